Background: an optimization exercise with open tools, aiming at small area, a short achievable clock period and few clock cycles per item. Do not read the settings as production practice.
At most, simulation tests tie the RTL to the original design; equivalence was not proved.
Runs are listed by start time; runs that overlapped did not see each other's results, and the first one shown may already differ from the original design.
Some runs may be left out. An edit can pass the tests and still lose a function that they never use.
For runs 10 to 13 and 16 to 18, only the layout was checked, not whether the RTL still works.

==> flow/design.v <==
module rom #( parameter  DATA_WIDTH = 16, ADDR_WIDTH = 4)
(
	input [(ADDR_WIDTH-1):0] addr,
	output[(DATA_WIDTH-1):0] q
);
	parameter INITIAL_VALUE ={
  	  16'h3244,
	  16'h1dac,
	  16'h0fae,
	  16'h07f5,
	  16'h03ff,
	  16'h0200,
	  16'h0100,
	  16'h0080,
	  16'h0040,
	  16'h0020,
	  16'h0010,
	  16'h0008,
	  16'h0004,
	  16'h0002,
	  16'h0001,
	  16'h0001
	  };
	assign q = INITIAL_VALUE[((2**ADDR_WIDTH-1)-addr)*DATA_WIDTH +: DATA_WIDTH];
endmodule
module cordic_core #(parameter DATA_WIDTH = 16, ADDR_WIDTH = 4)
(
	input	clk, rst, en,
	input signed [DATA_WIDTH-1:0] z,q,
	output [ADDR_WIDTH-1:0] addr,
	output done,
	output signed [DATA_WIDTH-1:0] x,y
);
	reg [4:0] n,n_next;
	reg done_int, done_dly;
	wire done_redge;
	reg signed [19:0]x_reg,y_reg,x_next,y_next,z_reg,z_next;
	reg [1:0] state,state_next; 
	parameter idle = 1'b0, iteration = 1'b1;
	always @ (posedge clk, posedge rst) 
	begin
		if (rst)
		begin
			state <= idle;
			n 	  <= 0;
			x_reg <= 0;
			y_reg <= 0;
			z_reg <= 0;
			done_dly <=1;
		end
		else
		begin
			state <= state_next;
			n 	  <= n_next;
			x_reg <= x_next;
			y_reg <= y_next;
			z_reg <= z_next;
			done_dly <= done_int;
		end	
	end
	always @ (*)
	begin
		n_next = n;
		done_int = 1'b0;
		state_next = idle;
		case (state)
			idle:
			begin
				if (en)
				begin
					state_next = iteration;
				end
				else
				begin
					state_next = idle;
				end
				n_next = 0;
				done_int = 1'b1;
			end
			iteration:
			begin
				if (n == (DATA_WIDTH-2))
				begin
					state_next = idle;
				end
				else
				begin
					n_next = n + 1'b1;
					state_next = iteration;
				end
			end
		endcase
	end
	always @ (*)
	begin
		x_next = x_reg;
		y_next = y_reg;
		z_next = z_reg;
		case (state)
			idle:
			begin
				x_next = 16'h26dd;
				y_next = 0;
				z_next = z;
			end
			iteration:
			begin
				if (z_reg[DATA_WIDTH-1]==1'b0) 
				begin
					x_next = x_reg - (y_reg >>> n);
					y_next = y_reg + (x_reg >>> n);
					z_next = z_reg - q;
				end
				else
				begin
					x_next = x_reg + (y_reg >>> n);
					y_next = y_reg - (x_reg >>> n);
					z_next = z_reg + q;
				end
			end
		endcase
	end
	assign addr = n;
	assign done = done_redge;
	assign done_redge = done_int & (~done_dly);   
	assign x = done_redge? x_reg: 0;
	assign y = done_redge? y_reg: 0;
endmodule
`timescale 1ns/100ps
module cordic #(parameter DATA_WIDTH = 16 , ADDR_WIDTH = 4)
(
	input  clk,rst,en,
	output done,
	input  signed [DATA_WIDTH-1:0] z,
	output signed [DATA_WIDTH-1:0] x,y
);
	wire [ADDR_WIDTH-1:0] rom_addr;
	wire [DATA_WIDTH-1:0] rom_data;
	cordic_core #(.DATA_WIDTH(DATA_WIDTH),.ADDR_WIDTH(ADDR_WIDTH)) u_cordic_core
	(
		.clk(clk),
		.rst(rst),
		.en(en),
		.done(done), 
		.z(z),
		.addr(rom_addr),
		.q(rom_data),
		.x(x),
		.y(y)
	);
	rom #(.DATA_WIDTH(DATA_WIDTH),.ADDR_WIDTH(ADDR_WIDTH)) u_rom
	(
		.addr(rom_addr),
		.q(rom_data)
	);
endmodule
==> flow/run.sh <==
#!/bin/bash
# synth_recipe.tcl (not shown) runs the flow's synth.tcl, then flattens the netlist and writes it again
# the make line also repeats each setting of config.mk as NAME=value (left out here)
make -C /OpenROAD-flow-scripts/flow DESIGN_CONFIG=/design/flow/config.mk WORK_HOME=/design/flow/orfs CLKGATE_MAP_FILE= SYNTH_SCRIPT=/design/flow/synth_recipe.tcl finish
==> flow/config.mk <==
export PLATFORM = sky130hd
export DESIGN_NAME = cordic
export DESIGN_NICKNAME = cordic
export VERILOG_FILES = /design/flow/design.v
export SDC_FILE = /design/flow/constraint.sdc
export NUM_CORES = 4
export LEC_CHECK = 0
export CAP_MARGIN = 20
export CORE_MARGIN = 2
export CORE_UTILIZATION = 40
export SLEW_MARGIN = 20
==> flow/constraint.sdc <==
create_clock -name core_clock -period 6.0 [get_ports {clk}]
set_input_delay 1.2000 -clock core_clock [delete_from_list [all_inputs] [get_ports {clk}]]
set_output_delay 1.2000 -clock core_clock [all_outputs]
set_load 0.01 [all_outputs]
==> results of run 1 <==
area by class of cell:
cell class,instances,area (sq um),area share (%)
Clock buffer,12,236,2.44
Clock inverter,4,22.5,0.233
Sequential cell,63,1580,16.4
Multi-Input combinational cell,862,6560,67.7
Tap cell,275,344,3.56
Inverter,35,131,1.36
Timing Repair Buffer,87,806,8.33
per-layer routing:
metal  vias to the layer above  part of all wire (%)  global-route usage, %
li1                       3823                     -                      -
met1                      3898                    46                   34.8
met2                       320                    44                   36.9
met3                        56                   6.3                   3.60
met4                         0                   3.6                   10.5
met5                         -                     0                      0
cell usage in the layout, fill, tap and decap left out, types with 32 or more instances in the layout:
| cell type | n |
|---|---|
| a21oi_1 | 87 |
| and2_1 | 36 |
| buf_4 | 34 |
| clkdlybuf4s50_1 | 51 |
| dfrtp_1 | 60 |
| ha_1 | 69 |
| inv_1 | 32 |
| mux2_2 | 35 |
| mux4_2 | 34 |
| nand2_1 | 81 |
| nor2_1 | 101 |
| o21ai_0 | 45 |
| xnor2_1 | 55 |
cells by family (layout without fill, tap and decap cells):
family	after synthesis	in the layout	synth area share, %
and+or+nand+nor	334	334	19.2
buffers and inverters	96	138	4.72
xor gates and xnor gates	82	82	8.42
muxes	97	97	17.0
adders and majority gates	72	72	10.8
DFF	63	63	18.5
AOI/OAI and AO/OA	277	277	21.3
tightest hold or removal path, cell delays in order (launching register included):
cell	delay (ps)
dfrtp_1	330
ha_1	120
mux2_2	140
stage by stage:
| stage | cell area [sq um] | setup WS [ps] | instances | utilization, % |
|---|---|---|---|---|
| floorplan | 8530 | 733 | 1021 | - |
| global placement | 9390 | 485 | 1321 | 44.8 |
| detailed placement | 9390 | 368 | 1321 | 44.8 |
| CTS | 9650 | 345 | 1337 | 46.1 |
| global route | 9680 | 234 | 1338 | 46.2 |
| finish | 9680 | 492 | 1338 | 46.2 |
worst max path at each step:
stage / depth (start not counted) / end / slack [ps]
global route: 19 / u_cordic_core.x_reg[19]$_DFF_PP0_ / 230
detailed placement: 19 / u_cordic_core.x_reg[19]$_DFF_PP0_ / 370
finish: 16 / u_cordic_core.y_reg[19]$_DFF_PP0_ / 490
CTS: 19 / u_cordic_core.x_reg[19]$_DFF_PP0_ / 350
floorplan: 21 / u_cordic_core.x_reg[19]$_DFF_PP0_ / 730
global placement: 19 / u_cordic_core.x_reg[19]$_DFF_PP0_ / 490
repair_timing:
action                     4_1_cts  5_1_grt
buffers inserted                 0        1
hold endpoints to repair         0        0
setup endpoints to repair        0        1
hold buffers                     0        0
==> Flow_metrics.wiki, run 1 <==
{| class="wikitable"
! Metric !! Value
|-
| WHS || 617 ps
|-
| Worst stage delay on the critical path || 670 ps
|-
| Number of global-route vias before repair || 7643
|-
| First-pass detailed-route iteration total || 5
|-
| Result of the run || complete, no violations
|-
| Floorplan row count || 53
|-
| Mapped Cells || 1021
|-
| Cell area after technology mapping || 8530 sq um
|-
| Area overhead of the layout relative to synthesis || 13.5%
|-
| EDFF count, synth || 0
|-
| Setup repair after global routing missed its margin || false
|-
| Final TNS setup || 0 ps
|-
| Number of violations of the max-capacitance limit || 0
|-
| Detailed-route DRC error count || 0
|-
| Setup crit start || u_cordic_core.n[0]$_DFFE_PP0P_
|-
| Top_reg_cell synth || dfrtp_1
|-
| Depth of the worst hold-timing path || 2
|-
| Worst hold path type || reg -> reg
|-
| Share of the synthesized area in the top cell type || 18.2%
|-
| Endpoints failing hold || 0
|-
| Register-to-register setup slack || 490 ps
|-
| Leading cell type by number of instances after synthesis || nor2_1
|-
| Number of buffer and inverter instances along the worst setup path || 1
|-
| Share of synthesized flip-flops with an asynchronous set or reset || 100%
|-
| CP delay by family, top || simple AND/OR/NAND/NOR gates
|-
| Synth top cells by count || nor2_1, a21oi_1, nand2_1, ha_1, dfrtp_1
|-
| Cell Chain, Critical Path || buf_12, mux4_2, a221o_1, or2_2, or4_4, or2_4, or4_1, and2_0, o32a_1, ha_1, or3_1, a211o_1, a41oi_1, o21ai_0, xnor2_1, and2_1
|-
| Total Wirelength || 26900 microns
|-
| Number of resized instances in the post-cts repair step || 0
|-
| Type of element launching the critical path || flip-flop
|-
| Max frequency || 182 MHz
|-
| Worst Setup Path Type || reg -> reg
|-
| Final Wtd Congestion || 0.974
|-
| Area of the die || 22500 sq um
|-
| Layout filler cell count || 2113
|-
| Core area || 21000 sq um
|-
| Reg-to-reg critical path endpoint || u_cordic_core.y_reg[19]$_DFF_PP0_
|-
| Max-slew violation count || 0
|-
| Antenna violations before repair || 0
|-
| Crit path capture type || flip-flop
|-
| Number of warnings issued by yosys || 1
|-
| Slowest-stage cell, CP || dfrtp_4
|-
| Overflow left after global routing || 0
|-
| Final-report setup violation count || 0
|-
| Total number of H-tree levels || 3
|-
| Number of nets with antenna violations after routing || 0
|-
| IO Port Bufs || 51
|-
| Diode insertion count for antenna repair || 0
|-
| Worst min-delay path startpoint || u_cordic_core.z_reg[0]$_DFF_PP0_
|-
| Total number of vias || 8097
|-
| Die height || 150 microns
|-
| Count of nets after finishing || 1149
|-
| Max_slew headroom || 35.3%
|-
| Final HPWL from detailed placement || 20100 microns
|-
| Fraction of final layout cells with drive strength greater than 1 || 13.0%
|-
| Total Routing Usage GR || 24.5%
|-
| Max clock buf depth || 2
|-
| Horiz. Die Dim || 150 microns
|-
| Least-Margin Pin Slew || 960 ps
|-
| Post-synthesis cell type count || 84
|-
| Cell accounting for the most synthesized area || dfrtp_1
|-
| Initial Utilization || 40.7%
|-
| Count of boundary I/O pins || 52
|-
| Post-synth net total || 1112
|-
| Clock-pin slew of the registers on the worst-case setup and hold paths || 60 ps
|-
| Number of flip-flops and latches in the synthesized netlist || 63
|-
| Final period utilization || 91.8%
|-
| Peak fanout along the critical path || 25
|-
| Sink Count || 63
|-
| DRT iter0 DRCs || 716
|-
| Worst hold endpoint || u_cordic_core.z_reg[0]$_DFF_PP0_
|-
| Top cells by area, synth || dfrtp_1, ha_1, mux4_2
|-
| Sequential share of the synthesized area || 18.5%
|-
| CTS root buf || clkbuf_16
|-
| Maximum number of pins on one net before global-route repair || 48
|-
| Worst Clk Skew || 7.66 ps
|-
| CP Data Arrival Time || 5750 ps
|-
| First-pass GRT wire length || 42500 microns
|-
| Period minus WS final || 5510 ps
|-
| Post-DR vias/cell || 6.05
|-
| Worst r2r src || u_cordic_core.n[0]$_DFFE_PP0P_
|-
| Avg Synthesized Cell Area || 8.35 sq um
|-
| Register-to-Register Path Depth || 16
|-
| CTS tree || done
|-
| Clock latency on the worst-skew pair || 350 ps
|-
| Avg WL per Cell || 20.1 microns
|-
| Number of buffers created by CTS || 9
|-
| Worst Path Required || 6250 ps
|}
Testbench counts, summed over its fixed seeds: cycles 38,400, items 2,400.
Power of run 1 is left out: the tool's default activity adds up to more than one toggle a clock period on the data nets, which glitch-free logic cannot reach.
==> inputs of run 2 (changes only) <==
==> flow/design.v (replaced) <==
module rom (
	input  [3:0]  addr,
	output [15:0] q
);
	assign q = (addr == 4'd0) ? 16'h3244 :
	           (addr == 4'd1) ? 16'h1dac :
	           (addr == 4'd2) ? 16'h0fae :
	           (addr == 4'd3) ? 16'h07f5 :
	           (addr == 4'd4) ? 16'h03ff :
	           (addr == 4'd15) ? 16'h0001 :
	           (16'h4000 >> addr);
endmodule
module cordic_core (
	input             clk, rst, en,
	input      [15:0] z,
	input      [15:0] q,
	output     [3:0]  addr,
	output reg        done,
	output     [15:0] x, y
);
	localparam [15:0] A0 = 16'h3244, X0 = 16'h26dd;
	reg               busy;
	reg        [3:0]  n;
	reg signed [15:0] xr, yr, zr;
	wire accept = en & ~busy;
	wire               dn = zr[15];
	wire signed [15:0] ysh = yr >>> n;
	wire signed [15:0] xsh = xr >>> n;
	wire        [15:0] oy = ysh ^ {16{~dn}};
	wire        [15:0] ox = xsh ^ {16{dn}};
	wire        [15:0] oz = q ^ {16{~dn}};
	wire        [16:0] sx = {xr, 1'b1} + {oy, ~dn};
	wire        [16:0] sy = {yr, 1'b1} + {ox, dn};
	wire        [16:0] sz = {zr, 1'b1} + {oz, ~dn};
	always @(posedge clk) begin
		if (accept) begin
			xr <= X0;
			yr <= z[15] ? -X0 : X0;
			zr <= z[15] ? z + A0 : z - A0;
			n  <= 4'd1;
		end else begin
			xr <= sx[16:1];
			yr <= sy[16:1];
			zr <= sz[16:1];
			n  <= n + 4'd1;
		end
	end
	always @(posedge clk, posedge rst) begin
		if (rst) begin
			busy <= 1'b0;
			done <= 1'b0;
		end else begin
			busy <= accept | (busy & (n != 4'd14));
			done <= busy & (n == 4'd14);
		end
	end
	assign addr = n;
	assign x = xr;
	assign y = yr;
endmodule
module cordic (
	input                clk, rst, en,
	output               done,
	input  signed [15:0] z,
	output signed [15:0] x, y
);
	wire [3:0]  rom_addr;
	wire [15:0] rom_data;
	cordic_core u_cordic_core (
		.clk(clk), .rst(rst), .en(en), .z(z),
		.addr(rom_addr), .q(rom_data),
		.done(done), .x(x), .y(y)
	);
	rom u_rom (.addr(rom_addr), .q(rom_data));
endmodule
--- a/flow/config.mk
+++ b/flow/config.mk
@@ -5,6 +5,7 @@
 export SDC_FILE = /design/flow/constraint.sdc
 export NUM_CORES = 4
 export LEC_CHECK = 0
+export ABC_AREA = 1
 export CAP_MARGIN = 20
 export CORE_MARGIN = 2
 export CORE_UTILIZATION = 40
==> run 2 against run 1 <==
Effect of this change: still clean on timing, DRC and antenna; global-route usage decreased by 2.9 points; synthesized cell count decreased by 4.8%; flip-flop and latch count decreased by 9; first-iteration DRC count decreased by 34%; cell count decreased by 11%; setup slack improved by 1500 ps; critical path type unchanged.
==> Flow_metrics.wiki, run 2 <==
{| class="wikitable"
! Metric !! Value
|-
| DRT iter0 DRCs || 476 (was 716)
|-
| First-pass detailed-route iteration total || 5 (unchanged)
|-
| Most frequent cells in the layout || nand2_1, nand3_1, o21ai_0, inv_1, a21oi_1 (was nor2_1, a21oi_1, nand2_1, ha_1, dfrtp_1)
|-
| Final HPWL from detailed placement || 13400 microns (was 20100 microns)
|-
| Avg WL per Cell || 14.4 microns (was 20.1 microns)
|-
| Simple-Gate Fraction of Synth Area || 30.5% (was 19.2%)
|-
| Critical path endpoint || u_cordic_core.zr[12]$_DFF_P_ (was u_cordic_core.y_reg[19]$_DFF_PP0_)
|-
| Worst Path Required || 6210 ps (was 6250 ps)
|-
| Cell Chain, Critical Path || inv_1, ha_1, nand2_1, inv_1, nand2_2, nand2_2, nor2_2, nor2_1, nand2_1, nand2_1, inv_1, ha_1, nand2_1, a21oi_1, a21oi_1, o21ai_1, nand2_1, a31oi_1, nand2_1, nand2_1, nand2_1, nand3_1, nand2_1 (was buf_12, mux4_2, a221o_1, or2_2, or4_4, or2_4, or4_1, and2_0, o32a_1, ha_1, or3_1, a211o_1, a41oi_1, o21ai_0, xnor2_1, and2_1)
|-
| Detailed-route DRC error count || 0 (unchanged)
|-
| Number of flip-flops and latches in the synthesized netlist || 54 (was 63)
|-
| Count of nets after finishing || 1089 (was 1149)
|-
| Overflow left after global routing || 0 (unchanged)
|-
| Sequential share of the synthesized area || 17.7% (was 18.5%)
|-
| Least-Margin Pin Slew || 976 ps (was 960 ps)
|-
| EDFF count, synth || 0 (unchanged)
|-
| Total setup buffers inserted after CTS || 0 (unchanged)
|-
| Leading cell type by number of instances after synthesis || nand2_1 (was nor2_1)
|-
| Final Wtd Congestion || 0.890 (was 0.974)
|-
| Post-synth net total || 1056 (was 1112)
|-
| Post-DR vias/cell || 5.30 (was 6.05)
|-
| Max_slew headroom || 34.8% (was 35.3%)
|-
| Core area || 15100 sq um (was 21000 sq um)
|-
| Worst Setup Path Type || reg -> reg (unchanged)
|-
| Total number of H-tree levels || 2 (was 3)
|-
| Result of the run || complete, no violations (unchanged)
|-
| Worst r2r src || u_cordic_core.n[1]$_SDFF_PP0_ (was u_cordic_core.n[0]$_DFFE_PP0P_)
|-
| Sink Count || 54 (was 63)
|-
| Dominant combinational cell family by area after synthesis || simple AND/OR/NAND/NOR gates (was compound AO/OA/AOI/OAI gates)
|-
| Compound-gate portion of the synthesized area || 21.1% (was 21.3%)
|-
| Floorplan row count || 45 (was 53)
|-
| Final period utilization || 66.7% (was 91.8%)
|-
| First-pass GRT wire length || 28700 microns (was 42500 microns)
|-
| XOR/XNOR Fraction of Synth Area || 8.67% (was 8.42%)
|-
| Horiz. Die Dim || 128 microns (was 150 microns)
|-
| Final-report setup violation count || 0 (unchanged)
|-
| Worst stage delay on the critical path || 630 ps (was 670 ps)
|-
| CP Data Arrival Time || 4210 ps (was 5750 ps)
|-
| Sequential cell area || 1090 sq um (was 1580 sq um)
|-
| Register-to-register setup slack || 2000 ps (was 490 ps)
|-
| Number of violations of the max-capacitance limit || 0 (unchanged)
|-
| Area overhead of the layout relative to synthesis || 13.0% (was 13.5%)
|-
| Clock latency on the worst-skew pair || 310 ps (was 350 ps)
|-
| Number of nets with antenna violations after routing || 0 (unchanged)
|-
| Initial Utilization || 40.7% (about the same)
|-
| Cell area after technology mapping || 6160 sq um (was 8530 sq um)
|-
| Avg Synthesized Cell Area || 6.34 sq um (was 8.35 sq um)
|-
| Type of element launching the critical path || flip-flop (unchanged)
|-
| Total number of vias || 6333 (was 8097)
|-
| Number of resized instances in the post-cts repair step || 0 (unchanged)
|-
| Total Wirelength || 17200 microns (was 26900 microns)
|-
| Synth top cells by count || nand2_1, nand3_1, inv_1, o21ai_0, a21oi_1 (was nor2_1, a21oi_1, nand2_1, ha_1, dfrtp_1)
|-
| Top cells by area, synth || dfxtp_1, nand2_1, ha_1 (was dfrtp_1, ha_1, mux4_2)
|-
| Max clock buf depth || 2 (unchanged)
|-
| Worst hold path type || reg -> reg (unchanged)
|-
| Fraction of final layout cells with drive strength greater than 1 || 4.17% (was 13.0%)
|-
| Maximum number of pins on one net before global-route repair || 37 (was 48)
|-
| Share of synthesized area spent on multiplexers || 0.812% (was 17.0%)
|-
| Most used cell along the critical path || nand2_1
|-
| Register-to-Register Path Depth || 23 (was 16)
|-
| Number of global-route vias before repair || 5928 (was 7643)
|-
| Number of buffers created by CTS || 5 (was 9)
|-
| Layout filler cell count || 1570 (was 2113)
|-
| Peak fanout along the critical path || 31 (was 25)
|-
| Depth of the worst hold-timing path || 2 (unchanged)
|-
| Period minus WS final || 4000 ps (was 5510 ps)
|-
| Area of combinational cells with multiple inputs || 4590 sq um (was 6560 sq um)
|-
| IO Port Bufs || 51 (unchanged)
|-
| Top_reg_cell synth || dfxtp_1 (was dfrtp_1)
|-
| Area share of fa/ha/maj cells after synthesis || 13.3% (was 10.8%)
|-
| Setup crit start || u_cordic_core.n[1]$_SDFF_PP0_ (was u_cordic_core.n[0]$_DFFE_PP0P_)
|-
| Crit path capture type || flip-flop (unchanged)
|-
| Antenna violations before repair || 0 (unchanged)
|-
| Mapped Cells || 972 (was 1021)
|-
| Reg-to-reg critical path endpoint || u_cordic_core.zr[12]$_DFF_P_ (was u_cordic_core.y_reg[19]$_DFF_PP0_)
|-
| CTS hold repair buffers || 0 (unchanged)
|-
| Final TNS setup || 0 ps (unchanged)
|-
| Max-slew violation count || 0 (unchanged)
|-
| Slowest-stage cell, CP || inv_1 (was dfrtp_4)
|-
| Clock-pin slew of the registers on the worst-case setup and hold paths || 70 ps (was 60 ps)
|-
| Commonest non-fill, non-tap cell in the layout || nand2_1 (was nor2_1)
|-
| Area of the die || 16400 sq um (was 22500 sq um)
|-
| Endpoints failing hold || 0 (unchanged)
|-
| CTS root buf || clkbuf_16 (unchanged)
|-
| Diode insertion count for antenna repair || 0 (unchanged)
|-
| Die height || 128 microns (was 150 microns)
|-
| Setup repair after global routing missed its margin || false (unchanged)
|-
| Total Routing Usage GR || 21.5% (was 24.5%)
|-
| Post-synthesis cell type count || 53 (was 84)
|-
| Number of warnings issued by yosys || 1 (unchanged)
|-
| Share of synthesized flip-flops with an asynchronous set or reset || 3.70% (was 100%)
|-
| Worst Clk Skew || 10.4 ps (was 7.66 ps)
|-
| Share of the synthesized area in the top cell type || 16.9% (was 18.2%)
|-
| Count of boundary I/O pins || 52 (unchanged)
|-
| Max frequency || 250 MHz (was 182 MHz)
|-
| CTS tree || done (unchanged)
|-
| Cell accounting for the most synthesized area || dfxtp_1 (was dfrtp_1)
|}
==> run 2: cells by family (layout without fill, tap and decap cells) <==
kind of cell / after synthesis / after routing
mux: 5 / 5
simple gates: 444 / 444
flops: 54 / 54
fa+ha+maj: 65 / 65
compound gates: 225 / 225
buf+inv: 118 / 152
xor+xnor: 61 / 61
==> run 2: critical path: cells and delay by family (launching register included) <==
kind,cells,cell delay (ps)
and+or+nand+nor,14,1160
AOI/OAI and AO/OA,4,960
buffers and inverters,3,800
adders and majority gates,2,650
DFF,1,310
==> run 2: per-stage QoR <==
step | cell area (sq um) | util [%] | cells | setup WS (ps) | hold WS (ps)
after detailed placement | 6800 | 44.9 | 1186 | 1990 | 496
after floorplan | 6160 | - | 972 | 2720 | 468
after global routing | 6960 | 46.0 | 1194 | 1430 | 584
after global placement | 6800 | 44.9 | 1186 | 2010 | 495
final | 6960 | 46.0 | 1194 | 2000 | 503
after CTS | 6960 | 46.0 | 1194 | 1960 | 514
==> run 2: area by class of cell <==
cell class                      count  share of cell area [%]
Clock buffer                        5                    1.80
Sequential cell                    54                    15.7
Inverter                           87                    4.76
Multi-Input combinational cell    800                    65.8
Tap cell                          188                    3.38
Clock inverter                      3                   0.575
Timing Repair Buffer               57                    7.98
==> run 2: how the worst min path moves through the flow <==
stage                                       startpoint  slack (ps)                            to
after floorplan           u_cordic_core.busy$_DFF_PP0_         470  u_cordic_core.done$_DFF_PP0_
after global placement    u_cordic_core.busy$_DFF_PP0_         500  u_cordic_core.done$_DFF_PP0_
after detailed placement  u_cordic_core.busy$_DFF_PP0_         500  u_cordic_core.done$_DFF_PP0_
after CTS                 u_cordic_core.busy$_DFF_PP0_         510  u_cordic_core.done$_DFF_PP0_
after global routing      u_cordic_core.busy$_DFF_PP0_         580  u_cordic_core.done$_DFF_PP0_
final                     u_cordic_core.busy$_DFF_PP0_         500  u_cordic_core.done$_DFF_PP0_
==> run 2: layer usage <==
metal / GRT usage (%) / vias up / wire length (microns)
met5: 0 / - / 0
met2: 38.4 / 161 / 8330
met1: 27.1 / 2793 / 7860
met4: 6.40 / 0 / 330
met3: 2.67 / 19 / 695
li1: - / 3360 / -
Testbench counts for the RTL of run 2, summed over its fixed seeds: cycles 36,000, items 2,400.
Power of run 2 is left out for the same reason.
==> inputs of run 3 (changes only) <==
--- a/flow/config.mk
+++ b/flow/config.mk
@@ -8,5 +8,6 @@
 export ABC_AREA = 1
 export CAP_MARGIN = 20
 export CORE_MARGIN = 2
-export CORE_UTILIZATION = 40
+export CORE_UTILIZATION = 60
+export SETUP_SLACK_MARGIN = 2.0
 export SLEW_MARGIN = 20
==> run 3 against run 2 <==
Effect of this change: die area is 32% lower; critical path depth is the same; clock-buffer cell count grew 1; critical endpoint unchanged; via count increased by 7.2%; register-to-register slack improved by 180 ps; setup slack better by 180 ps; first-iteration DRC count grew 5.5%; sequential share of layout area rose by 0.34 points; routed wire length increased by 6.1%.
==> Flow_metrics.wiki, run 3 <==
{| class="wikitable"
! Metric !! Value
|-
| Sequential share of the synthesized area || 17.7% (unchanged)
|-
| Slowest-stage cell, CP || dfxtp_1 (was inv_1)
|-
| Top_reg_cell synth || dfxtp_1 (unchanged)
|-
| Area of the die || 11100 sq um (was 16400 sq um)
|-
| Clock latency on the worst-skew pair || 330 ps (was 310 ps)
|-
| Area overhead of the layout relative to synthesis || 10.8% (was 13.0%)
|-
| Final Wtd Congestion || 0.987 (was 0.890)
|-
| Clock-pin slew of the registers on the worst-case setup and hold paths || 110 ps (was 70 ps)
|-
| Total number of vias || 6787 (was 6333)
|-
| First-pass detailed-route iteration total || 7 (was 5)
|-
| Peak fanout along the critical path || 32 (was 31)
|-
| Number of buffers created by CTS || 5 (unchanged)
|-
| Share of the synthesized area in the top cell type || 16.9% (unchanged)
|-
| Overflow left after global routing || 0 (unchanged)
|-
| Total Wirelength || 18300 microns (was 17200 microns)
|-
| CP Data Arrival Time || 4050 ps (was 4210 ps)
|-
| Number of global-route vias before repair || 6425 (was 5928)
|-
| Worst Clk Skew || 12.3 ps (was 10.4 ps)
|-
| Diode insertion count for antenna repair || 0 (unchanged)
|-
| Top cells by area, synth || dfxtp_1, nand2_1, ha_1 (unchanged)
|-
| Max clock buf depth || 2 (unchanged)
|-
| Die height || 105 microns (was 128 microns)
|-
| Period minus WS final || 3820 ps (was 4000 ps)
|-
| Max-slew violation count || 0 (unchanged)
|-
| Floorplan row count || 37 (was 45)
|-
| Final HPWL from detailed placement || 14200 microns (was 13400 microns)
|-
| Worst Path Required || 6220 ps (was 6210 ps)
|-
| Total Routing Usage GR || 32.8% (was 21.5%)
|-
| Avg Synthesized Cell Area || 6.34 sq um (unchanged)
|-
| Result of the run || complete, no violations (unchanged)
|-
| Antenna violations before repair || 0 (unchanged)
|-
| Detailed-route DRC error count || 0 (unchanged)
|-
| First-pass GRT wire length || 29800 microns (was 28700 microns)
|-
| Post-DR vias/cell || 5.95 (was 5.30)
|-
| Number of violations of the max-capacitance limit || 0 (unchanged)
|-
| Post-synth net total || 1056 (unchanged)
|-
| Worst stage delay on the critical path || 450 ps (was 630 ps)
|-
| Commonest non-fill, non-tap cell in the layout || nand2_1 (unchanged)
|-
| Least-Margin Pin Slew || 695 ps (was 976 ps)
|-
| Type of element launching the critical path || flip-flop (unchanged)
|-
| Worst Setup Path Type || reg -> reg (unchanged)
|-
| CTS root buf || clkbuf_8 (was clkbuf_16)
|-
| Leading cell type by number of instances after synthesis || nand2_1 (unchanged)
|-
| Number of flip-flops and latches in the synthesized netlist || 54 (unchanged)
|-
| Cell accounting for the most synthesized area || dfxtp_1 (unchanged)
|-
| Core area || 10100 sq um (was 15100 sq um)
|-
| Share of synthesized flip-flops with an asynchronous set or reset || 3.70% (unchanged)
|-
| Fraction of final layout cells with drive strength greater than 1 || 4.58% (was 4.17%)
|-
| Synth top cells by count || nand2_1, nand3_1, inv_1, o21ai_0, a21oi_1 (unchanged)
|-
| Final core area utilization || 67.4% (was 46.0%)
|-
| Max frequency || 261 MHz (was 250 MHz)
|-
| Final period utilization || 63.7% (was 66.7%)
|-
| EDFF count, synth || 0 (unchanged)
|-
| Count of nets after finishing || 1088 (was 1089)
|-
| DRT iter0 DRCs || 502 (was 476)
|-
| Total number of H-tree levels || 2 (unchanged)
|-
| Cell Chain, Critical Path || buf_6, ha_1, inv_1, nor2_1, inv_2, nand2_1, nor2_2, nor2_1, nand2_1, nand2_1, inv_1, ha_1, nand2_1, a21oi_2, a21oi_1, o21ai_1, nand2_1, a31oi_1, nand2_1, nand2_1, nand2_1, nand3_1, nand2_1 (was inv_1, ha_1, nand2_1, inv_1, nand2_2, nand2_2, nor2_2, nor2_1, nand2_1, nand2_1, inv_1, ha_1, nand2_1, a21oi_1, a21oi_1, o21ai_1, nand2_1, a31oi_1, nand2_1, nand2_1, nand2_1, nand3_1, nand2_1)
|-
| Min setup slack post-route || 2180 ps (was 2000 ps)
|-
| Maximum number of pins on one net before global-route repair || 39 (was 37)
|-
| CTS tree || done (unchanged)
|-
| Horiz. Die Dim || 105 microns (was 128 microns)
|-
| Avg WL per Cell || 16.0 microns (was 14.4 microns)
|-
| Endpoints failing hold || 0 (unchanged)
|-
| Worst hold path type || reg -> reg (unchanged)
|-
| Placement Setup Slack || 1980 ps (was 1990 ps)
|-
| Most frequent cells in the layout || nand2_1, nand3_1, o21ai_0, inv_1, a21oi_1 (unchanged)
|-
| Register-to-register setup slack || 2180 ps (was 2000 ps)
|-
| Most used cell along the critical path || nand2_1 (unchanged)
|-
| Final-report setup violation count || 0 (unchanged)
|-
| Number of nets with antenna violations after routing || 0 (unchanged)
|-
| Post-synthesis cell type count || 53 (unchanged)
|-
| Sink Count || 54 (unchanged)
|-
| Final TNS setup || 0 ps (unchanged)
|-
| Number of warnings issued by yosys || 1 (unchanged)
|-
| Setup repair after global routing missed its margin || true (was false)
|-
| Initial Utilization || 60.8% (was 40.7%)
|-
| Count of boundary I/O pins || 52 (unchanged)
|-
| IO Port Bufs || 51 (unchanged)
|-
| Crit path capture type || flip-flop (unchanged)
|-
| Mapped Cells || 972 (unchanged)
|-
| CTS hold repair buffers || 0 (unchanged)
|-
| Cell area after technology mapping || 6160 sq um (unchanged)
|-
| Max_slew headroom || 53.6% (was 34.8%)
|}
-- run 3: kinds of logic after synthesis --
family / synth area share, %
compound gates: 21.1
xor+xnor: 8.67
fa+ha+maj: 13.3
buf+inv: 7.92
flops: 17.7
mux: 0.812
simple gates: 30.5
-- run 3: worst paths after layout --
kind,to,cells after the start,from
worst max-delay path,u_cordic_core.zr[12]$_DFF_P_,23,u_cordic_core.n[1]$_SDFF_PP0_
min in group asynchronous,u_cordic_core.done$_DFF_PP0_,2,rst
max in group asynchronous,u_cordic_core.busy$_DFF_PP0_,2,rst
worst max register to register,u_cordic_core.zr[12]$_DFF_P_,23,u_cordic_core.n[1]$_SDFF_PP0_
worst min register to register,u_cordic_core.done$_DFF_PP0_,2,u_cordic_core.busy$_DFF_PP0_
worst min-delay path,u_cordic_core.done$_DFF_PP0_,2,u_cordic_core.busy$_DFF_PP0_
-- run 3: routing by layer --
metal / wire length, microns / global-route usage, % / vias up
li1: - / - / 3354
met1: 7370 / 38.4 / 3088
met2: 8850 / 57.1 / 282
met3: 1190 / 5.13 / 63
met4: 851 / 17.6 / 0
met5: 0 / 0 / -
-- run 3: worst max-delay path, delay by kind of cell, from the launching register on --
family | cells | cell delay (ps)
flops | 1 | 450
compound gates | 4 | 950
buf+inv | 4 | 530
fa+ha+maj | 2 | 530
simple gates | 13 | 1220
-- run 3: what timing repair did --
| item | in CTS | in global routing |
|---|---|---|
| hold endpoints to repair | 0 | 0 |
| endpoints found under the setup margin | 1 | 12 |
| buffers inserted | 0 | 0 |
| cloned | 1 | 0 |
| gates resized for setup | 1 | 6 |
-- run 3: final cells by class --
class                           instances  area (sq um)
Sequential cell                        54          1090
Fill cell                             925          3310
Clock inverter                          2          13.8
Timing Repair inverter                  1          5.00
Clock buffer                            6          72.6
Inverter                               87           335
Tap cell                              136           170
Multi-Input combinational cell        800          4590
Timing Repair Buffer                   55           548
-- run 3: per-stage QoR --
step	hold slack, ps	std cells	instance area (sq um)
after global routing	585	1141	6830
after floorplan	468	972	6160
after global placement	492	1132	6720
final	539	1141	6830
after CTS	528	1141	6810
after detailed placement	506	1132	6720
Power of run 3 is left out for the same reason.
==> inputs of run 4 (changes only) <==
--- a/flow/config.mk
+++ b/flow/config.mk
@@ -9,5 +9,6 @@
 export CAP_MARGIN = 20
 export CORE_MARGIN = 2
 export CORE_UTILIZATION = 60
-export SETUP_SLACK_MARGIN = 2.0
+export GPL_TIMING_DRIVEN = 1
+export SETUP_SLACK_MARGIN = 2.5
 export SLEW_MARGIN = 20
==> run 4 against run 3 <==
Effect of this change: still clean; fmax rose by 12%; cell count rose by 1.2%; die area did not move; area after synthesis did not move; critical endpoint unchanged.
==> Flow_metrics.wiki, run 4 <==
{| class="wikitable"
! Metric !! Value
|-
| Result of the run || complete, no violations (unchanged)
|-
| Area overhead of the layout relative to synthesis || 13.6% (was 10.8%)
|-
| Core area || 10100 sq um (unchanged)
|-
| Overflow left after global routing || 0 (unchanged)
|-
| Crit path capture type || flip-flop (unchanged)
|-
| Horiz. Die Dim || 105 microns (unchanged)
|-
| Cell Chain, Critical Path || buf_12, ha_1, inv_1, nor2_2, inv_2, nand2_1, nor2_2, nor2_1, nand2_1, nand2_1, inv_1, ha_1, nand2_1, a21oi_2, a21oi_1, o21ai_2, nand2_1, a31oi_2, nand2_1, nand2_1, nand2_1, nand3_1, nand2_1 (was buf_6, ha_1, inv_1, nor2_1, inv_2, nand2_1, nor2_2, nor2_1, nand2_1, nand2_1, inv_1, ha_1, nand2_1, a21oi_2, a21oi_1, o21ai_1, nand2_1, a31oi_1, nand2_1, nand2_1, nand2_1, nand3_1, nand2_1)
|-
| Avg WL per Cell || 16.0 microns (about the same)
|-
| Top_reg_cell synth || dfxtp_1 (unchanged)
|-
| Total number of vias || 6879 (was 6787)
|-
| Worst stage delay on the critical path || 410 ps (was 450 ps)
|-
| Cell accounting for the most synthesized area || dfxtp_1 (unchanged)
|-
| Number of violations of the max-capacitance limit || 0 (unchanged)
|-
| Count of nets after finishing || 1102 (was 1088)
|-
| Number of nets with antenna violations after routing || 0 (unchanged)
|-
| Clock latency on the worst-skew pair || 330 ps (about the same)
|-
| Worst Setup Path Type || reg -> reg (unchanged)
|-
| Floorplan row count || 37 (unchanged)
|-
| Post-synth net total || 1056 (unchanged)
|-
| Area of the die || 11100 sq um (unchanged)
|-
| Number of global-route vias before repair || 6469 (was 6425)
|-
| Reg-to-reg critical path endpoint || u_cordic_core.zr[12]$_DFF_P_ (unchanged)
|-
| Diode insertion count for antenna repair || 0 (unchanged)
|-
| Maximum number of pins on one net before global-route repair || 39 (unchanged)
|-
| Register-to-register setup slack || 2580 ps (was 2180 ps)
|-
| Worst Clk Skew || 14.6 ps (was 12.3 ps)
|-
| Total Routing Usage GR || 33.0% (was 32.8%)
|-
| Most used cell along the critical path || nand2_1 (unchanged)
|-
| Avg Synthesized Cell Area || 6.34 sq um (unchanged)
|-
| Worst Path Required || 6230 ps (was 6220 ps)
|-
| CTS tree || done (unchanged)
|-
| Post-DR vias/cell || 5.96 (was 5.95)
|-
| Post-synthesis cell type count || 53 (unchanged)
|-
| DRT iter0 DRCs || 565 (was 502)
|-
| Mapped Cells || 972 (unchanged)
|-
| Final Wtd Congestion || 0.987 (unchanged)
|-
| CP delay by family, top || simple AND/OR/NAND/NOR gates (unchanged)
|-
| Number of warnings issued by yosys || 1 (unchanged)
|-
| Number of buffer and inverter instances along the worst setup path || 4 (unchanged)
|-
| Least-Margin Pin Slew || 626 ps (was 695 ps)
|-
| Register-to-Register Path Depth || 23 (unchanged)
|-
| Commonest non-fill, non-tap cell in the layout || nand2_1 (unchanged)
|-
| Period minus WS final || 3420 ps (was 3820 ps)
|-
| IO Port Bufs || 51 (unchanged)
|-
| Share of synthesized flip-flops with an asynchronous set or reset || 3.70% (unchanged)
|-
| Type of element launching the critical path || flip-flop (unchanged)
|-
| Slowest-stage cell, CP || dfxtp_4 (was dfxtp_1)
|-
| Sequential share of the synthesized area || 17.7% (unchanged)
|-
| Min setup slack post-route || 2580 ps (was 2180 ps)
|-
| Cell area after technology mapping || 6160 sq um (unchanged)
|-
| First-pass GRT wire length || 30000 microns (was 29800 microns)
|-
| Max-slew violation count || 0 (unchanged)
|-
| Number of flip-flops and latches in the synthesized netlist || 54 (unchanged)
|-
| CTS root buf || clkbuf_8 (unchanged)
|-
| Fraction of final layout cells with drive strength greater than 1 || 6.87% (was 4.58%)
|-
| Final period utilization || 57.0% (was 63.7%)
|-
| Leading cell type by number of instances after synthesis || nand2_1 (unchanged)
|-
| Most frequent cells in the layout || nand2_1, nand3_1, inv_1, o21ai_0, a21oi_1 (was nand2_1, nand3_1, o21ai_0, inv_1, a21oi_1)
|-
| Number of buffers created by CTS || 5 (unchanged)
|-
| Share of the synthesized area in the top cell type || 16.9% (unchanged)
|-
| Worst hold endpoint || u_cordic_core.done$_DFF_PP0_ (unchanged)
|-
| Max clock buf depth || 2 (unchanged)
|-
| Die height || 105 microns (unchanged)
|-
| Peak fanout along the critical path || 32 (unchanged)
|-
| Initial Utilization || 60.8% (unchanged)
|-
| Clock-pin slew of the registers on the worst-case setup and hold paths || 110 ps (about the same)
|-
| Worst hold path type || reg -> reg (unchanged)
|-
| Total number of H-tree levels || 2 (unchanged)
|-
| CP Data Arrival Time || 3650 ps (was 4050 ps)
|-
| Placement Setup Slack || 1980 ps (unchanged)
|-
| First-pass detailed-route iteration total || 6 (was 7)
|-
| Final HPWL from detailed placement || 14200 microns (unchanged)
|-
| Final TNS setup || 0 ps (unchanged)
|-
| Sink Count || 54 (unchanged)
|-
| Detailed-route DRC error count || 0 (unchanged)
|-
| Antenna violations before repair || 0 (unchanged)
|-
| Max frequency || 292 MHz (was 261 MHz)
|-
| Synth top cells by count || nand2_1, nand3_1, inv_1, o21ai_0, a21oi_1 (unchanged)
|-
| Count of boundary I/O pins || 52 (unchanged)
|-
| Setup repair after global routing missed its margin || true (unchanged)
|-
| Final-report setup violation count || 0 (unchanged)
|-
| Depth of the worst hold-timing path || 2 (unchanged)
|-
| Top cells by area, synth || dfxtp_1, nand2_1, ha_1 (unchanged)
|-
| Worst r2r src || u_cordic_core.n[1]$_SDFF_PP0_ (unchanged)
|-
| Endpoints failing hold || 0 (unchanged)
|-
| Max_slew headroom || 58.2% (was 53.6%)
|-
| Worst min-delay path startpoint || u_cordic_core.busy$_DFF_PP0_ (unchanged)
|-
| EDFF count, synth || 0 (unchanged)
|-
| Total Wirelength || 18500 microns (was 18300 microns)
|}
-- run 4: cell counts after synthesis --
Identical to the previous run, type by type.
-- run 4: how the worst max path moves through the flow --
stage,from,endpoint,slack [ps],cells after the start
CTS,u_cordic_core.n[1]$_SDFF_PP0_,u_cordic_core.zr[12]$_DFF_P_,2460,23
detailed placement,en,u_cordic_core.zr[15]$_DFF_P_,1980,6
floorplan,u_cordic_core.n[1]$_SDFF_PP0_,u_cordic_core.zr[12]$_DFF_P_,2720,25
finish,u_cordic_core.n[1]$_SDFF_PP0_,u_cordic_core.zr[12]$_DFF_P_,2580,23
global route,u_cordic_core.n[1]$_SDFF_PP0_,u_cordic_core.zr[12]$_DFF_P_,2390,23
global placement,z[15],u_cordic_core.zr[12]$_DFF_P_,2000,13
-- run 4: final cells by class --
class                           count  area [sq um]
Clock buffer                        6          72.6
Clock inverter                      2          13.8
Fill cell                         904          3140
Inverter                           87           344
Multi-Input combinational cell    800          4620
Sequential cell                    54          1100
Tap cell                          136           170
Timing Repair Buffer               69           671
Timing Repair inverter              1          7.51
-- run 4: cells by family after synthesis --
family	share of synthesized area, %
AO/OA/AOI/OAI	21.1
XOR/XNOR	8.67
adder cells (fa/ha/maj)	13.3
buffers and inverters	7.92
flip-flops	17.7
multiplexers	0.812
AND/OR/NAND/NOR	30.5
-- run 4: stage by stage --
stage / instance area, sq um / util, % / cells / hold WS [ps]
after global routing: 7000 / 69.0 / 1155 / 585
after floorplan: 6160 / - / 972 / 468
after global placement: 6720 / 66.3 / 1132 / 492
after CTS: 6880 / 67.8 / 1145 / 528
after detailed placement: 6720 / 66.3 / 1132 / 506
final: 7000 / 69.0 / 1155 / 534
-- run 4: worst min-delay path: stages, from the launching register on --
cell and delay, ps:
dfrtp_1 340, inv_1 60, nor2_1 100
-- run 4: what timing repair did --
action,CTS,global route
resized for setup,14,20
buffers inserted,4,10
setup endpoints to repair,27,21
cloned,1,0
endpoints found under the hold margin,0,0
hold buffers,0,0
pin swaps,0,4
-- run 4: layer usage --
layer  global-route usage, %  wire, microns  part of all wire (%)  vias up
li1                        -              -                     -     3374
met1                    38.7           7400                    40     3155
met2                    58.0           9100                    49      288
met3                    4.58           1170                   6.3       62
met4                    17.0            822                   4.4        0
met5                       0              0                     0        -
Power of run 4 is left out for the same reason.
==> inputs of run 5 (changes only) <==
--- a/flow/config.mk
+++ b/flow/config.mk
@@ -9,6 +9,5 @@
 export CAP_MARGIN = 20
 export CORE_MARGIN = 2
 export CORE_UTILIZATION = 60
-export GPL_TIMING_DRIVEN = 1
-export SETUP_SLACK_MARGIN = 2.5
+export SETUP_SLACK_MARGIN = 2.3
 export SLEW_MARGIN = 20
==> run 5 against run 4 <==
Effect of this change: routed wire length shrank 0.67%; via count about the same; largest cell class unchanged; critical endpoint unchanged; flip-flop and latch count unchanged; critical path type unchanged; non-clock buffer count fell by 2; fmax is 1.8% lower; global-route usage down 0.12 points; die area unchanged; utilization is 0.36 points lower.
==> Flow_metrics.wiki, run 5 <==
{| class="wikitable"
! Metric !! Value
|-
| Total Routing Usage GR || 32.8% (was 33.0%)
|-
| Result of the run || complete, no violations (unchanged)
|-
| Detailed-route DRC error count || 0 (unchanged)
|-
| Post-DR vias/cell || 5.97 (was 5.96)
|-
| Most frequent cells in the layout || nand2_1, nand3_1, o21ai_0, inv_1, a21oi_1 (was nand2_1, nand3_1, inv_1, o21ai_0, a21oi_1)
|-
| Overflow left after global routing || 0 (unchanged)
|-
| Diode insertion count for antenna repair || 0 (unchanged)
|-
| Core area || 10100 sq um (unchanged)
|-
| Area share of fa/ha/maj cells after synthesis || 13.3% (unchanged)
|-
| Number of global-route vias before repair || 6438 (was 6469)
|-
| Area of the die || 11100 sq um (unchanged)
|-
| Number of flip-flops and latches in the synthesized netlist || 54 (unchanged)
|-
| Period minus WS final || 3490 ps (was 3420 ps)
|-
| Mapped Cells || 972 (unchanged)
|-
| Type of element launching the critical path || flip-flop (unchanged)
|-
| Max clock buf depth || 2 (unchanged)
|-
| Post-synth net total || 1056 (unchanged)
|-
| Dominant combinational cell family by area after synthesis || simple AND/OR/NAND/NOR gates (unchanged)
|-
| IO Port Bufs || 51 (unchanged)
|-
| Initial Utilization || 60.8% (unchanged)
|-
| Peak fanout along the critical path || 32 (unchanged)
|-
| Floorplan row count || 37 (unchanged)
|-
| Setup repair after global routing missed its margin || false (was true)
|-
| Final HPWL from detailed placement || 14200 microns (unchanged)
|-
| Antenna violations before repair || 0 (unchanged)
|-
| Worst Path Required || 6230 ps (about the same)
|-
| Final period utilization || 58.1% (was 57.0%)
|-
| Max frequency || 287 MHz (was 292 MHz)
|-
| Total Wirelength || 18400 microns (was 18500 microns)
|-
| CP Data Arrival Time || 3710 ps (was 3650 ps)
|-
| Share of synthesized flip-flops with an asynchronous set or reset || 3.70% (unchanged)
|-
| Worst hold path type || reg -> reg (unchanged)
|-
| Leading cell type by number of instances after synthesis || nand2_1 (unchanged)
|-
| Top_reg_cell synth || dfxtp_1 (unchanged)
|-
| Horiz. Die Dim || 105 microns (unchanged)
|-
| Sequential share of the synthesized area || 17.7% (unchanged)
|-
| Cell area after technology mapping || 6160 sq um (unchanged)
|-
| XOR/XNOR Fraction of Synth Area || 8.67% (unchanged)
|-
| Number of nets with antenna violations after routing || 0 (unchanged)
|-
| First-pass GRT wire length || 29900 microns (was 30000 microns)
|-
| Worst Setup Path Type || reg -> reg (unchanged)
|-
| Area overhead of the layout relative to synthesis || 13.0% (was 13.6%)
|-
| Max-slew violation count || 0 (unchanged)
|-
| CTS hold repair buffers || 0 (unchanged)
|-
| Cell accounting for the most synthesized area || dfxtp_1 (unchanged)
|-
| Register-to-register setup slack || 2510 ps (was 2580 ps)
|-
| Register-to-Register Path Depth || 23 (unchanged)
|-
| Number of violations of the max-capacitance limit || 0 (unchanged)
|-
| Worst min-delay path startpoint || u_cordic_core.busy$_DFF_PP0_ (unchanged)
|-
| Commonest non-fill, non-tap cell in the layout || nand2_1 (unchanged)
|-
| CTS tree || done (unchanged)
|-
| Worst r2r src || u_cordic_core.n[1]$_SDFF_PP0_ (unchanged)
|-
| Final Wtd Congestion || 0.987 (unchanged)
|-
| Worst hold endpoint || u_cordic_core.done$_DFF_PP0_ (unchanged)
|-
| Share of synthesized area spent on multiplexers || 0.812% (unchanged)
|-
| Top cells by area, synth || dfxtp_1, nand2_1, ha_1 (unchanged)
|-
| Endpoints failing hold || 0 (unchanged)
|-
| Synth top cells by count || nand2_1, nand3_1, inv_1, o21ai_0, a21oi_1 (unchanged)
|-
| First-pass detailed-route iteration total || 6 (unchanged)
|-
| Fraction of final layout cells with drive strength greater than 1 || 6.39% (was 6.87%)
|-
| Max_slew headroom || 54.5% (was 58.2%)
|-
| DRT iter0 DRCs || 526 (was 565)
|-
| Compound-gate portion of the synthesized area || 21.1% (unchanged)
|-
| Simple-Gate Fraction of Synth Area || 30.5% (unchanged)
|-
| Maximum number of pins on one net before global-route repair || 39 (unchanged)
|-
| Clock-pin slew of the registers on the worst-case setup and hold paths || 110 ps (about the same)
|-
| Sink Count || 54 (unchanged)
|-
| Reg-to-reg critical path endpoint || u_cordic_core.zr[12]$_DFF_P_ (unchanged)
|-
| Count of boundary I/O pins || 52 (unchanged)
|-
| Final-report setup violation count || 0 (unchanged)
|-
| Total number of H-tree levels || 2 (unchanged)
|-
| Crit path capture type || flip-flop (unchanged)
|-
| Total number of vias || 6885 (was 6879)
|-
| Number of buffers created by CTS || 5 (unchanged)
|-
| Post-synthesis cell type count || 53 (unchanged)
|-
| Count of nets after finishing || 1100 (was 1102)
|-
| Avg Synthesized Cell Area || 6.34 sq um (unchanged)
|-
| Final TNS setup || 0 ps (unchanged)
|-
| CTS root buf || clkbuf_8 (unchanged)
|-
| Die height || 105 microns (unchanged)
|-
| Clock latency on the worst-skew pair || 330 ps (about the same)
|-
| Share of the synthesized area in the top cell type || 16.9% (unchanged)
|-
| Number of warnings issued by yosys || 1 (unchanged)
|-
| Avg WL per Cell || 15.9 microns (was 16.0 microns)
|-
| Layout filler cell count || 900 (was 904)
|-
| EDFF count, synth || 0 (unchanged)
|-
| Worst Clk Skew || 13.2 ps (was 14.6 ps)
|-
| Least-Margin Pin Slew || 682 ps (was 626 ps)
|-
| Depth of the worst hold-timing path || 2 (unchanged)
|}
==> run 5: cell counts after synthesis <==
Identical to the previous run, type by type.
==> run 5: critical path, cell delays in order, from the launching register on <==
cell and delay [ps]:
dfxtp_2 430, buf_8 230, ha_1 240, inv_1 120, nor2_2 190, inv_2 80, nand2_1 70, nor2_2 50
nor2_1 120, nand2_1 60, nand2_1 90, inv_1 40, ha_1 280, nand2_1 90, a21oi_2 240, a21oi_1 130
o21ai_2 240, nand2_1 130, a31oi_2 210, nand2_1 100, nand2_1 70, nand2_1 40, nand3_1 60, nand2_1 50
==> run 5: logic make-up after synthesis <==
group	after synthesis
adder cells (fa/ha/maj)	65
AO/OA/AOI/OAI	225
flip-flops	54
buffers and inverters	118
XOR/XNOR	61
AND/OR/NAND/NOR	444
multiplexers	5
==> run 5: cell type report <==
cell class	count	area [sq um]	share of cell area, %
timing repair buffer	67	653	9.38
inverter	87	343	4.92
clock buffer	6	72.6	1.04
sequential	54	1100	15.8
timing repair inverter	1	7.51	0.108
multi-input combinational	800	4610	66.1
clock inverter	2	13.8	0.198
tap	136	170	2.44
==> run 5: timing repair <==
item	4_1_cts	5_1_grt
gates resized for setup	5	16
endpoints found under the hold margin	0	0
gates cloned	1	0
setup endpoints to repair	7	13
buffers inserted	1	11
pin swaps	0	1
==> run 5: how the worst max path moves through the flow <==
stage | cells after the start | startpoint | slack [ps] | to
after floorplan | 25 | u_cordic_core.n[1]$_SDFF_PP0_ | 2720 | u_cordic_core.zr[12]$_DFF_P_
after global placement | 13 | z[15] | 2000 | u_cordic_core.zr[12]$_DFF_P_
after detailed placement | 6 | en | 1980 | u_cordic_core.zr[15]$_DFF_P_
after CTS | 23 | u_cordic_core.n[1]$_SDFF_PP0_ | 2270 | u_cordic_core.zr[12]$_DFF_P_
after global routing | 23 | u_cordic_core.n[1]$_SDFF_PP0_ | 2280 | u_cordic_core.zr[12]$_DFF_P_
final | 23 | u_cordic_core.n[1]$_SDFF_PP0_ | 2510 | u_cordic_core.zr[12]$_DFF_P_
==> run 5: stage by stage <==
step	hold slack (ps)	util (%)	std cells	setup WS [ps]	cell area (sq um)
floorplan	468	-	972	2720	6160
global placement	492	66.3	1132	2000	6720
detailed placement	506	66.3	1132	1980	6720
CTS	528	67.4	1142	2270	6830
global route	585	68.7	1153	2280	6960
finish	536	68.7	1153	2510	6960
==> run 5: layer usage <==
layer / up-vias / track usage (%) / wire length (microns)
met3: 68 / 5.07 / 1240
li1: 3378 / - / -
met2: 291 / 57.2 / 8910
met1: 3148 / 38.4 / 7300
met4: 0 / 17.9 / 918
met5: - / 0 / 0
Power of run 5 is left out for the same reason.
==> inputs of run 6 (changes only) <==
--- a/flow/config.mk
+++ b/flow/config.mk
@@ -8,6 +8,7 @@
 export ABC_AREA = 1
 export CAP_MARGIN = 20
 export CORE_MARGIN = 2
-export CORE_UTILIZATION = 60
-export SETUP_SLACK_MARGIN = 2.3
+export CORE_UTILIZATION = 70
+export GPL_TIMING_DRIVEN = 1
+export SETUP_SLACK_MARGIN = 2.5
 export SLEW_MARGIN = 20
==> run 6 against run 5 <==
Effect of this change: still clean; fmax is 2.9% lower; global-route usage is 4.3 points higher; flip-flop and latch count unchanged; cell count decreased by 1.1%; area after synthesis is the same; via count increased by 8.6%; setup slack got worse by 100 ps; clock-buffer cell count is 1 lower; clock skew increased by 3.5 ps; register-to-register slack got worse by 100 ps; routed wire length grew 13%.
==> Flow_metrics.wiki, run 6 <==
{| class="wikitable"
! Metric !! Value
|-
| Least-Margin Pin Slew || 644 ps (was 682 ps)
|-
| Cell accounting for the most synthesized area || dfxtp_1 (unchanged)
|-
| Final Wtd Congestion || 1.03 (was 0.987)
|-
| Detailed-route DRC error count || 0 (unchanged)
|-
| Initial Utilization || 71.4% (was 60.8%)
|-
| Number of buffer and inverter instances along the worst setup path || 2 (was 4)
|-
| Sink Count || 54 (unchanged)
|-
| Worst Clk Skew || 16.6 ps (was 13.2 ps)
|-
| Cell Chain, Critical Path || buf_12, inv_16, o21ai_0, nand2_1, o21ai_1, nand2_1, o211ai_1, xor2_1, ha_1, a21oi_1, nand2_1, a21oi_2, o21ai_2, a21boi_1, o21ai_1, a21boi_1, nand2_1, nand2_1, nor2_1 (was buf_8, ha_1, inv_1, nor2_2, inv_2, nand2_1, nor2_2, nor2_1, nand2_1, nand2_1, inv_1, ha_1, nand2_1, a21oi_2, a21oi_1, o21ai_2, nand2_1, a31oi_2, nand2_1, nand2_1, nand2_1, nand3_1, nand2_1)
|-
| First-pass detailed-route iteration total || 8 (was 6)
|-
| Final period utilization || 59.8% (was 58.1%)
|-
| Max clock buf depth || 2 (unchanged)
|-
| Result of the run || complete, no violations (unchanged)
|-
| Post-DR vias/cell || 6.56 (was 5.97)
|-
| First-pass GRT wire length || 30100 microns (was 29900 microns)
|-
| Cell area after technology mapping || 6160 sq um (unchanged)
|-
| Post-synth net total || 1056 (unchanged)
|-
| DRT iter0 DRCs || 1001 (was 526)
|-
| Slowest-stage cell, CP || dfxtp_4 (was dfxtp_2)
|-
| Count of nets after finishing || 1115 (was 1100)
|-
| Count of boundary I/O pins || 52 (unchanged)
|-
| Worst stage delay on the critical path || 410 ps (was 430 ps)
|-
| Worst hold path type || reg -> reg (unchanged)
|-
| CTS root buf || clkbuf_8 (unchanged)
|-
| Post-synthesis cell type count || 53 (unchanged)
|-
| Clock latency on the worst-skew pair || 330 ps (about the same)
|-
| Total number of vias || 7480 (was 6885)
|-
| Total number of H-tree levels || 2 (unchanged)
|-
| Most frequent cells in the layout || nand2_1, nand3_1, inv_1, o21ai_0, a21oi_1 (was nand2_1, nand3_1, o21ai_0, inv_1, a21oi_1)
|-
| Avg Synthesized Cell Area || 6.34 sq um (unchanged)
|-
| Number of warnings issued by yosys || 1 (unchanged)
|-
| Total Wirelength || 20700 microns (was 18400 microns)
|-
| Peak fanout along the critical path || 27 (was 32)
|-
| Avg WL per Cell || 18.2 microns (was 15.9 microns)
|-
| Core area || 8640 sq um (was 10100 sq um)
|-
| Fraction of final layout cells with drive strength greater than 1 || 9.21% (was 6.39%)
|-
| CP delay by family, top || compound AO/OA/AOI/OAI gates (was simple AND/OR/NAND/NOR gates)
|-
| Horiz. Die Dim || 97.8 microns (was 105 microns)
|-
| Final-report setup violation count || 0 (unchanged)
|-
| Top_reg_cell synth || dfxtp_1 (unchanged)
|-
| Overflow left after global routing || 0 (unchanged)
|-
| Max frequency || 279 MHz (was 287 MHz)
|-
| CP Data Arrival Time || 3820 ps (was 3710 ps)
|-
| CTS hold repair buffers || 0 (unchanged)
|-
| Period minus WS final || 3590 ps (was 3490 ps)
|-
| Share of the synthesized area in the top cell type || 16.9% (unchanged)
|-
| CTS tree || done (unchanged)
|-
| Final TNS setup || 0 ps (unchanged)
|-
| Floorplan row count || 34 (was 37)
|-
| Max_slew headroom || 57.0% (was 54.5%)
|-
| Endpoints failing hold || 0 (unchanged)
|-
| Sequential share of the synthesized area || 17.7% (unchanged)
|-
| Mapped Cells || 972 (unchanged)
|-
| Maximum number of pins on one net before global-route repair || 40 (was 39)
|-
| Number of nets with antenna violations after routing || 0 (unchanged)
|-
| IO Port Bufs || 51 (unchanged)
|-
| Worst Path Required || 6230 ps (about the same)
|-
| Total Routing Usage GR || 37.1% (was 32.8%)
|-
| Area overhead of the layout relative to synthesis || 17.1% (was 13.0%)
|-
| Share of synthesized flip-flops with an asynchronous set or reset || 3.70% (unchanged)
|-
| Crit path capture type || flip-flop (unchanged)
|-
| Number of buffers created by CTS || 5 (unchanged)
|-
| Synth top cells by count || nand2_1, nand3_1, inv_1, o21ai_0, a21oi_1 (unchanged)
|-
| Type of element launching the critical path || flip-flop (unchanged)
|-
| Leading cell type by number of instances after synthesis || nand2_1 (unchanged)
|-
| Final HPWL from detailed placement || 13500 microns (was 14200 microns)
|-
| Number of global-route vias before repair || 6616 (was 6438)
|-
| Clock-pin slew of the registers on the worst-case setup and hold paths || 120 ps (was 110 ps)
|-
| Diode insertion count for antenna repair || 0 (unchanged)
|-
| Number of flip-flops and latches in the synthesized netlist || 54 (unchanged)
|-
| Worst Setup Path Type || reg -> reg (unchanged)
|-
| Commonest non-fill, non-tap cell in the layout || nand2_1 (unchanged)
|-
| Most used cell along the critical path || nand2_1 (unchanged)
|-
| Max-slew violation count || 0 (unchanged)
|-
| Die height || 97.8 microns (was 105 microns)
|-
| EDFF count, synth || 0 (unchanged)
|-
| Area of the die || 9570 sq um (was 11100 sq um)
|-
| Top cells by area, synth || dfxtp_1, nand2_1, ha_1 (unchanged)
|-
| Antenna violations before repair || 0 (unchanged)
|-
| Setup repair after global routing missed its margin || true (was false)
|-
| Number of violations of the max-capacitance limit || 0 (unchanged)
|}
-- run 6: kinds of logic (layout without fill, tap and decap cells) --
| group | after synthesis | in the layout | synth area share, % |
|---|---|---|---|
| buffers and inverters | 118 | 178 | 7.92 |
| muxes | 5 | 5 | 0.812 |
| AOI/OAI and AO/OA | 225 | 225 | 21.1 |
| DFF | 54 | 54 | 17.7 |
| xor gates and xnor gates | 61 | 61 | 8.67 |
| and+or+nand+nor | 444 | 444 | 30.5 |
| adders and majority gates | 65 | 65 | 13.3 |
-- run 6: path summary, 6_finish.rpt --
kind / start / end / slack [ps] / cells after the start
max in group asynchronous: rst / u_cordic_core.busy$_DFF_PP0_ / 4870 / 2
max reg2reg: u_cordic_core.n[0]$_SDFF_PP1_ / u_cordic_core.xr[12]$_SDFF_PP0_ / 2410 / 19
min: u_cordic_core.busy$_DFF_PP0_ / u_cordic_core.done$_DFF_PP0_ / 580 / 2
min in group asynchronous: rst / u_cordic_core.busy$_DFF_PP0_ / 1020 / 2
max: u_cordic_core.n[0]$_SDFF_PP1_ / u_cordic_core.xr[12]$_SDFF_PP0_ / 2410 / 19
min reg2reg: u_cordic_core.busy$_DFF_PP0_ / u_cordic_core.done$_DFF_PP0_ / 580 / 2
-- run 6: worst reg2reg max path, stage by stage, from the launching register on --
cell	delay, ps
dfxtp_4	410
buf_12	190
inv_16	80
o21ai_0	420
nand2_1	120
o21ai_1	160
nand2_1	80
o211ai_1	120
xor2_1	190
ha_1	300
a21oi_1	250
nand2_1	170
a21oi_2	210
o21ai_2	110
a21boi_1	190
o21ai_1	130
a21boi_1	190
nand2_1	70
nand2_1	70
nor2_1	40
-- run 6: area by class of cell --
cell class	instances	area, sq um
sequential	54	1110
timing repair inverter	1	7.51
fill	516	1420
clock inverter	3	22.5
multi-input combinational	800	4700
tap	108	135
timing repair buffer	82	822
clock buffer	5	68.8
inverter	87	354
-- run 6: timing repair --
action                                 CTS  global route
endpoints found under the hold margin    0             0
pin swaps                                0            10
gates resized for setup                 14            45
gates cloned                             1             2
setup endpoints to repair               30            19
setup buffers                            4            20
-- run 6: stage by stage --
step                utilization (%)  worst slack, ps  instance area, sq um  hold slack (ps)  cells
floorplan                         -             2720                  6160              468    972
global placement               77.5             2110                  6690              483   1105
detailed placement             77.5             1860                  6690              503   1105
CTS                            79.5             2510                  6870              530   1118
global route                   83.6             2210                  7220              585   1140
finish                         83.6             2410                  7220              583   1140
-- run 6: metal layers --
metal	track usage (%)	wire length [microns]	part of all wire [%]
met1	43.4	7330	35
met2	66.5	9700	47
met5	0	0	0
met3	4.51	2020	9.7
met4	18.7	1670	8.1
Power of run 6 is left out for the same reason.
==> inputs of run 7 (changes only) <==
--- a/flow/design.v
+++ b/flow/design.v
@@ -2,13 +2,11 @@
 	input  [3:0]  addr,
 	output [15:0] q
 );
-	assign q = (addr == 4'd0) ? 16'h3244 :
-	           (addr == 4'd1) ? 16'h1dac :
+	assign q = (addr == 4'd1) ? 16'h1dac :
 	           (addr == 4'd2) ? 16'h0fae :
 	           (addr == 4'd3) ? 16'h07f5 :
 	           (addr == 4'd4) ? 16'h03ff :
-	           (addr == 4'd15) ? 16'h0001 :
-	           (16'h4000 >> addr);
+	           16'h0200;
 endmodule
 module cordic_core (
 	input             clk, rst, en,
@@ -22,13 +20,14 @@
 	reg               busy;
 	reg        [3:0]  n;
 	reg signed [15:0] xr, yr, zr;
+	reg        [15:0] ar;     
 	wire accept = en & ~busy;
 	wire               dn = zr[15];
 	wire signed [15:0] ysh = yr >>> n;
 	wire signed [15:0] xsh = xr >>> n;
 	wire        [15:0] oy = ysh ^ {16{~dn}};
 	wire        [15:0] ox = xsh ^ {16{dn}};
-	wire        [15:0] oz = q ^ {16{~dn}};
+	wire        [15:0] oz = ar ^ {16{~dn}};
 	wire        [16:0] sx = {xr, 1'b1} + {oy, ~dn};
 	wire        [16:0] sy = {yr, 1'b1} + {ox, dn};
 	wire        [16:0] sz = {zr, 1'b1} + {oz, ~dn};
@@ -38,7 +37,9 @@
 			yr <= z[15] ? -X0 : X0;
 			zr <= z[15] ? z + A0 : z - A0;
 			n  <= 4'd1;
+			ar <= 16'h1dac;
 		end else begin
+			ar <= (n < 4'd5) ? q : (ar >> 1);
 			xr <= sx[16:1];
 			yr <= sy[16:1];
 			zr <= sz[16:1];
@@ -54,7 +55,7 @@
 			done <= busy & (n == 4'd14);
 		end
 	end
-	assign addr = n;
+	assign addr = n + 4'd1;
 	assign x = xr;
 	assign y = yr;
 endmodule
--- a/flow/config.mk
+++ b/flow/config.mk
@@ -8,7 +8,7 @@
 export ABC_AREA = 1
 export CAP_MARGIN = 20
 export CORE_MARGIN = 2
-export CORE_UTILIZATION = 70
+export CORE_UTILIZATION = 60
 export GPL_TIMING_DRIVEN = 1
 export SETUP_SLACK_MARGIN = 2.5
 export SLEW_MARGIN = 20
==> run 7 against run 6 <==
Effect of this change: still clean on timing, DRC and antenna; hold slack worse by 110 ps; critical path depth down 2; non-clock buffer count down 24; cell area up 0.17%; via count down 11%; critical endpoint unchanged; largest cell class unchanged; highest routed layer unchanged.
==> Flow_metrics.wiki, run 7 <==
{| class="wikitable"
! Metric !! Value
|-
| DRT iter0 DRCs || 383 (was 1001)
|-
| Clock latency on the worst-skew pair || 370 ps (was 330 ps)
|-
| Floorplan row count || 38 (was 34)
|-
| Dominant combinational cell family by area after synthesis || simple AND/OR/NAND/NOR gates (unchanged)
|-
| Detailed-route DRC error count || 0 (unchanged)
|-
| Area of the die || 11700 sq um (was 9570 sq um)
|-
| Critical path depth || 17 (was 19)
|-
| Diode insertion count for antenna repair || 0 (unchanged)
|-
| Number of buffers created by CTS || 9 (was 5)
|-
| Area overhead of the layout relative to synthesis || 10.9% (was 17.1%)
|-
| Top_reg_cell synth || dfxtp_1 (unchanged)
|-
| Final Wtd Congestion || 0.921 (was 1.03)
|-
| Layer carrying the most global-route usage || met2 (unchanged)
|-
| Mapped Cells || 989 (was 972)
|-
| Met2 track demand over resource || 51.1% (was 66.5%)
|-
| Total number of vias || 6625 (was 7480)
|-
| Antenna violations before repair || 0 (unchanged)
|-
| Max clock buf depth || 2 (unchanged)
|-
| Max-slew violation count || 0 (unchanged)
|-
| Depth of the worst hold-timing path || 1 (was 2)
|-
| First-pass detailed-route iteration total || 4 (was 8)
|-
| Least-Margin Pin Slew || 836 ps (was 644 ps)
|-
| Worst stage delay on the critical path || 420 ps (was 410 ps)
|-
| Count of boundary I/O pins || 52 (unchanged)
|-
| Post-synthesis cell type count || 52 (was 53)
|-
| Peak fanout along the critical path || 34 (was 27)
|-
| Post-DR vias/cell || 5.68 (was 6.56)
|-
| Endpoints failing hold || 0 (unchanged)
|-
| Count of nets after finishing || 1106 (was 1115)
|-
| Most used cell along the critical path || nand2_1 (unchanged)
|-
| Min setup slack post-route || 2710 ps (was 2410 ps)
|-
| CP delay by family, top || compound AO/OA/AOI/OAI gates (unchanged)
|-
| Period minus WS final || 3290 ps (was 3590 ps)
|-
| Worst Setup Path Type || reg -> reg (unchanged)
|-
| Commonest non-fill, non-tap cell in the layout || nand2_1 (unchanged)
|-
| Total Wirelength || 16500 microns (was 20700 microns)
|-
| Number of violations of the max-capacitance limit || 0 (unchanged)
|-
| Top cells by area, synth || dfxtp_1, nand2_1, ha_1 (unchanged)
|-
| Setup repair after global routing missed its margin || true (unchanged)
|-
| Core area || 10700 sq um (was 8640 sq um)
|-
| Slowest-stage cell, CP || dfxtp_2 (was dfxtp_4)
|-
| Register-to-Register Path Depth || 17 (was 19)
|-
| Worst Clk Skew || 18.6 ps (was 16.6 ps)
|-
| IO Port Bufs || 51 (unchanged)
|-
| Share of synthesized flip-flops with an asynchronous set or reset || 2.99% (was 3.70%)
|-
| Number of flip-flops and latches in the synthesized netlist || 67 (was 54)
|-
| Synth top cells by count || nand2_1, nand3_1, a21oi_1, o21ai_0, inv_1 (was nand2_1, nand3_1, inv_1, o21ai_0, a21oi_1)
|-
| Number of nets with antenna violations after routing || 0 (unchanged)
|-
| CP Data Arrival Time || 3540 ps (was 3820 ps)
|-
| Type of element launching the critical path || flip-flop (unchanged)
|-
| Avg WL per Cell || 14.2 microns (was 18.2 microns)
|-
| Final-report setup violation count || 0 (unchanged)
|-
| Share of the synthesized area in the top cell type || 19.9% (was 16.9%)
|-
| Worst hold path type || reg -> reg (unchanged)
|-
| Initial Utilization || 60.7% (was 71.4%)
|-
| Die height || 108 microns (was 97.8 microns)
|-
| CTS hold repair buffers || 0 (unchanged)
|-
| Most frequent cells in the layout || nand2_1, nand3_1, a21oi_1, o21ai_0, inv_1 (was nand2_1, nand3_1, inv_1, o21ai_0, a21oi_1)
|-
| Share of synthesized area spent on multiplexers || 0.460% (was 0.812%)
|-
| Overflow left after global routing || 0 (unchanged)
|-
| Result of the run || complete, no violations (unchanged)
|-
| CTS root buf || clkbuf_8 (unchanged)
|-
| Compound-gate portion of the synthesized area || 18.4% (was 21.1%)
|-
| Number of warnings issued by yosys || 1 (unchanged)
|-
| Placement Setup Slack || 1890 ps (was 1860 ps)
|-
| Crit path capture type || flip-flop (unchanged)
|-
| Register-to-register setup slack || 2710 ps (was 2410 ps)
|-
| Max frequency || 304 MHz (was 279 MHz)
|-
| Clock-pin slew of the registers on the worst-case setup and hold paths || 80 ps (was 120 ps)
|-
| Cell accounting for the most synthesized area || dfxtp_1 (unchanged)
|-
| Sink Count || 67 (was 54)
|-
| Final period utilization || 54.8% (was 59.8%)
|-
| Number of global-route vias before repair || 5972 (was 6616)
|-
| Final TNS setup || 0 ps (unchanged)
|-
| Worst Path Required || 6260 ps (was 6230 ps)
|-
| Horiz. Die Dim || 108 microns (was 97.8 microns)
|-
| Post-synth net total || 1073 (was 1056)
|-
| Fraction of final layout cells with drive strength greater than 1 || 7.70% (was 9.21%)
|-
| Cell area after technology mapping || 6520 sq um (was 6160 sq um)
|-
| EDFF count, synth || 0 (unchanged)
|-
| Sequential share of the synthesized area || 20.7% (was 17.7%)
|-
| Total Routing Usage GR || 29.3% (was 37.1%)
|-
| Maximum number of pins on one net before global-route repair || 46 (was 40)
|-
| Number of buffer and inverter instances along the worst setup path || 1 (was 2)
|-
| Leading cell type by number of instances after synthesis || nand2_1 (unchanged)
|-
| Final core area utilization || 67.3% (was 83.6%)
|-
| Area share of fa/ha/maj cells after synthesis || 12.6% (was 13.3%)
|-
| XOR/XNOR Fraction of Synth Area || 9.00% (was 8.67%)
|-
| Met3 Track Usage GR || 5.18% (was 4.51%)
|-
| Simple-Gate Fraction of Synth Area || 31.1% (was 30.5%)
|-
| Grt met1 use || 36.8% (was 43.4%)
|-
| Total number of H-tree levels || 3 (was 2)
|-
| Avg Synthesized Cell Area || 6.60 sq um (was 6.34 sq um)
|-
| Cell Chain, Critical Path || buf_8, mux2i_1, o21ai_0, o21ai_1, o22ai_1, xor2_1, ha_1, a21oi_1, nand2_1, a31oi_1, o21ai_2, a21boi_1, o21ai_1, nand2_1, nand3_1, nand2_1, nor2_1 (was buf_12, inv_16, o21ai_0, nand2_1, o21ai_1, nand2_1, o211ai_1, xor2_1, ha_1, a21oi_1, nand2_1, a21oi_2, o21ai_2, a21boi_1, o21ai_1, a21boi_1, nand2_1, nand2_1, nor2_1)
|-
| Final HPWL from detailed placement || 12500 microns (was 13500 microns)
|-
| CTS tree || done (unchanged)
|-
| First-pass GRT wire length || 27300 microns (was 30100 microns)
|-
| Max_slew headroom || 43.9% (was 57.0%)
|}
## run 7: repair_timing
action                                 in CTS  in global routing
setup buffers                               2                  0
gates resized for setup                     4                 10
endpoints found under the hold margin       0                  0
setup endpoints to repair                  10                 11
cloned                                      0                  0
## run 7: logic make-up (layout without fill, tap and decap cells)
| group | count (synthesis) | count (layout) |
|---|---|---|
| xor+xnor | 67 | 67 |
| buf+inv | 112 | 149 |
| compound gates | 217 | 217 |
| flops | 67 | 67 |
| fa+ha+maj | 65 | 65 |
| simple gates | 458 | 458 |
| mux | 3 | 3 |
## run 7: worst paths after layout
path / startpoint / to
min in group asynchronous: rst / u_cordic_core.done$_DFF_PP0_
min: u_cordic_core.n[0]$_SDFF_PP1_ / u_cordic_core.n[0]$_SDFF_PP1_
max in group asynchronous: rst / u_cordic_core.busy$_DFF_PP0_
max reg2reg: u_cordic_core.n[0]$_SDFF_PP1_ / u_cordic_core.xr[12]$_SDFF_PP0_
max: u_cordic_core.n[0]$_SDFF_PP1_ / u_cordic_core.xr[12]$_SDFF_PP0_
min reg2reg: u_cordic_core.n[0]$_SDFF_PP1_ / u_cordic_core.n[0]$_SDFF_PP1_
## run 7: area by class of cell
cell class	count	area, sq um
clock buffer	10	128
clock inverter	5	31.3
fill	1052	3510
inverter	76	297
multi-input combinational	810	4670
sequential	67	1360
tap	140	175
timing repair buffer	58	569
## run 7: per-layer routing
layer	part of all wire [%]	wire length (microns)
met1	45	7390
met2	49	8060
met3	4.7	777
met4	1.8	296
met5	0	0
## run 7: per-stage QoR
stage	instances	hold slack [ps]	instance area (sq um)
2_1_floorplan	989	442	6520
3_3_place_gp	1149	455	7040
3_5_place_dp	1149	458	7040
4_1_cts	1166	472	7220
5_1_grt	1166	478	7230
6_report	1166	470	7230
## run 7: worst register-to-register path, delay by kind of cell (launching register included)
kind | cells | cell delay [ps]
compound gates | 8 | 1380
flops | 1 | 420
fa+ha+maj | 1 | 340
simple gates | 5 | 340
mux | 1 | 260
buf+inv | 1 | 250
xor+xnor | 1 | 180
Testbench counts for the RTL of run 7, summed over its fixed seeds: cycles 36,000, items 2,400.
Power of run 7 is left out for the same reason.
==> inputs of run 8 (changes only) <==
--- a/flow/config.mk
+++ b/flow/config.mk
@@ -8,7 +8,7 @@
 export ABC_AREA = 1
 export CAP_MARGIN = 20
 export CORE_MARGIN = 2
-export CORE_UTILIZATION = 60
+export CORE_UTILIZATION = 55
 export GPL_TIMING_DRIVEN = 1
-export SETUP_SLACK_MARGIN = 2.5
+export SETUP_SLACK_MARGIN = 3.0
 export SLEW_MARGIN = 20
==> run 8 against run 7 <==
Effect of this change: die area up 8.7%; first-iteration DRC count up 21%; utilization up 3.1 points; area after synthesis unchanged; register-to-register slack better by 230 ps; cell area up 12%; via count up 3.7%; cell count up 2.8%; critical path type unchanged.
==> Flow_metrics.wiki, run 8 <==
{| class="wikitable"
! Metric !! Value
|-
| XOR/XNOR Fraction of Synth Area || 9.00% (unchanged)
|-
| Total number of H-tree levels || 3 (unchanged)
|-
| First-pass GRT wire length || 28800 microns (was 27300 microns)
|-
| Worst Setup Path Type || reg -> reg (unchanged)
|-
| Worst Path Required || 6240 ps (was 6260 ps)
|-
| Detailed-route DRC error count || 0 (unchanged)
|-
| Compound-gate portion of the synthesized area || 18.4% (unchanged)
|-
| Avg WL per Cell || 15.4 microns (was 14.2 microns)
|-
| Peak fanout along the critical path || 7 (was 34)
|-
| Max clock buf depth || 2 (unchanged)
|-
| Post-synth net total || 1073 (unchanged)
|-
| Count of boundary I/O pins || 52 (unchanged)
|-
| Post-DR vias/cell || 5.73 (was 5.68)
|-
| Avg Synthesized Cell Area || 6.60 sq um (unchanged)
|-
| Number of warnings issued by yosys || 1 (unchanged)
|-
| Horiz. Die Dim || 113 microns (was 108 microns)
|-
| Max frequency || 327 MHz (was 304 MHz)
|-
| Top_reg_cell synth || dfxtp_1 (unchanged)
|-
| Number of buffers created by CTS || 9 (unchanged)
|-
| Area share of fa/ha/maj cells after synthesis || 12.6% (unchanged)
|-
| Cell accounting for the most synthesized area || dfxtp_1 (unchanged)
|-
| Crit path capture type || flip-flop (unchanged)
|-
| Max_slew headroom || 44.8% (was 43.9%)
|-
| Initial Utilization || 56.6% (was 60.7%)
|-
| Share of the synthesized area in the top cell type || 19.9% (unchanged)
|-
| Sequential share of the synthesized area || 20.7% (unchanged)
|-
| CTS root buf || clkbuf_16 (was clkbuf_8)
|-
| Total number of vias || 6873 (was 6625)
|-
| Number of nets with antenna violations after routing || 0 (unchanged)
|-
| DRT iter0 DRCs || 465 (was 383)
|-
| Final TNS setup || 0 ps (unchanged)
|-
| Sink Count || 67 (unchanged)
|-
| Synth top cells by count || nand2_1, nand3_1, a21oi_1, o21ai_0, inv_1 (unchanged)
|-
| Cell area after technology mapping || 6520 sq um (unchanged)
|-
| Type of element launching the critical path || flip-flop (unchanged)
|-
| Number of violations of the max-capacitance limit || 0 (unchanged)
|-
| Count of nets after finishing || 1135 (was 1106)
|-
| Simple-Gate Fraction of Synth Area || 31.1% (unchanged)
|-
| Total Wirelength || 18400 microns (was 16500 microns)
|-
| Number of global-route vias before repair || 6093 (was 5972)
|-
| Share of synthesized area spent on multiplexers || 0.460% (unchanged)
|-
| Mapped Cells || 989 (unchanged)
|-
| CP Data Arrival Time || 3300 ps (was 3540 ps)
|-
| EDFF count, synth || 0 (unchanged)
|-
| Worst Clk Skew || 13.7 ps (was 18.6 ps)
|-
| CTS tree || done (unchanged)
|-
| First-pass detailed-route iteration total || 16 (was 4)
|-
| Area of the die || 12700 sq um (was 11700 sq um)
|-
| Least-Margin Pin Slew || 823 ps (was 836 ps)
|-
| Endpoints failing hold || 0 (unchanged)
|-
| Core area || 11500 sq um (was 10700 sq um)
|-
| Final HPWL from detailed placement || 12700 microns (was 12500 microns)
|-
| Result of the run || complete, no violations (unchanged)
|-
| Leading cell type by number of instances after synthesis || nand2_1 (unchanged)
|-
| Commonest non-fill, non-tap cell in the layout || nand2_1 (unchanged)
|-
| Clock-pin slew of the registers on the worst-case setup and hold paths || 70 ps (was 80 ps)
|-
| Diode insertion count for antenna repair || 0 (unchanged)
|-
| Final Wtd Congestion || 0.920 (was 0.921)
|-
| Dominant combinational cell family by area after synthesis || simple AND/OR/NAND/NOR gates (unchanged)
|-
| Fraction of final layout cells with drive strength greater than 1 || 17.5% (was 7.70%)
|-
| Period minus WS final || 3060 ps (was 3290 ps)
|-
| Share of synthesized flip-flops with an asynchronous set or reset || 2.99% (unchanged)
|-
| Maximum number of pins on one net before global-route repair || 45 (was 46)
|-
| Layout filler cell count || 1039 (was 1052)
|-
| IO Port Bufs || 51 (unchanged)
|-
| Clock latency on the worst-skew pair || 350 ps (was 370 ps)
|-
| Die height || 113 microns (was 108 microns)
|-
| Max-slew violation count || 0 (unchanged)
|-
| Number of flip-flops and latches in the synthesized netlist || 67 (unchanged)
|-
| Antenna violations before repair || 0 (unchanged)
|-
| Top cells by area, synth || dfxtp_1, nand2_1, ha_1 (unchanged)
|-
| Total Routing Usage GR || 27.8% (was 29.3%)
|-
| Post-synthesis cell type count || 52 (unchanged)
|-
| Worst hold path type || reg -> reg (unchanged)
|-
| Setup repair after global routing missed its margin || true (unchanged)
|-
| Overflow left after global routing || 0 (unchanged)
|-
| Area overhead of the layout relative to synthesis || 24.3% (was 10.9%)
|-
| Floorplan row count || 39 (was 38)
|-
| Final-report setup violation count || 0 (unchanged)
|-
| Most frequent cells in the layout || nand2_1, nand3_1, inv_1, a21oi_1, dfxtp_1 (was nand2_1, nand3_1, a21oi_1, o21ai_0, inv_1)
|-
| Final period utilization || 51.0% (was 54.8%)
|}
-- run 8: layout make-up --
cell class                      instances  area [sq um]  share of cell area (%)
Clock inverter                          6          70.1                   0.864
Tap cell                              143           179                    2.21
Clock buffer                           10           239                    2.95
Inverter                               76           332                    4.09
Sequential cell                        67          1360                    16.8
Timing Repair Buffer                   86           862                    10.6
Timing Repair inverter                  1          16.3                   0.201
Multi-Input combinational cell        810          5050                    62.2
-- run 8: path summary, 6_finish.rpt --
kind / start / endpoint / slack [ps] / depth (start not counted)
setup reg to reg: u_cordic_core.n[0]$_SDFF_PP1_ / u_cordic_core.yr[10]$_DFF_P_ / 2940 / 19
max in group asynchronous: rst / u_cordic_core.busy$_DFF_PP0_ / 4880 / 2
hold reg to reg: u_cordic_core.ar[8]$_SDFF_PP1_ / u_cordic_core.ar[7]$_SDFF_PP1_ / 460 / 2
setup / recovery: u_cordic_core.n[0]$_SDFF_PP1_ / u_cordic_core.yr[10]$_DFF_P_ / 2940 / 19
hold / removal: u_cordic_core.ar[8]$_SDFF_PP1_ / u_cordic_core.ar[7]$_SDFF_PP1_ / 460 / 2
min in group asynchronous: rst / u_cordic_core.done$_DFF_PP0_ / 1010 / 2
-- run 8: cell families (layout without fill, tap and decap cells) --
group	after synthesis	after routing
AO/OA/AOI/OAI	217	217
XOR/XNOR	67	67
adder cells (fa/ha/maj)	65	65
buffers and inverters	112	179
flip-flops	67	67
multiplexers	3	3
AND/OR/NAND/NOR	458	458
-- run 8: per-layer routing --
metal  up-vias  part of all wire, %  GRT usage [%]
met5         -                    0              0
met4         0                  2.4           10.6
met3        36                  5.2           4.07
met2       206                   50           48.0
met1      3171                   42           35.3
li1       3460                    -              -
-- run 8: metrics by stage --
stage               cells  cell area (sq um)  util (%)  hold slack (ps)  worst slack [ps]
floorplan             989               6520         -              442              3050
global placement     1153               7050      61.2              460              2390
detailed placement   1153               7050      61.2              461              2330
CTS                  1177               7530      65.4              470              2890
global route         1199               8110      70.4              505              2760
finish               1199               8110      70.4              465              2940
-- run 8: critical path, cell delays in order (launching register included) --
cell	delay [ps]
dfxtp_4	370
buf_12	160
buf_8	140
mux2i_4	250
nand2_1	100
o21ai_2	80
o21ai_1	80
inv_1	110
o21ai_1	80
xor2_1	170
ha_1	390
a21oi_2	190
nand2_2	100
nand3_1	90
nand2_2	90
nand3_2	90
a31oi_2	90
or2_1	230
nand3_1	60
nand2_1	50
-- run 8: timing repair --
action                     in CTS  in global routing
pin swaps                       4                 37
setup endpoints to repair      29                 25
gates resized for setup        30                116
hold buffers                    0                  0
setup buffers                   7                 20
cloned                          1                  2
Power of run 8 is left out for the same reason.
==> inputs of run 9 (changes only) <==
--- a/flow/config.mk
+++ b/flow/config.mk
@@ -8,7 +8,7 @@
 export ABC_AREA = 1
 export CAP_MARGIN = 20
 export CORE_MARGIN = 2
-export CORE_UTILIZATION = 55
+export CORE_UTILIZATION = 60
 export GPL_TIMING_DRIVEN = 1
-export SETUP_SLACK_MARGIN = 3.0
+export SETUP_SLACK_MARGIN = 2.8
 export SLEW_MARGIN = 20
==> run 9 against run 8 <==
Effect of this change: die area is 8.0% lower; flip-flop and latch count stayed put; hold slack better by 7.9 ps; critical path depth is 1 lower; cell area is 8.8% lower; first-iteration DRC count is 5.8% lower; still clean on timing, DRC and antenna; sequential share of layout area is 1.6 points higher; largest cell class unchanged.
==> Flow_metrics.wiki, run 9 <==
{| class="wikitable"
! Metric !! Value
|-
| Avg WL per Cell || 14.4 microns (was 15.4 microns)
|-
| Simple-Gate Fraction of Synth Area || 31.1% (unchanged)
|-
| Share of the synthesized area in the top cell type || 19.9% (unchanged)
|-
| Top cells by area, synth || dfxtp_1, nand2_1, ha_1 (unchanged)
|-
| Cell area after technology mapping || 6520 sq um (unchanged)
|-
| Final period utilization || 52.3% (was 51.0%)
|-
| Post-DR vias/cell || 5.68 (was 5.73)
|-
| Number of buffer and inverter instances along the worst setup path || 1 (was 3)
|-
| EDFF count, synth || 0 (unchanged)
|-
| Leading cell type by number of instances after synthesis || nand2_1 (unchanged)
|-
| Count of nets after finishing || 1111 (was 1135)
|-
| Maximum number of pins on one net before global-route repair || 46 (was 45)
|-
| Sequential share of the synthesized area || 20.7% (unchanged)
|-
| Worst r2r src || u_cordic_core.n[0]$_SDFF_PP1_ (unchanged)
|-
| Fraction of final layout cells with drive strength greater than 1 || 9.31% (was 17.5%)
|-
| Max frequency || 318 MHz (was 327 MHz)
|-
| Total Routing Usage GR || 29.3% (was 27.8%)
|-
| Number of warnings issued by yosys || 1 (unchanged)
|-
| Area share of fa/ha/maj cells after synthesis || 12.6% (unchanged)
|-
| Most frequent cells in the layout || nand2_1, nand3_1, a21oi_1, o21ai_0, inv_1 (was nand2_1, nand3_1, inv_1, a21oi_1, dfxtp_1)
|-
| Max clock buf depth || 2 (unchanged)
|-
| Initial Utilization || 60.7% (was 56.6%)
|-
| Post-synth net total || 1073 (unchanged)
|-
| Final Wtd Congestion || 0.921 (was 0.920)
|-
| Endpoints failing hold || 0 (unchanged)
|-
| Final TNS setup || 0 ps (unchanged)
|-
| Avg Synthesized Cell Area || 6.60 sq um (unchanged)
|-
| IO Port Bufs || 51 (unchanged)
|-
| Overflow left after global routing || 0 (unchanged)
|-
| Area overhead of the layout relative to synthesis || 13.3% (was 24.3%)
|-
| Met2 track demand over resource || 51.1% (was 48.0%)
|-
| Worst min-delay path startpoint || u_cordic_core.ar[6]$_SDFF_PP0_ (was u_cordic_core.ar[8]$_SDFF_PP1_)
|-
| Count of boundary I/O pins || 52 (unchanged)
|-
| Floorplan row count || 38 (was 39)
|-
| Least-Margin Pin Slew || 826 ps (was 823 ps)
|-
| Dominant combinational cell family by area after synthesis || simple AND/OR/NAND/NOR gates (unchanged)
|-
| Layer carrying the most global-route usage || met2 (unchanged)
|-
| Worst stage delay on the critical path || 460 ps (was 390 ps)
|-
| Worst Clk Skew || 17.7 ps (was 13.7 ps)
|-
| Core area || 10700 sq um (was 11500 sq um)
|-
| Sequential cell area || 1370 sq um (was 1360 sq um)
|-
| Diode insertion count for antenna repair || 0 (unchanged)
|-
| Clock latency on the worst-skew pair || 370 ps (was 350 ps)
|-
| Number of violations of the max-capacitance limit || 0 (unchanged)
|-
| Worst hold path type || reg -> reg (unchanged)
|-
| CTS tree || done (unchanged)
|-
| Sink Count || 67 (unchanged)
|-
| Peak fanout along the critical path || 15 (was 7)
|-
| Share of synthesized flip-flops with an asynchronous set or reset || 2.99% (unchanged)
|-
| Most used cell along the critical path || nand2_1
|-
| Antenna violations before repair || 0 (unchanged)
|-
| Result of the run || complete, no violations (unchanged)
|-
| Period minus WS final || 3140 ps (was 3060 ps)
|-
| Setup repair after global routing missed its margin || true (unchanged)
|-
| Met3 Track Usage GR || 5.18% (was 4.07%)
|-
| Number of flip-flops and latches in the synthesized netlist || 67 (unchanged)
|-
| Horiz. Die Dim || 108 microns (was 113 microns)
|-
| Clock-pin slew of the registers on the worst-case setup and hold paths || 80 ps (was 70 ps)
|-
| Layout filler cell count || 1028 (was 1039)
|-
| Commonest non-fill, non-tap cell in the layout || nand2_1 (unchanged)
|-
| Number of global-route vias before repair || 5974 (was 6093)
|-
| Slowest-stage cell, CP || dfxtp_4 (was ha_1)
|-
| Total Wirelength || 16900 microns (was 18400 microns)
|-
| Cell Chain, Critical Path || clkinv_8, nand2_1, o21ai_0, o21ai_1, nand2_1, o21ai_1, o22ai_1, xor2_1, ha_1, nand3_1, nand2_1, a31oi_2, o21ai_2, a21boi_2, o21ai_2, nand2_1, a21oi_1, nor2_1 (was buf_12, buf_8, mux2i_4, nand2_1, o21ai_2, o21ai_1, inv_1, o21ai_1, xor2_1, ha_1, a21oi_2, nand2_2, nand3_1, nand2_2, nand3_2, a31oi_2, or2_1, nand3_1, nand2_1)
|-
| Number of nets with antenna violations after routing || 0 (unchanged)
|-
| Setup crit start || u_cordic_core.n[0]$_SDFF_PP1_ (unchanged)
|-
| Area of combinational cells with multiple inputs || 4730 sq um (was 5050 sq um)
|-
| CP Data Arrival Time || 3400 ps (was 3300 ps)
|-
| Grt met1 use || 36.9% (was 35.3%)
|-
| Synth top cells by count || nand2_1, nand3_1, a21oi_1, o21ai_0, inv_1 (unchanged)
|-
| Crit path capture type || flip-flop (unchanged)
|-
| Mapped Cells || 989 (unchanged)
|-
| Worst Setup Path Type || reg -> reg (unchanged)
|-
| DRT iter0 DRCs || 438 (was 465)
|-
| Final HPWL from detailed placement || 12500 microns (was 12700 microns)
|-
| Number of buffers created by CTS || 9 (unchanged)
|-
| CP delay by family, top || compound AO/OA/AOI/OAI gates (was simple AND/OR/NAND/NOR gates)
|-
| XOR/XNOR Fraction of Synth Area || 9.00% (unchanged)
|-
| Worst Path Required || 6260 ps (was 6240 ps)
|-
| Max-slew violation count || 0 (unchanged)
|-
| Final-report setup violation count || 0 (unchanged)
|-
| CTS root buf || clkbuf_8 (was clkbuf_16)
|-
| Total number of vias || 6651 (was 6873)
|-
| Type of element launching the critical path || flip-flop (unchanged)
|-
| First-pass GRT wire length || 27300 microns (was 28800 microns)
|-
| Compound-gate portion of the synthesized area || 18.4% (unchanged)
|-
| Top_reg_cell synth || dfxtp_1 (unchanged)
|-
| First-pass detailed-route iteration total || 5 (was 16)
|-
| Max_slew headroom || 44.6% (was 44.8%)
|-
| Die height || 108 microns (was 113 microns)
|-
| Area of the die || 11700 sq um (was 12700 sq um)
|-
| Total number of H-tree levels || 3 (unchanged)
|-
| Post-synthesis cell type count || 52 (unchanged)
|-
| Detailed-route DRC error count || 0 (unchanged)
|-
| Share of synthesized area spent on multiplexers || 0.460% (unchanged)
|-
| Cell accounting for the most synthesized area || dfxtp_1 (unchanged)
|}
## run 9: cell counts after synthesis
Identical to the previous run, type by type.
## run 9: metrics by stage
step | utilization, % | worst slack (ps) | hold WS [ps] | area [sq um] | cells
floorplan | - | 3050 | 442 | 6520 | 989
global placement | 65.5 | 1930 | 455 | 7040 | 1149
detailed placement | 65.5 | 1890 | 458 | 7040 | 1149
CTS | 67.4 | 2750 | 472 | 7240 | 1166
global route | 68.8 | 2630 | 503 | 7390 | 1171
finish | 68.8 | 2860 | 473 | 7390 | 1171
## run 9: logic make-up after synthesis
| kind of cell | count (synthesis) |
|---|---|
| AOI/OAI and AO/OA | 217 |
| xor gates and xnor gates | 67 |
| adders and majority gates | 65 |
| buffers and inverters | 112 |
| DFF | 67 |
| muxes | 3 |
| and+or+nand+nor | 458 |
## run 9: repair_timing
action / 4_1_cts / 5_1_grt
buffers inserted: 2 / 3
pin swaps: 0 / 3
resized for setup: 14 / 31
hold buffers: 0 / 0
cloned: 0 / 2
setup endpoints to repair: 35 / 13
## run 9: final timing paths
check / end / slack, ps / cells past startpoint
setup / recovery: u_cordic_core.xr[12]$_SDFF_PP0_ / 2860 / 18
hold / removal: u_cordic_core.ar[5]$_SDFF_PP1_ / 470 / 2
setup reg to reg: u_cordic_core.xr[12]$_SDFF_PP0_ / 2860 / 18
hold reg to reg: u_cordic_core.ar[5]$_SDFF_PP1_ / 470 / 2
max in group asynchronous: u_cordic_core.busy$_DFF_PP0_ / 4900 / 2
min in group asynchronous: u_cordic_core.done$_DFF_PP0_ / 990 / 2
## run 9: layout make-up
cell class,instances,area share (%)
Multi-Input combinational cell,810,64.0
Sequential cell,67,18.5
Timing Repair Buffer,62,8.66
Inverter,76,4.20
Tap cell,140,2.37
Clock buffer,10,1.73
Clock inverter,5,0.423
Timing Repair inverter,1,0.118
## run 9: layer usage
layer  wire length [microns]  up-vias
li1                        -     3415
met1                    7430     3006
met2                    8220      196
met3                     867       34
met4                     388        0
met5                       0        -
## run 9: worst min-delay path: cells and delay by family, from the launching register on
| family | cells | cell delay [ps] |
|---|---|---|
| flip-flops | 1 | 320 |
| AND/OR/NAND/NOR | 2 | 110 |
Power of run 9 is left out for the same reason.
==> inputs of run 10 (changes only) <==
--- a/flow/design.v
+++ b/flow/design.v
@@ -2,11 +2,10 @@
 	input  [3:0]  addr,
 	output [15:0] q
 );
-	assign q = (addr == 4'd1) ? 16'h1dac :
-	           (addr == 4'd2) ? 16'h0fae :
-	           (addr == 4'd3) ? 16'h07f5 :
-	           (addr == 4'd4) ? 16'h03ff :
-	           16'h0200;
+	assign q = (addr[1:0] == 2'd1) ? 16'h1dac :
+	           (addr[1:0] == 2'd2) ? 16'h0fae :
+	           (addr[1:0] == 2'd3) ? 16'h07f5 :
+	           16'h03ff;
 endmodule
 module cordic_core (
 	input             clk, rst, en,
@@ -20,31 +19,45 @@
 	reg               busy;
 	reg        [3:0]  n;
 	reg signed [15:0] xr, yr, zr;
-	reg        [15:0] ar;     
+	reg               inr;     
+	reg               dn;      
+	reg        [4:0]  zs;      
 	wire accept = en & ~busy;
-	wire               dn = zr[15];
+	wire inr_v  = (zr[15:10] == 6'b000000) | (zr[15:10] == 6'b111111);
 	wire signed [15:0] ysh = yr >>> n;
 	wire signed [15:0] xsh = xr >>> n;
 	wire        [15:0] oy = ysh ^ {16{~dn}};
 	wire        [15:0] ox = xsh ^ {16{dn}};
-	wire        [15:0] oz = ar ^ {16{~dn}};
+	wire        [15:0] qa = ({16{zs[0]}} & 16'h1dac) | ({16{zs[1]}} & 16'h0fae) |
+	                        ({16{zs[2]}} & 16'h07f5) | ({16{zs[3]}} & 16'h03ff);
+	wire        [15:0] oz = qa ^ {16{~dn}};
 	wire        [16:0] sx = {xr, 1'b1} + {oy, ~dn};
 	wire        [16:0] sy = {yr, 1'b1} + {ox, dn};
 	wire        [16:0] sz = {zr, 1'b1} + {oz, ~dn};
+	wire [15:0] z1 = z[15] ? z + A0 : z - A0;
 	always @(posedge clk) begin
 		if (accept) begin
 			xr <= X0;
 			yr <= z[15] ? -X0 : X0;
-			zr <= z[15] ? z + A0 : z - A0;
+			zr <= z1;
+			dn <= z1[15];
 			n  <= 4'd1;
-			ar <= 16'h1dac;
+			zs <= 5'b00001;
 		end else begin
-			ar <= (n < 4'd5) ? q : (ar >> 1);
 			xr <= sx[16:1];
 			yr <= sy[16:1];
-			zr <= sz[16:1];
+			zr <= (|zs[3:0]) ? sz[16:1] : {zr[15], zr[13:0], 1'b0};
 			n  <= n + 4'd1;
+			zs <= {zs[3:0], 1'b0};
+			if (|zs[3:0])
+				dn <= sz[16];
+			else if (zs[4] ? inr_v : inr)
+				dn <= ~zr[9];
+			else
+				dn <= zr[15];
 		end
+		if (zs[4])
+			inr <= inr_v;
 	end
 	always @(posedge clk, posedge rst) begin
 		if (rst) begin
@@ -55,7 +68,7 @@
 			done <= busy & (n == 4'd14);
 		end
 	end
-	assign addr = n + 4'd1;
+	assign addr = n;
 	assign x = xr;
 	assign y = yr;
 endmodule
==> run 10 against run 9 <==
Effect of this change: largest cell class unchanged; area after synthesis decreased by 1.2%; sequential share of layout area decreased by 1.6 points; critical path depth unchanged; synthesized cell count increased by 1.4%; still clean; die area decreased by 1.2%; critical path type unchanged; clock-buffer cell count decreased by 1; critical endpoint is now u_cordic_core.xr[10]$_SDFF_PP1_.
==> Flow_metrics.wiki, run 10 <==
{| class="wikitable"
! Metric !! Value
|-
| Result of the run || complete, no violations (unchanged)
|-
| Antenna violations before repair || 0 (unchanged)
|-
| Number of violations of the max-capacitance limit || 0 (unchanged)
|-
| Post-synth net total || 1086 (was 1073)
|-
| Clock-pin slew of the registers on the worst-case setup and hold paths || 80 ps (about the same)
|-
| Number of flip-flops and latches in the synthesized netlist || 61 (was 67)
|-
| Total Wirelength || 18400 microns (was 16900 microns)
|-
| Total Routing Usage GR || 32.2% (was 29.3%)
|-
| Peak fanout along the critical path || 9 (was 15)
|-
| Final TNS setup || 0 ps (unchanged)
|-
| Cell area after technology mapping || 6440 sq um (was 6520 sq um)
|-
| Count of boundary I/O pins || 52 (unchanged)
|-
| Met3 Track Usage GR || 5.15% (was 5.18%)
|-
| Final Wtd Congestion || 0.943 (was 0.921)
|-
| Max frequency || 321 MHz (was 318 MHz)
|-
| Area of the die || 11600 sq um (was 11700 sq um)
|-
| Maximum number of pins on one net before global-route repair || 38 (was 46)
|-
| DRT iter0 DRCs || 561 (was 438)
|-
| Layer carrying the most global-route usage || met2 (unchanged)
|-
| Setup crit start || u_cordic_core.n[0]$_SDFF_PP1_ (unchanged)
|-
| Number of global-route vias before repair || 6333 (was 5974)
|-
| Floorplan row count || 37 (was 38)
|-
| Worst r2r src || u_cordic_core.n[0]$_SDFF_PP1_ (unchanged)
|-
| Core area || 10400 sq um (was 10700 sq um)
|-
| Register-to-register setup slack || 2890 ps (was 2860 ps)
|-
| Least-Margin Pin Slew || 635 ps (was 826 ps)
|-
| Period minus WS final || 3110 ps (was 3140 ps)
|-
| Cell accounting for the most synthesized area || dfxtp_1 (unchanged)
|-
| CTS root buf || clkbuf_8 (unchanged)
|-
| First-pass detailed-route iteration total || 6 (was 5)
|-
| Top cells by area, synth || dfxtp_1, nand2_1, ha_1 (unchanged)
|-
| CP Data Arrival Time || 3370 ps (was 3400 ps)
|-
| Depth of the worst hold-timing path || 2 (unchanged)
|-
| Total number of H-tree levels || 3 (unchanged)
|-
| Number of nets with antenna violations after routing || 0 (unchanged)
|-
| First-pass GRT wire length || 29600 microns (was 27300 microns)
|-
| Die height || 108 microns (about the same)
|-
| Top_reg_cell synth || dfxtp_1 (unchanged)
|-
| Post-synthesis cell type count || 50 (was 52)
|-
| Max clock buf depth || 2 (unchanged)
|-
| Max_slew headroom || 57.6% (was 44.6%)
|-
| Grt met1 use || 39.2% (was 36.9%)
|-
| Avg Synthesized Cell Area || 6.42 sq um (was 6.60 sq um)
|-
| EDFF count, synth || 1 (was 0)
|-
| Area overhead of the layout relative to synthesis || 15.5% (was 13.3%)
|-
| Reg-to-reg critical path endpoint || u_cordic_core.xr[10]$_SDFF_PP1_ (was u_cordic_core.xr[12]$_SDFF_PP0_)
|-
| Number of buffers created by CTS || 9 (unchanged)
|-
| Commonest non-fill, non-tap cell in the layout || nand2_1 (unchanged)
|-
| Detailed-route DRC error count || 0 (unchanged)
|-
| Total number of vias || 6957 (was 6651)
|-
| Met2 track demand over resource || 57.0% (was 51.1%)
|-
| Final HPWL from detailed placement || 13800 microns (was 12500 microns)
|-
| Initial Utilization || 62.1% (was 60.7%)
|-
| Mapped Cells || 1003 (was 989)
|-
| Leading cell type by number of instances after synthesis || nand2_1 (unchanged)
|-
| Fraction of final layout cells with drive strength greater than 1 || 9.56% (was 9.31%)
|-
| Sequential share of the synthesized area || 19.3% (was 20.7%)
|-
| Share of synthesized flip-flops with an asynchronous set or reset || 3.28% (was 2.99%)
|-
| Register-to-Register Path Depth || 18 (unchanged)
|-
| Worst Setup Path Type || reg -> reg (unchanged)
|-
| Horiz. Die Dim || 108 microns (about the same)
|-
| Most frequent cells in the layout || nand2_1, nand3_1, inv_1, a21oi_1, o21ai_0 (was nand2_1, nand3_1, a21oi_1, o21ai_0, inv_1)
|-
| Number of warnings issued by yosys || 1 (unchanged)
|-
| Avg WL per Cell || 15.4 microns (was 14.4 microns)
|-
| Type of element launching the critical path || flip-flop (unchanged)
|-
| Final period utilization || 51.9% (was 52.3%)
|-
| Worst Path Required || 6260 ps (about the same)
|-
| Overflow left after global routing || 0 (unchanged)
|-
| Layout filler cell count || 955 (was 1028)
|-
| Worst hold path type || reg -> reg (unchanged)
|-
| CTS tree || done (unchanged)
|-
| Setup repair after global routing missed its margin || true (unchanged)
|-
| Final-report setup violation count || 0 (unchanged)
|-
| Sink Count || 61 (was 67)
|-
| Worst Clk Skew || 17.0 ps (was 17.7 ps)
|-
| Critical path endpoint || u_cordic_core.xr[10]$_SDFF_PP1_ (was u_cordic_core.xr[12]$_SDFF_PP0_)
|-
| Synth top cells by count || nand2_1, nand3_1, inv_1, o21ai_0, a21oi_1 (was nand2_1, nand3_1, a21oi_1, o21ai_0, inv_1)
|-
| Crit path capture type || flip-flop (unchanged)
|-
| Clock latency on the worst-skew pair || 380 ps (was 370 ps)
|-
| Diode insertion count for antenna repair || 0 (unchanged)
|-
| Share of the synthesized area in the top cell type || 18.0% (was 19.9%)
|-
| Post-DR vias/cell || 5.84 (was 5.68)
|-
| Endpoints failing hold || 0 (unchanged)
|-
| IO Port Bufs || 51 (unchanged)
|-
| Max-slew violation count || 0 (unchanged)
|-
| Count of nets after finishing || 1134 (was 1111)
|}
-- run 10: cell count changes after synthesis, sizes merged, moves of 5 or more --
| cell | previous run | this run |
|---|---|---|
| a21oi | 83 | 70 |
| inv | 75 | 88 |
| clkbuf | 17 | 5 |
| buf | 19 | 27 |
| o21ai | 98 | 90 |
| dfxtp | 65 | 58 |
| o211ai | 4 | 11 |
| xnor2 | 25 | 18 |
| a211oi | 2 | 7 |
| nor2 | 50 | 55 |
-- run 10: stage by stage --
stage / instance area (sq um) / hold slack (ps) / util [%] / setup slack (ps) / cells
after detailed placement: 6980 / 450 / 67.3 / 2170 / 1162
after floorplan: 6440 / 430 / - / 3040 / 1003
final: 7440 / 474 / 71.8 / 2890 / 1192
after CTS: 7200 / 456 / 69.4 / 2800 / 1180
after global placement: 6980 / 440 / 67.3 / 2150 / 1162
after global routing: 7440 / 495 / 71.8 / 2640 / 1192
-- run 10: repair_timing --
item | in CTS | in global routing
hold buffers | 0 | 0
setup buffers | 2 | 11
setup endpoints to repair | 36 | 24
gates cloned | 0 | 1
resized for setup | 16 | 54
pin swaps | 0 | 10
-- run 10: how the worst min path moves through the flow --
stage | start | to | slack [ps]
global placement | u_cordic_core.zs[2]$_SDFF_PP0_ | u_cordic_core.zs[3]$_SDFF_PP0_ | 440
detailed placement | u_cordic_core.zs[2]$_SDFF_PP0_ | u_cordic_core.zs[3]$_SDFF_PP0_ | 450
global route | u_cordic_core.zs[2]$_SDFF_PP0_ | u_cordic_core.zs[3]$_SDFF_PP0_ | 490
floorplan | u_cordic_core.zs[2]$_SDFF_PP0_ | u_cordic_core.zs[3]$_SDFF_PP0_ | 430
CTS | u_cordic_core.zs[2]$_SDFF_PP0_ | u_cordic_core.zs[3]$_SDFF_PP0_ | 460
finish | u_cordic_core.zs[2]$_SDFF_PP0_ | u_cordic_core.zs[3]$_SDFF_PP0_ | 470
-- run 10: kinds of logic (layout without fill, tap and decap cells) --
group,after synthesis,count (layout),share of synthesized area [%]
compound gates,213,213,18.9
xor+xnor,63,63,8.56
fa+ha+maj,64,64,12.5
buf+inv,122,175,7.98
flops,61,61,19.3
mux,4,4,0.622
simple gates,476,476,32.1
-- run 10: cell type report --
type	instances	area [sq um]	share of cell area, %
Clock buffer	9	124	1.66
Clock inverter	7	51.3	0.689
Inverter	90	359	4.82
Multi-Input combinational cell	820	4800	64.4
Sequential cell	61	1250	16.9
Tap cell	136	170	2.29
Timing Repair Buffer	69	687	9.23
-- run 10: per-layer routing --
| layer | wire length, microns | vias up |
|---|---|---|
| met3 | 953 | 46 |
| met1 | 7880 | 3154 |
| li1 | - | 3492 |
| met2 | 9090 | 265 |
| met4 | 491 | 0 |
| met5 | 0 | - |
-- run 10: critical path: stages, from the launching register on --
cell and delay, ps:
dfxtp_4 420, buf_12 150, buf_4 130, mux2i_2 230, nand2_1 100, o21ai_2 90
o21ai_0 110, nand2_1 90, o21ai_0 100, xor2_1 160, ha_1 350, a21oi_1 170
nand2_2 100, a21oi_4 150, o21bai_1 110, a21oi_2 210, o21ai_2 110, a21oi_1 160
o21ai_1 70
Power of run 10 is left out for the same reason.
==> inputs of run 11 (changes only) <==
--- a/flow/config.mk
+++ b/flow/config.mk
@@ -8,7 +8,7 @@
 export ABC_AREA = 1
 export CAP_MARGIN = 20
 export CORE_MARGIN = 2
-export CORE_UTILIZATION = 60
+export CORE_UTILIZATION = 65
 export GPL_TIMING_DRIVEN = 1
-export SETUP_SLACK_MARGIN = 2.8
+export SETUP_SLACK_MARGIN = 2.7
 export SLEW_MARGIN = 20
==> run 11 against run 10 <==
Effect of this change: register-to-register slack worse by 30 ps; highest routed layer unchanged; cell area is 1.2% lower; hold slack got worse by 9.0 ps; die area is 7.4% lower; utilization is 4.1 points higher; via count up 0.20%; critical endpoint is now u_cordic_core.zr[6]$_DFF_P_; setup slack worse by 61 ps; non-clock buffer count is 1 lower; cell count down 0.34%; first-iteration DRC count shrank 16%; sequential share of layout area grew 0.21 points; global-route usage rose by 1.1 points; still clean on timing, DRC and antenna.
==> Flow_metrics.wiki, run 11 <==
{| class="wikitable"
! Metric !! Value
|-
| Routed wire length on met2 || 8660 microns (was 9090 microns)
|-
| Period minus WS final || 3170 ps (was 3110 ps)
|-
| Clock-pin slew of the registers on the worst-case setup and hold paths || 70 ps (was 80 ps)
|-
| Worst Setup Path Type || in -> reg (was reg -> reg)
|-
| Detailed-route DRC error count || 0 (unchanged)
|-
| Met3 wire len || 1260 microns (was 953 microns)
|-
| Count of boundary I/O pins || 52 (unchanged)
|-
| Number of standard cells in the final layout excluding fillers || 1188 (was 1192)
|-
| Antenna violations before repair || 0 (unchanged)
|-
| Post-synthesis cell type count || 50 (unchanged)
|-
| Number of cells after detailed placement || 1159 (was 1162)
|-
| Number of flip-flops and latches in the synthesized netlist || 61 (unchanged)
|-
| Final Wtd Congestion || 0.943 (about the same)
|-
| Horiz. Die Dim || 104 microns (was 108 microns)
|-
| Result of the run || complete, no violations (unchanged)
|-
| Endpoints failing hold || 0 (unchanged)
|-
| Worst hold path type || reg -> reg (unchanged)
|-
| Area of the die || 10700 sq um (was 11600 sq um)
|-
| Cell area after technology mapping || 6440 sq um (unchanged)
|-
| Leading cell type by number of instances after synthesis || nand2_1 (unchanged)
|-
| Worst Clk Skew || 10.5 ps (was 17.0 ps)
|-
| Cell accounting for the most synthesized area || dfxtp_1 (unchanged)
|-
| Post-synth net total || 1086 (unchanged)
|-
| CTS hold repair buffers || 0 (unchanged)
|-
| IO Port Bufs || 51 (unchanged)
|-
| Avg WL per Cell || 15.1 microns (was 15.4 microns)
|-
| Mapped Cells || 1003 (unchanged)
|-
| First-pass detailed-route iteration total || 7 (was 6)
|-
| First-pass GRT wire length || 29500 microns (was 29600 microns)
|-
| Overflow left after global routing || 0 (unchanged)
|-
| Sequential share of the synthesized area || 19.3% (unchanged)
|-
| Post-DR vias/cell || 5.87 (was 5.84)
|-
| CTS root buf || clkbuf_8 (unchanged)
|-
| CP Data Arrival Time || 3430 ps (was 3370 ps)
|-
| Max frequency || 315 MHz (was 321 MHz)
|-
| Fraction of final layout cells with drive strength greater than 1 || 8.44% (was 9.56%)
|-
| Crit path capture type || flip-flop (unchanged)
|-
| Sink Count || 61 (unchanged)
|-
| Top layer used by detailed routing || met4 (unchanged)
|-
| EDFF count, synth || 1 (unchanged)
|-
| Setup repair after global routing missed its margin || true (unchanged)
|-
| Number of warnings issued by yosys || 1 (unchanged)
|-
| Diode insertion count for antenna repair || 0 (unchanged)
|-
| Total Wirelength || 17900 microns (was 18400 microns)
|-
| Count of nets after finishing || 1133 (was 1134)
|-
| Number of nets with antenna violations after routing || 0 (unchanged)
|-
| Peak fanout along the critical path || 28 (was 9)
|-
| Final-report setup violation count || 0 (unchanged)
|-
| Most frequent cells in the layout || nand2_1, nand3_1, inv_1, o21ai_0, a21oi_1 (was nand2_1, nand3_1, inv_1, a21oi_1, o21ai_0)
|-
| Floorplan row count || 36 (was 37)
|-
| Least-Margin Pin Slew || 641 ps (was 635 ps)
|-
| Total number of H-tree levels || 3 (unchanged)
|-
| Die height || 104 microns (was 108 microns)
|-
| Avg Synthesized Cell Area || 6.42 sq um (unchanged)
|-
| Share of the synthesized area in the top cell type || 18.0% (unchanged)
|-
| CTS tree || done (unchanged)
|-
| DRT iter0 DRCs || 472 (was 561)
|-
| Area overhead of the layout relative to synthesis || 14.1% (was 15.5%)
|-
| Clock latency on the worst-skew pair || 360 ps (was 380 ps)
|-
| Worst Path Required || 6260 ps (about the same)
|-
| Type of element launching the critical path || input pin (was flip-flop)
|-
| Total number of vias || 6971 (was 6957)
|-
| Number of violations of the max-capacitance limit || 0 (unchanged)
|-
| Number of buffers created by CTS || 9 (unchanged)
|-
| Total Routing Usage GR || 33.3% (was 32.2%)
|-
| Max_slew headroom || 57.2% (was 57.6%)
|-
| Core area || 9680 sq um (was 10400 sq um)
|-
| Routed metal-1 wirelength || 7420 microns (was 7880 microns)
|-
| Top cells by area, synth || dfxtp_1, nand2_1, ha_1 (unchanged)
|-
| Synth top cells by count || nand2_1, nand3_1, inv_1, o21ai_0, a21oi_1 (unchanged)
|-
| Commonest non-fill, non-tap cell in the layout || nand2_1 (unchanged)
|-
| Max clock buf depth || 2 (unchanged)
|-
| Layout filler cell count || 778 (was 955)
|-
| Min setup slack post-route || 2830 ps (was 2890 ps)
|-
| Initial Utilization || 66.5% (was 62.1%)
|-
| Share of synthesized flip-flops with an asynchronous set or reset || 3.28% (unchanged)
|-
| Final HPWL from detailed placement || 13400 microns (was 13800 microns)
|-
| Max-slew violation count || 0 (unchanged)
|-
| Maximum number of pins on one net before global-route repair || 38 (unchanged)
|-
| Final period utilization || 52.9% (was 51.9%)
|-
| Number of global-route vias before repair || 6169 (was 6333)
|-
| Top_reg_cell synth || dfxtp_1 (unchanged)
|-
| Placement Setup Slack || 2030 ps (was 2170 ps)
|-
| Final TNS setup || 0 ps (unchanged)
|}
==> run 11: cell counts after synthesis <==
No cell type changed its count.
==> run 11: worst max-delay path: stages <==
cell and delay, ps:
clkdlybuf4s50_1 460, nand2_4 340, clkinv_1 280, nor2_2 410, clkinv_1 380, o311ai_1 340
==> run 11: metal layers <==
layer,track usage [%],up-vias
li1,-,3504
met1,41.9,3095
met2,57.4,320
met3,5.03,52
met4,12.8,0
met5,0,-
==> run 11: final cells by class <==
| class | instances | area [sq um] | share of cell area [%] |
|---|---|---|---|
| Clock buffer | 11 | 131 | 1.79 |
| Clock inverter | 5 | 52.6 | 0.715 |
| Inverter | 90 | 353 | 4.80 |
| Multi-Input combinational cell | 820 | 4740 | 64.4 |
| Sequential cell | 61 | 1250 | 17.1 |
| Tap cell | 133 | 166 | 2.26 |
| Timing Repair Buffer | 68 | 657 | 8.93 |
==> run 11: stage by stage <==
stage / utilization (%) / cell area (sq um) / hold slack, ps
after detailed placement: 72.0 / 6970 / 448
after floorplan: - / 6440 / 430
after global placement: 72.0 / 6970 / 452
final: 75.9 / 7350 / 465
after global routing: 75.9 / 7350 / 485
after CTS: 74.3 / 7190 / 466
==> run 11: logic make-up after synthesis <==
logic type               count (synthesis)  synth area share, %
XOR/XNOR                                63                 8.56
adder cells (fa/ha/maj)                 64                 12.5
buffers and inverters                  122                 7.98
AO/OA/AOI/OAI                          213                 18.9
multiplexers                             4                0.622
flip-flops                              61                 19.3
AND/OR/NAND/NOR                        476                 32.1
==> run 11: timing repair <==
action | in CTS | in global routing
pin swaps | 0 | 3
gates resized for setup | 13 | 30
buffers inserted | 1 | 12
endpoints found under the setup margin | 36 | 17
==> run 11: worst paths after layout <==
kind / slack, ps / to / from / cells past startpoint
setup reg to reg: 2860 / u_cordic_core.yr[10]$_DFF_P_ / u_cordic_core.n[0]$_SDFF_PP1_ / 21
hold / removal: 470 / u_cordic_core.zs[3]$_SDFF_PP0_ / u_cordic_core.zs[2]$_SDFF_PP0_ / 2
max in group asynchronous: 4880 / u_cordic_core.busy$_DFF_PP0_ / rst / 2
hold reg to reg: 470 / u_cordic_core.zs[3]$_SDFF_PP0_ / u_cordic_core.zs[2]$_SDFF_PP0_ / 2
setup / recovery: 2830 / u_cordic_core.zr[6]$_DFF_P_ / en / 6
min in group asynchronous: 1010 / u_cordic_core.done$_DFF_PP0_ / rst / 2
Power of run 11 is left out for the same reason.
==> inputs of run 12 (changes only) <==
--- a/flow/config.mk
+++ b/flow/config.mk
@@ -8,7 +8,7 @@
 export ABC_AREA = 1
 export CAP_MARGIN = 20
 export CORE_MARGIN = 2
-export CORE_UTILIZATION = 65
+export CORE_UTILIZATION = 50
 export GPL_TIMING_DRIVEN = 1
-export SETUP_SLACK_MARGIN = 2.7
+export SETUP_SLACK_MARGIN = 2.8
 export SLEW_MARGIN = 20
==> run 12 against run 11 <==
Effect of this change: routed wire length is 7.3% higher; sequential share of layout area decreased by 0.73 points; non-clock buffer count up 1; cell area rose by 4.2%; flip-flop and latch count stayed put; fmax is 1.5% higher; hold slack lost 6.6 ps; largest cell class unchanged; highest routed layer unchanged.
==> Flow_metrics.wiki, run 12 <==
{| class="wikitable"
! Metric !! Value
|-
| Total Wirelength || 19300 microns (was 17900 microns)
|-
| Clock-pin slew of the registers on the worst-case setup and hold paths || 50 ps (was 70 ps)
|-
| Final Wtd Congestion || 0.893 (was 0.943)
|-
| Synth top cells by count || nand2_1, nand3_1, inv_1, o21ai_0, a21oi_1 (unchanged)
|-
| Top_reg_cell synth || dfxtp_1 (unchanged)
|-
| Worst Path Required || 6220 ps (was 6260 ps)
|-
| Period minus WS final || 3130 ps (was 3170 ps)
|-
| Diode insertion count for antenna repair || 0 (unchanged)
|-
| Post-DR vias/cell || 5.53 (was 5.87)
|-
| Setup repair after global routing missed its margin || true (unchanged)
|-
| Initial Utilization || 51.1% (was 66.5%)
|-
| CTS root buf || clkbuf_16 (was clkbuf_8)
|-
| Final-report setup violation count || 0 (unchanged)
|-
| Final TNS setup || 0 ps (unchanged)
|-
| Number of nets with antenna violations after routing || 0 (unchanged)
|-
| CTS tree || done (unchanged)
|-
| Placement Setup Slack || 2100 ps (was 2030 ps)
|-
| First-pass GRT wire length || 31300 microns (was 29500 microns)
|-
| Number of flip-flops and latches in the synthesized netlist || 61 (unchanged)
|-
| Avg WL per Cell || 15.7 microns (was 15.1 microns)
|-
| Worst hold path type || reg -> reg (unchanged)
|-
| Floorplan row count || 41 (was 36)
|-
| Sequential cell area || 1250 sq um (about the same)
|-
| DRT iter0 DRCs || 469 (was 472)
|-
| Cell area after technology mapping || 6440 sq um (unchanged)
|-
| Number of warnings issued by yosys || 1 (unchanged)
|-
| Share of synthesized flip-flops with an asynchronous set or reset || 3.28% (unchanged)
|-
| Number of violations of the max-capacitance limit || 0 (unchanged)
|-
| Top cells by area, synth || dfxtp_1, nand2_1, ha_1 (unchanged)
|-
| Count of boundary I/O pins || 52 (unchanged)
|-
| Maximum number of pins on one net before global-route repair || 38 (unchanged)
|-
| Overflow left after global routing || 0 (unchanged)
|-
| Clock latency on the worst-skew pair || 350 ps (was 360 ps)
|-
| Max clock buf depth || 2 (unchanged)
|-
| Number of buffer and inverter instances along the worst setup path || 2 (was 3)
|-
| Final HPWL from detailed placement || 14300 microns (was 13400 microns)
|-
| Avg Synthesized Cell Area || 6.42 sq um (unchanged)
|-
| Area overhead of the layout relative to synthesis || 19.0% (was 14.1%)
|-
| EDFF count, synth || 1 (unchanged)
|-
| Min setup slack post-route || 2870 ps (was 2830 ps)
|-
| Crit path capture type || flip-flop (unchanged)
|-
| Cell accounting for the most synthesized area || dfxtp_1 (unchanged)
|-
| Commonest non-fill, non-tap cell in the layout || nand2_1 (unchanged)
|-
| Mapped Cells || 1003 (unchanged)
|-
| Worst Setup Path Type || reg -> reg (was in -> reg)
|-
| Final period utilization || 52.1% (was 52.9%)
|-
| Total number of H-tree levels || 3 (unchanged)
|-
| CP Data Arrival Time || 3350 ps (was 3430 ps)
|-
| Sink Count || 61 (unchanged)
|-
| Total Routing Usage GR || 27.8% (was 33.3%)
|-
| Post-synth net total || 1086 (unchanged)
|-
| Number of buffers created by CTS || 9 (unchanged)
|-
| Die height || 118 microns (was 104 microns)
|-
| Detailed-route DRC error count || 0 (unchanged)
|-
| Post-synthesis cell type count || 50 (unchanged)
|-
| Count of nets after finishing || 1134 (was 1133)
|-
| Result of the run || complete, no violations (unchanged)
|-
| IO Port Bufs || 51 (unchanged)
|-
| Horiz. Die Dim || 118 microns (was 104 microns)
|-
| Share of the synthesized area in the top cell type || 18.0% (unchanged)
|-
| Peak fanout along the critical path || 5 (was 28)
|-
| Area of combinational cells with multiple inputs || 4820 sq um (was 4740 sq um)
|-
| First-pass detailed-route iteration total || 5 (was 7)
|-
| Worst Clk Skew || 6.97 ps (was 10.5 ps)
|-
| Worst stage delay on the critical path || 460 ps (about the same)
|-
| Antenna violations before repair || 0 (unchanged)
|-
| Leading cell type by number of instances after synthesis || nand2_1 (unchanged)
|-
| Cell Chain, Critical Path || clkbuf_16, nand2_1, nand2_1, o21ai_0, o21ai_0, inv_1, o21ai_0, xor2_1, ha_1, a21oi_1, nand2_2, nand3_1, nand2_2, nand3_2, a31oi_1, or2_2, nand3_1, nand2_1 (was clkdlybuf4s50_1, nand2_4, clkinv_1, nor2_2, clkinv_1, o311ai_1)
|-
| Layer carrying the most global-route usage || met2 (unchanged)
|-
| Grt met1 use || 35.7% (was 41.9%)
|-
| Max-slew violation count || 0 (unchanged)
|-
| Fraction of final layout cells with drive strength greater than 1 || 10.3% (was 8.44%)
|-
| Type of element launching the critical path || flip-flop (was input pin)
|-
| Layout filler cell count || 1304 (was 778)
|-
| CTS hold repair buffers || 0 (unchanged)
|-
| CP delay by family, top || simple AND/OR/NAND/NOR gates (was buffers and inverters)
|-
| Met2 track demand over resource || 48.1% (was 57.4%)
|-
| Sequential share of the synthesized area || 19.3% (unchanged)
|-
| Total number of vias || 6795 (was 6971)
|-
| Most frequent cells in the layout || nand2_1, nand3_1, inv_1, o21ai_0, a21oi_1 (unchanged)
|-
| Number of global-route vias before repair || 6307 (was 6169)
|-
| Area of the die || 13800 sq um (was 10700 sq um)
|-
| Core area || 12600 sq um (was 9680 sq um)
|-
| Max_slew headroom || 57.2% (about the same)
|-
| Endpoints failing hold || 0 (unchanged)
|-
| Least-Margin Pin Slew || 641 ps (about the same)
|-
| Met3 Track Usage GR || 4.07% (was 5.03%)
|-
| Slowest-stage cell, CP || dfxtp_4 (was clkdlybuf4s50_1)
|-
| Max frequency || 320 MHz (was 315 MHz)
|}
[run 12: layout make-up]
class / instances / area share, %
repair buffers: 69 / 9.53
clock buffers: 11 / 3.04
multi-input cells: 820 / 62.9
well taps: 172 / 2.81
clock inverters: 5 / 0.686
inverters: 90 / 4.65
flip-flops and latches: 61 / 16.3
[run 12: kinds of logic after synthesis]
family | synth area share, %
fa+ha+maj | 12.5
xor+xnor | 8.56
buf+inv | 7.98
compound gates | 18.9
mux | 0.622
flops | 19.3
simple gates | 32.1
[run 12: worst reg2reg max path, delay by kind of cell (launching register included)]
family	cells	cell delay (ps)
AND/OR/NAND/NOR	9	940
AO/OA/AOI/OAI	5	820
flip-flops	1	460
adder cells (fa/ha/maj)	1	300
buffers and inverters	2	290
XOR/XNOR	1	200
[run 12: worst paths after layout]
path / endpoint / from / slack, ps / depth (start not counted)
max in group asynchronous: u_cordic_core.busy$_DFF_PP0_ / rst / 4870 / 2
hold / removal: u_cordic_core.zs[3]$_SDFF_PP0_ / u_cordic_core.zs[2]$_SDFF_PP0_ / 460 / 2
hold reg to reg: u_cordic_core.zs[3]$_SDFF_PP0_ / u_cordic_core.zs[2]$_SDFF_PP0_ / 460 / 2
min in group asynchronous: u_cordic_core.done$_DFF_PP0_ / rst / 1010 / 2
setup / recovery: u_cordic_core.yr[10]$_DFF_P_ / u_cordic_core.n[0]$_SDFF_PP1_ / 2870 / 18
setup reg to reg: u_cordic_core.yr[10]$_DFF_P_ / u_cordic_core.n[0]$_SDFF_PP1_ / 2870 / 18
[run 12: repair_timing]
item / 4_1_cts / 5_1_grt
endpoints found under the setup margin: 30 / 27
hold endpoints to repair: 0 / 0
pin swaps: 0 / 7
setup buffers: 2 / 8
gates resized for setup: 19 / 55
cloned: 1 / 2
[run 12: metrics by stage]
stage | utilization (%) | hold WS [ps] | cell area (sq um) | instances
floorplan | - | 430 | 6440 | 1003
global placement | 55.7 | 451 | 7030 | 1199
detailed placement | 55.7 | 453 | 7030 | 1199
CTS | 58.6 | 462 | 7400 | 1218
global route | 60.7 | 475 | 7660 | 1228
finish | 60.7 | 459 | 7660 | 1228
[run 12: layer usage]
| metal | up-vias | wire length [microns] |
|---|---|---|
| met5 | - | 0 |
| met1 | 3105 | 8550 |
| met3 | 24 | 869 |
| met2 | 164 | 9480 |
| li1 | 3502 | - |
| met4 | 0 | 369 |
Power of run 12 is left out for the same reason.
==> inputs of run 13 (changes only) <==
--- a/flow/design.v
+++ b/flow/design.v
@@ -15,48 +15,59 @@
 	output reg        done,
 	output     [15:0] x, y
 );
-	localparam [15:0] A0 = 16'h3244, X0 = 16'h26dd;
 	reg               busy;
 	reg        [3:0]  n;
 	reg signed [15:0] xr, yr, zr;
 	reg               inr;     
 	reg               dn;      
-	reg        [4:0]  zs;      
+	reg        [2:0]  kd;      
+	reg        [3:0]  zs;      
 	wire accept = en & ~busy;
 	wire inr_v  = (zr[15:10] == 6'b000000) | (zr[15:10] == 6'b111111);
+	wire signed [15:0] zi = z;
+	wire d0 = zi[15];
+	wire d1 = d0 ? (zi < -16'sd12868) : (zi < 16'sd12868);
+	wire d2 = d0 ? (d1 ? (zi < -16'sd20464) : (zi < -16'sd5272))
+	             : (d1 ? (zi <  16'sd5272)  : (zi <  16'sd20464));
+	wire [15:0] x2 = (d1 == d0) ? (d0 ? 16'h136e : 16'h136f) : (d0 ? 16'h3a4c : 16'h3a4b);
+	wire [15:0] y2 = d1 ? (d0 ? 16'hc5b5 : 16'h136f) : (d0 ? 16'hec91 : 16'h3a4b);
+	wire [15:0] kz = (kd == 3'd0) ? 16'ha062 : (kd == 3'd1) ? 16'h04ea :
+	                 (kd == 3'd2) ? 16'hdbba : (kd == 3'd3) ? 16'h4042 :
+	                 (kd == 3'd4) ? 16'hbfbe : (kd == 3'd5) ? 16'h2446 :
+	                 (kd == 3'd6) ? 16'hfb16 : 16'h5f9e;
 	wire signed [15:0] ysh = yr >>> n;
 	wire signed [15:0] xsh = xr >>> n;
 	wire        [15:0] oy = ysh ^ {16{~dn}};
 	wire        [15:0] ox = xsh ^ {16{dn}};
-	wire        [15:0] qa = ({16{zs[0]}} & 16'h1dac) | ({16{zs[1]}} & 16'h0fae) |
-	                        ({16{zs[2]}} & 16'h07f5) | ({16{zs[3]}} & 16'h03ff);
-	wire        [15:0] oz = qa ^ {16{~dn}};
+	wire        [15:0] qa = ({16{zs[1]}} & 16'h07f5) | ({16{zs[2]}} & 16'h03ff);
+	wire        [15:0] oz = zs[0] ? kz : (qa ^ {16{~dn}});
+	wire               cz = ~zs[0] & ~dn;
 	wire        [16:0] sx = {xr, 1'b1} + {oy, ~dn};
 	wire        [16:0] sy = {yr, 1'b1} + {ox, dn};
-	wire        [16:0] sz = {zr, 1'b1} + {oz, ~dn};
-	wire [15:0] z1 = z[15] ? z + A0 : z - A0;
+	wire        [16:0] sz = {zr, 1'b1} + {oz, cz};
 	always @(posedge clk) begin
 		if (accept) begin
-			xr <= X0;
-			yr <= z[15] ? -X0 : X0;
-			zr <= z1;
-			dn <= z1[15];
-			n  <= 4'd1;
-			zs <= 5'b00001;
+			xr <= x2;
+			yr <= y2;
+			zr <= z;
+			dn <= d2;
+			kd <= {d2, d1, d0};
+			n  <= 4'd2;
+			zs <= 4'b0001;
 		end else begin
 			xr <= sx[16:1];
 			yr <= sy[16:1];
-			zr <= (|zs[3:0]) ? sz[16:1] : {zr[15], zr[13:0], 1'b0};
+			zr <= (|zs[2:0]) ? sz[16:1] : {zr[15], zr[13:0], 1'b0};
 			n  <= n + 4'd1;
-			zs <= {zs[3:0], 1'b0};
-			if (|zs[3:0])
+			zs <= {zs[2:0], 1'b0};
+			if (|zs[2:0])
 				dn <= sz[16];
-			else if (zs[4] ? inr_v : inr)
+			else if (zs[3] ? inr_v : inr)
 				dn <= ~zr[9];
 			else
 				dn <= zr[15];
 		end
-		if (zs[4])
+		if (zs[3])
 			inr <= inr_v;
 	end
 	always @(posedge clk, posedge rst) begin
--- a/flow/config.mk
+++ b/flow/config.mk
@@ -8,7 +8,7 @@
 export ABC_AREA = 1
 export CAP_MARGIN = 20
 export CORE_MARGIN = 2
-export CORE_UTILIZATION = 50
+export CORE_UTILIZATION = 60
 export GPL_TIMING_DRIVEN = 1
 export SETUP_SLACK_MARGIN = 2.8
 export SLEW_MARGIN = 20
==> run 13 against run 12 <==
Effect of this change: clock-buffer cell count decreased by 2; routed wire length decreased by 3.0%; first-iteration DRC count grew 17%; flip-flop and latch count rose by 2; area after synthesis decreased by 2.2%; fmax increased by 0.89%.
==> Flow_metrics.wiki, run 13 <==
{| class="wikitable"
! Metric !! Value
|-
| Total Wirelength || 18700 microns (was 19300 microns)
|-
| Cell Chain, Critical Path || clkdlybuf4s50_1, inv_1, nand2_1, nor4_1, o2111ai_1, a311oi_1, ha_1, o311ai_0, nand3_1, nand2_1, nand2_1, nand2_1, nand3_1 (was clkbuf_16, nand2_1, nand2_1, o21ai_0, o21ai_0, inv_1, o21ai_0, xor2_1, ha_1, a21oi_1, nand2_2, nand3_1, nand2_2, nand3_2, a31oi_1, or2_2, nand3_1, nand2_1)
|-
| Count of nets after finishing || 1114 (was 1134)
|-
| Max frequency || 323 MHz (was 320 MHz)
|-
| Avg WL per Cell || 15.7 microns (about the same)
|-
| Crit path capture type || flip-flop (unchanged)
|-
| Worst Setup Path Type || in -> reg (was reg -> reg)
|-
| Final TNS setup || 0 ps (unchanged)
|-
| Horiz. Die Dim || 107 microns (was 118 microns)
|-
| Top cells by area, synth || dfxtp_1, nand2_1, ha_1 (unchanged)
|-
| Worst hold path type || reg -> reg (unchanged)
|-
| Final-report setup violation count || 0 (unchanged)
|-
| Slowest-stage cell, CP || clkdlybuf4s50_1 (was dfxtp_4)
|-
| Initial Utilization || 61.3% (was 51.1%)
|-
| Top_reg_cell synth || dfxtp_1 (unchanged)
|-
| Clock latency on the worst-skew pair || 380 ps (was 350 ps)
|-
| Number of warnings issued by yosys || 1 (unchanged)
|-
| Worst Path Required || 6260 ps (was 6220 ps)
|-
| DRT iter0 DRCs || 548 (was 469)
|-
| Sequential cell area || 1320 sq um (was 1250 sq um)
|-
| Critical path depth || 13 (was 18)
|-
| Register-to-Register Path Depth || 14 (was 18)
|-
| Number of flip-flops and latches in the synthesized netlist || 63 (was 61)
|-
| Die height || 107 microns (was 118 microns)
|-
| Total number of H-tree levels || 3 (unchanged)
|-
| Register-to-register setup slack || 2960 ps (was 2870 ps)
|-
| Most frequent cells in the layout || nand2_1, inv_1, nand3_1, o21ai_0, a21oi_1 (was nand2_1, nand3_1, inv_1, o21ai_0, a21oi_1)
|-
| EDFF count, synth || 4 (was 1)
|-
| Cell accounting for the most synthesized area || dfxtp_1 (unchanged)
|-
| Total Routing Usage GR || 33.5% (was 27.8%)
|-
| Count of boundary I/O pins || 52 (unchanged)
|-
| Floorplan row count || 37 (was 41)
|-
| Worst r2r src || u_cordic_core.n[0]$_SDFF_PP0_ (was u_cordic_core.n[0]$_SDFF_PP1_)
|-
| Max-slew violation count || 0 (unchanged)
|-
| CTS tree || done (unchanged)
|-
| Overflow left after global routing || 0 (unchanged)
|-
| Clock-pin slew of the registers on the worst-case setup and hold paths || 80 ps (was 50 ps)
|-
| Avg Synthesized Cell Area || 6.36 sq um (was 6.42 sq um)
|-
| Maximum number of pins on one net before global-route repair || 44 (was 38)
|-
| Layout filler cell count || 928 (was 1304)
|-
| Worst stage delay on the critical path || 500 ps (was 460 ps)
|-
| CP delay by family, top || simple AND/OR/NAND/NOR gates (unchanged)
|-
| Critical path endpoint || u_cordic_core.dn$_DFF_P_ (was u_cordic_core.yr[10]$_DFF_P_)
|-
| IO Port Bufs || 51 (unchanged)
|-
| Final period utilization || 51.7% (was 52.1%)
|-
| Post-DR vias/cell || 5.86 (was 5.53)
|-
| Synth top cells by count || nand2_1, o21ai_0, inv_1, nand3_1, a21oi_1 (was nand2_1, nand3_1, inv_1, o21ai_0, a21oi_1)
|-
| Sink Count || 63 (was 61)
|-
| Number of violations of the max-capacitance limit || 0 (unchanged)
|-
| CTS root buf || clkbuf_8 (was clkbuf_16)
|-
| Detailed-route DRC error count || 0 (unchanged)
|-
| Diode insertion count for antenna repair || 0 (unchanged)
|-
| Fraction of final layout cells with drive strength greater than 1 || 10.8% (was 10.3%)
|-
| Core area || 10300 sq um (was 12600 sq um)
|-
| Post-synth net total || 1059 (was 1086)
|-
| Least-Margin Pin Slew || 1050 ps (was 641 ps)
|-
| Area overhead of the layout relative to synthesis || 16.7% (was 19.0%)
|-
| Sequential share of the synthesized area || 20.8% (was 19.3%)
|-
| Share of synthesized flip-flops with an asynchronous set or reset || 3.17% (was 3.28%)
|-
| Post-synthesis cell type count || 49 (was 50)
|-
| Number of nets with antenna violations after routing || 0 (unchanged)
|-
| Leading cell type by number of instances after synthesis || nand2_1 (unchanged)
|-
| Setup crit start || z[3] (was u_cordic_core.n[0]$_SDFF_PP1_)
|-
| Result of the run || complete, no violations (unchanged)
|-
| Period minus WS final || 3100 ps (was 3130 ps)
|-
| Max clock buf depth || 2 (unchanged)
|-
| Share of the synthesized area in the top cell type || 18.1% (was 18.0%)
|-
| Most used cell along the critical path || nand2_1
|-
| Commonest non-fill, non-tap cell in the layout || nand2_1 (unchanged)
|-
| Setup repair after global routing missed its margin || true (unchanged)
|-
| Cell area after technology mapping || 6300 sq um (was 6440 sq um)
|-
| Type of element launching the critical path || input pin (was flip-flop)
|-
| Worst Clk Skew || 15.2 ps (was 6.97 ps)
|-
| First-pass GRT wire length || 30200 microns (was 31300 microns)
|-
| Max_slew headroom || 29.5% (was 57.2%)
|-
| First-pass detailed-route iteration total || 6 (was 5)
|-
| CTS hold repair buffers || 0 (unchanged)
|-
| Final Wtd Congestion || 0.904 (was 0.893)
|-
| Final HPWL from detailed placement || 13600 microns (was 14300 microns)
|-
| Mapped Cells || 991 (was 1003)
|-
| Area of combinational cells with multiple inputs || 4540 sq um (was 4820 sq um)
|-
| Number of buffer and inverter instances along the worst setup path || 2 (unchanged)
|-
| Reg-to-reg critical path endpoint || u_cordic_core.yr[12]$_DFF_P_ (was u_cordic_core.yr[10]$_DFF_P_)
|-
| Area of the die || 11300 sq um (was 13800 sq um)
|-
| CP Data Arrival Time || 3360 ps (was 3350 ps)
|-
| Number of global-route vias before repair || 6352 (was 6307)
|-
| Antenna violations before repair || 0 (unchanged)
|-
| Peak fanout along the critical path || 4 (was 5)
|-
| Number of buffers created by CTS || 9 (unchanged)
|-
| Endpoints failing hold || 0 (unchanged)
|-
| Total number of vias || 6953 (was 6795)
|}
run 13: changes by cell type after synthesis, moves of 4 or more:
cell / before / now
a211oi_1: 7 / 3
nand3_1: 100 / 84
xor2_1: 45 / 37
clkbuf_1: 5 / 14
a21oi_1: 70 / 80
ha_1: 63 / 48
inv_1: 83 / 90
buf_1: 12 / 5
nand2_1: 270 / 259
nand2_2: 16 / 20
a22oi_1: 0 / 13
xnor2_1: 18 / 5
o21ai_0: 82 / 101
o21bai_1: 4 / 0
run 13: stage by stage:
| stage | setup slack [ps] | utilization [%] | hold WS (ps) | area [sq um] | instances |
|---|---|---|---|---|---|
| after floorplan | 2990 | - | 431 | 6300 | 991 |
| after global placement | 2180 | 66.7 | 453 | 6860 | 1151 |
| after detailed placement | 2110 | 66.7 | 465 | 6860 | 1151 |
| after CTS | 2820 | 69.5 | 489 | 7150 | 1177 |
| after global routing | 2740 | 71.6 | 513 | 7350 | 1187 |
| final | 2900 | 71.6 | 486 | 7350 | 1187 |
run 13: layer usage:
layer	track usage (%)	part of all wire (%)
met5	0	0
met1	41.4	42
met3	5.21	6.9
met4	14.6	3.5
met2	57.6	48
run 13: how the worst min path moves through the flow:
stage                              startpoint                              to  slack (ps)  depth (start not counted)
6_report         u_cordic_core.busy$_DFF_PP0_    u_cordic_core.busy$_DFF_PP0_         490                          2
5_1_grt        u_cordic_core.zs[1]$_SDFF_PP0_  u_cordic_core.zs[2]$_SDFF_PP0_         510                          2
4_1_cts        u_cordic_core.zs[1]$_SDFF_PP0_  u_cordic_core.zs[2]$_SDFF_PP0_         490                          2
3_5_place_dp   u_cordic_core.zs[1]$_SDFF_PP0_  u_cordic_core.zs[2]$_SDFF_PP0_         460                          2
3_3_place_gp     u_cordic_core.busy$_DFF_PP0_    u_cordic_core.busy$_DFF_PP0_         450                          2
2_1_floorplan  u_cordic_core.zs[2]$_SDFF_PP0_  u_cordic_core.zs[3]$_SDFF_PP0_         430                          2
run 13: tightest hold or removal path, stage by stage, from the launching register on:
cell	delay, ps
dfrtp_1	350
nand2_1	60
nand2_1	50
run 13: logic make-up (layout without fill, tap and decap cells):
group,Yosys count,in the layout,synth area share [%]
AOI/OAI and AO/OA,249,249,22.4
xor gates and xnor gates,42,42,5.84
adders and majority gates,50,50,10.0
buffers and inverters,128,188,8.59
DFF,63,63,20.8
muxes,3,3,0.476
and+or+nand+nor,456,456,31.9
run 13: layout make-up:
cell class                 count  share of cell area, %
clock buffer                   9                   1.68
clock inverter                 7                  0.987
inverter                      93                   4.98
multi-input combinational    800                   61.7
sequential                    63                   18.0
tap                          136                   2.31
timing repair buffer          75                   10.0
timing repair inverter         4                  0.374
run 13: what timing repair did:
item                                    in CTS  in global routing
gates resized for setup                     11                 53
buffers inserted                             7                  8
endpoints found under the setup margin      26                 21
pin swaps                                    0                  7
gates cloned                                 3                  2
Power of run 13 is left out for the same reason.
==> inputs of run 14 (changes only) <==
--- a/flow/design.v
+++ b/flow/design.v
@@ -24,11 +24,22 @@
 	reg        [3:0]  zs;      
 	wire accept = en & ~busy;
 	wire inr_v  = (zr[15:10] == 6'b000000) | (zr[15:10] == 6'b111111);
-	wire signed [15:0] zi = z;
-	wire d0 = zi[15];
-	wire d1 = d0 ? (zi < -16'sd12868) : (zi < 16'sd12868);
-	wire d2 = d0 ? (d1 ? (zi < -16'sd20464) : (zi < -16'sd5272))
-	             : (d1 ? (zi <  16'sd5272)  : (zi <  16'sd20464));
+	function lt;
+		input [15:0] a, c;
+		integer i;
+		begin
+			lt = 1'b0;
+			for (i = 0; i < 16; i = i + 1)
+				if (c[i] ^ (i == 15))
+					lt = ~(a[i] ^ (i == 15)) | lt;
+				else
+					lt = ~(a[i] ^ (i == 15)) & lt;
+		end
+	endfunction
+	wire d0 = z[15];
+	wire d1 = d0 ? lt(z, -16'sd12868) : lt(z, 16'sd12868);
+	wire d2 = d0 ? (d1 ? lt(z, -16'sd20464) : lt(z, -16'sd5272))
+	             : (d1 ? lt(z,  16'sd5272)  : lt(z,  16'sd20464));
 	wire [15:0] x2 = (d1 == d0) ? (d0 ? 16'h136e : 16'h136f) : (d0 ? 16'h3a4c : 16'h3a4b);
 	wire [15:0] y2 = d1 ? (d0 ? 16'hc5b5 : 16'h136f) : (d0 ? 16'hec91 : 16'h3a4b);
 	wire [15:0] kz = (kd == 3'd0) ? 16'ha062 : (kd == 3'd1) ? 16'h04ea :
@@ -51,7 +62,6 @@
 			yr <= y2;
 			zr <= z;
 			dn <= d2;
-			kd <= {d2, d1, d0};
 			n  <= 4'd2;
 			zs <= 4'b0001;
 		end else begin
@@ -69,6 +79,7 @@
 		end
 		if (zs[3])
 			inr <= inr_v;
+		kd <= {d2, d1, d0};    
 	end
 	always @(posedge clk, posedge rst) begin
 		if (rst) begin
==> run 14 against run 13 <==
Effect of this change: cell count shrank 1.4%; die area decreased by 1.9%; routed wire length rose by 4.7%; first-iteration DRC count grew 19%; area after synthesis shrank 1.9%; synthesized cell count fell by 0.91%; critical path depth increased by 4; hold slack worse by 4.4 ps; flip-flop and latch count unchanged; clock-buffer cell count up 4.
==> Flow_metrics.wiki, run 14 <==
{| class="wikitable"
! Metric !! Value
|-
| Setup repair after global routing missed its margin || true (unchanged)
|-
| Number of standard cells in the final layout excluding fillers || 1170 (was 1187)
|-
| Worst stage delay on the critical path || 450 ps (was 500 ps)
|-
| Number of flip-flops and latches in the synthesized netlist || 63 (unchanged)
|-
| Number of violations of the max-capacitance limit || 0 (unchanged)
|-
| Avg WL per Cell || 16.7 microns (was 15.7 microns)
|-
| Post-DR vias/cell || 6.05 (was 5.86)
|-
| Core area || 10100 sq um (was 10300 sq um)
|-
| Max clock buf depth || 2 (unchanged)
|-
| Floorplan row count || 37 (unchanged)
|-
| Layout filler cell count || 858 (was 928)
|-
| Total number of H-tree levels || 3 (unchanged)
|-
| Cell Chain, Critical Path || clkbuf_16, o21ai_0, o21ai_1, nand2_1, nand3_1, nand2_1, xor2_1, ha_1, nand3_1, nand2_2, a31oi_4, o21ai_2, inv_1, o21ai_2, nand4_1, nand3_1, nand3_1 (was clkdlybuf4s50_1, inv_1, nand2_1, nor4_1, o2111ai_1, a311oi_1, ha_1, o311ai_0, nand3_1, nand2_1, nand2_1, nand2_1, nand3_1)
|-
| Share of the synthesized area in the top cell type || 19.4% (was 18.1%)
|-
| Area overhead of the layout relative to synthesis || 18.1% (was 16.7%)
|-
| Number of buffers created by CTS || 9 (unchanged)
|-
| CTS root buf || clkbuf_8 (unchanged)
|-
| Mapped Cells || 982 (was 991)
|-
| First-pass GRT wire length || 30800 microns (was 30200 microns)
|-
| Clock-pin slew of the registers on the worst-case setup and hold paths || 90 ps (was 80 ps)
|-
| Worst Clk Skew || 22.0 ps (was 15.2 ps)
|-
| Number of cells after detailed placement || 1139 (was 1151)
|-
| Final TNS setup || 0 ps (unchanged)
|-
| Cell accounting for the most synthesized area || dfxtp_1 (unchanged)
|-
| Worst r2r src || u_cordic_core.n[0]$_SDFF_PP0_ (unchanged)
|-
| IO Port Bufs || 51 (unchanged)
|-
| Worst hold endpoint || u_cordic_core.zs[3]$_SDFF_PP0_ (was u_cordic_core.busy$_DFF_PP0_)
|-
| Maximum number of pins on one net before global-route repair || 41 (was 44)
|-
| Most frequent cells in the layout || nand2_1, o21ai_0, nand3_1, inv_1, a21oi_1 (was nand2_1, inv_1, nand3_1, o21ai_0, a21oi_1)
|-
| Least-Margin Pin Slew || 630 ps (was 1050 ps)
|-
| Total number of vias || 7081 (was 6953)
|-
| Top_reg_cell synth || dfxtp_1 (unchanged)
|-
| Count of boundary I/O pins || 52 (unchanged)
|-
| Cell area after placement || 6710 sq um (was 6860 sq um)
|-
| Final HPWL from detailed placement || 14200 microns (was 13600 microns)
|-
| Antenna violations before repair || 0 (unchanged)
|-
| Endpoints failing hold || 0 (unchanged)
|-
| Post-synth net total || 1050 (was 1059)
|-
| Synth top cells by count || nand2_1, o21ai_0, nand3_1, inv_1, a21oi_1 (was nand2_1, o21ai_0, inv_1, nand3_1, a21oi_1)
|-
| Reg-to-reg critical path endpoint || u_cordic_core.xr[12]$_SDFF_PP1_ (was u_cordic_core.yr[12]$_DFF_P_)
|-
| Peak fanout along the critical path || 9 (was 4)
|-
| Depth of the worst hold-timing path || 2 (unchanged)
|-
| Commonest non-fill, non-tap cell in the layout || nand2_1 (unchanged)
|-
| Final-report setup violation count || 0 (unchanged)
|-
| Final Wtd Congestion || 0.972 (was 0.904)
|-
| Horiz. Die Dim || 105 microns (was 107 microns)
|-
| Leading cell type by number of instances after synthesis || nand2_1 (unchanged)
|-
| Die height || 105 microns (was 107 microns)
|-
| Detailed-route DRC error count || 0 (unchanged)
|-
| Sink Count || 63 (unchanged)
|-
| Total Wirelength || 19600 microns (was 18700 microns)
|-
| Number of warnings issued by yosys || 1 (unchanged)
|-
| Worst Path Required || 6260 ps (about the same)
|-
| Number of nets with antenna violations after routing || 0 (unchanged)
|-
| Register-to-Register Path Depth || 17 (was 14)
|-
| Number of global-route vias before repair || 6643 (was 6352)
|-
| Count of nets after finishing || 1097 (was 1114)
|-
| Crit path capture type || flip-flop (unchanged)
|-
| Sequential share of the synthesized area || 20.7% (was 20.8%)
|-
| Cell area after technology mapping || 6180 sq um (was 6300 sq um)
|-
| Worst Setup Path Type || reg -> reg (was in -> reg)
|-
| Share of synthesized flip-flops with an asynchronous set or reset || 3.17% (unchanged)
|-
| Result of the run || complete, no violations (unchanged)
|-
| Diode insertion count for antenna repair || 0 (unchanged)
|-
| Clock latency on the worst-skew pair || 380 ps (about the same)
|-
| Most used cell along the critical path || nand3_1 (was nand2_1)
|-
| Fraction of final layout cells with drive strength greater than 1 || 9.28% (was 10.8%)
|-
| Overflow left after global routing || 0 (unchanged)
|-
| Final cell area excluding filler cells || 7300 sq um (was 7350 sq um)
|-
| Worst min-delay path startpoint || u_cordic_core.zs[2]$_SDFF_PP0_ (was u_cordic_core.busy$_DFF_PP0_)
|-
| Area of the die || 11100 sq um (was 11300 sq um)
|-
| Top cells by area, synth || dfxtp_1, nand2_1, ha_1 (unchanged)
|-
| CP Data Arrival Time || 3320 ps (was 3360 ps)
|-
| Period minus WS final || 3060 ps (was 3100 ps)
|-
| Worst hold path type || reg -> reg (unchanged)
|-
| Sequential cell area || 1290 sq um (was 1320 sq um)
|-
| First-pass detailed-route iteration total || 5 (was 6)
|-
| Max frequency || 327 MHz (was 323 MHz)
|-
| Max_slew headroom || 57.9% (was 29.5%)
|-
| Type of element launching the critical path || flip-flop (was input pin)
|-
| DRT iter0 DRCs || 650 (was 548)
|-
| Initial Utilization || 61.0% (was 61.3%)
|-
| Final period utilization || 51.0% (was 51.7%)
|-
| Area of combinational cells with multiple inputs || 4500 sq um (was 4540 sq um)
|-
| Total Routing Usage GR || 34.3% (was 33.5%)
|-
| Register-to-register setup slack || 2940 ps (was 2960 ps)
|-
| Slowest-stage cell, CP || dfxtp_4 (was clkdlybuf4s50_1)
|-
| Avg Synthesized Cell Area || 6.29 sq um (was 6.36 sq um)
|-
| EDFF count, synth || 1 (was 4)
|-
| Max-slew violation count || 0 (unchanged)
|-
| Post-synthesis cell type count || 51 (was 49)
|-
| CTS tree || done (unchanged)
|}
[run 14: critical path: cells and delay by family, from the launching register on]
| family | cells | cell delay [ps] |
|---|---|---|
| compound gates | 5 | 880 |
| xor+xnor | 1 | 150 |
| fa+ha+maj | 1 | 360 |
| buf+inv | 2 | 280 |
| flops | 1 | 450 |
| simple gates | 8 | 820 |
[run 14: cell type report]
type | instances | share of cell area, %
Timing Repair Buffer | 69 | 9.72
Inverter | 89 | 4.99
Clock buffer | 13 | 2.18
Tap cell | 136 | 2.33
Clock inverter | 3 | 1.23
Multi-Input combinational cell | 795 | 61.6
Timing Repair inverter | 2 | 0.206
Sequential cell | 63 | 17.7
[run 14: per-layer routing]
layer	wire length, microns	vias up	global-route usage, %
li1	-	3423	-
met1	7670	3213	39.6
met2	9670	353	60.9
met3	1360	92	5.81
met4	876	0	17.3
met5	0	-	0
[run 14: repair_timing]
item                                    in CTS  in global routing
buffers inserted                             0                 11
gates cloned                                 2                  2
resized for setup                           18                 49
endpoints found under the setup margin      34                 33
endpoints found under the hold margin        0                  0
pin swaps                                    0                 10
hold buffers                                 0                  0
[run 14: through the flow]
step,util [%],worst slack [ps],hold slack [ps]
finish,72.0,2940,481
CTS,69.3,2800,482
global placement,66.2,2260,435
detailed placement,66.2,2120,441
floorplan,-,3010,431
global route,72.0,2720,497
[run 14: worst max path at each step]
stage,from,endpoint,slack (ps),depth (start not counted)
floorplan,u_cordic_core.n[0]$_SDFF_PP0_,u_cordic_core.yr[10]$_DFF_P_,3010,18
global placement,u_cordic_core.n[2]$_SDFF_PP0_,u_cordic_core.yr[10]$_DFF_P_,2260,14
detailed placement,u_cordic_core.n[2]$_SDFF_PP0_,u_cordic_core.yr[10]$_DFF_P_,2120,14
CTS,u_cordic_core.n[0]$_SDFF_PP0_,u_cordic_core.yr[10]$_DFF_P_,2800,16
global route,u_cordic_core.n[0]$_SDFF_PP0_,u_cordic_core.xr[12]$_SDFF_PP1_,2720,17
finish,u_cordic_core.n[0]$_SDFF_PP0_,u_cordic_core.xr[12]$_SDFF_PP1_,2940,17
[run 14: kinds of logic (layout without fill, tap and decap cells)]
logic type	after synthesis	count (layout)	synth area share, %
fa+ha+maj	50	50	10.2
xor+xnor	49	49	6.94
flops	63	63	20.7
simple gates	447	447	30.8
compound gates	246	246	22.4
mux	3	3	0.486
buf+inv	124	176	8.44
Testbench counts for the RTL of run 14, summed over its fixed seeds: cycles 33,600, items 2,400.
Power of run 14 is left out for the same reason.
==> inputs of run 15 (changes only) <==
--- a/flow/config.mk
+++ b/flow/config.mk
@@ -10,5 +10,5 @@
 export CORE_MARGIN = 2
 export CORE_UTILIZATION = 60
 export GPL_TIMING_DRIVEN = 1
-export SETUP_SLACK_MARGIN = 2.8
+export SETUP_SLACK_MARGIN = 3.0
 export SLEW_MARGIN = 20
==> run 15 against run 14 <==
Effect of this change: still clean on timing, DRC and antenna; via count up 4.1%; setup slack worse by 25 ps; routed wire length up 6.7%; flip-flop and latch count unchanged; clock-buffer cell count unchanged; global-route usage up 0.40 points; utilization up 4.1 points; fmax down 0.83%.
==> Flow_metrics.wiki, run 15 <==
{| class="wikitable"
! Metric !! Value
|-
| Mapped Cells || 982 (unchanged)
|-
| Post-DR vias/cell || 6.20 (was 6.05)
|-
| Diode insertion count for antenna repair || 0 (unchanged)
|-
| Least-Margin Pin Slew || 453 ps (was 630 ps)
|-
| CTS hold repair buffers || 0 (unchanged)
|-
| Cell accounting for the most synthesized area || dfxtp_1 (unchanged)
|-
| Setup crit start || u_cordic_core.n[0]$_SDFF_PP0_ (unchanged)
|-
| Max clock buf depth || 2 (unchanged)
|-
| Final HPWL from detailed placement || 14200 microns (unchanged)
|-
| Worst r2r src || u_cordic_core.n[0]$_SDFF_PP0_ (unchanged)
|-
| Floorplan row count || 37 (unchanged)
|-
| Horiz. Die Dim || 105 microns (unchanged)
|-
| Crit path capture type || flip-flop (unchanged)
|-
| DRT iter0 DRCs || 756 (was 650)
|-
| Detailed-route DRC error count || 0 (unchanged)
|-
| CTS tree || done (unchanged)
|-
| Total Wirelength || 20900 microns (was 19600 microns)
|-
| Overflow left after global routing || 0 (unchanged)
|-
| Final Wtd Congestion || 0.972 (unchanged)
|-
| Final period utilization || 51.4% (was 51.0%)
|-
| Placement Setup Slack || 2120 ps (unchanged)
|-
| Initial Utilization || 61.0% (unchanged)
|-
| Total Routing Usage GR || 34.7% (was 34.3%)
|-
| EDFF count, synth || 1 (unchanged)
|-
| Period minus WS final || 3080 ps (was 3060 ps)
|-
| Sink Count || 63 (unchanged)
|-
| Max_slew headroom || 69.5% (was 57.9%)
|-
| Max frequency || 324 MHz (was 327 MHz)
|-
| Commonest non-fill, non-tap cell in the layout || nand2_1 (unchanged)
|-
| Worst Path Required || 6310 ps (was 6260 ps)
|-
| Top_reg_cell synth || dfxtp_1 (unchanged)
|-
| Result of the run || complete, no violations (unchanged)
|-
| Number of flip-flops and latches in the synthesized netlist || 63 (unchanged)
|-
| Number of violations of the max-capacitance limit || 0 (unchanged)
|-
| Worst min-delay path startpoint || u_cordic_core.zs[2]$_SDFF_PP0_ (unchanged)
|-
| Synth top cells by count || nand2_1, o21ai_0, nand3_1, inv_1, a21oi_1 (unchanged)
|-
| Clock-pin slew of the registers on the worst-case setup and hold paths || 80 ps (was 90 ps)
|-
| CP Data Arrival Time || 3400 ps (was 3320 ps)
|-
| Total number of H-tree levels || 3 (unchanged)
|-
| Die height || 105 microns (unchanged)
|-
| Number of global-route vias before repair || 6721 (was 6643)
|-
| Worst hold path type || reg -> reg (unchanged)
|-
| Share of the synthesized area in the top cell type || 19.4% (unchanged)
|-
| Number of nets with antenna violations after routing || 0 (unchanged)
|-
| First-pass GRT wire length || 31100 microns (was 30800 microns)
|-
| Sequential share of the synthesized area || 20.7% (unchanged)
|-
| Final TNS setup || 0 ps (unchanged)
|-
| IO Port Bufs || 51 (unchanged)
|-
| Top cells by area, synth || dfxtp_1, nand2_1, ha_1 (unchanged)
|-
| Area overhead of the layout relative to synthesis || 24.8% (was 18.1%)
|-
| Clock latency on the worst-skew pair || 390 ps (was 380 ps)
|-
| Post-synth net total || 1050 (unchanged)
|-
| Min setup slack post-route || 2920 ps (was 2940 ps)
|-
| Core area || 10100 sq um (unchanged)
|-
| Number of buffers created by CTS || 9 (unchanged)
|-
| Fraction of final layout cells with drive strength greater than 1 || 14.9% (was 9.28%)
|-
| Area of the die || 11100 sq um (unchanged)
|-
| CTS root buf || clkbuf_8 (unchanged)
|-
| Layout filler cell count || 756 (was 858)
|-
| Post-synthesis cell type count || 51 (unchanged)
|-
| Worst Setup Path Type || reg -> reg (unchanged)
|-
| Cell area after technology mapping || 6180 sq um (unchanged)
|-
| Worst Clk Skew || 22.0 ps (about the same)
|-
| Maximum number of pins on one net before global-route repair || 41 (unchanged)
|-
| Endpoints failing hold || 0 (unchanged)
|-
| Max-slew violation count || 0 (unchanged)
|-
| Avg WL per Cell || 17.6 microns (was 16.7 microns)
|-
| Final-report setup violation count || 0 (unchanged)
|-
| Total number of vias || 7368 (was 7081)
|-
| Type of element launching the critical path || flip-flop (unchanged)
|-
| Share of synthesized flip-flops with an asynchronous set or reset || 3.17% (unchanged)
|-
| Antenna violations before repair || 0 (unchanged)
|-
| Avg Synthesized Cell Area || 6.29 sq um (unchanged)
|-
| First-pass detailed-route iteration total || 8 (was 5)
|-
| Count of nets after finishing || 1116 (was 1097)
|-
| Number of warnings issued by yosys || 1 (unchanged)
|-
| Setup repair after global routing missed its margin || true (unchanged)
|-
| Most frequent cells in the layout || nand2_1, nand3_1, inv_1, o21ai_0, a21oi_1 (was nand2_1, o21ai_0, nand3_1, inv_1, a21oi_1)
|-
| Count of boundary I/O pins || 52 (unchanged)
|-
| Peak fanout along the critical path || 7 (was 9)
|-
| Leading cell type by number of instances after synthesis || nand2_1 (unchanged)
|}
[run 15: cell counts after synthesis]
Identical to the previous run, type by type.
[run 15: what timing repair did]
action,CTS,global route
cloned,3,4
pin swaps,1,34
endpoints found under the setup margin,45,36
gates resized for setup,41,106
buffers inserted,0,27
[run 15: area by class of cell]
type                       instances  area [sq um]  area share, %
timing repair inverter             2          15.0          0.195
sequential                        63          1300           16.8
tap                              136           170           2.21
timing repair buffer              88           905           11.7
clock inverter                     3          90.1           1.17
inverter                          89           373           4.83
multi-input combinational        795          4710           61.0
clock buffer                      13           159           2.06
[run 15: final timing paths]
kind / to / slack (ps) / cells past startpoint
max: u_cordic_core.yr[10]$_DFF_P_ / 2920 / 20
min: u_cordic_core.zs[3]$_SDFF_PP0_ / 490 / 2
max reg2reg: u_cordic_core.yr[10]$_DFF_P_ / 2920 / 20
min reg2reg: u_cordic_core.zs[3]$_SDFF_PP0_ / 490 / 2
max in group asynchronous: u_cordic_core.done$_DFF_PP0_ / 4890 / 2
min in group asynchronous: u_cordic_core.busy$_DFF_PP0_ / 990 / 2
[run 15: cell families after synthesis]
group | after synthesis | synth area share [%]
multiplexers | 3 | 0.486
XOR/XNOR | 49 | 6.94
AO/OA/AOI/OAI | 246 | 22.4
buffers and inverters | 124 | 8.44
flip-flops | 63 | 20.7
adder cells (fa/ha/maj) | 50 | 10.2
AND/OR/NAND/NOR | 447 | 30.8
[run 15: critical path: stages, from the launching register on]
cell	delay [ps]
dfxtp_4	470
buf_12	170
nand2_2	50
nand2_2	70
nor2_2	40
a31oi_2	230
o21ai_1	120
o22ai_1	210
xor2_1	210
ha_2	270
nor2_2	60
nand2_2	90
o21ai_4	80
o21ai_4	180
nand3_2	80
nand2_2	110
nand3_2	100
a31oi_2	220
or2_4	140
nand3_1	60
nand2_1	70
[run 15: stage by stage]
stage	utilization (%)	hold WS, ps	std cells	instance area [sq um]
after floorplan	-	431	982	6180
after global placement	66.2	435	1139	6710
after detailed placement	66.2	441	1139	6710
after CTS	70.2	482	1158	7120
after global routing	76.1	507	1189	7720
final	76.1	493	1189	7720
[run 15: layer usage]
metal  global-route usage [%]  part of all wire, %
met1                     39.8                   37
met4                     19.3                  4.9
met2                     61.1                   50
met5                        0                    0
met3                     5.88                  8.7
Power of run 15 is left out for the same reason.
==> inputs of run 16 (changes only) <==
--- a/flow/design.v
+++ b/flow/design.v
@@ -46,10 +46,10 @@
 	                 (kd == 3'd2) ? 16'hdbba : (kd == 3'd3) ? 16'h4042 :
 	                 (kd == 3'd4) ? 16'hbfbe : (kd == 3'd5) ? 16'h2446 :
 	                 (kd == 3'd6) ? 16'hfb16 : 16'h5f9e;
-	wire signed [15:0] ysh = yr >>> n;
-	wire signed [15:0] xsh = xr >>> n;
-	wire        [15:0] oy = ysh ^ {16{~dn}};
-	wire        [15:0] ox = xsh ^ {16{dn}};
+	wire signed [15:0] yc = yr ^ {16{~dn}};
+	wire signed [15:0] xc = xr ^ {16{dn}};
+	wire        [15:0] oy = yc >>> n;
+	wire        [15:0] ox = xc >>> n;
 	wire        [15:0] qa = ({16{zs[1]}} & 16'h07f5) | ({16{zs[2]}} & 16'h03ff);
 	wire        [15:0] oz = zs[0] ? kz : (qa ^ {16{~dn}});
 	wire               cz = ~zs[0] & ~dn;
--- a/flow/config.mk
+++ b/flow/config.mk
@@ -10,5 +10,5 @@
 export CORE_MARGIN = 2
 export CORE_UTILIZATION = 60
 export GPL_TIMING_DRIVEN = 1
-export SETUP_SLACK_MARGIN = 3.0
+export SETUP_SLACK_MARGIN = 2.8
 export SLEW_MARGIN = 20
==> run 16 against run 15 <==
Effect of this change: still clean; setup slack better by 3.1 ps; via count is 11% lower; critical path depth down 3; global-route usage down 2.0 points; highest routed layer unchanged.
==> Flow_metrics.wiki, run 16 <==
{| class="wikitable"
! Metric !! Value
|-
| Endpoints failing hold || 0 (unchanged)
|-
| Horiz. Die Dim || 105 microns (about the same)
|-
| Most frequent cells in the layout || nand2_1, inv_1, o21ai_0, a21oi_1, nor2_1 (was nand2_1, nand3_1, inv_1, o21ai_0, a21oi_1)
|-
| DRT iter0 DRCs || 463 (was 756)
|-
| Floorplan row count || 36 (was 37)
|-
| First-pass GRT wire length || 29200 microns (was 31100 microns)
|-
| Count of nets after finishing || 1094 (was 1116)
|-
| Dominant combinational cell family by area after synthesis || simple AND/OR/NAND/NOR gates (unchanged)
|-
| Top cells by area, synth || dfxtp_1, nand2_1, ha_1 (unchanged)
|-
| Final Wtd Congestion || 0.975 (was 0.972)
|-
| Depth of the worst hold-timing path || 2 (unchanged)
|-
| Final-report setup violation count || 0 (unchanged)
|-
| CTS hold repair buffers || 0 (unchanged)
|-
| Cell accounting for the most synthesized area || dfxtp_1 (unchanged)
|-
| Worst r2r src || u_cordic_core.dn$_DFF_P_ (was u_cordic_core.n[0]$_SDFF_PP0_)
|-
| Clock-pin slew of the registers on the worst-case setup and hold paths || 80 ps (about the same)
|-
| Max clock buf depth || 2 (unchanged)
|-
| Maximum number of pins on one net before global-route repair || 41 (unchanged)
|-
| Setup crit start || u_cordic_core.dn$_DFF_P_ (was u_cordic_core.n[0]$_SDFF_PP0_)
|-
| Number of flip-flops and latches in the synthesized netlist || 63 (unchanged)
|-
| Register-to-Register Path Depth || 17 (was 20)
|-
| Area share of fa/ha/maj cells after synthesis || 10.9% (was 10.2%)
|-
| Number of violations of the max-capacitance limit || 0 (unchanged)
|-
| Area overhead of the layout relative to synthesis || 15.9% (was 24.8%)
|-
| Register-to-register setup slack || 2920 ps (about the same)
|-
| Share of synthesized area spent on multiplexers || 1.14% (was 0.486%)
|-
| Mapped Cells || 981 (was 982)
|-
| Slowest-stage cell, CP || ha_1 (was dfxtp_4)
|-
| Share of the synthesized area in the top cell type || 19.5% (was 19.4%)
|-
| Max frequency || 325 MHz (was 324 MHz)
|-
| Count of boundary I/O pins || 52 (unchanged)
|-
| Worst stage delay on the critical path || 400 ps (was 470 ps)
|-
| Worst min-delay path startpoint || u_cordic_core.busy$_DFF_PP0_ (was u_cordic_core.zs[2]$_SDFF_PP0_)
|-
| Overflow left after global routing || 0 (unchanged)
|-
| Diode insertion count for antenna repair || 0 (unchanged)
|-
| Total Routing Usage GR || 32.8% (was 34.7%)
|-
| Post-DR vias/cell || 5.65 (was 6.20)
|-
| Number of nets with antenna violations after routing || 0 (unchanged)
|-
| Number of warnings issued by yosys || 1 (unchanged)
|-
| Simple-Gate Fraction of Synth Area || 28.5% (was 30.8%)
|-
| Period minus WS final || 3080 ps (about the same)
|-
| Worst Clk Skew || 13.0 ps (was 22.0 ps)
|-
| Post-synthesis cell type count || 44 (was 51)
|-
| Clock latency on the worst-skew pair || 360 ps (was 390 ps)
|-
| Post-synth net total || 1051 (was 1050)
|-
| Synth top cells by count || nand2_1, o21ai_0, inv_1, a21oi_1, nor2_1 (was nand2_1, o21ai_0, nand3_1, inv_1, a21oi_1)
|-
| Worst Setup Path Type || reg -> reg (unchanged)
|-
| Area of the die || 11100 sq um (about the same)
|-
| Crit path capture type || flip-flop (unchanged)
|-
| CTS tree || done (unchanged)
|-
| Reg-to-reg critical path endpoint || u_cordic_core.yr[12]$_DFF_P_ (was u_cordic_core.yr[10]$_DFF_P_)
|-
| Avg WL per Cell || 15.4 microns (was 17.6 microns)
|-
| Max-slew violation count || 0 (unchanged)
|-
| Avg Synthesized Cell Area || 6.27 sq um (was 6.29 sq um)
|-
| Number of buffers created by CTS || 9 (unchanged)
|-
| Cell Chain, Critical Path || clkbuf_16, xnor2_1, nand2_1, o21ai_0, o21ai_1, buf_4, o211ai_1, o21ai_0, ha_1, nand2_1, o21ai_0, nand2_1, nand3_1, nand3_1, nand2_1, xor2_1, o21ai_0 (was buf_12, nand2_2, nand2_2, nor2_2, a31oi_2, o21ai_1, o22ai_1, xor2_1, ha_2, nor2_2, nand2_2, o21ai_4, o21ai_4, nand3_2, nand2_2, nand3_2, a31oi_2, or2_4, nand3_1, nand2_1)
|-
| Total Wirelength || 17900 microns (was 20900 microns)
|-
| Worst hold path type || reg -> reg (unchanged)
|-
| Result of the run || complete, no violations (unchanged)
|-
| Sink Count || 63 (unchanged)
|-
| Worst Path Required || 6220 ps (was 6310 ps)
|-
| Sequential share of the synthesized area || 20.8% (was 20.7%)
|-
| Least-Margin Pin Slew || 601 ps (was 453 ps)
|-
| Total number of vias || 6563 (was 7368)
|-
| Number of global-route vias before repair || 5918 (was 6721)
|-
| Share of synthesized flip-flops with an asynchronous set or reset || 3.17% (unchanged)
|-
| Peak fanout along the critical path || 10 (was 7)
|-
| First-pass detailed-route iteration total || 6 (was 8)
|-
| Setup repair after global routing missed its margin || true (unchanged)
|-
| XOR/XNOR Fraction of Synth Area || 6.69% (was 6.94%)
|-
| Total number of H-tree levels || 3 (unchanged)
|-
| Final TNS setup || 0 ps (unchanged)
|-
| Max_slew headroom || 59.8% (was 69.5%)
|-
| Compound-gate portion of the synthesized area || 23.2% (was 22.4%)
|-
| Fraction of final layout cells with drive strength greater than 1 || 6.22% (was 14.9%)
|-
| Worst hold endpoint || u_cordic_core.busy$_DFF_PP0_ (was u_cordic_core.zs[3]$_SDFF_PP0_)
|-
| Die height || 105 microns (about the same)
|-
| CP Data Arrival Time || 3300 ps (was 3400 ps)
|-
| Leading cell type by number of instances after synthesis || nand2_1 (unchanged)
|-
| Initial Utilization || 62.4% (was 61.0%)
|-
| IO Port Bufs || 51 (unchanged)
|-
| Final period utilization || 51.3% (was 51.4%)
|-
| Core area || 9860 sq um (was 10100 sq um)
|-
| Top_reg_cell synth || dfxtp_1 (unchanged)
|-
| Detailed-route DRC error count || 0 (unchanged)
|-
| Final HPWL from detailed placement || 13700 microns (was 14200 microns)
|-
| EDFF count, synth || 1 (unchanged)
|-
| Type of element launching the critical path || flip-flop (unchanged)
|-
| Commonest non-fill, non-tap cell in the layout || nand2_1 (unchanged)
|-
| Antenna violations before repair || 0 (unchanged)
|-
| CTS root buf || clkbuf_8 (unchanged)
|-
| Cell area after technology mapping || 6150 sq um (was 6180 sq um)
|}
[run 16: cell type report]
| class | instances | area [sq um] |
|---|---|---|
| multi-input combinational | 789 | 4430 |
| fill | 877 | 2730 |
| sequential | 63 | 1290 |
| timing repair buffer | 64 | 651 |
| inverter | 97 | 372 |
| tap | 133 | 166 |
| clock buffer | 11 | 151 |
| clock inverter | 5 | 80.1 |
[run 16: metal layers]
layer	vias to the layer above	routed length [microns]	global-route usage [%]
met1	2879	8020	43.9
li1	3379	-	-
met4	0	421	10.1
met2	270	8070	53.6
met3	35	1430	5.75
met5	-	0	0
[run 16: what timing repair did]
action | in CTS | in global routing
endpoints found under the setup margin | 34 | 34
gates resized for setup | 10 | 37
pin swaps | 0 | 5
cloned | 0 | 1
buffers inserted | 1 | 4
[run 16: worst max path at each step]
stage                                    to  cells after the start
2_1_floorplan  u_cordic_core.xr[13]$_DFF_P_                     19
3_3_place_gp    u_cordic_core.yr[9]$_DFF_P_                     13
3_5_place_dp    u_cordic_core.yr[9]$_DFF_P_                     13
4_1_cts         u_cordic_core.yr[9]$_DFF_P_                     15
5_1_grt        u_cordic_core.xr[13]$_DFF_P_                     19
6_report       u_cordic_core.yr[12]$_DFF_P_                     17
[run 16: per-stage QoR]
step	hold slack, ps	setup WS (ps)	instances	instance area (sq um)	util (%)
detailed placement	460	2180	1139	6710	68.0
finish	478	2920	1162	7130	72.3
global route	506	2710	1162	7130	72.3
CTS	480	2800	1156	6970	70.6
global placement	454	2290	1139	6710	68.0
floorplan	431	3190	981	6150	-
[run 16: cells by family (layout without fill, tap and decap cells)]
logic type               Yosys count  after routing
flip-flops                        63             63
XOR/XNOR                          47             47
multiplexers                       7              7
AND/OR/NAND/NOR                  428            428
AO/OA/AOI/OAI                    255            255
adder cells (fa/ha/maj)           52             52
buffers and inverters            129            177
[run 16: worst max-delay path: cells and delay by family, from the launching register on]
family / cells / cell delay, ps
buffers and inverters: 2 / 340
DFF: 1 / 380
and+or+nand+nor: 6 / 560
AOI/OAI and AO/OA: 6 / 870
xor gates and xnor gates: 2 / 390
adders and majority gates: 1 / 400
Power of run 16 is left out for the same reason.
==> inputs of run 17 (changes only) <==
--- a/flow/config.mk
+++ b/flow/config.mk
@@ -10,5 +10,5 @@
 export CORE_MARGIN = 2
 export CORE_UTILIZATION = 60
 export GPL_TIMING_DRIVEN = 1
-export SETUP_SLACK_MARGIN = 2.8
+export SETUP_SLACK_MARGIN = 2.6
 export SLEW_MARGIN = 20
==> run 17 against run 16 <==
Effect of this change: cell area down 1.7%; first-iteration DRC count down 4.3%; sequential share of layout area up 0.29 points; non-clock buffer count down 5; cell count down 0.43%; critical path depth down 7; clock-buffer cell count unchanged; flip-flop and latch count unchanged; fmax down 4.0%; clock skew up 0.56 ps; via count down 0.78%.
==> Flow_metrics.wiki, run 17 <==
{| class="wikitable"
! Metric !! Value
|-
| Post-synthesis cell type count || 44 (unchanged)
|-
| Number of violations of the max-capacitance limit || 0 (unchanged)
|-
| Number of global-route vias before repair || 5916 (was 5918)
|-
| Max frequency || 312 MHz (was 325 MHz)
|-
| Result of the run || complete, no violations (unchanged)
|-
| First-pass GRT wire length || 29100 microns (was 29200 microns)
|-
| Crit path capture type || flip-flop (unchanged)
|-
| Layout filler cell count || 902 (was 877)
|-
| Avg Synthesized Cell Area || 6.27 sq um (unchanged)
|-
| Worst Path Required || 6290 ps (was 6220 ps)
|-
| Antenna violations before repair || 0 (unchanged)
|-
| Cell accounting for the most synthesized area || dfxtp_1 (unchanged)
|-
| Post-DR vias/cell || 5.63 (was 5.65)
|-
| Final-report setup violation count || 0 (unchanged)
|-
| Top cells by area, synth || dfxtp_1, nand2_1, ha_1 (unchanged)
|-
| Max-slew violation count || 0 (unchanged)
|-
| Worst Clk Skew || 13.5 ps (was 13.0 ps)
|-
| Avg WL per Cell || 15.3 microns (was 15.4 microns)
|-
| Peak fanout along the critical path || 40 (was 10)
|-
| Final period utilization || 53.5% (was 51.3%)
|-
| Post-synth net total || 1051 (unchanged)
|-
| CP Data Arrival Time || 3500 ps (was 3300 ps)
|-
| Area share of fa/ha/maj cells after synthesis || 10.9% (unchanged)
|-
| Total Routing Usage GR || 32.6% (was 32.8%)
|-
| Endpoints failing hold || 0 (unchanged)
|-
| Final TNS setup || 0 ps (unchanged)
|-
| CTS root buf || clkbuf_8 (unchanged)
|-
| Dominant combinational cell family by area after synthesis || simple AND/OR/NAND/NOR gates (unchanged)
|-
| Cell Chain, Critical Path || clkdlybuf4s50_1, nand2_2, buf_4, inv_1, buf_4, nor2_2, inv_1, a21oi_1, o21ai_0, nand2_1 (was clkbuf_16, xnor2_1, nand2_1, o21ai_0, o21ai_1, buf_4, o211ai_1, o21ai_0, ha_1, nand2_1, o21ai_0, nand2_1, nand3_1, nand3_1, nand2_1, xor2_1, o21ai_0)
|-
| Mapped Cells || 981 (unchanged)
|-
| Number of flip-flops and latches in the synthesized netlist || 63 (unchanged)
|-
| Core area || 9860 sq um (unchanged)
|-
| Total Wirelength || 17700 microns (was 17900 microns)
|-
| Cell area after technology mapping || 6150 sq um (unchanged)
|-
| Die height || 105 microns (unchanged)
|-
| Register-to-register setup slack || 2800 ps (was 2920 ps)
|-
| Reg-to-reg critical path endpoint || u_cordic_core.yr[8]$_DFF_P_ (was u_cordic_core.yr[12]$_DFF_P_)
|-
| Worst hold endpoint || u_cordic_core.busy$_DFF_PP0_ (unchanged)
|-
| Number of warnings issued by yosys || 1 (unchanged)
|-
| Diode insertion count for antenna repair || 0 (unchanged)
|-
| Horiz. Die Dim || 105 microns (unchanged)
|-
| Setup repair after global routing missed its margin || true (unchanged)
|-
| EDFF count, synth || 1 (unchanged)
|-
| Total number of vias || 6512 (was 6563)
|-
| Synth top cells by count || nand2_1, o21ai_0, inv_1, a21oi_1, nor2_1 (unchanged)
|-
| Sink Count || 63 (unchanged)
|-
| Type of element launching the critical path || input pin (was flip-flop)
|-
| Area of the die || 11100 sq um (unchanged)
|-
| Final core area utilization || 71.1% (was 72.3%)
|-
| Max clock buf depth || 2 (unchanged)
|-
| Final Wtd Congestion || 0.975 (unchanged)
|-
| Worst r2r src || u_cordic_core.dn$_DFF_P_ (unchanged)
|-
| CP delay by family, top || buffers and inverters (was compound AO/OA/AOI/OAI gates)
|-
| Number of buffers created by CTS || 9 (unchanged)
|-
| Detailed-route DRC error count || 0 (unchanged)
|-
| Final HPWL from detailed placement || 13700 microns (unchanged)
|-
| Overflow left after global routing || 0 (unchanged)
|-
| Most frequent cells in the layout || nand2_1, o21ai_0, inv_1, a21oi_1, nor2_1 (was nand2_1, inv_1, o21ai_0, a21oi_1, nor2_1)
|-
| Area overhead of the layout relative to synthesis || 13.9% (was 15.9%)
|-
| Maximum number of pins on one net before global-route repair || 41 (unchanged)
|-
| Worst Setup Path Type || in -> reg (was reg -> reg)
|-
| Slowest-stage cell, CP || nor2_2 (was ha_1)
|-
| Number of buffer and inverter instances along the worst setup path || 5 (was 2)
|-
| Least-Margin Pin Slew || 603 ps (was 601 ps)
|-
| Simple-Gate Fraction of Synth Area || 28.5% (unchanged)
|-
| Fraction of final layout cells with drive strength greater than 1 || 4.79% (was 6.22%)
|-
| Number of cells after detailed placement || 1139 (unchanged)
|-
| Worst min-delay path startpoint || u_cordic_core.busy$_DFF_PP0_ (unchanged)
|-
| Depth of the worst hold-timing path || 2 (unchanged)
|-
| Number of nets with antenna violations after routing || 0 (unchanged)
|-
| Top_reg_cell synth || dfxtp_1 (unchanged)
|-
| Initial Utilization || 62.4% (unchanged)
|-
| Clock-pin slew of the registers on the worst-case setup and hold paths || 80 ps (about the same)
|-
| IO Port Bufs || 51 (unchanged)
|-
| Share of synthesized area spent on multiplexers || 1.14% (unchanged)
|-
| Commonest non-fill, non-tap cell in the layout || nand2_1 (unchanged)
|-
| Number of standard cells in the final layout excluding fillers || 1157 (was 1162)
|-
| CTS tree || done (unchanged)
|-
| Max_slew headroom || 59.6% (was 59.8%)
|-
| XOR/XNOR Fraction of Synth Area || 6.69% (unchanged)
|-
| Total number of H-tree levels || 3 (unchanged)
|-
| Cell area after placement || 6710 sq um (unchanged)
|-
| Share of the synthesized area in the top cell type || 19.5% (unchanged)
|-
| Share of synthesized flip-flops with an asynchronous set or reset || 3.17% (unchanged)
|-
| Register-to-Register Path Depth || 15 (was 17)
|-
| Clock latency on the worst-skew pair || 360 ps (about the same)
|-
| Worst hold path type || reg -> reg (unchanged)
|-
| Compound-gate portion of the synthesized area || 23.2% (unchanged)
|-
| DRT iter0 DRCs || 443 (was 463)
|-
| Count of boundary I/O pins || 52 (unchanged)
|-
| Leading cell type by number of instances after synthesis || nand2_1 (unchanged)
|-
| Floorplan row count || 36 (unchanged)
|-
| First-pass detailed-route iteration total || 7 (was 6)
|-
| Worst stage delay on the critical path || 440 ps (was 400 ps)
|-
| Final cell area excluding filler cells || 7010 sq um (was 7130 sq um)
|-
| Period minus WS final || 3210 ps (was 3080 ps)
|-
| Sequential share of the synthesized area || 20.8% (unchanged)
|-
| Count of nets after finishing || 1089 (was 1094)
|}
[run 17: cell families after synthesis]
group,count (synthesis)
compound gates,255
flops,63
mux,7
xor+xnor,47
fa+ha+maj,52
simple gates,428
buf+inv,129
[run 17: what timing repair did]
item / in CTS / in global routing
hold buffers: 0 / 0
setup buffers: 0 / 1
setup endpoints to repair: 24 / 23
gates resized for setup: 6 / 19
[run 17: cell type report]
type	count	area [sq um]	share of cell area, %
clock buffers	11	151	2.16
well taps	133	166	2.37
inverters	97	368	5.25
multi-input cells	789	4370	62.3
clock inverters	5	80.1	1.14
repair buffers	59	589	8.40
flip-flops and latches	63	1290	18.3
[run 17: worst max-delay path by stage]
| stage | start | end | cells after the start | slack, ps |
|---|---|---|---|---|
| 3_3_place_gp | u_cordic_core.n[2]$_SDFF_PP0_ | u_cordic_core.yr[9]$_DFF_P_ | 13 | 2290 |
| 6_report | en | u_cordic_core.zr[7]$_DFF_P_ | 10 | 2790 |
| 2_1_floorplan | u_cordic_core.dn$_DFF_P_ | u_cordic_core.xr[13]$_DFF_P_ | 19 | 3190 |
| 5_1_grt | u_cordic_core.n[0]$_SDFF_PP0_ | u_cordic_core.yr[9]$_DFF_P_ | 16 | 2540 |
| 3_5_place_dp | u_cordic_core.n[2]$_SDFF_PP0_ | u_cordic_core.yr[9]$_DFF_P_ | 13 | 2180 |
| 4_1_cts | u_cordic_core.dn$_DFF_P_ | u_cordic_core.yr[8]$_DFF_P_ | 16 | 2600 |
[run 17: worst reg2reg max path: stages (launching register included)]
cell and delay, ps:
dfxtp_4 480, buf_12 230, xor2_1 250, o21ai_0 150
o21ai_0 320, o21ai_0 190, o21ai_1 220, ha_1 310
a21oi_1 210, a21boi_1 290, o21ai_2 120, nand3_1 110
nand2_1 60, nand2_1 50, nand2_1 50, a21oi_1 120
[run 17: stage by stage]
step	hold slack, ps	worst slack [ps]
floorplan	431	3190
global placement	454	2290
detailed placement	460	2180
CTS	480	2600
global route	506	2540
finish	479	2790
[run 17: metal layers]
metal / global-route usage [%] / vias to the layer above / wire length, microns
li1: - / 3378 / -
met5: 0 / - / 0
met3: 5.75 / 32 / 1360
met1: 43.8 / 2853 / 7970
met4: 10.5 / 0 / 363
met2: 53.0 / 249 / 7970
Power of run 17 is left out for the same reason.
==> inputs of run 18 (changes only) <==
--- a/flow/config.mk
+++ b/flow/config.mk
@@ -10,5 +10,5 @@
 export CORE_MARGIN = 2
 export CORE_UTILIZATION = 60
 export GPL_TIMING_DRIVEN = 1
-export SETUP_SLACK_MARGIN = 2.6
+export SETUP_SLACK_MARGIN = 3.0
 export SLEW_MARGIN = 20
==> run 18 against run 17 <==
Effect of this change: die area unchanged; setup slack better by 200 ps; area after synthesis unchanged; synthesized cell count unchanged; utilization up 6.7 points.
==> Flow_metrics.wiki, run 18 <==
{| class="wikitable"
! Metric !! Value
|-
| Peak fanout along the critical path || 5 (was 40)
|-
| Result of the run || complete, no violations (unchanged)
|-
| CP Data Arrival Time || 3220 ps (was 3500 ps)
|-
| Number of warnings issued by yosys || 1 (unchanged)
|-
| Count of nets after finishing || 1114 (was 1089)
|-
| Detailed-route DRC error count || 0 (unchanged)
|-
| Max clock buf depth || 2 (unchanged)
|-
| DRT iter0 DRCs || 566 (was 443)
|-
| CP delay by family, top || compound AO/OA/AOI/OAI gates (was buffers and inverters)
|-
| Number of violations of the max-capacitance limit || 0 (unchanged)
|-
| XOR/XNOR Fraction of Synth Area || 6.69% (unchanged)
|-
| Register-to-Register Path Depth || 17 (was 15)
|-
| Avg WL per Cell || 16.2 microns (was 15.3 microns)
|-
| Total number of H-tree levels || 3 (unchanged)
|-
| Worst min-delay path startpoint || u_cordic_core.busy$_DFF_PP0_ (unchanged)
|-
| Floorplan row count || 36 (unchanged)
|-
| Worst Path Required || 6220 ps (was 6290 ps)
|-
| Count of boundary I/O pins || 52 (unchanged)
|-
| Area share of fa/ha/maj cells after synthesis || 10.9% (unchanged)
|-
| Compound-gate portion of the synthesized area || 23.2% (unchanged)
|-
| Type of element launching the critical path || flip-flop (was input pin)
|-
| Initial Utilization || 62.4% (unchanged)
|-
| Area of the die || 11100 sq um (unchanged)
|-
| Final-report setup violation count || 0 (unchanged)
|-
| Clock-pin slew of the registers on the worst-case setup and hold paths || 80 ps (about the same)
|-
| Period minus WS final || 3010 ps (was 3210 ps)
|-
| CTS root buf || clkbuf_8 (unchanged)
|-
| Die height || 105 microns (unchanged)
|-
| Reg-to-reg critical path endpoint || u_cordic_core.yr[6]$_DFF_P_ (was u_cordic_core.yr[8]$_DFF_P_)
|-
| Total number of vias || 6806 (was 6512)
|-
| Sequential share of the synthesized area || 20.8% (unchanged)
|-
| Dominant combinational cell family by area after synthesis || simple AND/OR/NAND/NOR gates (unchanged)
|-
| Slowest-stage cell, CP || dfxtp_4 (was nor2_2)
|-
| Worst stage delay on the critical path || 390 ps (was 440 ps)
|-
| Layout filler cell count || 768 (was 902)
|-
| Total Routing Usage GR || 33.0% (was 32.6%)
|-
| Area overhead of the layout relative to synthesis || 24.7% (was 13.9%)
|-
| Share of the synthesized area in the top cell type || 19.5% (unchanged)
|-
| Worst hold path type || reg -> reg (unchanged)
|-
| Cell accounting for the most synthesized area || dfxtp_1 (unchanged)
|-
| Layer carrying the most global-route usage || met2 (unchanged)
|-
| Overflow left after global routing || 0 (unchanged)
|-
| Sink Count || 63 (unchanged)
|-
| Total Wirelength || 19200 microns (was 17700 microns)
|-
| Number of buffer and inverter instances along the worst setup path || 4 (was 5)
|-
| Antenna violations before repair || 0 (unchanged)
|-
| Commonest non-fill, non-tap cell in the layout || nand2_1 (unchanged)
|-
| Fraction of final layout cells with drive strength greater than 1 || 14.4% (was 4.79%)
|-
| Clock latency on the worst-skew pair || 360 ps (about the same)
|-
| Top_reg_cell synth || dfxtp_1 (unchanged)
|-
| Post-synth net total || 1051 (unchanged)
|-
| Horiz. Die Dim || 105 microns (unchanged)
|-
| Crit path capture type || flip-flop (unchanged)
|-
| First-pass detailed-route iteration total || 5 (was 7)
|-
| Setup repair after global routing missed its margin || true (unchanged)
|-
| Simple-Gate Fraction of Synth Area || 28.5% (unchanged)
|-
| Depth of the worst hold-timing path || 2 (unchanged)
|-
| Met3 Track Usage GR || 6.00% (was 5.75%)
|-
| Mapped Cells || 981 (unchanged)
|-
| Maximum number of pins on one net before global-route repair || 41 (unchanged)
|-
| Share of synthesized flip-flops with an asynchronous set or reset || 3.17% (unchanged)
|-
| Leading cell type by number of instances after synthesis || nand2_1 (unchanged)
|-
| Number of flip-flops and latches in the synthesized netlist || 63 (unchanged)
|-
| CTS hold repair buffers || 0 (unchanged)
|-
| Worst Setup Path Type || reg -> reg (was in -> reg)
|-
| Post-synthesis cell type count || 44 (unchanged)
|-
| Final period utilization || 50.1% (was 53.5%)
|-
| Cell area after technology mapping || 6150 sq um (unchanged)
|-
| Final Wtd Congestion || 0.975 (unchanged)
|-
| Share of synthesized area spent on multiplexers || 1.14% (unchanged)
|-
| Register-to-register setup slack || 2990 ps (was 2800 ps)
|-
| Synth top cells by count || nand2_1, o21ai_0, inv_1, a21oi_1, nor2_1 (unchanged)
|-
| Max_slew headroom || 53.2% (was 59.6%)
|-
| EDFF count, synth || 1 (unchanged)
|-
| Worst Clk Skew || 14.9 ps (was 13.5 ps)
|-
| Final TNS setup || 0 ps (unchanged)
|-
| CTS tree || done (unchanged)
|-
| Area of combinational cells with multiple inputs || 4770 sq um (was 4370 sq um)
|-
| Number of buffers created by CTS || 9 (unchanged)
|-
| Avg Synthesized Cell Area || 6.27 sq um (unchanged)
|-
| Least-Margin Pin Slew || 701 ps (was 603 ps)
|-
| Met2 track demand over resource || 54.0% (was 53.0%)
|-
| Grt met1 use || 43.9% (was 43.8%)
|-
| Endpoints failing hold || 0 (unchanged)
|-
| Max-slew violation count || 0 (unchanged)
|-
| Diode insertion count for antenna repair || 0 (unchanged)
|-
| Max frequency || 333 MHz (was 312 MHz)
|-
| Number of global-route vias before repair || 5969 (was 5916)
|-
| Sequential cell area || 1290 sq um (about the same)
|-
| First-pass GRT wire length || 29400 microns (was 29100 microns)
|-
| Core area || 9860 sq um (unchanged)
|-
| Top cells by area, synth || dfxtp_1, nand2_1, ha_1 (unchanged)
|-
| Most frequent cells in the layout || nand2_1, inv_1, a21oi_1, o21ai_0 (was nand2_1, o21ai_0, inv_1, a21oi_1, nor2_1)
|-
| Final HPWL from detailed placement || 13700 microns (unchanged)
|-
| Worst r2r src || u_cordic_core.dn$_DFF_P_ (unchanged)
|-
| Worst hold endpoint || u_cordic_core.busy$_DFF_PP0_ (unchanged)
|-
| IO Port Bufs || 51 (unchanged)
|-
| Number of nets with antenna violations after routing || 0 (unchanged)
|-
| Post-DR vias/cell || 5.76 (was 5.63)
|-
| Cell Chain, Critical Path || clkbuf_16, xor2_1, mux2i_1, nand2_1, o21ai_1, nor2_1, a31oi_2, o21ai_1, ha_1, buf_4, nand2_1, inv_1, a21boi_2, o21ai_2, buf_4, xnor2_1, o21ai_0 (was clkdlybuf4s50_1, nand2_2, buf_4, inv_1, buf_4, nor2_2, inv_1, a21oi_1, o21ai_0, nand2_1)
|}
[run 18: timing repair]
action	CTS	global route
resized for setup	24	126
setup endpoints to repair	47	35
pin swaps	0	27
cloned	0	2
setup buffers	2	23
[run 18: how the worst max path moves through the flow]
stage,cells past startpoint,end,start
floorplan,19,u_cordic_core.xr[13]$_DFF_P_,u_cordic_core.dn$_DFF_P_
global placement,13,u_cordic_core.yr[9]$_DFF_P_,u_cordic_core.n[2]$_SDFF_PP0_
detailed placement,13,u_cordic_core.yr[9]$_DFF_P_,u_cordic_core.n[2]$_SDFF_PP0_
CTS,15,u_cordic_core.yr[9]$_DFF_P_,u_cordic_core.n[1]$_SDFF_PP1_
global route,15,u_cordic_core.yr[6]$_DFF_P_,u_cordic_core.n[0]$_SDFF_PP0_
finish,17,u_cordic_core.yr[6]$_DFF_P_,u_cordic_core.dn$_DFF_P_
[run 18: final cells by class]
class                      instances  area share (%)
timing repair buffer              84            10.9
clock buffer                      11            1.97
inverter                          97            4.96
sequential                        63            16.8
tap                              133            2.17
clock inverter                     5            1.04
multi-input combinational        789            62.2
[run 18: worst register-to-register path, cell delays in order, from the launching register on]
cell and delay, ps:
dfxtp_4 390, clkbuf_16 180, xor2_1 180, mux2i_1 250, nand2_1 80, o21ai_1 110
nor2_1 80, a31oi_2 200, o21ai_1 90, ha_1 340, buf_4 160, nand2_1 90
inv_1 60, a21boi_2 170, o21ai_2 120, buf_4 150, xnor2_1 120, o21ai_0 90
[run 18: per-stage QoR]
stage	cell area [sq um]	hold WS, ps	instances	setup slack [ps]	util, %
after CTS	7030	480	1157	2970	71.3
after floorplan	6150	431	981	3190	-
after global routing	7670	506	1182	2850	77.8
final	7670	481	1182	2990	77.8
after detailed placement	6710	460	1139	2180	68.0
after global placement	6710	454	1139	2290	68.0
[run 18: cells by family (layout without fill, tap and decap cells)]
kind of cell,count (synthesis),count (layout)
AO/OA/AOI/OAI,255,255
XOR/XNOR,47,47
flip-flops,63,63
AND/OR/NAND/NOR,428,428
buffers and inverters,129,197
multiplexers,7,7
adder cells (fa/ha/maj),52,52
[run 18: metal layers]
| layer | wire length (microns) | share of wire, % | up-vias |
|---|---|---|---|
| met3 | 1580 | 8.2 | 37 |
| met1 | 8190 | 43 | 3034 |
| met2 | 8970 | 47 | 316 |
| met5 | 0 | 0 | - |
| li1 | - | - | 3419 |
| met4 | 421 | 2.2 | 0 |
Power of run 18 is left out for the same reason.
==> inputs of run 19 (changes only) <==
--- a/flow/design.v
+++ b/flow/design.v
@@ -1,17 +1,17 @@
 module rom (
-	input  [3:0]  addr,
+	input  [2:0]  addr,
 	output [15:0] q
 );
-	assign q = (addr[1:0] == 2'd1) ? 16'h1dac :
-	           (addr[1:0] == 2'd2) ? 16'h0fae :
-	           (addr[1:0] == 2'd3) ? 16'h07f5 :
-	           16'h03ff;
+	assign q = (addr == 3'd0) ? 16'ha062 : (addr == 3'd1) ? 16'h04ea :
+	           (addr == 3'd2) ? 16'hdbba : (addr == 3'd3) ? 16'h4042 :
+	           (addr == 3'd4) ? 16'hbfbe : (addr == 3'd5) ? 16'h2446 :
+	           (addr == 3'd6) ? 16'hfb16 : 16'h5f9e;
 endmodule
 module cordic_core (
 	input             clk, rst, en,
 	input      [15:0] z,
 	input      [15:0] q,
-	output     [3:0]  addr,
+	output     [2:0]  addr,
 	output reg        done,
 	output     [15:0] x, y
 );
@@ -42,16 +42,12 @@
 	             : (d1 ? lt(z,  16'sd5272)  : lt(z,  16'sd20464));
 	wire [15:0] x2 = (d1 == d0) ? (d0 ? 16'h136e : 16'h136f) : (d0 ? 16'h3a4c : 16'h3a4b);
 	wire [15:0] y2 = d1 ? (d0 ? 16'hc5b5 : 16'h136f) : (d0 ? 16'hec91 : 16'h3a4b);
-	wire [15:0] kz = (kd == 3'd0) ? 16'ha062 : (kd == 3'd1) ? 16'h04ea :
-	                 (kd == 3'd2) ? 16'hdbba : (kd == 3'd3) ? 16'h4042 :
-	                 (kd == 3'd4) ? 16'hbfbe : (kd == 3'd5) ? 16'h2446 :
-	                 (kd == 3'd6) ? 16'hfb16 : 16'h5f9e;
 	wire signed [15:0] yc = yr ^ {16{~dn}};
 	wire signed [15:0] xc = xr ^ {16{dn}};
 	wire        [15:0] oy = yc >>> n;
 	wire        [15:0] ox = xc >>> n;
 	wire        [15:0] qa = ({16{zs[1]}} & 16'h07f5) | ({16{zs[2]}} & 16'h03ff);
-	wire        [15:0] oz = zs[0] ? kz : (qa ^ {16{~dn}});
+	wire        [15:0] oz = zs[0] ? q : (qa ^ {16{~dn}});
 	wire               cz = ~zs[0] & ~dn;
 	wire        [16:0] sx = {xr, 1'b1} + {oy, ~dn};
 	wire        [16:0] sy = {yr, 1'b1} + {ox, dn};
@@ -90,7 +86,7 @@
 			done <= busy & (n == 4'd14);
 		end
 	end
-	assign addr = n;
+	assign addr = kd;
 	assign x = xr;
 	assign y = yr;
 endmodule
@@ -100,7 +96,7 @@
 	input  signed [15:0] z,
 	output signed [15:0] x, y
 );
-	wire [3:0]  rom_addr;
+	wire [2:0]  rom_addr;
 	wire [15:0] rom_data;
 	cordic_core u_cordic_core (
 		.clk(clk), .rst(rst), .en(en), .z(z),
--- a/flow/config.mk
+++ b/flow/config.mk
@@ -10,5 +10,5 @@
 export CORE_MARGIN = 2
 export CORE_UTILIZATION = 60
 export GPL_TIMING_DRIVEN = 1
-export SETUP_SLACK_MARGIN = 3.0
+export SETUP_SLACK_MARGIN = 2.8
 export SLEW_MARGIN = 20
==> run 19 against run 18 <==
Effect of this change: still clean on timing, DRC and antenna; synthesized cell count stayed put; fmax is 5.8% lower; setup slack worse by 190 ps; register-to-register slack worse by 190 ps; routed wire length is 2.2% lower; area after synthesis stayed put.
==> Flow_metrics.wiki, run 19 <==
{| class="wikitable"
! Metric !! Value
|-
| Result of the run || complete, no violations (unchanged)
|-
| Number of flip-flops and latches in the synthesized netlist || 63 (unchanged)
|-
| Die height || 105 microns (unchanged)
|-
| Count of nets after finishing || 1104 (was 1114)
|-
| CP delay by family, top || simple AND/OR/NAND/NOR gates (was compound AO/OA/AOI/OAI gates)
|-
| Routed wire length on met2 || 8660 microns (was 8970 microns)
|-
| CTS tree || done (unchanged)
|-
| Clock latency on the worst-skew pair || 350 ps (was 360 ps)
|-
| Share of synthesized flip-flops with an asynchronous set or reset || 3.17% (unchanged)
|-
| Fraction of final layout cells with drive strength greater than 1 || 9.91% (was 14.4%)
|-
| Floorplan row count || 36 (unchanged)
|-
| Number of global-route vias before repair || 6124 (was 5969)
|-
| Leading cell type by number of instances after synthesis || nand2_1 (unchanged)
|-
| Share of synthesized area spent on multiplexers || 1.14% (unchanged)
|-
| Slowest-stage cell, CP || ha_1 (was dfxtp_4)
|-
| Critical path endpoint || u_cordic_core.yr[9]$_DFF_P_ (was u_cordic_core.yr[6]$_DFF_P_)
|-
| Compound-gate portion of the synthesized area || 23.2% (unchanged)
|-
| Cell area after technology mapping || 6150 sq um (unchanged)
|-
| Final TNS setup || 0 ps (unchanged)
|-
| Diode insertion count for antenna repair || 0 (unchanged)
|-
| Worst hold path type || reg -> reg (unchanged)
|-
| Reg-to-reg critical path endpoint || u_cordic_core.yr[9]$_DFF_P_ (was u_cordic_core.yr[6]$_DFF_P_)
|-
| Type of element launching the critical path || flip-flop (unchanged)
|-
| Sequential cell area || 1290 sq um (unchanged)
|-
| Number of buffers created by CTS || 9 (unchanged)
|-
| Count of boundary I/O pins || 52 (unchanged)
|-
| Max-slew violation count || 0 (unchanged)
|-
| Core area || 9860 sq um (unchanged)
|-
| Max frequency || 313 MHz (was 333 MHz)
|-
| Avg Synthesized Cell Area || 6.27 sq um (unchanged)
|-
| Number of violations of the max-capacitance limit || 0 (unchanged)
|-
| CTS root buf || clkbuf_8 (unchanged)
|-
| Share of the synthesized area in the top cell type || 19.5% (unchanged)
|-
| Post-synth net total || 1051 (unchanged)
|-
| Horiz. Die Dim || 105 microns (unchanged)
|-
| Most frequent cells in the layout || nand2_1, inv_1, o21ai_0, a21oi_1, nor2_1 (was nand2_1, inv_1, a21oi_1, o21ai_0)
|-
| Final Wtd Congestion || 0.978 (was 0.975)
|-
| Min setup slack post-route || 2810 ps (was 2990 ps)
|-
| Initial Utilization || 62.4% (unchanged)
|-
| Final-report setup violation count || 0 (unchanged)
|-
| Post-synthesis cell type count || 44 (unchanged)
|-
| Setup crit start || u_cordic_core.dn$_DFF_P_ (unchanged)
|-
| Area of the die || 11100 sq um (unchanged)
|-
| EDFF count, synth || 1 (unchanged)
|-
| Antenna violations before repair || 0 (unchanged)
|-
| XOR/XNOR Fraction of Synth Area || 6.69% (unchanged)
|-
| Sequential share of the synthesized area || 20.8% (unchanged)
|-
| IO Port Bufs || 51 (unchanged)
|-
| First-pass detailed-route iteration total || 5 (unchanged)
|-
| Critical path depth || 18 (was 17)
|-
| Final cell area excluding filler cells || 7350 sq um (was 7670 sq um)
|-
| Worst r2r src || u_cordic_core.dn$_DFF_P_ (unchanged)
|-
| Placement Setup Slack || 2180 ps (about the same)
|-
| Cell Chain, Critical Path || buf_6, clkbuf_16, xor2_2, mux2i_1, nand2_1, o21ai_2, nor2_1, a31oi_1, o21ai_0, ha_1, nand3_1, nand2_2, a21boi_2, o21ai_2, a21oi_2, or2_2, nand3_1, nand2_1 (was clkbuf_16, xor2_1, mux2i_1, nand2_1, o21ai_1, nor2_1, a31oi_2, o21ai_1, ha_1, buf_4, nand2_1, inv_1, a21boi_2, o21ai_2, buf_4, xnor2_1, o21ai_0)
|-
| DRT iter0 DRCs || 563 (was 566)
|-
| Total number of vias || 6725 (was 6806)
|-
| Period minus WS final || 3190 ps (was 3010 ps)
|-
| Detailed-route DRC error count || 0 (unchanged)
|-
| Post-DR vias/cell || 5.74 (was 5.76)
|-
| Total Routing Usage GR || 33.0% (about the same)
|-
| Worst stage delay on the critical path || 410 ps (was 390 ps)
|-
| Avg WL per Cell || 16.0 microns (was 16.2 microns)
|-
| Endpoints failing hold || 0 (unchanged)
|-
| Total number of H-tree levels || 3 (unchanged)
|-
| Clock-pin slew of the registers on the worst-case setup and hold paths || 80 ps (about the same)
|-
| Worst Path Required || 6240 ps (was 6220 ps)
|-
| Final period utilization || 53.2% (was 50.1%)
|-
| Top layer used by detailed routing || met4 (unchanged)
|-
| Area share of fa/ha/maj cells after synthesis || 10.9% (unchanged)
|-
| Cell area after placement || 6710 sq um (about the same)
|-
| Number of nets with antenna violations after routing || 0 (unchanged)
|-
| Area of combinational cells with multiple inputs || 4560 sq um (was 4770 sq um)
|-
| Number of warnings issued by yosys || 1 (unchanged)
|-
| Layout filler cell count || 833 (was 768)
|-
| First-pass GRT wire length || 29400 microns (about the same)
|-
| Final HPWL from detailed placement || 13700 microns (about the same)
|-
| Max_slew headroom || 63.8% (was 53.2%)
|-
| Number of buffer and inverter instances along the worst setup path || 2 (was 4)
|-
| Worst Clk Skew || 9.36 ps (was 14.9 ps)
|-
| CTS hold repair buffers || 0 (unchanged)
|-
| Mapped Cells || 981 (unchanged)
|-
| Commonest non-fill, non-tap cell in the layout || nand2_1 (unchanged)
|-
| Crit path capture type || flip-flop (unchanged)
|-
| Total Wirelength || 18700 microns (was 19200 microns)
|-
| Met3 wire len || 1510 microns (was 1580 microns)
|-
| Register-to-Register Path Depth || 18 (was 17)
|-
| Synth top cells by count || nand2_1, o21ai_0, inv_1, a21oi_1, nor2_1 (unchanged)
|-
| Least-Margin Pin Slew || 542 ps (was 701 ps)
|-
| Max clock buf depth || 2 (unchanged)
|-
| Top cells by area, synth || dfxtp_1, nand2_1, ha_1 (unchanged)
|-
| Top_reg_cell synth || dfxtp_1 (unchanged)
|-
| Maximum number of pins on one net before global-route repair || 41 (unchanged)
|-
| Setup repair after global routing missed its margin || true (unchanged)
|-
| Dominant combinational cell family by area after synthesis || simple AND/OR/NAND/NOR gates (unchanged)
|-
| Sink Count || 63 (unchanged)
|-
| Cell accounting for the most synthesized area || dfxtp_1 (unchanged)
|-
| Overflow left after global routing || 0 (unchanged)
|-
| Area overhead of the layout relative to synthesis || 19.4% (was 24.7%)
|-
| Worst Setup Path Type || reg -> reg (unchanged)
|-
| Routed metal-1 wirelength || 8170 microns (was 8190 microns)
|-
| Register-to-register setup slack || 2810 ps (was 2990 ps)
|-
| Simple-Gate Fraction of Synth Area || 28.5% (unchanged)
|-
| Peak fanout along the critical path || 9 (was 5)
|-
| CP Data Arrival Time || 3430 ps (was 3220 ps)
|}
==> run 19: cell counts after synthesis <==
No cell type changed its count.
==> run 19: how the worst min path moves through the flow <==
stage	start	endpoint	slack [ps]	cells after the start
floorplan	u_cordic_core.zs[2]$_SDFF_PP0_	u_cordic_core.zs[3]$_SDFF_PP0_	430	2
finish	u_cordic_core.busy$_DFF_PP0_	u_cordic_core.busy$_DFF_PP0_	480	2
detailed placement	u_cordic_core.busy$_DFF_PP0_	u_cordic_core.busy$_DFF_PP0_	470	2
global placement	u_cordic_core.busy$_DFF_PP0_	u_cordic_core.busy$_DFF_PP0_	460	2
global route	u_cordic_core.busy$_DFF_PP0_	u_cordic_core.busy$_DFF_PP0_	520	2
CTS	u_cordic_core.zs[1]$_SDFF_PP0_	u_cordic_core.zs[2]$_SDFF_PP0_	480	2
==> run 19: stage by stage <==
step | cells | hold slack (ps) | util, %
2_1_floorplan | 981 | 431 | -
3_3_place_gp | 1140 | 462 | 68.1
3_5_place_dp | 1140 | 467 | 68.1
4_1_cts | 1157 | 483 | 70.7
5_1_grt | 1172 | 520 | 74.5
6_report | 1172 | 478 | 74.5
==> run 19: layout make-up <==
| class | count | area share [%] |
|---|---|---|
| Multi-Input combinational cell | 789 | 62.0 |
| Inverter | 97 | 5.09 |
| Clock buffer | 12 | 2.40 |
| Sequential cell | 63 | 17.5 |
| Timing Repair Buffer | 74 | 10.0 |
| Clock inverter | 4 | 0.681 |
| Tap cell | 133 | 2.26 |
==> run 19: layer usage <==
layer	vias up	global-route usage, %
li1	3389	-
met1	3013	42.6
met2	288	54.9
met3	35	7.61
met4	0	9.43
met5	-	0
==> run 19: repair_timing <==
action / CTS / global route
endpoints found under the setup margin: 37 / 28
resized for setup: 15 / 75
endpoints found under the hold margin: 0 / 0
gates cloned: 0 / 2
setup buffers: 1 / 13
pin swaps: 0 / 15
==> run 19: tightest hold or removal path: cells and delay by family (launching register included) <==
kind          cells  cell delay, ps
flops             1             350
simple gates      2              90
==> run 19: cells by family after synthesis <==
logic type,count (synthesis)
AO/OA/AOI/OAI,255
XOR/XNOR,47
buffers and inverters,129
AND/OR/NAND/NOR,428
multiplexers,7
adder cells (fa/ha/maj),52
flip-flops,63
Testbench counts for the RTL of run 19, summed over its fixed seeds: cycles 33,600, items 2,400.
Power of run 19 is left out for the same reason.
==> inputs of run 20 (changes only) <==
--- a/flow/design.v
+++ b/flow/design.v
@@ -16,7 +16,7 @@
 	output     [15:0] x, y
 );
 	reg               busy;
-	reg        [3:0]  n;
+	reg        [3:0]  m;       
 	reg signed [15:0] xr, yr, zr;
 	reg               inr;     
 	reg               dn;      
@@ -44,8 +44,10 @@
 	wire [15:0] y2 = d1 ? (d0 ? 16'hc5b5 : 16'h136f) : (d0 ? 16'hec91 : 16'h3a4b);
 	wire signed [15:0] yc = yr ^ {16{~dn}};
 	wire signed [15:0] xc = xr ^ {16{dn}};
-	wire        [15:0] oy = yc >>> n;
-	wire        [15:0] ox = xc >>> n;
+	wire signed [15:0] yc2 = yc >>> 2;
+	wire signed [15:0] xc2 = xc >>> 2;
+	wire        [15:0] oy = yc2 >>> m;
+	wire        [15:0] ox = xc2 >>> m;
 	wire        [15:0] qa = ({16{zs[1]}} & 16'h07f5) | ({16{zs[2]}} & 16'h03ff);
 	wire        [15:0] oz = zs[0] ? q : (qa ^ {16{~dn}});
 	wire               cz = ~zs[0] & ~dn;
@@ -58,13 +60,13 @@
 			yr <= y2;
 			zr <= z;
 			dn <= d2;
-			n  <= 4'd2;
+			m  <= 4'd0;
 			zs <= 4'b0001;
 		end else begin
 			xr <= sx[16:1];
 			yr <= sy[16:1];
 			zr <= (|zs[2:0]) ? sz[16:1] : {zr[15], zr[13:0], 1'b0};
-			n  <= n + 4'd1;
+			m  <= m + 4'd1;
 			zs <= {zs[2:0], 1'b0};
 			if (|zs[2:0])
 				dn <= sz[16];
@@ -82,8 +84,8 @@
 			busy <= 1'b0;
 			done <= 1'b0;
 		end else begin
-			busy <= accept | (busy & (n != 4'd14));
-			done <= busy & (n == 4'd14);
+			busy <= accept | (busy & (m != 4'd12));
+			done <= busy & (m == 4'd12);
 		end
 	end
 	assign addr = kd;
==> run 20 against run 19 <==
Effect of this change: still clean; fmax rose by 4.0%; clock-buffer cell count rose by 1; area after synthesis shrank 2.3%; critical path depth rose by 1; synthesized cell count down 3.3%; die area down 2.2%; largest cell class unchanged.
==> Flow_metrics.wiki, run 20 <==
{| class="wikitable"
! Metric !! Value
|-
| Result of the run || complete, no violations (unchanged)
|-
| Detailed-route DRC error count || 0 (unchanged)
|-
| Peak fanout along the critical path || 9 (unchanged)
|-
| Max clock buf depth || 2 (unchanged)
|-
| Diode insertion count for antenna repair || 0 (unchanged)
|-
| CTS tree || done (unchanged)
|-
| Final TNS setup || 0 ps (unchanged)
|-
| Max-slew violation count || 0 (unchanged)
|-
| WHS || 467 ps (was 478 ps)
|-
| Number of nets with antenna violations after routing || 0 (unchanged)
|-
| Final Wtd Congestion || 0.947 (was 0.978)
|-
| Crit path capture type || flip-flop (unchanged)
|-
| Post-synth net total || 1019 (was 1051)
|-
| Number of global-route vias before repair || 6277 (was 6124)
|-
| Overflow left after global routing || 0 (unchanged)
|-
| Share of synthesized flip-flops with an asynchronous set or reset || 3.17% (unchanged)
|-
| Count of nets after finishing || 1080 (was 1104)
|-
| Commonest non-fill, non-tap cell in the layout || nand2_1 (unchanged)
|-
| Post-synthesis cell type count || 47 (was 44)
|-
| Endpoints failing hold || 0 (unchanged)
|-
| CP Data Arrival Time || 3330 ps (was 3430 ps)
|-
| Cell area after technology mapping || 6010 sq um (was 6150 sq um)
|-
| Max frequency || 326 MHz (was 313 MHz)
|-
| CTS hold repair buffers || 0 (unchanged)
|-
| Core area || 9730 sq um (was 9860 sq um)
|-
| Share of the synthesized area in the top cell type || 20.0% (was 19.5%)
|-
| Final period utilization || 51.1% (was 53.2%)
|-
| Worst r2r src || u_cordic_core.dn$_DFF_P_ (unchanged)
|-
| Worst Clk Skew || 11.4 ps (was 9.36 ps)
|-
| Most used cell along the critical path || nand2_1
|-
| Clock-pin slew of the registers on the worst-case setup and hold paths || 70 ps (was 80 ps)
|-
| First-pass GRT wire length || 29500 microns (was 29400 microns)
|-
| Reg-to-reg critical path endpoint || u_cordic_core.xr[11]$_DFF_P_ (was u_cordic_core.yr[9]$_DFF_P_)
|-
| Floorplan row count || 36 (unchanged)
|-
| Number of flip-flops and latches in the synthesized netlist || 63 (unchanged)
|-
| Number of violations of the max-capacitance limit || 0 (unchanged)
|-
| Avg Synthesized Cell Area || 6.34 sq um (was 6.27 sq um)
|-
| Count of boundary I/O pins || 52 (unchanged)
|-
| Fraction of final layout cells with drive strength greater than 1 || 8.28% (was 9.91%)
|-
| Avg WL per Cell || 16.0 microns (about the same)
|-
| DRT iter0 DRCs || 493 (was 563)
|-
| Leading cell type by number of instances after synthesis || nand2_1 (unchanged)
|-
| Horiz. Die Dim || 104 microns (was 105 microns)
|-
| Worst hold path type || reg -> reg (unchanged)
|-
| Cell Chain, Critical Path || buf_4, xnor2_4, nand2_1, o21ai_1, nand2_1, o21ai_0, o21ai_1, o21ai_1, ha_1, a21oi_1, o21ai_2, nand2_1, nand2_1, a21oi_2, inv_1, nand2_1, nand3b_1, nand3_1, nand2_1 (was buf_6, clkbuf_16, xor2_2, mux2i_1, nand2_1, o21ai_2, nor2_1, a31oi_1, o21ai_0, ha_1, nand3_1, nand2_2, a21boi_2, o21ai_2, a21oi_2, or2_2, nand3_1, nand2_1)
|-
| Type of element launching the critical path || flip-flop (unchanged)
|-
| Mapped Cells || 949 (was 981)
|-
| Final-report setup violation count || 0 (unchanged)
|-
| Synth top cells by count || nand2_1, inv_1, o21ai_0, a21oi_1, nor2_1 (was nand2_1, o21ai_0, inv_1, a21oi_1, nor2_1)
|-
| First-pass detailed-route iteration total || 5 (unchanged)
|-
| Final HPWL from detailed placement || 13400 microns (was 13700 microns)
|-
| Worst stage delay on the critical path || 400 ps (was 410 ps)
|-
| Sink Count || 63 (unchanged)
|-
| Period minus WS final || 3070 ps (was 3190 ps)
|-
| Die height || 104 microns (was 105 microns)
|-
| Number of warnings issued by yosys || 1 (unchanged)
|-
| Max_slew headroom || 56.8% (was 63.8%)
|-
| Least-Margin Pin Slew || 647 ps (was 542 ps)
|-
| Total number of H-tree levels || 3 (unchanged)
|-
| Total Wirelength || 18300 microns (was 18700 microns)
|-
| Initial Utilization || 61.8% (was 62.4%)
|-
| Area overhead of the layout relative to synthesis || 18.1% (was 19.4%)
|-
| Setup crit start || u_cordic_core.dn$_DFF_P_ (unchanged)
|-
| Post-DR vias/cell || 5.83 (was 5.74)
|-
| Worst Path Required || 6260 ps (was 6240 ps)
|-
| Total number of vias || 6689 (was 6725)
|-
| Placement Setup Slack || 1860 ps (was 2180 ps)
|-
| Total Routing Usage GR || 33.4% (was 33.0%)
|-
| Maximum number of pins on one net before global-route repair || 41 (unchanged)
|-
| Min setup slack post-route || 2930 ps (was 2810 ps)
|-
| Top cells by area, synth || dfxtp_1, nand2_1, ha_1 (unchanged)
|-
| CTS root buf || clkbuf_8 (unchanged)
|-
| IO Port Bufs || 51 (unchanged)
|-
| Most frequent cells in the layout || nand2_1, inv_1, a21oi_1, o21ai_0, nor2_1 (was nand2_1, inv_1, o21ai_0, a21oi_1, nor2_1)
|-
| Cell accounting for the most synthesized area || dfxtp_1 (unchanged)
|-
| Clock latency on the worst-skew pair || 370 ps (was 350 ps)
|-
| Area of the die || 10800 sq um (was 11100 sq um)
|-
| EDFF count, synth || 1 (unchanged)
|-
| Final cell area excluding filler cells || 7100 sq um (was 7350 sq um)
|-
| Number of buffers created by CTS || 9 (unchanged)
|-
| Slowest-stage cell, CP || dfxtp_4 (was ha_1)
|-
| Setup repair after global routing missed its margin || true (unchanged)
|-
| Register-to-Register Path Depth || 19 (was 18)
|-
| Cell area after placement || 6520 sq um (was 6710 sq um)
|-
| Antenna violations before repair || 0 (unchanged)
|-
| Worst Setup Path Type || reg -> reg (unchanged)
|-
| Register-to-register setup slack || 2930 ps (was 2810 ps)
|-
| Top_reg_cell synth || dfxtp_1 (unchanged)
|-
| Sequential share of the synthesized area || 21.3% (was 20.8%)
|-
| Critical path endpoint || u_cordic_core.xr[11]$_DFF_P_ (was u_cordic_core.yr[9]$_DFF_P_)
|}
-- run 20: cell families (layout without fill, tap and decap cells) --
| group | after synthesis | in the layout | share of synthesized area [%] |
|---|---|---|---|
| simple gates | 403 | 403 | 27.5 |
| buf+inv | 130 | 196 | 9.34 |
| flops | 63 | 63 | 21.3 |
| fa+ha+maj | 51 | 51 | 11.0 |
| xor+xnor | 45 | 45 | 6.68 |
| compound gates | 252 | 252 | 23.3 |
| mux | 5 | 5 | 0.832 |
-- run 20: how the worst min path moves through the flow --
| stage | start | end | slack, ps | cells past startpoint |
|---|---|---|---|---|
| after detailed placement | u_cordic_core.zs[1]$_SDFF_PP0_ | u_cordic_core.zs[2]$_SDFF_PP0_ | 450 | 2 |
| after global placement | u_cordic_core.zs[1]$_SDFF_PP0_ | u_cordic_core.zs[2]$_SDFF_PP0_ | 450 | 2 |
| after global routing | u_cordic_core.zs[1]$_SDFF_PP0_ | u_cordic_core.zs[2]$_SDFF_PP0_ | 480 | 2 |
| final | u_cordic_core.zs[1]$_SDFF_PP0_ | u_cordic_core.zs[2]$_SDFF_PP0_ | 470 | 2 |
| after CTS | u_cordic_core.zs[1]$_SDFF_PP0_ | u_cordic_core.zs[2]$_SDFF_PP0_ | 460 | 2 |
| after floorplan | u_cordic_core.zs[2]$_SDFF_PP0_ | u_cordic_core.zs[3]$_SDFF_PP0_ | 430 | 2 |
-- run 20: layout make-up --
type / count / area, sq um
fillers: 850 / 2630
clock inverters: 3 / 65.1
multi-input cells: 756 / 4270
flip-flops and latches: 63 / 1290
clock buffers: 13 / 169
repair buffers: 76 / 721
repair inverters: 3 / 22.5
inverters: 101 / 397
well taps: 133 / 166
-- run 20: through the flow --
| stage | instances | utilization (%) |
|---|---|---|
| 6_report | 1148 | 73.0 |
| 3_3_place_gp | 1106 | 67.0 |
| 3_5_place_dp | 1106 | 67.0 |
| 2_1_floorplan | 949 | - |
| 4_1_cts | 1132 | 70.7 |
| 5_1_grt | 1148 | 73.0 |
-- run 20: metal layers --
layer | global-route usage, % | up-vias | routed length, microns
met1 | 39.6 | 3069 | 7250
met4 | 14.6 | 0 | 658
met2 | 59.8 | 278 | 9220
met3 | 4.70 | 60 | 1190
li1 | - | 3282 | -
met5 | 0 | - | 0
-- run 20: repair_timing --
action / CTS / global route
gates resized for setup: 19 / 27
pin swaps: 0 / 2
setup buffers: 7 / 16
setup endpoints to repair: 39 / 32
gates cloned: 3 / 0
-- run 20: critical path: cells and delay by family (launching register included) --
family	cells	cell delay, ps
flops	1	400
xor+xnor	1	230
simple gates	8	670
fa+ha+maj	1	300
compound gates	7	1110
buf+inv	2	240
Testbench counts for the RTL of run 20, summed over its fixed seeds: cycles 33,600, items 2,400.
Power of run 20 is left out for the same reason.
==> inputs of run 21 (changes only) <==
--- a/flow/config.mk
+++ b/flow/config.mk
@@ -10,5 +10,5 @@
 export CORE_MARGIN = 2
 export CORE_UTILIZATION = 60
 export GPL_TIMING_DRIVEN = 1
-export SETUP_SLACK_MARGIN = 2.8
+export SETUP_SLACK_MARGIN = 3.0
 export SLEW_MARGIN = 20
==> run 21 against run 20 <==
Effect of this change: still clean on timing, DRC and antenna; register-to-register slack lost 70 ps; clock skew shrank 0.92 ps; first-iteration DRC count grew 27%; fmax shrank 2.3%; critical endpoint is now u_cordic_core.yr[9]$_DFF_P_; highest routed layer unchanged.
==> Flow_metrics.wiki, run 21 <==
{| class="wikitable"
! Metric !! Value
|-
| Result of the run || complete, no violations (unchanged)
|-
| Number of nets with antenna violations after routing || 0 (unchanged)
|-
| Count of boundary I/O pins || 52 (unchanged)
|-
| CP Data Arrival Time || 3400 ps (was 3330 ps)
|-
| Floorplan row count || 36 (unchanged)
|-
| Cell Chain, Critical Path || buf_8, buf_4, xor2_4, or2_2, o21ai_1, a21oi_1, nand2_1, o21ai_1, ha_1, nand2_1, inv_1, a21boi_2, o21ai_2, a21oi_2, or2_1, nand3_1, nand2_1 (was buf_4, xnor2_4, nand2_1, o21ai_1, nand2_1, o21ai_0, o21ai_1, o21ai_1, ha_1, a21oi_1, o21ai_2, nand2_1, nand2_1, a21oi_2, inv_1, nand2_1, nand3b_1, nand3_1, nand2_1)
|-
| First-pass GRT wire length || 29900 microns (was 29500 microns)
|-
| Total number of vias || 6925 (was 6689)
|-
| Cell accounting for the most synthesized area || dfxtp_1 (unchanged)
|-
| Slowest-stage cell, CP || dfxtp_4 (unchanged)
|-
| Detailed-route DRC error count || 0 (unchanged)
|-
| Peak fanout along the critical path || 7 (was 9)
|-
| CP delay by family, top || simple AND/OR/NAND/NOR gates (was compound AO/OA/AOI/OAI gates)
|-
| Initial Utilization || 61.8% (unchanged)
|-
| Total Routing Usage GR || 33.7% (was 33.4%)
|-
| Post-synth net total || 1019 (unchanged)
|-
| First-pass detailed-route iteration total || 6 (was 5)
|-
| Cell area after technology mapping || 6010 sq um (unchanged)
|-
| CTS tree || done (unchanged)
|-
| Max clock buf depth || 2 (unchanged)
|-
| Leading cell type by number of instances after synthesis || nand2_1 (unchanged)
|-
| Most frequent cells in the layout || nand2_1, inv_1, a21oi_1, nor2_1, o21ai_0 (was nand2_1, inv_1, a21oi_1, o21ai_0, nor2_1)
|-
| Share of synthesized area spent on multiplexers || 0.832% (unchanged)
|-
| Final-report setup violation count || 0 (unchanged)
|-
| Horiz. Die Dim || 104 microns (unchanged)
|-
| Maximum number of pins on one net before global-route repair || 41 (unchanged)
|-
| Count of nets after finishing || 1096 (was 1080)
|-
| Post-synthesis cell type count || 47 (unchanged)
|-
| Number of cells after detailed placement || 1106 (unchanged)
|-
| Area share of fa/ha/maj cells after synthesis || 11.0% (unchanged)
|-
| Worst min-delay path startpoint || u_cordic_core.zs[1]$_SDFF_PP0_ (unchanged)
|-
| Final period utilization || 52.3% (was 51.1%)
|-
| CTS root buf || clkbuf_8 (unchanged)
|-
| Sequential share of the synthesized area || 21.3% (unchanged)
|-
| Max frequency || 319 MHz (was 326 MHz)
|-
| Worst Path Required || 6260 ps (about the same)
|-
| Type of element launching the critical path || flip-flop (unchanged)
|-
| Area overhead of the layout relative to synthesis || 25.7% (was 18.1%)
|-
| Avg Synthesized Cell Area || 6.34 sq um (unchanged)
|-
| Max_slew headroom || 57.0% (was 56.8%)
|-
| Die height || 104 microns (unchanged)
|-
| Synth top cells by count || nand2_1, inv_1, o21ai_0, a21oi_1, nor2_1 (unchanged)
|-
| Avg WL per Cell || 16.9 microns (was 16.0 microns)
|-
| Share of synthesized flip-flops with an asynchronous set or reset || 3.17% (unchanged)
|-
| Most used cell along the critical path || nand2_1 (unchanged)
|-
| Antenna violations before repair || 0 (unchanged)
|-
| Final Wtd Congestion || 0.947 (unchanged)
|-
| Top_reg_cell synth || dfxtp_1 (unchanged)
|-
| Simple-Gate Fraction of Synth Area || 27.5% (unchanged)
|-
| Period minus WS final || 3140 ps (was 3070 ps)
|-
| Worst Clk Skew || 10.5 ps (was 11.4 ps)
|-
| Diode insertion count for antenna repair || 0 (unchanged)
|-
| Compound-gate portion of the synthesized area || 23.3% (unchanged)
|-
| Clock latency on the worst-skew pair || 370 ps (about the same)
|-
| Worst r2r src || u_cordic_core.dn$_DFF_P_ (unchanged)
|-
| Final TNS setup || 0 ps (unchanged)
|-
| Crit path capture type || flip-flop (unchanged)
|-
| Number of violations of the max-capacitance limit || 0 (unchanged)
|-
| Total Wirelength || 19700 microns (was 18300 microns)
|-
| Number of standard cells in the final layout excluding fillers || 1164 (was 1148)
|-
| Endpoints failing hold || 0 (unchanged)
|-
| IO Port Bufs || 51 (unchanged)
|-
| Number of flip-flops and latches in the synthesized netlist || 63 (unchanged)
|-
| Commonest non-fill, non-tap cell in the layout || nand2_1 (unchanged)
|-
| Mapped Cells || 949 (unchanged)
|-
| Post-DR vias/cell || 5.95 (was 5.83)
|-
| Dominant combinational cell family by area after synthesis || simple AND/OR/NAND/NOR gates (unchanged)
|-
| Fraction of final layout cells with drive strength greater than 1 || 15.2% (was 8.28%)
|-
| Final HPWL from detailed placement || 13400 microns (unchanged)
|-
| Overflow left after global routing || 0 (unchanged)
|-
| Worst hold path type || reg -> reg (unchanged)
|-
| CTS hold repair buffers || 0 (unchanged)
|-
| Sink Count || 63 (unchanged)
|-
| Number of warnings issued by yosys || 1 (unchanged)
|-
| Number of buffer and inverter instances along the worst setup path || 3 (was 2)
|-
| Number of buffers created by CTS || 9 (unchanged)
|-
| Total number of H-tree levels || 3 (unchanged)
|-
| Max-slew violation count || 0 (unchanged)
|-
| Clock-pin slew of the registers on the worst-case setup and hold paths || 70 ps (about the same)
|-
| Share of the synthesized area in the top cell type || 20.0% (unchanged)
|-
| Setup crit start || u_cordic_core.dn$_DFF_P_ (unchanged)
|-
| Area of the die || 10800 sq um (unchanged)
|-
| Worst stage delay on the critical path || 400 ps (about the same)
|-
| Least-Margin Pin Slew || 644 ps (was 647 ps)
|-
| Number of global-route vias before repair || 6311 (was 6277)
|-
| Worst Setup Path Type || reg -> reg (unchanged)
|-
| Top cells by area, synth || dfxtp_1, nand2_1, ha_1 (unchanged)
|-
| DRT iter0 DRCs || 625 (was 493)
|-
| Setup repair after global routing missed its margin || true (unchanged)
|-
| EDFF count, synth || 1 (unchanged)
|-
| XOR/XNOR Fraction of Synth Area || 6.68% (unchanged)
|-
| Core area || 9730 sq um (unchanged)
|}
==> run 21: layout make-up <==
type                    count  area, sq um
clock buffers              13          169
clock inverters             3         65.1
fillers                   742         2170
inverters                 101          397
multi-input cells         756         4570
flip-flops and latches     63         1300
well taps                 133          166
repair buffers             92          872
repair inverters            3         22.5
==> run 21: what timing repair did <==
item,in CTS,in global routing
setup endpoints to repair,49,36
resized for setup,28,97
buffers inserted,12,26
pin swaps,1,21
cloned,3,1
==> run 21: worst min-delay path: cells and delay by family, from the launching register on <==
| kind | cells | cell delay, ps |
|---|---|---|
| buffers and inverters | 1 | 60 |
| AND/OR/NAND/NOR | 1 | 30 |
| flip-flops | 1 | 340 |
==> run 21: worst paths after layout <==
path,end,slack (ps),depth (start not counted)
max,u_cordic_core.yr[9]$_DFF_P_,2860,17
min reg2reg,u_cordic_core.zs[2]$_SDFF_PP0_,470,2
min in group asynchronous,u_cordic_core.busy$_DFF_PP0_,980,2
max reg2reg,u_cordic_core.yr[9]$_DFF_P_,2860,17
min,u_cordic_core.zs[2]$_SDFF_PP0_,470,2
max in group asynchronous,u_cordic_core.done$_DFF_PP0_,4910,2
==> run 21: per-layer routing <==
layer | routed length, microns | share of wire, % | up-vias | GRT usage [%]
li1 | - | - | 3317 | -
met1 | 7470 | 38 | 3207 | 40.2
met2 | 9890 | 50 | 314 | 60.4
met3 | 1440 | 7.3 | 87 | 4.70
met4 | 892 | 4.5 | 0 | 14.6
met5 | 0 | 0 | - | 0
==> run 21: per-stage QoR <==
| stage | instance area [sq um] | worst slack [ps] | hold WS, ps | util [%] |
|---|---|---|---|---|
| finish | 7560 | 2860 | 466 | 77.7 |
| global route | 7560 | 2760 | 484 | 77.7 |
| CTS | 6960 | 2910 | 464 | 71.6 |
| detailed placement | 6520 | 1860 | 449 | 67.0 |
| global placement | 6520 | 1950 | 446 | 67.0 |
| floorplan | 6010 | 3300 | 431 | - |
==> run 21: kinds of logic (layout without fill, tap and decap cells) <==
family,count (synthesis),in the layout
xor gates and xnor gates,45,45
muxes,5,5
and+or+nand+nor,403,403
adders and majority gates,51,51
DFF,63,63
buffers and inverters,130,212
AOI/OAI and AO/OA,252,252
Power of run 21 is left out for the same reason.
==> inputs of run 22 (changes only) <==
--- a/flow/config.mk
+++ b/flow/config.mk
@@ -8,7 +8,7 @@
 export ABC_AREA = 1
 export CAP_MARGIN = 20
 export CORE_MARGIN = 2
-export CORE_UTILIZATION = 60
+export CORE_UTILIZATION = 65
 export GPL_TIMING_DRIVEN = 1
-export SETUP_SLACK_MARGIN = 3.0
+export SETUP_SLACK_MARGIN = 2.8
 export SLEW_MARGIN = 20
==> run 22 against run 21 <==
Effect of this change: still clean on timing, DRC and antenna; cell area fell by 6.1%; clock-buffer cell count is 3 lower; synthesized cell count did not move; hold slack better by 6.2 ps; non-clock buffer count fell by 11; largest cell class unchanged.
==> Flow_metrics.wiki, run 22 <==
{| class="wikitable"
! Metric !! Value
|-
| Number of buffers created by CTS || 9 (unchanged)
|-
| Worst Clk Skew || 7.99 ps (was 10.5 ps)
|-
| Worst stage delay on the critical path || 460 ps (was 400 ps)
|-
| Final period utilization || 54.8% (was 52.3%)
|-
| Share of the synthesized area in the top cell type || 20.0% (unchanged)
|-
| Top_reg_cell synth || dfxtp_1 (unchanged)
|-
| Post-DR vias/cell || 6.14 (was 5.95)
|-
| Final Wtd Congestion || 0.965 (was 0.947)
|-
| Cell area after technology mapping || 6010 sq um (unchanged)
|-
| Total number of vias || 6938 (was 6925)
|-
| Max frequency || 304 MHz (was 319 MHz)
|-
| Final HPWL from detailed placement || 13200 microns (was 13400 microns)
|-
| Mapped Cells || 949 (unchanged)
|-
| Die height || 100 microns (was 104 microns)
|-
| Max clock buf depth || 2 (unchanged)
|-
| Number of global-route vias before repair || 6488 (was 6311)
|-
| Top cells by area, synth || dfxtp_1, nand2_1, ha_1 (unchanged)
|-
| Most frequent cells in the layout || nand2_1, inv_1, a21oi_1, o21ai_0, nor2_1 (was nand2_1, inv_1, a21oi_1, nor2_1, o21ai_0)
|-
| Period minus WS final || 3290 ps (was 3140 ps)
|-
| Count of nets after finishing || 1084 (was 1096)
|-
| Placement Setup Slack || 1930 ps (was 1860 ps)
|-
| Number of nets with antenna violations after routing || 0 (unchanged)
|-
| Crit path capture type || flip-flop (unchanged)
|-
| Most used cell along the critical path || nand2_1 (unchanged)
|-
| DRT iter0 DRCs || 633 (was 625)
|-
| Avg Synthesized Cell Area || 6.34 sq um (unchanged)
|-
| Max_slew headroom || 54.8% (was 57.0%)
|-
| Sequential share of the synthesized area || 21.3% (unchanged)
|-
| Clock-pin slew of the registers on the worst-case setup and hold paths || 80 ps (was 70 ps)
|-
| Diode insertion count for antenna repair || 0 (unchanged)
|-
| Number of flip-flops and latches in the synthesized netlist || 63 (unchanged)
|-
| Sink Count || 63 (unchanged)
|-
| Worst r2r src || u_cordic_core.dn$_DFF_P_ (unchanged)
|-
| Layout filler cell count || 709 (was 742)
|-
| Min setup slack post-route || 2710 ps (was 2860 ps)
|-
| Area of combinational cells with multiple inputs || 4270 sq um (was 4570 sq um)
|-
| Antenna violations before repair || 0 (unchanged)
|-
| Peak fanout along the critical path || 8 (was 7)
|-
| Number of violations of the max-capacitance limit || 0 (unchanged)
|-
| First-pass GRT wire length || 29800 microns (was 29900 microns)
|-
| Total number of H-tree levels || 3 (unchanged)
|-
| Commonest non-fill, non-tap cell in the layout || nand2_1 (unchanged)
|-
| Initial Utilization || 66.0% (was 61.8%)
|-
| Cell accounting for the most synthesized area || dfxtp_1 (unchanged)
|-
| Worst Setup Path Type || reg -> reg (unchanged)
|-
| Avg WL per Cell || 16.9 microns (about the same)
|-
| EDFF count, synth || 1 (unchanged)
|-
| Number of warnings issued by yosys || 1 (unchanged)
|-
| CTS tree || done (unchanged)
|-
| Final core area utilization || 77.9% (was 77.7%)
|-
| Worst Path Required || 6260 ps (about the same)
|-
| Worst hold path type || reg -> reg (unchanged)
|-
| Register-to-Register Path Depth || 17 (unchanged)
|-
| Area overhead of the layout relative to synthesis || 18.0% (was 25.7%)
|-
| Fraction of final layout cells with drive strength greater than 1 || 9.32% (was 15.2%)
|-
| Setup repair after global routing missed its margin || true (unchanged)
|-
| Total Routing Usage GR || 36.8% (was 33.7%)
|-
| Overflow left after global routing || 0 (unchanged)
|-
| Final TNS setup || 0 ps (unchanged)
|-
| CP Data Arrival Time || 3550 ps (was 3400 ps)
|-
| Core area || 9110 sq um (was 9730 sq um)
|-
| Area of the die || 10000 sq um (was 10800 sq um)
|-
| Register-to-register setup slack || 2710 ps (was 2860 ps)
|-
| Share of synthesized flip-flops with an asynchronous set or reset || 3.17% (unchanged)
|-
| Post-synth net total || 1019 (unchanged)
|-
| Clock latency on the worst-skew pair || 360 ps (was 370 ps)
|-
| CP delay by family, top || compound AO/OA/AOI/OAI gates (was simple AND/OR/NAND/NOR gates)
|-
| Result of the run || complete, no violations (unchanged)
|-
| Setup crit start || u_cordic_core.dn$_DFF_P_ (unchanged)
|-
| Least-Margin Pin Slew || 678 ps (was 644 ps)
|-
| IO Port Bufs || 51 (unchanged)
|-
| Post-synthesis cell type count || 47 (unchanged)
|-
| Horiz. Die Dim || 100 microns (was 104 microns)
|-
| Maximum number of pins on one net before global-route repair || 41 (unchanged)
|-
| Total Wirelength || 19100 microns (was 19700 microns)
|-
| Critical path depth || 17 (unchanged)
|-
| Critical path endpoint || u_cordic_core.xr[11]$_DFF_P_ (was u_cordic_core.yr[9]$_DFF_P_)
|-
| Floorplan row count || 35 (was 36)
|-
| Number of buffer and inverter instances along the worst setup path || 2 (was 3)
|-
| Detailed-route DRC error count || 0 (unchanged)
|-
| Cell Chain, Critical Path || buf_4, xor2_1, o21ai_1, mux2i_1, nand2_1, o21ai_1, a21oi_1, ha_1, a21o_1, a21oi_1, nand2_1, a21oi_2, inv_1, nand2_1, nand3b_1, nand3_1, nand2_1 (was buf_8, buf_4, xor2_4, or2_2, o21ai_1, a21oi_1, nand2_1, o21ai_1, ha_1, nand2_1, inv_1, a21boi_2, o21ai_2, a21oi_2, or2_1, nand3_1, nand2_1)
|-
| Type of element launching the critical path || flip-flop (unchanged)
|-
| Endpoints failing hold || 0 (unchanged)
|-
| Max-slew violation count || 0 (unchanged)
|-
| CTS hold repair buffers || 0 (unchanged)
|-
| First-pass detailed-route iteration total || 7 (was 6)
|-
| Leading cell type by number of instances after synthesis || nand2_1 (unchanged)
|-
| Slowest-stage cell, CP || dfxtp_4 (unchanged)
|-
| CTS root buf || clkbuf_8 (unchanged)
|-
| Sequential cell area || 1300 sq um (unchanged)
|-
| Synth top cells by count || nand2_1, inv_1, o21ai_0, a21oi_1, nor2_1 (unchanged)
|-
| Final-report setup violation count || 0 (unchanged)
|-
| Count of boundary I/O pins || 52 (unchanged)
|-
| Reg-to-reg critical path endpoint || u_cordic_core.xr[11]$_DFF_P_ (was u_cordic_core.yr[9]$_DFF_P_)
|}
-- run 22: cell counts after synthesis --
Identical to the previous run, type by type.
-- run 22: worst min path at each step --
| stage | start | endpoint | slack, ps | cells after the start |
|---|---|---|---|---|
| global placement | u_cordic_core.zs[1]$_SDFF_PP0_ | u_cordic_core.zs[2]$_SDFF_PP0_ | 450 | 2 |
| global route | u_cordic_core.zs[1]$_SDFF_PP0_ | u_cordic_core.zs[2]$_SDFF_PP0_ | 490 | 2 |
| CTS | u_cordic_core.zs[1]$_SDFF_PP0_ | u_cordic_core.zs[2]$_SDFF_PP0_ | 470 | 2 |
| detailed placement | u_cordic_core.zs[1]$_SDFF_PP0_ | u_cordic_core.zs[2]$_SDFF_PP0_ | 450 | 2 |
| finish | u_cordic_core.zs[1]$_SDFF_PP0_ | u_cordic_core.zs[2]$_SDFF_PP0_ | 470 | 2 |
| floorplan | u_cordic_core.zs[2]$_SDFF_PP0_ | u_cordic_core.zs[3]$_SDFF_PP0_ | 430 | 2 |
-- run 22: kinds of logic after synthesis --
group,count (synthesis),synth area share [%]
buf+inv,130,9.34
fa+ha+maj,51,11.0
flops,63,21.3
simple gates,403,27.5
xor+xnor,45,6.68
mux,5,0.832
compound gates,252,23.3
-- run 22: timing repair --
item / 4_1_cts / 5_1_grt
resized for setup: 16 / 35
setup buffers: 7 / 22
setup endpoints to repair: 39 / 29
cloned: 2 / 0
pin swaps: 0 / 10
-- run 22: metal layers --
layer	GRT usage [%]	vias to the layer above	share of wire [%]
met3	5.36	100	7.7
met2	66.3	381	50
li1	-	3290	-
met1	43.1	3167	37
met5	0	-	0
met4	16.3	0	4.9
-- run 22: through the flow --
| step | area (sq um) | cells | hold WS, ps |
|---|---|---|---|
| 2_1_floorplan | 6010 | 949 | 431 |
| 3_3_place_gp | 6490 | 1083 | 451 |
| 3_5_place_dp | 6490 | 1083 | 448 |
| 4_1_cts | 6830 | 1108 | 470 |
| 5_1_grt | 7100 | 1130 | 488 |
| 6_report | 7100 | 1130 | 473 |
-- run 22: layout make-up --
class / count / area share, %
clock buffer: 10 / 1.94
clock inverter: 6 / 1.30
inverter: 101 / 5.59
multi-input combinational: 756 / 60.2
sequential: 63 / 18.3
tap: 111 / 1.96
timing repair buffer: 81 / 10.5
timing repair inverter: 2 / 0.212
-- run 22: worst min-delay path, cell delays in order, from the launching register on --
cell and delay (ps):
dfxtp_1 340, inv_1 60, nor2_1 40
Power of run 22 is left out for the same reason.
==> inputs of run 23 (changes only) <==
--- a/flow/config.mk
+++ b/flow/config.mk
@@ -8,7 +8,7 @@
 export ABC_AREA = 1
 export CAP_MARGIN = 20
 export CORE_MARGIN = 2
-export CORE_UTILIZATION = 65
+export CORE_UTILIZATION = 55
 export GPL_TIMING_DRIVEN = 1
 export SETUP_SLACK_MARGIN = 2.8
 export SLEW_MARGIN = 20
==> run 23 against run 22 <==
Effect of this change: still clean on timing, DRC and antenna; utilization fell by 11 points; synthesized cell count did not move; hold slack worse by 0.80 ps; setup slack better by 230 ps; highest routed layer unchanged.
==> Flow_metrics.wiki, run 23 <==
{| class="wikitable"
! Metric !! Value
|-
| Clock latency on the worst-skew pair || 380 ps (was 360 ps)
|-
| Post-DR vias/cell || 5.77 (was 6.14)
|-
| Cell area after technology mapping || 6010 sq um (unchanged)
|-
| CTS hold repair buffers || 0 (unchanged)
|-
| Number of global-route vias before repair || 6070 (was 6488)
|-
| Slowest-stage cell, CP || dfxtp_4 (unchanged)
|-
| Post-synth net total || 1019 (unchanged)
|-
| CTS root buf || clkbuf_8 (unchanged)
|-
| Top cells by area, synth || dfxtp_1, nand2_1, ha_1 (unchanged)
|-
| First-pass detailed-route iteration total || 5 (was 7)
|-
| Count of boundary I/O pins || 52 (unchanged)
|-
| Worst stage delay on the critical path || 400 ps (was 460 ps)
|-
| Cell area after placement || 6520 sq um (was 6490 sq um)
|-
| Total Routing Usage GR || 31.6% (was 36.8%)
|-
| Worst Setup Path Type || reg -> reg (unchanged)
|-
| Max-slew violation count || 0 (unchanged)
|-
| IO Port Bufs || 51 (unchanged)
|-
| Cell accounting for the most synthesized area || dfxtp_1 (unchanged)
|-
| DRT iter0 DRCs || 519 (was 633)
|-
| Avg WL per Cell || 16.1 microns (was 16.9 microns)
|-
| CP Data Arrival Time || 3320 ps (was 3550 ps)
|-
| Leading cell type by number of instances after synthesis || nand2_1 (unchanged)
|-
| Initial Utilization || 56.0% (was 66.0%)
|-
| Worst min-delay path startpoint || u_cordic_core.zs[2]$_SDFF_PP0_ (was u_cordic_core.zs[1]$_SDFF_PP0_)
|-
| Area overhead of the layout relative to synthesis || 19.6% (was 18.0%)
|-
| Final-report setup violation count || 0 (unchanged)
|-
| Die height || 109 microns (was 100 microns)
|-
| Type of element launching the critical path || flip-flop (unchanged)
|-
| Overflow left after global routing || 0 (unchanged)
|-
| Area of combinational cells with multiple inputs || 4360 sq um (was 4270 sq um)
|-
| Worst hold path type || reg -> reg (unchanged)
|-
| Final core area utilization || 66.9% (was 77.9%)
|-
| Setup repair after global routing missed its margin || true (unchanged)
|-
| Post-synthesis cell type count || 47 (unchanged)
|-
| Total Wirelength || 18600 microns (was 19100 microns)
|-
| Synth top cells by count || nand2_1, inv_1, o21ai_0, a21oi_1, nor2_1 (unchanged)
|-
| Sequential share of the synthesized area || 21.3% (unchanged)
|-
| Clock-pin slew of the registers on the worst-case setup and hold paths || 70 ps (was 80 ps)
|-
| Horiz. Die Dim || 109 microns (was 100 microns)
|-
| Final TNS setup || 0 ps (unchanged)
|-
| Area of the die || 11800 sq um (was 10000 sq um)
|-
| Final HPWL from detailed placement || 13500 microns (was 13200 microns)
|-
| Sequential cell area || 1300 sq um (unchanged)
|-
| Endpoints failing hold || 0 (unchanged)
|-
| Sink Count || 63 (unchanged)
|-
| Top_reg_cell synth || dfxtp_1 (unchanged)
|-
| Max clock buf depth || 2 (unchanged)
|-
| Period minus WS final || 3060 ps (was 3290 ps)
|-
| Result of the run || complete, no violations (unchanged)
|-
| Number of standard cells in the final layout excluding fillers || 1159 (was 1130)
|-
| Worst r2r src || u_cordic_core.dn$_DFF_P_ (unchanged)
|-
| Crit path capture type || flip-flop (unchanged)
|-
| Count of nets after finishing || 1084 (unchanged)
|-
| Avg Synthesized Cell Area || 6.34 sq um (unchanged)
|-
| Worst Path Required || 6260 ps (about the same)
|-
| EDFF count, synth || 1 (unchanged)
|-
| Number of buffers created by CTS || 9 (unchanged)
|-
| Max frequency || 327 MHz (was 304 MHz)
|-
| Peak fanout along the critical path || 8 (unchanged)
|-
| Core area || 10700 sq um (was 9110 sq um)
|-
| Most used cell along the critical path || nand2_1 (unchanged)
|-
| Final Wtd Congestion || 0.952 (was 0.965)
|-
| Number of violations of the max-capacitance limit || 0 (unchanged)
|-
| Diode insertion count for antenna repair || 0 (unchanged)
|-
| Total number of vias || 6685 (was 6938)
|-
| Total number of H-tree levels || 3 (unchanged)
|-
| Final period utilization || 50.9% (was 54.8%)
|-
| Number of cells after detailed placement || 1112 (was 1083)
|-
| Number of warnings issued by yosys || 1 (unchanged)
|-
| Final cell area excluding filler cells || 7190 sq um (was 7100 sq um)
|-
| Commonest non-fill, non-tap cell in the layout || nand2_1 (unchanged)
|-
| Detailed-route DRC error count || 0 (unchanged)
|-
| Cell Chain, Critical Path || buf_4, xor2_4, nand2_1, o21ai_0, nand2_1, o21ai_0, o21ai_1, o21ai_1, ha_1, nand3_1, nand2_1, a21boi_2, o21ai_2, a21oi_2, or2_1, nand3_1, nand2_1 (was buf_4, xor2_1, o21ai_1, mux2i_1, nand2_1, o21ai_1, a21oi_1, ha_1, a21o_1, a21oi_1, nand2_1, a21oi_2, inv_1, nand2_1, nand3b_1, nand3_1, nand2_1)
|-
| Floorplan row count || 38 (was 35)
|-
| Worst Clk Skew || 12.0 ps (was 7.99 ps)
|-
| CP delay by family, top || compound AO/OA/AOI/OAI gates (unchanged)
|-
| Number of buffer and inverter instances along the worst setup path || 1 (was 2)
|-
| Least-Margin Pin Slew || 631 ps (was 678 ps)
|-
| Layout filler cell count || 1018 (was 709)
|-
| CTS tree || done (unchanged)
|-
| Share of synthesized flip-flops with an asynchronous set or reset || 3.17% (unchanged)
|-
| Antenna violations before repair || 0 (unchanged)
|-
| Number of nets with antenna violations after routing || 0 (unchanged)
|-
| Max_slew headroom || 57.9% (was 54.8%)
|-
| Mapped Cells || 949 (unchanged)
|-
| Fraction of final layout cells with drive strength greater than 1 || 10.2% (was 9.32%)
|-
| Setup crit start || u_cordic_core.dn$_DFF_P_ (unchanged)
|-
| Most frequent cells in the layout || nand2_1, inv_1, o21ai_0, a21oi_1, nor2_1 (was nand2_1, inv_1, a21oi_1, o21ai_0, nor2_1)
|-
| Maximum number of pins on one net before global-route repair || 41 (unchanged)
|-
| Number of flip-flops and latches in the synthesized netlist || 63 (unchanged)
|-
| First-pass GRT wire length || 28900 microns (was 29800 microns)
|-
| Share of the synthesized area in the top cell type || 20.0% (unchanged)
|}
[run 23: cell counts after synthesis]
No cell type changed its count.
[run 23: metrics by stage]
stage	hold slack, ps	setup slack [ps]
after detailed placement	465	1780
after CTS	478	2800
final	472	2940
after floorplan	431	3300
after global placement	450	1850
after global routing	500	2740
[run 23: path summary, 6_finish.rpt]
kind,slack (ps),cells after the start,to
min reg2reg,470,2,u_cordic_core.zs[3]$_SDFF_PP0_
min in group asynchronous,980,2,u_cordic_core.done$_DFF_PP0_
min,470,2,u_cordic_core.zs[3]$_SDFF_PP0_
max reg2reg,2940,17,u_cordic_core.yr[9]$_DFF_P_
max,2940,17,u_cordic_core.yr[9]$_DFF_P_
max in group asynchronous,4920,2,u_cordic_core.busy$_DFF_PP0_
[run 23: tightest hold or removal path: cells and delay by family, from the launching register on]
| family | cells | cell delay, ps |
|---|---|---|
| flip-flops | 1 | 330 |
| buffers and inverters | 1 | 60 |
| AND/OR/NAND/NOR | 1 | 40 |
[run 23: routing by layer]
metal	GRT usage, %	routed length [microns]
met4	16.9	854
met1	37.3	7430
met3	5.67	1320
met2	54.0	9020
met5	0	0
[run 23: cells by family after synthesis]
logic type                 synth area share [%]
and+or+nand+nor                            27.5
AOI/OAI and AO/OA                          23.3
buffers and inverters                      9.34
DFF                                        21.3
adders and majority gates                  11.0
xor gates and xnor gates                   6.68
muxes                                     0.832
[run 23: area by class of cell]
| type | count | area share (%) |
|---|---|---|
| clock buffer | 13 | 2.21 |
| clock inverter | 3 | 0.592 |
| inverter | 101 | 5.48 |
| multi-input combinational | 756 | 60.6 |
| sequential | 63 | 18.0 |
| tap | 140 | 2.44 |
| timing repair buffer | 81 | 10.4 |
| timing repair inverter | 2 | 0.209 |
[run 23: timing repair]
action / in CTS / in global routing
cloned: 2 / 0
resized for setup: 13 / 47
buffers inserted: 9 / 20
pin swaps: 0 / 3
endpoints found under the setup margin: 41 / 31
Power of run 23 is left out for the same reason.
==> inputs of run 24 (changes only) <==
--- a/flow/config.mk
+++ b/flow/config.mk
@@ -8,7 +8,9 @@
 export ABC_AREA = 1
 export CAP_MARGIN = 20
 export CORE_MARGIN = 2
-export CORE_UTILIZATION = 55
+export CORE_UTILIZATION = 60
+export CTS_BUF_LIST = sky130_fd_sc_hd__clkbuf_4 sky130_fd_sc_hd__clkbuf_8
+export CTS_CLUSTER_SIZE = 32
 export GPL_TIMING_DRIVEN = 1
 export SETUP_SLACK_MARGIN = 2.8
 export SLEW_MARGIN = 20
==> run 24 against run 23 <==
Effect of this change: critical path type unchanged; global-route usage is 1.8 points higher; synthesized cell count unchanged; fmax down 0.28%.
==> Flow_metrics.wiki, run 24 <==
{| class="wikitable"
! Metric !! Value
|-
| Result of the run || complete, no violations (unchanged)
|-
| Total Wirelength || 18300 microns (was 18600 microns)
|-
| Period minus WS final || 3070 ps (was 3060 ps)
|-
| Worst stage delay on the critical path || 400 ps (about the same)
|-
| Least-Margin Pin Slew || 647 ps (was 631 ps)
|-
| Min setup slack post-route || 2930 ps (was 2940 ps)
|-
| Top_reg_cell synth || dfxtp_1 (unchanged)
|-
| Initial Utilization || 61.8% (was 56.0%)
|-
| DRT iter0 DRCs || 493 (was 519)
|-
| Worst Path Required || 6260 ps (about the same)
|-
| CP Data Arrival Time || 3330 ps (was 3320 ps)
|-
| Clock latency on the worst-skew pair || 370 ps (was 380 ps)
|-
| Final period utilization || 51.1% (was 50.9%)
|-
| Area of the die || 10800 sq um (was 11800 sq um)
|-
| Total Routing Usage GR || 33.4% (was 31.6%)
|-
| Post-DR vias/cell || 5.84 (was 5.77)
|-
| Setup repair after global routing missed its margin || true (unchanged)
|-
| Synth top cells by count || nand2_1, inv_1, o21ai_0, a21oi_1, nor2_1 (unchanged)
|-
| Post-synthesis cell type count || 47 (unchanged)
|-
| Number of buffer and inverter instances along the worst setup path || 2 (was 1)
|-
| Most frequent cells in the layout || nand2_1, inv_1, a21oi_1, o21ai_0, nor2_1 (was nand2_1, inv_1, o21ai_0, a21oi_1, nor2_1)
|-
| Type of element launching the critical path || flip-flop (unchanged)
|-
| Max-slew violation count || 0 (unchanged)
|-
| Reg-to-reg critical path endpoint || u_cordic_core.xr[11]$_DFF_P_ (was u_cordic_core.yr[9]$_DFF_P_)
|-
| Floorplan row count || 36 (was 38)
|-
| Diode insertion count for antenna repair || 0 (unchanged)
|-
| Cell area after placement || 6520 sq um (about the same)
|-
| Number of flip-flops and latches in the synthesized netlist || 63 (unchanged)
|-
| Die height || 104 microns (was 109 microns)
|-
| Critical path endpoint || u_cordic_core.xr[11]$_DFF_P_ (was u_cordic_core.yr[9]$_DFF_P_)
|-
| Sink Count || 63 (unchanged)
|-
| Number of nets with antenna violations after routing || 0 (unchanged)
|-
| Clock-pin slew of the registers on the worst-case setup and hold paths || 70 ps (about the same)
|-
| Worst r2r src || u_cordic_core.dn$_DFF_P_ (unchanged)
|-
| Top cells by area, synth || dfxtp_1, nand2_1, ha_1 (unchanged)
|-
| Max clock buf depth || 2 (unchanged)
|-
| Share of the synthesized area in the top cell type || 20.0% (unchanged)
|-
| Final HPWL from detailed placement || 13400 microns (was 13500 microns)
|-
| CTS root buf || clkbuf_8 (unchanged)
|-
| Final TNS setup || 0 ps (unchanged)
|-
| WHS || 467 ps (was 472 ps)
|-
| Leading cell type by number of instances after synthesis || nand2_1 (unchanged)
|-
| Worst hold path type || reg -> reg (unchanged)
|-
| Max_slew headroom || 56.8% (was 57.9%)
|-
| Final-report setup violation count || 0 (unchanged)
|-
| First-pass detailed-route iteration total || 5 (unchanged)
|-
| Critical path depth || 19 (was 17)
|-
| Peak fanout along the critical path || 9 (was 8)
|-
| Cell accounting for the most synthesized area || dfxtp_1 (unchanged)
|-
| Mapped Cells || 949 (unchanged)
|-
| Cell area after technology mapping || 6010 sq um (unchanged)
|-
| Total number of H-tree levels || 3 (unchanged)
|-
| Slowest-stage cell, CP || dfxtp_4 (unchanged)
|-
| Number of warnings issued by yosys || 1 (unchanged)
|-
| Placement Setup Slack || 1860 ps (was 1780 ps)
|-
| Core area || 9730 sq um (was 10700 sq um)
|-
| Horiz. Die Dim || 104 microns (was 109 microns)
|-
| Avg Synthesized Cell Area || 6.34 sq um (unchanged)
|-
| Post-synth net total || 1019 (unchanged)
|-
| CP delay by family, top || compound AO/OA/AOI/OAI gates (unchanged)
|-
| Register-to-register setup slack || 2930 ps (was 2940 ps)
|-
| Total number of vias || 6702 (was 6685)
|-
| Crit path capture type || flip-flop (unchanged)
|-
| CTS tree || done (unchanged)
|-
| Maximum number of pins on one net before global-route repair || 41 (unchanged)
|-
| Number of global-route vias before repair || 6277 (was 6070)
|-
| EDFF count, synth || 1 (unchanged)
|-
| Max frequency || 326 MHz (was 327 MHz)
|-
| Register-to-Register Path Depth || 19 (was 17)
|-
| Fraction of final layout cells with drive strength greater than 1 || 8.37% (was 10.2%)
|-
| First-pass GRT wire length || 29500 microns (was 28900 microns)
|-
| Overflow left after global routing || 0 (unchanged)
|-
| CTS hold repair buffers || 0 (unchanged)
|-
| Setup crit start || u_cordic_core.dn$_DFF_P_ (unchanged)
|-
| Avg WL per Cell || 16.0 microns (was 16.1 microns)
|-
| IO Port Bufs || 51 (unchanged)
|-
| Share of synthesized flip-flops with an asynchronous set or reset || 3.17% (unchanged)
|-
| Endpoints failing hold || 0 (unchanged)
|-
| Number of violations of the max-capacitance limit || 0 (unchanged)
|-
| Cell Chain, Critical Path || buf_4, xnor2_4, nand2_1, o21ai_1, nand2_1, o21ai_0, o21ai_1, o21ai_1, ha_1, a21oi_1, o21ai_2, nand2_1, nand2_1, a21oi_2, inv_1, nand2_1, nand3b_1, nand3_1, nand2_1 (was buf_4, xor2_4, nand2_1, o21ai_0, nand2_1, o21ai_0, o21ai_1, o21ai_1, ha_1, nand3_1, nand2_1, a21boi_2, o21ai_2, a21oi_2, or2_1, nand3_1, nand2_1)
|-
| Count of nets after finishing || 1080 (was 1084)
|-
| Final Wtd Congestion || 0.947 (was 0.952)
|-
| Worst Clk Skew || 11.5 ps (was 12.0 ps)
|-
| Most used cell along the critical path || nand2_1 (unchanged)
|-
| Area overhead of the layout relative to synthesis || 18.2% (was 19.6%)
|-
| Final cell area excluding filler cells || 7100 sq um (was 7190 sq um)
|-
| Antenna violations before repair || 0 (unchanged)
|-
| Sequential share of the synthesized area || 21.3% (unchanged)
|-
| Count of boundary I/O pins || 52 (unchanged)
|-
| Number of buffers created by CTS || 9 (unchanged)
|-
| Worst Setup Path Type || reg -> reg (unchanged)
|-
| Detailed-route DRC error count || 0 (unchanged)
|-
| Commonest non-fill, non-tap cell in the layout || nand2_1 (unchanged)
|}
==> run 24: cell counts after synthesis <==
No cell type changed its count.
==> run 24: worst register-to-register path, delay by kind of cell, from the launching register on <==
kind	cells	cell delay, ps
adder cells (fa/ha/maj)	1	300
XOR/XNOR	1	230
buffers and inverters	2	240
AO/OA/AOI/OAI	7	1120
flip-flops	1	400
AND/OR/NAND/NOR	8	670
==> run 24: final cells by class <==
type | instances | area [sq um]
multi-input cells | 756 | 4270
fillers | 848 | 2630
flip-flops and latches | 63 | 1290
repair buffers | 76 | 721
inverters | 101 | 397
clock buffers | 13 | 173
well taps | 133 | 166
clock inverters | 3 | 65.1
repair inverters | 3 | 22.5
==> run 24: what timing repair did <==
action / in CTS / in global routing
buffers inserted: 7 / 16
setup endpoints to repair: 39 / 32
endpoints found under the hold margin: 0 / 0
pin swaps: 0 / 2
gates resized for setup: 19 / 27
gates cloned: 3 / 0
==> run 24: routing by layer <==
| layer | track usage (%) | vias up | share of wire, % |
|---|---|---|---|
| met3 | 4.70 | 67 | 6.5 |
| li1 | - | 3285 | - |
| met4 | 14.6 | 0 | 3.7 |
| met1 | 39.6 | 3068 | 40 |
| met5 | 0 | - | 0 |
| met2 | 59.8 | 282 | 50 |
==> run 24: kinds of logic after synthesis <==
kind of cell / share of synthesized area (%)
AOI/OAI and AO/OA: 23.3
xor gates and xnor gates: 6.68
adders and majority gates: 11.0
buffers and inverters: 9.34
DFF: 21.3
muxes: 0.832
and+or+nand+nor: 27.5
==> run 24: worst min-delay path by stage <==
stage | startpoint | end | slack, ps | cells after the start
2_1_floorplan | u_cordic_core.zs[2]$_SDFF_PP0_ | u_cordic_core.zs[3]$_SDFF_PP0_ | 430 | 2
3_3_place_gp | u_cordic_core.zs[1]$_SDFF_PP0_ | u_cordic_core.zs[2]$_SDFF_PP0_ | 450 | 2
3_5_place_dp | u_cordic_core.zs[1]$_SDFF_PP0_ | u_cordic_core.zs[2]$_SDFF_PP0_ | 450 | 2
4_1_cts | u_cordic_core.zs[1]$_SDFF_PP0_ | u_cordic_core.zs[2]$_SDFF_PP0_ | 460 | 2
5_1_grt | u_cordic_core.zs[1]$_SDFF_PP0_ | u_cordic_core.zs[2]$_SDFF_PP0_ | 480 | 2
6_report | u_cordic_core.zs[1]$_SDFF_PP0_ | u_cordic_core.zs[2]$_SDFF_PP0_ | 470 | 2
==> run 24: stage by stage <==
step / cells / utilization [%]
final: 1148 / 73.0
after detailed placement: 1106 / 67.0
after global routing: 1148 / 73.0
after global placement: 1106 / 67.0
after floorplan: 949 / -
after CTS: 1132 / 70.7
Power of run 24 is left out for the same reason.
==> inputs of run 25 (changes only) <==
==> flow/config.mk (replaced) <==
export PLATFORM = sky130hd
export DESIGN_NAME = cordic
export DESIGN_NICKNAME = cordic
export VERILOG_FILES = /design/flow/design.v
export SDC_FILE = /design/flow/constraint.sdc
export NUM_CORES = 4
export LEC_CHECK = 0
export ABC_AREA = 1
export CAP_MARGIN = 0
export CORE_MARGIN = 2
export CORE_UTILIZATION = 60
export GPL_TIMING_DRIVEN = 1
export SETUP_SLACK_MARGIN = 2.8
export SLEW_MARGIN = 0
==> run 25 against run 24 <==
Effect of this change: clock-buffer cell count did not move; global-route usage did not move; flip-flop and latch count did not move; fmax barely moved; hold slack barely moved; die area did not move; clock skew barely moved.
==> Flow_metrics.wiki, run 25 <==
{| class="wikitable"
! Metric !! Value
|-
| Worst Path Required || 6260 ps (about the same)
|-
| Final-report setup violation count || 0 (unchanged)
|-
| Synth top cells by count || nand2_1, inv_1, o21ai_0, a21oi_1, nor2_1 (unchanged)
|-
| Fraction of final layout cells with drive strength greater than 1 || 8.28% (was 8.37%)
|-
| Post-synthesis cell type count || 47 (unchanged)
|-
| Top_reg_cell synth || dfxtp_1 (unchanged)
|-
| Reg-to-reg critical path endpoint || u_cordic_core.xr[11]$_DFF_P_ (unchanged)
|-
| EDFF count, synth || 1 (unchanged)
|-
| Initial Utilization || 61.8% (unchanged)
|-
| Most frequent cells in the layout || nand2_1, inv_1, a21oi_1, o21ai_0, nor2_1 (unchanged)
|-
| Die height || 104 microns (unchanged)
|-
| Worst min-delay path startpoint || u_cordic_core.zs[1]$_SDFF_PP0_ (unchanged)
|-
| Worst hold endpoint || u_cordic_core.zs[2]$_SDFF_PP0_ (unchanged)
|-
| Number of flip-flops and latches in the synthesized netlist || 63 (unchanged)
|-
| Type of element launching the critical path || flip-flop (unchanged)
|-
| Period minus WS final || 3070 ps (about the same)
|-
| CP Data Arrival Time || 3330 ps (about the same)
|-
| Number of buffers created by CTS || 9 (unchanged)
|-
| Final TNS setup || 0 ps (unchanged)
|-
| Max frequency || 326 MHz (about the same)
|-
| Total Routing Usage GR || 33.4% (unchanged)
|-
| Max clock buf depth || 2 (unchanged)
|-
| Total number of vias || 6689 (was 6702)
|-
| Maximum number of pins on one net before global-route repair || 41 (unchanged)
|-
| Crit path capture type || flip-flop (unchanged)
|-
| Antenna violations before repair || 0 (unchanged)
|-
| First-pass detailed-route iteration total || 5 (unchanged)
|-
| Horiz. Die Dim || 104 microns (unchanged)
|-
| Overflow left after global routing || 0 (unchanged)
|-
| Sink Count || 63 (unchanged)
|-
| Mapped Cells || 949 (unchanged)
|-
| Count of nets after finishing || 1080 (unchanged)
|-
| Clock latency on the worst-skew pair || 370 ps (about the same)
|-
| Share of synthesized flip-flops with an asynchronous set or reset || 3.17% (unchanged)
|-
| Area of the die || 10800 sq um (unchanged)
|-
| Least-Margin Pin Slew || 647 ps (about the same)
|-
| Number of nets with antenna violations after routing || 0 (unchanged)
|-
| Total Wirelength || 18300 microns (about the same)
|-
| Worst Setup Path Type || reg -> reg (unchanged)
|-
| Setup repair after global routing missed its margin || true (unchanged)
|-
| Worst Clk Skew || 11.4 ps (was 11.5 ps)
|-
| Final Wtd Congestion || 0.947 (unchanged)
|-
| Peak fanout along the critical path || 9 (unchanged)
|-
| Final HPWL from detailed placement || 13400 microns (unchanged)
|-
| Area overhead of the layout relative to synthesis || 18.1% (was 18.2%)
|-
| Commonest non-fill, non-tap cell in the layout || nand2_1 (unchanged)
|-
| Floorplan row count || 36 (unchanged)
|-
| IO Port Bufs || 51 (unchanged)
|-
| Number of violations of the max-capacitance limit || 0 (unchanged)
|-
| Max_slew headroom || 56.8% (about the same)
|-
| Avg WL per Cell || 16.0 microns (about the same)
|-
| Register-to-register setup slack || 2930 ps (about the same)
|-
| Final period utilization || 51.1% (about the same)
|-
| Diode insertion count for antenna repair || 0 (unchanged)
|-
| Worst hold path type || reg -> reg (unchanged)
|-
| First-pass GRT wire length || 29500 microns (unchanged)
|-
| Leading cell type by number of instances after synthesis || nand2_1 (unchanged)
|-
| Post-DR vias/cell || 5.83 (was 5.84)
|-
| Clock-pin slew of the registers on the worst-case setup and hold paths || 70 ps (about the same)
|-
| Worst r2r src || u_cordic_core.dn$_DFF_P_ (unchanged)
|-
| Share of the synthesized area in the top cell type || 20.0% (unchanged)
|-
| Result of the run || complete, no violations (unchanged)
|-
| Layout filler cell count || 850 (was 848)
|-
| Post-synth net total || 1019 (unchanged)
|-
| Depth of the worst hold-timing path || 2 (unchanged)
|-
| Max-slew violation count || 0 (unchanged)
|-
| DRT iter0 DRCs || 493 (unchanged)
|-
| Count of boundary I/O pins || 52 (unchanged)
|-
| Top cells by area, synth || dfxtp_1, nand2_1, ha_1 (unchanged)
|-
| CTS root buf || clkbuf_8 (unchanged)
|-
| Total number of H-tree levels || 3 (unchanged)
|-
| CTS hold repair buffers || 0 (unchanged)
|-
| Avg Synthesized Cell Area || 6.34 sq um (unchanged)
|-
| Setup crit start || u_cordic_core.dn$_DFF_P_ (unchanged)
|-
| Cell area after technology mapping || 6010 sq um (unchanged)
|-
| Core area || 9730 sq um (unchanged)
|-
| Endpoints failing hold || 0 (unchanged)
|-
| Sequential share of the synthesized area || 21.3% (unchanged)
|-
| Register-to-Register Path Depth || 19 (unchanged)
|-
| CTS tree || done (unchanged)
|-
| Cell accounting for the most synthesized area || dfxtp_1 (unchanged)
|-
| Detailed-route DRC error count || 0 (unchanged)
|-
| Number of warnings issued by yosys || 1 (unchanged)
|-
| Number of global-route vias before repair || 6277 (unchanged)
|}
## run 25: cell type report
class	count	area [sq um]	share of cell area, %
well taps	133	166	2.34
clock inverters	3	65.1	0.916
flip-flops and latches	63	1290	18.2
repair buffers	76	721	10.1
multi-input cells	756	4270	60.1
inverters	101	397	5.59
repair inverters	3	22.5	0.317
clock buffers	13	169	2.38
## run 25: kinds of logic after synthesis
| kind of cell | synth area share (%) |
|---|---|
| DFF | 21.3 |
| muxes | 0.832 |
| adders and majority gates | 11.0 |
| and+or+nand+nor | 27.5 |
| AOI/OAI and AO/OA | 23.3 |
| xor gates and xnor gates | 6.68 |
| buffers and inverters | 9.34 |
## run 25: worst max-delay path by stage
stage,end,slack (ps)
finish,u_cordic_core.xr[11]$_DFF_P_,2930
global route,u_cordic_core.xr[8]$_DFF_P_,2650
CTS,u_cordic_core.xr[11]$_DFF_P_,2800
detailed placement,u_cordic_core.xr[11]$_DFF_P_,1860
global placement,u_cordic_core.xr[11]$_DFF_P_,1950
floorplan,u_cordic_core.yr[9]$_DFF_P_,3300
## run 25: layer usage
metal / vias to the layer above / global-route usage (%) / wire, microns
met5: - / 0 / 0
met4: 0 / 14.6 / 658
met3: 60 / 4.70 / 1190
met2: 278 / 59.8 / 9220
met1: 3069 / 39.6 / 7250
li1: 3282 / - / -
## run 25: worst max-delay path: stages (launching register included)
cell and delay [ps]:
dfxtp_4 400, buf_4 190, xnor2_4 230, nand2_1 90, o21ai_1 140, nand2_1 70, o21ai_0 120, o21ai_1 150
o21ai_1 190, ha_1 300, a21oi_1 210, o21ai_2 110, nand2_1 70, nand2_1 130, a21oi_2 190, inv_1 50
nand2_1 70, nand3b_1 90, nand3_1 100, nand2_1 50
## run 25: per-stage QoR
stage	hold slack (ps)	worst slack (ps)	util (%)	instances	cell area, sq um
6_report	467	2930	73.0	1148	7100
5_1_grt	484	2650	73.0	1148	7100
4_1_cts	464	2800	70.7	1132	6880
3_5_place_dp	449	1860	67.0	1106	6520
3_3_place_gp	446	1950	67.0	1106	6520
2_1_floorplan	431	3300	-	949	6010
## run 25: what timing repair did
item                                    CTS  global route
endpoints found under the setup margin   39            32
gates cloned                              3             0
gates resized for setup                  19            27
pin swaps                                 0             2
setup buffers                             7            16
Power of run 25 is left out for the same reason.
==> inputs of run 26 (changes only) <==
==> flow/flow/run.sh (new file) <==
#!/bin/bash
# The standard layout (standard.sh, standard synthesis unchanged),
# with the port buffers that global placement inserts made of the smallest
# buffer cell instead of the resizer's default pick. Every input and output
# port still gets its own buffer.
set -e
cp standard.sh standard.sh.log
export BUFFER_PORTS_ARGS="-buffer_cell sky130_fd_sc_hd__buf_1"
bash standard.sh > standard.log 2>&1
==> flow/standard.sh (new file) <==
#!/bin/bash
# synth_recipe.tcl (not shown) runs the flow's synth.tcl, then flattens the netlist and writes it again
# the make line also repeats each setting of config.mk as NAME=value (left out here)
make -C /OpenROAD-flow-scripts/flow DESIGN_CONFIG=/design/flow/config.mk WORK_HOME=/design/flow/orfs CLKGATE_MAP_FILE= SYNTH_SCRIPT=/design/flow/synth_recipe.tcl "${@:-finish}"
--- a/flow/config.mk
+++ b/flow/config.mk
@@ -6,9 +6,9 @@
 export NUM_CORES = 4
 export LEC_CHECK = 0
 export ABC_AREA = 1
-export CAP_MARGIN = 0
+export CAP_MARGIN = 20
 export CORE_MARGIN = 2
 export CORE_UTILIZATION = 60
 export GPL_TIMING_DRIVEN = 1
 export SETUP_SLACK_MARGIN = 2.8
-export SLEW_MARGIN = 0
+export SLEW_MARGIN = 20
removed: flow/run.sh
==> run 26 against run 25 <==
Effect of this change: still clean on timing, DRC and antenna; utilization down 2.7 points; cell area decreased by 3.7%; non-clock buffer count grew 4; routed wire length is 1.6% lower; via count fell by 0.19%; first-iteration DRC count is 4.9% higher; sequential share of layout area is 0.72 points higher; clock-buffer cell count is 2 lower; register-to-register slack barely moved; setup slack better by 4.6 ps; critical endpoint is now u_cordic_core.xr[8]$_DFF_P_; largest cell class unchanged; highest routed layer unchanged.
==> Flow_metrics.wiki, run 26 <==
{| class="wikitable"
! Metric !! Value
|-
| Post-synth net total || 1019 (unchanged)
|-
| Sequential cell area || 1300 sq um (was 1290 sq um)
|-
| Count of boundary I/O pins || 52 (unchanged)
|-
| Crit path capture type || flip-flop (unchanged)
|-
| Die height || 104 microns (unchanged)
|-
| CP Data Arrival Time || 3320 ps (was 3330 ps)
|-
| Max_slew headroom || 26.8% (was 56.8%)
|-
| Worst Path Required || 6260 ps (about the same)
|-
| Area overhead of the layout relative to synthesis || 13.7% (was 18.1%)
|-
| Least-Margin Pin Slew || 1090 ps (was 647 ps)
|-
| Top cells by area, synth || dfxtp_1, nand2_1, ha_1 (unchanged)
|-
| Antenna violations before repair || 0 (unchanged)
|-
| Number of violations of the max-capacitance limit || 0 (unchanged)
|-
| Top_reg_cell synth || dfxtp_1 (unchanged)
|-
| Overflow left after global routing || 0 (unchanged)
|-
| Min setup slack post-route || 2940 ps (was 2930 ps)
|-
| Final period utilization || 51.1% (about the same)
|-
| Type of element launching the critical path || flip-flop (unchanged)
|-
| Share of the synthesized area in the top cell type || 20.0% (unchanged)
|-
| Initial Utilization || 61.8% (unchanged)
|-
| Max clock buf depth || 2 (unchanged)
|-
| Final-report setup violation count || 0 (unchanged)
|-
| Core area || 9730 sq um (unchanged)
|-
| Endpoints failing hold || 0 (unchanged)
|-
| Commonest non-fill, non-tap cell in the layout || nand2_1 (unchanged)
|-
| Share of synthesized flip-flops with an asynchronous set or reset || 3.17% (unchanged)
|-
| Number of nets with antenna violations after routing || 0 (unchanged)
|-
| Placement Setup Slack || 1900 ps (was 1860 ps)
|-
| Met3 wire len || 898 microns (was 1190 microns)
|-
| Total number of vias || 6676 (was 6689)
|-
| Max frequency || 326 MHz (about the same)
|-
| Leading cell type by number of instances after synthesis || nand2_1 (unchanged)
|-
| First-pass detailed-route iteration total || 5 (unchanged)
|-
| Sequential share of the synthesized area || 21.3% (unchanged)
|-
| Post-synthesis cell type count || 47 (unchanged)
|-
| Worst hold path type || reg -> reg (unchanged)
|-
| Avg Synthesized Cell Area || 6.34 sq um (unchanged)
|-
| Avg WL per Cell || 15.7 microns (was 16.0 microns)
|-
| Period minus WS final || 3060 ps (was 3070 ps)
|-
| Most frequent cells in the layout || nand2_1, inv_1, a21oi_1, o21ai_0, nor2_1 (unchanged)
|-
| CTS root buf || clkbuf_8 (unchanged)
|-
| Clock latency on the worst-skew pair || 370 ps (about the same)
|-
| Number of buffers created by CTS || 9 (unchanged)
|-
| Mapped Cells || 949 (unchanged)
|-
| Result of the run || complete, no violations (unchanged)
|-
| Maximum number of pins on one net before global-route repair || 41 (unchanged)
|-
| Post-DR vias/cell || 5.80 (was 5.83)
|-
| Final TNS setup || 0 ps (unchanged)
|-
| Number of warnings issued by yosys || 1 (unchanged)
|-
| DRT iter0 DRCs || 517 (was 493)
|-
| First-pass GRT wire length || 28700 microns (was 29500 microns)
|-
| Count of nets after finishing || 1083 (was 1080)
|-
| Detailed-route DRC error count || 0 (unchanged)
|-
| Final HPWL from detailed placement || 13300 microns (was 13400 microns)
|-
| Final Wtd Congestion || 0.953 (was 0.947)
|-
| Area of combinational cells with multiple inputs || 4320 sq um (was 4270 sq um)
|-
| Number of flip-flops and latches in the synthesized netlist || 63 (unchanged)
|-
| Max-slew violation count || 0 (unchanged)
|-
| Synth top cells by count || nand2_1, inv_1, o21ai_0, a21oi_1, nor2_1 (unchanged)
|-
| EDFF count, synth || 1 (unchanged)
|-
| Clock-pin slew of the registers on the worst-case setup and hold paths || 80 ps (was 70 ps)
|-
| Cell accounting for the most synthesized area || dfxtp_1 (unchanged)
|-
| CTS tree || done (unchanged)
|-
| Cell area after technology mapping || 6010 sq um (unchanged)
|-
| IO Port Bufs || 51 (unchanged)
|-
| Number of global-route vias before repair || 6077 (was 6277)
|-
| Area of the die || 10800 sq um (unchanged)
|-
| Total Wirelength || 18000 microns (was 18300 microns)
|-
| Routed wire length on met2 || 9060 microns (was 9220 microns)
|-
| Routed metal-1 wirelength || 7410 microns (was 7250 microns)
|-
| Floorplan row count || 36 (unchanged)
|-
| Sink Count || 63 (unchanged)
|-
| Total Routing Usage GR || 32.4% (was 33.4%)
|-
| Top layer used by detailed routing || met4 (unchanged)
|-
| Worst Clk Skew || 7.58 ps (was 11.4 ps)
|-
| Setup repair after global routing missed its margin || true (unchanged)
|-
| Peak fanout along the critical path || 7 (was 9)
|-
| Fraction of final layout cells with drive strength greater than 1 || 9.63% (was 8.28%)
|-
| Diode insertion count for antenna repair || 0 (unchanged)
|-
| Worst Setup Path Type || reg -> reg (unchanged)
|-
| Total number of H-tree levels || 3 (unchanged)
|-
| Horiz. Die Dim || 104 microns (unchanged)
|-
| Layout filler cell count || 899 (was 850)
|}
## run 26: cell counts after synthesis
No cell type changed its count.
## run 26: timing repair
action | CTS | global route
resized for setup | 15 | 41
hold buffers | 0 | 0
setup endpoints to repair | 36 | 22
pin swaps | 0 | 6
cloned | 2 | 1
buffers inserted | 6 | 20
## run 26: per-stage QoR
stage / cells / utilization (%) / area (sq um) / hold slack [ps]
after detailed placement: 1106 / 63.8 / 6200 / 451
after CTS: 1130 / 66.9 / 6510 / 465
after global routing: 1151 / 70.3 / 6840 / 505
after floorplan: 949 / - / 6010 / 431
final: 1151 / 70.3 / 6840 / 466
after global placement: 1106 / 63.8 / 6200 / 448
## run 26: critical path, cell delays in order, from the launching register on
cell     delay, ps
dfxtp_4        470
buf_6          190
xnor2_1        170
nand2_1         80
o21ai_1        130
nand2_1         60
o21ai_0        120
o21ai_1        160
o21ai_1        190
ha_1           320
a21oi_1        230
nand2_2        130
a21oi_4        200
o21ai_2        100
inv_1           70
nor2_1          40
nor2_1          90
nand2_1         50
nand3_1         70
nand2_1         60
## run 26: area by class of cell
cell class                      instances  area share, %
Timing Repair inverter                  2          0.220
Sequential cell                        63           19.0
Inverter                              101           5.76
Tap cell                              133           2.43
Clock inverter                          5          0.823
Clock buffer                           11           2.21
Timing Repair Buffer                   80           6.48
Multi-Input combinational cell        756           63.1
## run 26: logic make-up (layout without fill, tap and decap cells)
logic type	after synthesis	after routing	share of synthesized area [%]
simple gates	403	403	27.5
buf+inv	130	199	9.34
xor+xnor	45	45	6.68
flops	63	63	21.3
fa+ha+maj	51	51	11.0
mux	5	5	0.832
compound gates	252	252	23.3
## run 26: final timing paths
check,start,end,slack [ps],cells past startpoint
max reg2reg,u_cordic_core.dn$_DFF_P_,u_cordic_core.xr[8]$_DFF_P_,2940,19
min in group asynchronous,rst,u_cordic_core.done$_DFF_PP0_,650,2
min,u_cordic_core.zs[1]$_SDFF_PP0_,u_cordic_core.zs[2]$_SDFF_PP0_,470,2
max,u_cordic_core.dn$_DFF_P_,u_cordic_core.xr[8]$_DFF_P_,2940,19
max in group asynchronous,rst,u_cordic_core.busy$_DFF_PP0_,5240,2
min reg2reg,u_cordic_core.zs[1]$_SDFF_PP0_,u_cordic_core.zs[2]$_SDFF_PP0_,470,2
## run 26: routing by layer
| layer | track usage [%] | up-vias |
|---|---|---|
| met5 | 0 | - |
| met4 | 12.4 | 0 |
| met3 | 3.57 | 49 |
| met2 | 59.1 | 241 |
| met1 | 38.8 | 3094 |
| li1 | - | 3292 |
Power of run 26 is left out for the same reason.
==> inputs of run 27 (changes only) <==
--- a/flow/config.mk
+++ b/flow/config.mk
@@ -10,5 +10,5 @@
 export CORE_MARGIN = 2
 export CORE_UTILIZATION = 60
 export GPL_TIMING_DRIVEN = 1
-export SETUP_SLACK_MARGIN = 2.8
+export SETUP_SLACK_MARGIN = 2.9
 export SLEW_MARGIN = 20
==> run 27 against run 26 <==
Effect of this change: first-iteration DRC count increased by 7.2%; setup slack better by 21 ps; hold slack better by 3.8 ps.
==> Flow_metrics.wiki, run 27 <==
{| class="wikitable"
! Metric !! Value
|-
| First-pass GRT wire length || 29100 microns (was 28700 microns)
|-
| Result of the run || complete, no violations (unchanged)
|-
| Final-report setup violation count || 0 (unchanged)
|-
| Clock-pin slew of the registers on the worst-case setup and hold paths || 80 ps (about the same)
|-
| Crit path capture type || flip-flop (unchanged)
|-
| Max-slew violation count || 0 (unchanged)
|-
| Post-synthesis cell type count || 47 (unchanged)
|-
| Share of the synthesized area in the top cell type || 20.0% (unchanged)
|-
| Overflow left after global routing || 0 (unchanged)
|-
| Number of nets with antenna violations after routing || 0 (unchanged)
|-
| Total Routing Usage GR || 32.8% (was 32.4%)
|-
| Top cells by area, synth || dfxtp_1, nand2_1, ha_1 (unchanged)
|-
| Number of buffers created by CTS || 9 (unchanged)
|-
| Cell area after technology mapping || 6010 sq um (unchanged)
|-
| Least-Margin Pin Slew || 660 ps (was 1090 ps)
|-
| Number of standard cells in the final layout excluding fillers || 1155 (was 1151)
|-
| Max clock buf depth || 2 (unchanged)
|-
| Total number of H-tree levels || 3 (unchanged)
|-
| Worst r2r src || u_cordic_core.dn$_DFF_P_ (unchanged)
|-
| Worst Path Required || 6250 ps (was 6260 ps)
|-
| Avg Synthesized Cell Area || 6.34 sq um (unchanged)
|-
| Setup crit start || u_cordic_core.dn$_DFF_P_ (unchanged)
|-
| Commonest non-fill, non-tap cell in the layout || nand2_1 (unchanged)
|-
| Reg-to-reg critical path endpoint || u_cordic_core.xr[8]$_DFF_P_ (unchanged)
|-
| Count of nets after finishing || 1087 (was 1083)
|-
| IO Port Bufs || 51 (unchanged)
|-
| Worst hold path type || reg -> reg (unchanged)
|-
| Number of cells after detailed placement || 1106 (unchanged)
|-
| Sink Count || 63 (unchanged)
|-
| Final TNS setup || 0 ps (unchanged)
|-
| Number of violations of the max-capacitance limit || 0 (unchanged)
|-
| Clock latency on the worst-skew pair || 370 ps (about the same)
|-
| Period minus WS final || 3040 ps (was 3060 ps)
|-
| Leading cell type by number of instances after synthesis || nand2_1 (unchanged)
|-
| EDFF count, synth || 1 (unchanged)
|-
| Floorplan row count || 36 (unchanged)
|-
| Dominant combinational cell family by area after synthesis || simple AND/OR/NAND/NOR gates (unchanged)
|-
| Top_reg_cell synth || dfxtp_1 (unchanged)
|-
| Number of flip-flops and latches in the synthesized netlist || 63 (unchanged)
|-
| Final HPWL from detailed placement || 13300 microns (unchanged)
|-
| Horiz. Die Dim || 104 microns (unchanged)
|-
| Post-DR vias/cell || 5.84 (was 5.80)
|-
| Cell accounting for the most synthesized area || dfxtp_1 (unchanged)
|-
| Sequential share of the synthesized area || 21.3% (unchanged)
|-
| Mapped Cells || 949 (unchanged)
|-
| Compound-gate portion of the synthesized area || 23.3% (unchanged)
|-
| CP Data Arrival Time || 3300 ps (was 3320 ps)
|-
| Max frequency || 329 MHz (was 326 MHz)
|-
| Critical path endpoint || u_cordic_core.xr[8]$_DFF_P_ (unchanged)
|-
| Worst Setup Path Type || reg -> reg (unchanged)
|-
| Simple-Gate Fraction of Synth Area || 27.5% (unchanged)
|-
| Core area || 9730 sq um (unchanged)
|-
| Antenna violations before repair || 0 (unchanged)
|-
| CTS tree || done (unchanged)
|-
| Register-to-Register Path Depth || 19 (unchanged)
|-
| Initial Utilization || 61.8% (unchanged)
|-
| Synth top cells by count || nand2_1, inv_1, o21ai_0, a21oi_1, nor2_1 (unchanged)
|-
| Avg WL per Cell || 15.8 microns (was 15.7 microns)
|-
| Detailed-route DRC error count || 0 (unchanged)
|-
| Die height || 104 microns (unchanged)
|-
| Count of boundary I/O pins || 52 (unchanged)
|-
| Number of warnings issued by yosys || 1 (unchanged)
|-
| Cell area after placement || 6200 sq um (unchanged)
|-
| Worst Clk Skew || 9.62 ps (was 7.58 ps)
|-
| Fraction of final layout cells with drive strength greater than 1 || 11.0% (was 9.63%)
|-
| Post-synth net total || 1019 (unchanged)
|-
| XOR/XNOR Fraction of Synth Area || 6.68% (unchanged)
|-
| Total number of vias || 6749 (was 6676)
|-
| Area overhead of the layout relative to synthesis || 15.1% (was 13.7%)
|-
| Register-to-register setup slack || 2960 ps (was 2940 ps)
|-
| Most frequent cells in the layout || nand2_1, inv_1, a21oi_1, o21ai_0, nor2_1 (unchanged)
|-
| Final period utilization || 50.7% (was 51.1%)
|-
| Maximum number of pins on one net before global-route repair || 41 (unchanged)
|-
| Diode insertion count for antenna repair || 0 (unchanged)
|-
| Area share of fa/ha/maj cells after synthesis || 11.0% (unchanged)
|-
| Final cell area excluding filler cells || 6920 sq um (was 6840 sq um)
|-
| Peak fanout along the critical path || 7 (unchanged)
|-
| Max_slew headroom || 55.9% (was 26.8%)
|-
| Number of global-route vias before repair || 6102 (was 6077)
|-
| Endpoints failing hold || 0 (unchanged)
|-
| Total Wirelength || 18300 microns (was 18000 microns)
|-
| Setup repair after global routing missed its margin || true (unchanged)
|-
| Final Wtd Congestion || 0.953 (unchanged)
|-
| CTS root buf || clkbuf_8 (unchanged)
|-
| Share of synthesized flip-flops with an asynchronous set or reset || 3.17% (unchanged)
|-
| First-pass detailed-route iteration total || 7 (was 5)
|-
| Layout filler cell count || 887 (was 899)
|-
| DRT iter0 DRCs || 554 (was 517)
|-
| CTS hold repair buffers || 0 (unchanged)
|-
| Share of synthesized area spent on multiplexers || 0.832% (unchanged)
|-
| Type of element launching the critical path || flip-flop (unchanged)
|-
| Area of the die || 10800 sq um (unchanged)
|}
## run 27: stage by stage
| step | utilization (%) | worst slack, ps | hold slack, ps |
|---|---|---|---|
| floorplan | - | 3300 | 431 |
| CTS | 67.4 | 2900 | 465 |
| finish | 71.1 | 2960 | 470 |
| global placement | 63.8 | 1930 | 448 |
| global route | 71.1 | 2730 | 506 |
| detailed placement | 63.8 | 1900 | 451 |
## run 27: final cells by class
cell class / instances / area (sq um) / share of cell area (%)
Multi-Input combinational cell: 756 / 4360 / 63.1
Sequential cell: 63 / 1300 / 18.7
Timing Repair Buffer: 84 / 473 / 6.83
Inverter: 101 / 397 / 5.73
Tap cell: 133 / 166 / 2.40
Clock buffer: 11 / 151 / 2.19
Clock inverter: 5 / 56.3 / 0.814
Timing Repair inverter: 2 / 15.0 / 0.217
## run 27: worst min path at each step
| stage | to | cells after the start | startpoint |
|---|---|---|---|
| after floorplan | u_cordic_core.zs[3]$_SDFF_PP0_ | 2 | u_cordic_core.zs[2]$_SDFF_PP0_ |
| after global placement | u_cordic_core.zs[2]$_SDFF_PP0_ | 2 | u_cordic_core.zs[1]$_SDFF_PP0_ |
| after detailed placement | u_cordic_core.zs[2]$_SDFF_PP0_ | 2 | u_cordic_core.zs[1]$_SDFF_PP0_ |
| after CTS | u_cordic_core.zs[2]$_SDFF_PP0_ | 2 | u_cordic_core.zs[1]$_SDFF_PP0_ |
| after global routing | u_cordic_core.busy$_DFF_PP0_ | 2 | u_cordic_core.busy$_DFF_PP0_ |
| final | u_cordic_core.zs[2]$_SDFF_PP0_ | 2 | u_cordic_core.zs[1]$_SDFF_PP0_ |
## run 27: worst max-delay path, cell delays in order, from the launching register on
cell     delay, ps
dfxtp_4        450
buf_6          190
xnor2_1        150
nand2_1         80
o21ai_1        140
nand2_1         70
o21ai_0        130
o21ai_1        160
o21ai_1        190
ha_1           320
a21oi_1        230
nand2_2        140
a21oi_4        190
o21ai_2        100
inv_1           70
nor2_1          40
nor2_1          90
nand2_1         60
nand3_1         70
nand2_1         60
## run 27: what timing repair did
action	CTS	global route
buffers inserted	10	20
gates resized for setup	19	50
endpoints found under the hold margin	0	0
pin swaps	0	10
setup endpoints to repair	40	27
cloned	2	1
## run 27: logic make-up (layout without fill, tap and decap cells)
logic type / after synthesis / count (layout)
buffers and inverters: 130 / 203
DFF: 63 / 63
adders and majority gates: 51 / 51
muxes: 5 / 5
and+or+nand+nor: 403 / 403
xor gates and xnor gates: 45 / 45
AOI/OAI and AO/OA: 252 / 252
## run 27: metal layers
layer / track usage, % / vias up / part of all wire (%)
li1: - / 3298 / -
met1: 39.2 / 3092 / 40
met2: 60.2 / 297 / 50
met3: 3.63 / 62 / 5.9
met4: 12.3 / 0 / 4.1
met5: 0 / - / 0
Power of run 27 is left out for the same reason.
==> inputs of run 28 (changes only) <==
--- a/flow/config.mk
+++ b/flow/config.mk
@@ -10,5 +10,5 @@
 export CORE_MARGIN = 2
 export CORE_UTILIZATION = 60
 export GPL_TIMING_DRIVEN = 1
-export SETUP_SLACK_MARGIN = 2.9
+export SETUP_SLACK_MARGIN = 2.7
 export SLEW_MARGIN = 20
==> run 28 against run 27 <==
Effect of this change: non-clock buffer count down 9; hold slack worse by 3.7 ps; largest cell class unchanged; synthesized cell count unchanged; clock skew up 2.1 ps; flip-flop and latch count unchanged; cell area down 3.1%; sequential share of layout area up 0.59 points; fmax down 2.8%; utilization down 2.2 points; via count down 2.1%.
==> Flow_metrics.wiki, run 28 <==
{| class="wikitable"
! Metric !! Value
|-
| Area of the die || 10800 sq um (unchanged)
|-
| CTS tree || done (unchanged)
|-
| IO Port Bufs || 51 (unchanged)
|-
| First-pass GRT wire length || 28600 microns (was 29100 microns)
|-
| Worst Clk Skew || 11.7 ps (was 9.62 ps)
|-
| Setup repair after global routing missed its margin || true (unchanged)
|-
| DRT iter0 DRCs || 484 (was 554)
|-
| Layout filler cell count || 916 (was 887)
|-
| Sink Count || 63 (unchanged)
|-
| EDFF count, synth || 1 (unchanged)
|-
| Floorplan row count || 36 (unchanged)
|-
| Antenna violations before repair || 0 (unchanged)
|-
| Crit path capture type || flip-flop (unchanged)
|-
| Most frequent cells in the layout || nand2_1, inv_1, o21ai_0, a21oi_1, nor2_1 (was nand2_1, inv_1, a21oi_1, o21ai_0, nor2_1)
|-
| Final TNS setup || 0 ps (unchanged)
|-
| Cell Chain, Critical Path || clkinvlp_4, buf_4, o21ai_0, o21ai_0, o221ai_1, o21ai_0, ha_1, nand2_1, o21ai_2, nand2_1, nand2_1, a21oi_2, inv_1, nand2_1, nand2_1, nand2_1, nand3_1, nand2_1 (was buf_6, xnor2_1, nand2_1, o21ai_1, nand2_1, o21ai_0, o21ai_1, o21ai_1, ha_1, a21oi_1, nand2_2, a21oi_4, o21ai_2, inv_1, nor2_1, nor2_1, nand2_1, nand3_1, nand2_1)
|-
| Total Wirelength || 17500 microns (was 18300 microns)
|-
| Area of combinational cells with multiple inputs || 4240 sq um (was 4360 sq um)
|-
| Synth top cells by count || nand2_1, inv_1, o21ai_0, a21oi_1, nor2_1 (unchanged)
|-
| Horiz. Die Dim || 104 microns (unchanged)
|-
| Commonest non-fill, non-tap cell in the layout || nand2_1 (unchanged)
|-
| Avg Synthesized Cell Area || 6.34 sq um (unchanged)
|-
| Number of warnings issued by yosys || 1 (unchanged)
|-
| Cell accounting for the most synthesized area || dfxtp_1 (unchanged)
|-
| CTS root buf || clkbuf_8 (unchanged)
|-
| Post-DR vias/cell || 5.77 (was 5.84)
|-
| CP Data Arrival Time || 3390 ps (was 3300 ps)
|-
| Least-Margin Pin Slew || 1070 ps (was 660 ps)
|-
| Max clock buf depth || 2 (unchanged)
|-
| Number of buffers created by CTS || 9 (unchanged)
|-
| Period minus WS final || 3130 ps (was 3040 ps)
|-
| CP delay by family, top || compound AO/OA/AOI/OAI gates (unchanged)
|-
| Slowest-stage cell, CP || dfxtp_4 (unchanged)
|-
| Core area || 9730 sq um (unchanged)
|-
| Diode insertion count for antenna repair || 0 (unchanged)
|-
| Number of buffer and inverter instances along the worst setup path || 3 (was 2)
|-
| Avg WL per Cell || 15.2 microns (was 15.8 microns)
|-
| Peak fanout along the critical path || 14 (was 7)
|-
| Initial Utilization || 61.8% (unchanged)
|-
| Total Routing Usage GR || 32.3% (was 32.8%)
|-
| Clock-pin slew of the registers on the worst-case setup and hold paths || 80 ps (about the same)
|-
| Most used cell along the critical path || nand2_1 (unchanged)
|-
| Leading cell type by number of instances after synthesis || nand2_1 (unchanged)
|-
| Sequential cell area || 1300 sq um (about the same)
|-
| Max_slew headroom || 28.1% (was 55.9%)
|-
| Detailed-route DRC error count || 0 (unchanged)
|-
| Number of global-route vias before repair || 6031 (was 6102)
|-
| Die height || 104 microns (unchanged)
|-
| Overflow left after global routing || 0 (unchanged)
|-
| Count of boundary I/O pins || 52 (unchanged)
|-
| Sequential share of the synthesized area || 21.3% (unchanged)
|-
| Post-synthesis cell type count || 47 (unchanged)
|-
| Top cells by area, synth || dfxtp_1, nand2_1, ha_1 (unchanged)
|-
| Top_reg_cell synth || dfxtp_1 (unchanged)
|-
| Share of the synthesized area in the top cell type || 20.0% (unchanged)
|-
| Count of nets after finishing || 1078 (was 1087)
|-
| Share of synthesized flip-flops with an asynchronous set or reset || 3.17% (unchanged)
|-
| Maximum number of pins on one net before global-route repair || 41 (unchanged)
|-
| Worst Setup Path Type || reg -> reg (unchanged)
|-
| Total number of H-tree levels || 3 (unchanged)
|-
| Final-report setup violation count || 0 (unchanged)
|-
| Clock latency on the worst-skew pair || 370 ps (about the same)
|-
| Number of flip-flops and latches in the synthesized netlist || 63 (unchanged)
|-
| Mapped Cells || 949 (unchanged)
|-
| CTS hold repair buffers || 0 (unchanged)
|-
| Result of the run || complete, no violations (unchanged)
|-
| Total number of vias || 6607 (was 6749)
|-
| Max-slew violation count || 0 (unchanged)
|-
| Post-synth net total || 1019 (unchanged)
|-
| Final HPWL from detailed placement || 13300 microns (unchanged)
|-
| Number of violations of the max-capacitance limit || 0 (unchanged)
|-
| Endpoints failing hold || 0 (unchanged)
|-
| Worst Path Required || 6250 ps (about the same)
|-
| Worst hold path type || reg -> reg (unchanged)
|-
| Type of element launching the critical path || flip-flop (unchanged)
|-
| Cell area after technology mapping || 6010 sq um (unchanged)
|-
| Final period utilization || 52.2% (was 50.7%)
|-
| Max frequency || 319 MHz (was 329 MHz)
|-
| First-pass detailed-route iteration total || 5 (was 7)
|-
| Number of nets with antenna violations after routing || 0 (unchanged)
|-
| Worst stage delay on the critical path || 460 ps (was 450 ps)
|-
| Final Wtd Congestion || 0.953 (unchanged)
|-
| Fraction of final layout cells with drive strength greater than 1 || 7.90% (was 11.0%)
|-
| Area overhead of the layout relative to synthesis || 11.5% (was 15.1%)
|}
[run 28: changes by cell type in the layout (fill, tap and decap cells not counted), sizes merged]
| cell | change |
|---|---|
| clkinv | -2 |
| inv | +2 |
| clkbuf | -1 |
| buf | -8 |
[run 28: repair_timing]
| item | CTS | global route |
|---|---|---|
| pin swaps | 0 | 4 |
| buffers inserted | 0 | 22 |
| setup endpoints to repair | 32 | 25 |
| gates cloned | 2 | 0 |
| gates resized for setup | 13 | 23 |
[run 28: worst min-delay path, cell delays in order, from the launching register on]
cell     delay (ps)
dfxtp_1         340
inv_1            60
nor2_1           40
[run 28: logic make-up after synthesis]
family | after synthesis | share of synthesized area [%]
buffers and inverters | 130 | 9.34
flip-flops | 63 | 21.3
AO/OA/AOI/OAI | 252 | 23.3
AND/OR/NAND/NOR | 403 | 27.5
adder cells (fa/ha/maj) | 51 | 11.0
multiplexers | 5 | 0.832
XOR/XNOR | 45 | 6.68
[run 28: final cells by class]
| type | count | share of cell area (%) |
|---|---|---|
| multi-input combinational | 756 | 63.2 |
| inverter | 101 | 5.84 |
| sequential | 63 | 19.3 |
| clock buffer | 11 | 2.26 |
| timing repair buffer | 75 | 5.79 |
| clock inverter | 5 | 0.840 |
| timing repair inverter | 2 | 0.224 |
| tap | 133 | 2.48 |
[run 28: worst paths after layout]
kind,startpoint,end,slack [ps],cells past startpoint
max,u_cordic_core.m[0]$_SDFF_PP0_,u_cordic_core.xr[11]$_DFF_P_,2870,18
min,u_cordic_core.zs[1]$_SDFF_PP0_,u_cordic_core.zs[2]$_SDFF_PP0_,470,2
max reg2reg,u_cordic_core.m[0]$_SDFF_PP0_,u_cordic_core.xr[11]$_DFF_P_,2870,18
min reg2reg,u_cordic_core.zs[1]$_SDFF_PP0_,u_cordic_core.zs[2]$_SDFF_PP0_,470,2
max in group asynchronous,rst,u_cordic_core.busy$_DFF_PP0_,5240,2
min in group asynchronous,rst,u_cordic_core.done$_DFF_PP0_,650,2
[run 28: metal layers]
layer / vias to the layer above / GRT usage [%] / part of all wire (%)
met3: 37 / 3.57 / 5.6
met1: 3051 / 38.7 / 41
met2: 245 / 59.1 / 50
met4: 0 / 11.8 / 3.1
li1: 3274 / - / -
met5: - / 0 / 0
[run 28: per-stage QoR]
step,hold slack [ps],setup WS (ps),area (sq um),std cells,util (%)
CTS,465,2680,6450,1124,66.3
global placement,448,1930,6200,1106,63.8
global route,506,2630,6700,1146,68.9
detailed placement,451,1900,6200,1106,63.8
floorplan,431,3300,6010,949,-
finish,467,2870,6700,1146,68.9
Power of run 28 is left out for the same reason.
==> inputs of run 29 (changes only) <==
--- a/flow/config.mk
+++ b/flow/config.mk
@@ -9,6 +9,7 @@
 export CAP_MARGIN = 20
 export CORE_MARGIN = 2
 export CORE_UTILIZATION = 60
+export GPL_ROUTABILITY_DRIVEN = 0
 export GPL_TIMING_DRIVEN = 1
-export SETUP_SLACK_MARGIN = 2.7
+export SETUP_SLACK_MARGIN = 2.8
 export SLEW_MARGIN = 20
==> run 29 against run 28 <==
Effect of this change: cell area rose by 0.80%; via count is 0.67% lower; still clean on timing, DRC and antenna; first-iteration DRC count fell by 7.4%.
==> Flow_metrics.wiki, run 29 <==
{| class="wikitable"
! Metric !! Value
|-
| Number of global-route vias before repair || 5953 (was 6031)
|-
| Endpoints failing hold || 0 (unchanged)
|-
| Simple-Gate Fraction of Synth Area || 27.5% (unchanged)
|-
| XOR/XNOR Fraction of Synth Area || 6.68% (unchanged)
|-
| Max clock buf depth || 2 (unchanged)
|-
| Share of synthesized area spent on multiplexers || 0.832% (unchanged)
|-
| IO Port Bufs || 51 (unchanged)
|-
| Worst hold path type || reg -> reg (unchanged)
|-
| Number of violations of the max-capacitance limit || 0 (unchanged)
|-
| Diode insertion count for antenna repair || 0 (unchanged)
|-
| Least-Margin Pin Slew || 1050 ps (was 1070 ps)
|-
| Number of buffer and inverter instances along the worst setup path || 2 (was 3)
|-
| Max frequency || 324 MHz (was 319 MHz)
|-
| Type of element launching the critical path || flip-flop (unchanged)
|-
| Leading cell type by number of instances after synthesis || nand2_1 (unchanged)
|-
| First-pass detailed-route iteration total || 7 (was 5)
|-
| Compound-gate portion of the synthesized area || 23.3% (unchanged)
|-
| Antenna violations before repair || 0 (unchanged)
|-
| Most frequent cells in the layout || nand2_1, inv_1, a21oi_1, o21ai_0, nor2_1 (was nand2_1, inv_1, o21ai_0, a21oi_1, nor2_1)
|-
| Mapped Cells || 949 (unchanged)
|-
| Share of the synthesized area in the top cell type || 20.0% (unchanged)
|-
| Number of warnings issued by yosys || 1 (unchanged)
|-
| First-pass GRT wire length || 28100 microns (was 28600 microns)
|-
| Top_reg_cell synth || dfxtp_1 (unchanged)
|-
| Worst Clk Skew || 11.2 ps (was 11.7 ps)
|-
| EDFF count, synth || 1 (unchanged)
|-
| Overflow left after global routing || 0 (unchanged)
|-
| Crit path capture type || flip-flop (unchanged)
|-
| Dominant combinational cell family by area after synthesis || simple AND/OR/NAND/NOR gates (unchanged)
|-
| Initial Utilization || 61.8% (unchanged)
|-
| Final-report setup violation count || 0 (unchanged)
|-
| Number of flip-flops and latches in the synthesized netlist || 63 (unchanged)
|-
| CP delay by family, top || simple AND/OR/NAND/NOR gates (was compound AO/OA/AOI/OAI gates)
|-
| Depth of the worst hold-timing path || 2 (unchanged)
|-
| Most used cell along the critical path || nand2_1 (unchanged)
|-
| Top cells by area, synth || dfxtp_1, nand2_1, ha_1 (unchanged)
|-
| Maximum number of pins on one net before global-route repair || 41 (unchanged)
|-
| Reg-to-reg critical path endpoint || u_cordic_core.yr[12]$_DFF_P_ (was u_cordic_core.xr[11]$_DFF_P_)
|-
| Final HPWL from detailed placement || 12900 microns (was 13300 microns)
|-
| Post-synth net total || 1019 (unchanged)
|-
| Commonest non-fill, non-tap cell in the layout || nand2_1 (unchanged)
|-
| Setup crit start || u_cordic_core.dn$_DFF_P_ (was u_cordic_core.m[0]$_SDFF_PP0_)
|-
| Cell area after technology mapping || 6010 sq um (unchanged)
|-
| Cell accounting for the most synthesized area || dfxtp_1 (unchanged)
|-
| DRT iter0 DRCs || 448 (was 484)
|-
| Worst stage delay on the critical path || 380 ps (was 460 ps)
|-
| Area overhead of the layout relative to synthesis || 12.4% (was 11.5%)
|-
| Avg Synthesized Cell Area || 6.34 sq um (unchanged)
|-
| Detailed-route DRC error count || 0 (unchanged)
|-
| Die height || 104 microns (unchanged)
|-
| Result of the run || complete, no violations (unchanged)
|-
| Count of nets after finishing || 1075 (was 1078)
|-
| Total Routing Usage GR || 31.6% (was 32.3%)
|-
| CP Data Arrival Time || 3320 ps (was 3390 ps)
|-
| Core area || 9730 sq um (unchanged)
|-
| Share of synthesized flip-flops with an asynchronous set or reset || 3.17% (unchanged)
|-
| Worst hold endpoint || u_cordic_core.zs[3]$_SDFF_PP0_ (was u_cordic_core.zs[2]$_SDFF_PP0_)
|-
| Floorplan row count || 36 (unchanged)
|-
| Worst min-delay path startpoint || u_cordic_core.zs[2]$_SDFF_PP0_ (was u_cordic_core.zs[1]$_SDFF_PP0_)
|-
| Cell Chain, Critical Path || clkbuf_4, xnor2_1, nand2_1, o21ai_1, o21ai_0, nand2_1, o21ai_1, o21ai_0, inv_1, ha_1, nand2_1, nor2_2, nand3_1, nand3_1, nand3_1, nand2_1, xor2_1, o21ai_0 (was clkinvlp_4, buf_4, o21ai_0, o21ai_0, o221ai_1, o21ai_0, ha_1, nand2_1, o21ai_2, nand2_1, nand2_1, a21oi_2, inv_1, nand2_1, nand2_1, nand2_1, nand3_1, nand2_1)
|-
| CTS hold repair buffers || 0 (unchanged)
|-
| Number of nets with antenna violations after routing || 0 (unchanged)
|-
| Max_slew headroom || 30.0% (was 28.1%)
|-
| Worst Setup Path Type || reg -> reg (unchanged)
|-
| Final TNS setup || 0 ps (unchanged)
|-
| Sequential share of the synthesized area || 21.3% (unchanged)
|-
| Register-to-Register Path Depth || 18 (unchanged)
|-
| Register-to-register setup slack || 2920 ps (was 2870 ps)
|-
| CTS root buf || clkbuf_8 (unchanged)
|-
| Number of buffers created by CTS || 9 (unchanged)
|-
| Fraction of final layout cells with drive strength greater than 1 || 8.61% (was 7.90%)
|-
| Worst Path Required || 6240 ps (was 6250 ps)
|-
| Peak fanout along the critical path || 6 (was 14)
|-
| Total Wirelength || 17600 microns (was 17500 microns)
|-
| Final period utilization || 51.4% (was 52.2%)
|-
| Clock-pin slew of the registers on the worst-case setup and hold paths || 80 ps (about the same)
|-
| Horiz. Die Dim || 104 microns (unchanged)
|-
| Avg WL per Cell || 15.4 microns (was 15.2 microns)
|-
| Period minus WS final || 3080 ps (was 3130 ps)
|-
| CTS tree || done (unchanged)
|-
| Area share of fa/ha/maj cells after synthesis || 11.0% (unchanged)
|-
| Area of the die || 10800 sq um (unchanged)
|-
| Post-DR vias/cell || 5.74 (was 5.77)
|-
| Total number of H-tree levels || 3 (unchanged)
|-
| Synth top cells by count || nand2_1, inv_1, o21ai_0, a21oi_1, nor2_1 (unchanged)
|-
| Clock latency on the worst-skew pair || 360 ps (was 370 ps)
|-
| Total number of vias || 6563 (was 6607)
|-
| Count of boundary I/O pins || 52 (unchanged)
|-
| Max-slew violation count || 0 (unchanged)
|-
| Sink Count || 63 (unchanged)
|-
| Setup repair after global routing missed its margin || true (unchanged)
|-
| Slowest-stage cell, CP || dfxtp_4 (unchanged)
|-
| Final core area utilization || 69.5% (was 68.9%)
|-
| Worst r2r src || u_cordic_core.dn$_DFF_P_ (was u_cordic_core.m[0]$_SDFF_PP0_)
|-
| Post-synthesis cell type count || 47 (unchanged)
|}
[run 29: area by class of cell]
type	count	area, sq um
Tap cell	133	166
Clock inverter	4	70.1
Timing Repair inverter	3	22.5
Fill cell	920	2970
Inverter	101	394
Timing Repair Buffer	71	367
Clock buffer	12	145
Multi-Input combinational cell	756	4300
Sequential cell	63	1290
[run 29: worst max path at each step]
stage / endpoint / slack, ps / cells after the start
after CTS: u_cordic_core.xr[11]$_DFF_P_ / 2810 / 16
after global routing: u_cordic_core.xr[11]$_DFF_P_ / 2720 / 20
after global placement: u_cordic_core.xr[11]$_DFF_P_ / 1980 / 16
final: u_cordic_core.yr[12]$_DFF_P_ / 2920 / 18
after floorplan: u_cordic_core.yr[9]$_DFF_P_ / 3300 / 18
after detailed placement: u_cordic_core.xr[11]$_DFF_P_ / 1930 / 16
[run 29: routing by layer]
metal / global-route usage [%] / vias up / routed length, microns
li1: - / 3282 / -
met2: 55.8 / 262 / 8660
met1: 37.8 / 2966 / 7260
met4: 13.2 / 0 / 658
met3: 5.45 / 53 / 1050
met5: 0 / - / 0
[run 29: repair_timing]
item,4_1_cts,5_1_grt
pin swaps,0,6
gates resized for setup,15,41
endpoints found under the setup margin,35,25
buffers inserted,3,15
cloned,3,0
[run 29: per-stage QoR]
stage                     area [sq um]  setup WS, ps  instances  hold slack [ps]
after global placement            6200          1980       1106              449
final                             6760          2920       1143              471
after CTS                         6490          2810       1128              469
after detailed placement          6200          1930       1106              457
after floorplan                   6010          3300        949              431
after global routing              6760          2720       1143              503
[run 29: logic make-up after synthesis]
logic type	after synthesis
AND/OR/NAND/NOR	403
flip-flops	63
adder cells (fa/ha/maj)	51
XOR/XNOR	45
multiplexers	5
AO/OA/AOI/OAI	252
buffers and inverters	130
[run 29: worst reg2reg max path, stage by stage (launching register included)]
cell      delay [ps]
dfxtp_4          380
clkbuf_4         190
xnor2_1          230
nand2_1           70
o21ai_1          130
o21ai_0          140
nand2_1          100
o21ai_1          100
o21ai_0          250
inv_1             70
ha_1             350
nand2_1          120
nor2_2           210
nand3_1          110
nand3_1          160
nand3_1           90
nand2_1           80
xor2_1           130
o21ai_0           80
Power of run 29 is left out for the same reason.
==> inputs of run 30 (changes only) <==
==> flow/flow/run.sh (replaced) <==
#!/bin/bash
# The standard layout (standard.sh, standard synthesis unchanged),
# with two changes to how the layout is made:
# - the port buffers that global placement inserts are the smallest buffer
#   cell instead of the resizer's default pick (every input and output port
#   still gets its own buffer);
# - clock tree synthesis clusters the clock sinks into larger groups, so the
#   small register count is reached through fewer clock buffers.
set -e
cp standard.sh standard.sh.log
export BUFFER_PORTS_ARGS="-buffer_cell sky130_fd_sc_hd__buf_1"
export CTS_ARGS="-sink_clustering_enable -repair_clock_nets -sink_clustering_size 32 -sink_clustering_max_diameter 150 -buf_list sky130_fd_sc_hd__clkbuf_8"
bash standard.sh > standard.log 2>&1
--- a/flow/config.mk
+++ b/flow/config.mk
@@ -9,7 +9,6 @@
 export CAP_MARGIN = 20
 export CORE_MARGIN = 2
 export CORE_UTILIZATION = 60
-export GPL_ROUTABILITY_DRIVEN = 0
 export GPL_TIMING_DRIVEN = 1
 export SETUP_SLACK_MARGIN = 2.8
 export SLEW_MARGIN = 20
==> run 30 against run 29 <==
Effect of this change: critical path depth up 1; cell area up 1.2%; die area unchanged; via count up 1.7%; global-route usage up 0.75 points; synthesized cell count unchanged; hold slack worse by 4.5 ps; non-clock buffer count up 9; sequential share of layout area down 0.21 points.
==> Flow_metrics.wiki, run 30 <==
{| class="wikitable"
! Metric !! Value
|-
| Result of the run || complete, no violations (unchanged)
|-
| Number of warnings issued by yosys || 1 (unchanged)
|-
| Max frequency || 326 MHz (was 324 MHz)
|-
| Met3 wire len || 898 microns (was 1050 microns)
|-
| Cell area after technology mapping || 6010 sq um (unchanged)
|-
| Total Wirelength || 18000 microns (was 17600 microns)
|-
| DRT iter0 DRCs || 517 (was 448)
|-
| Avg WL per Cell || 15.7 microns (was 15.4 microns)
|-
| Min setup slack post-route || 2940 ps (was 2920 ps)
|-
| Top layer used by detailed routing || met4 (unchanged)
|-
| Worst stage delay on the critical path || 470 ps (was 380 ps)
|-
| Share of the synthesized area in the top cell type || 20.0% (unchanged)
|-
| Overflow left after global routing || 0 (unchanged)
|-
| Post-DR vias/cell || 5.80 (was 5.74)
|-
| Final TNS setup || 0 ps (unchanged)
|-
| Fraction of final layout cells with drive strength greater than 1 || 9.63% (was 8.61%)
|-
| Type of element launching the critical path || flip-flop (unchanged)
|-
| Reg-to-reg critical path endpoint || u_cordic_core.xr[8]$_DFF_P_ (was u_cordic_core.yr[12]$_DFF_P_)
|-
| Final HPWL from detailed placement || 13300 microns (was 12900 microns)
|-
| Core area || 9730 sq um (unchanged)
|-
| CP Data Arrival Time || 3320 ps (about the same)
|-
| Number of standard cells in the final layout excluding fillers || 1151 (was 1143)
|-
| Max-slew violation count || 0 (unchanged)
|-
| Commonest non-fill, non-tap cell in the layout || nand2_1 (unchanged)
|-
| Register-to-register setup slack || 2940 ps (was 2920 ps)
|-
| Avg Synthesized Cell Area || 6.34 sq um (unchanged)
|-
| Slowest-stage cell, CP || dfxtp_4 (unchanged)
|-
| Total number of H-tree levels || 3 (unchanged)
|-
| Routed metal-1 wirelength || 7410 microns (was 7260 microns)
|-
| Post-synth net total || 1019 (unchanged)
|-
| Leading cell type by number of instances after synthesis || nand2_1 (unchanged)
|-
| Register-to-Register Path Depth || 19 (was 18)
|-
| Final Wtd Congestion || 0.953
|-
| Cell Chain, Critical Path || buf_6, xnor2_1, nand2_1, o21ai_1, nand2_1, o21ai_0, o21ai_1, o21ai_1, ha_1, a21oi_1, nand2_2, a21oi_4, o21ai_2, inv_1, nor2_1, nor2_1, nand2_1, nand3_1, nand2_1 (was clkbuf_4, xnor2_1, nand2_1, o21ai_1, o21ai_0, nand2_1, o21ai_1, o21ai_0, inv_1, ha_1, nand2_1, nor2_2, nand3_1, nand3_1, nand3_1, nand2_1, xor2_1, o21ai_0)
|-
| Number of flip-flops and latches in the synthesized netlist || 63 (unchanged)
|-
| Setup crit start || u_cordic_core.dn$_DFF_P_ (unchanged)
|-
| Cell accounting for the most synthesized area || dfxtp_1 (unchanged)
|-
| First-pass GRT wire length || 28700 microns (was 28100 microns)
|-
| Most frequent cells in the layout || nand2_1, inv_1, a21oi_1, o21ai_0, nor2_1 (unchanged)
|-
| Die height || 104 microns (unchanged)
|-
| EDFF count, synth || 1 (unchanged)
|-
| Area overhead of the layout relative to synthesis || 13.7% (was 12.4%)
|-
| Worst hold path type || reg -> reg (unchanged)
|-
| Max_slew headroom || 26.8% (was 30.0%)
|-
| IO Port Bufs || 51 (unchanged)
|-
| Diode insertion count for antenna repair || 0 (unchanged)
|-
| Worst r2r src || u_cordic_core.dn$_DFF_P_ (unchanged)
|-
| CTS hold repair buffers || 0 (unchanged)
|-
| Clock-pin slew of the registers on the worst-case setup and hold paths || 80 ps (about the same)
|-
| CTS tree || done (unchanged)
|-
| Number of violations of the max-capacitance limit || 0 (unchanged)
|-
| Top cells by area, synth || dfxtp_1, nand2_1, ha_1 (unchanged)
|-
| Worst Clk Skew || 7.58 ps (was 11.2 ps)
|-
| Top_reg_cell synth || dfxtp_1 (unchanged)
|-
| Routed wire length on met2 || 9060 microns (was 8660 microns)
|-
| Horiz. Die Dim || 104 microns (unchanged)
|-
| Worst Path Required || 6260 ps (was 6240 ps)
|-
| Mapped Cells || 949 (unchanged)
|-
| Sequential share of the synthesized area || 21.3% (unchanged)
|-
| Clock latency on the worst-skew pair || 370 ps (was 360 ps)
|-
| Placement Setup Slack || 1900 ps (was 1930 ps)
|-
| Area of the die || 10800 sq um (unchanged)
|-
| Least-Margin Pin Slew || 1090 ps (was 1050 ps)
|-
| Number of buffers created by CTS || 9 (unchanged)
|-
| Critical path endpoint || u_cordic_core.xr[8]$_DFF_P_ (was u_cordic_core.yr[12]$_DFF_P_)
|-
| Count of boundary I/O pins || 52 (unchanged)
|-
| Period minus WS final || 3060 ps (was 3080 ps)
|-
| Worst Setup Path Type || reg -> reg (unchanged)
|-
| Endpoints failing hold || 0 (unchanged)
|-
| Max clock buf depth || 2 (unchanged)
|-
| Maximum number of pins on one net before global-route repair || 41 (unchanged)
|-
| Count of nets after finishing || 1083 (was 1075)
|-
| Floorplan row count || 36 (unchanged)
|-
| Synth top cells by count || nand2_1, inv_1, o21ai_0, a21oi_1, nor2_1 (unchanged)
|-
| Crit path capture type || flip-flop (unchanged)
|-
| Initial Utilization || 61.8% (unchanged)
|-
| Peak fanout along the critical path || 7 (was 6)
|-
| Number of nets with antenna violations after routing || 0 (unchanged)
|-
| Cell area after placement || 6200 sq um (unchanged)
|-
| Sink Count || 63 (unchanged)
|-
| Most used cell along the critical path || nand2_1 (unchanged)
|-
| Final cell area excluding filler cells || 6840 sq um (was 6760 sq um)
|-
| Number of cells after detailed placement || 1106 (unchanged)
|-
| Antenna violations before repair || 0 (unchanged)
|-
| Final period utilization || 51.1% (was 51.4%)
|-
| Total number of vias || 6676 (was 6563)
|-
| First-pass detailed-route iteration total || 5 (was 7)
|-
| Final-report setup violation count || 0 (unchanged)
|-
| Share of synthesized flip-flops with an asynchronous set or reset || 3.17% (unchanged)
|-
| Number of global-route vias before repair || 6077 (was 5953)
|-
| Post-synthesis cell type count || 47 (unchanged)
|-
| Setup repair after global routing missed its margin || true (unchanged)
|-
| Total Routing Usage GR || 32.4% (was 31.6%)
|-
| CTS root buf || clkbuf_8 (unchanged)
|-
| Detailed-route DRC error count || 0 (unchanged)
|}
==> run 30: logic make-up after synthesis <==
family / synth area share [%]
AOI/OAI and AO/OA: 23.3
and+or+nand+nor: 27.5
xor gates and xnor gates: 6.68
buffers and inverters: 9.34
muxes: 0.832
adders and majority gates: 11.0
DFF: 21.3
==> run 30: layout make-up <==
type	instances	area [sq um]
timing repair buffer	80	443
clock buffer	11	151
timing repair inverter	2	15.0
multi-input combinational	756	4320
clock inverter	5	56.3
fill	899	2890
sequential	63	1300
inverter	101	394
tap	133	166
==> run 30: worst min path at each step <==
stage	start	end	slack [ps]	depth (start not counted)
after floorplan	u_cordic_core.zs[2]$_SDFF_PP0_	u_cordic_core.zs[3]$_SDFF_PP0_	430	2
after global placement	u_cordic_core.zs[1]$_SDFF_PP0_	u_cordic_core.zs[2]$_SDFF_PP0_	450	2
after detailed placement	u_cordic_core.zs[1]$_SDFF_PP0_	u_cordic_core.zs[2]$_SDFF_PP0_	450	2
after CTS	u_cordic_core.zs[1]$_SDFF_PP0_	u_cordic_core.zs[2]$_SDFF_PP0_	460	2
after global routing	u_cordic_core.busy$_DFF_PP0_	u_cordic_core.busy$_DFF_PP0_	510	2
final	u_cordic_core.zs[1]$_SDFF_PP0_	u_cordic_core.zs[2]$_SDFF_PP0_	470	2
==> run 30: metal layers <==
layer,vias up,global-route usage [%]
met5,-,0
met4,0,12.4
met3,49,3.57
met1,3094,38.8
li1,3292,-
met2,241,59.1
==> run 30: repair_timing <==
item | CTS | global route
endpoints found under the setup margin | 36 | 22
gates cloned | 2 | 1
pin swaps | 0 | 6
buffers inserted | 6 | 20
gates resized for setup | 15 | 41
==> run 30: critical path: cells and delay by family, from the launching register on <==
family	cells	cell delay, ps
adder cells (fa/ha/maj)	1	320
AND/OR/NAND/NOR	8	580
AO/OA/AOI/OAI	7	1130
buffers and inverters	2	260
flip-flops	1	470
XOR/XNOR	1	170
==> run 30: through the flow <==
stage          hold WS (ps)  utilization, %
3_5_place_dp            451            63.8
6_report                466            70.3
3_3_place_gp            448            63.8
4_1_cts                 465            66.9
5_1_grt                 505            70.3
2_1_floorplan           431               -
Power of run 30 is left out for the same reason.
==> inputs of run 31 (changes only) <==
--- a/flow/flow/run.sh
+++ b/flow/flow/run.sh
@@ -9,5 +9,5 @@
 set -e
 cp standard.sh standard.sh.log
 export BUFFER_PORTS_ARGS="-buffer_cell sky130_fd_sc_hd__buf_1"
-export CTS_ARGS="-sink_clustering_enable -repair_clock_nets -sink_clustering_size 32 -sink_clustering_max_diameter 150 -buf_list sky130_fd_sc_hd__clkbuf_8"
+export CTS_ARGS="-repair_clock_nets -root_buf sky130_fd_sc_hd__clkbuf_16 -buf_list sky130_fd_sc_hd__clkbuf_16"
 bash standard.sh > standard.log 2>&1
==> run 31 against run 30 <==
Effect of this change: routed wire length is 3.2% higher; critical path type unchanged; flip-flop and latch count stayed put; clock skew down 0.66 ps; cell area rose by 2.3%; largest cell class unchanged; setup slack improved by 9.1 ps; register-to-register slack about the same.
==> Flow_metrics.wiki, run 31 <==
{| class="wikitable"
! Metric !! Value
|-
| Total Wirelength || 18600 microns (was 18000 microns)
|-
| Type of element launching the critical path || flip-flop (unchanged)
|-
| CTS root buf || clkbuf_16 (was clkbuf_8)
|-
| Count of boundary I/O pins || 52 (unchanged)
|-
| Worst Path Required || 6230 ps (was 6260 ps)
|-
| Number of flip-flops and latches in the synthesized netlist || 63 (unchanged)
|-
| Synth top cells by count || nand2_1, inv_1, o21ai_0, a21oi_1, nor2_1 (unchanged)
|-
| Number of warnings issued by yosys || 1 (unchanged)
|-
| Number of nets with antenna violations after routing || 0 (unchanged)
|-
| Final Wtd Congestion || 0.953 (unchanged)
|-
| Number of cells after detailed placement || 1106 (unchanged)
|-
| Most frequent cells in the layout || nand2_1, inv_1, a21oi_1, o21ai_0, nor2_1 (unchanged)
|-
| Max frequency || 327 MHz (was 326 MHz)
|-
| Max clock buf depth || 2 (unchanged)
|-
| Peak fanout along the critical path || 6 (was 7)
|-
| Core area || 9730 sq um (unchanged)
|-
| Layout filler cell count || 880 (was 899)
|-
| EDFF count, synth || 1 (unchanged)
|-
| Floorplan row count || 36 (unchanged)
|-
| Horiz. Die Dim || 104 microns (unchanged)
|-
| Share of the synthesized area in the top cell type || 20.0% (unchanged)
|-
| Max_slew headroom || 56.1% (was 26.8%)
|-
| Final-report setup violation count || 0 (unchanged)
|-
| CTS tree || done (unchanged)
|-
| Area of the die || 10800 sq um (unchanged)
|-
| Fraction of final layout cells with drive strength greater than 1 || 10.3% (was 9.63%)
|-
| Antenna violations before repair || 0 (unchanged)
|-
| Worst Clk Skew || 6.92 ps (was 7.58 ps)
|-
| Area overhead of the layout relative to synthesis || 16.3% (was 13.7%)
|-
| Number of global-route vias before repair || 6121 (was 6077)
|-
| Commonest non-fill, non-tap cell in the layout || nand2_1 (unchanged)
|-
| CP Data Arrival Time || 3280 ps (was 3320 ps)
|-
| Maximum number of pins on one net before global-route repair || 41 (unchanged)
|-
| Leading cell type by number of instances after synthesis || nand2_1 (unchanged)
|-
| First-pass detailed-route iteration total || 6 (was 5)
|-
| Final core area utilization || 71.9% (was 70.3%)
|-
| Diode insertion count for antenna repair || 0 (unchanged)
|-
| Final period utilization || 50.9% (was 51.1%)
|-
| IO Port Bufs || 51 (unchanged)
|-
| Period minus WS final || 3050 ps (was 3060 ps)
|-
| Endpoints failing hold || 0 (unchanged)
|-
| Post-synthesis cell type count || 47 (unchanged)
|-
| Placement Setup Slack || 1900 ps (unchanged)
|-
| Number of standard cells in the final layout excluding fillers || 1158 (was 1151)
|-
| Worst stage delay on the critical path || 450 ps (was 470 ps)
|-
| Min setup slack post-route || 2950 ps (was 2940 ps)
|-
| Crit path capture type || flip-flop (unchanged)
|-
| Total number of H-tree levels || 3 (unchanged)
|-
| Worst hold path type || reg -> reg (unchanged)
|-
| Detailed-route DRC error count || 0 (unchanged)
|-
| Clock-pin slew of the registers on the worst-case setup and hold paths || 60 ps (was 80 ps)
|-
| Avg Synthesized Cell Area || 6.34 sq um (unchanged)
|-
| DRT iter0 DRCs || 510 (was 517)
|-
| Max-slew violation count || 0 (unchanged)
|-
| Total Routing Usage GR || 33.3% (was 32.4%)
|-
| Post-DR vias/cell || 5.87 (was 5.80)
|-
| Total number of vias || 6798 (was 6676)
|-
| Die height || 104 microns (unchanged)
|-
| Share of synthesized flip-flops with an asynchronous set or reset || 3.17% (unchanged)
|-
| Top_reg_cell synth || dfxtp_1 (unchanged)
|-
| Sequential share of the synthesized area || 21.3% (unchanged)
|-
| Mapped Cells || 949 (unchanged)
|-
| Number of buffers created by CTS || 9 (unchanged)
|-
| Top cells by area, synth || dfxtp_1, nand2_1, ha_1 (unchanged)
|-
| Count of nets after finishing || 1090 (was 1083)
|-
| Worst Setup Path Type || reg -> reg (unchanged)
|-
| Sink Count || 63 (unchanged)
|-
| Setup repair after global routing missed its margin || false (was true)
|-
| Clock latency on the worst-skew pair || 340 ps (was 370 ps)
|-
| Result of the run || complete, no violations (unchanged)
|-
| Least-Margin Pin Slew || 658 ps (was 1090 ps)
|-
| Number of violations of the max-capacitance limit || 0 (unchanged)
|-
| Final TNS setup || 0 ps (unchanged)
|-
| Avg WL per Cell || 16.1 microns (was 15.7 microns)
|-
| Cell Chain, Critical Path || buf_6, xor2_1, nand2_1, nand2_1, o21ai_0, o21ai_1, o21ai_1, ha_1, a21oi_1, nand2_1, a21oi_4, o21ai_2, inv_1, nor2_1, nor2_1, nand2_1, nand3_1, nand2_1 (was buf_6, xnor2_1, nand2_1, o21ai_1, nand2_1, o21ai_0, o21ai_1, o21ai_1, ha_1, a21oi_1, nand2_2, a21oi_4, o21ai_2, inv_1, nor2_1, nor2_1, nand2_1, nand3_1, nand2_1)
|-
| Final HPWL from detailed placement || 13300 microns (unchanged)
|-
| First-pass GRT wire length || 29400 microns (was 28700 microns)
|-
| Initial Utilization || 61.8% (unchanged)
|-
| Cell area after technology mapping || 6010 sq um (unchanged)
|-
| Overflow left after global routing || 0 (unchanged)
|-
| Post-synth net total || 1019 (unchanged)
|-
| Slowest-stage cell, CP || dfxtp_4 (unchanged)
|-
| Cell accounting for the most synthesized area || dfxtp_1 (unchanged)
|-
| Most used cell along the critical path || nand2_1 (unchanged)
|}
[run 31: cell counts after synthesis]
Identical to the previous run, type by type.
[run 31: layer usage]
layer	track usage [%]	part of all wire, %
met1	39.7	40
met2	60.2	50
met3	5.51	6.4
met4	11.4	3.3
met5	0	0
[run 31: path summary, 6_finish.rpt]
kind	cells past startpoint	slack, ps	end	start
worst min register to register	2	460	u_cordic_core.zs[2]$_SDFF_PP0_	u_cordic_core.zs[1]$_SDFF_PP0_
worst max-delay path	18	2950	u_cordic_core.xr[8]$_DFF_P_	u_cordic_core.dn$_DFF_P_
worst max register to register	18	2950	u_cordic_core.xr[8]$_DFF_P_	u_cordic_core.dn$_DFF_P_
worst min-delay path	2	460	u_cordic_core.zs[2]$_SDFF_PP0_	u_cordic_core.zs[1]$_SDFF_PP0_
max in group asynchronous	2	5210	u_cordic_core.busy$_DFF_PP0_	rst
min in group asynchronous	2	680	u_cordic_core.done$_DFF_PP0_	rst
[run 31: logic make-up after synthesis]
logic type / share of synthesized area (%)
flops: 21.3
buf+inv: 9.34
mux: 0.832
simple gates: 27.5
fa+ha+maj: 11.0
xor+xnor: 6.68
compound gates: 23.3
[run 31: cell type report]
class	instances	area, sq um	area share (%)
repair inverters	3	22.5	0.322
flip-flops and latches	63	1300	18.6
clock buffers	9	225	3.22
inverters	101	397	5.67
clock inverters	7	63.8	0.913
well taps	133	166	2.38
multi-input cells	756	4330	61.9
repair buffers	86	489	7.00
[run 31: per-stage QoR]
| step | instance area (sq um) | hold slack (ps) |
|---|---|---|
| floorplan | 6010 | 431 |
| global placement | 6200 | 448 |
| detailed placement | 6200 | 451 |
| CTS | 6580 | 462 |
| global route | 6990 | 501 |
| finish | 6990 | 462 |
[run 31: timing repair]
action / in CTS / in global routing
setup buffers: 4 / 28
cloned: 3 / 1
setup endpoints to repair: 36 / 25
gates resized for setup: 16 / 46
hold buffers: 0 / 0
pin swaps: 0 / 10
[run 31: worst max-delay path, delay by kind of cell (launching register included)]
| family | cells | cell delay, ps |
|---|---|---|
| and+or+nand+nor | 8 | 650 |
| xor gates and xnor gates | 1 | 230 |
| DFF | 1 | 450 |
| buffers and inverters | 2 | 260 |
| adders and majority gates | 1 | 350 |
| AOI/OAI and AO/OA | 6 | 980 |
Power of run 31 is left out for the same reason.
==> inputs of run 32 (changes only) <==
--- a/flow/flow/run.sh
+++ b/flow/flow/run.sh
@@ -9,5 +9,5 @@
 set -e
 cp standard.sh standard.sh.log
 export BUFFER_PORTS_ARGS="-buffer_cell sky130_fd_sc_hd__buf_1"
-export CTS_ARGS="-repair_clock_nets -root_buf sky130_fd_sc_hd__clkbuf_16 -buf_list sky130_fd_sc_hd__clkbuf_16"
+export CTS_ARGS="-sink_clustering_enable -repair_clock_nets -sink_clustering_size 64 -sink_clustering_max_diameter 500 -sink_clustering_levels 1 -buf_list sky130_fd_sc_hd__clkbuf_8"
 bash standard.sh > standard.log 2>&1
==> run 32 against run 31 <==
Effect of this change: still clean on timing, DRC and antenna; clock skew rose by 0.66 ps; critical path depth increased by 1; via count is 1.8% lower; synthesized cell count unchanged; non-clock buffer count is 6 lower; setup slack worse by 9.1 ps; fmax decreased by 0.30%.
==> Flow_metrics.wiki, run 32 <==
{| class="wikitable"
! Metric !! Value
|-
| Result of the run || complete, no violations (unchanged)
|-
| Count of boundary I/O pins || 52 (unchanged)
|-
| Clock latency on the worst-skew pair || 370 ps (was 340 ps)
|-
| Post-DR vias/cell || 5.80 (was 5.87)
|-
| Slowest-stage cell, CP || dfxtp_4 (unchanged)
|-
| Avg WL per Cell || 15.7 microns (was 16.1 microns)
|-
| Total Wirelength || 18000 microns (was 18600 microns)
|-
| Total number of H-tree levels || 3 (unchanged)
|-
| Post-synthesis cell type count || 47 (unchanged)
|-
| Most used cell along the critical path || nand2_1 (unchanged)
|-
| Endpoints failing hold || 0 (unchanged)
|-
| Max-slew violation count || 0 (unchanged)
|-
| Worst hold path type || reg -> reg (unchanged)
|-
| Worst stage delay on the critical path || 470 ps (was 450 ps)
|-
| Number of warnings issued by yosys || 1 (unchanged)
|-
| Floorplan row count || 36 (unchanged)
|-
| Cell area after technology mapping || 6010 sq um (unchanged)
|-
| EDFF count, synth || 1 (unchanged)
|-
| Setup repair after global routing missed its margin || true (was false)
|-
| Area overhead of the layout relative to synthesis || 13.7% (was 16.3%)
|-
| Max_slew headroom || 26.8% (was 56.1%)
|-
| Final TNS setup || 0 ps (unchanged)
|-
| Leading cell type by number of instances after synthesis || nand2_1 (unchanged)
|-
| Total Routing Usage GR || 32.4% (was 33.3%)
|-
| Final-report setup violation count || 0 (unchanged)
|-
| Top cells by area, synth || dfxtp_1, nand2_1, ha_1 (unchanged)
|-
| Horiz. Die Dim || 104 microns (unchanged)
|-
| Final Wtd Congestion || 0.953 (unchanged)
|-
| Number of buffers created by CTS || 9 (unchanged)
|-
| Core area || 9730 sq um (unchanged)
|-
| Type of element launching the critical path || flip-flop (unchanged)
|-
| Detailed-route DRC error count || 0 (unchanged)
|-
| Mapped Cells || 949 (unchanged)
|-
| Total number of vias || 6676 (was 6798)
|-
| Top_reg_cell synth || dfxtp_1 (unchanged)
|-
| Worst Clk Skew || 7.58 ps (was 6.92 ps)
|-
| Diode insertion count for antenna repair || 0 (unchanged)
|-
| Number of buffer and inverter instances along the worst setup path || 2 (unchanged)
|-
| Worst Path Required || 6260 ps (was 6230 ps)
|-
| Synth top cells by count || nand2_1, inv_1, o21ai_0, a21oi_1, nor2_1 (unchanged)
|-
| Cell area after placement || 6200 sq um (unchanged)
|-
| WHS || 466 ps (was 462 ps)
|-
| Commonest non-fill, non-tap cell in the layout || nand2_1 (unchanged)
|-
| CP delay by family, top || compound AO/OA/AOI/OAI gates (unchanged)
|-
| Antenna violations before repair || 0 (unchanged)
|-
| Max frequency || 326 MHz (was 327 MHz)
|-
| Max clock buf depth || 2 (unchanged)
|-
| Fraction of final layout cells with drive strength greater than 1 || 9.63% (was 10.3%)
|-
| Number of global-route vias before repair || 6077 (was 6121)
|-
| First-pass detailed-route iteration total || 5 (was 6)
|-
| Sink Count || 63 (unchanged)
|-
| CTS tree || done (unchanged)
|-
| CTS root buf || clkbuf_8 (was clkbuf_16)
|-
| Initial Utilization || 61.8% (unchanged)
|-
| Number of nets with antenna violations after routing || 0 (unchanged)
|-
| Count of nets after finishing || 1083 (was 1090)
|-
| Clock-pin slew of the registers on the worst-case setup and hold paths || 80 ps (was 60 ps)
|-
| Most frequent cells in the layout || nand2_1, inv_1, a21oi_1, o21ai_0, nor2_1 (unchanged)
|-
| Final period utilization || 51.1% (was 50.9%)
|-
| Share of the synthesized area in the top cell type || 20.0% (unchanged)
|-
| Least-Margin Pin Slew || 1090 ps (was 658 ps)
|-
| Worst Setup Path Type || reg -> reg (unchanged)
|-
| Peak fanout along the critical path || 7 (was 6)
|-
| Die height || 104 microns (unchanged)
|-
| Final HPWL from detailed placement || 13300 microns (unchanged)
|-
| Share of synthesized flip-flops with an asynchronous set or reset || 3.17% (unchanged)
|-
| Maximum number of pins on one net before global-route repair || 41 (unchanged)
|-
| Final cell area excluding filler cells || 6840 sq um (was 6990 sq um)
|-
| Period minus WS final || 3060 ps (was 3050 ps)
|-
| Cell Chain, Critical Path || buf_6, xnor2_1, nand2_1, o21ai_1, nand2_1, o21ai_0, o21ai_1, o21ai_1, ha_1, a21oi_1, nand2_2, a21oi_4, o21ai_2, inv_1, nor2_1, nor2_1, nand2_1, nand3_1, nand2_1 (was buf_6, xor2_1, nand2_1, nand2_1, o21ai_0, o21ai_1, o21ai_1, ha_1, a21oi_1, nand2_1, a21oi_4, o21ai_2, inv_1, nor2_1, nor2_1, nand2_1, nand3_1, nand2_1)
|-
| Overflow left after global routing || 0 (unchanged)
|-
| Avg Synthesized Cell Area || 6.34 sq um (unchanged)
|-
| DRT iter0 DRCs || 517 (was 510)
|-
| Number of flip-flops and latches in the synthesized netlist || 63 (unchanged)
|-
| Area of the die || 10800 sq um (unchanged)
|-
| Cell accounting for the most synthesized area || dfxtp_1 (unchanged)
|-
| Number of violations of the max-capacitance limit || 0 (unchanged)
|-
| Sequential share of the synthesized area || 21.3% (unchanged)
|-
| First-pass GRT wire length || 28700 microns (was 29400 microns)
|-
| Post-synth net total || 1019 (unchanged)
|-
| Crit path capture type || flip-flop (unchanged)
|-
| CP Data Arrival Time || 3320 ps (was 3280 ps)
|-
| IO Port Bufs || 51 (unchanged)
|}
[run 32: worst reg2reg max path, cell delays in order (launching register included)]
cell and delay, ps:
dfxtp_4 470, buf_6 200, xnor2_1 170, nand2_1 80, o21ai_1 130, nand2_1 70
o21ai_0 120, o21ai_1 160, o21ai_1 190, ha_1 320, a21oi_1 230, nand2_2 130
a21oi_4 200, o21ai_2 100, inv_1 70, nor2_1 40, nor2_1 90, nand2_1 50
nand3_1 70, nand2_1 60
[run 32: layout make-up]
type	instances	area [sq um]
multi-input combinational	756	4320
timing repair buffer	80	443
inverter	101	394
clock buffer	11	151
timing repair inverter	2	15.0
clock inverter	5	56.3
sequential	63	1300
fill	899	2890
tap	133	166
[run 32: metal layers]
metal	GRT usage [%]	vias to the layer above	wire [microns]
met2	59.1	241	9060
met5	0	-	0
met4	12.4	0	657
li1	-	3292	-
met3	3.57	49	898
met1	38.8	3094	7410
[run 32: per-stage QoR]
step / utilization [%] / worst slack [ps] / cells
2_1_floorplan: - / 3300 / 949
3_3_place_gp: 63.8 / 1930 / 1106
3_5_place_dp: 63.8 / 1900 / 1106
4_1_cts: 66.9 / 2800 / 1130
5_1_grt: 70.3 / 2710 / 1151
6_report: 70.3 / 2940 / 1151
[run 32: repair_timing]
item / CTS / global route
resized for setup: 15 / 41
endpoints found under the setup margin: 36 / 22
gates cloned: 2 / 1
hold buffers: 0 / 0
pin swaps: 0 / 6
buffers inserted: 6 / 20
[run 32: kinds of logic after synthesis]
family	synth area share (%)
and+or+nand+nor	27.5
AOI/OAI and AO/OA	23.3
buffers and inverters	9.34
DFF	21.3
adders and majority gates	11.0
xor gates and xnor gates	6.68
muxes	0.832
[run 32: worst paths after layout]
kind	from	endpoint	slack [ps]	cells after the start
max in group asynchronous	rst	u_cordic_core.busy$_DFF_PP0_	5240	2
hold / removal	u_cordic_core.zs[1]$_SDFF_PP0_	u_cordic_core.zs[2]$_SDFF_PP0_	470	2
setup reg to reg	u_cordic_core.dn$_DFF_P_	u_cordic_core.xr[8]$_DFF_P_	2940	19
hold reg to reg	u_cordic_core.zs[1]$_SDFF_PP0_	u_cordic_core.zs[2]$_SDFF_PP0_	470	2
min in group asynchronous	rst	u_cordic_core.done$_DFF_PP0_	650	2
setup / recovery	u_cordic_core.dn$_DFF_P_	u_cordic_core.xr[8]$_DFF_P_	2940	19
Power of run 32 is left out for the same reason.
==> inputs of run 33 (changes only) <==
==> flow/flow/run.sh (replaced) <==
#!/bin/bash
# The standard layout (standard.sh, standard synthesis unchanged),
# with the port buffers that global placement inserts made of the smallest
# buffer cell instead of the resizer's default pick. Every input and output
# port still gets its own buffer.
set -e
cp standard.sh standard.sh.log
export BUFFER_PORTS_ARGS="-buffer_cell sky130_fd_sc_hd__buf_1"
bash standard.sh > standard.log 2>&1
--- a/flow/config.mk
+++ b/flow/config.mk
@@ -10,5 +10,6 @@
 export CORE_MARGIN = 2
 export CORE_UTILIZATION = 60
 export GPL_TIMING_DRIVEN = 1
+export PLACE_DENSITY = 0.7
 export SETUP_SLACK_MARGIN = 2.8
 export SLEW_MARGIN = 20
==> run 33 against run 32 <==
Effect of this change: flip-flop and latch count unchanged; routed wire length stayed put; clock skew did not move; die area unchanged; synthesized cell count is the same; global-route usage stayed put; cell area unchanged; first-iteration DRC count is the same; via count is the same; largest cell class unchanged; highest routed layer unchanged.
==> Flow_metrics.wiki, run 33 <==
{| class="wikitable"
! Metric !! Value
|-
| Result of the run || complete, no violations (unchanged)
|-
| Routed metal-1 wirelength || 7410 microns (unchanged)
|-
| Cell Chain, Critical Path || buf_6, xnor2_1, nand2_1, o21ai_1, nand2_1, o21ai_0, o21ai_1, o21ai_1, ha_1, a21oi_1, nand2_2, a21oi_4, o21ai_2, inv_1, nor2_1, nor2_1, nand2_1, nand3_1, nand2_1 (unchanged)
|-
| Peak fanout along the critical path || 7 (unchanged)
|-
| Worst min-delay path startpoint || u_cordic_core.zs[1]$_SDFF_PP0_ (unchanged)
|-
| Reg-to-reg critical path endpoint || u_cordic_core.xr[8]$_DFF_P_ (unchanged)
|-
| Share of synthesized area spent on multiplexers || 0.832% (unchanged)
|-
| Worst Path Required || 6260 ps (about the same)
|-
| IO Port Bufs || 51 (unchanged)
|-
| Number of flip-flops and latches in the synthesized netlist || 63 (unchanged)
|-
| First-pass GRT wire length || 28700 microns (unchanged)
|-
| Clock latency on the worst-skew pair || 370 ps (about the same)
|-
| Routed wire length on met2 || 9060 microns (unchanged)
|-
| Worst Clk Skew || 7.58 ps (unchanged)
|-
| Slowest-stage cell, CP || dfxtp_4 (unchanged)
|-
| Cell area after technology mapping || 6010 sq um (unchanged)
|-
| Final HPWL from detailed placement || 13300 microns (unchanged)
|-
| Worst Setup Path Type || reg -> reg (unchanged)
|-
| Mapped Cells || 949 (unchanged)
|-
| Final period utilization || 51.1% (unchanged)
|-
| DRT iter0 DRCs || 517 (unchanged)
|-
| Final Wtd Congestion || 0.953 (unchanged)
|-
| Least-Margin Pin Slew || 1090 ps (unchanged)
|-
| Final TNS setup || 0 ps (unchanged)
|-
| Maximum number of pins on one net before global-route repair || 41 (unchanged)
|-
| Detailed-route DRC error count || 0 (unchanged)
|-
| Diode insertion count for antenna repair || 0 (unchanged)
|-
| Top_reg_cell synth || dfxtp_1 (unchanged)
|-
| Initial Utilization || 61.8% (unchanged)
|-
| Period minus WS final || 3060 ps (unchanged)
|-
| Met3 wire len || 898 microns (unchanged)
|-
| Register-to-register setup slack || 2940 ps (about the same)
|-
| Avg Synthesized Cell Area || 6.34 sq um (unchanged)
|-
| Dominant combinational cell family by area after synthesis || simple AND/OR/NAND/NOR gates (unchanged)
|-
| Share of synthesized flip-flops with an asynchronous set or reset || 3.17% (unchanged)
|-
| Area overhead of the layout relative to synthesis || 13.7% (unchanged)
|-
| Antenna violations before repair || 0 (unchanged)
|-
| Worst stage delay on the critical path || 470 ps (about the same)
|-
| CP Data Arrival Time || 3320 ps (about the same)
|-
| Commonest non-fill, non-tap cell in the layout || nand2_1 (unchanged)
|-
| Number of buffers created by CTS || 9 (unchanged)
|-
| Leading cell type by number of instances after synthesis || nand2_1 (unchanged)
|-
| Setup repair after global routing missed its margin || true (unchanged)
|-
| Final core area utilization || 70.3% (unchanged)
|-
| Total number of vias || 6676 (unchanged)
|-
| Fraction of final layout cells with drive strength greater than 1 || 9.63% (unchanged)
|-
| Number of global-route vias before repair || 6077 (unchanged)
|-
| CTS tree || done (unchanged)
|-
| Synth top cells by count || nand2_1, inv_1, o21ai_0, a21oi_1, nor2_1 (unchanged)
|-
| Depth of the worst hold-timing path || 2 (unchanged)
|-
| Most used cell along the critical path || nand2_1 (unchanged)
|-
| Worst r2r src || u_cordic_core.dn$_DFF_P_ (unchanged)
|-
| Max-slew violation count || 0 (unchanged)
|-
| Compound-gate portion of the synthesized area || 23.3% (unchanged)
|-
| Number of nets with antenna violations after routing || 0 (unchanged)
|-
| Simple-Gate Fraction of Synth Area || 27.5% (unchanged)
|-
| Cell accounting for the most synthesized area || dfxtp_1 (unchanged)
|-
| Register-to-Register Path Depth || 19 (unchanged)
|-
| Horiz. Die Dim || 104 microns (unchanged)
|-
| Type of element launching the critical path || flip-flop (unchanged)
|-
| Max clock buf depth || 2 (unchanged)
|-
| Die height || 104 microns (unchanged)
|-
| Post-DR vias/cell || 5.80 (unchanged)
|-
| Crit path capture type || flip-flop (unchanged)
|-
| Worst hold path type || reg -> reg (unchanged)
|-
| Overflow left after global routing || 0 (unchanged)
|-
| Number of warnings issued by yosys || 1 (unchanged)
|-
| Share of the synthesized area in the top cell type || 20.0% (unchanged)
|-
| Top layer used by detailed routing || met4 (unchanged)
|-
| Endpoints failing hold || 0 (unchanged)
|-
| Post-synth net total || 1019 (unchanged)
|-
| Max_slew headroom || 26.8% (unchanged)
|-
| XOR/XNOR Fraction of Synth Area || 6.68% (unchanged)
|-
| Area of the die || 10800 sq um (unchanged)
|-
| Final-report setup violation count || 0 (unchanged)
|-
| Total number of H-tree levels || 3 (unchanged)
|-
| Most frequent cells in the layout || nand2_1, inv_1, a21oi_1, o21ai_0, nor2_1 (unchanged)
|-
| Area share of fa/ha/maj cells after synthesis || 11.0% (unchanged)
|-
| Top cells by area, synth || dfxtp_1, nand2_1, ha_1 (unchanged)
|-
| Count of nets after finishing || 1083 (unchanged)
|-
| Worst hold endpoint || u_cordic_core.zs[2]$_SDFF_PP0_ (unchanged)
|-
| Total Routing Usage GR || 32.4% (unchanged)
|-
| First-pass detailed-route iteration total || 5 (unchanged)
|-
| Core area || 9730 sq um (unchanged)
|-
| CTS root buf || clkbuf_8 (unchanged)
|-
| Post-synthesis cell type count || 47 (unchanged)
|-
| Clock-pin slew of the registers on the worst-case setup and hold paths || 80 ps (about the same)
|-
| Sink Count || 63 (unchanged)
|-
| Avg WL per Cell || 15.7 microns (unchanged)
|-
| Number of violations of the max-capacitance limit || 0 (unchanged)
|-
| Sequential share of the synthesized area || 21.3% (unchanged)
|-
| EDFF count, synth || 1 (unchanged)
|-
| Count of boundary I/O pins || 52 (unchanged)
|-
| Layout filler cell count || 899 (unchanged)
|-
| Total Wirelength || 18000 microns (unchanged)
|-
| Floorplan row count || 36 (unchanged)
|-
| Max frequency || 326 MHz (unchanged)
|}
-- run 33: cell counts after synthesis --
Identical to the previous run, type by type.
-- run 33: area by class of cell --
type                       count  area (sq um)  area share, %
multi-input combinational    756          4320           63.1
sequential                    63          1300           19.0
timing repair buffer          80           443           6.48
inverter                     101           394           5.76
tap                          133           166           2.43
clock buffer                  11           151           2.21
clock inverter                 5          56.3          0.823
timing repair inverter         2          15.0          0.220
-- run 33: logic make-up after synthesis --
group / Yosys count
multiplexers: 5
AO/OA/AOI/OAI: 252
AND/OR/NAND/NOR: 403
flip-flops: 63
adder cells (fa/ha/maj): 51
XOR/XNOR: 45
buffers and inverters: 130
-- run 33: per-stage QoR --
stage | setup WS (ps) | area, sq um | hold WS (ps) | cells
after floorplan | 3300 | 6010 | 431 | 949
after global placement | 1930 | 6200 | 448 | 1106
after detailed placement | 1900 | 6200 | 451 | 1106
after CTS | 2800 | 6510 | 465 | 1130
after global routing | 2710 | 6840 | 505 | 1151
final | 2940 | 6840 | 466 | 1151
-- run 33: timing repair --
action | CTS | global route
hold buffers | 0 | 0
buffers inserted | 6 | 20
endpoints found under the setup margin | 36 | 22
pin swaps | 0 | 6
gates resized for setup | 15 | 41
gates cloned | 2 | 1
-- run 33: worst max-delay path by stage --
stage / start / endpoint / slack [ps] / cells after the start
2_1_floorplan: u_cordic_core.dn$_DFF_P_ / u_cordic_core.yr[9]$_DFF_P_ / 3300 / 18
3_3_place_gp: u_cordic_core.m[0]$_SDFF_PP0_ / u_cordic_core.xr[11]$_DFF_P_ / 1930 / 16
3_5_place_dp: u_cordic_core.m[0]$_SDFF_PP0_ / u_cordic_core.xr[13]$_DFF_P_ / 1900 / 15
4_1_cts: u_cordic_core.m[3]$_SDFF_PP0_ / u_cordic_core.yr[12]$_DFF_P_ / 2800 / 14
5_1_grt: u_cordic_core.dn$_DFF_P_ / u_cordic_core.yr[12]$_DFF_P_ / 2710 / 16
6_report: u_cordic_core.dn$_DFF_P_ / u_cordic_core.xr[8]$_DFF_P_ / 2940 / 19
-- run 33: worst max-delay path: cells and delay by family, from the launching register on --
| kind | cells | cell delay (ps) |
|---|---|---|
| compound gates | 7 | 1130 |
| simple gates | 8 | 580 |
| flops | 1 | 470 |
| fa+ha+maj | 1 | 320 |
| buf+inv | 2 | 260 |
| xor+xnor | 1 | 170 |
-- run 33: per-layer routing --
metal	vias to the layer above	track usage, %
met1	3094	38.8
met3	49	3.57
met2	241	59.1
li1	3292	-
met5	-	0
met4	0	12.4
Power of run 33 is left out for the same reason.
==> inputs of run 34 (changes only) <==
--- a/flow/config.mk
+++ b/flow/config.mk
@@ -10,6 +10,6 @@
 export CORE_MARGIN = 2
 export CORE_UTILIZATION = 60
 export GPL_TIMING_DRIVEN = 1
-export PLACE_DENSITY = 0.7
+export PLACE_DENSITY = 0.85
 export SETUP_SLACK_MARGIN = 2.8
 export SLEW_MARGIN = 20
==> run 34 against run 33 <==
Effect of this change: critical path depth is 2 lower; sequential share of layout area rose by 0.31 points; area after synthesis stayed put; synthesized cell count did not move; via count decreased by 0.91%; utilization down 1.2 points; flip-flop and latch count stayed put.
==> Flow_metrics.wiki, run 34 <==
{| class="wikitable"
! Metric !! Value
|-
| Total number of H-tree levels || 3 (unchanged)
|-
| Post-synth net total || 1019 (unchanged)
|-
| Number of global-route vias before repair || 5901 (was 6077)
|-
| Area of combinational cells with multiple inputs || 4310 sq um (was 4320 sq um)
|-
| Clock latency on the worst-skew pair || 370 ps (about the same)
|-
| Leading cell type by number of instances after synthesis || nand2_1 (unchanged)
|-
| Top cells by area, synth || dfxtp_1, nand2_1, ha_1 (unchanged)
|-
| Setup crit start || u_cordic_core.dn$_DFF_P_ (unchanged)
|-
| Area overhead of the layout relative to synthesis || 11.8% (was 13.7%)
|-
| Max-slew violation count || 0 (unchanged)
|-
| Top_reg_cell synth || dfxtp_1 (unchanged)
|-
| Number of standard cells in the final layout excluding fillers || 1143 (was 1151)
|-
| Period minus WS final || 3050 ps (was 3060 ps)
|-
| Maximum number of pins on one net before global-route repair || 41 (unchanged)
|-
| Detailed-route DRC error count || 0 (unchanged)
|-
| Cell accounting for the most synthesized area || dfxtp_1 (unchanged)
|-
| Number of buffers created by CTS || 9 (unchanged)
|-
| Cell Chain, Critical Path || buf_12, xor2_4, nand2_1, o21ai_0, nand2_1, o21ai_0, o21ai_1, o21ai_1, ha_1, a21oi_1, nand2_1, a21boi_2, o21ai_2, a21oi_1, nand2_1, nand3_1, nand2_1 (was buf_6, xnor2_1, nand2_1, o21ai_1, nand2_1, o21ai_0, o21ai_1, o21ai_1, ha_1, a21oi_1, nand2_2, a21oi_4, o21ai_2, inv_1, nor2_1, nor2_1, nand2_1, nand3_1, nand2_1)
|-
| Count of nets after finishing || 1075 (was 1083)
|-
| Register-to-Register Path Depth || 17 (was 19)
|-
| Result of the run || complete, no violations (unchanged)
|-
| Final period utilization || 50.9% (was 51.1%)
|-
| First-pass detailed-route iteration total || 7 (was 5)
|-
| Mapped Cells || 949 (unchanged)
|-
| Floorplan row count || 36 (unchanged)
|-
| Share of the synthesized area in the top cell type || 20.0% (unchanged)
|-
| Most used cell along the critical path || nand2_1 (unchanged)
|-
| Final HPWL from detailed placement || 12400 microns (was 13300 microns)
|-
| Crit path capture type || flip-flop (unchanged)
|-
| Endpoints failing hold || 0 (unchanged)
|-
| Layout filler cell count || 875 (was 899)
|-
| Total number of vias || 6615 (was 6676)
|-
| Sink Count || 63 (unchanged)
|-
| Horiz. Die Dim || 104 microns (unchanged)
|-
| Least-Margin Pin Slew || 997 ps (was 1090 ps)
|-
| DRT iter0 DRCs || 504 (was 517)
|-
| Number of violations of the max-capacitance limit || 0 (unchanged)
|-
| Share of synthesized flip-flops with an asynchronous set or reset || 3.17% (unchanged)
|-
| Max frequency || 327 MHz (was 326 MHz)
|-
| Worst Clk Skew || 13.1 ps (was 7.58 ps)
|-
| Total Wirelength || 17000 microns (was 18000 microns)
|-
| Reg-to-reg critical path endpoint || u_cordic_core.yr[9]$_DFF_P_ (was u_cordic_core.xr[8]$_DFF_P_)
|-
| Commonest non-fill, non-tap cell in the layout || nand2_1 (unchanged)
|-
| Slowest-stage cell, CP || dfxtp_4 (unchanged)
|-
| Final core area utilization || 69.1% (was 70.3%)
|-
| Register-to-register setup slack || 2950 ps (was 2940 ps)
|-
| Final TNS setup || 0 ps (unchanged)
|-
| Post-synthesis cell type count || 47 (unchanged)
|-
| Number of cells after detailed placement || 1107 (was 1106)
|-
| CTS tree || done (unchanged)
|-
| Min setup slack post-route || 2950 ps (was 2940 ps)
|-
| Worst stage delay on the critical path || 390 ps (was 470 ps)
|-
| Max_slew headroom || 33.3% (was 26.8%)
|-
| Worst r2r src || u_cordic_core.dn$_DFF_P_ (unchanged)
|-
| Final-report setup violation count || 0 (unchanged)
|-
| Clock-pin slew of the registers on the worst-case setup and hold paths || 80 ps (about the same)
|-
| Worst Path Required || 6250 ps (was 6260 ps)
|-
| Synth top cells by count || nand2_1, inv_1, o21ai_0, a21oi_1, nor2_1 (unchanged)
|-
| Total Routing Usage GR || 30.7% (was 32.4%)
|-
| Number of flip-flops and latches in the synthesized netlist || 63 (unchanged)
|-
| Placement Setup Slack || 2010 ps (was 1900 ps)
|-
| Count of boundary I/O pins || 52 (unchanged)
|-
| Final Wtd Congestion || 0.953 (about the same)
|-
| Critical path endpoint || u_cordic_core.yr[9]$_DFF_P_ (was u_cordic_core.xr[8]$_DFF_P_)
|-
| Worst Setup Path Type || reg -> reg (unchanged)
|-
| CTS root buf || clkbuf_8 (unchanged)
|-
| First-pass GRT wire length || 27500 microns (was 28700 microns)
|-
| Die height || 104 microns (unchanged)
|-
| Overflow left after global routing || 0 (unchanged)
|-
| Cell area after technology mapping || 6010 sq um (unchanged)
|-
| Setup repair after global routing missed its margin || true (unchanged)
|-
| Initial Utilization || 61.8% (unchanged)
|-
| EDFF count, synth || 1 (unchanged)
|-
| Sequential share of the synthesized area || 21.3% (unchanged)
|-
| Max clock buf depth || 2 (unchanged)
|-
| Diode insertion count for antenna repair || 0 (unchanged)
|-
| Fraction of final layout cells with drive strength greater than 1 || 8.42% (was 9.63%)
|-
| Most frequent cells in the layout || nand2_1, inv_1, a21oi_1, o21ai_0, nor2_1 (unchanged)
|-
| Avg WL per Cell || 14.8 microns (was 15.7 microns)
|-
| IO Port Bufs || 51 (unchanged)
|-
| Post-DR vias/cell || 5.79 (was 5.80)
|-
| Number of warnings issued by yosys || 1 (unchanged)
|-
| Worst hold path type || reg -> reg (unchanged)
|-
| CP Data Arrival Time || 3310 ps (was 3320 ps)
|-
| Peak fanout along the critical path || 17 (was 7)
|-
| Sequential cell area || 1290 sq um (was 1300 sq um)
|-
| Core area || 9730 sq um (unchanged)
|-
| Avg Synthesized Cell Area || 6.34 sq um (unchanged)
|-
| Type of element launching the critical path || flip-flop (unchanged)
|-
| Number of nets with antenna violations after routing || 0 (unchanged)
|-
| CTS hold repair buffers || 0 (unchanged)
|-
| Antenna violations before repair || 0 (unchanged)
|-
| Area of the die || 10800 sq um (unchanged)
|}
[run 34: cell type report]
type | instances | area share [%]
Multi-Input combinational cell | 756 | 64.0
Sequential cell | 63 | 19.3
Inverter | 101 | 5.83
Timing Repair Buffer | 71 | 5.27
Tap cell | 133 | 2.48
Clock buffer | 11 | 1.95
Clock inverter | 5 | 0.875
Timing Repair inverter | 3 | 0.298
[run 34: worst min path at each step]
| stage | cells past startpoint | end | start | slack [ps] |
|---|---|---|---|---|
| after floorplan | 2 | u_cordic_core.zs[3]$_SDFF_PP0_ | u_cordic_core.zs[2]$_SDFF_PP0_ | 430 |
| after global placement | 2 | u_cordic_core.zs[2]$_SDFF_PP0_ | u_cordic_core.zs[1]$_SDFF_PP0_ | 450 |
| after detailed placement | 2 | u_cordic_core.zs[2]$_SDFF_PP0_ | u_cordic_core.zs[1]$_SDFF_PP0_ | 450 |
| after CTS | 2 | u_cordic_core.zs[2]$_SDFF_PP0_ | u_cordic_core.zs[1]$_SDFF_PP0_ | 470 |
| after global routing | 2 | u_cordic_core.zs[2]$_SDFF_PP0_ | u_cordic_core.zs[1]$_SDFF_PP0_ | 500 |
| final | 2 | u_cordic_core.zs[2]$_SDFF_PP0_ | u_cordic_core.zs[1]$_SDFF_PP0_ | 460 |
[run 34: metal layers]
layer	vias to the layer above	routed length, microns	global-route usage [%]
met5	-	0	0
met4	0	402	11.5
met3	42	1170	5.14
met2	294	8280	53.7
met1	2995	7100	37.8
li1	3284	-	-
[run 34: cells by family after synthesis]
group	after synthesis	synth area share (%)
xor+xnor	45	6.68
buf+inv	130	9.34
fa+ha+maj	51	11.0
simple gates	403	27.5
flops	63	21.3
mux	5	0.832
compound gates	252	23.3
[run 34: critical path: cells and delay by family, from the launching register on]
kind / cells / cell delay [ps]
simple gates: 6 / 490
flops: 1 / 390
compound gates: 8 / 1260
buf+inv: 1 / 210
fa+ha+maj: 1 / 320
xor+xnor: 1 / 260
[run 34: per-stage QoR]
step                      instance area (sq um)  hold WS [ps]
final                                      6720           462
after CTS                                  6480           466
after global placement                     6210           447
after floorplan                            6010           431
after global routing                       6720           495
after detailed placement                   6210           453
[run 34: what timing repair did]
item | 4_1_cts | 5_1_grt
buffers inserted | 1 | 16
endpoints found under the setup margin | 31 | 23
gates resized for setup | 16 | 33
gates cloned | 2 | 1
pin swaps | 0 | 4
Power of run 34 is left out for the same reason.
==> inputs of run 35 (changes only) <==
--- a/flow/config.mk
+++ b/flow/config.mk
@@ -10,6 +10,6 @@
 export CORE_MARGIN = 2
 export CORE_UTILIZATION = 60
 export GPL_TIMING_DRIVEN = 1
-export PLACE_DENSITY = 0.85
+export PLACE_DENSITY = 0.95
 export SETUP_SLACK_MARGIN = 2.8
 export SLEW_MARGIN = 20
==> run 35 against run 34 <==
Effect of this change: still clean; register-to-register slack about the same; critical path depth up 1; non-clock buffer count down 1; cell area up 0.13%; utilization up 0.090 points; area after synthesis unchanged; sequential share of layout area about the same; setup slack worse by 14 ps; cell count about the same; flip-flop and latch count unchanged; critical path type unchanged; highest routed layer unchanged.
==> Flow_metrics.wiki, run 35 <==
{| class="wikitable"
! Metric !! Value
|-
| Result of the run || complete, no violations (unchanged)
|-
| First-pass GRT wire length || 27600 microns (was 27500 microns)
|-
| Sink Count || 63 (unchanged)
|-
| Share of the synthesized area in the top cell type || 20.0% (unchanged)
|-
| Share of synthesized flip-flops with an asynchronous set or reset || 3.17% (unchanged)
|-
| Number of global-route vias before repair || 6154 (was 5901)
|-
| Most frequent cells in the layout || nand2_1, inv_1, o21ai_0, a21oi_1, nor2_1 (was nand2_1, inv_1, a21oi_1, o21ai_0, nor2_1)
|-
| Reg-to-reg critical path endpoint || u_cordic_core.xr[8]$_DFF_P_ (was u_cordic_core.yr[9]$_DFF_P_)
|-
| Count of nets after finishing || 1074 (was 1075)
|-
| Synth top cells by count || nand2_1, inv_1, o21ai_0, a21oi_1, nor2_1 (unchanged)
|-
| Clock latency on the worst-skew pair || 370 ps (about the same)
|-
| Detailed-route DRC error count || 0 (unchanged)
|-
| Number of standard cells in the final layout excluding fillers || 1142 (was 1143)
|-
| Post-DR vias/cell || 5.84 (was 5.79)
|-
| Final-report setup violation count || 0 (unchanged)
|-
| Total Routing Usage GR || 30.7% (about the same)
|-
| CTS root buf || clkbuf_8 (unchanged)
|-
| Cell accounting for the most synthesized area || dfxtp_1 (unchanged)
|-
| IO Port Bufs || 51 (unchanged)
|-
| Leading cell type by number of instances after synthesis || nand2_1 (unchanged)
|-
| First-pass detailed-route iteration total || 5 (was 7)
|-
| Fraction of final layout cells with drive strength greater than 1 || 8.72% (was 8.42%)
|-
| Worst Setup Path Type || reg -> reg (unchanged)
|-
| Core area || 9730 sq um (unchanged)
|-
| Min setup slack post-route || 2930 ps (was 2950 ps)
|-
| Cell Chain, Critical Path || buf_12, buf_4, xnor2_2, o21ai_0, o21ai_0, o221ai_1, o21ai_1, ha_1, a21oi_2, nand2_2, a21oi_4, o21ai_2, inv_1, nor2_1, nor2_1, nand2_1, nand3_1, nand2_1 (was buf_12, xor2_4, nand2_1, o21ai_0, nand2_1, o21ai_0, o21ai_1, o21ai_1, ha_1, a21oi_1, nand2_1, a21boi_2, o21ai_2, a21oi_1, nand2_1, nand3_1, nand2_1)
|-
| EDFF count, synth || 1 (unchanged)
|-
| Top cells by area, synth || dfxtp_1, nand2_1, ha_1 (unchanged)
|-
| Post-synthesis cell type count || 47 (unchanged)
|-
| Peak fanout along the critical path || 17 (unchanged)
|-
| CTS tree || done (unchanged)
|-
| Placement Setup Slack || 2030 ps (was 2010 ps)
|-
| Worst hold path type || reg -> reg (unchanged)
|-
| Final TNS setup || 0 ps (unchanged)
|-
| Max clock buf depth || 2 (unchanged)
|-
| Total number of vias || 6670 (was 6615)
|-
| Clock-pin slew of the registers on the worst-case setup and hold paths || 80 ps (about the same)
|-
| Horiz. Die Dim || 104 microns (unchanged)
|-
| Worst Path Required || 6260 ps (was 6250 ps)
|-
| CP Data Arrival Time || 3330 ps (was 3310 ps)
|-
| Endpoints failing hold || 0 (unchanged)
|-
| Final Wtd Congestion || 0.970 (was 0.953)
|-
| Register-to-Register Path Depth || 18 (was 17)
|-
| Sequential share of the synthesized area || 21.3% (unchanged)
|-
| Number of cells after detailed placement || 1105 (was 1107)
|-
| Diode insertion count for antenna repair || 0 (unchanged)
|-
| Final HPWL from detailed placement || 12000 microns (was 12400 microns)
|-
| Final core area utilization || 69.2% (was 69.1%)
|-
| Final period utilization || 51.1% (was 50.9%)
|-
| Cell area after technology mapping || 6010 sq um (unchanged)
|-
| DRT iter0 DRCs || 418 (was 504)
|-
| Area overhead of the layout relative to synthesis || 12.0% (was 11.8%)
|-
| Top_reg_cell synth || dfxtp_1 (unchanged)
|-
| CTS hold repair buffers || 0 (unchanged)
|-
| Max-slew violation count || 0 (unchanged)
|-
| Avg Synthesized Cell Area || 6.34 sq um (unchanged)
|-
| Worst r2r src || u_cordic_core.dn$_DFF_P_ (unchanged)
|-
| Register-to-register setup slack || 2930 ps (was 2950 ps)
|-
| Die height || 104 microns (unchanged)
|-
| Setup repair after global routing missed its margin || true (unchanged)
|-
| Type of element launching the critical path || flip-flop (unchanged)
|-
| Avg WL per Cell || 15.1 microns (was 14.8 microns)
|-
| Worst Clk Skew || 11.1 ps (was 13.1 ps)
|-
| Area of the die || 10800 sq um (unchanged)
|-
| Max frequency || 326 MHz (was 327 MHz)
|-
| Initial Utilization || 61.8% (unchanged)
|-
| Max_slew headroom || 57.1% (was 33.3%)
|-
| Post-synth net total || 1019 (unchanged)
|-
| Number of nets with antenna violations after routing || 0 (unchanged)
|-
| Total Wirelength || 17300 microns (was 17000 microns)
|-
| Slowest-stage cell, CP || ha_1 (was dfxtp_4)
|-
| Worst hold endpoint || u_cordic_core.zs[2]$_SDFF_PP0_ (unchanged)
|-
| Depth of the worst hold-timing path || 2 (unchanged)
|-
| Overflow left after global routing || 0 (unchanged)
|-
| Number of buffers created by CTS || 9 (unchanged)
|-
| Count of boundary I/O pins || 52 (unchanged)
|-
| Floorplan row count || 36 (unchanged)
|-
| Number of flip-flops and latches in the synthesized netlist || 63 (unchanged)
|-
| Maximum number of pins on one net before global-route repair || 42 (was 41)
|-
| Total number of H-tree levels || 3 (unchanged)
|-
| Number of warnings issued by yosys || 1 (unchanged)
|-
| Worst min-delay path startpoint || u_cordic_core.zs[1]$_SDFF_PP0_ (unchanged)
|-
| Period minus WS final || 3070 ps (was 3050 ps)
|-
| Antenna violations before repair || 0 (unchanged)
|-
| Least-Margin Pin Slew || 643 ps (was 997 ps)
|-
| Crit path capture type || flip-flop (unchanged)
|-
| Number of violations of the max-capacitance limit || 0 (unchanged)
|-
| Mapped Cells || 949 (unchanged)
|-
| Worst stage delay on the critical path || 380 ps (was 390 ps)
|-
| Commonest non-fill, non-tap cell in the layout || nand2_1 (unchanged)
|}
-- run 35: cell count changes in the layout (fill, tap and decap cells not counted), sizes merged --
cell | before | now
buf | 71 | 70
clkbuf | 11 | 13
clkinv | 2 | 4
inv | 99 | 97
bufinv | 1 | 0
clkinvlp | 7 | 6
-- run 35: area by class of cell --
class / count / area, sq um
Timing Repair Buffer: 70 / 354
Inverter: 101 / 397
Timing Repair inverter: 3 / 22.5
Sequential cell: 63 / 1300
Clock inverter: 3 / 17.5
Multi-Input combinational cell: 756 / 4320
Tap cell: 133 / 166
Fill cell: 796 / 3000
Clock buffer: 13 / 159
-- run 35: worst max path at each step --
stage / startpoint / endpoint / slack (ps)
detailed placement: u_cordic_core.m[0]$_SDFF_PP0_ / u_cordic_core.xr[11]$_DFF_P_ / 2030
CTS: u_cordic_core.m[0]$_SDFF_PP0_ / u_cordic_core.xr[11]$_DFF_P_ / 2800
floorplan: u_cordic_core.dn$_DFF_P_ / u_cordic_core.yr[9]$_DFF_P_ / 3300
global placement: u_cordic_core.m[0]$_SDFF_PP0_ / u_cordic_core.xr[11]$_DFF_P_ / 2080
global route: u_cordic_core.dn$_DFF_P_ / u_cordic_core.yr[12]$_DFF_P_ / 2730
finish: u_cordic_core.dn$_DFF_P_ / u_cordic_core.xr[8]$_DFF_P_ / 2930
-- run 35: per-layer routing --
metal	up-vias	global-route usage (%)	share of wire (%)
met5	-	0	0
met4	0	18.6	4.5
met1	2958	35.8	39
met2	348	52.8	48
li1	3279	-	-
met3	85	5.08	7.9
-- run 35: logic make-up (layout without fill, tap and decap cells) --
family	Yosys count	after routing	share of synthesized area (%)
AOI/OAI and AO/OA	252	252	23.3
DFF	63	63	21.3
adders and majority gates	51	51	11.0
muxes	5	5	0.832
xor gates and xnor gates	45	45	6.68
and+or+nand+nor	403	403	27.5
buffers and inverters	130	190	9.34
-- run 35: through the flow --
stage	instance area, sq um	hold slack [ps]
6_report	6730	471
5_1_grt	6730	479
4_1_cts	6460	460
3_5_place_dp	6200	452
3_3_place_gp	6200	450
2_1_floorplan	6010	431
-- run 35: worst max-delay path: cells and delay by family, from the launching register on --
family	cells	cell delay (ps)
and+or+nand+nor	6	530
xor gates and xnor gates	1	150
adders and majority gates	1	380
AOI/OAI and AO/OA	7	1070
DFF	1	350
buffers and inverters	3	430
-- run 35: timing repair --
action / 4_1_cts / 5_1_grt
setup buffers: 4 / 14
endpoints found under the hold margin: 0 / 0
setup endpoints to repair: 38 / 27
pin swaps: 0 / 4
cloned: 3 / 0
gates resized for setup: 15 / 38
Power of run 35 is left out for the same reason.
==> inputs of run 36 (changes only) <==
--- a/flow/config.mk
+++ b/flow/config.mk
@@ -10,6 +10,6 @@
 export CORE_MARGIN = 2
 export CORE_UTILIZATION = 60
 export GPL_TIMING_DRIVEN = 1
-export PLACE_DENSITY = 0.95
-export SETUP_SLACK_MARGIN = 2.8
+export PLACE_DENSITY = 0.85
+export SETUP_SLACK_MARGIN = 2.7
 export SLEW_MARGIN = 20
==> run 36 against run 35 <==
Effect of this change: setup slack got worse by 64 ps; clock-buffer cell count down 2; hold slack lost 8.3 ps; still clean; cell area down 1.0%; register-to-register slack lost 60 ps; sequential share of layout area rose by 0.16 points; largest cell class unchanged.
==> Flow_metrics.wiki, run 36 <==
{| class="wikitable"
! Metric !! Value
|-
| Fraction of final layout cells with drive strength greater than 1 || 7.43% (was 8.72%)
|-
| Max-slew violation count || 0 (unchanged)
|-
| Max_slew headroom || 34.1% (was 57.1%)
|-
| Final-report setup violation count || 0 (unchanged)
|-
| XOR/XNOR Fraction of Synth Area || 6.68% (unchanged)
|-
| Cell Chain, Critical Path || buf_12, xor2_1, o21ai_0, o21ai_0, o21ai_1, o21ai_1, ha_1, nand3_1, nand2_1, a21boi_1, o21ai_2, a21oi_1, or2_1, nand3_1, nand2_1 (was buf_12, buf_4, xnor2_2, o21ai_0, o21ai_0, o221ai_1, o21ai_1, ha_1, a21oi_2, nand2_2, a21oi_4, o21ai_2, inv_1, nor2_1, nor2_1, nand2_1, nand3_1, nand2_1)
|-
| Max frequency || 319 MHz (was 326 MHz)
|-
| Area of the die || 10800 sq um (unchanged)
|-
| Post-DR vias/cell || 5.80 (was 5.84)
|-
| Reg-to-reg critical path endpoint || u_cordic_core.yr[9]$_DFF_P_ (was u_cordic_core.xr[8]$_DFF_P_)
|-
| Count of boundary I/O pins || 52 (unchanged)
|-
| Commonest non-fill, non-tap cell in the layout || nand2_1 (unchanged)
|-
| Number of cells after detailed placement || 1107 (was 1105)
|-
| Crit path capture type || flip-flop (unchanged)
|-
| Diode insertion count for antenna repair || 0 (unchanged)
|-
| Total Wirelength || 16900 microns (was 17300 microns)
|-
| Simple-Gate Fraction of Synth Area || 27.5% (unchanged)
|-
| Overflow left after global routing || 0 (unchanged)
|-
| Avg WL per Cell || 14.8 microns (was 15.1 microns)
|-
| Placement Setup Slack || 2010 ps (was 2030 ps)
|-
| Type of element launching the critical path || flip-flop (unchanged)
|-
| CTS hold repair buffers || 0 (unchanged)
|-
| Total number of vias || 6619 (was 6670)
|-
| Worst min-delay path startpoint || u_cordic_core.zs[1]$_SDFF_PP0_ (unchanged)
|-
| Slowest-stage cell, CP || dfxtp_4 (was ha_1)
|-
| Top_reg_cell synth || dfxtp_1 (unchanged)
|-
| Peak fanout along the critical path || 17 (unchanged)
|-
| Number of standard cells in the final layout excluding fillers || 1142 (unchanged)
|-
| Share of the synthesized area in the top cell type || 20.0% (unchanged)
|-
| First-pass GRT wire length || 27500 microns (was 27600 microns)
|-
| DRT iter0 DRCs || 445 (was 418)
|-
| CP Data Arrival Time || 3380 ps (was 3330 ps)
|-
| Most frequent cells in the layout || nand2_1, inv_1, o21ai_0, a21oi_1, nor2_1 (unchanged)
|-
| Worst Setup Path Type || reg -> reg (unchanged)
|-
| Number of flip-flops and latches in the synthesized netlist || 63 (unchanged)
|-
| Max clock buf depth || 2 (unchanged)
|-
| Detailed-route DRC error count || 0 (unchanged)
|-
| Worst Path Required || 6250 ps (was 6260 ps)
|-
| Layer carrying the most global-route usage || met2 (unchanged)
|-
| Endpoints failing hold || 0 (unchanged)
|-
| Mapped Cells || 949 (unchanged)
|-
| Number of buffers created by CTS || 9 (unchanged)
|-
| Initial Utilization || 61.8% (unchanged)
|-
| Final Wtd Congestion || 0.953 (was 0.970)
|-
| Clock latency on the worst-skew pair || 360 ps (was 370 ps)
|-
| CTS root buf || clkbuf_8 (unchanged)
|-
| Met2 track demand over resource || 53.6% (was 52.8%)
|-
| Number of nets with antenna violations after routing || 0 (unchanged)
|-
| Worst hold path type || reg -> reg (unchanged)
|-
| Synth top cells by count || nand2_1, inv_1, o21ai_0, a21oi_1, nor2_1 (unchanged)
|-
| Worst stage delay on the critical path || 370 ps (was 380 ps)
|-
| Sequential share of the synthesized area || 21.3% (unchanged)
|-
| Final period utilization || 52.2% (was 51.1%)
|-
| Die height || 104 microns (unchanged)
|-
| Total Routing Usage GR || 30.7% (about the same)
|-
| Final HPWL from detailed placement || 12400 microns (was 12000 microns)
|-
| Worst r2r src || u_cordic_core.dn$_DFF_P_ (unchanged)
|-
| Leading cell type by number of instances after synthesis || nand2_1 (unchanged)
|-
| Maximum number of pins on one net before global-route repair || 41 (was 42)
|-
| EDFF count, synth || 1 (unchanged)
|-
| Number of violations of the max-capacitance limit || 0 (unchanged)
|-
| Compound-gate portion of the synthesized area || 23.3% (unchanged)
|-
| Antenna violations before repair || 0 (unchanged)
|-
| Post-synthesis cell type count || 47 (unchanged)
|-
| Floorplan row count || 36 (unchanged)
|-
| Setup repair after global routing missed its margin || true (unchanged)
|-
| Area share of fa/ha/maj cells after synthesis || 11.0% (unchanged)
|-
| Final TNS setup || 0 ps (unchanged)
|-
| Horiz. Die Dim || 104 microns (unchanged)
|-
| Least-Margin Pin Slew || 985 ps (was 643 ps)
|-
| Share of synthesized area spent on multiplexers || 0.832% (unchanged)
|-
| Worst Clk Skew || 12.6 ps (was 11.1 ps)
|-
| CTS tree || done (unchanged)
|-
| Top cells by area, synth || dfxtp_1, nand2_1, ha_1 (unchanged)
|-
| Worst hold endpoint || u_cordic_core.zs[2]$_SDFF_PP0_ (unchanged)
|-
| Number of warnings issued by yosys || 1 (unchanged)
|-
| Cell accounting for the most synthesized area || dfxtp_1 (unchanged)
|-
| Dominant combinational cell family by area after synthesis || simple AND/OR/NAND/NOR gates (unchanged)
|-
| Clock-pin slew of the registers on the worst-case setup and hold paths || 80 ps (about the same)
|-
| Met3 Track Usage GR || 5.14% (was 5.08%)
|-
| Post-synth net total || 1019 (unchanged)
|-
| Register-to-register setup slack || 2870 ps (was 2930 ps)
|-
| Sink Count || 63 (unchanged)
|-
| Register-to-Register Path Depth || 15 (was 18)
|-
| Result of the run || complete, no violations (unchanged)
|-
| Period minus WS final || 3130 ps (was 3070 ps)
|-
| Total number of H-tree levels || 3 (unchanged)
|-
| Cell area after technology mapping || 6010 sq um (unchanged)
|-
| IO Port Bufs || 51 (unchanged)
|-
| Count of nets after finishing || 1074 (unchanged)
|-
| Share of synthesized flip-flops with an asynchronous set or reset || 3.17% (unchanged)
|-
| Core area || 9730 sq um (unchanged)
|-
| Number of global-route vias before repair || 5887 (was 6154)
|-
| Depth of the worst hold-timing path || 2 (unchanged)
|-
| Grt met1 use || 37.9% (was 35.8%)
|-
| WHS || 462 ps (was 471 ps)
|-
| Avg Synthesized Cell Area || 6.34 sq um (unchanged)
|-
| Min setup slack post-route || 2870 ps (was 2930 ps)
|-
| Area overhead of the layout relative to synthesis || 10.8% (was 12.0%)
|-
| First-pass detailed-route iteration total || 8 (was 5)
|}
## run 36: cell counts after synthesis
No cell type changed its count.
## run 36: how the worst max path moves through the flow
stage | cells after the start | to | slack [ps] | startpoint
floorplan | 18 | u_cordic_core.yr[9]$_DFF_P_ | 3300 | u_cordic_core.dn$_DFF_P_
global placement | 16 | u_cordic_core.xr[11]$_DFF_P_ | 2000 | u_cordic_core.m[0]$_SDFF_PP0_
detailed placement | 16 | u_cordic_core.xr[11]$_DFF_P_ | 2010 | u_cordic_core.m[0]$_SDFF_PP0_
CTS | 18 | u_cordic_core.xr[11]$_DFF_P_ | 2720 | u_cordic_core.dn$_DFF_P_
global route | 19 | u_cordic_core.xr[11]$_DFF_P_ | 2550 | u_cordic_core.dn$_DFF_P_
finish | 15 | u_cordic_core.yr[9]$_DFF_P_ | 2870 | u_cordic_core.dn$_DFF_P_
## run 36: through the flow
step / utilization (%) / cell area (sq um)
CTS: 66.4 / 6460
global placement: 63.8 / 6210
detailed placement: 63.8 / 6210
global route: 68.5 / 6660
floorplan: - / 6010
finish: 68.5 / 6660
## run 36: worst max-delay path: cells and delay by family (launching register included)
family | cells | cell delay (ps)
flops | 1 | 370
xor+xnor | 1 | 180
simple gates | 5 | 570
buf+inv | 1 | 170
fa+ha+maj | 1 | 370
compound gates | 7 | 1380
## run 36: layout make-up
type | count | area [sq um]
repair buffers | 71 | 354
fillers | 893 | 3070
clock buffers | 11 | 131
multi-input cells | 756 | 4250
well taps | 133 | 166
clock inverters | 5 | 58.8
repair inverters | 2 | 15.0
flip-flops and latches | 63 | 1290
inverters | 101 | 392
## run 36: cell families after synthesis
family	Yosys count
AO/OA/AOI/OAI	252
flip-flops	63
multiplexers	5
buffers and inverters	130
XOR/XNOR	45
AND/OR/NAND/NOR	403
adder cells (fa/ha/maj)	51
## run 36: what timing repair did
| item | 4_1_cts | 5_1_grt |
|---|---|---|
| cloned | 2 | 0 |
| buffers inserted | 1 | 16 |
| pin swaps | 0 | 2 |
| endpoints found under the hold margin | 0 | 0 |
| resized for setup | 13 | 24 |
| endpoints found under the setup margin | 29 | 23 |
## run 36: metal layers
metal / routed length, microns / vias to the layer above
li1: - / 3282
met1: 7020 / 2975
met2: 8190 / 306
met3: 1220 / 56
met4: 467 / 0
met5: 0 / -
Power of run 36 is left out for the same reason.
==> inputs of run 37 (changes only) <==
--- a/flow/config.mk
+++ b/flow/config.mk
@@ -11,5 +11,5 @@
 export CORE_UTILIZATION = 60
 export GPL_TIMING_DRIVEN = 1
 export PLACE_DENSITY = 0.85
-export SETUP_SLACK_MARGIN = 2.7
+export SETUP_SLACK_MARGIN = 2.9
 export SLEW_MARGIN = 20
==> run 37 against run 36 <==
Effect of this change: first-iteration DRC count increased by 12%; utilization up 2.1 points; highest routed layer unchanged; routed wire length increased by 3.0%; non-clock buffer count increased by 5; clock skew down 1.1 ps; register-to-register slack better by 160 ps; critical endpoint is now u_cordic_core.yr[13]$_DFF_P_; synthesized cell count did not move; fmax increased by 5.4%.
==> Flow_metrics.wiki, run 37 <==
{| class="wikitable"
! Metric !! Value
|-
| Leading cell type by number of instances after synthesis || nand2_1 (unchanged)
|-
| Slowest-stage cell, CP || dfxtp_4 (unchanged)
|-
| Diode insertion count for antenna repair || 0 (unchanged)
|-
| Avg WL per Cell || 15.2 microns (was 14.8 microns)
|-
| Clock-pin slew of the registers on the worst-case setup and hold paths || 80 ps (about the same)
|-
| EDFF count, synth || 1 (unchanged)
|-
| Synth top cells by count || nand2_1, inv_1, o21ai_0, a21oi_1, nor2_1 (unchanged)
|-
| Max-slew violation count || 0 (unchanged)
|-
| Number of nets with antenna violations after routing || 0 (unchanged)
|-
| Post-synthesis cell type count || 47 (unchanged)
|-
| Number of flip-flops and latches in the synthesized netlist || 63 (unchanged)
|-
| Sink Count || 63 (unchanged)
|-
| Worst stage delay on the critical path || 370 ps (about the same)
|-
| Worst hold path type || reg -> reg (unchanged)
|-
| Fraction of final layout cells with drive strength greater than 1 || 11.0% (was 7.43%)
|-
| Final core area utilization || 70.6% (was 68.5%)
|-
| Sequential cell area || 1300 sq um (was 1290 sq um)
|-
| DRT iter0 DRCs || 498 (was 445)
|-
| Number of violations of the max-capacitance limit || 0 (unchanged)
|-
| Number of warnings issued by yosys || 1 (unchanged)
|-
| CTS tree || done (unchanged)
|-
| Worst Path Required || 6320 ps (was 6250 ps)
|-
| Type of element launching the critical path || flip-flop (unchanged)
|-
| Register-to-Register Path Depth || 19 (was 15)
|-
| CTS hold repair buffers || 0 (unchanged)
|-
| Endpoints failing hold || 0 (unchanged)
|-
| Overflow left after global routing || 0 (unchanged)
|-
| Least-Margin Pin Slew || 972 ps (was 985 ps)
|-
| Most used cell along the critical path || nand2_1
|-
| Register-to-register setup slack || 3030 ps (was 2870 ps)
|-
| Crit path capture type || flip-flop (unchanged)
|-
| Min setup slack post-route || 3030 ps (was 2870 ps)
|-
| Area of combinational cells with multiple inputs || 4400 sq um (was 4250 sq um)
|-
| Initial Utilization || 61.8% (unchanged)
|-
| Total number of vias || 6672 (was 6619)
|-
| Share of synthesized flip-flops with an asynchronous set or reset || 3.17% (unchanged)
|-
| First-pass detailed-route iteration total || 5 (was 8)
|-
| Most frequent cells in the layout || nand2_1, inv_1, a21oi_1, o21ai_0, nor2_1 (was nand2_1, inv_1, o21ai_0, a21oi_1, nor2_1)
|-
| Mapped Cells || 949 (unchanged)
|-
| Period minus WS final || 2970 ps (was 3130 ps)
|-
| Post-synth net total || 1019 (unchanged)
|-
| Area of the die || 10800 sq um (unchanged)
|-
| Top_reg_cell synth || dfxtp_1 (unchanged)
|-
| Setup crit start || u_cordic_core.dn$_DFF_P_ (unchanged)
|-
| Total number of H-tree levels || 3 (unchanged)
|-
| Cell accounting for the most synthesized area || dfxtp_1 (unchanged)
|-
| Worst Clk Skew || 11.5 ps (was 12.6 ps)
|-
| CP Data Arrival Time || 3290 ps (was 3380 ps)
|-
| Setup repair after global routing missed its margin || true (unchanged)
|-
| Die height || 104 microns (unchanged)
|-
| Total Wirelength || 17400 microns (was 16900 microns)
|-
| Layout filler cell count || 833 (was 893)
|-
| Reg-to-reg critical path endpoint || u_cordic_core.yr[13]$_DFF_P_ (was u_cordic_core.yr[9]$_DFF_P_)
|-
| IO Port Bufs || 51 (unchanged)
|-
| Number of global-route vias before repair || 5950 (was 5887)
|-
| Sequential share of the synthesized area || 21.3% (unchanged)
|-
| Total Routing Usage GR || 31.0% (was 30.7%)
|-
| Floorplan row count || 36 (unchanged)
|-
| Count of nets after finishing || 1080 (was 1074)
|-
| Final-report setup violation count || 0 (unchanged)
|-
| Worst r2r src || u_cordic_core.dn$_DFF_P_ (unchanged)
|-
| Worst Setup Path Type || reg -> reg (unchanged)
|-
| Final period utilization || 49.5% (was 52.2%)
|-
| Maximum number of pins on one net before global-route repair || 41 (unchanged)
|-
| Commonest non-fill, non-tap cell in the layout || nand2_1 (unchanged)
|-
| Number of buffers created by CTS || 9 (unchanged)
|-
| Top cells by area, synth || dfxtp_1, nand2_1, ha_1 (unchanged)
|-
| Max_slew headroom || 35.0% (was 34.1%)
|-
| First-pass GRT wire length || 27700 microns (was 27500 microns)
|-
| Placement Setup Slack || 2010 ps (unchanged)
|-
| CTS root buf || clkbuf_8 (unchanged)
|-
| Final TNS setup || 0 ps (unchanged)
|-
| Max frequency || 336 MHz (was 319 MHz)
|-
| Final Wtd Congestion || 0.953 (unchanged)
|-
| Final HPWL from detailed placement || 12400 microns (unchanged)
|-
| Post-DR vias/cell || 5.81 (was 5.80)
|-
| Count of boundary I/O pins || 52 (unchanged)
|-
| Area overhead of the layout relative to synthesis || 14.2% (was 10.8%)
|-
| Horiz. Die Dim || 104 microns (unchanged)
|-
| Critical path endpoint || u_cordic_core.yr[13]$_DFF_P_ (was u_cordic_core.yr[9]$_DFF_P_)
|-
| Detailed-route DRC error count || 0 (unchanged)
|-
| Cell Chain, Critical Path || buf_12, xnor2_1, nand2_1, o21ai_1, nand2_1, o21ai_0, nor2_1, o21ai_0, inv_1, ha_1, nand2_1, nor2_1, nand3_1, nand3_1, nand2_1, nand2_1, xor2_1, nand2_1, nand2_1 (was buf_12, xor2_1, o21ai_0, o21ai_0, o21ai_1, o21ai_1, ha_1, nand3_1, nand2_1, a21boi_1, o21ai_2, a21oi_1, or2_1, nand3_1, nand2_1)
|-
| Avg Synthesized Cell Area || 6.34 sq um (unchanged)
|-
| Antenna violations before repair || 0 (unchanged)
|-
| Share of the synthesized area in the top cell type || 20.0% (unchanged)
|-
| Clock latency on the worst-skew pair || 370 ps (was 360 ps)
|-
| Peak fanout along the critical path || 17 (unchanged)
|-
| Result of the run || complete, no violations (unchanged)
|-
| Max clock buf depth || 2 (unchanged)
|-
| Cell area after technology mapping || 6010 sq um (unchanged)
|-
| Core area || 9730 sq um (unchanged)
|-
| WHS || 463 ps (was 462 ps)
|}
-- run 37: cell types whose count changed in the layout (fill, tap and decap cells not counted), moves of 5 or more --
cell,previous run,this run
a21oi_1,85,80
a21oi_2,1,6
buf_4,19,24
o21ai_0,87,76
o21ai_2,10,19
xnor2_1,23,18
xnor2_2,1,6
-- run 37: critical path, delay by kind of cell (launching register included) --
kind            cells  cell delay [ps]
fa+ha+maj           1              360
compound gates      3              490
buf+inv             2              250
simple gates       11             1070
xor+xnor            2              400
flops               1              370
-- run 37: worst min path at each step --
stage | startpoint | end | slack, ps | cells past startpoint
after floorplan | u_cordic_core.zs[2]$_SDFF_PP0_ | u_cordic_core.zs[3]$_SDFF_PP0_ | 430 | 2
after CTS | u_cordic_core.zs[1]$_SDFF_PP0_ | u_cordic_core.zs[2]$_SDFF_PP0_ | 470 | 2
after detailed placement | u_cordic_core.zs[1]$_SDFF_PP0_ | u_cordic_core.zs[2]$_SDFF_PP0_ | 450 | 2
final | u_cordic_core.zs[1]$_SDFF_PP0_ | u_cordic_core.zs[2]$_SDFF_PP0_ | 460 | 2
after global routing | u_cordic_core.zs[1]$_SDFF_PP0_ | u_cordic_core.zs[2]$_SDFF_PP0_ | 500 | 2
after global placement | u_cordic_core.zs[1]$_SDFF_PP0_ | u_cordic_core.zs[2]$_SDFF_PP0_ | 450 | 2
-- run 37: routing by layer --
| layer | global-route usage [%] | part of all wire [%] | up-vias |
|---|---|---|---|
| met1 | 38.0 | 41 | 3027 |
| met5 | 0 | 0 | - |
| met4 | 11.7 | 2.6 | 0 |
| met3 | 5.45 | 7.7 | 51 |
| met2 | 54.2 | 49 | 304 |
| li1 | - | - | 3290 |
-- run 37: logic make-up (layout without fill, tap and decap cells) --
group	after synthesis	after routing	share of synthesized area, %
adder cells (fa/ha/maj)	51	51	11.0
AND/OR/NAND/NOR	403	403	27.5
multiplexers	5	5	0.832
AO/OA/AOI/OAI	252	252	23.3
XOR/XNOR	45	45	6.68
flip-flops	63	63	21.3
buffers and inverters	130	196	9.34
-- run 37: stage by stage --
| stage | instances | area, sq um |
|---|---|---|
| global placement | 1107 | 6210 |
| detailed placement | 1107 | 6210 |
| finish | 1148 | 6870 |
| global route | 1148 | 6870 |
| CTS | 1129 | 6520 |
| floorplan | 949 | 6010 |
-- run 37: area by class of cell --
class	instances	area share [%]
Clock buffer	11	1.91
Inverter	101	5.78
Tap cell	133	2.42
Multi-Input combinational cell	756	64.1
Timing Repair inverter	3	0.328
Timing Repair Buffer	76	5.70
Sequential cell	63	18.9
Clock inverter	5	0.857
-- run 37: repair_timing --
item	CTS	global route
pin swaps	2	12
cloned	3	0
resized for setup	21	60
setup endpoints to repair	35	24
setup buffers	3	19
hold endpoints to repair	0	0
Power of run 37 is left out for the same reason.

-- static timing again, ports no longer ideal --
In the flow no input, the clock included, has a driving cell. The finished layouts below were timed again as built, in two steps. Step 1, drivers: a clkbuf_16 drives clk and a buf_2 each remaining input, both assumed. Step 2, shift: input delay + t, output delay - t, t = (earliest + latest rising clock arrival at the registers) / 2. This alone moves slack from input paths to output paths. a / b / c = ideal ports / drivers / drivers and shift; a / b = the first two.
run	shift t [ns]	slack for setup (ns)	worst setup path after step 2	clock arrival spread, ns	worst register clock-pin slew, ns
run 1	0.392	0.492 / 0.492 / 0.492	register to register	0.008 / 0.008	0.06 / 0.06
run 2	0.346	1.999 / 1.999 / 1.999	register to register	0.010 / 0.010	0.07 / 0.07
run 3	0.357	2.176 / 2.176 / 1.971	input to register	0.012 / 0.012	0.11 / 0.11
run 4	0.361	2.578 / 2.578 / 2.334	input to register	0.015 / 0.014	0.11 / 0.11
run 5	0.360	2.515 / 2.515 / 2.438	input to register	0.013 / 0.013	0.11 / 0.11
run 6	0.361	2.411 / 2.411 / 2.280	input to register	0.016 / 0.016	0.12 / 0.12
run 7	0.396	2.713 / 2.713 / 2.351	input to register	0.019 / 0.019	0.08 / 0.08
run 8	0.387	2.942 / 2.942 / 2.778	input to register	0.014 / 0.014	0.07 / 0.07
run 9	0.396	2.859 / 2.859 / 2.603	input to register	0.018 / 0.018	0.08 / 0.08
run 10	0.402	2.887 / 2.887 / 2.576	input to register	0.017 / 0.017	0.08 / 0.08
run 11	0.386	2.826 / 2.841 / 2.455	input to register	0.010 / 0.010	0.08 / 0.08
run 12	0.385	2.873 / 2.873 / 2.661	input to register	0.007 / 0.008	0.05 / 0.05
run 13	0.410	2.901 / 2.918 / 2.507	input to register	0.016 / 0.015	0.09 / 0.09
run 14	0.406	2.943 / 2.943 / 2.591	input to register	0.022 / 0.022	0.09 / 0.09
run 15	0.413	2.918 / 2.918 / 2.723	input to register	0.022 / 0.022	0.09 / 0.09
run 16	0.383	2.921 / 2.921 / 2.621	input to register	0.013 / 0.013	0.08 / 0.08
run 17	0.384	2.791 / 2.796 / 2.419	input to register	0.013 / 0.014	0.08 / 0.08
run 18	0.388	2.995 / 2.995 / 2.733	input to register	0.015 / 0.015	0.08 / 0.08
run 19	0.382	2.809 / 2.809 / 2.691	input to register	0.009 / 0.010	0.08 / 0.08
run 20	0.401	2.932 / 2.932 / 2.601	input to register	0.011 / 0.012	0.07 / 0.07
run 21	0.403	2.861 / 2.861 / 2.740	input to register	0.010 / 0.011	0.07 / 0.07
run 22	0.392	2.710 / 2.710 / 2.620	input to register	0.008 / 0.008	0.08 / 0.08
run 23	0.415	2.943 / 2.943 / 2.642	input to register	0.012 / 0.012	0.08 / 0.08
run 24	0.401	2.935 / 2.935 / 2.600	input to register	0.011 / 0.012	0.08 / 0.08
run 25	0.401	2.932 / 2.932 / 2.601	input to register	0.011 / 0.012	0.07 / 0.07
run 26	0.397	2.937 / 2.937 / 2.632	input to register	0.007 / 0.007	0.08 / 0.08
run 27	0.395	2.957 / 2.957 / 2.760	input to register	0.010 / 0.010	0.08 / 0.08
run 28	0.394	2.868 / 2.868 / 2.635	input to register	0.011 / 0.011	0.08 / 0.08
run 29	0.398	2.916 / 2.916 / 2.714	input to register	0.011 / 0.011	0.08 / 0.08
run 30	0.397	2.937 / 2.937 / 2.632	input to register	0.007 / 0.007	0.08 / 0.08
run 31	0.383	2.946 / 2.946 / 2.781	input to register	0.007 / 0.007	0.06 / 0.06
run 32	0.397	2.937 / 2.937 / 2.632	input to register	0.007 / 0.007	0.08 / 0.08
run 33	0.397	2.937 / 2.937 / 2.632	input to register	0.007 / 0.007	0.08 / 0.08
run 34	0.394	2.945 / 2.945 / 2.882	input to register	0.013 / 0.013	0.08 / 0.08
run 35	0.397	2.931 / 2.931 / 2.757	input to register	0.011 / 0.011	0.08 / 0.08
run 36	0.392	2.867 / 2.867 / 2.867	register to register	0.013 / 0.012	0.08 / 0.08
run 37	0.398	3.028 / 3.028 / 2.908	input to register	0.011 / 0.012	0.08 / 0.08
After both steps every run listed still meets setup and hold. For run 13, which loses most, drivers alone change the setup slack by +0.017 ns; drivers and shift together by -0.394 ns.
